Background: an optimization exercise with open tools, aiming at small area, a short achievable clock period and few clock cycles. Do not read the settings as production practice.
RTL that was checked went through simulation tests only; none was proved equivalent to the original.
The runs stand in the order in which they began. Some may have run side by side, so a run need not build on the results above it, and the first need not be the original design.
Some runs may be left out. An edit can pass the tests and still lose a function that they never use.
No functional check of the RTL was part of runs 19 to 21, 23 to 27, 29, 34, 40, 42 and 43.
The clock input has no modelled driver; a real chip could not lean on it and would need a root buffer or a full tree.
Power is estimated from default activity; no workload was simulated.

==> design/flow/design.v <==
module lcd_ctrl(clk, reset, datain, cmd, cmd_valid, dataout, output_valid, busy);
input           clk;
input           reset;
input   [7:0]   datain;
input   [2:0]   cmd;
input           cmd_valid;
output  reg     [7:0]dataout;
output  reg     output_valid;
output  reg     busy;
reg   [7:0]buffer[35:0];   
reg   [5:0]count;
reg   [3:0]out_count;
reg   [5:0]origin;
reg   valid;
parameter reflash = 3'd0,
          load = 3'd1,
          right = 3'd2,
          left = 3'd3,
          up = 3'd4,
          down = 3'd5;  
integer i;
always@(posedge clk)
  begin
    if(reset)
      begin
        origin <= 6'd0;
        valid <= 1'b0;
        output_valid <= 1'b0;  
        out_count <= 4'd0; 
        busy <= 1'b0;      
        count <= 6'd0;  
        for(i = 0; i < 36; i = i + 1)
          begin
            buffer[i] <= 0;
        end 
    end
    else
      begin
        if(cmd_valid)
          begin
            if(!busy)
              begin
                busy <= 1'b1;
                case(cmd)
                  reflash:begin
                    origin <= origin;
                    output_valid <= 1'b1;
                  end
                  load:begin          
                    origin <= 6'd14;
                    valid <= 1'b1;  
                    output_valid <= 1'b0; 
                  end
                  right:begin
                    if(origin == 6'd3 || origin == 6'd9 || origin == 6'd15 || origin == 6'd21)
                      origin <= origin;
                    else
                      origin <= origin + 1;
                    output_valid <= 1'b1;
                  end
                  left:begin
                    if(origin == 6'd0 || origin == 6'd6 || origin == 6'd12 || origin == 6'd18)
                      origin <= origin;
                    else
                      origin <= origin - 1;
                    output_valid <= 1'b1;
                  end
                  up:begin
                    if(origin == 6'd0 || origin == 6'd1 || origin == 6'd2 || origin == 6'd3)
                      origin <= origin;
                    else
                      origin <= origin - 6;
                    output_valid <= 1'b1;
                  end
                  down:begin
                    if(origin == 6'd18 || origin == 6'd19 || origin == 6'd20 || origin == 6'd21)
                      origin <= origin;
                    else
                      origin <= origin + 6;
                    output_valid <= 1'b1;
                  end
                  default:begin
                    origin <= origin;
                    output_valid <= 1'b0;
                  end
                endcase
            end
            else
              begin
                origin <= origin;
                valid <= valid;
                output_valid <= output_valid;
            end
        end 
        else
          begin
            output_valid <= output_valid;
            origin <= origin;
            valid <= valid;
            if(valid)
              begin
                busy <= 1'b1;
                if(count == 6'd36)
                  begin
                    count <= count;
                    output_valid <= 1'b1;
                    valid <= 1'b0;
                end
       	        else
                  begin         
                    buffer[count] <= datain;
                    count <= count + 1;
                    output_valid <= 1'b0;
                end
            end
            else
              begin
                if(output_valid)
                  begin  
                    if(out_count == 4'd8)
                      begin                     
                        busy <= 1'b0;
                        output_valid <= 1'b0;
                        out_count <= 4'd0;
                        count <= 6'd0;
                        origin <= origin - 14;
                    end
                    else 
                      begin                       
              	         busy <= 1'b1;
              	         out_count <= out_count + 1'b1;
                        if(out_count == 4'd2 || out_count == 4'd5)
              	           begin
                            origin <= origin + 4;
                        end               	 	 	
                        else
                          begin             
                            origin <= origin + 1; 
                    	   end
                    end
                end
                else
                  begin
                    origin <= origin;
                    valid <= valid;
                   	output_valid <= output_valid;
                end
          	 end
        end
    end
end  
always@(negedge clk)
begin
  if(reset)
      dataout <= 8'd0;     
  else
    begin
    if(valid)
        dataout <= 8'd0;
    else
        dataout <= buffer[origin];
  end 
end                                                                             
endmodule
==> design/flow/run.sh <==
#!/bin/bash
# synth_recipe.tcl (not shown) runs the flow's synth.tcl, then flattens the netlist and writes it again
# the make line also repeats each setting of config.mk as NAME=value (left out here)
make -C /OpenROAD-flow-scripts/flow DESIGN_CONFIG=/design/flow/config.mk WORK_HOME=/design/flow/orfs CLKGATE_MAP_FILE= SYNTH_SCRIPT=/design/flow/synth_recipe.tcl finish
==> design/flow/config.mk <==
export PLATFORM = sky130hd
export DESIGN_NAME = lcd_ctrl
export DESIGN_NICKNAME = lcd_ctrl
export VERILOG_FILES = /design/flow/design.v
export SDC_FILE = /design/flow/constraint.sdc
export NUM_CORES = 4
export LEC_CHECK = 0
export CAP_MARGIN = 20
export CORE_MARGIN = 2
export CORE_UTILIZATION = 40
export SETUP_SLACK_MARGIN = 0.2
export SLEW_MARGIN = 20
==> design/flow/constraint.sdc <==
create_clock -name core_clock -period 5.5 [get_ports {clk}]
set_input_delay 1.1000 -clock core_clock [delete_from_list [all_inputs] [get_ports {clk}]]
set_output_delay 1.1000 -clock core_clock [all_outputs]
set_load 0.01 [all_outputs]
==> run_results.csv, run 1 <==
group,metric,value,unit
finish,nNetsFinal,1644,
critical_path,crit_arrival,4.10,ns
finish,final_layout_size_suffix_gt1_frac,0.179,
placed_design,placed_cells,2318,
floorplan,io_pins,24,
critical_path,reg2reg_to,"dataout[2]$_SDFF_NP0_",
power,power.density,343,nW/um2
routing,postRouteAntennaNets,0,
synth,syn_area,24100,um2
grt,grt_pass1_wl,90800,um
cts,holdBufCountCts,0,
cts,numClockSinks,539,
timing,grt_setup_unrepaired,"false",
cts,htreeDepth,2,
timing,setup_viol,0,
floorplan,die_x,249,um
critical_path,r2r_setup_slack,0.32,ns
min_path,hold_path.startpoint,"out_count[1]$_SDFFE_PP0P_",
placed_design,numPortBuffers,23,
critical_path,cp_cell_sequence,"dlygate4sd2_1",
synth,ys_ff_latch,539,
floorplan,start_util,0.407,
timing,fin_ws,0.299,ns
grt,grt_max_degree,65,
placed_design,dp_hpwl,38400,um
timing,hold_violations,0,
cts,clock-root-buffer,"clkbuf_16",
synth,synth_edf_count,512,
critical_path,cp_top_family,"flip-flops",
critical_path,worstSetupPathType,"register to primary output",
min_path,min_path_type,"register to register",
grt,antenna_found_initial,3,
routing,vias,13637,
placed_design,gp_congestion,0.871,
synth,async_flop_share,0,
cts,clk_latency,0.66,ns
finish,final_util,0.456,
critical_path,reg2reg_from,"origin[1]$_SDFFE_PP0P_",
synth,yosys_most_used_dff,"edfxtp_1",
floorplan,die_h,249,um
routing,drcViolationCount,0,
outcome,status,"finished clean",
critical_path,end_kind,"primary output",
cts,clock_path_buffers,3,
routing,routed_wl,60800,um
floorplan,die_area,62200,um2
critical_path,cp-start-kind,"register",
finish,area_growth,12.2,%
floorplan,fp.coreArea,59200,um2
cts,cts_tree,"yes",
critical_path,path_max_fanout,1,
finish,instances_no_fill,2431,
timing,skew,0.0563,ns
critical_path,cp_slowest_cell,"dfxtp_1",
cts,cts_buffers,56,
flow_run,maxCapViolCount,0,
critical_path,crit_required,4.40,ns
power,ir_worst_vdd,0.282,mV
placed_design,pre_cts_slack,0.245,ns
cts,path_clk_slew,0.06,ns
power,p_leak,9.18,nW
placed_design,dpl-instance-area,25200,um2
finish,design_area,27000,um2
grt,grt_usage,0.196,
routing,wl_per_cell,25.0,um
critical_path,startpoint,"dataout[6]$_SDFF_NP0_",
critical_path,critPathMaxStageDelay,0.40,ns
finish,num_antenna_cells,0,
synth,synth_warnings,1,
min_path,hold_end,"out_count[3]$_SDFFE_PP0P_",
critical_path,ff2ff_path_depth,8,
synth,ys_types,64,
floorplan,row_count,89,
timing,worst_pin_slew,0.911,ns
routing,dr.pass1.iters,5,
routing,drt_iter0_markers,1284,
synth,avgSynthCellArea,15.4,um2
timing,holdWs,0.606,ns
min_path,holdPathStages,3,
synth,synth_cells,1566,
synth,seq_area_frac_synth,0.661,
power,total_power,9.26,mW
grt,grt_pass1_vias,13701,
routing,vias_per_cell,5.61,
synth,syn_nets,1599,
finish,fillers,5165,
grt,globalRouteOverflowTotal,0,
timing,slew_headroom,0.390,
critical_path,path_buf_inv,1,
timing,setup_tns,0,ns
timing,drv_slew,0,
## worst register-to-register path, stage by stage, from the launching register on
cell and delay [ns]:
dfxtp_4 0.48, buf_12 0.31, buf_6 0.30, mux2i_1 0.14, a221oi_1 0.28, o21ai_0 0.22, nand2_1 0.19, a21oi_1 0.09
nor4_1 0.34
## routing by layer
layer | up-vias | wire (um) | GRT usage
met4 | 0 | 1190 | 0.0537
li1 | 6036 | - | -
met3 | 71 | 3960 | 0.0288
met1 | 7005 | 26900 | 0.283
met5 | - | 0 | 0
met2 | 525 | 28800 | 0.311
## cell type report
type,instances,area (um2),share of cell area
repair buffers,75,664,0.0246
clock inverters,43,327,0.0121
clock buffers,70,1490,0.0553
well taps,773,967,0.0358
multi-input cells,918,7600,0.281
flip-flops and latches,539,15900,0.589
inverters,13,48.8,0.00181
## what timing repair did
action	CTS	global route
setup buffers	0	1
pin swaps	0	0
resized for setup	8	1
endpoints found under the setup margin	8	7
cloned	0	0
## synthesized netlist by cell type (5+ instances only)
cell type | number | area share
edfxtp_1 | 512 | 0.64
and2_1 | 289 | 0.075
mux4_2 | 101 | 0.094
nor2_1 | 90 | 0.014
nand2_1 | 58 | 0.0090
mux2i_1 | 52 | 0.022
clkbuf_1 | 49 | 0.0076
a21oi_1 | 43 | 0.0089
or2_2 | 37 | 0.0096
o21ai_0 | 32 | 0.0066
nand3_1 | 30 | 0.0062
dfxtp_1 | 27 | 0.022
a221oi_1 | 21 | 0.0076
ha_1 | 19 | 0.0099
buf_2 | 18 | 0.0037
nor2b_1 | 15 | 0.0039
buf_4 | 14 | 0.0044
inv_1 | 12 | 0.0019
buf_6 | 9 | 0.0042
nand2b_1 | 9 | 0.0023
a221o_1 | 8 | 0.0033
a22oi_1 | 7 | 0.0022
mux4_1 | 7 | 0.0076
nor4_1 | 7 | 0.0018
xnor2_1 | 7 | 0.0025
xor2_1 | 7 | 0.0025
nor3_1 | 6 | 0.0012
o31ai_1 | 6 | 0.0019
a31oi_1 | 5 | 0.0013
or3_1 | 5 | 0.0013
## worst max-delay path by stage
| stage | to | slack (ns) | cells past startpoint |
|---|---|---|---|
| after floorplan | dataout[0]$_SDFF_NP0_ | 0.72 | 4 |
| after global placement | dataout[1]$_SDFF_NP0_ | 0.19 | 7 |
| after detailed placement | dataout[0]$_SDFF_NP0_ | 0.24 | 7 |
| after CTS | dataout[0]$_SDFF_NP0_ | 0.22 | 7 |
| after global routing | dataout[2]$_SDFF_NP0_ | 0.23 | 8 |
| final | dataout[6] | 0.30 | 1 |
## sequential cells by signal, summed over array words and instances, names as in the netlist
name	flops
dataout	8
output_valid	1
valid	1
busy	1
origin	6
count	6
buffer	512
out_count	4
## kinds of logic after synthesis
kind of cell             count (synthesis)  share of synthesized area
AND/OR/NAND/NOR                        567                      0.132
flip-flops                             539                      0.661
multiplexers                           160                      0.124
AO/OA/AOI/OAI                          158                     0.0451
buffers and inverters                  109                     0.0238
adder cells (fa/ha/maj)                 19                    0.00987
XOR/XNOR                                14                    0.00509
## power by group
| group | internal, mW | switching [mW] | total [mW] |
|---|---|---|---|
| Sequential | 4.57 | 0.0551 | 4.63 |
| Clock | 2.12 | 1.62 | 3.74 |
| Combinational | 0.349 | 0.536 | 0.885 |
| Total | 7.04 | 2.22 | 9.26 |
## cells in the final DEF (no fill, tap or decap), types with 9 or more instances in the layout
master,instances
o21ai_0,32
buf_4,43
mux2i_1,52
nand2_1,58
buf_2,9
clkinv_2,12
nor2b_1,15
nand3_1,30
mux4_2,101
nand2b_1,9
clkbuf_1,10
edfxtp_1,512
and2_1,289
clkinv_1,11
or2_2,37
ha_1,19
a221oi_1,21
inv_1,19
a21oi_1,43
nor2_1,90
dfxtp_1,24
clkbuf_16,56
Testbench counts, summed over its fixed seeds: cycles 14,476.
==> inputs of run 2 (changes only) <==
==> design/flow/design.v (replaced) <==
module lcd_ctrl(clk, reset, datain, cmd, cmd_valid, dataout, output_valid, busy);
input           clk;
input           reset;
input   [7:0]   datain;
input   [2:0]   cmd;
input           cmd_valid;
output  reg [7:0] dataout;
output  reg     output_valid;
output  reg     busy;
reg  [7:0] p [0:35];     
reg        loading;      
reg  [5:0] lcnt;         
reg  [1:0] wr, wc;       
reg  [3:0] pq;           
reg  [1:0] pm;
reg        qv;           
reg        rd;           
reg  [3:0] rcnt;         
reg  [3:0] rq;           
reg  [2:0] uc;           
integer i;
wire acc   = cmd_valid & ~busy;
wire c_ld  = (cmd == 3'd1);
wire c_rt  = (cmd == 3'd2) & (wc != 2'd3);
wire c_lf  = (cmd == 3'd3) & (wc != 2'd0);
wire c_up  = cmd[2] & ~cmd[0] & (wr != 2'd0);
wire c_dn  = cmd[2] &  cmd[0] & (wr != 2'd3);
wire       m0 = (pm == 2'd0);
reg  [1:0] npm;
reg  [3:0] dq;           
always @* begin
  npm = m0 ? 2'd2 : pm - 2'd1;
  dq  = m0 ? 4'd11 : 4'd0;
  if (acc) begin
    if (c_rt) begin
      npm = pm; dq = 4'd0;
    end else if (c_lf) begin
      npm = (pm == 2'd2) ? 2'd0 : pm + 2'd1;
      dq  = (pm == 2'd2) ? 4'd0 : 4'd11;
    end else if (c_up) begin
      dq  = m0 ? 4'd9 : 4'd10;
    end else if (c_dn) begin
      dq  = m0 ? 4'd1 : 4'd2;
    end
  end
end
wire [4:0] qs  = pq + dq;
wire [3:0] npq = (qs >= 5'd12) ? qs[3:0] - 4'd12 : qs[3:0];
wire last   = (rcnt == 4'd8);
wire free   = ~rd | last;
wire start  = qv & free & (pm == 2'd1);
wire ldpulse = loading & ((lcnt == 6'd16) | (lcnt == 6'd17) | (lcnt == 6'd18) |
                          (lcnt == 6'd22) | (lcnt == 6'd23) | (lcnt == 6'd24) |
                          (lcnt == 6'd28) | (lcnt == 6'd29) | (lcnt == 6'd30));
wire       nload = reset ? 1'b0 : (acc & c_ld) ? 1'b1 : (loading & (lcnt == 6'd35)) ? 1'b0 : loading;
wire       nqv   = reset ? 1'b0 : (acc & ~c_ld) ? 1'b1 : start ? 1'b0 : qv;
wire [2:0] nuc   = reset ? 3'd0 :
                   start ? ((pq == 4'd9) ? 3'd5 : (pq == 4'd8 || pq == 4'd10) ? 3'd2 : 3'd0) :
                   (uc != 3'd0) ? uc - 3'd1 : 3'd0;
always @(posedge clk) begin
  for (i = 0; i < 35; i = i + 1)
    p[i] <= p[i+1];
  p[35] <= loading ? datain : p[0];
  dataout <= p[3*rq];
  loading <= nload;
  lcnt    <= (acc & c_ld) ? 6'd0 : lcnt + 6'd1;
  qv      <= nqv;
  uc      <= nuc;
  busy    <= nload | nqv | (nuc != 3'd0);
  output_valid <= ~reset & rd;
  if (acc & c_ld) begin
    wr <= 2'd2; wc <= 2'd2;
    pq <= 4'd4; pm <= 2'd2;
  end else begin
    if (acc & c_rt) wc <= wc + 2'd1;
    if (acc & c_lf) wc <= wc - 2'd1;
    if (acc & c_up) wr <= wr - 2'd1;
    if (acc & c_dn) wr <= wr + 2'd1;
    pq <= npq; pm <= npm;
  end
  if (reset) begin
    rd <= 1'b0;
    rcnt <= 4'd8;
  end else if (start) begin
    rd <= 1'b1;
    rcnt <= 4'd0;
    rq <= pq;
  end else if (rd & ~last) begin
    rcnt <= rcnt + 4'd1;
    if (rcnt == 4'd2 || rcnt == 4'd5)
      rq <= (rq == 4'd11) ? 4'd0 : rq + 4'd1;
  end else begin
    rd <= ldpulse;
    if (ldpulse) rq <= 4'd11;
  end
end
endmodule
==> run 2 against run 1 <==
  * Critical path depth is 9 higher
  * Clock power is about 40% lower
  * Sequential power is 42% lower
  * Count of clock-buffer cells in the layout is 25 lower
  * Synthesized cell count is 41% lower
  * Register-to-register slack better by 1.0 ns
  * Still clean on timing, DRC and antenna
  * Combinational power is 25% lower
  * Total power is 40% lower
==> run_results.csv, run 2 <==
group,metric,value,unit
outcome,status,"finished clean",
grt,globalRouteOverflowTotal,0,
finish,reg_top3,"p x288, dataout x8, lcnt x6",
timing,setup_viol,0,
critical_path,end_kind,"register",
power,switching_share,0.251,
critical_path,path_buf_inv,1,
routing,postRouteAntennaNets,0,
routing,drcViolationCount,0,
cts,cts_buffers,34,
finish,nNetsFinal,1008,
finish,num_antenna_cells,0,
power,power.density,450,nW/um2
routing,vias_per_cell,5.63,
timing,fmax,241,MHz
placed_design,dp_hpwl,18000,um
finish,final_cell_mix,"324 x dfxtp_1, 61 x nand2_1, 44 x a22oi_1",
floorplan,row_count,59,
grt,grt_pass1_vias,7402,
placed_design,numPortBuffers,23,
synth,synth_edf_count,4,
power,p_int,4.19,mW
floorplan,die_h,167,um
routing,wl_per_cell,21.3,um
synth,synth_warnings,2,
min_path,min_path_type,"register to register",
finish,area_growth,16.8,%
power,seq_power_share,0.479,
cts,postCtsSetupRepairBufs,0,
synth,synth_common_cells,"324 x dfxtp_1, 61 x nand2_1, 44 x a22oi_1",
floorplan,die_area,27900,um2
critical_path,cp_top_family,"compound AO/OA/AOI/OAI gates",
timing,grt_setup_unrepaired,"false",
finish,fillers,2338,
timing,fin_crit_sh,0.756,
placed_design,gp_congestion,0.862,
critical_path,critPathMaxStageDelay,0.56,ns
placed_design,placed_cells,1261,
power,p_comb_frac,0.118,
critical_path,cp_slowest_cell,"fa_1",
critical_path,crit_required,5.89,ns
routing,routed_wl,28100,um
cts,cts_resized,0,
power,p_leak,4.81,nW
grt,grt_max_degree,42,
synth,yosys_most_used_dff,"dfxtp_1",
timing,setup_tns,0,ns
synth,synthTopCellsByArea,"dfxtp_1 61%, ha_1 3.5%, a22oi_1 3.1%",
timing,hold_violations,0,
power,switchingPower,1.40,mW
synth,yosys.area.top_type,"dfxtp_1",
cts,clock-root-buffer,"clkbuf_16",
synth,async_flop_share,0,
cts,numClockSinks,328,
routing,dr.pass1.iters,5,
synth,synth_top_area_share,0.610,
cts,clock_path_buffers,3,
timing,worst_pin_slew,1.25,ns
floorplan,fp.coreArea,26100,um2
critical_path,cp-start-kind,"register",
critical_path,crit_arrival,4.55,ns
synth,ys_ff_latch,328,
grt,antenna_found_initial,0,
finish,final_util,0.477,
synth,syn_nets,968,
routing,vias,7421,
finish,largest_reg_flops,288,
synth,avgSynthCellArea,11.5,um2
cts,holdBufCountCts,0,
cts,htreeDepth,2,
power,ir_worst_vdd,0.311,mV
floorplan,die_x,167,um
floorplan,io_pins,24,
critical_path,path_max_fanout,12,
power,pwr-share-clk,0.403,
finish,final_layout_size_suffix_gt1_frac,0.111,
critical_path,worstSetupPathType,"register to register",
grt,grt_usage,0.200,
timing,slew_headroom,0.158,
timing,drv_slew,0,
cts,path_clk_slew,0.06,ns
synth,syn_area,10600,um2
cts,clk_latency,0.51,ns
grt,grt_pass1_wl,43400,um
synth,synth_cells,922,
timing,skew,0.0153,ns
finish,final_common_cell,"dfxtp_1",
synth,ys_types,81,
cts,cts_tree,"yes",
floorplan,start_util,0.408,
timing,min_period,4.16,ns
critical_path,cp_cell_sequence,"ha_1, fa_1, or3b_1, a211oi_2, buf_4, a2111oi_0, nand2_1, a2111oi_4, nand3_4, mux2_4",
finish,top_register,"p",
flow_run,maxCapViolCount,0,
finish,instances_no_fill,1319,
routing,drt_iter0_markers,681,
synth,seq_area_frac_synth,0.621,
synth,synth.most_common_cell,"dfxtp_1",
## run 2: path summary, 6_finish.rpt
kind	slack, ns	endpoint	startpoint	cells past startpoint
setup / recovery	1.34	dataout[6]$_DFF_P_	rq[1]$_DFFE_PP_	10
hold reg to reg	0.34	p[21][3]$_DFF_P_	p[22][3]$_DFF_P_	0
setup reg to reg	1.34	dataout[6]$_DFF_P_	rq[1]$_DFFE_PP_	10
hold / removal	0.34	p[21][3]$_DFF_P_	p[22][3]$_DFF_P_	0
## run 2: through the flow
| step | worst slack, ns | instance area, um2 | total power, mW | hold WS, ns |
|---|---|---|---|---|
| floorplan | 1.45 | 10600 | 3.17 | 0.322 |
| global placement | 1.20 | 11300 | 3.37 | 0.331 |
| detailed placement | 1.13 | 11300 | 3.37 | 0.335 |
| CTS | 1.38 | 12400 | 5.62 | 0.341 |
| global route | 1.07 | 12400 | 5.83 | 0.348 |
| finish | 1.34 | 12400 | 5.59 | 0.335 |
## run 2: area by class of cell
cell class	instances	area (um2)	share of cell area
timing repair buffer	52	448	0.0361
clock buffer	45	932	0.0750
multi-input combinational	524	3770	0.304
tap	335	419	0.0337
inverter	22	82.6	0.00665
clock inverter	13	161	0.0130
sequential	328	6610	0.532
## run 2: per-layer routing
metal / share of wire / global-route usage / wire [um] / vias up
met3: 0.069 / 0.0349 / 1930 / 60
met1: 0.45 / 0.275 / 12700 / 3595
met5: 0 / 0 / 0 / -
met4: 0.028 / 0.0678 / 795 / 0
met2: 0.45 / 0.320 / 12700 / 285
li1: - / - / - / 3481
## run 2: cells by family (layout without fill, tap and decap cells)
| family | Yosys count | count (layout) | share of synthesized area |
|---|---|---|---|
| flip-flops | 328 | 328 | 0.621 |
| AO/OA/AOI/OAI | 247 | 247 | 0.177 |
| AND/OR/NAND/NOR | 210 | 210 | 0.102 |
| buffers and inverters | 70 | 132 | 0.0262 |
| adder cells (fa/ha/maj) | 32 | 32 | 0.0390 |
| multiplexers | 23 | 23 | 0.0245 |
| XOR/XNOR | 12 | 12 | 0.00988 |
## run 2: power by group through the flow
| stage | clock network (mW) | registers, mW | logic [mW] |
|---|---|---|---|
| floorplan | 0 | 2.69 | 0.482 |
| CTS | 2.29 | 2.68 | 0.655 |
| detailed placement | 0 | 2.72 | 0.648 |
| finish | 2.25 | 2.68 | 0.660 |
| global route | 2.39 | 2.70 | 0.736 |
| global placement | 0 | 2.73 | 0.643 |
Testbench counts for the RTL of run 2, summed over its fixed seeds: cycles 12,106.
==> inputs of run 3 (changes only) <==
--- a/design/flow/design.v
+++ b/design/flow/design.v
@@ -20,4 +20,14 @@
 reg  [2:0] uc;           
 integer i;
+reg [7:0] g0, g1, g2, tap;
+always @* begin
+  case (rq[1:0])
+    2'd0: begin g0 = p[0];  g1 = p[12]; g2 = p[24]; end
+    2'd1: begin g0 = p[3];  g1 = p[15]; g2 = p[27]; end
+    2'd2: begin g0 = p[6];  g1 = p[18]; g2 = p[30]; end
+    default: begin g0 = p[9]; g1 = p[21]; g2 = p[33]; end
+  endcase
+  tap = rq[3] ? g2 : rq[2] ? g1 : g0;
+end
 wire acc   = cmd_valid & ~busy;
 wire c_ld  = (cmd == 3'd1);
@@ -62,5 +72,5 @@
     p[i] <= p[i+1];
   p[35] <= loading ? datain : p[0];
-  dataout <= p[3*rq];
+  dataout <= tap;
   loading <= nload;
   lcnt    <= (acc & c_ld) ? 6'd0 : lcnt + 6'd1;
==> run 3 against run 2 <==
  * Worst hold slack worse by 0.014 ns
  * Die area down 18%
  * Synthesized cell count down 32%
  * Non-clock buffer count down 25
  * Combinational power down 19%
  * Clock power down 8%
  * Total power down 6.2%
  * Via count down 39%
  * Count of clock-buffer cells in the layout down 3
  * Critical path depth up 4
  * Sequential cell count unchanged
  * Critical path type is now input pin to register
  * Critical endpoint is now pq[2]$_SDFF_PP1_
  * Highest routed layer unchanged
==> run_results.csv, run 3 <==
group,metric,value,unit
outcome,status,"finished clean",
grt,grtUsageMet1,0.176,
finish,reg_top3,"p x288, dataout x8, lcnt x6",
critical_path,worstSetupPathType,"input pin to register",
min_path,holdPathStages,0,
min_path,hold_end,"p[0][2]$_DFF_P_",
critical_path,reg2reg_from,"pm[0]$_SDFFE_PP0N_",
placed_design,placed_cells,917,
grt,grt-busiest-layer,"met2",
synth,synth_warnings,2,
grt,grt_usage,0.130,
synth,avgSynthCellArea,13.9,um2
finish,final_layout_size_suffix_gt1_frac,0.107,
cts,clock-root-buffer,"clkbuf_16",
routing,drt_iter0_markers,369,
placed_design,numPortBuffers,23,
routing,vias,4534,
grt,globalRouteOverflowTotal,0,
timing,fin_crit_sh,0.805,
synth,synth_common_cells,"324 x dfxtp_1, 30 x nor2_1, 25 x mux2i_1",
grt,grt_pass1_vias,4704,
finish,top_register,"p",
synth,syn_nets,668,
critical_path,path_max_fanout,15,
floorplan,row_count,54,
cts,cts_buffers,31,
synth,synth_cells,629,
finish,largest_reg_flops,288,
finish,num_antenna_cells,0,
timing,grt_setup_unrepaired,"false",
synth,syn_area,8720,um2
grt,grt_pass1_wl,23900,um
finish,instances_no_fill,972,
cts,cts_resized,0,
timing,setup_viol,0,
placed_design,dp_hpwl,8660,um
critical_path,ff2ff_path_depth,14,
power,power.density,511,nW/um2
critical_path,critPathMaxStageDelay,0.76,ns
timing,worst_pin_slew,0.929,ns
cts,clk_latency,0.54,ns
cts,numClockSinks,328,
grt,grt_max_degree,37,
critical_path,path_common_cell,"ha_1",
critical_path,cp-start-kind,"input pin",
power,ir_worst_vdd,0.270,mV
critical_path,reg2reg_to,"pq[2]$_SDFF_PP1_",
grt,met2_usage,0.208,
grt,antenna_found_initial,0,
finish,area_growth,17.6,%
floorplan,die_x,152,um
synth,synth.most_common_cell,"dfxtp_1",
routing,routed_wl,14600,um
cts,path_clk_slew,0.06,ns
floorplan,fp.coreArea,21600,um2
routing,wl_per_cell,15.0,um
floorplan,die_h,152,um
timing,drv_slew,0,
grt,grt_use_met3,0.0272,
timing,min_period,4.43,ns
timing,slew_headroom,0.380,
critical_path,crit_arrival,4.83,ns
placed_design,dpl-instance-area,9250,um2
routing,drcViolationCount,0,
timing,skew,0.0163,ns
synth,yosys_most_used_dff,"dfxtp_1",
cts,cts_tree,"yes",
routing,vias_per_cell,4.66,
synth,synth_top_area_share,0.744,
synth,ys_types,57,
min_path,hold_path.startpoint,"p[1][2]$_DFF_P_",
routing,dr.pass1.iters,5,
routing,postRouteAntennaNets,0,
cts,htreeDepth,1,
synth,ys_ff_latch,328,
cts,clock_path_buffers,3,
floorplan,die_area,23000,um2
timing,fmax,226,MHz
finish,final_cell_mix,"324 x dfxtp_1, 32 x clkbuf_16, 30 x nor2_1",
synth,synth_edf_count,4,
synth,synthTopCellsByArea,"dfxtp_1 74%, ha_1 3.4%, mux2i_1 2.9%",
finish,final_common_cell,"dfxtp_1",
synth,async_flop_share,0,
critical_path,end_kind,"register",
critical_path,cp_cell_sequence,"clkdlybuf4s50_1, nand3_1, ha_1, o21ba_2, o32a_1, o22a_1, fa_1, xnor2_1, inv_1, ha_1, nor3b_1, a311oi_1, and2_1, o21ai_0",
timing,setup_tns,0,ns
power,p_leak,4.11,nW
critical_path,r2r_setup_slack,1.80,ns
floorplan,start_util,0.403,
finish,design_area,10300,um2
timing,holdWs,0.321,ns
cts,holdBufCountCts,0,
critical_path,cp_slowest_cell,"clkdlybuf4s50_1",
synth,seq_area_frac_synth,0.757,
cts,postCtsSetupRepairBufs,0,
synth,yosys.area.top_type,"dfxtp_1",
placed_design,gp_congestion,0.826,
floorplan,io_pins,24,
critical_path,crit_required,5.91,ns
finish,nNetsFinal,709,
timing,hold_violations,0,
flow_run,maxCapViolCount,0,
min_path,min_path_type,"register to register",
==> run 3: through the flow <==
stage | power (mW) | setup slack [ns] | util
after floorplan | 3.07 | 1.58 | -
after CTS | 5.30 | 1.16 | 0.474
after detailed placement | 3.23 | 0.573 | 0.428
final | 5.25 | 1.07 | 0.474
after global placement | 3.19 | 0.850 | 0.428
after global routing | 5.49 | 0.917 | 0.474
==> run 3: cells by family (layout without fill, tap and decap cells) <==
group / Yosys count / after routing / share of synthesized area
xor+xnor: 8 / 8 / 0.00803
compound gates: 95 / 95 / 0.0782
simple gates: 101 / 101 / 0.0597
mux: 36 / 36 / 0.0433
flops: 328 / 328 / 0.757
fa+ha+maj: 25 / 25 / 0.0367
buf+inv: 36 / 99 / 0.0166
==> run 3: worst max path at each step <==
stage,from,endpoint
floorplan,cmd[0],pq[2]$_SDFF_PP1_
global placement,cmd[0],pq[2]$_SDFF_PP1_
detailed placement,cmd[0],pq[2]$_SDFF_PP1_
CTS,cmd[0],pq[2]$_SDFF_PP1_
global route,cmd[0],pq[2]$_SDFF_PP1_
finish,cmd[0],pq[2]$_SDFF_PP1_
==> run 3: area by class of cell <==
cell class                 count  area (um2)
clock buffer                  42         878
timing repair buffer          27         260
multi-input combinational    265        1970
tap                          280         350
inverter                      17        63.8
clock inverter                13         126
fill                        1900       11400
sequential                   328        6610
==> run 3: worst max-delay path: cells and delay by family <==
family	cells	cell delay [ns]
AOI/OAI and AO/OA	5	1.11
xor gates and xnor gates	1	0.28
and+or+nand+nor	3	0.48
adders and majority gates	3	0.99
buffers and inverters	2	0.84
==> run 3: routing by layer <==
| layer | vias to the layer above | part of all wire |
|---|---|---|
| met5 | - | 0 |
| met4 | 0 | 0.025 |
| met2 | 83 | 0.46 |
| met1 | 2155 | 0.48 |
| met3 | 31 | 0.041 |
| li1 | 2265 | - |
==> run 3: power by group <==
group	internal, mW	switching [mW]	leakage (nW)
registers	2.54	0.117	2.67
clock network	1.21	0.846	0.503
logic	0.255	0.277	0.937
total	4.01	1.24	4.11
Testbench counts for the RTL of run 3, summed over its fixed seeds: cycles 12,106.
==> inputs of run 4 (changes only) <==
--- a/design/flow/config.mk
+++ b/design/flow/config.mk
@@ -9,4 +9,6 @@
 export CORE_MARGIN = 2
 export CORE_UTILIZATION = 40
+export CTS_BUF_LIST = sky130_fd_sc_hd__clkbuf_8
+export CTS_CLUSTER_SIZE = 30
 export SETUP_SLACK_MARGIN = 0.2
 export SLEW_MARGIN = 20
==> run 4 against run 3 <==
  * Clock skew up 0.0028 ns
  * Sequential cell count unchanged
  * Synthesized cell count unchanged
  * Count of clock-buffer cells in the layout up 18
  * Critical path type unchanged
  * Largest cell class unchanged
==> run_results.csv, run 4 <==
group,metric,value,unit
outcome,status,"finished clean",
floorplan,die_h,152,um
grt,grt_pass1_vias,4862,
grt,grt_usage,0.134,
placed_design,gp_congestion,0.826,
grt,grt_max_degree,37,
synth,syn_nets,668,
synth,synth_warnings,2,
cts,clk_latency,0.55,ns
power,ir_worst_vdd,0.190,mV
cts,htreeDepth,2,
finish,largest_reg_flops,288,
synth,async_flop_share,0,
timing,fin_crit_sh,0.804,
critical_path,path_max_fanout,15,
synth,synth_edf_count,4,
cts,cts_tree,"yes",
cts,path_clk_slew,0.06,ns
power,power.density,498,nW/um2
timing,skew,0.0191,ns
synth,seq_area_frac_synth,0.757,
timing,hold_violations,0,
timing,min_period,4.42,ns
finish,final_cell_mix,"324 x dfxtp_1, 60 x clkbuf_8, 30 x inv_1, 30 x nor2_1, 25 x mux2i_1",
routing,vias,4662,
synth,synth_cells,629,
synth,synthTopCellsByArea,"dfxtp_1 74%, ha_1 3.4%, mux2i_1 2.9%",
timing,fin_ws,1.08,ns
critical_path,crit_arrival,4.82,ns
floorplan,start_util,0.403,
finish,top_register,"p",
synth,syn_area,8720,um2
grt,globalRouteOverflowTotal,0,
synth,yosys.area.top_type,"dfxtp_1",
finish,area_growth,17.3,%
floorplan,io_pins,24,
synth,avgSynthCellArea,13.9,um2
flow_run,maxCapViolCount,0,
timing,slew_headroom,0.394,
finish,final_common_cell,"dfxtp_1",
floorplan,fp.coreArea,21600,um2
routing,drcViolationCount,0,
critical_path,crit_required,5.90,ns
timing,drv_slew,0,
finish,final_layout_size_suffix_gt1_frac,0.133,
cts,cts_resized,0,
placed_design,numPortBuffers,23,
grt,antenna_found_initial,0,
cts,clock_path_buffers,3,
finish,reg_top3,"p x288, dataout x8, lcnt x6",
timing,fmax,226,MHz
power,total_power,5.09,mW
finish,num_antenna_cells,0,
cts,holdBufCountCts,0,
routing,dr.pass1.iters,5,
routing,wl_per_cell,14.8,um
critical_path,end_kind,"register",
power,p_leak,4.17,nW
floorplan,die_area,23000,um2
timing,setup_viol,0,
placed_design,pre_cts_slack,0.573,ns
timing,worst_pin_slew,0.909,ns
synth,synth_top_area_share,0.744,
synth,synth_common_cells,"324 x dfxtp_1, 30 x nor2_1, 25 x mux2i_1",
floorplan,die_x,152,um
min_path,min_path_type,"register to register",
routing,vias_per_cell,4.65,
finish,nNetsFinal,727,
routing,routed_wl,14900,um
timing,setup_tns,0,ns
cts,postCtsSetupRepairBufs,0,
cts,numClockSinks,328,
routing,postRouteAntennaNets,0,
routing,drt_iter0_markers,306,
synth,synth.most_common_cell,"dfxtp_1",
floorplan,row_count,54,
critical_path,cp-start-kind,"input pin",
grt,grt_pass1_wl,24300,um
timing,grt_setup_unrepaired,"false",
synth,ys_types,57,
cts,clock-root-buffer,"clkbuf_8",
synth,ys_ff_latch,328,
placed_design,dp_hpwl,8660,um
critical_path,worstSetupPathType,"input pin to register",
synth,yosys_most_used_dff,"dfxtp_1",
cts,cts_buffers,49,
==> run 4: cell count changes in the layout (fill, tap and decap cells not counted), moves of 6 or more <==
cell,previous run,this run
clkbuf_16,32,0
clkbuf_8,4,60
inv_1,16,30
clkbuf_1,6,0
==> run 4: per-layer routing <==
metal / part of all wire / vias up / GRT usage
met5: 0 / - / 0
met4: 0.024 / 0 / 0.0519
met3: 0.049 / 35 / 0.0392
met2: 0.45 / 96 / 0.208
met1: 0.48 / 2219 / 0.178
li1: - / 2312 / -
==> run 4: logic make-up after synthesis <==
| group | after synthesis | share of synthesized area |
|---|---|---|
| xor gates and xnor gates | 8 | 0.00803 |
| adders and majority gates | 25 | 0.0367 |
| buffers and inverters | 36 | 0.0166 |
| and+or+nand+nor | 101 | 0.0597 |
| DFF | 328 | 0.757 |
| muxes | 36 | 0.0433 |
| AOI/OAI and AO/OA | 95 | 0.0782 |
==> run 4: cell type report <==
cell class	count	area [um2]
clock inverters	25	151
inverters	17	63.8
well taps	280	350
clock buffers	60	826
flip-flops and latches	328	6610
repair buffers	27	260
fillers	1903	11400
multi-input cells	265	1970
==> run 4: through the flow <==
stage	area (um2)	std cells	hold slack (ns)	util
after floorplan	8720	629	0.310	-
after global placement	9250	917	0.311	0.428
after detailed placement	9250	917	0.312	0.428
after CTS	10200	1002	0.310	0.473
after global routing	10200	1002	0.323	0.473
final	10200	1002	0.312	0.473
==> run 4: path summary, 6_finish.rpt <==
check,startpoint,endpoint,slack (ns),depth (start not counted)
setup / recovery,cmd[0],pq[2]$_SDFF_PP1_,1.08,14
hold / removal,p[16][4]$_DFF_P_,p[15][4]$_DFF_P_,0.31,0
setup reg to reg,pm[0]$_SDFFE_PP0N_,pq[2]$_SDFF_PP1_,1.81,14
hold reg to reg,p[16][4]$_DFF_P_,p[15][4]$_DFF_P_,0.31,0
==> run 4: critical path, stage by stage <==
cell	delay, ns
clkdlybuf4s50_1	0.76
nand3_1	0.14
ha_1	0.34
o21ba_2	0.16
o32a_1	0.28
o22a_1	0.23
fa_1	0.45
xnor2_1	0.28
inv_1	0.08
ha_1	0.20
nor3b_1	0.13
a311oi_1	0.35
and2_1	0.21
o21ai_0	0.10
==> run 4: where the power goes <==
part           switching, mW  internal, mW  total, mW
Combinational          0.279         0.255      0.534
Sequential             0.117          2.54       2.66
Clock                  0.860          1.04       1.90
==> inputs of run 5 (changes only) <==
==> design/flow/design.v (replaced) <==
module lcd_ctrl(clk, reset, datain, cmd, cmd_valid, dataout, output_valid, busy);
input           clk;
input           reset;
input   [7:0]   datain;
input   [2:0]   cmd;
input           cmd_valid;
output  reg [7:0] dataout;
output  reg     output_valid;
output  reg     busy;
reg  [7:0] p [0:35];     
reg        loading;      
reg  [1:0] wr, wc;       
reg  [3:0] pq;           
reg  [1:0] pm;
reg        qv;           
reg        rd;           
reg  [3:0] rcnt;         
reg  [3:0] rq;           
reg  [2:0] uc;           
integer i;
reg [7:0] g0, g1, g2, tap;
always @* begin
  case (rq[1:0])
    2'd0: begin g0 = p[0];  g1 = p[12]; g2 = p[24]; end
    2'd1: begin g0 = p[3];  g1 = p[15]; g2 = p[27]; end
    2'd2: begin g0 = p[6];  g1 = p[18]; g2 = p[30]; end
    default: begin g0 = p[9]; g1 = p[21]; g2 = p[33]; end
  endcase
  tap = rq[3] ? g2 : rq[2] ? g1 : g0;
end
wire       m0  = (pm == 2'd0);
wire       m2  = (pm == 2'd2);
wire [3:0] qm1 = (pq == 4'd0) ? 4'd11 : pq - 4'd1;
wire [3:0] qm2 = (pq <  4'd2) ? pq + 4'd10 : pq - 4'd2;
wire [3:0] qm3 = (pq <  4'd3) ? pq + 4'd9  : pq - 4'd3;
wire [3:0] qp1 = (pq == 4'd11) ? 4'd0 : pq + 4'd1;
wire [3:0] qp2 = (pq >= 4'd10) ? pq - 4'd10 : pq + 4'd2;
wire [1:0] pm_dec = m0 ? 2'd2 : pm - 2'd1;
wire [3:0] pq_dec = m0 ? qm1 : pq;
wire [1:0] pm_lf  = m2 ? 2'd0 : pm + 2'd1;
wire [3:0] pq_lf  = m2 ? pq : qm1;
wire [3:0] pq_up  = m0 ? qm3 : qm2;
wire [3:0] pq_dn  = m0 ? qp1 : qp2;
wire acc   = cmd_valid & ~busy;
wire s_ld  = acc & (cmd == 3'd1);
wire s_rt  = acc & (cmd == 3'd2) & (wc != 2'd3);
wire s_lf  = acc & (cmd == 3'd3) & (wc != 2'd0);
wire s_up  = acc & cmd[2] & ~cmd[0] & (wr != 2'd0);
wire s_dn  = acc & cmd[2] &  cmd[0] & (wr != 2'd3);
wire s_st  = ~(s_ld | s_rt | s_lf | s_up | s_dn);
wire [3:0] npq = ({4{s_ld}} & 4'd4) | ({4{s_rt}} & pq) | ({4{s_lf}} & pq_lf) |
                 ({4{s_up}} & pq_up) | ({4{s_dn}} & pq_dn) | ({4{s_st}} & pq_dec);
wire [1:0] npm = ({2{s_ld}} & 2'd2) | ({2{s_rt}} & pm) | ({2{s_lf}} & pm_lf) |
                 ({2{s_up | s_dn | s_st}} & pm_dec);
wire last    = (rcnt == 4'd8);
wire free    = ~rd | last;
wire start   = qv & free & (pm == 2'd1);
wire ldpulse = loading & (((pq == 4'd11) & ~m2) | ((pq == 4'd10) & m2) |
                          ((pq == 4'd9)  & ~m2) | ((pq == 4'd8)  & m2) |
                          ((pq == 4'd7)  & ~m2) | ((pq == 4'd6)  & m2));
wire ldend   = (pq == 4'd5) & m0;
wire       nload = ~reset & (s_ld | (loading & ~ldend));
wire       nqv   = ~reset & ((acc & ~(cmd == 3'd1)) | (qv & ~start));
wire [2:0] nuc   = reset ? 3'd0 :
                   start ? ((pq == 4'd9) ? 3'd5 : (pq == 4'd8 || pq == 4'd10) ? 3'd2 : 3'd0) :
                   (uc != 3'd0) ? uc - 3'd1 : 3'd0;
always @(posedge clk) begin
  for (i = 0; i < 35; i = i + 1)
    p[i] <= p[i+1];
  p[35] <= loading ? datain : p[0];
  dataout <= tap;
  loading <= nload;
  qv      <= nqv;
  uc      <= nuc;
  busy    <= nload | nqv | (nuc != 3'd0);
  output_valid <= ~reset & rd;
  pq <= npq;
  pm <= npm;
  if (s_ld) begin
    wr <= 2'd2; wc <= 2'd2;
  end else begin
    if (s_rt) wc <= wc + 2'd1;
    if (s_lf) wc <= wc - 2'd1;
    if (s_up) wr <= wr - 2'd1;
    if (s_dn) wr <= wr + 2'd1;
  end
  if (reset) begin
    rd <= 1'b0;
    rcnt <= 4'd8;
  end else if (start) begin
    rd <= 1'b1;
    rcnt <= 4'd0;
    rq <= pq;
  end else if (rd & ~last) begin
    rcnt <= rcnt + 4'd1;
    if (rcnt == 4'd2 || rcnt == 4'd5)
      rq <= (rq == 4'd11) ? 4'd0 : rq + 4'd1;
  end else begin
    rd <= ldpulse;
    if (ldpulse) rq <= 4'd11;
  end
end
endmodule
--- a/design/flow/config.mk
+++ b/design/flow/config.mk
@@ -9,6 +9,4 @@
 export CORE_MARGIN = 2
 export CORE_UTILIZATION = 40
-export CTS_BUF_LIST = sky130_fd_sc_hd__clkbuf_8
-export CTS_CLUSTER_SIZE = 30
 export SETUP_SLACK_MARGIN = 0.2
 export SLEW_MARGIN = 20
==> run 5 against run 4 <==
  * Sequential power fell by 3%
  * Critical endpoint is now pq[3]$_DFF_P_
  * Count of clock-buffer cells in the layout fell by 18
  * Clock skew fell by 0.0063 ns
  * Largest cell class unchanged
  * Die area rose by 1.4%
  * Via count rose by 5.0%
  * Core utilization rose by 0.98 points
  * Non-clock buffer count rose by 1
  * Fmax rose by 58%
  * Highest routed layer unchanged
  * Area after synthesis rose by 1.4%
==> run_results.csv, run 5 <==
group,metric,value,unit
outcome,status,"finished clean",
synth,synthTopCellsByArea,"dfxtp_1 72%, ha_1 3.4%, mux2i_1 3.1%",
routing,drcViolationCount,0,
critical_path,r2r_setup_slack,2.71,ns
power,power.density,522,nW/um2
cts,path_clk_slew,0.07,ns
timing,fmax,359,MHz
finish,nNetsFinal,745,
synth,synth_edf_count,4,
critical_path,endpoint,"pq[3]$_DFF_P_",
finish,final_common_cell,"dfxtp_1",
timing,setup_tns,0,ns
synth,synth_top_area_share,0.720,
floorplan,die_h,153,um
finish,fillers,1894,
synth,avgSynthCellArea,13.1,um2
critical_path,ff2ff_path_depth,6,
synth,synth_warnings,2,
critical_path,end_kind,"register",
synth,synth_cells,673,
synth,ys_types,55,
finish,area_growth,18.8,%
synth,seq_area_frac_synth,0.733,
grt,grt_pass1_vias,5100,
floorplan,start_util,0.407,
synth,yosys.area.top_type,"dfxtp_1",
power,ir_worst_vdd,0.281,mV
critical_path,crit_arrival,3.21,ns
routing,drt_iter0_markers,384,
floorplan,die_x,153,um
placed_design,gp_congestion,0.861,
synth,yosys_most_used_dff,"dfxtp_1",
grt,antenna_found_initial,0,
synth,syn_nets,711,
timing,slew_headroom,0.432,
floorplan,fp.coreArea,21800,um2
finish,top_register,"p",
critical_path,reg2reg_from,"pq[2]$_DFF_P_",
finish,num_antenna_cells,0,
cts,postCtsSetupRepairBufs,0,
floorplan,row_count,54,
timing,min_period,2.79,ns
placed_design,numPortBuffers,23,
grt,grt_pass1_wl,26000,um
placed_design,dp_hpwl,9370,um
cts,htreeDepth,1,
timing,worst_pin_slew,0.851,ns
cts,holdBufCountCts,0,
timing,drv_slew,0,
critical_path,worstSetupPathType,"register to register",
finish,reg_top3,"p x288, dataout x8",
critical_path,startpoint,"pq[2]$_DFF_P_",
timing,grt_setup_unrepaired,"false",
placed_design,placed_cells,954,
timing,fin_crit_sh,0.507,
finish,largest_reg_flops,288,
floorplan,die_area,23300,um2
grt,globalRouteOverflowTotal,0,
floorplan,io_pins,24,
routing,wl_per_cell,15.8,um
critical_path,cp-start-kind,"register",
cts,numClockSinks,322,
routing,postRouteAntennaNets,0,
grt,grt_usage,0.136,
synth,synth.most_common_cell,"dfxtp_1",
routing,routed_wl,15900,um
cts,clk_latency,0.55,ns
timing,hold_violations,0,
synth,syn_area,8850,um2
timing,setup_viol,0,
cts,cts_tree,"yes",
cts,cts_buffers,31,
timing,holdWs,0.321,ns
routing,vias_per_cell,4.84,
synth,async_flop_share,0,
finish,final_cell_mix,"318 x dfxtp_1, 33 x nand2_1, 31 x clkbuf_16",
power,p_leak,4.18,nW
critical_path,crit_required,5.92,ns
critical_path,path_max_fanout,20,
critical_path,reg2reg_to,"pq[3]$_DFF_P_",
flow_run,maxCapViolCount,0,
cts,clock_path_buffers,3,
min_path,min_path_type,"register to register",
finish,final_layout_size_suffix_gt1_frac,0.113,
finish,instances_no_fill,1012,
timing,skew,0.0127,ns
routing,dr.pass1.iters,5,
cts,cts_resized,0,
synth,ys_ff_latch,322,
cts,clock-root-buffer,"clkbuf_16",
grt,grt_max_degree,37,
routing,vias,4897,
synth,synth_common_cells,"318 x dfxtp_1, 33 x nand2_1, 30 x a21oi_1",
[run 5: metrics by stage]
step	power, mW	instance area (um2)	setup slack, ns	utilization
after floorplan	3.07	8850	3.37	-
after global placement	3.22	9350	2.29	0.430
after detailed placement	3.23	9350	2.25	0.430
after CTS	5.52	10500	2.81	0.483
after global routing	5.73	10500	2.51	0.483
final	5.49	10500	2.71	0.483
[run 5: logic make-up after synthesis]
| kind of cell | Yosys count | share of synthesized area |
|---|---|---|
| AOI/OAI and AO/OA | 130 | 0.103 |
| DFF | 322 | 0.733 |
| xor gates and xnor gates | 4 | 0.00396 |
| muxes | 37 | 0.0433 |
| buffers and inverters | 48 | 0.0215 |
| and+or+nand+nor | 108 | 0.0608 |
| adders and majority gates | 24 | 0.0339 |
[run 5: how the worst min path moves through the flow]
stage,startpoint,to,depth (start not counted)
after global routing,p[31][7]$_DFF_P_,p[30][7]$_DFF_P_,0
after CTS,p[2][0]$_DFF_P_,p[1][0]$_DFF_P_,0
after detailed placement,p[20][5]$_DFF_P_,p[19][5]$_DFF_P_,0
final,p[28][2]$_DFF_P_,p[27][2]$_DFF_P_,0
after floorplan,p[1][0]$_DFF_P_,p[0][0]$_DFF_P_,0
after global placement,p[26][0]$_DFF_P_,p[25][0]$_DFF_P_,0
[run 5: layout make-up]
| cell class | count | area [um2] | area share |
|---|---|---|---|
| multi-input combinational | 303 | 2170 | 0.207 |
| clock buffer | 42 | 917 | 0.0873 |
| timing repair buffer | 28 | 268 | 0.0255 |
| clock inverter | 16 | 236 | 0.0225 |
| tap | 280 | 350 | 0.0333 |
| sequential | 322 | 6490 | 0.617 |
| inverter | 21 | 78.8 | 0.00750 |
[run 5: report_power, final]
group	switching [mW]	internal, mW	total (mW)
sequential	0.126	2.46	2.58
combinational	0.364	0.254	0.618
clock	0.878	1.41	2.29
total	1.37	4.12	5.49
[run 5: critical path, stage by stage, from the launching register on]
cell and delay (ns):
dfxtp_1 0.77, clkinv_1 0.52, ha_1 0.33, a21boi_0 0.50, o21ai_0 0.19, a32oi_1 0.24, nand4_1 0.10
[run 5: metal layers]
layer,vias up,wire [um],GRT usage
met4,0,303,0.0463
met1,2342,7490,0.181
met3,23,797,0.0290
met2,108,7350,0.220
li1,2424,-,-
met5,-,0,0
Testbench counts for the RTL of run 5, summed over its fixed seeds: cycles 12,106.
==> inputs of run 6 (changes only) <==
--- a/design/flow/config.mk
+++ b/design/flow/config.mk
@@ -6,7 +6,8 @@
 export NUM_CORES = 4
 export LEC_CHECK = 0
+export ABC_CLOCK_PERIOD_IN_PS = 2500
 export CAP_MARGIN = 20
 export CORE_MARGIN = 2
 export CORE_UTILIZATION = 40
-export SETUP_SLACK_MARGIN = 0.2
+export SETUP_SLACK_MARGIN = 2.5
 export SLEW_MARGIN = 20
==> run 6 against run 5 <==
  * Still clean
  * Synthesized cell count stayed put
  * Core utilization unchanged
  * Area after synthesis unchanged
  * Critical endpoint unchanged
==> run_results.csv, run 6 <==
group,metric,value,unit
routing,dr.pass1.iters,5,
outcome,status,"finished clean",
min_path,hold_path.startpoint,"p[28][2]$_DFF_P_",
power,total_power,5.49,mW
timing,min_period,2.79,ns
cts,clk_latency,0.55,ns
synth,yosys.area.top_type,"dfxtp_1",
placed_design,numPortBuffers,23,
floorplan,die_h,153,um
grt,grt_usage,0.136,
cts,clock-root-buffer,"clkbuf_16",
finish,num_antenna_cells,0,
critical_path,critPathMaxStageDelay,0.77,ns
finish,largest_reg_flops,288,
timing,hold_violations,0,
cts,cts_tree,"yes",
finish,area_growth,18.8,%
critical_path,path_max_fanout,20,
routing,dr_wl_met3,797,um
timing,setup_tns,0,ns
cts,htreeDepth,1,
power,power.density,522,nW/um2
timing,slew_headroom,0.432,
synth,synth_top_area_share,0.720,
synth,seq_area_frac_synth,0.733,
finish,final_common_cell,"dfxtp_1",
critical_path,r2r_setup_slack,2.71,ns
timing,fmax,359,MHz
synth,async_flop_share,0,
synth,synth_edf_count,4,
cts,holdBufCountCts,0,
routing,wl_per_cell,15.8,um
critical_path,cp-start-kind,"register",
critical_path,cp_top_family,"compound AO/OA/AOI/OAI gates",
floorplan,start_util,0.407,
timing,setup_viol,0,
critical_path,worstSetupPathType,"register to register",
synth,syn_area,8850,um2
finish,top_register,"p",
routing,drcViolationCount,0,
routing,vias,4897,
critical_path,crit_arrival,3.21,ns
routing,top_layer,"met4",
critical_path,reg2reg_from,"pq[2]$_DFF_P_",
cts,cts_buffers,31,
timing,worst_pin_slew,0.851,ns
cts,clock_path_buffers,3,
synth,synth_cells,673,
placed_design,gp_congestion,0.861,
timing,drv_slew,0,
grt,globalRouteOverflowTotal,0,
synth,synth_common_cells,"318 x dfxtp_1, 33 x nand2_1, 30 x a21oi_1",
min_path,hold_end,"p[27][2]$_DFF_P_",
routing,postRouteAntennaNets,0,
synth,ys_ff_latch,322,
floorplan,die_area,23300,um2
synth,ys_types,55,
critical_path,end_kind,"register",
finish,nNetsFinal,745,
synth,syn_nets,711,
critical_path,ff2ff_path_depth,6,
floorplan,fp.coreArea,21800,um2
timing,grt_setup_unrepaired,"false",
power,ir_worst_vdd,0.281,mV
placed_design,dp_hpwl,9370,um
routing,drt_iter0_markers,384,
cts,numClockSinks,322,
routing,drt-met1-wl,7490,um
synth,synth.most_common_cell,"dfxtp_1",
min_path,holdPathStages,0,
floorplan,die_x,153,um
routing,routed_wl,15900,um
synth,avgSynthCellArea,13.1,um2
floorplan,row_count,54,
timing,skew,0.0127,ns
finish,final_layout_size_suffix_gt1_frac,0.113,
finish,fillers,1894,
critical_path,crit_required,5.92,ns
min_path,min_path_type,"register to register",
synth,synthTopCellsByArea,"dfxtp_1 72%, ha_1 3.4%, mux2i_1 3.1%",
critical_path,path_buf_inv,1,
synth,yosys_most_used_dff,"dfxtp_1",
flow_run,maxCapViolCount,0,
routing,wl_met2,7350,um
finish,reg_top3,"p x288, dataout x8",
synth,synth_warnings,2,
finish,final_cell_mix,"318 x dfxtp_1, 33 x nand2_1, 31 x clkbuf_16",
critical_path,reg2reg_to,"pq[3]$_DFF_P_",
cts,cts_resized,0,
cts,path_clk_slew,0.07,ns
routing,vias_per_cell,4.84,
floorplan,io_pins,24,
grt,grt_max_degree,37,
grt,grt_pass1_wl,26000,um
grt,grt_pass1_vias,5100,
critical_path,cp_cell_sequence,"clkinv_1, ha_1, a21boi_0, o21ai_0, a32oi_1, nand4_1",
power,p_leak,4.18,nW
cts,postCtsSetupRepairBufs,0,
grt,antenna_found_initial,0,
critical_path,cp_slowest_cell,"dfxtp_1",
timing,fin_crit_sh,0.507,
==> run 6: cell counts after synthesis <==
No cell type changed its count.
==> run 6: per-layer routing <==
| metal | vias up | global-route usage |
|---|---|---|
| met3 | 23 | 0.0290 |
| met5 | - | 0 |
| li1 | 2424 | - |
| met2 | 108 | 0.220 |
| met4 | 0 | 0.0463 |
| met1 | 2342 | 0.181 |
==> run 6: logic make-up after synthesis <==
family / after synthesis / share of synthesized area
adders and majority gates: 24 / 0.0339
buffers and inverters: 48 / 0.0215
AOI/OAI and AO/OA: 130 / 0.103
and+or+nand+nor: 108 / 0.0608
xor gates and xnor gates: 4 / 0.00396
muxes: 37 / 0.0433
DFF: 322 / 0.733
==> run 6: layout make-up <==
type	instances	area, um2	area share
clock inverters	16	236	0.0225
inverters	21	78.8	0.00750
well taps	280	350	0.0333
repair buffers	28	268	0.0255
clock buffers	42	917	0.0873
multi-input cells	303	2170	0.207
flip-flops and latches	322	6490	0.617
==> run 6: worst register-to-register path, cell delays in order, from the launching register on <==
cell	delay, ns
dfxtp_1	0.77
clkinv_1	0.52
ha_1	0.33
a21boi_0	0.50
o21ai_0	0.19
a32oi_1	0.24
nand4_1	0.10
==> run 6: where the power goes <==
| group | total [mW] | switching, mW | internal (mW) |
|---|---|---|---|
| registers | 2.58 | 0.126 | 2.46 |
| logic | 0.618 | 0.364 | 0.254 |
| clock network | 2.29 | 0.878 | 1.41 |
| total | 5.49 | 1.37 | 4.12 |
==> run 6: per-stage QoR <==
step	hold slack [ns]	worst slack, ns	area, um2	util	cells
2_1_floorplan	0.310	3.37	8850	-	673
3_3_place_gp	0.311	2.29	9350	0.430	954
3_5_place_dp	0.312	2.25	9350	0.430	954
4_1_cts	0.326	2.81	10500	0.483	1012
5_1_grt	0.328	2.51	10500	0.483	1012
6_report	0.321	2.71	10500	0.483	1012
==> run 6: worst max path at each step <==
| stage | start | endpoint | slack (ns) | cells past startpoint |
|---|---|---|---|---|
| floorplan | cmd[0] | pq[0]$_DFF_P_ | 3.37 | 5 |
| global placement | cmd[0] | pq[0]$_DFF_P_ | 2.29 | 6 |
| detailed placement | cmd[0] | pq[0]$_DFF_P_ | 2.25 | 6 |
| CTS | pq[2]$_DFF_P_ | pq[2]$_DFF_P_ | 2.81 | 7 |
| global route | pq[2]$_DFF_P_ | pq[2]$_DFF_P_ | 2.51 | 7 |
| finish | pq[2]$_DFF_P_ | pq[3]$_DFF_P_ | 2.71 | 6 |
==> inputs of run 7 (changes only) <==
--- a/design/flow/config.mk
+++ b/design/flow/config.mk
@@ -6,8 +6,8 @@
 export NUM_CORES = 4
 export LEC_CHECK = 0
-export ABC_CLOCK_PERIOD_IN_PS = 2500
+export ABC_CLOCK_PERIOD_IN_PS = 2000
 export CAP_MARGIN = 20
 export CORE_MARGIN = 2
 export CORE_UTILIZATION = 40
-export SETUP_SLACK_MARGIN = 2.5
+export SETUP_SLACK_MARGIN = 3.3
 export SLEW_MARGIN = 20
==> run 7 against run 6 <==
  * Core utilization grew 0.10 points
  * Total power rose by 0.31%
  * Worst setup slack improved by 0.65 ns
  * Sequential share of layout area about the same
  * Still clean
  * Worst hold slack worse by 0.00074 ns
==> run_results.csv, run 7 <==
group,metric,value,unit
power,total_power,5.50,mW
synth,synth_cells,673,
critical_path,r2r_setup_slack,3.44,ns
cts,path_clk_slew,0.07,ns
cts,cts_buffers,31,
timing,setup_tns,0,ns
finish,multi_input_area,2190,um2
critical_path,worstSetupPathType,"input pin to register",
min_path,hold_end,"p[27][2]$_DFF_P_",
timing,grt_setup_unrepaired,"true",
timing,slew_headroom,0.434,
min_path,min_path_type,"register to register",
finish,area_growth,19.0,%
floorplan,row_count,54,
grt,grt_pass1_vias,5135,
floorplan,die_area,23300,um2
cts,htreeDepth,1,
timing,setup_viol,0,
synth,async_flop_share,0,
finish,num_antenna_cells,0,
grt,grt_usage,0.136,
finish,largest_reg_flops,288,
cts,holdBufCountCts,0,
critical_path,crit_required,5.93,ns
cts,clock-root-buffer,"clkbuf_16",
synth,ys_types,55,
floorplan,io_pins,24,
critical_path,ff2ff_path_depth,7,
floorplan,fp.coreArea,21800,um2
grt,grt_max_degree,37,
finish,final_layout_size_suffix_gt1_frac,0.154,
synth,synth_edf_count,4,
synth,syn_area,8850,um2
critical_path,cp-start-kind,"input pin",
routing,dr.pass1.iters,6,
timing,worst_pin_slew,0.848,ns
flow_run,maxCapViolCount,0,
routing,vias,4924,
min_path,holdPathStages,0,
timing,drv_slew,0,
routing,wl_per_cell,15.7,um
routing,drcViolationCount,0,
critical_path,reg2reg_from,"pq[0]$_DFF_P_",
synth,synth_top_area_share,0.720,
floorplan,die_x,153,um
critical_path,reg2reg_to,"pq[2]$_DFF_P_",
timing,skew,0.0135,ns
cts,clk_latency,0.56,ns
timing,hold_violations,0,
power,ir_worst_vdd,0.281,mV
finish,final_cell_mix,"311 x dfxtp_1, 32 x nand2_1, 31 x clkbuf_16",
cts,numClockSinks,322,
routing,routed_wl,16000,um
critical_path,path_max_fanout,6,
placed_design,numPortBuffers,23,
placed_design,dpl-instance-area,9350,um2
synth,synthTopCellsByArea,"dfxtp_1 72%, ha_1 3.4%, mux2i_1 3.1%",
timing,fin_crit_sh,0.388,
synth,syn_nets,711,
synth,yosys_most_used_dff,"dfxtp_1",
finish,top_register,"p",
routing,postRouteAntennaNets,0,
placed_design,dp_hpwl,9370,um
floorplan,start_util,0.407,
min_path,hold_path.startpoint,"p[28][2]$_DFF_P_",
synth,seq_area_frac_synth,0.733,
timing,holdWs,0.320,ns
timing,min_period,2.14,ns
grt,globalRouteOverflowTotal,0,
synth,avgSynthCellArea,13.1,um2
power,p_leak,4.23,nW
finish,reg_top3,"p x288, dataout x8",
routing,vias_per_cell,4.85,
cts,cts_tree,"yes",
finish,fillers,1895,
placed_design,placed_cells,954,
timing,fmax,468,MHz
routing,drt_iter0_markers,380,
finish,final_common_cell,"dfxtp_1",
placed_design,gp_congestion,0.861,
floorplan,die_h,153,um
synth,yosys.area.top_type,"dfxtp_1",
finish,regArea,6500,um2
finish,design_area,10500,um2
finish,instances_no_fill,1016,
cts,clock_path_buffers,3,
outcome,status,"finished clean",
grt,grt_pass1_wl,26100,um
synth,synth_common_cells,"318 x dfxtp_1, 33 x nand2_1, 30 x a21oi_1",
synth,synth.most_common_cell,"dfxtp_1",
synth,synth_warnings,2,
critical_path,end_kind,"register",
critical_path,crit_arrival,2.57,ns
finish,nNetsFinal,749,
power,power.density,523,nW/um2
synth,ys_ff_latch,322,
grt,antenna_found_initial,0,
[run 7: cell counts after synthesis]
No cell type changed its count.
[run 7: worst max-delay path, cell delays in order]
cell and delay [ns]:
clkdlybuf4s50_1 0.52, nor3b_4 0.26, nand2_2 0.11, o32a_1 0.28
a21bo_2 0.23, nand3_1 0.07
[run 7: kinds of logic after synthesis]
kind of cell,Yosys count,synth area share
xor gates and xnor gates,4,0.00396
AOI/OAI and AO/OA,130,0.103
buffers and inverters,48,0.0215
and+or+nand+nor,108,0.0608
DFF,322,0.733
adders and majority gates,24,0.0339
muxes,37,0.0433
[run 7: layer usage]
metal | vias up | share of wire | GRT usage
met5 | - | 0 | 0
met4 | 0 | 0.018 | 0.0463
met3 | 23 | 0.050 | 0.0290
met2 | 116 | 0.46 | 0.221
met1 | 2354 | 0.47 | 0.181
li1 | 2431 | - | -
[run 7: report_power, final]
group	internal, mW	switching, mW	leakage [nW]	total, mW
combinational	0.257	0.367	1.05	0.624
clock	1.41	0.880	0.565	2.29
sequential	2.46	0.129	2.62	2.59
total	4.13	1.38	4.23	5.50
[run 7: final cells by class]
| type | count | share of cell area |
|---|---|---|
| Clock buffer | 42 | 0.0871 |
| Clock inverter | 16 | 0.0225 |
| Inverter | 21 | 0.00784 |
| Multi-Input combinational cell | 303 | 0.208 |
| Sequential cell | 322 | 0.617 |
| Tap cell | 280 | 0.0333 |
| Timing Repair Buffer | 32 | 0.0238 |
[run 7: worst max-delay path by stage]
stage,endpoint,from,slack (ns),depth (start not counted)
after global routing,pq[2]$_DFF_P_,pq[2]$_DFF_P_,3.30,7
final,pq[0]$_DFF_P_,cmd_valid,3.36,6
after CTS,dataout[5],dataout[5]$_DFF_P_,3.30,1
after global placement,pq[0]$_DFF_P_,cmd[0],2.29,6
after detailed placement,pq[0]$_DFF_P_,cmd[0],2.25,6
after floorplan,pq[0]$_DFF_P_,cmd[0],3.37,5
[run 7: through the flow]
stage,util,setup WS (ns)
3_5_place_dp,0.430,2.25
2_1_floorplan,-,3.37
5_1_grt,0.484,3.30
4_1_cts,0.484,3.30
3_3_place_gp,0.430,2.29
6_report,0.484,3.36
[run 7: what timing repair did]
item                       in CTS  in global routing
resized for setup              48                 18
buffers inserted                2                  2
pin swaps                       2                  2
setup endpoints to repair      23                 20
==> inputs of run 8 (changes only) <==
--- a/design/flow/config.mk
+++ b/design/flow/config.mk
@@ -10,4 +10,4 @@
 export CORE_MARGIN = 2
 export CORE_UTILIZATION = 40
-export SETUP_SLACK_MARGIN = 3.3
+export SETUP_SLACK_MARGIN = 3.7
 export SLEW_MARGIN = 20
==> run 8 against run 7 <==
  * Sequential cell count stayed put
  * Total power is 2.7% higher
  * Register-to-register slack better by 0.28 ns
  * Clock power is 3% lower
  * Critical path depth is 5 lower
  * Cell area is 6.3% higher
  * Final cell count is 3.0% higher
  * Largest power group unchanged
  * Synthesized cell count stayed put
  * Sequential share of layout area is 3.5 points lower
==> run_results.csv, run 8 <==
group,metric,value,unit
outcome,status,"finished clean",
grt,antenna_found_initial,0,
timing,fin_ws,3.41,ns
synth,synth_top_area_share,0.720,
critical_path,cp.depth,1,
synth,async_flop_share,0,
synth,synth_edf_count,4,
synth,synth_top_family_by_area,"compound AO/OA/AOI/OAI gates",
routing,drcViolationCount,0,
synth,synth_warnings,2,
synth,ys_types,55,
power,power.density,505,nW/um2
timing,skew,0.0311,ns
synth,synth-simple-area-share,0.0608,
routing,wl_per_cell,16.6,um
placed_design,pre_cts_slack,2.25,ns
timing,min_period,2.09,ns
finish,nNetsFinal,781,
min_path,min_path_type,"register to register",
cts,cts_buffers,30,
finish,final_cell_mix,"304 x dfxtp_1, 33 x clkbuf_16, 30 x nand2_1",
critical_path,end_kind,"primary output",
finish,fillers,1836,
critical_path,critPathMaxStageDelay,0.34,ns
floorplan,die_area,23300,um2
synth,syn_nets,711,
grt,globalRouteOverflowTotal,0,
power,p_leak,4.47,nW
synth,ys_ff_latch,322,
cts,holdBufCountCts,0,
timing,hold_violations,0,
finish,instances_no_fill,1046,
floorplan,die_x,153,um
routing,top_layer,"met4",
floorplan,fp.coreArea,21800,um2
grt,grt_max_degree,37,
placed_design,dp_hpwl,9080,um
grt,grt_usage,0.143,
synth,synth.most_common_cell,"dfxtp_1",
synth,synth_xor_area_frac,0.00396,
floorplan,start_util,0.407,
critical_path,cp_top_family,"flip-flops",
cts,clock-root-buffer,"clkbuf_16",
finish,reg_top3,"p x288, dataout x8",
routing,drt_iter0_markers,322,
cts,clock_path_buffers,3,
critical_path,worstSetupPathType,"register to primary output",
placed_design,numPortBuffers,23,
critical_path,reg2reg_from,"rq[1]$_DFFE_PP_",
synth,muxShareOfSynthArea,0.0433,
power,total_power,5.65,mW
synth,synth_common_cells,"318 x dfxtp_1, 33 x nand2_1, 30 x a21oi_1",
critical_path,crit_arrival,0.99,ns
critical_path,cp_slowest_cell,"dfxtp_4",
timing,fmax,478,MHz
synth,avgSynthCellArea,13.1,um2
synth,syn_area,8850,um2
routing,vias,5153,
timing,setup_tns,0,ns
synth,synth_cells,673,
routing,vias_per_cell,4.93,
routing,dr_wl_met3,795,um
finish,top_register,"p",
placed_design,placed_cells,954,
cts,htreeDepth,1,
critical_path,crit_required,4.40,ns
routing,wl_met2,8190,um
critical_path,cp-start-kind,"register",
critical_path,ff2ff_path_depth,8,
finish,num_antenna_cells,0,
routing,postRouteAntennaNets,0,
grt,grt_pass1_wl,27000,um
synth,synth_compound_area_frac,0.103,
placed_design,gp_congestion,0.781,
power,ir_worst_vdd,0.219,mV
timing,drv_slew,0,
floorplan,io_pins,24,
floorplan,row_count,54,
flow_run,maxCapViolCount,0,
synth,synthTopCellsByArea,"dfxtp_1 72%, ha_1 3.4%, mux2i_1 3.1%",
finish,final_layout_size_suffix_gt1_frac,0.234,
synth,yosys.area_share.adder,0.0339,
finish,area_growth,26.5,%
critical_path,endpoint,"busy",
routing,dr.pass1.iters,5,
critical_path,r2r_setup_slack,3.72,ns
finish,final_common_cell,"dfxtp_1",
critical_path,path_max_fanout,2,
critical_path,path_buf_inv,1,
routing,routed_wl,17400,um
critical_path,startpoint,"busy$_DFF_P_",
critical_path,cp_cell_sequence,"buf_6",
cts,clk_latency,0.56,ns
synth,seq_area_frac_synth,0.733,
cts,numClockSinks,322,
timing,grt_setup_unrepaired,"true",
cts,cts_tree,"yes",
synth,yosys_most_used_dff,"dfxtp_1",
finish,largest_reg_flops,288,
routing,drt-met1-wl,8090,um
critical_path,reg2reg_to,"dataout[7]$_DFF_P_",
timing,worst_pin_slew,0.789,ns
timing,setup_viol,0,
floorplan,die_h,153,um
cts,path_clk_slew,0.06,ns
timing,fin_crit_sh,0.381,
synth,yosys.area.top_type,"dfxtp_1",
grt,grt_pass1_vias,5111,
timing,slew_headroom,0.473,
-- run 8: stage by stage --
| step | hold WS [ns] | instance area, um2 | util |
|---|---|---|---|
| 2_1_floorplan | 0.310 | 8900 | - |
| 3_3_place_gp | 0.311 | 9390 | 0.432 |
| 6_report | 0.307 | 11200 | 0.514 |
| 3_5_place_dp | 0.312 | 9390 | 0.432 |
| 5_1_grt | 0.310 | 11200 | 0.514 |
| 4_1_cts | 0.309 | 10900 | 0.500 |
-- run 8: kinds of logic (layout without fill, tap and decap cells) --
logic type | after synthesis | count (layout)
AOI/OAI and AO/OA | 130 | 130
xor gates and xnor gates | 4 | 4
adders and majority gates | 24 | 24
buffers and inverters | 48 | 141
DFF | 322 | 322
muxes | 37 | 37
and+or+nand+nor | 108 | 108
-- run 8: per-layer routing --
| metal | vias up | track usage |
|---|---|---|
| met4 | 0 | 0.0445 |
| met1 | 2521 | 0.194 |
| met5 | - | 0 |
| met3 | 20 | 0.0245 |
| li1 | 2502 | - |
| met2 | 110 | 0.235 |
-- run 8: final cells by class --
class / instances / area, um2 / share of cell area
multi-input combinational: 303 / 2410 / 0.216
tap: 280 / 350 / 0.0313
clock buffer: 42 / 887 / 0.0793
timing repair buffer: 65 / 696 / 0.0622
clock inverter: 13 / 228 / 0.0203
inverter: 21 / 101 / 0.00906
sequential: 322 / 6520 / 0.582
-- run 8: where the power goes --
part | switching (mW) | total [mW] | leakage [nW] | internal, mW
registers | 0.125 | 2.59 | 2.62 | 2.47
clock network | 0.860 | 2.23 | 0.539 | 1.37
logic | 0.442 | 0.831 | 1.31 | 0.389
-- run 8: what timing repair did --
action,CTS,global route
gates resized for setup,120,49
gates cloned,4,2
setup endpoints to repair,36,35
pin swaps,18,16
buffers inserted,16,15
-- run 8: worst min path at each step --
stage                     startpoint               end  slack [ns]  cells past startpoint
detailed placement  p[16][0]$_DFF_P_  p[15][0]$_DFF_P_        0.31                      0
global placement    p[20][0]$_DFF_P_  p[19][0]$_DFF_P_        0.31                      0
CTS                 p[16][2]$_DFF_P_  p[15][2]$_DFF_P_        0.31                      0
global route        p[16][2]$_DFF_P_  p[15][2]$_DFF_P_        0.31                      0
finish              p[16][2]$_DFF_P_  p[15][2]$_DFF_P_        0.31                      0
floorplan            p[1][0]$_DFF_P_   p[0][0]$_DFF_P_        0.31                      0
==> inputs of run 9 (changes only) <==
--- a/design/flow/design.v
+++ b/design/flow/design.v
@@ -31,12 +31,17 @@
 wire       m0  = (pm == 2'd0);
 wire       m2  = (pm == 2'd2);
-wire [3:0] qm1 = (pq == 4'd0) ? 4'd11 : pq - 4'd1;
-wire [3:0] qm2 = (pq <  4'd2) ? pq + 4'd10 : pq - 4'd2;
-wire [3:0] qm3 = (pq <  4'd3) ? pq + 4'd9  : pq - 4'd3;
-wire [3:0] qp1 = (pq == 4'd11) ? 4'd0 : pq + 4'd1;
-wire [3:0] qp2 = (pq >= 4'd10) ? pq - 4'd10 : pq + 4'd2;
-wire [1:0] pm_dec = m0 ? 2'd2 : pm - 2'd1;
+reg [3:0] qm1, qm2, qm3, qp1, qp2;
+integer k;
+always @* begin
+  qm1 = 4'd0; qm2 = 4'd0; qm3 = 4'd0; qp1 = 4'd0; qp2 = 4'd0;
+  for (k = 0; k < 12; k = k + 1)
+    if (pq == k) begin
+      qm1 = (k + 11) % 12; qm2 = (k + 10) % 12; qm3 = (k + 9) % 12;
+      qp1 = (k + 1) % 12;  qp2 = (k + 2) % 12;
+    end
+end
+wire [1:0] pm_dec = m0 ? 2'd2 : {1'b0, pm[1]};           
 wire [3:0] pq_dec = m0 ? qm1 : pq;
-wire [1:0] pm_lf  = m2 ? 2'd0 : pm + 2'd1;
+wire [1:0] pm_lf  = {pm[0], ~pm[1] & ~pm[0]};          
 wire [3:0] pq_lf  = m2 ? pq : qm1;
 wire [3:0] pq_up  = m0 ? qm3 : qm2;
@@ -53,4 +58,13 @@
 wire [1:0] npm = ({2{s_ld}} & 2'd2) | ({2{s_rt}} & pm) | ({2{s_lf}} & pm_lf) |
                  ({2{s_up | s_dn | s_st}} & pm_dec);
+reg [3:0] rq_inc, rcnt_inc;
+always @* begin
+  rq_inc = 4'd0; rcnt_inc = 4'd0;
+  for (k = 0; k < 12; k = k + 1)
+    if (rq == k) rq_inc = (k + 1) % 12;
+  for (k = 0; k < 8; k = k + 1)
+    if (rcnt == k) rcnt_inc = k + 1;
+end
+wire [2:0] uc_dec = {uc[2] & (uc[1] | uc[0]), (uc[1] & uc[0]) | (uc[2] & ~uc[1] & ~uc[0]), uc[1] & ~uc[0] | uc[2] & ~uc[0]};
 wire last    = (rcnt == 4'd8);
 wire free    = ~rd | last;
@@ -64,5 +78,5 @@
 wire [2:0] nuc   = reset ? 3'd0 :
                    start ? ((pq == 4'd9) ? 3'd5 : (pq == 4'd8 || pq == 4'd10) ? 3'd2 : 3'd0) :
-                   (uc != 3'd0) ? uc - 3'd1 : 3'd0;
+                   uc_dec;
 always @(posedge clk) begin
   for (i = 0; i < 35; i = i + 1)
@@ -80,8 +94,8 @@
     wr <= 2'd2; wc <= 2'd2;
   end else begin
-    if (s_rt) wc <= wc + 2'd1;
-    if (s_lf) wc <= wc - 2'd1;
-    if (s_up) wr <= wr - 2'd1;
-    if (s_dn) wr <= wr + 2'd1;
+    if (s_rt) wc <= {wc[1] ^ wc[0], ~wc[0]};
+    if (s_lf) wc <= {wc[1] ^ ~wc[0], ~wc[0]};
+    if (s_up) wr <= {wr[1] ^ ~wr[0], ~wr[0]};
+    if (s_dn) wr <= {wr[1] ^ wr[0], ~wr[0]};
   end
   if (reset) begin
@@ -93,7 +107,7 @@
     rq <= pq;
   end else if (rd & ~last) begin
-    rcnt <= rcnt + 4'd1;
+    rcnt <= rcnt_inc;
     if (rcnt == 4'd2 || rcnt == 4'd5)
-      rq <= (rq == 4'd11) ? 4'd0 : rq + 4'd1;
+      rq <= rq_inc;
   end else begin
     rd <= ldpulse;
--- a/design/flow/config.mk
+++ b/design/flow/config.mk
@@ -10,4 +10,4 @@
 export CORE_MARGIN = 2
 export CORE_UTILIZATION = 40
-export SETUP_SLACK_MARGIN = 3.7
+export SETUP_SLACK_MARGIN = 3.3
 export SLEW_MARGIN = 20
==> run 9 against run 8 <==
  * Still clean
  * Wire length down 23%
  * Die area decreased by 3.8%
  * Synthesized cell count decreased by 14%
  * First-iteration DRC count down 22%
  * Sequential share of layout area up 7.1 points
  * Combinational power shrank about 60%
  * Clock power fell by 12%
  * Worst setup slack worse by 0.069 ns
  * Global-route usage fell by 2.1 points
  * Fmax shrank 3.2%
  * Critical path type unchanged
  * Largest cell class unchanged
  * Highest routed layer unchanged
==> run_results.csv, run 9 <==
group,metric,value,unit
grt,met2_usage,0.195,
routing,routed_wl,13300,um
grt,grt-busiest-layer,"met2",
floorplan,row_count,53,
finish,area_growth,16.9,%
floorplan,die_area,22400,um2
timing,setup_viol,0,
synth,synth_common_cells,"318 x dfxtp_1, 24 x mux4_2, 21 x a21oi_1",
critical_path,cp-start-kind,"register",
finish,fillers,1844,
critical_path,end_kind,"primary output",
power,p_leak,3.80,nW
finish,reg_top3,"p x288, dataout x8",
floorplan,die_h,150,um
critical_path,cp_slowest_cell,"dfxtp_1",
synth,synth.most_common_cell,"dfxtp_1",
power,pwr-share-clk,0.402,
critical_path,critPathMaxStageDelay,0.31,ns
cts,cts_tree,"yes",
critical_path,crit_arrival,1.06,ns
grt,grtUsageMet1,0.164,
grt,grt_pass1_wl,22100,um
power,p_int,3.74,mW
routing,postRouteAntennaNets,0,
floorplan,start_util,0.406,
synth,ys_types,59,
placed_design,gp_congestion,0.822,
timing,slew_headroom,0.446,
timing,skew,0.0137,ns
power,switching_share,0.236,
finish,num_antenna_cells,0,
critical_path,cp_cell_sequence,"clkdlybuf4s15_2",
power,ir_worst_vdd,0.231,mV
synth,yosys.area_share.adder,0,
timing,grt_setup_unrepaired,"false",
timing,drv_slew,0,
cts,holdBufCountCts,0,
outcome,status,"finished clean",
finish,nNetsFinal,623,
synth,synth_top_area_share,0.749,
grt,grt_max_degree,27,
synth,seq_area_frac_synth,0.763,
cts,postCtsSetupRepairBufs,0,
power,total_power,4.89,mW
cts,htreeDepth,1,
power,switchingPower,1.16,mW
synth,muxShareOfSynthArea,0.0872,
placed_design,dp_hpwl,7890,um
finish,final_cell_mix,"317 x dfxtp_1, 30 x clkbuf_16, 24 x mux4_2",
cts,clock-root-buffer,"clkbuf_16",
grt,grt_use_met3,0.0235,
flow_run,maxCapViolCount,0,
finish,final_layout_size_suffix_gt1_frac,0.181,
synth,ys_ff_latch,322,
synth,synthTopCellsByArea,"dfxtp_1 75%, mux4_2 6.4%, edfxtp_1 1.4%",
placed_design,numPortBuffers,23,
synth,async_flop_share,0,
cts,cts_resized,33,
synth,synth_cells,579,
timing,fin_crit_sh,0.393,
routing,wl_per_cell,14.7,um
timing,setup_tns,0,ns
cts,cts_buffers,29,
critical_path,path_max_fanout,1,
grt,antenna_found_initial,0,
timing,hold_violations,0,
critical_path,path_buf_inv,1,
synth,synth_edf_count,4,
cts,clk_latency,0.54,ns
cts,path_clk_slew,0.06,ns
finish,final_common_cell,"dfxtp_1",
synth,synth_xor_area_frac,0.00618,
synth,syn_area,8500,um2
synth,synth_warnings,2,
critical_path,r2r_setup_slack,3.46,ns
finish,top_register,"p",
routing,drt_iter0_markers,251,
floorplan,fp.coreArea,21000,um2
synth,yosys.area.top_type,"dfxtp_1",
synth,synth_top_family_by_area,"multiplexers",
cts,clock_path_buffers,3,
routing,dr.pass1.iters,4,
finish,largest_reg_flops,288,
power,seq_power_share,0.531,
grt,grt_usage,0.122,
routing,drcViolationCount,0,
routing,vias,4235,
power,power.density,492,nW/um2
timing,worst_pin_slew,0.831,ns
critical_path,crit_required,4.40,ns
grt,globalRouteOverflowTotal,0,
routing,vias_per_cell,4.67,
floorplan,io_pins,24,
cts,numClockSinks,322,
synth,synth_compound_area_frac,0.0655,
timing,min_period,2.16,ns
synth,avgSynthCellArea,14.7,um2
grt,grt_pass1_vias,4409,
synth,synth-simple-area-share,0.0606,
floorplan,die_x,150,um
synth,syn_nets,593,
min_path,min_path_type,"register to register",
timing,fmax,462,MHz
critical_path,cp_top_family,"flip-flops",
power,p_comb_frac,0.067,
critical_path,worstSetupPathType,"register to primary output",
synth,yosys_most_used_dff,"dfxtp_1",
## run 9: cell types whose count changed after synthesis, moves of 4 or more
cell,change
inv_1,-9
buf_4,+5
buf_2,-4
mux4_2,+24
a222oi_1,-22
nand2_1,-16
a31oi_1,-5
o21ai_0,-11
ha_1,-24
nor2b_1,-5
nor2_1,-12
mux2i_1,-17
a21oi_1,-9
## run 9: routing by layer
layer | vias up | share of wire
met5 | - | 0
li1 | 2091 | -
met3 | 36 | 0.044
met4 | 0 | 0.027
met2 | 90 | 0.45
met1 | 2018 | 0.48
## run 9: kinds of logic (layout without fill, tap and decap cells)
logic type	count (synthesis)	count (layout)
flops	322	322
simple gates	92	92
compound gates	82	82
mux	43	43
buf+inv	34	86
xor+xnor	6	6
## run 9: path summary, 6_finish.rpt
path	to	from	cells after the start
setup / recovery	dataout[5]	dataout[5]$_DFF_P_	1
hold / removal	p[27][2]$_DFF_P_	p[28][2]$_DFF_P_	0
setup reg to reg	rq[1]$_DFFE_PP_	rcnt[0]$_SDFFE_PP0P_	4
hold reg to reg	p[27][2]$_DFF_P_	p[28][2]$_DFF_P_	0
## run 9: power by group through the flow
stage / Clock (mW) / Combinational (mW) / Sequential [mW]
finish: 1.97 / 0.329 / 2.60
global route: 2.11 / 0.363 / 2.61
CTS: 2.02 / 0.329 / 2.59
detailed placement: 0 / 0.328 / 2.64
global placement: 0 / 0.321 / 2.64
floorplan: 0 / 0.329 / 2.54
## run 9: area by class of cell
type	instances	area, um2	area share
Sequential cell	322	6490	0.653
Clock buffer	41	832	0.0837
Timing Repair Buffer	25	201	0.0203
Clock inverter	12	126	0.0127
Tap cell	275	344	0.0346
Inverter	8	30.0	0.00302
Multi-Input combinational cell	223	1920	0.193
## run 9: metrics by stage
stage / util / instances / cell area [um2] / setup WS [ns] / hold slack, ns
5_1_grt: 0.474 / 906 / 9940 / 3.30 / 0.319
3_5_place_dp: 0.429 / 853 / 8990 / 2.45 / 0.312
3_3_place_gp: 0.429 / 853 / 8990 / 2.57 / 0.311
6_report: 0.474 / 906 / 9940 / 3.34 / 0.315
4_1_cts: 0.476 / 906 / 9980 / 3.22 / 0.317
2_1_floorplan: - / 579 / 8540 / 3.26 / 0.310
Testbench counts for the RTL of run 9, summed over its fixed seeds: cycles 12,106.
==> inputs of run 10 (changes only) <==
--- a/design/flow/config.mk
+++ b/design/flow/config.mk
@@ -6,4 +6,5 @@
 export NUM_CORES = 4
 export LEC_CHECK = 0
+export ABC_AREA = 1
 export ABC_CLOCK_PERIOD_IN_PS = 2000
 export CAP_MARGIN = 20
==> run 10 against run 9 <==
  * Still clean
  * Critical path type unchanged
  * Worst setup slack better by 0.048 ns
  * First-iteration DRC count is 24% higher
  * Sequential share of layout area decreased by 0.24 points
  * Global-route usage is 1.1 points higher
  * Core utilization up 0.32 points
  * Final cell count rose by 20%
==> run_results.csv, run 10 <==
group,metric,value,unit
outcome,status,"finished clean",
power,ir_worst_vdd,0.208,mV
cts,cts_buffers,30,
grt,grt_pass1_wl,23600,um
floorplan,row_count,53,
placed_design,numPortBuffers,23,
routing,vias_per_cell,4.42,
placed_design,pre_cts_slack,2.86,ns
critical_path,end_kind,"primary output",
critical_path,cp_cell_sequence,"buf_2",
critical_path,crit_required,4.40,ns
power,p_leak,4.25,nW
timing,fmax,473,MHz
finish,area_growth,18.2,%
finish,largest_reg_flops,288,
cts,numClockSinks,322,
synth,ys_types,35,
finish,fillers,1899,
placed_design,gp_congestion,0.857,
routing,postRouteAntennaNets,0,
finish,design_area,9970,um2
floorplan,io_pins,24,
timing,grt_setup_unrepaired,"false",
critical_path,worstSetupPathType,"register to primary output",
timing,slew_headroom,0.436,
synth,async_flop_share,0,
min_path,min_path_type,"register to register",
timing,skew,0.0177,ns
synth,yosys_most_used_dff,"dfxtp_1",
timing,fin_ws,3.39,ns
timing,setup_viol,0,
grt,grt_pass1_vias,4598,
critical_path,path_buf_inv,1,
synth,ys_ff_latch,322,
synth,syn_nets,761,
finish,final_layout_size_suffix_gt1_frac,0.124,
cts,htreeDepth,1,
finish,final_util,0.478,
cts,postCtsSetupRepairBufs,0,
power,total_power,5.19,mW
finish,final_common_cell,"dfxtp_1",
routing,dr.pass1.iters,4,
timing,worst_pin_slew,0.842,ns
floorplan,fp.coreArea,20900,um2
timing,setup_tns,0,ns
finish,reg_top3,"p x288, dataout x8",
timing,fin_crit_sh,0.384,
finish,num_antenna_cells,0,
routing,routed_wl,14500,um
synth,synth.most_common_cell,"dfxtp_1",
synth,synth_cells,747,
finish,nNetsFinal,807,
grt,antenna_found_initial,0,
critical_path,path_max_fanout,3,
timing,min_period,2.11,ns
floorplan,die_h,149,um
critical_path,cp_top_family,"flip-flops",
synth,syn_area,8440,um2
critical_path,cp_slowest_cell,"dfxtp_2",
routing,wl_per_cell,13.3,um
placed_design,dp_hpwl,8890,um
floorplan,die_x,149,um
grt,grt_usage,0.133,
cts,path_clk_slew,0.06,ns
finish,final_cell_mix,"317 x dfxtp_1, 185 x nand2_1, 43 x nand3_1",
power,power.density,520,nW/um2
routing,vias,4825,
cts,clk_latency,0.55,ns
synth,synth_edf_count,4,
critical_path,critPathMaxStageDelay,0.35,ns
routing,drcViolationCount,0,
synth,seq_area_frac_synth,0.769,
synth,synthTopCellsByArea,"dfxtp_1 75%, nand2_1 8.3%, nand3_1 2.6%",
flow_run,maxCapViolCount,0,
grt,globalRouteOverflowTotal,0,
cts,clock-root-buffer,"clkbuf_16",
floorplan,die_area,22300,um2
finish,top_register,"p",
critical_path,cp-start-kind,"register",
synth,avgSynthCellArea,11.3,um2
synth,synth_common_cells,"318 x dfxtp_1, 187 x nand2_1, 43 x nand3_1",
synth,yosys.area.top_type,"dfxtp_1",
cts,cts_tree,"yes",
routing,drt_iter0_markers,311,
timing,hold_violations,0,
synth,synth_top_area_share,0.755,
critical_path,crit_arrival,1.01,ns
placed_design,dpl-instance-area,8960,um2
floorplan,start_util,0.404,
cts,clock_path_buffers,3,
grt,grt_max_degree,25,
timing,drv_slew,0,
synth,synth_warnings,2,
==> run 10: cell types whose count changed after synthesis, moves of 8 or more <==
cell	change
clkbuf_1	-13
inv_1	+27
inv_2	+11
mux2i_1	-10
mux4_2	-24
nand2_1	+170
nand2b_1	-8
nand3_1	+37
nand4_1	+13
nor2_1	+13
==> run 10: worst paths after layout <==
check / slack (ns) / cells past startpoint / to / start
max: 3.39 / 1 / busy / busy$_DFF_P_
max reg2reg: 3.54 / 7 / dataout[7]$_DFF_P_ / rq[0]$_DFFE_PP_
min: 0.31 / 0 / p[0][4]$_DFF_P_ / p[1][4]$_DFF_P_
min reg2reg: 0.31 / 0 / p[0][4]$_DFF_P_ / p[1][4]$_DFF_P_
==> run 10: metrics by stage <==
| stage | instances | hold slack (ns) |
|---|---|---|
| 2_1_floorplan | 747 | 0.310 |
| 3_3_place_gp | 1036 | 0.310 |
| 3_5_place_dp | 1036 | 0.312 |
| 4_1_cts | 1091 | 0.318 |
| 5_1_grt | 1091 | 0.327 |
| 6_report | 1091 | 0.314 |
==> run 10: cell families (layout without fill, tap and decap cells) <==
kind of cell,after synthesis,after routing,share of synthesized area
compound gates,58,58,0.0380
xor+xnor,1,1,0.00104
mux,6,6,0.00801
buf+inv,60,129,0.0306
simple gates,300,300,0.154
flops,322,322,0.769
==> run 10: timing repair <==
action,in CTS,in global routing
hold buffers,0,0
gates cloned,0,0
resized for setup,28,11
endpoints found under the setup margin,10,13
==> run 10: layout make-up <==
cell class | instances | area, um2 | area share
well taps | 275 | 344 | 0.0345
multi-input cells | 365 | 1700 | 0.170
clock inverters | 18 | 220 | 0.0221
clock buffers | 37 | 837 | 0.0839
flip-flops and latches | 322 | 6490 | 0.650
inverters | 48 | 183 | 0.0183
repair buffers | 26 | 203 | 0.0203
==> run 10: per-layer routing <==
metal	vias up	global-route usage	part of all wire
li1	2498	-	-
met1	2219	0.188	0.50
met2	87	0.210	0.44
met3	21	0.0223	0.038
met4	0	0.0424	0.019
met5	-	0	0
==> run 10: power by group <==
part           internal (mW)  leakage [nW]  switching (mW)  total, mW
clock network           1.27         0.525           0.849       2.12
registers               2.50          2.62           0.102       2.60
logic                  0.161          1.11           0.307      0.468
==> inputs of run 11 (changes only) <==
==> design/flow/flow/run.sh (new file) <==
#!/bin/bash
set -euo pipefail
export CTS_ARGS="-sink_clustering_enable -repair_clock_nets -dont_use_dummy_load"
bash standard.sh > standard.log 2>&1
==> design/flow/standard.sh (new file) <==
#!/bin/bash
# synth_recipe.tcl (not shown) runs the flow's synth.tcl, then flattens the netlist and writes it again
# the make line also repeats each setting of config.mk as NAME=value (left out here)
make -C /OpenROAD-flow-scripts/flow DESIGN_CONFIG=/design/flow/config.mk WORK_HOME=/design/flow/orfs CLKGATE_MAP_FILE= SYNTH_SCRIPT=/design/flow/synth_recipe.tcl "${@:-finish}"
--- a/design/flow/config.mk
+++ b/design/flow/config.mk
@@ -6,5 +6,4 @@
 export NUM_CORES = 4
 export LEC_CHECK = 0
-export ABC_AREA = 1
 export ABC_CLOCK_PERIOD_IN_PS = 2000
 export CAP_MARGIN = 20
removed: design/flow/run.sh
==> run 11 against run 10 <==
  * Still clean
  * Sequential cell count unchanged
  * Sequential share of layout area up 1.3 points
  * Non-clock buffer count unchanged
  * Core utilization fell by 1.1 points
  * Count of clock-buffer cells in the layout is 8 lower
  * Cell area shrank 2.0%
  * Critical path depth unchanged
  * Register-to-register slack got worse by 0.06 ns
  * Area after synthesis grew 0.80%
  * Highest routed layer unchanged
==> run_results.csv, run 11 <==
group,metric,value,unit
synth,synth_edf_count,4,
synth,seq_area_frac_synth,0.763,
finish,reg_top3,"p x288, dataout x8",
synth,synthTopCellsByArea,"dfxtp_1 75%, mux4_2 6.4%, edfxtp_1 1.4%",
placed_design,gp_congestion,0.822,
floorplan,fp.coreArea,21000,um2
critical_path,crit_arrival,1.06,ns
routing,dr.pass1.iters,4,
grt,grt_max_degree,27,
synth,ys_types,59,
timing,min_period,2.16,ns
synth,synth_warnings,2,
floorplan,row_count,53,
cts,cts_tree,"yes",
timing,hold_violations,0,
timing,slew_headroom,0.446,
finish,final_layout_size_suffix_gt1_frac,0.158,
placed_design,placed_cells,853,
critical_path,reg2reg_to,"rq[2]$_DFFE_PP_",
synth,syn_area,8500,um2
finish,final_common_cell,"dfxtp_1",
critical_path,r2r_setup_slack,3.48,ns
critical_path,critPathMaxStageDelay,0.31,ns
floorplan,die_x,150,um
routing,drcViolationCount,0,
timing,setup_tns,0,ns
synth,yosys.area.top_type,"dfxtp_1",
synth,synth.most_common_cell,"dfxtp_1",
timing,fin_crit_sh,0.392,
routing,wl_per_cell,15.1,um
grt,antenna_found_initial,0,
min_path,min_path_type,"register to register",
routing,vias,4249,
cts,numClockSinks,322,
finish,area_growth,15.0,%
cts,holdBufCountCts,0,
floorplan,start_util,0.406,
critical_path,cp_top_family,"flip-flops",
grt,globalRouteOverflowTotal,0,
synth,synth_top_area_share,0.749,
floorplan,die_area,22400,um2
min_path,hold_end,"p[33][1]$_DFF_P_",
finish,nNetsFinal,624,
cts,path_clk_slew,0.06,ns
power,ir_worst_vdd,0.229,mV
timing,skew,0.0551,ns
routing,postRouteAntennaNets,0,
critical_path,crit_required,4.40,ns
critical_path,cp-start-kind,"register",
synth,yosys_most_used_dff,"dfxtp_1",
timing,fmax,464,MHz
min_path,holdPathStages,0,
floorplan,die_h,150,um
timing,grt_setup_unrepaired,"true",
timing,holdWs,0.269,ns
min_path,hold_path.startpoint,"p[34][1]$_DFF_P_",
timing,setup_viol,0,
synth,syn_nets,593,
critical_path,reg2reg_from,"pm[0]$_DFF_P_",
placed_design,numPortBuffers,23,
cts,cts_buffers,29,
timing,drv_slew,0,
power,p_leak,3.71,nW
critical_path,end_kind,"primary output",
timing,worst_pin_slew,0.831,ns
synth,async_flop_share,0,
critical_path,worstSetupPathType,"register to primary output",
outcome,status,"finished clean",
cts,clock_path_buffers,3,
flow_run,maxCapViolCount,0,
finish,instances_no_fill,883,
finish,num_antenna_cells,0,
synth,synth_cells,579,
routing,drt_iter0_markers,246,
grt,grt_usage,0.123,
finish,top_register,"p",
critical_path,cp_cell_sequence,"clkdlybuf4s15_2",
floorplan,io_pins,24,
critical_path,ff2ff_path_depth,4,
critical_path,cp_slowest_cell,"dfxtp_1",
grt,grt_pass1_vias,4377,
power,total_power,4.58,mW
finish,largest_reg_flops,288,
synth,synth_common_cells,"318 x dfxtp_1, 24 x mux4_2, 21 x a21oi_1",
cts,clock-root-buffer,"clkbuf_16",
critical_path,path_max_fanout,1,
synth,avgSynthCellArea,14.7,um2
cts,htreeDepth,1,
power,power.density,469,nW/um2
finish,final_cell_mix,"317 x dfxtp_1, 29 x clkbuf_16, 24 x mux4_2",
placed_design,dp_hpwl,7890,um
routing,vias_per_cell,4.81,
cts,clk_latency,0.53,ns
critical_path,path_buf_inv,1,
synth,ys_ff_latch,322,
routing,routed_wl,13300,um
grt,grt_pass1_wl,22100,um
-- run 11: cell types whose count changed in the layout (fill, tap and decap cells not counted), moves of 6 or more --
cell,before,now
nand2_1,185,16
inv_1,35,8
mux2i_1,0,10
clkbuf_8,6,0
mux4_2,0,24
o21ai_1,6,0
nor2_1,29,17
nor2_2,7,0
nand2b_1,0,8
nand3_1,43,6
nand4_1,20,7
inv_2,11,0
clkinv_2,11,0
-- run 11: where the power goes --
group / total, mW / internal [mW] / switching, mW
sequential: 2.60 / 2.45 / 0.148
combinational: 0.337 / 0.167 / 0.170
clock: 1.64 / 0.920 / 0.725
-- run 11: cell families after synthesis --
group / synth area share
xor gates and xnor gates: 0.00618
AOI/OAI and AO/OA: 0.0655
DFF: 0.763
buffers and inverters: 0.0178
muxes: 0.0872
and+or+nand+nor: 0.0606
-- run 11: final cells by class --
class	count	area (um2)
Clock buffer	29	726
Fill cell	1845	11200
Inverter	8	30.0
Multi-Input combinational cell	223	1950
Sequential cell	322	6490
Tap cell	275	344
Timing Repair Buffer	26	240
-- run 11: how the worst max path moves through the flow --
| stage | cells after the start | endpoint | slack, ns | start |
|---|---|---|---|---|
| after global placement | 5 | pq[3]$_DFF_P_ | 2.57 | cmd[0] |
| after detailed placement | 5 | pq[2]$_DFF_P_ | 2.45 | cmd[0] |
| after CTS | 1 | busy | 3.21 | busy$_DFF_P_ |
| final | 1 | dataout[7] | 3.34 | dataout[7]$_DFF_P_ |
| after floorplan | 5 | busy$_DFF_P_ | 3.26 | cmd[2] |
| after global routing | 2 | rq[2]$_DFFE_PP_ | 3.30 | reset |
-- run 11: per-stage QoR --
stage          setup WS, ns  cell area [um2]  utilization
6_report               3.34             9780        0.467
3_5_place_dp           2.45             8990        0.429
3_3_place_gp           2.57             8990        0.429
2_1_floorplan          3.26             8540            -
4_1_cts                3.21             9760        0.466
5_1_grt                3.30             9780        0.467
-- run 11: timing repair --
item	4_1_cts	5_1_grt
gates resized for setup	32	14
setup endpoints to repair	24	15
buffers inserted	1	0
pin swaps	1	2
-- run 11: per-layer routing --
metal  global-route usage  vias to the layer above  part of all wire  wire (um)
li1                     -                     2063                 -          -
met1                0.161                     2036              0.47       6230
met2                0.197                      111              0.46       6100
met3               0.0250                       39             0.045        592
met4               0.0509                        0             0.028        367
met5                    0                        -                 0          0
==> inputs of run 12 (changes only) <==
==> design/flow/flow/run.sh (replaced) <==
#!/bin/bash
set -euo pipefail
export CTS_ARGS="-sink_clustering_enable -repair_clock_nets -dont_use_dummy_load -buf_list sky130_fd_sc_hd__clkbuf_8 -sink_clustering_size 25"
bash standard.sh > standard.log 2>&1
==> run 12 against run 11 <==
  * Still clean
  * Sequential power hardly changed
  * Core utilization is 0.64 points lower
  * Synthesized cell count stayed put
  * Combinational power is 2% lower
  * Global-route usage is 0.30 points higher
  * Clock power is 9% lower
  * Critical path type unchanged
  * Largest cell class unchanged
==> run_results.csv, run 12 <==
group,metric,value,unit
floorplan,fp.coreArea,21000,um2
cts,clock-root-buffer,"clkbuf_8",
critical_path,path_buf_inv,1,
grt,antenna_found_initial,0,
power,switchingPower,1.04,mW
floorplan,die_x,150,um
cts,clk_latency,0.54,ns
finish,num_antenna_cells,0,
critical_path,end_kind,"primary output",
synth,synth_cells,579,
routing,dr.pass1.iters,4,
cts,path_clk_slew,0.05,ns
critical_path,critPathMaxStageDelay,0.36,ns
synth,synth.most_common_cell,"dfxtp_1",
power,p_int,3.39,mW
power,power.density,459,nW/um2
finish,area_growth,13.4,%
finish,final_common_cell,"dfxtp_1",
synth,ys_ff_latch,322,
flow_run,maxCapViolCount,0,
power,pwr-share-clk,0.338,
timing,min_period,2.19,ns
routing,wl_per_cell,14.9,um
floorplan,die_h,150,um
timing,hold_violations,0,
synth,syn_area,8500,um2
timing,grt_setup_unrepaired,"true",
timing,holdWs,0.278,ns
synth,synth_edf_count,4,
timing,skew,0.0541,ns
floorplan,die_area,22400,um2
synth,avgSynthCellArea,14.7,um2
cts,holdBufCountCts,0,
timing,setup_viol,0,
routing,vias_per_cell,4.77,
critical_path,cp-start-kind,"register",
power,switching_share,0.235,
floorplan,io_pins,24,
synth,synth_top_area_share,0.749,
synth,seq_area_frac_synth,0.763,
critical_path,path_max_fanout,6,
timing,drv_slew,0,
power,p_leak,3.68,nW
placed_design,gp_congestion,0.822,
critical_path,cp_cell_sequence,"clkdlybuf4s15_1",
critical_path,cp_slowest_cell,"dfxtp_2",
min_path,min_path_type,"register to register",
grt,grt_usage,0.126,
timing,slew_headroom,0.432,
finish,nNetsFinal,642,
routing,postRouteAntennaNets,0,
floorplan,start_util,0.406,
critical_path,cp_top_family,"flip-flops",
grt,globalRouteOverflowTotal,0,
grt,grt_max_degree,27,
critical_path,worstSetupPathType,"register to primary output",
synth,ys_types,59,
power,seq_power_share,0.587,
finish,top_register,"p",
finish,fillers,1850,
finish,final_cell_mix,"317 x dfxtp_1, 48 x clkbuf_8, 24 x mux4_2",
synth,yosys.area.top_type,"dfxtp_1",
placed_design,numPortBuffers,23,
critical_path,crit_arrival,1.09,ns
finish,final_layout_size_suffix_gt1_frac,0.182,
placed_design,dp_hpwl,7890,um
grt,grt_pass1_wl,22400,um
synth,syn_nets,593,
critical_path,ff2ff_path_depth,4,
timing,fin_ws,3.31,ns
power,ir_worst_vdd,0.189,mV
synth,yosys_most_used_dff,"dfxtp_1",
critical_path,crit_required,4.40,ns
placed_design,pre_cts_slack,2.45,ns
synth,synth_warnings,2,
synth,synth_common_cells,"318 x dfxtp_1, 24 x mux4_2, 21 x a21oi_1",
min_path,holdPathStages,0,
routing,routed_wl,13400,um
synth,synthTopCellsByArea,"dfxtp_1 75%, mux4_2 6.4%, edfxtp_1 1.4%",
timing,fin_crit_sh,0.398,
finish,largest_reg_flops,288,
power,p_comb_frac,0.075,
cts,htreeDepth,2,
finish,final_util,0.460,
routing,vias,4300,
routing,drcViolationCount,0,
timing,setup_tns,0,ns
synth,async_flop_share,0,
grt,grt_pass1_vias,4529,
cts,clock_path_buffers,3,
timing,worst_pin_slew,0.852,ns
cts,cts_tree,"yes",
timing,fmax,456,MHz
routing,drt_iter0_markers,253,
finish,reg_top3,"p x288, dataout x8",
cts,numClockSinks,322,
outcome,status,"finished clean",
critical_path,cp.depth,1,
cts,cts_buffers,48,
floorplan,row_count,53,
==> run 12: cell counts after synthesis <==
Identical to the previous run, type by type.
==> run 12: path summary, 6_finish.rpt <==
check	slack, ns	end	start
worst max register to register	3.42	rq[2]$_DFFE_PP_	pm[0]$_DFF_P_
worst min-delay path	0.28	p[30][0]$_DFF_P_	p[31][0]$_DFF_P_
worst min register to register	0.28	p[30][0]$_DFF_P_	p[31][0]$_DFF_P_
worst max-delay path	3.31	busy	busy$_DFF_P_
==> run 12: power by group through the flow <==
stage / clock network [mW] / registers (mW) / logic (mW)
5_1_grt: 1.65 / 2.62 / 0.365
3_5_place_dp: 0 / 2.64 / 0.328
4_1_cts: 1.56 / 2.59 / 0.329
6_report: 1.50 / 2.60 / 0.331
2_1_floorplan: 0 / 2.54 / 0.329
3_3_place_gp: 0 / 2.64 / 0.321
==> run 12: logic make-up after synthesis <==
logic type,count (synthesis),synth area share
flip-flops,322,0.763
AND/OR/NAND/NOR,92,0.0606
AO/OA/AOI/OAI,82,0.0655
multiplexers,43,0.0872
buffers and inverters,34,0.0178
XOR/XNOR,6,0.00618
==> run 12: what timing repair did <==
item,CTS,global route
buffers inserted,0,0
endpoints found under the setup margin,23,18
resized for setup,34,10
==> run 12: through the flow <==
stage / std cells / area, um2 / total power [mW]
after global placement: 853 / 8990 / 2.96
after floorplan: 579 / 8540 / 2.87
after global routing: 901 / 9640 / 4.63
after detailed placement: 853 / 8990 / 2.97
final: 901 / 9640 / 4.43
after CTS: 901 / 9670 / 4.48
==> run 12: per-layer routing <==
layer	track usage	wire, um	part of all wire
met4	0.0608	337	0.025
met5	0	0	0
met1	0.160	6160	0.46
met2	0.196	6210	0.46
met3	0.0366	732	0.054
==> run 12: final cells by class <==
| cell class | instances | area, um2 | area share |
|---|---|---|---|
| flip-flops and latches | 322 | 6490 | 0.673 |
| multi-input cells | 223 | 1920 | 0.199 |
| clock buffers | 48 | 661 | 0.0685 |
| well taps | 275 | 344 | 0.0357 |
| repair buffers | 25 | 205 | 0.0213 |
| inverters | 8 | 30.0 | 0.00311 |
==> inputs of run 13 (changes only) <==
--- a/design/flow/design.v
+++ b/design/flow/design.v
@@ -17,5 +17,4 @@
 reg  [3:0] rcnt;         
 reg  [3:0] rq;           
-reg  [2:0] uc;           
 integer i;
 reg [7:0] g0, g1, g2, tap;
@@ -66,5 +65,4 @@
     if (rcnt == k) rcnt_inc = k + 1;
 end
-wire [2:0] uc_dec = {uc[2] & (uc[1] | uc[0]), (uc[1] & uc[0]) | (uc[2] & ~uc[1] & ~uc[0]), uc[1] & ~uc[0] | uc[2] & ~uc[0]};
 wire last    = (rcnt == 4'd8);
 wire free    = ~rd | last;
@@ -74,9 +72,29 @@
                           ((pq == 4'd7)  & ~m2) | ((pq == 4'd6)  & m2));
 wire ldend   = (pq == 4'd5) & m0;
+reg        nrd;
+reg  [3:0] nrcnt, nrq;
+always @* begin
+  nrd = rd; nrcnt = rcnt; nrq = rq;
+  if (reset) begin
+    nrd = 1'b0;
+    nrcnt = 4'd8;
+  end else if (start) begin
+    nrd = 1'b1;
+    nrcnt = 4'd0;
+    nrq = pq;
+  end else if (rd & ~last) begin
+    nrcnt = rcnt_inc;
+    if (rcnt == 4'd2 || rcnt == 4'd5)
+      nrq = rq_inc;
+  end else begin
+    nrd = ldpulse;
+    if (ldpulse) nrq = 4'd11;
+  end
+end
+wire unsafe = nrd & (((nrq == 4'd8)  & (nrcnt < 4'd2)) |
+                     ((nrq == 4'd9)  & (nrcnt < 4'd3)) |
+                     ((nrq == 4'd10) & ((nrcnt < 4'd2) | (nrcnt == 4'd3) | (nrcnt == 4'd4))));
 wire       nload = ~reset & (s_ld | (loading & ~ldend));
 wire       nqv   = ~reset & ((acc & ~(cmd == 3'd1)) | (qv & ~start));
-wire [2:0] nuc   = reset ? 3'd0 :
-                   start ? ((pq == 4'd9) ? 3'd5 : (pq == 4'd8 || pq == 4'd10) ? 3'd2 : 3'd0) :
-                   uc_dec;
 always @(posedge clk) begin
   for (i = 0; i < 35; i = i + 1)
@@ -86,6 +104,5 @@
   loading <= nload;
   qv      <= nqv;
-  uc      <= nuc;
-  busy    <= nload | nqv | (nuc != 3'd0);
+  busy    <= nload | nqv | unsafe;
   output_valid <= ~reset & rd;
   pq <= npq;
@@ -99,19 +116,7 @@
     if (s_dn) wr <= {wr[1] ^ wr[0], ~wr[0]};
   end
-  if (reset) begin
-    rd <= 1'b0;
-    rcnt <= 4'd8;
-  end else if (start) begin
-    rd <= 1'b1;
-    rcnt <= 4'd0;
-    rq <= pq;
-  end else if (rd & ~last) begin
-    rcnt <= rcnt_inc;
-    if (rcnt == 4'd2 || rcnt == 4'd5)
-      rq <= rq_inc;
-  end else begin
-    rd <= ldpulse;
-    if (ldpulse) rq <= 4'd11;
-  end
+  rd   <= nrd;
+  rcnt <= nrcnt;
+  rq   <= nrq;
 end
 endmodule
==> design/flow/flow/run.sh (replaced) <==
#!/bin/bash
set -euo pipefail
export CTS_ARGS="-sink_clustering_enable -repair_clock_nets -dont_use_dummy_load -buf_list sky130_fd_sc_hd__clkbuf_16 -sink_clustering_size 30 -sink_clustering_max_diameter 200 -sink_buffer_max_cap_derate 0.12"
bash standard.sh > standard.log 2>&1
==> run 13 against run 12 <==
  * Cell area is 3.2% lower
  * Sequential cell count is 3 lower
  * Largest power group unchanged
  * Highest routed layer unchanged
  * Count of clock-buffer cells in the layout shrank 34
  * Synthesized cell count increased by 0.52%
  * Non-clock buffer count rose by 10
  * Final cell count fell by 2.3%
  * Core utilization fell by 0.20 points
  * Wire length shrank 1.5%
  * Critical path depth increased by 6
  * Register-to-register slack is essentially flat
  * Fmax is 0.83% higher
==> run_results.csv, run 13 <==
group,metric,value,unit
synth,synth_common_cells,"319 x dfxtp_1, 30 x o21ai_0, 25 x nor2_1",
floorplan,die_area,22100,um2
synth,yosys_most_used_dff,"dfxtp_1",
synth,synth.most_common_cell,"dfxtp_1",
min_path,min_path_type,"register to register",
timing,setup_tns,0,ns
synth,syn_nets,596,
critical_path,cp-start-kind,"input pin",
timing,setup_viol,0,
finish,multi_input_area,1900,um2
placed_design,gp_congestion,0.776,
finish,reg_top3,"p x288, dataout x8",
finish,final_layout_size_suffix_gt1_frac,0.139,
synth,synth_cells,582,
timing,worst_pin_slew,0.879,ns
floorplan,io_pins,24,
synth,async_flop_share,0,
synth,seq_area_frac_synth,0.763,
timing,hold_violations,0,
cts,cts_tree,"yes",
synth,ys_ff_latch,319,
critical_path,crit_arrival,2.59,ns
power,power.density,451,nW/um2
cts,path_clk_slew,0.11,ns
finish,regArea,6390,um2
finish,num_antenna_cells,0,
placed_design,dp_hpwl,8040,um
cts,clock_path_buffers,3,
critical_path,worstSetupPathType,"input pin to register",
timing,fmax,460,MHz
routing,dr.pass1.iters,4,
grt,grt_pass1_vias,4240,
finish,fillers,1801,
critical_path,end_kind,"register",
flow_run,maxCapViolCount,0,
synth,synth_edf_count,0,
routing,vias,4224,
critical_path,path_max_fanout,6,
routing,drcViolationCount,0,
cts,htreeDepth,1,
grt,grt_pass1_wl,21900,um
cts,numClockSinks,319,
finish,final_common_cell,"dfxtp_1",
routing,routed_wl,13200,um
grt,antenna_found_initial,0,
cts,cts_buffers,14,
power,ir_worst_vdd,0.261,mV
synth,synthTopCellsByArea,"dfxtp_1 76%, mux4_2 5.9%, o21ai_0 1.8%",
synth,synth_top_area_share,0.763,
timing,drv_slew,0,
floorplan,die_h,149,um
grt,grt_max_degree,34,
cts,clock-root-buffer,"clkbuf_16",
routing,drt_iter0_markers,196,
routing,wl_per_cell,15.0,um
timing,holdWs,0.299,ns
routing,vias_per_cell,4.80,
floorplan,row_count,52,
routing,postRouteAntennaNets,0,
timing,slew_headroom,0.413,
grt,grt_usage,0.121,
finish,largest_reg_flops,288,
placed_design,numPortBuffers,23,
floorplan,start_util,0.411,
timing,min_period,2.17,ns
finish,nNetsFinal,626,
timing,grt_setup_unrepaired,"true",
critical_path,crit_required,5.92,ns
finish,final_cell_mix,"314 x dfxtp_1, 27 x o21ai_0, 25 x nor2_1",
synth,synth_warnings,2,
timing,fin_crit_sh,0.395,
floorplan,die_x,149,um
power,p_leak,3.58,nW
cts,clk_latency,0.47,ns
timing,skew,0.0303,ns
synth,yosys.area.top_type,"dfxtp_1",
grt,globalRouteOverflowTotal,0,
synth,avgSynthCellArea,14.4,um2
floorplan,fp.coreArea,20400,um2
synth,ys_types,56,
outcome,status,"finished clean",
synth,syn_area,8370,um2
finish,area_growth,11.5,%
finish,top_register,"p",
cts,holdBufCountCts,0,
-- run 13: changes by cell type after synthesis, sizes merged, moves of 4 or more --
cell,before,now
a21oi,22,17
a22oi,2,8
clkbuf,15,10
edfxtp,4,0
inv,8,12
nand2,17,24
nand2b,8,4
nand3b,6,2
nand4,7,2
nor2,17,25
nor3,8,12
o211ai,7,0
o21ai,18,31
-- run 13: final timing paths --
path                                 startpoint         endpoint  slack (ns)  cells after the start
worst max-delay path                  cmd_valid    pq[0]$_DFF_P_        3.33                      7
worst min-delay path            p[2][0]$_DFF_P_  p[1][0]$_DFF_P_        0.30                      0
worst max register to register    rq[3]$_DFF_P_     busy$_DFF_P_        3.43                      6
worst min register to register  p[2][0]$_DFF_P_  p[1][0]$_DFF_P_        0.30                      0
-- run 13: final cells by class --
type | count | share of cell area
tap | 270 | 0.0362
multi-input combinational | 230 | 0.204
clock buffer | 14 | 0.0375
inverter | 12 | 0.00523
sequential | 319 | 0.685
timing repair buffer | 35 | 0.0322
-- run 13: cells by family (layout without fill, tap and decap cells) --
kind of cell,after synthesis,in the layout,share of synthesized area
xor+xnor,4,4,0.00419
buf+inv,33,61,0.0200
flops,319,319,0.763
simple gates,94,94,0.0575
mux,43,43,0.0856
compound gates,89,89,0.0698
-- run 13: per-layer routing --
metal | vias to the layer above | wire length [um] | track usage
met3 | 26 | 507 | 0.0233
met4 | 0 | 220 | 0.0300
li1 | 2058 | - | -
met5 | - | 0 | 0
met1 | 2071 | 6380 | 0.170
met2 | 69 | 6130 | 0.196
-- run 13: what timing repair did --
item | in CTS | in global routing
endpoints found under the setup margin | 21 | 18
setup buffers | 7 | 4
gates resized for setup | 28 | 24
pin swaps | 3 | 2
-- run 13: critical path: stages --
cell	delay, ns
dlygate4sd2_1	0.27
nand3b_1	0.24
nor3_4	0.09
or4_4	0.55
a22oi_2	0.14
nor2_1	0.06
a21oi_1	0.14
-- run 13: metrics by stage --
step	util	power [mW]	area [um2]	worst slack [ns]	cells
after floorplan	-	2.98	8430	3.01	582
after global placement	0.435	3.14	8860	2.39	855
after detailed placement	0.435	3.15	8860	2.36	855
after CTS	0.456	4.23	9290	3.30	876
after global routing	0.458	4.41	9330	3.29	880
final	0.458	4.21	9330	3.33	880
-- run 13: power by group --
part	leakage, nW	switching, mW	internal [mW]	total, mW
Clock	0.173	0.625	0.461	1.09
Sequential	2.59	0.205	2.43	2.64
Combinational	0.818	0.245	0.240	0.485
Testbench counts for the RTL of run 13, summed over its fixed seeds: cycles 12,106.
==> inputs of run 14 (changes only) <==
==> design/flow/flow/run.sh (replaced) <==
#!/bin/bash
set -euo pipefail
export CTS_ARGS="-sink_clustering_enable -repair_clock_nets -dont_use_dummy_load -buf_list sky130_fd_sc_hd__clkbuf_16 -sink_clustering_size 24 -sink_clustering_max_diameter 200 -sink_buffer_max_cap_derate 0.12"
bash standard.sh > standard.log 2>&1
==> run 14 against run 13 <==
  * Die area is the same
  * Largest power group unchanged
  * Area after synthesis is the same
  * Total power grew 2.7%
  * Worst setup slack gained 0.020 ns
  * Clock power grew about 10%
  * Sequential power is essentially flat
  * Critical endpoint is now busy$_DFF_P_
  * Core utilization grew 0.38 points
  * Via count shrank 0.38%
  * Worst hold slack lost 0.021 ns
  * Final cell count grew 0.23%
  * Combinational power is essentially flat
  * Clock skew grew 0.0083 ns
==> run_results.csv, run 14 <==
group,metric,value,unit
grt,grt_max_degree,34,
power,switching_share,0.254,
floorplan,fp.coreArea,20400,um2
timing,fin_ws,3.35,ns
min_path,hold_path.startpoint,"p[2][0]$_DFF_P_",
timing,fin_crit_sh,0.392,
grt,globalRouteOverflowTotal,0,
critical_path,cp-start-kind,"input pin",
grt,antenna_found_initial,0,
synth,synth_warnings,2,
floorplan,die_h,149,um
min_path,holdPathStages,0,
cts,clk_latency,0.48,ns
cts,clock_path_buffers,3,
timing,worst_pin_slew,0.865,ns
critical_path,crit_required,5.88,ns
timing,setup_viol,0,
floorplan,start_util,0.411,
timing,setup_tns,0,ns
synth,seq_area_frac_synth,0.763,
min_path,hold_end,"p[1][0]$_DFF_P_",
critical_path,cp_slowest_cell,"dlygate4sd2_1",
floorplan,io_pins,24,
synth,syn_nets,596,
timing,skew,0.0386,ns
grt,grt_pass1_vias,4296,
critical_path,critPathMaxStageDelay,0.50,ns
routing,drcViolationCount,0,
synth,synth_cells,582,
grt,grt_pass1_wl,22200,um
floorplan,die_x,149,um
finish,top_register,"p",
placed_design,dp_hpwl,8040,um
timing,min_period,2.15,ns
timing,fmax,464,MHz
critical_path,reg2reg_from,"rq[3]$_DFF_P_",
critical_path,end_kind,"register",
power,pwr-share-clk,0.278,
synth,yosys.area.top_type,"dfxtp_1",
timing,hold_violations,0,
routing,vias,4208,
synth,synth_common_cells,"319 x dfxtp_1, 30 x o21ai_0, 25 x nor2_1",
placed_design,pre_cts_slack,2.36,ns
critical_path,path_buf_inv,2,
synth,ys_types,56,
critical_path,ff2ff_path_depth,6,
routing,dr.pass1.iters,4,
floorplan,row_count,52,
finish,largest_reg_flops,288,
finish,regArea,6390,um2
power,seq_power_share,0.610,
routing,drt_iter0_markers,197,
synth,synthTopCellsByArea,"dfxtp_1 76%, mux4_2 5.9%, o21ai_0 1.8%",
power,p_comb_frac,0.112,
finish,num_antenna_cells,0,
cts,holdBufCountCts,0,
cts,path_clk_slew,0.10,ns
outcome,status,"finished clean",
routing,wl_per_cell,15.3,um
placed_design,gp_congestion,0.776,
critical_path,reg2reg_to,"busy$_DFF_P_",
synth,avgSynthCellArea,14.4,um2
power,p_leak,3.61,nW
min_path,min_path_type,"register to register",
power,power.density,459,nW/um2
finish,area_growth,12.4,%
timing,drv_slew,0,
synth,syn_area,8370,um2
routing,postRouteAntennaNets,0,
timing,grt_setup_unrepaired,"true",
finish,design_area,9410,um2
synth,async_flop_share,0,
flow_run,maxCapViolCount,0,
critical_path,cp_cell_sequence,"dlygate4sd2_1, inv_2, a32oi_1, o31a_1, mux2i_1, o21ai_1",
cts,clock-root-buffer,"clkbuf_16",
power,switchingPower,1.10,mW
grt,grt_usage,0.124,
cts,cts_buffers,17,
timing,slew_headroom,0.423,
critical_path,cp_top_family,"buffers and inverters",
routing,vias_per_cell,4.77,
floorplan,die_area,22100,um2
critical_path,r2r_setup_slack,3.43,ns
critical_path,worstSetupPathType,"input pin to register",
finish,nNetsFinal,628,
critical_path,path_max_fanout,12,
finish,final_layout_size_suffix_gt1_frac,0.139,
finish,reg_top3,"p x288, dataout x8",
finish,final_common_cell,"dfxtp_1",
finish,fillers,1791,
critical_path,crit_arrival,2.54,ns
cts,cts_tree,"yes",
placed_design,numPortBuffers,23,
synth,synth.most_common_cell,"dfxtp_1",
cts,numClockSinks,319,
finish,multi_input_area,1890,um2
synth,synth_top_area_share,0.763,
power,p_int,3.23,mW
finish,final_cell_mix,"314 x dfxtp_1, 26 x o21ai_0, 25 x nor2_1",
power,ir_worst_vdd,0.241,mV
synth,yosys_most_used_dff,"dfxtp_1",
synth,ys_ff_latch,319,
cts,htreeDepth,1,
routing,routed_wl,13500,um
synth,synth_edf_count,0,
placed_design,dpl-instance-area,8860,um2
run 14: cell counts after synthesis:
No cell type changed its count.
run 14: metal layers:
metal  track usage  routed length [um]  up-vias
li1              -                   -     2059
met1         0.172                6470     2046
met2         0.200                6250       79
met3        0.0212                 488       24
met4        0.0371                 261        0
met5             0                   0        -
run 14: timing repair:
| item | CTS | global route |
|---|---|---|
| resized for setup | 28 | 23 |
| pin swaps | 4 | 2 |
| hold endpoints to repair | 0 | 0 |
| endpoints found under the setup margin | 21 | 13 |
| buffers inserted | 7 | 3 |
run 14: kinds of logic (layout without fill, tap and decap cells):
kind of cell	count (synthesis)	count (layout)	share of synthesized area
flip-flops	319	319	0.763
multiplexers	43	43	0.0856
AO/OA/AOI/OAI	89	89	0.0698
AND/OR/NAND/NOR	94	94	0.0575
XOR/XNOR	4	4	0.00419
buffers and inverters	33	63	0.0200
run 14: area by class of cell:
class | instances | share of cell area
Sequential cell | 319 | 0.680
Multi-Input combinational cell | 230 | 0.201
Clock buffer | 17 | 0.0452
Tap cell | 270 | 0.0359
Timing Repair Buffer | 34 | 0.0327
Inverter | 12 | 0.00519
run 14: worst max-delay path by stage:
stage                start             to  slack (ns)  cells past startpoint
CTS                 cmd[2]  pq[0]$_DFF_P_        3.28                      7
global placement    cmd[2]  pq[3]$_DFF_P_        2.39                      7
finish               reset   busy$_DFF_P_        3.35                      6
detailed placement  cmd[0]  pq[3]$_DFF_P_        2.36                      7
global route         reset   busy$_DFF_P_        3.28                      6
floorplan           cmd[2]  pq[3]$_DFF_P_        3.01                      7
run 14: stage by stage:
stage / util / total power, mW / std cells / hold WS (ns)
floorplan: - / 2.98 / 582 / 0.310
global placement: 0.435 / 3.14 / 855 / 0.310
detailed placement: 0.435 / 3.15 / 855 / 0.312
CTS: 0.460 / 4.34 / 879 / 0.280
global route: 0.462 / 4.53 / 882 / 0.280
finish: 0.462 / 4.32 / 882 / 0.279
run 14: power groups by stage:
stage	Sequential, mW	Clock [mW]	Combinational, mW
after floorplan	2.54	0	0.442
after global placement	2.68	0	0.459
after detailed placement	2.69	0	0.457
after CTS	2.64	1.24	0.460
after global routing	2.67	1.33	0.530
final	2.64	1.20	0.484
==> inputs of run 15 (changes only) <==
==> design/flow/flow/run.sh (replaced) <==
#!/bin/bash
set -euo pipefail
export CTS_ARGS="-sink_clustering_enable -repair_clock_nets -dont_use_dummy_load -buf_list sky130_fd_sc_hd__clkbuf_16 -sink_clustering_size 30 -sink_clustering_max_diameter 200 -sink_buffer_max_cap_derate 0.12"
export BUFFER_PORTS_ARGS="-buffer_cell sky130_fd_sc_hd__buf_2"
bash standard.sh > standard.log 2>&1
==> run 15 against run 14 <==
  * Still clean
  * Register-to-register slack lost 0.02 ns
  * Sequential share of layout area up 1.7 points
  * Final cell count shrank 0.68%
  * Via count down 1.3%
  * Global-route usage fell by 0.40 points
  * Critical path type unchanged
  * Critical endpoint is now pq[0]$_DFF_P_
==> run_results.csv, run 15 <==
group,metric,value,unit
outcome,status,"finished clean",
routing,dr.pass1.iters,4,
synth,synth_cells,582,
timing,fin_crit_sh,0.386,
timing,drv_slew,0,
routing,vias_per_cell,4.74,
min_path,hold_end,"p[27][0]$_DFF_P_",
floorplan,row_count,52,
placed_design,dp_hpwl,8040,um
finish,reg_top3,"p x288, dataout x8",
finish,top_register,"p",
critical_path,crit_required,5.89,ns
floorplan,die_area,22100,um2
critical_path,r2r_setup_slack,3.41,ns
power,power.density,453,nW/um2
placed_design,numPortBuffers,23,
critical_path,path_max_fanout,9,
critical_path,end_kind,"register",
timing,fin_ws,3.38,ns
timing,grt_setup_unrepaired,"true",
routing,drcViolationCount,0,
synth,avgSynthCellArea,14.4,um2
routing,routed_wl,13000,um
cts,holdBufCountCts,0,
timing,hold_violations,0,
placed_design,placed_cells,855,
critical_path,ff2ff_path_depth,7,
timing,setup_viol,0,
placed_design,gp_congestion,0.824,
cts,clk_latency,0.49,ns
synth,synth_common_cells,"319 x dfxtp_1, 30 x o21ai_0, 25 x nor2_1",
finish,area_growth,9.82,%
cts,clock_path_buffers,3,
timing,setup_tns,0,ns
cts,clock-root-buffer,"clkbuf_16",
placed_design,dpl-instance-area,8750,um2
cts,cts_tree,"yes",
finish,design_area,9190,um2
critical_path,crit_arrival,2.51,ns
cts,path_clk_slew,0.12,ns
critical_path,worstSetupPathType,"input pin to register",
finish,final_cell_mix,"311 x dfxtp_1, 28 x o21ai_0, 25 x nor2_1",
finish,final_common_cell,"dfxtp_1",
timing,fmax,471,MHz
floorplan,die_x,149,um
finish,final_layout_size_suffix_gt1_frac,0.167,
cts,cts_buffers,14,
min_path,min_path_type,"register to register",
power,p_leak,3.56,nW
floorplan,fp.coreArea,20400,um2
timing,holdWs,0.313,ns
synth,yosys_most_used_dff,"dfxtp_1",
timing,min_period,2.12,ns
synth,syn_nets,596,
finish,largest_reg_flops,288,
finish,instances_no_fill,876,
timing,worst_pin_slew,0.670,ns
grt,antenna_found_initial,0,
cts,numClockSinks,319,
routing,postRouteAntennaNets,0,
cts,htreeDepth,1,
floorplan,io_pins,24,
synth,async_flop_share,0,
grt,grt_pass1_wl,21500,um
finish,num_antenna_cells,0,
timing,slew_headroom,0.553,
synth,seq_area_frac_synth,0.763,
min_path,hold_path.startpoint,"p[28][0]$_DFF_P_",
synth,synth.most_common_cell,"dfxtp_1",
grt,globalRouteOverflowTotal,0,
power,ir_worst_vdd,0.260,mV
synth,syn_area,8370,um2
flow_run,maxCapViolCount,0,
synth,synth_warnings,2,
floorplan,start_util,0.411,
synth,synth_edf_count,0,
routing,wl_per_cell,14.8,um
finish,fillers,1769,
grt,grt_pass1_vias,4179,
finish,final_util,0.451,
synth,ys_ff_latch,319,
floorplan,die_h,149,um
synth,synthTopCellsByArea,"dfxtp_1 76%, mux4_2 5.9%, o21ai_0 1.8%",
synth,ys_types,56,
grt,grt_max_degree,34,
timing,skew,0.0485,ns
finish,nNetsFinal,622,
power,total_power,4.16,mW
placed_design,pre_cts_slack,2.79,ns
routing,drt_iter0_markers,178,
synth,yosys.area.top_type,"dfxtp_1",
critical_path,reg2reg_to,"busy$_DFF_P_",
critical_path,cp-start-kind,"input pin",
synth,synth_top_area_share,0.763,
routing,vias,4154,
min_path,holdPathStages,0,
grt,grt_usage,0.120,
critical_path,reg2reg_from,"rcnt[0]$_DFF_P_",
-- run 15: area by class of cell --
class	count	area (um2)	area share
inverter	12	45.0	0.00490
sequential	319	6400	0.696
clock buffer	14	350	0.0381
timing repair buffer	31	175	0.0191
multi-input combinational	230	1880	0.205
tap	270	338	0.0367
-- run 15: worst max path at each step --
stage | from | end | slack [ns] | cells past startpoint
CTS | pq[2]$_DFF_P_ | busy$_DFF_P_ | 3.32 | 7
floorplan | cmd[2] | pq[3]$_DFF_P_ | 3.01 | 7
detailed placement | cmd_valid | pq[3]$_DFF_P_ | 2.79 | 7
finish | cmd[0] | pq[0]$_DFF_P_ | 3.38 | 8
global placement | cmd[2] | pq[3]$_DFF_P_ | 2.85 | 7
global route | cmd[2] | pq[3]$_DFF_P_ | 3.26 | 7
-- run 15: what timing repair did --
| item | in CTS | in global routing |
|---|---|---|
| buffers inserted | 0 | 7 |
| setup endpoints to repair | 7 | 5 |
| pin swaps | 1 | 3 |
| resized for setup | 4 | 11 |
-- run 15: power by group --
part           switching (mW)  leakage, nW  internal, mW
combinational           0.227        0.803         0.218
sequential              0.202         2.59          2.44
clock                   0.620        0.173         0.461
-- run 15: cell families (layout without fill, tap and decap cells) --
family / count (synthesis) / count (layout) / share of synthesized area
flops: 319 / 319 / 0.763
simple gates: 94 / 94 / 0.0575
compound gates: 89 / 89 / 0.0698
mux: 43 / 43 / 0.0856
buf+inv: 33 / 57 / 0.0200
xor+xnor: 4 / 4 / 0.00419
-- run 15: layer usage --
layer	GRT usage	up-vias	wire, um	part of all wire
met5	0	-	0	0
met1	0.175	2005	6350	0.49
met2	0.189	79	5910	0.46
met4	0.0319	0	310	0.024
met3	0.0169	20	391	0.030
li1	-	2050	-	-
-- run 15: critical path, cell delays in order --
cell      delay (ns)
buf_2           0.19
nand3b_1        0.18
nor3_4          0.35
buf_4           0.18
nand3_1         0.08
o21ai_0         0.12
o21ai_0         0.12
a21oi_1         0.18
==> inputs of run 16 (changes only) <==
--- a/design/flow/config.mk
+++ b/design/flow/config.mk
@@ -10,4 +10,4 @@
 export CORE_MARGIN = 2
 export CORE_UTILIZATION = 40
-export SETUP_SLACK_MARGIN = 3.3
+export SETUP_SLACK_MARGIN = 3.7
 export SLEW_MARGIN = 20
==> run 16 against run 15 <==
  * Still clean on timing, DRC and antenna
  * Non-clock buffer count rose by 18
  * Sequential share of layout area shrank 3.0 points
  * Final cell count up 2.1%
  * Sequential power about the same
  * Clock skew decreased by 0.016 ns
  * Critical path depth decreased by 7
  * Worst setup slack improved by 0.058 ns
  * Wire length increased by 9.4%
  * Sequential cell count did not move
  * Worst hold slack got worse by 0.013 ns
  * Critical path type is now register to primary output
  * Critical endpoint is now busy
==> run_results.csv, run 16 <==
group,metric,value,unit
outcome,status,"finished clean",
min_path,hold_path.startpoint,"p[1][0]$_DFF_P_",
finish,final_layout_size_suffix_gt1_frac,0.240,
critical_path,cp_top_family,"flip-flops",
critical_path,crit_arrival,0.96,ns
critical_path,cp-start-kind,"register",
timing,drv_slew,0,
power,p_leak,3.73,nW
synth,synthTopCellsByArea,"dfxtp_1 76%, mux4_2 5.9%, o21ai_0 1.8%",
power,total_power,4.33,mW
floorplan,start_util,0.411,
routing,wl_per_cell,15.9,um
critical_path,crit_required,4.40,ns
routing,vias_per_cell,4.79,
critical_path,cp_cell_sequence,"buf_6",
cts,cts_buffers,14,
synth,synth.most_common_cell,"dfxtp_1",
critical_path,cp_slowest_cell,"dfxtp_2",
timing,setup_tns,0,ns
grt,globalRouteOverflowTotal,0,
floorplan,die_x,149,um
critical_path,startpoint,"busy$_DFF_P_",
routing,dr.pass1.iters,4,
grt,grt_pass1_vias,4394,
cts,clock_path_buffers,3,
timing,worst_pin_slew,0.493,ns
synth,synth_top_area_share,0.763,
synth,yosys.area.top_type,"dfxtp_1",
critical_path,reg2reg_from,"rcnt[0]$_DFF_P_",
routing,postRouteAntennaNets,0,
critical_path,reg2reg_to,"busy$_DFF_P_",
finish,num_antenna_cells,0,
synth,synth_edf_count,0,
grt,antenna_found_initial,0,
routing,routed_wl,14200,um
flow_run,maxCapViolCount,0,
grt,grt_max_degree,31,
critical_path,ff2ff_path_depth,7,
timing,skew,0.0320,ns
finish,final_common_cell,"dfxtp_1",
critical_path,end_kind,"primary output",
critical_path,endpoint,"busy",
grt,grt_pass1_wl,22400,um
placed_design,dp_hpwl,8110,um
timing,setup_viol,0,
critical_path,critPathMaxStageDelay,0.38,ns
synth,avgSynthCellArea,14.4,um2
synth,ys_types,56,
floorplan,die_area,22100,um2
floorplan,fp.coreArea,20400,um2
floorplan,io_pins,24,
grt,grt_usage,0.125,
synth,syn_nets,596,
finish,top_register,"p",
synth,synth_cells,582,
critical_path,r2r_setup_slack,3.47,ns
floorplan,row_count,52,
synth,syn_area,8370,um2
power,power.density,449,nW/um2
cts,numClockSinks,319,
critical_path,path_buf_inv,1,
placed_design,gp_congestion,0.805,
synth,synth_common_cells,"319 x dfxtp_1, 30 x o21ai_0, 25 x nor2_1",
power,ir_worst_vdd,0.302,mV
finish,largest_reg_flops,288,
timing,slew_headroom,0.671,
cts,cts_tree,"yes",
timing,fmax,485,MHz
cts,path_clk_slew,0.12,ns
critical_path,path_max_fanout,2,
routing,drt_iter0_markers,291,
min_path,min_path_type,"register to register",
synth,async_flop_share,0,
synth,ys_ff_latch,319,
placed_design,numPortBuffers,23,
timing,hold_violations,0,
critical_path,cp.depth,1,
routing,vias,4285,
synth,seq_area_frac_synth,0.763,
routing,drcViolationCount,0,
timing,fin_crit_sh,0.375,
timing,min_period,2.06,ns
synth,synth_warnings,2,
timing,holdWs,0.301,ns
critical_path,worstSetupPathType,"register to primary output",
finish,fillers,1729,
finish,final_cell_mix,"304 x dfxtp_1, 24 x nand2_1, 23 x o21ai_0",
finish,area_growth,15.1,%
floorplan,die_h,149,um
cts,clock-root-buffer,"clkbuf_16",
synth,yosys_most_used_dff,"dfxtp_1",
finish,reg_top3,"p x288, dataout x8",
timing,grt_setup_unrepaired,"true",
finish,nNetsFinal,640,
cts,clk_latency,0.47,ns
cts,htreeDepth,1,
==> run 16: layout make-up <==
type,count,area [um2],share of cell area
multi-input combinational,230,2020,0.210
clock buffer,14,350,0.0364
tap,270,338,0.0351
inverter,12,48.8,0.00507
timing repair buffer,49,464,0.0482
sequential,319,6410,0.666
==> run 16: kinds of logic (layout without fill, tap and decap cells) <==
kind of cell	count (synthesis)	count (layout)	share of synthesized area
AOI/OAI and AO/OA	89	89	0.0698
xor gates and xnor gates	4	4	0.00419
buffers and inverters	33	75	0.0200
DFF	319	319	0.763
muxes	43	43	0.0856
and+or+nand+nor	94	94	0.0575
==> run 16: where the power goes <==
| part | total [mW] | switching, mW | internal [mW] |
|---|---|---|---|
| registers | 2.64 | 0.200 | 2.44 |
| clock network | 1.09 | 0.631 | 0.461 |
| logic | 0.601 | 0.307 | 0.295 |
==> run 16: metrics by stage <==
step | cells | utilization | area, um2 | worst slack (ns)
4_1_cts | 884 | 0.460 | 9380 | 3.43
3_5_place_dp | 855 | 0.430 | 8750 | 2.83
3_3_place_gp | 855 | 0.430 | 8750 | 2.82
6_report | 894 | 0.473 | 9630 | 3.44
2_1_floorplan | 582 | - | 8440 | 3.01
5_1_grt | 894 | 0.473 | 9630 | 3.39
==> run 16: how the worst min path moves through the flow <==
| stage | to | slack, ns | cells past startpoint |
|---|---|---|---|
| floorplan | p[0][0]$_DFF_P_ | 0.31 | 0 |
| global placement | p[22][2]$_DFF_P_ | 0.31 | 0 |
| detailed placement | p[16][1]$_DFF_P_ | 0.31 | 0 |
| CTS | p[0][0]$_DFF_P_ | 0.30 | 0 |
| global route | p[0][0]$_DFF_P_ | 0.31 | 0 |
| finish | p[0][0]$_DFF_P_ | 0.30 | 0 |
==> run 16: what timing repair did <==
item / 4_1_cts / 5_1_grt
gates cloned: 0 / 1
pin swaps: 8 / 17
buffers inserted: 15 / 9
hold buffers: 0 / 0
endpoints found under the setup margin: 30 / 22
resized for setup: 35 / 43
==> run 16: metal layers <==
metal,part of all wire,GRT usage
met5,0,0
met4,0.021,0.0329
met3,0.039,0.0187
met2,0.47,0.204
met1,0.47,0.176
==> inputs of run 17 (changes only) <==
--- a/design/flow/config.mk
+++ b/design/flow/config.mk
@@ -9,5 +9,5 @@
 export CAP_MARGIN = 20
 export CORE_MARGIN = 2
-export CORE_UTILIZATION = 40
-export SETUP_SLACK_MARGIN = 3.7
+export CORE_UTILIZATION = 60
+export SETUP_SLACK_MARGIN = 3.5
 export SLEW_MARGIN = 20
==> run 17 against run 16 <==
  * First-iteration DRC count increased by 18%
  * Sequential cell count unchanged
  * Area after synthesis unchanged
  * Total power decreased by 2.9%
  * Fmax shrank 0.39%
  * Wire length fell by 11%
  * Largest cell class unchanged
==> run_results.csv, run 17 <==
group,metric,value,unit
timing,drv_slew,0,
timing,holdWs,0.309,ns
power,ir_worst_vdd,0.312,mV
critical_path,cp-start-kind,"register",
critical_path,reg2reg_to,"busy$_DFF_P_",
grt,globalRouteOverflowTotal,0,
cts,clock_path_buffers,3,
routing,drcViolationCount,0,
flow_run,maxCapViolCount,0,
timing,setup_viol,0,
synth,ys_types,56,
floorplan,row_count,43,
routing,postRouteAntennaNets,0,
power,switchingPower,1.06,mW
timing,grt_setup_unrepaired,"true",
cts,path_clk_slew,0.11,ns
routing,routed_wl,12600,um
critical_path,worstSetupPathType,"register to register",
routing,vias,4175,
power,p_int,3.14,mW
critical_path,ff2ff_path_depth,7,
synth,yosys_most_used_dff,"dfxtp_1",
critical_path,critPathMaxStageDelay,0.60,ns
grt,antenna_found_initial,0,
cts,clk_latency,0.47,ns
min_path,min_path_type,"register to register",
cts,numClockSinks,319,
timing,fin_crit_sh,0.377,
synth,syn_area,8370,um2
grt,grt_pass1_vias,4081,
finish,largest_reg_flops,288,
synth,synth_common_cells,"319 x dfxtp_1, 30 x o21ai_0, 25 x nor2_1",
grt,grt_usage,0.173,
power,power.density,453,nW/um2
synth,async_flop_share,0,
timing,worst_pin_slew,0.562,ns
timing,min_period,2.07,ns
power,p_leak,3.64,nW
cts,cts_tree,"yes",
power,total_power,4.21,mW
synth,ys_ff_latch,319,
placed_design,numPortBuffers,23,
finish,reg_top3,"p x288, dataout x8",
critical_path,reg2reg_from,"rcnt[0]$_DFF_P_",
routing,dr_wl_met3,487,um
power,switching_share,0.252,
synth,synthTopCellsByArea,"dfxtp_1 76%, mux4_2 5.9%, o21ai_0 1.8%",
routing,vias_per_cell,5.24,
synth,syn_nets,596,
cts,clock-root-buffer,"clkbuf_16",
cts,holdBufCountCts,0,
synth,synth_top_area_share,0.763,
routing,drt-met1-wl,6330,um
placed_design,gp_congestion,0.849,
critical_path,path_max_fanout,9,
timing,slew_headroom,0.626,
placed_design,dp_hpwl,7520,um
routing,wl_per_cell,15.8,um
finish,design_area,9280,um2
finish,final_cell_mix,"308 x dfxtp_1, 27 x o21ai_0, 24 x nand2_1, 24 x nor2_1, 22 x mux4_2",
synth,synth.most_common_cell,"dfxtp_1",
floorplan,io_pins,24,
power,p_comb_frac,0.119,
cts,cts_buffers,14,
floorplan,die_h,122,um
power,seq_power_share,0.626,
timing,skew,0.0262,ns
floorplan,die_x,122,um
critical_path,endpoint,"busy$_DFF_P_",
critical_path,cp_slowest_cell,"or4b_4",
finish,num_antenna_cells,0,
finish,nNetsFinal,632,
synth,yosys.area.top_type,"dfxtp_1",
critical_path,cp_cell_sequence,"or4b_4, a21oi_4, nor3_2, o211a_1, a311oi_2, mux2i_1, o21ai_1",
routing,top_layer,"met4",
critical_path,end_kind,"register",
finish,final_layout_size_suffix_gt1_frac,0.201,
routing,drt_iter0_markers,344,
grt,grt_max_degree,34,
synth,synth_edf_count,0,
critical_path,startpoint,"rcnt[0]$_DFF_P_",
cts,htreeDepth,1,
routing,wl_met2,5570,um
synth,seq_area_frac_synth,0.763,
routing,dr.pass1.iters,5,
synth,synth_cells,582,
grt,grt_pass1_wl,20400,um
finish,final_util,0.674,
timing,fmax,483,MHz
synth,synth_warnings,2,
finish,final_common_cell,"dfxtp_1",
finish,top_register,"p",
synth,avgSynthCellArea,14.4,um2
critical_path,r2r_setup_slack,3.43,ns
power,pwr-share-clk,0.255,
timing,hold_violations,0,
placed_design,dpl-instance-area,8650,um2
floorplan,start_util,0.608,
floorplan,fp.coreArea,13800,um2
outcome,status,"finished clean",
timing,setup_tns,0,ns
critical_path,crit_required,5.91,ns
finish,area_growth,10.8,%
critical_path,crit_arrival,2.48,ns
floorplan,die_area,14900,um2
==> run 17: power groups by stage <==
stage               Combinational, mW  Sequential (mW)  Clock [mW]
floorplan                       0.444             2.54           0
global placement                0.438             2.68           0
detailed placement              0.440             2.68           0
CTS                             0.462             2.63        1.11
global route                    0.548             2.66        1.19
finish                          0.499             2.63        1.07
==> run 17: worst min-delay path by stage <==
| stage | slack [ns] | cells after the start | end | start |
|---|---|---|---|---|
| after floorplan | 0.31 | 0 | p[0][0]$_DFF_P_ | p[1][0]$_DFF_P_ |
| after global placement | 0.31 | 0 | p[3][0]$_DFF_P_ | p[4][0]$_DFF_P_ |
| after detailed placement | 0.31 | 0 | p[13][6]$_DFF_P_ | p[14][6]$_DFF_P_ |
| after CTS | 0.31 | 0 | p[3][0]$_DFF_P_ | p[4][0]$_DFF_P_ |
| after global routing | 0.31 | 0 | p[7][0]$_DFF_P_ | p[8][0]$_DFF_P_ |
| final | 0.31 | 0 | p[7][0]$_DFF_P_ | p[8][0]$_DFF_P_ |
==> run 17: area by class of cell <==
| cell class | count | area (um2) |
|---|---|---|
| Clock buffer | 14 | 350 |
| Inverter | 12 | 48.8 |
| Multi-Input combinational cell | 230 | 1940 |
| Timing Repair Buffer | 41 | 314 |
| Sequential cell | 319 | 6400 |
| Tap cell | 180 | 225 |
| Fill cell | 1027 | 4490 |
==> run 17: cell families (layout without fill, tap and decap cells) <==
group / Yosys count / in the layout / share of synthesized area
flops: 319 / 319 / 0.763
simple gates: 94 / 94 / 0.0575
compound gates: 89 / 89 / 0.0698
mux: 43 / 43 / 0.0856
buf+inv: 33 / 67 / 0.0200
xor+xnor: 4 / 4 / 0.00419
==> run 17: stage by stage <==
stage	cells	setup slack (ns)
after global routing	796	3.31
final	796	3.43
after floorplan	582	3.01
after CTS	788	3.43
after global placement	766	2.85
after detailed placement	766	2.82
==> run 17: repair_timing <==
item                                    CTS  global route
gates cloned                              0             0
endpoints found under the setup margin   21            16
gates resized for setup                  19            24
pin swaps                                 5             7
setup buffers                             8             8
==> run 17: layer usage <==
metal	GRT usage	up-vias
li1	-	2067
met1	0.259	2003
met2	0.263	83
met3	0.0304	22
met4	0.0431	0
met5	0	-
==> run 17: worst max-delay path, delay by kind of cell, from the launching register on <==
kind | cells | cell delay [ns]
mux | 1 | 0.11
flops | 1 | 0.42
compound gates | 4 | 0.80
simple gates | 2 | 0.69
==> inputs of run 18 (changes only) <==
==> design/flow/flow/run.sh (replaced) <==
#!/bin/bash
set -euo pipefail
export CTS_ARGS="-sink_clustering_enable -repair_clock_nets -dont_use_dummy_load -buf_list sky130_fd_sc_hd__clkbuf_16 -sink_clustering_size 30 -sink_clustering_max_diameter 200 -sink_buffer_max_cap_derate 0.12"
export BUFFER_PORTS_ARGS="-buffer_cell sky130_fd_sc_hd__buf_2"
export POST_CTS_TCL="$(pwd)/flow/post_cts.tcl"
bash standard.sh > standard.log 2>&1
==> design/flow/flow/post_cts.tcl (new file) <==
set block [ord::get_db_block]
set clknet [[$block findBTerm clk] getNet]
set roots {}
foreach it [$clknet getITerms] { lappend roots [$it getInst] }
if {[llength $roots] == 1} {
  set root [lindex $roots 0]
  set onet [[$root findITerm X] getNet]
  set loads {}
  foreach it [$onet getITerms] {
    if {[$it getInst] != $root} { lappend loads $it }
  }
  if {[llength $loads] <= 4} {
    puts "post_cts: removing clock root buffer [$root getName], [llength $loads] loads move to the clock port"
    foreach it $loads { $it disconnect; $it connect $clknet }
    odb::dbInst_destroy $root
    odb::dbNet_destroy $onet
    estimate_parasitics -placement
    repair_timing_helper
    detailed_placement
    check_placement -verbose
  }
}
--- a/design/flow/config.mk
+++ b/design/flow/config.mk
@@ -9,5 +9,5 @@
 export CAP_MARGIN = 20
 export CORE_MARGIN = 2
-export CORE_UTILIZATION = 60
+export CORE_UTILIZATION = 40
 export SETUP_SLACK_MARGIN = 3.5
 export SLEW_MARGIN = 20
==> run 18 against run 17 <==
  * Still clean
  * Cell area up 0.90%
  * Area after synthesis unchanged
  * Critical path depth unchanged
  * Largest cell class unchanged
==> run_results.csv, run 18 <==
group,metric,value,unit
critical_path,cp_cell_sequence,"buf_12, nand3b_1, nor3_4, or4_4, o21ai_2, a221oi_2, o21ai_1",
critical_path,worstSetupPathType,"input pin to register",
floorplan,io_pins,24,
routing,vias,4245,
critical_path,path_max_fanout,4,
power,power.density,447,nW/um2
placed_design,placed_cells,855,
finish,final_util,0.460,
routing,wl_per_cell,15.3,um
critical_path,startpoint,"cmd[0]",
timing,setup_tns,0,ns
critical_path,reg2reg_to,"busy$_DFF_P_",
timing,setup_viol,0,
cts,numClockSinks,319,
timing,slew_headroom,0.610,
min_path,hold_path.startpoint,"p[16][0]$_DFF_P_",
floorplan,start_util,0.411,
timing,fin_ws,3.37,ns
finish,reg_top3,"p x288, dataout x8",
critical_path,r2r_setup_slack,3.49,ns
placed_design,numPortBuffers,23,
critical_path,cp-start-kind,"input pin",
timing,worst_pin_slew,0.585,ns
critical_path,end_kind,"register",
power,p_comb_frac,0.119,
finish,final_common_cell,"dfxtp_1",
synth,synth_warnings,2,
outcome,status,"finished clean",
power,ir_worst_vdd,0.286,mV
critical_path,crit_required,5.78,ns
synth,avgSynthCellArea,14.4,um2
routing,vias_per_cell,4.80,
cts,path_clk_slew,0.11,ns
timing,fmax,471,MHz
finish,top_register,"p",
floorplan,die_area,22100,um2
grt,grt_pass1_wl,22400,um
synth,async_flop_share,0,
timing,grt_setup_unrepaired,"true",
floorplan,fp.coreArea,20400,um2
routing,postRouteAntennaNets,0,
critical_path,ff2ff_path_depth,7,
power,switchingPower,1.08,mW
finish,largest_reg_flops,288,
timing,drv_slew,0,
placed_design,dp_hpwl,8090,um
synth,synth_xor_area_frac,0.00418,
synth,synth_common_cells,"319 x dfxtp_1, 30 x o21ai_0, 25 x nor2_1",
finish,final_cell_mix,"306 x dfxtp_1, 26 x o21ai_0, 24 x nand2_1, 24 x nor2_1, 22 x mux4_2",
finish,num_antenna_cells,0,
synth,ys_ff_latch,319,
floorplan,die_x,149,um
synth,ys_types,56,
power,pwr-share-clk,0.249,
routing,dr.pass1.iters,5,
power,p_int,3.11,mW
synth,synth_cells,582,
synth,synth_edf_count,0,
cts,clk_latency,0.36,ns
min_path,hold_end,"p[15][0]$_DFF_P_",
synth,yosys_most_used_dff,"dfxtp_1",
critical_path,crit_arrival,2.40,ns
placed_design,pre_cts_slack,2.77,ns
timing,fin_crit_sh,0.386,
grt,grt_max_degree,34,
finish,instances_no_fill,884,
routing,drt_iter0_markers,161,
min_path,holdPathStages,0,
synth,seq_area_frac_synth,0.763,
synth,synth.most_common_cell,"dfxtp_1",
critical_path,critPathMaxStageDelay,0.56,ns
synth,synth_compound_area_frac,0.0698,
synth,synth_top_area_share,0.763,
grt,grt_pass1_vias,4492,
critical_path,cp_slowest_cell,"or4_4",
power,p_leak,3.62,nW
synth,yosys.area.top_type,"dfxtp_1",
synth,syn_area,8370,um2
grt,globalRouteOverflowTotal,0,
grt,grt_usage,0.124,
finish,nNetsFinal,630,
finish,fillers,1764,
floorplan,row_count,52,
critical_path,reg2reg_from,"rcnt[0]$_DFF_P_",
synth,syn_nets,596,
synth,synthTopCellsByArea,"dfxtp_1 76%, mux4_2 5.9%, o21ai_0 1.8%",
synth,yosys.area_share.adder,0,
synth,synth_top_family_by_area,"multiplexers",
synth,muxShareOfSynthArea,0.0856,
timing,holdWs,0.301,ns
power,seq_power_share,0.632,
min_path,min_path_type,"register to register",
synth,synth-simple-area-share,0.0575,
grt,antenna_found_initial,0,
power,switching_share,0.258,
routing,routed_wl,13500,um
flow_run,maxCapViolCount,0,
floorplan,die_h,149,um
placed_design,gp_congestion,0.821,
timing,min_period,2.13,ns
finish,area_growth,11.8,%
timing,hold_violations,0,
timing,skew,0.0275,ns
routing,drcViolationCount,0,
finish,final_layout_size_suffix_gt1_frac,0.204,
run 18: through the flow:
stage	instance area [um2]	total power [mW]
6_report	9360	4.19
3_5_place_dp	8750	3.13
5_1_grt	9360	4.39
3_3_place_gp	8750	3.11
2_1_floorplan	8440	2.99
run 18: worst max-delay path, delay by kind of cell:
kind,cells,cell delay (ns)
buffers and inverters,1,0.11
and+or+nand+nor,3,0.85
AOI/OAI and AO/OA,3,0.35
run 18: per-layer routing:
metal	vias up	share of wire	GRT usage	wire length, um
met1	2023	0.47	0.169	6410
met2	112	0.45	0.202	6110
met5	-	0	0	0
li1	2073	-	-	-
met4	0	0.028	0.0410	375
met3	37	0.045	0.0218	602
run 18: worst max-delay path by stage:
stage,depth (start not counted),to
final,7,pq[3]$_DFF_P_
after floorplan,7,pq[3]$_DFF_P_
after detailed placement,7,pq[3]$_DFF_P_
after global placement,7,pq[3]$_DFF_P_
after global routing,7,pq[0]$_DFF_P_
run 18: logic make-up (layout without fill, tap and decap cells):
group	after synthesis	count (layout)
mux	43	43
buf+inv	33	65
flops	319	319
simple gates	94	94
xor+xnor	4	4
compound gates	89	89
run 18: cell type report:
| class | count | area [um2] | share of cell area |
|---|---|---|---|
| inverters | 12 | 48.8 | 0.00521 |
| well taps | 270 | 338 | 0.0361 |
| multi-input cells | 230 | 1930 | 0.206 |
| flip-flops and latches | 319 | 6410 | 0.685 |
| clock buffers | 13 | 325 | 0.0347 |
| repair buffers | 40 | 308 | 0.0329 |
run 18: power by group through the flow:
stage	Combinational (mW)	Clock, mW	Sequential [mW]
after floorplan	0.444	0	2.54
after global placement	0.430	0	2.68
after detailed placement	0.444	0	2.69
after global routing	0.540	1.17	2.68
final	0.498	1.04	2.65
==> inputs of run 19 (changes only) <==
--- a/design/flow/design.v
+++ b/design/flow/design.v
@@ -46,15 +46,27 @@
 wire [3:0] pq_up  = m0 ? qm3 : qm2;
 wire [3:0] pq_dn  = m0 ? qp1 : qp2;
+wire rt_ok = (wc != 2'd3);
+wire lf_ok = (wc != 2'd0);
+wire up_ok = (wr != 2'd0);
+wire dn_ok = (wr != 2'd3);
+wire [1:0] wc_inc = {wc[1] ^ wc[0], ~wc[0]};
+wire [1:0] wc_dec = {wc[1] ^ ~wc[0], ~wc[0]};
+wire [1:0] wr_inc = {wr[1] ^ wr[0], ~wr[0]};
+wire [1:0] wr_dec = {wr[1] ^ ~wr[0], ~wr[0]};
+reg  [5:0] cand_p;       
+reg  [3:0] cand_w;       
+always @* begin
+  case (cmd)
+    3'd1:    begin cand_p = {4'd4, 2'd2}; cand_w = {2'd2, 2'd2}; end
+    3'd2:    begin cand_p = rt_ok ? {pq, pm} : {pq_dec, pm_dec};       cand_w = {wr, rt_ok ? wc_inc : wc}; end
+    3'd3:    begin cand_p = lf_ok ? {pq_lf, pm_lf} : {pq_dec, pm_dec}; cand_w = {wr, lf_ok ? wc_dec : wc}; end
+    3'd4, 3'd6: begin cand_p = {up_ok ? pq_up : pq_dec, pm_dec};       cand_w = {up_ok ? wr_dec : wr, wc}; end
+    3'd5, 3'd7: begin cand_p = {dn_ok ? pq_dn : pq_dec, pm_dec};       cand_w = {dn_ok ? wr_inc : wr, wc}; end
+    default: begin cand_p = {pq_dec, pm_dec}; cand_w = {wr, wc}; end
+  endcase
+end
 wire acc   = cmd_valid & ~busy;
-wire s_ld  = acc & (cmd == 3'd1);
-wire s_rt  = acc & (cmd == 3'd2) & (wc != 2'd3);
-wire s_lf  = acc & (cmd == 3'd3) & (wc != 2'd0);
-wire s_up  = acc & cmd[2] & ~cmd[0] & (wr != 2'd0);
-wire s_dn  = acc & cmd[2] &  cmd[0] & (wr != 2'd3);
-wire s_st  = ~(s_ld | s_rt | s_lf | s_up | s_dn);
-wire [3:0] npq = ({4{s_ld}} & 4'd4) | ({4{s_rt}} & pq) | ({4{s_lf}} & pq_lf) |
-                 ({4{s_up}} & pq_up) | ({4{s_dn}} & pq_dn) | ({4{s_st}} & pq_dec);
-wire [1:0] npm = ({2{s_ld}} & 2'd2) | ({2{s_rt}} & pm) | ({2{s_lf}} & pm_lf) |
-                 ({2{s_up | s_dn | s_st}} & pm_dec);
+wire [3:0] npq = acc ? cand_p[5:2] : pq_dec;
+wire [1:0] npm = acc ? cand_p[1:0] : pm_dec;
 reg [3:0] rq_inc, rcnt_inc;
 always @* begin
@@ -95,5 +107,6 @@
                      ((nrq == 4'd9)  & (nrcnt < 4'd3)) |
                      ((nrq == 4'd10) & ((nrcnt < 4'd2) | (nrcnt == 4'd3) | (nrcnt == 4'd4))));
-wire       nload = ~reset & (s_ld | (loading & ~ldend));
+wire       ld_in = acc & (cmd == 3'd1);
+wire       nload = ~reset & (ld_in | (loading & ~ldend));
 wire       nqv   = ~reset & ((acc & ~(cmd == 3'd1)) | (qv & ~start));
 always @(posedge clk) begin
@@ -104,16 +117,9 @@
   loading <= nload;
   qv      <= nqv;
-  busy    <= nload | nqv | unsafe;
+  busy    <= ~reset & (acc | (loading & ~ldend) | (qv & ~start) | unsafe);
   output_valid <= ~reset & rd;
   pq <= npq;
   pm <= npm;
-  if (s_ld) begin
-    wr <= 2'd2; wc <= 2'd2;
-  end else begin
-    if (s_rt) wc <= {wc[1] ^ wc[0], ~wc[0]};
-    if (s_lf) wc <= {wc[1] ^ ~wc[0], ~wc[0]};
-    if (s_up) wr <= {wr[1] ^ ~wr[0], ~wr[0]};
-    if (s_dn) wr <= {wr[1] ^ wr[0], ~wr[0]};
-  end
+  if (acc) {wr, wc} <= cand_w;
   rd   <= nrd;
   rcnt <= nrcnt;
==> run 19 against run 18 <==
  * Clock skew down 0.00081 ns
  * Core utilization about the same
  * Critical path depth down 1
  * Critical path type is now register to register
  * Highest routed layer unchanged
  * Sequential power down 2%
  * First-iteration DRC count up 35%
  * Wire length up 2.2%
  * Area after synthesis up 1.8%
  * Worst setup slack better by 0.065 ns
  * Sequential cell count unchanged
==> run_results.csv, run 19 <==
group,metric,value,unit
placed_design,gp_congestion,0.822,
critical_path,worstSetupPathType,"register to register",
floorplan,start_util,0.407,
finish,largest_reg_flops,288,
synth,synth_compound_area_frac,0.0741,
floorplan,die_h,150,um
synth,muxShareOfSynthArea,0.0845,
floorplan,fp.coreArea,21000,um2
grt,grt_max_degree,32,
synth,avgSynthCellArea,14.6,um2
finish,design_area,9620,um2
timing,skew,0.0266,ns
min_path,hold_path.startpoint,"p[8][0]$_DFF_P_",
critical_path,reg2reg_from,"pq[0]$_DFFE_PP_",
finish,final_common_cell,"dfxtp_1",
grt,grt_pass1_vias,4287,
critical_path,startpoint,"pq[0]$_DFFE_PP_",
synth,seq_area_frac_synth,0.761,
timing,hold_violations,0,
timing,setup_tns,0,ns
routing,wl_per_cell,15.4,um
critical_path,end_kind,"register",
finish,top_register,"p",
routing,postRouteAntennaNets,0,
synth,ys_types,58,
min_path,hold_end,"p[7][0]$_DFF_P_",
finish,num_antenna_cells,0,
timing,drv_slew,0,
grt,antenna_found_initial,0,
timing,worst_pin_slew,0.589,ns
synth,syn_area,8520,um2
power,p_leak,3.66,nW
cts,path_clk_slew,0.11,ns
critical_path,r2r_setup_slack,3.44,ns
synth,synth_top_family_by_area,"multiplexers",
cts,numClockSinks,319,
outcome,status,"finished clean",
critical_path,ff2ff_path_depth,6,
grt,grt_pass1_wl,22600,um
floorplan,row_count,53,
min_path,min_path_type,"register to register",
synth,synthTopCellsByArea,"dfxtp_1 73%, mux4_2 6.3%, edfxtp_1 3.5%",
grt,grt_usage,0.125,
routing,vias_per_cell,4.78,
routing,drt_iter0_markers,217,
synth,synth_xor_area_frac,0.00411,
power,power.density,444,nW/um2
critical_path,crit_arrival,2.31,ns
synth,synth-simple-area-share,0.0596,
synth,synth.most_common_cell,"dfxtp_1",
synth,synth_top_area_share,0.726,
timing,fin_crit_sh,0.375,
floorplan,io_pins,24,
timing,grt_setup_unrepaired,"true",
synth,synth_edf_count,10,
grt,globalRouteOverflowTotal,0,
critical_path,reg2reg_to,"busy$_DFF_P_",
floorplan,die_x,150,um
timing,setup_viol,0,
synth,synth_warnings,2,
synth,async_flop_share,0,
critical_path,cp-start-kind,"register",
routing,dr.pass1.iters,4,
finish,area_growth,12.9,%
synth,ys_ff_latch,319,
finish,nNetsFinal,639,
floorplan,die_area,22500,um2
finish,final_cell_mix,"298 x dfxtp_1, 31 x nand2_1, 24 x mux4_2",
critical_path,crit_required,5.75,ns
power,ir_worst_vdd,0.199,mV
routing,drcViolationCount,0,
synth,yosys.area_share.adder,0,
routing,routed_wl,13800,um
cts,clk_latency,0.34,ns
synth,synth_common_cells,"309 x dfxtp_1, 33 x nand2_1, 26 x o21ai_0",
placed_design,dpl-instance-area,8910,um2
routing,vias,4294,
finish,final_layout_size_suffix_gt1_frac,0.225,
critical_path,path_max_fanout,5,
synth,syn_nets,599,
finish,reg_top3,"p x288, dataout x8",
timing,min_period,2.06,ns
min_path,holdPathStages,0,
timing,slew_headroom,0.608,
synth,yosys_most_used_dff,"dfxtp_1",
flow_run,maxCapViolCount,0,
finish,final_util,0.459,
timing,fmax,485,MHz
placed_design,numPortBuffers,23,
synth,synth_cells,585,
placed_design,dp_hpwl,8330,um
synth,yosys.area.top_type,"dfxtp_1",
[run 19: cell types whose count changed after synthesis, moves of 7 or more]
cell and delta:
nor2_1 -7, nand2_1 +9, clkbuf_1 +8, edfxtp_1 +10, dfxtp_1 -10
[run 19: power breakdown]
group,internal [mW],switching [mW]
Clock,0.429,0.603
Sequential,2.45,0.163
Combinational,0.309,0.319
Total,3.19,1.08
[run 19: how the worst max path moves through the flow]
stage,endpoint,slack (ns)
detailed placement,pq[1]$_DFFE_PP_,2.90
finish,busy$_DFF_P_,3.44
global placement,pq[1]$_DFFE_PP_,2.93
floorplan,pq[0]$_DFFE_PP_,3.29
global route,pq[3]$_DFFE_PP_,3.31
[run 19: through the flow]
stage          hold WS, ns  power (mW)  cells  setup slack (ns)
2_1_floorplan        0.310        3.02    585              3.29
5_1_grt              0.308        4.48    898              3.31
3_5_place_dp         0.312        3.17    861              2.90
6_report             0.299        4.27    898              3.44
3_3_place_gp         0.310        3.17    861              2.93
[run 19: logic make-up (layout without fill, tap and decap cells)]
logic type                after synthesis  in the layout
AOI/OAI and AO/OA                      91             92
xor gates and xnor gates                4              4
buffers and inverters                  31             68
DFF                                   319            319
muxes                                  41             41
and+or+nand+nor                        99             99
[run 19: worst max-delay path, stage by stage, from the launching register on]
cell and delay [ns]:
edfxtp_1 0.42, buf_4 0.16, or4bb_4 0.52, o21ai_4 0.11
nand3_2 0.10, a211o_1 0.34, o41ai_2 0.33
[run 19: final cells by class]
type | count | area, um2
inverters | 8 | 30.0
multi-input cells | 236 | 2070
clock buffers | 13 | 325
flip-flops and latches | 319 | 6520
well taps | 275 | 344
repair buffers | 47 | 344
fillers | 1886 | 11300
[run 19: layer usage]
metal / wire length (um) / global-route usage
met5: 0 / 0
met4: 319 / 0.0358
met3: 505 / 0.0174
met2: 6410 / 0.199
met1: 6550 / 0.179
==> inputs of run 20 (changes only) <==
==> design/flow/flow/run.sh (replaced) <==
#!/bin/bash
set -euo pipefail
export CTS_ARGS="-sink_clustering_enable -repair_clock_nets -dont_use_dummy_load -buf_list sky130_fd_sc_hd__clkbuf_16 -sink_clustering_size 30 -sink_clustering_max_diameter 200 -sink_buffer_max_cap_derate 0.12"
export BUFFER_PORTS_ARGS="-buffer_cell sky130_fd_sc_hd__buf_2"
bash standard.sh > standard.log 2>&1
removed: design/flow/flow/post_cts.tcl
==> run 20 against run 19 <==
  * Non-clock buffer count is 4 higher
  * Fmax shrank 0.24%
  * First-iteration DRC count up 39%
  * Sequential cell count unchanged
  * Area after synthesis did not move
  * Via count up 1.3%
  * Global-route usage shrank 0.098 points
  * Final cell count increased by 0.56%
  * Sequential share of layout area fell by 0.31 points
  * Count of clock-buffer cells in the layout grew 1
  * Critical path type is now register to primary output
  * Critical endpoint is now busy
==> run_results.csv, run 20 <==
group,metric,value,unit
synth,yosys_most_used_dff,"dfxtp_1",
critical_path,worstSetupPathType,"register to primary output",
timing,drv_slew,0,
synth,seq_area_frac_synth,0.761,
timing,setup_tns,0,ns
critical_path,end_kind,"primary output",
power,p_leak,3.70,nW
synth,synth_warnings,2,
timing,worst_pin_slew,0.586,ns
finish,multi_input_area,2040,um2
finish,largest_reg_flops,288,
synth,async_flop_share,0,
synth,synth_edf_count,10,
placed_design,placed_cells,861,
floorplan,die_area,22500,um2
finish,final_layout_size_suffix_gt1_frac,0.231,
finish,instances_no_fill,903,
synth,ys_types,58,
finish,fillers,1877,
finish,regArea,6520,um2
critical_path,crit_required,4.40,ns
synth,synth.most_common_cell,"dfxtp_1",
critical_path,cp_slowest_cell,"dfxtp_4",
floorplan,die_x,150,um
cts,path_clk_slew,0.11,ns
finish,num_antenna_cells,0,
synth,synthTopCellsByArea,"dfxtp_1 73%, mux4_2 6.3%, edfxtp_1 3.5%",
cts,numClockSinks,319,
synth,syn_nets,599,
finish,area_growth,13.5,%
routing,vias_per_cell,4.82,
placed_design,gp_congestion,0.822,
finish,reg_top3,"p x288, dataout x8",
critical_path,crit_arrival,0.97,ns
timing,fin_crit_sh,0.375,
cts,clk_latency,0.47,ns
grt,grt_pass1_vias,4258,
finish,design_area,9680,um2
floorplan,fp.coreArea,21000,um2
power,ir_worst_vdd,0.198,mV
routing,wl_per_cell,15.3,um
floorplan,io_pins,24,
timing,min_period,2.07,ns
timing,fin_ws,3.43,ns
timing,setup_viol,0,
critical_path,path_buf_inv,1,
cts,cts_tree,"yes",
flow_run,maxCapViolCount,0,
routing,postRouteAntennaNets,0,
placed_design,pre_cts_slack,2.90,ns
grt,globalRouteOverflowTotal,0,
synth,syn_area,8520,um2
cts,htreeDepth,1,
routing,drcViolationCount,0,
outcome,status,"finished clean",
routing,dr.pass1.iters,4,
timing,fmax,484,MHz
synth,ys_ff_latch,319,
placed_design,dp_hpwl,8330,um
synth,synth_cells,585,
cts,clock_path_buffers,3,
grt,grt_max_degree,32,
routing,vias,4350,
critical_path,cp_top_family,"flip-flops",
placed_design,dpl-instance-area,8910,um2
finish,top_register,"p",
routing,routed_wl,13800,um
placed_design,numPortBuffers,23,
timing,hold_violations,0,
cts,holdBufCountCts,0,
grt,grt_usage,0.124,
synth,synth_top_area_share,0.726,
critical_path,critPathMaxStageDelay,0.38,ns
floorplan,die_h,150,um
finish,final_common_cell,"dfxtp_1",
grt,antenna_found_initial,0,
finish,final_cell_mix,"295 x dfxtp_1, 33 x nand2_1, 24 x mux4_2",
synth,yosys.area.top_type,"dfxtp_1",
critical_path,cp_cell_sequence,"buf_6",
cts,cts_buffers,14,
routing,drt_iter0_markers,302,
finish,nNetsFinal,644,
timing,grt_setup_unrepaired,"true",
cts,clock-root-buffer,"clkbuf_16",
grt,grt_pass1_wl,22300,um
timing,skew,0.0267,ns
power,power.density,451,nW/um2
timing,slew_headroom,0.609,
floorplan,row_count,53,
synth,avgSynthCellArea,14.6,um2
critical_path,cp-start-kind,"register",
min_path,min_path_type,"register to register",
floorplan,start_util,0.407,
critical_path,path_max_fanout,2,
synth,synth_common_cells,"309 x dfxtp_1, 33 x nand2_1, 26 x o21ai_0",
[run 20: area by class of cell]
class / instances / area share
well taps: 275 / 0.0356
repair buffers: 51 / 0.0405
flip-flops and latches: 319 / 0.674
multi-input cells: 236 / 0.211
clock buffers: 14 / 0.0362
inverters: 8 / 0.00310
[run 20: kinds of logic after synthesis]
family                 after synthesis  synth area share
XOR/XNOR                             4           0.00411
multiplexers                        41            0.0845
buffers and inverters               31            0.0167
flip-flops                         319             0.761
AND/OR/NAND/NOR                     99            0.0596
AO/OA/AOI/OAI                       91            0.0741
[run 20: power breakdown]
part	leakage [nW]	internal [mW]	switching, mW	total [mW]
Sequential	2.62	2.45	0.165	2.61
Combinational	0.905	0.344	0.329	0.673
Clock	0.173	0.461	0.614	1.08
Total	3.70	3.25	1.11	4.36
[run 20: through the flow]
stage	power, mW	util	hold WS [ns]
global route	4.57	0.462	0.308
detailed placement	3.17	0.425	0.312
finish	4.36	0.462	0.299
CTS	4.29	0.449	0.304
global placement	3.17	0.425	0.310
floorplan	3.02	-	0.310
[run 20: what timing repair did]
action	4_1_cts	5_1_grt
gates resized for setup	24	41
setup endpoints to repair	25	16
buffers inserted	9	18
cloned	1	0
pin swaps	2	17
[run 20: worst register-to-register path: stages (launching register included)]
cell and delay (ns):
edfxtp_1 0.40, buf_4 0.15, or4bb_1 0.52, o21ai_4 0.12, nand3_2 0.11, a211o_1 0.33, o41ai_2 0.30
[run 20: final timing paths]
path	from	to	slack [ns]	cells after the start
max	busy$_DFF_P_	busy	3.43	1
min	p[8][0]$_DFF_P_	p[7][0]$_DFF_P_	0.30	0
max reg2reg	pm[0]$_DFFE_PP_	busy$_DFF_P_	3.46	6
min reg2reg	p[8][0]$_DFF_P_	p[7][0]$_DFF_P_	0.30	0
[run 20: routing by layer]
layer / global-route usage / up-vias / share of wire
li1: - / 2115 / -
met1: 0.177 / 2125 / 0.48
met2: 0.195 / 85 / 0.46
met3: 0.0220 / 25 / 0.036
met4: 0.0363 / 0 / 0.025
met5: 0 / - / 0
==> inputs of run 21 (changes only) <==
--- a/design/flow/design.v
+++ b/design/flow/design.v
@@ -104,7 +104,9 @@
   end
 end
-wire unsafe = nrd & (((nrq == 4'd8)  & (nrcnt < 4'd2)) |
-                     ((nrq == 4'd9)  & (nrcnt < 4'd3)) |
-                     ((nrq == 4'd10) & ((nrcnt < 4'd2) | (nrcnt == 4'd3) | (nrcnt == 4'd4))));
+wire unsafe_st = (pq == 4'd8) | (pq == 4'd9) | (pq == 4'd10);
+wire unsafe_rd = rd & (((rq == 4'd8) & (rcnt == 4'd0)) |
+                       ((rq == 4'd9) & (rcnt <= 4'd2)) |
+                       ((rq == 4'd10) & ((rcnt == 4'd0) | (rcnt == 4'd3))));
+wire unsafe = ~reset & (start ? unsafe_st : unsafe_rd);
 wire       ld_in = acc & (cmd == 3'd1);
 wire       nload = ~reset & (ld_in | (loading & ~ldend));
==> design/flow/flow/run.sh (replaced) <==
#!/bin/bash
set -euo pipefail
export CTS_ARGS="-sink_clustering_enable -repair_clock_nets -dont_use_dummy_load -buf_list sky130_fd_sc_hd__clkbuf_16 -sink_clustering_size 30 -sink_clustering_max_diameter 200 -sink_buffer_max_cap_derate 0.12"
export BUFFER_PORTS_ARGS="-buffer_cell sky130_fd_sc_hd__buf_2"
export POST_CTS_TCL="$(pwd)/flow/post_cts.tcl"
bash standard.sh > standard.log 2>&1
==> design/flow/flow/post_cts.tcl (new file) <==
set block [ord::get_db_block]
set clknet [[$block findBTerm clk] getNet]
set roots {}
foreach it [$clknet getITerms] { lappend roots [$it getInst] }
if {[llength $roots] == 1} {
  set root [lindex $roots 0]
  set onet [[$root findITerm X] getNet]
  set loads {}
  foreach it [$onet getITerms] {
    if {[$it getInst] != $root} { lappend loads $it }
  }
  if {[llength $loads] <= 4} {
    puts "post_cts: removing clock root buffer [$root getName], [llength $loads] loads move to the clock port"
    foreach it $loads { $it disconnect; $it connect $clknet }
    odb::dbInst_destroy $root
    odb::dbNet_destroy $onet
    estimate_parasitics -placement
    repair_timing_helper
    detailed_placement
    check_placement -verbose
  }
}
==> run 21 against run 20 <==
  * Combinational power down 32%
  * First-iteration DRC count down 27%
  * Clock skew up 0.00053 ns
  * Worst hold slack about the same
  * Still clean on timing, DRC and antenna
  * Sequential power down 4%
  * Fmax down 1.4%
  * Register-to-register slack better by 0.08 ns
  * Non-clock buffer count down 7
  * Via count down 5.0%
  * Die area down 0.71%
  * Sequential cell count unchanged
==> run_results.csv, run 21 <==
group,metric,value,unit
floorplan,die_h,149,um
critical_path,crit_required,5.70,ns
floorplan,io_pins,24,
flow_run,maxCapViolCount,0,
synth,yosys.area.top_type,"dfxtp_1",
routing,vias,4131,
critical_path,cp_cell_sequence,"buf_8, nand3b_4, or3_4, a311oi_2, nor3_2, o22ai_1",
synth,synth.most_common_cell,"dfxtp_1",
finish,final_common_cell,"dfxtp_1",
timing,drv_slew,0,
synth,synth-simple-area-share,0.0543,
grt,grt_pass1_vias,4264,
grt,grt_usage,0.123,
synth,synth_common_cells,"305 x dfxtp_1, 26 x nand2_1, 24 x mux4_2",
synth,async_flop_share,0,
floorplan,row_count,53,
synth,syn_area,8460,um2
timing,grt_setup_unrepaired,"true",
cts,clk_latency,0.35,ns
synth,synth_edf_count,14,
routing,vias_per_cell,4.74,
power,p_leak,3.61,nW
routing,routed_wl,13500,um
grt,grt_max_degree,31,
finish,largest_reg_flops,288,
timing,worst_pin_slew,0.949,ns
finish,nNetsFinal,613,
synth,yosys.area_share.adder,0,
routing,drt_iter0_markers,219,
placed_design,dp_hpwl,7870,um
synth,ys_types,52,
min_path,min_path_type,"register to register",
critical_path,cp-start-kind,"input pin",
synth,synth_top_area_share,0.721,
routing,dr.pass1.iters,5,
finish,top_register,"p",
power,total_power,4.02,mW
floorplan,die_area,22300,um2
synth,yosys_most_used_dff,"dfxtp_1",
synth,muxShareOfSynthArea,0.0875,
critical_path,end_kind,"register",
power,ir_worst_vdd,0.255,mV
grt,antenna_found_initial,0,
routing,drcViolationCount,0,
outcome,status,"finished clean",
critical_path,path_max_fanout,15,
finish,final_layout_size_suffix_gt1_frac,0.186,
timing,fin_crit_sh,0.381,
placed_design,gp_congestion,0.845,
grt,grt_pass1_wl,22300,um
finish,num_antenna_cells,0,
synth,ys_ff_latch,319,
synth,synthTopCellsByArea,"dfxtp_1 72%, mux4_2 6.4%, edfxtp_1 5.0%",
timing,fmax,477,MHz
finish,multi_input_area,1860,um2
synth,synth_cells,563,
critical_path,critPathMaxStageDelay,0.33,ns
grt,globalRouteOverflowTotal,0,
synth,synth_top_family_by_area,"multiplexers",
critical_path,cp_slowest_cell,"or3_4",
timing,setup_viol,0,
synth,avgSynthCellArea,15.0,um2
synth,seq_area_frac_synth,0.771,
cts,path_clk_slew,0.12,ns
timing,holdWs,0.299,ns
finish,final_cell_mix,"301 x dfxtp_1, 26 x nand2_1, 24 x mux4_2",
finish,area_growth,11.0,%
timing,slew_headroom,0.367,
timing,setup_tns,0,ns
synth,syn_nets,577,
routing,postRouteAntennaNets,0,
finish,regArea,6530,um2
finish,fillers,1845,
synth,synth_warnings,2,
timing,min_period,2.10,ns
floorplan,start_util,0.405,
finish,reg_top3,"p x288, dataout x8",
floorplan,fp.coreArea,20900,um2
floorplan,die_x,149,um
timing,hold_violations,0,
synth,synth_xor_area_frac,0.0103,
power,power.density,428,nW/um2
critical_path,worstSetupPathType,"input pin to register",
placed_design,numPortBuffers,23,
critical_path,crit_arrival,2.29,ns
timing,skew,0.0272,ns
routing,wl_per_cell,15.5,um
cts,numClockSinks,319,
synth,synth_compound_area_frac,0.0584,
run 21: path summary, 6_finish.rpt:
| kind | depth (start not counted) | start | end | slack, ns |
|---|---|---|---|---|
| min | 0 | p[29][3]$_DFF_P_ | p[28][3]$_DFF_P_ | 0.30 |
| min reg2reg | 0 | p[29][3]$_DFF_P_ | p[28][3]$_DFF_P_ | 0.30 |
| max reg2reg | 5 | pm[1]$_DFFE_PP_ | pq[2]$_DFFE_PP_ | 3.54 |
| max | 6 | cmd[2] | pq[3]$_DFFE_PP_ | 3.40 |
run 21: routing by layer:
layer / GRT usage / vias up / wire length [um]
met3: 0.0177 / 38 / 451
met1: 0.178 / 2012 / 6620
met2: 0.196 / 84 / 5950
met5: 0 / - / 0
li1: - / 1997 / -
met4: 0.0338 / 0 / 452
run 21: cells by family after synthesis:
logic type / after synthesis
AO/OA/AOI/OAI: 73
XOR/XNOR: 10
buffers and inverters: 30
flip-flops: 319
multiplexers: 43
AND/OR/NAND/NOR: 88
run 21: layout make-up:
| cell class | instances | area share |
|---|---|---|
| flip-flops and latches | 319 | 0.695 |
| multi-input cells | 215 | 0.198 |
| well taps | 275 | 0.0366 |
| clock buffers | 13 | 0.0346 |
| repair buffers | 44 | 0.0334 |
| inverters | 6 | 0.00240 |
run 21: worst max-delay path, delay by kind of cell:
family / cells / cell delay [ns]
compound gates: 2 / 0.50
simple gates: 3 / 0.57
buf+inv: 1 / 0.12
run 21: where the power goes:
| group | total (mW) | leakage (nW) | switching (mW) | internal, mW |
|---|---|---|---|---|
| logic | 0.456 | 0.837 | 0.250 | 0.206 |
| clock network | 1.05 | 0.160 | 0.619 | 0.430 |
| registers | 2.51 | 2.61 | 0.0826 | 2.43 |
run 21: stage by stage:
step	instances	utilization	instance area [um2]	setup slack (ns)
after global routing	872	0.450	9390	3.35
final	872	0.450	9390	3.40
after global placement	839	0.423	8840	2.77
after detailed placement	839	0.423	8840	2.71
after floorplan	563	-	8520	3.31
==> inputs of run 22 (changes only) <==
==> design/flow/design.v: back to that of run 13 <==
==> design/flow/flow/run.sh (replaced) <==
#!/bin/bash
set -euo pipefail
export CTS_ARGS="-sink_clustering_enable -repair_clock_nets -dont_use_dummy_load -buf_list sky130_fd_sc_hd__clkbuf_16 -sink_clustering_size 30 -sink_clustering_max_diameter 200 -sink_buffer_max_cap_derate 0.12"
export BUFFER_PORTS_ARGS="-buffer_cell sky130_fd_sc_hd__buf_2"
bash standard.sh > standard.log 2>&1
removed: design/flow/flow/post_cts.tcl
==> run 22 against run 21 <==
  * Still clean
  * Fmax rose by 2.4%
  * Via count rose by 3.9%
  * Sequential power rose by 6%
  * Sequential cell count did not move
  * Combinational power rose by 12%
  * Wire length rose by 1.7%
  * Area after synthesis fell by 1.1%
  * Die area fell by 1.0%
==> run_results.csv, run 22 <==
group,metric,value,unit
cts,clock-root-buffer,"clkbuf_16",
placed_design,pre_cts_slack,2.77,ns
synth,syn_area,8370,um2
routing,vias_per_cell,4.81,
critical_path,cp_slowest_cell,"dfxtp_2",
cts,clk_latency,0.49,ns
synth,syn_nets,596,
cts,cts_buffers,14,
routing,drt_iter0_markers,179,
placed_design,dp_hpwl,8090,um
routing,postRouteAntennaNets,0,
synth,yosys_most_used_dff,"dfxtp_1",
power,switching_share,0.259,
power,p_int,3.15,mW
timing,fmax,489,MHz
finish,largest_reg_flops,288,
floorplan,start_util,0.411,
critical_path,r2r_setup_slack,3.49,ns
grt,grt_pass1_vias,4395,
cts,holdBufCountCts,0,
routing,dr.pass1.iters,4,
critical_path,worstSetupPathType,"register to primary output",
timing,setup_tns,0,ns
timing,worst_pin_slew,0.589,ns
synth,synth_warnings,2,
power,pwr-share-clk,0.256,
critical_path,crit_arrival,0.95,ns
critical_path,cp_cell_sequence,"buf_6",
finish,top_register,"p",
timing,hold_violations,0,
synth,synthTopCellsByArea,"dfxtp_1 76%, mux4_2 5.9%, o21ai_0 1.8%",
routing,routed_wl,13700,um
finish,num_antenna_cells,0,
finish,final_layout_size_suffix_gt1_frac,0.218,
floorplan,die_h,149,um
power,p_leak,3.68,nW
cts,htreeDepth,1,
synth,synth_edf_count,0,
critical_path,path_buf_inv,1,
synth,ys_ff_latch,319,
critical_path,crit_required,4.40,ns
min_path,min_path_type,"register to register",
routing,vias,4291,
timing,fin_crit_sh,0.372,
power,switchingPower,1.10,mW
critical_path,path_max_fanout,3,
finish,fillers,1749,
grt,globalRouteOverflowTotal,0,
finish,area_growth,13.2,%
floorplan,row_count,52,
cts,cts_tree,"yes",
timing,slew_headroom,0.607,
grt,grt_pass1_wl,22200,um
flow_run,maxCapViolCount,0,
floorplan,die_x,149,um
timing,min_period,2.05,ns
critical_path,end_kind,"primary output",
power,p_comb_frac,0.121,
synth,async_flop_share,0,
power,ir_worst_vdd,0.286,mV
floorplan,fp.coreArea,20400,um2
timing,drv_slew,0,
placed_design,numPortBuffers,23,
synth,ys_types,56,
synth,synth_common_cells,"319 x dfxtp_1, 30 x o21ai_0, 25 x nor2_1",
floorplan,io_pins,24,
outcome,status,"finished clean",
synth,seq_area_frac_synth,0.763,
synth,yosys.area.top_type,"dfxtp_1",
timing,setup_viol,0,
placed_design,gp_congestion,0.821,
timing,skew,0.0287,ns
routing,wl_per_cell,15.3,um
finish,final_cell_mix,"306 x dfxtp_1, 27 x o21ai_0, 24 x nand2_1, 24 x nor2_1",
routing,drcViolationCount,0,
synth,synth_top_area_share,0.763,
grt,grt_max_degree,34,
synth,avgSynthCellArea,14.4,um2
cts,numClockSinks,319,
finish,reg_top3,"p x288, dataout x8",
cts,clock_path_buffers,3,
power,seq_power_share,0.623,
finish,final_common_cell,"dfxtp_1",
grt,antenna_found_initial,0,
critical_path,critPathMaxStageDelay,0.37,ns
floorplan,die_area,22100,um2
critical_path,cp_top_family,"flip-flops",
synth,synth_cells,582,
synth,synth.most_common_cell,"dfxtp_1",
grt,grt_usage,0.124,
cts,path_clk_slew,0.11,ns
finish,nNetsFinal,639,
power,power.density,448,nW/um2
finish,final_util,0.465,
timing,grt_setup_unrepaired,"true",
critical_path,cp-start-kind,"register",
timing,fin_ws,3.45,ns
-- run 22: changes by cell type after synthesis, sizes merged, moves of 6 or more --
cell and change:
nor2 +7, dfxtp +14, edfxtp -14, nor3 +7, nor2b -6, inv +6, o21ai +12, a22oi +7
-- run 22: layout make-up --
class,count,area (um2),area share
flip-flops and latches,319,6410,0.677
multi-input cells,230,1950,0.206
repair buffers,48,374,0.0395
clock buffers,14,350,0.0370
well taps,270,338,0.0357
inverters,12,48.8,0.00515
-- run 22: per-stage QoR --
step,hold WS [ns],cells,total power [mW],cell area (um2)
after floorplan,0.310,582,2.99,8440
after global placement,0.311,855,3.11,8750
after detailed placement,0.312,855,3.13,8750
after CTS,0.301,878,4.23,9220
after global routing,0.298,893,4.45,9470
final,0.301,893,4.25,9470
-- run 22: power by group through the flow --
| stage | logic [mW] | registers [mW] | clock network (mW) |
|---|---|---|---|
| after global placement | 0.430 | 2.68 | 0 |
| after floorplan | 0.444 | 2.54 | 0 |
| after global routing | 0.556 | 2.68 | 1.21 |
| final | 0.512 | 2.65 | 1.09 |
| after CTS | 0.460 | 2.64 | 1.13 |
| after detailed placement | 0.444 | 2.69 | 0 |
-- run 22: kinds of logic after synthesis --
family / synth area share
simple gates: 0.0575
buf+inv: 0.0200
xor+xnor: 0.00419
compound gates: 0.0698
flops: 0.763
mux: 0.0856
-- run 22: path summary, 6_finish.rpt --
kind                    startpoint               end  cells past startpoint
setup / recovery      busy$_DFF_P_              busy                      1
hold / removal    p[16][0]$_DFF_P_  p[15][0]$_DFF_P_                      0
setup reg to reg   rcnt[2]$_DFF_P_      busy$_DFF_P_                      7
hold reg to reg   p[16][0]$_DFF_P_  p[15][0]$_DFF_P_                      0
-- run 22: what timing repair did --
| action | in CTS | in global routing |
|---|---|---|
| pin swaps | 6 | 15 |
| setup endpoints to repair | 23 | 16 |
| setup buffers | 9 | 15 |
| gates resized for setup | 16 | 40 |
-- run 22: per-layer routing --
layer | GRT usage | up-vias | wire, um
li1 | - | 2089 | -
met1 | 0.170 | 2056 | 6490
met2 | 0.200 | 112 | 6290
met3 | 0.0209 | 34 | 593
met4 | 0.0400 | 0 | 333
met5 | 0 | - | 0
Testbench counts for the RTL of run 22, summed over its fixed seeds: cycles 12,106.
==> inputs of run 23 (changes only) <==
==> design/flow/design.v: back to that of run 21 <==
==> design/flow/flow/run.sh (replaced) <==
#!/bin/bash
set -euo pipefail
export CTS_ARGS="-sink_clustering_enable -repair_clock_nets -dont_use_dummy_load -buf_list sky130_fd_sc_hd__clkbuf_16 -sink_clustering_size 30 -sink_clustering_max_diameter 200 -sink_buffer_max_cap_derate 0.12"
export BUFFER_PORTS_ARGS="-buffer_cell sky130_fd_sc_hd__buf_2"
export POST_CTS_TCL="$(pwd)/flow/post_cts.tcl"
bash standard.sh > standard.log 2>&1
==> design/flow/flow/post_cts.tcl (new file) <==
set block [ord::get_db_block]
set clknet [[$block findBTerm clk] getNet]
set roots {}
foreach it [$clknet getITerms] { lappend roots [$it getInst] }
if {[llength $roots] == 1} {
  set root [lindex $roots 0]
  set onet [[$root findITerm X] getNet]
  set loads {}
  foreach it [$onet getITerms] {
    if {[$it getInst] != $root} { lappend loads $it }
  }
  if {[llength $loads] <= 4} {
    puts "post_cts: removing clock root buffer [$root getName], [llength $loads] loads move to the clock port"
    foreach it $loads { $it disconnect; $it connect $clknet }
    odb::dbInst_destroy $root
    odb::dbNet_destroy $onet
    estimate_parasitics -placement
    repair_timing_helper
    detailed_placement
    check_placement -verbose
  }
}
--- a/design/flow/config.mk
+++ b/design/flow/config.mk
@@ -6,5 +6,5 @@
 export NUM_CORES = 4
 export LEC_CHECK = 0
-export ABC_CLOCK_PERIOD_IN_PS = 2000
+export ABC_CLOCK_PERIOD_IN_PS = 1000
 export CAP_MARGIN = 20
 export CORE_MARGIN = 2
==> run 23 against run 22 <==
  * Sequential share of layout area up 1.8 points
  * Core utilization shrank 1.6 points
  * Total power down 5.4%
  * Critical path depth up 5
  * Count of clock-buffer cells in the layout fell by 1
  * Sequential power is 5% lower
  * Area after synthesis rose by 1.1%
  * Via count is 3.7% lower
  * Wire length shrank 1.7%
  * Worst setup slack got worse by 0.049 ns
  * Combinational power shrank 11%
  * Clock skew shrank 0.0015 ns
  * Critical path type is now input pin to register
  * Largest cell class unchanged
  * Largest power group unchanged
==> run_results.csv, run 23 <==
group,metric,value,unit
synth,synthTopCellsByArea,"dfxtp_1 72%, mux4_2 6.4%, edfxtp_1 5.0%",
grt,globalRouteOverflowTotal,0,
timing,drv_slew,0,
timing,slew_headroom,0.367,
critical_path,critPathMaxStageDelay,0.33,ns
critical_path,crit_arrival,2.29,ns
cts,path_clk_slew,0.12,ns
timing,worst_pin_slew,0.949,ns
synth,synth_xor_area_frac,0.0103,
synth,ys_types,52,
routing,drt_iter0_markers,219,
finish,num_antenna_cells,0,
timing,hold_violations,0,
synth,synth_cells,563,
synth,synth_compound_area_frac,0.0584,
floorplan,die_x,149,um
critical_path,worstSetupPathType,"input pin to register",
power,ir_worst_vdd,0.255,mV
critical_path,cp_cell_sequence,"buf_8, nand3b_4, or3_4, a311oi_2, nor3_2, o22ai_1",
grt,grt_usage,0.123,
grt,antenna_found_initial,0,
power,p_leak,3.61,nW
routing,vias_per_cell,4.74,
synth,yosys_most_used_dff,"dfxtp_1",
synth,synth_edf_count,14,
finish,design_area,9390,um2
routing,dr.pass1.iters,5,
placed_design,gp_congestion,0.845,
finish,reg_top3,"p x288, dataout x8",
synth,avgSynthCellArea,15.0,um2
floorplan,die_area,22300,um2
flow_run,maxCapViolCount,0,
synth,yosys.area_share.adder,0,
finish,final_cell_mix,"301 x dfxtp_1, 26 x nand2_1, 24 x mux4_2",
routing,postRouteAntennaNets,0,
timing,fin_crit_sh,0.381,
outcome,status,"finished clean",
floorplan,die_h,149,um
critical_path,end_kind,"register",
floorplan,row_count,53,
placed_design,dp_hpwl,7870,um
finish,top_register,"p",
routing,vias,4131,
finish,nNetsFinal,613,
finish,final_layout_size_suffix_gt1_frac,0.186,
routing,drcViolationCount,0,
timing,setup_tns,0,ns
synth,synth-simple-area-share,0.0543,
floorplan,start_util,0.405,
critical_path,path_max_fanout,15,
synth,syn_area,8460,um2
synth,syn_nets,577,
synth,synth_warnings,2,
synth,synth.most_common_cell,"dfxtp_1",
synth,synth_common_cells,"305 x dfxtp_1, 26 x nand2_1, 24 x mux4_2",
routing,wl_per_cell,15.5,um
cts,numClockSinks,319,
timing,skew,0.0272,ns
timing,fin_ws,3.40,ns
cts,clk_latency,0.35,ns
synth,ys_ff_latch,319,
synth,seq_area_frac_synth,0.771,
timing,setup_viol,0,
finish,area_growth,11.0,%
grt,grt_max_degree,31,
power,power.density,428,nW/um2
finish,fillers,1845,
critical_path,cp_slowest_cell,"or3_4",
timing,min_period,2.10,ns
grt,grt_pass1_vias,4264,
synth,synth_top_area_share,0.721,
placed_design,numPortBuffers,23,
grt,grt_pass1_wl,22300,um
floorplan,fp.coreArea,20900,um2
placed_design,pre_cts_slack,2.71,ns
timing,fmax,477,MHz
finish,final_common_cell,"dfxtp_1",
timing,grt_setup_unrepaired,"true",
floorplan,io_pins,24,
synth,muxShareOfSynthArea,0.0875,
critical_path,cp-start-kind,"input pin",
routing,routed_wl,13500,um
finish,largest_reg_flops,288,
critical_path,crit_required,5.70,ns
placed_design,dpl-instance-area,8840,um2
synth,async_flop_share,0,
synth,synth_top_family_by_area,"multiplexers",
min_path,min_path_type,"register to register",
synth,yosys.area.top_type,"dfxtp_1",
run 23: cell types whose count changed in the layout (fill, tap and decap cells not counted), moves of 5 or more:
cell and change:
edfxtp_1 +14, o21ai_1 +9, nor2b_1 +9, dfxtp_1 -5, inv_1 -5, nor2_1 -7
o21ai_0 -20, dfxtp_2 -5, a22oi_1 -6
run 23: layout make-up:
type,instances,area (um2),area share
Timing Repair Buffer,44,314,0.0334
Tap cell,275,344,0.0366
Multi-Input combinational cell,215,1860,0.198
Inverter,6,22.5,0.00240
Clock buffer,13,325,0.0346
Sequential cell,319,6530,0.695
run 23: stage by stage:
| stage | util | power, mW | cells | hold WS, ns |
|---|---|---|---|---|
| detailed placement | 0.423 | 2.92 | 839 | 0.312 |
| finish | 0.450 | 4.02 | 872 | 0.299 |
| global placement | 0.423 | 2.91 | 839 | 0.311 |
| global route | 0.450 | 4.19 | 872 | 0.314 |
| floorplan | - | 2.84 | 563 | 0.310 |
run 23: cells by family (layout without fill, tap and decap cells):
logic type | after synthesis | after routing
DFF | 319 | 319
and+or+nand+nor | 88 | 89
AOI/OAI and AO/OA | 73 | 73
muxes | 43 | 43
buffers and inverters | 30 | 63
xor gates and xnor gates | 10 | 10
run 23: power breakdown:
part | switching, mW | internal [mW]
sequential | 0.0826 | 2.43
clock | 0.619 | 0.430
combinational | 0.250 | 0.206
run 23: path summary, 6_finish.rpt:
kind	to	start	cells past startpoint	slack [ns]
max	pq[3]$_DFFE_PP_	cmd[2]	6	3.40
min	p[28][3]$_DFF_P_	p[29][3]$_DFF_P_	0	0.30
max reg2reg	pq[2]$_DFFE_PP_	pm[1]$_DFFE_PP_	5	3.54
min reg2reg	p[28][3]$_DFF_P_	p[29][3]$_DFF_P_	0	0.30
run 23: worst max-delay path: cells and delay by family:
| kind | cells | cell delay [ns] |
|---|---|---|
| buf+inv | 1 | 0.12 |
| simple gates | 3 | 0.57 |
| compound gates | 2 | 0.50 |
run 23: routing by layer:
layer | GRT usage | wire length (um) | vias to the layer above
met5 | 0 | 0 | -
met1 | 0.178 | 6620 | 2012
met4 | 0.0338 | 452 | 0
met3 | 0.0177 | 451 | 38
met2 | 0.196 | 5950 | 84
li1 | - | - | 1997
==> inputs of run 24 (changes only) <==
==> design/flow/design.v (replaced) <==
module lcd_ctrl(clk, reset, datain, cmd, cmd_valid, dataout, output_valid, busy);
input           clk;
input           reset;
input   [7:0]   datain;
input   [2:0]   cmd;
input           cmd_valid;
output  reg [7:0] dataout;
output  reg     output_valid;
output  reg     busy;
reg  [7:0] p [0:35];     
reg        loading;      
reg  [1:0] wr, wc;       
reg  [3:0] pq;           
reg  [1:0] pm;
reg        cv_r;         
reg  [2:0] cmd_r;        
reg        qv;           
reg        rd;           
reg  [3:0] rcnt;         
reg  [3:0] rq;           
integer i, k;
reg [7:0] g0, g1, g2, tap;
always @* begin
  case (rq[1:0])
    2'd0: begin g0 = p[0];  g1 = p[12]; g2 = p[24]; end
    2'd1: begin g0 = p[3];  g1 = p[15]; g2 = p[27]; end
    2'd2: begin g0 = p[6];  g1 = p[18]; g2 = p[30]; end
    default: begin g0 = p[9]; g1 = p[21]; g2 = p[33]; end
  endcase
  tap = rq[3] ? g2 : rq[2] ? g1 : g0;
end
reg [3:0] qm1, qm2, qm3, qp1, qp2;
always @* begin
  qm1 = 4'd0; qm2 = 4'd0; qm3 = 4'd0; qp1 = 4'd0; qp2 = 4'd0;
  for (k = 0; k < 12; k = k + 1)
    if (pq == k) begin
      qm1 = (k + 11) % 12; qm2 = (k + 10) % 12; qm3 = (k + 9) % 12;
      qp1 = (k + 1) % 12;  qp2 = (k + 2) % 12;
    end
end
wire       m0 = (pm == 2'd0);
wire       m1 = (pm == 2'd1);
wire [1:0] pm_dec = m0 ? 2'd2 : {1'b0, pm[1]};           
wire [1:0] pm_inc = {pm[0], ~pm[1] & ~pm[0]};            
wire rt_ok = (wc != 2'd3);
wire lf_ok = (wc != 2'd0);
wire up_ok = (wr != 2'd0);
wire dn_ok = (wr != 2'd3);
wire acc = cmd_valid & ~busy;
reg  [1:0] npm;
always @* begin
  npm = pm_dec;
  if (acc)
    case (cmd)
      3'd1: npm = 2'd2;
      3'd2: if (rt_ok) npm = pm;
      3'd3: if (lf_ok) npm = pm_inc;
      default: ;
    endcase
end
wire r_ld = cv_r & (cmd_r == 3'd1);
wire r_rt = cv_r & (cmd_r == 3'd2) & rt_ok;
wire r_lf = cv_r & (cmd_r == 3'd3) & lf_ok;
wire r_up = cv_r & cmd_r[2] & ~cmd_r[0] & up_ok;
wire r_dn = cv_r & cmd_r[2] &  cmd_r[0] & dn_ok;
wire r_st = ~(r_ld | r_rt | r_lf | r_up | r_dn);      
wire [3:0] npq = acc  ? pq :
                 ({4{r_ld}} & 4'd4) |
                 ({4{r_st & cv_r}} & (m1 ? pq : qm1)) |
                 ({4{~cv_r | r_rt}} & (m0 ? qm1 : pq)) |
                 ({4{r_lf}} & qm1) |
                 ({4{r_up}} & (m1 ? qm2 : qm3)) |
                 ({4{r_dn}} & (m1 ? qp2 : qp1));
wire [3:0] pq_s = ({4{r_st | r_rt}} & pq) | ({4{r_lf}} & qm1) |
                  ({4{r_up}} & qm2) | ({4{r_dn}} & qp2);
reg [3:0] rq_inc, rcnt_inc;
always @* begin
  rq_inc = 4'd0; rcnt_inc = 4'd0;
  for (k = 0; k < 12; k = k + 1)
    if (rq == k) rq_inc = (k + 1) % 12;
  for (k = 0; k < 8; k = k + 1)
    if (rcnt == k) rcnt_inc = k + 1;
end
wire last    = (rcnt == 4'd8);
wire free    = ~rd | last;
wire start   = qv & free & m1;
wire m2      = (pm == 2'd2);
wire ldpulse = loading & ~cv_r & (((pq == 4'd11) & ~m2) | ((pq == 4'd10) & m2) |
                                  ((pq == 4'd9)  & ~m2) | ((pq == 4'd8)  & m2) |
                                  ((pq == 4'd7)  & ~m2) | ((pq == 4'd6)  & m2));
wire ldend   = (pq == 4'd5) & m0 & ~cv_r;
reg        nrd;
reg  [3:0] nrcnt, nrq;
always @* begin
  nrd = rd; nrcnt = rcnt; nrq = rq;
  if (reset) begin
    nrd = 1'b0;
    nrcnt = 4'd8;
  end else if (start) begin
    nrd = 1'b1;
    nrcnt = 4'd0;
    nrq = pq_s;
  end else if (rd & ~last) begin
    nrcnt = rcnt_inc;
    if (rcnt == 4'd2 || rcnt == 4'd5)
      nrq = rq_inc;
  end else begin
    nrd = ldpulse;
    if (ldpulse) nrq = 4'd11;
  end
end
wire unsafe_st = (pq_s == 4'd8) | (pq_s == 4'd9) | (pq_s == 4'd10);
wire unsafe_rd = rd & (((rq == 4'd8) & (rcnt == 4'd0)) |
                       ((rq == 4'd9) & (rcnt <= 4'd2)) |
                       ((rq == 4'd10) & ((rcnt == 4'd0) | (rcnt == 4'd3))));
wire unsafe = ~reset & (start ? unsafe_st : unsafe_rd);
wire       nload = ~reset & ((acc & (cmd == 3'd1)) | (loading & ~ldend));
wire       nqv   = ~reset & ((acc & ~(cmd == 3'd1)) | (qv & ~start));
always @(posedge clk) begin
  for (i = 0; i < 35; i = i + 1)
    p[i] <= p[i+1];
  p[35] <= loading ? datain : p[0];
  dataout <= tap;
  loading <= nload;
  qv      <= nqv;
  busy    <= ~reset & (acc | (loading & ~ldend) | (qv & ~start) | unsafe);
  output_valid <= ~reset & rd;
  cv_r  <= ~reset & acc;
  cmd_r <= cmd;
  pq    <= npq;
  pm    <= npm;
  if (r_ld) begin
    wr <= 2'd2; wc <= 2'd2;
  end else begin
    if (r_rt) wc <= {wc[1] ^ wc[0], ~wc[0]};
    if (r_lf) wc <= {wc[1] ^ ~wc[0], ~wc[0]};
    if (r_up) wr <= {wr[1] ^ ~wr[0], ~wr[0]};
    if (r_dn) wr <= {wr[1] ^ wr[0], ~wr[0]};
  end
  rd   <= nrd;
  rcnt <= nrcnt;
  rq   <= nrq;
end
endmodule
--- a/design/flow/config.mk
+++ b/design/flow/config.mk
@@ -6,5 +6,5 @@
 export NUM_CORES = 4
 export LEC_CHECK = 0
-export ABC_CLOCK_PERIOD_IN_PS = 1000
+export ABC_CLOCK_PERIOD_IN_PS = 2000
 export CAP_MARGIN = 20
 export CORE_MARGIN = 2
==> run 24 against run 23 <==
  * Still clean on timing, DRC and antenna
  * Die area up 4.0%
  * Worst hold slack better by 0.013 ns
  * Synthesized cell count up 11%
  * Count of clock-buffer cells in the layout unchanged
  * Global-route usage up 0.32 points
  * Sequential share of layout area down 2.9 points
  * Final cell count up 8.0%
  * First-iteration DRC count down 9.6%
  * Via count up 12%
  * Wire length up 11%
  * Largest power group unchanged
  * Highest routed layer unchanged
==> run_results.csv, run 24 <==
group,metric,value,unit
critical_path,cp-start-kind,"register",
routing,wl_per_cell,15.9,um
timing,worst_pin_slew,0.877,ns
power,seq_power_share,0.610,
grt,grt_usage,0.127,
placed_design,pre_cts_slack,2.87,ns
synth,muxShareOfSynthArea,0.0841,
critical_path,end_kind,"register",
synth,synth_edf_count,10,
critical_path,crit_arrival,2.20,ns
routing,dr.pass1.iters,4,
synth,synth_top_family_by_area,"multiplexers",
synth,seq_area_frac_synth,0.746,
synth,yosys.area.top_type,"dfxtp_1",
timing,slew_headroom,0.415,
synth,synthTopCellsByArea,"dfxtp_1 71%, mux4_2 6.1%, edfxtp_1 3.4%",
floorplan,start_util,0.406,
timing,setup_viol,0,
finish,final_cell_mix,"300 x dfxtp_1, 31 x buf_4, 25 x nand2_1",
synth,yosys_most_used_dff,"dfxtp_1",
power,pwr-share-clk,0.250,
synth,async_flop_share,0,
synth,ys_types,66,
floorplan,io_pins,24,
finish,reg_top3,"p x288, dataout x8",
synth,synth_top_area_share,0.711,
critical_path,path_max_fanout,7,
timing,skew,0.0219,ns
finish,largest_reg_flops,288,
finish,top_register,"p",
grt,grt_pass1_wl,24400,um
routing,vias,4608,
grt,grt_max_degree,31,
outcome,status,"finished clean",
placed_design,numPortBuffers,23,
synth,yosys.area_share.adder,0,
power,switchingPower,1.05,mW
synth,synth_warnings,2,
critical_path,crit_required,5.74,ns
cts,numClockSinks,323,
critical_path,r2r_setup_slack,3.54,ns
placed_design,dp_hpwl,9200,um
finish,final_layout_size_suffix_gt1_frac,0.228,
routing,routed_wl,15000,um
timing,hold_violations,0,
finish,final_common_cell,"dfxtp_1",
synth,synth_xor_area_frac,0.00398,
synth,syn_nets,638,
routing,drt_iter0_markers,198,
power,p_leak,3.80,nW
timing,grt_setup_unrepaired,"true",
min_path,min_path_type,"register to register",
finish,nNetsFinal,678,
finish,num_antenna_cells,0,
floorplan,row_count,54,
synth,syn_area,8810,um2
power,p_int,3.16,mW
synth,synth_cells,624,
power,power.density,426,nW/um2
cts,path_clk_slew,0.12,ns
timing,fin_ws,3.54,ns
synth,ys_ff_latch,323,
floorplan,die_x,152,um
timing,setup_tns,0,ns
synth,synth.most_common_cell,"dfxtp_1",
routing,postRouteAntennaNets,0,
floorplan,die_h,152,um
synth,synth_common_cells,"313 x dfxtp_1, 26 x a21oi_1, 26 x nand2_1",
timing,fmax,511,MHz
floorplan,die_area,23200,um2
power,switching_share,0.249,
routing,drcViolationCount,0,
grt,grt_pass1_vias,4687,
placed_design,gp_congestion,0.766,
synth,synth_compound_area_frac,0.0794,
power,ir_worst_vdd,0.245,mV
grt,antenna_found_initial,0,
timing,drv_slew,0,
flow_run,maxCapViolCount,0,
routing,vias_per_cell,4.89,
synth,synth-simple-area-share,0.0656,
power,p_comb_frac,0.140,
timing,fin_crit_sh,0.356,
floorplan,fp.coreArea,21700,um2
timing,min_period,1.96,ns
synth,avgSynthCellArea,14.1,um2
cts,clk_latency,0.35,ns
finish,area_growth,12.4,%
grt,globalRouteOverflowTotal,0,
critical_path,worstSetupPathType,"register to register",
run 24: changes by cell type in the layout (fill, tap and decap cells not counted), moves of 5 or more:
cell and change:
a21oi_1 +5, nor2_1 +6, nor3_1 +7, nor2b_1 -7
o211ai_1 +5, dfxtp_2 +5, buf_4 +11, o21ai_0 +14
o21ai_1 -8
run 24: kinds of logic (layout without fill, tap and decap cells):
family	count (synthesis)	after routing
simple gates	112	112
flops	323	323
buf+inv	40	78
xor+xnor	4	4
compound gates	102	102
mux	43	43
run 24: through the flow:
step	hold slack [ns]	util	cell area, um2	power [mW]	std cells
after global placement	0.310	0.422	9140	3.04	898
after floorplan	0.310	-	8820	2.93	624
final	0.313	0.456	9900	4.21	942
after global routing	0.328	0.456	9900	4.40	942
after detailed placement	0.312	0.422	9140	3.05	898
run 24: final timing paths:
| kind | from | end | depth (start not counted) |
|---|---|---|---|
| max | pq[2]$_DFFE_PN_ | busy$_DFF_P_ | 6 |
| min | p[19][5]$_DFF_P_ | p[18][5]$_DFF_P_ | 0 |
| max reg2reg | pq[2]$_DFFE_PN_ | busy$_DFF_P_ | 6 |
| min reg2reg | p[19][5]$_DFF_P_ | p[18][5]$_DFF_P_ | 0 |
run 24: metal layers:
metal / share of wire / GRT usage
met1: 0.48 / 0.177
met4: 0.019 / 0.0347
met2: 0.47 / 0.208
met5: 0 / 0
met3: 0.038 / 0.0173
run 24: cell type report:
cell class / count / area [um2]
fillers: 1920 / 11800
flip-flops and latches: 323 / 6590
multi-input cells: 261 / 2200
repair buffers: 56 / 395
well taps: 280 / 350
clock buffers: 13 / 325
inverters: 9 / 37.5
run 24: worst max-delay path: stages, from the launching register on:
cell and delay (ns):
edfxtp_1 0.53, and2_2 0.29, or4_1 0.49, o21ai_0 0.09
o22ai_1 0.15, o21ai_1 0.20, o41ai_2 0.10
run 24: power by group through the flow:
stage               sequential, mW  clock (mW)  combinational [mW]
floorplan                     2.56           0               0.371
global placement              2.66           0               0.380
detailed placement            2.66           0               0.383
global route                  2.59        1.17               0.643
finish                        2.57        1.05               0.591
==> inputs of run 25 (changes only) <==
--- a/design/flow/config.mk
+++ b/design/flow/config.mk
@@ -10,4 +10,4 @@
 export CORE_MARGIN = 2
 export CORE_UTILIZATION = 40
-export SETUP_SLACK_MARGIN = 3.5
+export SETUP_SLACK_MARGIN = 3.3
 export SLEW_MARGIN = 20
==> run 25 against run 24 <==
  * Die area stayed put
  * Clock power hardly changed
  * Fmax is 7.5% lower
  * Largest cell class unchanged
==> run_results.csv, run 25 <==
group,metric,value,unit
power,total_power,4.17,mW
routing,postRouteAntennaNets,0,
synth,seq_area_frac_synth,0.746,
timing,fin_ws,3.38,ns
power,seq_power_share,0.616,
synth,avgSynthCellArea,14.1,um2
power,switchingPower,1.03,mW
critical_path,path_buf_inv,1,
finish,reg_top3,"p x288, dataout x8",
routing,routed_wl,14600,um
synth,async_flop_share,0,
timing,drv_slew,0,
synth,yosys_most_used_dff,"dfxtp_1",
cts,clk_latency,0.34,ns
timing,skew,0.0194,ns
synth,synth.most_common_cell,"dfxtp_1",
timing,setup_viol,0,
critical_path,cp_slowest_cell,"edfxtp_1",
cts,numClockSinks,323,
finish,top_register,"p",
finish,nNetsFinal,664,
routing,wl_per_cell,15.7,um
power,p_comb_frac,0.131,
critical_path,cp_cell_sequence,"buf_4, and2_1, or4_1, o21ai_0, o22ai_1, o21ai_1, o41ai_2",
critical_path,path_max_fanout,7,
timing,fmax,472,MHz
grt,antenna_found_initial,1,
timing,slew_headroom,0.395,
timing,worst_pin_slew,0.908,ns
flow_run,maxCapViolCount,0,
timing,hold_violations,0,
placed_design,numPortBuffers,23,
power,p_int,3.14,mW
grt,grt-busiest-layer,"met2",
synth,ys_types,66,
placed_design,dp_hpwl,8860,um
grt,grt_pass1_wl,23600,um
synth,synthTopCellsByArea,"dfxtp_1 71%, mux4_2 6.1%, edfxtp_1 3.4%",
routing,dr.pass1.iters,4,
critical_path,crit_required,5.73,ns
synth,synth_top_area_share,0.711,
floorplan,fp.coreArea,21700,um2
critical_path,crit_arrival,2.34,ns
synth,synth_common_cells,"313 x dfxtp_1, 26 x a21oi_1, 26 x nand2_1",
grt,grt_pass1_vias,4537,
synth,yosys.area.top_type,"dfxtp_1",
routing,drcViolationCount,0,
timing,fin_crit_sh,0.385,
synth,synth_cells,624,
synth,ys_ff_latch,323,
timing,min_period,2.12,ns
synth,synth_warnings,2,
critical_path,cp-start-kind,"register",
routing,drt_iter0_markers,211,
floorplan,die_x,152,um
timing,grt_setup_unrepaired,"false",
finish,largest_reg_flops,288,
critical_path,critPathMaxStageDelay,0.52,ns
placed_design,pre_cts_slack,2.92,ns
power,pwr-share-clk,0.253,
finish,final_cell_mix,"308 x dfxtp_1, 26 x nand2_1, 25 x nor2_1, 25 x a21oi_1, 24 x mux4_2",
finish,final_common_cell,"dfxtp_1",
outcome,status,"finished clean",
critical_path,end_kind,"register",
grt,grt_max_degree,31,
min_path,min_path_type,"register to register",
finish,area_growth,9.56,%
routing,vias,4574,
grt,grt_use_met3,0.0216,
power,power.density,433,nW/um2
critical_path,cp_top_family,"simple AND/OR/NAND/NOR gates",
grt,grtUsageMet1,0.168,
power,switching_share,0.248,
synth,syn_area,8810,um2
floorplan,io_pins,24,
floorplan,start_util,0.406,
floorplan,die_h,152,um
grt,met2_usage,0.203,
grt,grt_usage,0.123,
synth,synth_edf_count,10,
floorplan,row_count,54,
synth,syn_nets,638,
routing,vias_per_cell,4.93,
power,p_leak,3.70,nW
placed_design,gp_congestion,0.801,
grt,globalRouteOverflowTotal,0,
finish,num_antenna_cells,0,
cts,path_clk_slew,0.12,ns
power,ir_worst_vdd,0.245,mV
finish,final_layout_size_suffix_gt1_frac,0.174,
timing,setup_tns,0,ns
critical_path,worstSetupPathType,"register to register",
floorplan,die_area,23200,um2
==> run 25: routing by layer <==
layer  vias to the layer above  wire [um]
met4                         2        264
met1                      2256       6960
met5                         -         11
met3                        22        566
met2                        83       6780
li1                       2211          -
==> run 25: worst register-to-register path, stage by stage, from the launching register on <==
cell      delay (ns)
edfxtp_1        0.52
buf_4           0.21
and2_1          0.23
or4_1           0.51
o21ai_0         0.10
o22ai_1         0.14
o21ai_1         0.20
o41ai_2         0.09
==> run 25: final cells by class <==
type                    count  area (um2)
flip-flops and latches    323        6580
repair buffers             42         258
well taps                 280         350
multi-input cells         261        2110
fillers                  1910       12000
clock buffers              13         325
inverters                   9        33.8
==> run 25: kinds of logic after synthesis <==
logic type,count (synthesis),share of synthesized area
buf+inv,40,0.0213
xor+xnor,4,0.00398
flops,323,0.746
mux,43,0.0841
simple gates,112,0.0656
compound gates,102,0.0794
==> run 25: power groups by stage <==
stage / registers, mW / clock network [mW] / logic, mW
6_report: 2.57 / 1.06 / 0.549
5_1_grt: 2.59 / 1.18 / 0.602
3_5_place_dp: 2.66 / 0 / 0.389
3_3_place_gp: 2.65 / 0 / 0.388
2_1_floorplan: 2.56 / 0 / 0.369
==> run 25: path summary, 6_finish.rpt <==
path                                        from          endpoint  slack (ns)  cells after the start
worst min-delay path            p[17][5]$_DFF_P_  p[16][5]$_DFF_P_        0.32                      0
worst max-delay path             pq[3]$_DFFE_PN_      busy$_DFF_P_        3.38                      7
worst min register to register  p[17][5]$_DFF_P_  p[16][5]$_DFF_P_        0.32                      0
worst max register to register   pq[3]$_DFFE_PN_      busy$_DFF_P_        3.38                      7
==> run 25: per-stage QoR <==
| step | instances | hold slack (ns) | cell area, um2 | util |
|---|---|---|---|---|
| after detailed placement | 898 | 0.312 | 9140 | 0.421 |
| final | 928 | 0.316 | 9650 | 0.445 |
| after global routing | 928 | 0.328 | 9650 | 0.445 |
| after floorplan | 624 | 0.310 | 8810 | - |
| after global placement | 898 | 0.311 | 9140 | 0.421 |
==> inputs of run 26 (changes only) <==
==> design/flow/design.v (replaced) <==
module lcd_ctrl(clk, reset, datain, cmd, cmd_valid, dataout, output_valid, busy);
input           clk;
input           reset;
input   [7:0]   datain;
input   [2:0]   cmd;
input           cmd_valid;
output  reg [7:0] dataout;
output  reg     output_valid;
output  reg     busy;
reg  [7:0] p [0:35];     
reg        loading;      
reg  [1:0] wr, wc;       
reg  [3:0] pq;           
reg  [1:0] pm;
reg        qv;           
reg        rd;           
reg  [3:0] rcnt;         
reg  [3:0] rq;           
integer i;
reg [7:0] g0, g1, g2, tap;
always @* begin
  case (rq[1:0])
    2'd0: begin g0 = p[0];  g1 = p[12]; g2 = p[24]; end
    2'd1: begin g0 = p[3];  g1 = p[15]; g2 = p[27]; end
    2'd2: begin g0 = p[6];  g1 = p[18]; g2 = p[30]; end
    default: begin g0 = p[9]; g1 = p[21]; g2 = p[33]; end
  endcase
  tap = rq[3] ? g2 : rq[2] ? g1 : g0;
end
wire       m0  = (pm == 2'd0);
wire       m2  = (pm == 2'd2);
reg [3:0] qm1, qm2, qm3, qp1, qp2;
integer k;
always @* begin
  qm1 = 4'd0; qm2 = 4'd0; qm3 = 4'd0; qp1 = 4'd0; qp2 = 4'd0;
  for (k = 0; k < 12; k = k + 1)
    if (pq == k) begin
      qm1 = (k + 11) % 12; qm2 = (k + 10) % 12; qm3 = (k + 9) % 12;
      qp1 = (k + 1) % 12;  qp2 = (k + 2) % 12;
    end
end
wire [1:0] pm_dec = m0 ? 2'd2 : {1'b0, pm[1]};           
wire [3:0] pq_dec = m0 ? qm1 : pq;
wire [1:0] pm_lf  = {pm[0], ~pm[1] & ~pm[0]};          
wire [3:0] pq_lf  = m2 ? pq : qm1;
wire [3:0] pq_up  = m0 ? qm3 : qm2;
wire [3:0] pq_dn  = m0 ? qp1 : qp2;
wire acc   = cmd_valid & ~busy;
wire s_ld  = acc & (cmd == 3'd1);
wire s_rt  = acc & (cmd == 3'd2) & (wc != 2'd3);
wire s_lf  = acc & (cmd == 3'd3) & (wc != 2'd0);
wire s_up  = acc & cmd[2] & ~cmd[0] & (wr != 2'd0);
wire s_dn  = acc & cmd[2] &  cmd[0] & (wr != 2'd3);
wire s_st  = ~(s_ld | s_rt | s_lf | s_up | s_dn);
wire [3:0] npq = ({4{s_ld}} & 4'd4) | ({4{s_rt}} & pq) | ({4{s_lf}} & pq_lf) |
                 ({4{s_up}} & pq_up) | ({4{s_dn}} & pq_dn) | ({4{s_st}} & pq_dec);
wire [1:0] npm = ({2{s_ld}} & 2'd2) | ({2{s_rt}} & pm) | ({2{s_lf}} & pm_lf) |
                 ({2{s_up | s_dn | s_st}} & pm_dec);
reg [3:0] rq_inc, rcnt_inc;
always @* begin
  rq_inc = 4'd0; rcnt_inc = 4'd0;
  for (k = 0; k < 12; k = k + 1)
    if (rq == k) rq_inc = (k + 1) % 12;
  for (k = 0; k < 8; k = k + 1)
    if (rcnt == k) rcnt_inc = k + 1;
end
wire last    = (rcnt == 4'd8);
wire free    = ~rd | last;
wire start   = qv & free & (pm == 2'd1) & (~loading | (pq == 4'd9));
wire ldend   = (pq == 4'd5) & m0;
reg        nrd;
reg  [3:0] nrcnt, nrq;
always @* begin
  nrd = rd; nrcnt = rcnt; nrq = rq;
  if (reset) begin
    nrd = 1'b0;
    nrcnt = 4'd8;
  end else if (start) begin
    nrd = 1'b1;
    nrcnt = 4'd0;
    nrq = pq;
  end else if (rd & ~last) begin
    nrcnt = rcnt_inc;
    if (rcnt == 4'd2 || rcnt == 4'd5)
      nrq = rq_inc;
  end else begin
    nrd = 1'b0;
  end
end
wire unsafe = nrd & (((nrq == 4'd8)  & (nrcnt < 4'd2)) |
                     ((nrq == 4'd9)  & (nrcnt < 4'd3)) |
                     ((nrq == 4'd10) & ((nrcnt < 4'd2) | (nrcnt == 4'd3) | (nrcnt == 4'd4))));
wire early = qv & ~start & (pm == 2'd2) & (~rd | last | (rcnt == 4'd7)) &
             ~loading & ~((pq == 4'd8) | (pq == 4'd9) | (pq == 4'd10));
wire       nload = ~reset & (s_ld | (loading & ~ldend));
wire       nqv   = ~reset & (acc | (qv & ~start));
always @(posedge clk) begin
  for (i = 0; i < 35; i = i + 1)
    p[i] <= p[i+1];
  p[35] <= loading ? datain : p[0];
  dataout <= tap;
  loading <= nload;
  qv      <= nqv;
  busy    <= nload | (nqv & ~(~acc & early)) | unsafe;
  output_valid <= ~reset & rd;
  pq <= npq;
  pm <= npm;
  if (s_ld) begin
    wr <= 2'd2; wc <= 2'd2;
  end else begin
    if (s_rt) wc <= {wc[1] ^ wc[0], ~wc[0]};
    if (s_lf) wc <= {wc[1] ^ ~wc[0], ~wc[0]};
    if (s_up) wr <= {wr[1] ^ ~wr[0], ~wr[0]};
    if (s_dn) wr <= {wr[1] ^ wr[0], ~wr[0]};
  end
  rd   <= nrd;
  rcnt <= nrcnt;
  rq   <= nrq;
end
endmodule
==> design/flow/flow/run.sh (replaced) <==
#!/bin/bash
set -euo pipefail
export CTS_ARGS="-sink_clustering_enable -repair_clock_nets -dont_use_dummy_load -buf_list sky130_fd_sc_hd__clkbuf_16 -sink_clustering_size 30 -sink_clustering_max_diameter 200 -sink_buffer_max_cap_derate 0.12"
export BUFFER_PORTS_ARGS="-buffer_cell sky130_fd_sc_hd__buf_2"
bash standard.sh > standard.log 2>&1
--- a/design/flow/config.mk
+++ b/design/flow/config.mk
@@ -10,4 +10,4 @@
 export CORE_MARGIN = 2
 export CORE_UTILIZATION = 40
-export SETUP_SLACK_MARGIN = 3.3
+export SETUP_SLACK_MARGIN = 3.5
 export SLEW_MARGIN = 20
removed: design/flow/flow/post_cts.tcl
==> run 26 against run 25 <==
  * Still clean
  * Global-route usage hardly changed
  * Fmax is 2.7% lower
  * Clock skew is 0.044 ns higher
  * Critical path depth stayed put
  * Area after synthesis is 4.5% lower
  * Total power is 6.2% higher
  * Die area is 4.4% lower
  * Synthesized cell count is 7.5% lower
  * Register-to-register slack worse by 0.06 ns
  * Via count is 8.8% lower
  * Sequential power is 6% higher
  * Critical path type unchanged
==> run_results.csv, run 26 <==
group,metric,value,unit
outcome,status,"finished clean",
routing,wl_per_cell,15.4,um
cts,clk_latency,0.50,ns
routing,postRouteAntennaNets,0,
timing,min_period,2.18,ns
timing,fmax,460,MHz
power,ir_worst_vdd,0.299,mV
finish,nNetsFinal,621,
critical_path,worstSetupPathType,"register to register",
timing,worst_pin_slew,0.602,ns
min_path,min_path_type,"register to register",
floorplan,io_pins,24,
finish,area_growth,12.4,%
power,power.density,469,nW/um2
critical_path,path_max_fanout,8,
finish,top_register,"p",
power,switchingPower,1.16,mW
placed_design,gp_congestion,0.786,
critical_path,crit_required,5.93,ns
synth,yosys_most_used_dff,"dfxtp_1",
synth,synth_common_cells,"319 x dfxtp_1, 26 x nand2_1, 24 x mux4_2",
routing,drt_iter0_markers,214,
placed_design,dpl-instance-area,8810,um2
cts,cts_buffers,14,
timing,slew_headroom,0.599,
synth,seq_area_frac_synth,0.759,
routing,routed_wl,13500,um
floorplan,die_h,149,um
synth,syn_nets,591,
flow_run,maxCapViolCount,0,
synth,syn_area,8410,um2
finish,design_area,9460,um2
power,switching_share,0.262,
finish,final_layout_size_suffix_gt1_frac,0.217,
synth,ys_types,62,
timing,drv_slew,0,
synth,synth.most_common_cell,"dfxtp_1",
grt,grt_pass1_wl,21900,um
synth,yosys.area.top_type,"dfxtp_1",
timing,hold_violations,0,
timing,setup_tns,0,ns
cts,htreeDepth,1,
cts,numClockSinks,319,
grt,grt_usage,0.123,
finish,num_antenna_cells,0,
finish,final_util,0.454,
floorplan,die_x,149,um
finish,largest_reg_flops,288,
synth,async_flop_share,0,
synth,synth_warnings,2,
power,p_leak,3.63,nW
critical_path,r2r_setup_slack,3.32,ns
floorplan,row_count,53,
routing,vias_per_cell,4.74,
cts,holdBufCountCts,0,
synth,ys_ff_latch,319,
placed_design,dp_hpwl,7780,um
cts,cts_tree,"yes",
critical_path,end_kind,"register",
critical_path,crit_arrival,2.60,ns
routing,dr.pass1.iters,4,
power,seq_power_share,0.614,
routing,vias,4173,
floorplan,start_util,0.404,
synth,synth_top_area_share,0.759,
power,p_comb_frac,0.139,
cts,clock-root-buffer,"clkbuf_16",
synth,synth_cells,577,
grt,antenna_found_initial,0,
timing,grt_setup_unrepaired,"true",
cts,clock_path_buffers,3,
timing,skew,0.0635,ns
finish,final_cell_mix,"302 x dfxtp_1, 25 x nand2_1, 24 x mux4_2",
routing,drcViolationCount,0,
synth,synth_edf_count,0,
grt,grt_pass1_vias,4200,
timing,holdWs,0.297,ns
timing,fin_crit_sh,0.396,
floorplan,die_area,22200,um2
grt,globalRouteOverflowTotal,0,
critical_path,cp-start-kind,"register",
synth,avgSynthCellArea,14.6,um2
finish,final_common_cell,"dfxtp_1",
grt,grt_max_degree,31,
finish,reg_top3,"p x288, dataout x8",
power,pwr-share-clk,0.247,
timing,setup_viol,0,
synth,synthTopCellsByArea,"dfxtp_1 76%, mux4_2 6.4%, mux2i_1 1.7%",
placed_design,numPortBuffers,23,
power,p_int,3.27,mW
floorplan,fp.coreArea,20800,um2
cts,path_clk_slew,0.12,ns
-- run 26: changes by cell type in the layout (fill, tap and decap cells not counted), moves of 4 or more --
cell,before,now
a21oi_1,25,14
dfxtp_2,4,14
edfxtp_1,10,0
nor2_1,25,15
buf_6,0,9
buf_2,23,15
o21ai_0,23,15
buf_4,19,12
nor3_1,10,3
dfxtp_1,308,302
a22o_1,4,0
-- run 26: final timing paths --
kind,from,to,cells after the start
setup / recovery,rcnt[1]$_DFF_P_,busy$_DFF_P_,7
hold / removal,p[28][7]$_DFF_P_,p[27][7]$_DFF_P_,0
setup reg to reg,rcnt[1]$_DFF_P_,busy$_DFF_P_,7
hold reg to reg,p[28][7]$_DFF_P_,p[27][7]$_DFF_P_,0
-- run 26: per-layer routing --
| layer | part of all wire | global-route usage | vias to the layer above |
|---|---|---|---|
| met5 | 0 | 0 | - |
| met4 | 0.015 | 0.0348 | 0 |
| met3 | 0.032 | 0.0211 | 18 |
| met2 | 0.46 | 0.192 | 59 |
| met1 | 0.49 | 0.176 | 2054 |
| li1 | - | - | 2042 |
-- run 26: what timing repair did --
action	in CTS	in global routing
resized for setup	31	19
buffers inserted	9	4
gates cloned	0	1
pin swaps	9	9
endpoints found under the setup margin	27	23
-- run 26: kinds of logic after synthesis --
group,after synthesis,synth area share
flops,319,0.759
simple gates,91,0.0588
compound gates,84,0.0701
mux,46,0.0916
buf+inv,34,0.0173
xor+xnor,3,0.00312
-- run 26: layout make-up --
class | count | area, um2
timing repair buffer | 38 | 312
clock buffer | 14 | 350
tap | 275 | 344
inverter | 10 | 37.5
multi-input combinational | 224 | 2000
fill | 1868 | 11400
sequential | 319 | 6410
-- run 26: power groups by stage --
stage               Sequential, mW  Combinational [mW]  Clock, mW
global route                  2.76               0.678       1.22
floorplan                     2.59               0.549          0
finish                        2.72               0.615       1.10
global placement              2.76               0.551          0
detailed placement            2.77               0.549          0
CTS                           2.72               0.588       1.14
-- run 26: worst max-delay path, cell delays in order (launching register included) --
cell and delay, ns:
dfxtp_4 0.36, or4b_4 0.56, a221oi_4 0.30, buf_6 0.18
and3_4 0.23, a211oi_2 0.05, o31a_1 0.27, a22oi_2 0.15
-- run 26: through the flow --
stage	setup slack, ns	total power, mW	instances
finish	3.32	4.43	880
global route	3.25	4.65	880
CTS	3.38	4.45	875
detailed placement	2.84	3.31	852
global placement	2.86	3.31	852
floorplan	3.16	3.14	577
==> inputs of run 27 (changes only) <==
==> design/flow/flow/run.sh (replaced) <==
#!/bin/bash
set -euo pipefail
export CTS_ARGS="-sink_clustering_enable -repair_clock_nets -dont_use_dummy_load -buf_list sky130_fd_sc_hd__clkbuf_16 -sink_clustering_size 30 -sink_clustering_max_diameter 200 -sink_buffer_max_cap_derate 0.12"
export BUFFER_PORTS_ARGS="-buffer_cell sky130_fd_sc_hd__buf_2"
export POST_CTS_TCL="$(pwd)/flow/post_cts.tcl"
bash standard.sh > standard.log 2>&1
==> design/flow/flow/post_cts.tcl (new file) <==
set block [ord::get_db_block]
set clknet [[$block findBTerm clk] getNet]
set roots {}
foreach it [$clknet getITerms] { lappend roots [$it getInst] }
if {[llength $roots] == 1} {
  set root [lindex $roots 0]
  set onet [[$root findITerm X] getNet]
  set loads {}
  foreach it [$onet getITerms] {
    if {[$it getInst] != $root} { lappend loads $it }
  }
  if {[llength $loads] <= 4} {
    puts "post_cts: removing clock root buffer [$root getName], [llength $loads] loads move to the clock port"
    foreach it $loads { $it disconnect; $it connect $clknet }
    odb::dbInst_destroy $root
    odb::dbNet_destroy $onet
    estimate_parasitics -placement
    repair_timing_helper
    detailed_placement
    check_placement -verbose
  }
}
==> run 27 against run 26 <==
  * Worst setup slack worse by 0.0053 ns
  * Area after synthesis unchanged
  * First-iteration DRC count down 1.4%
  * Global-route usage about the same
  * Clock skew down 0.0014 ns
  * Non-clock buffer count up 6
  * Sequential cell count unchanged
  * Combinational power up 2%
  * Worst hold slack about the same
  * Register-to-register slack about the same
  * Critical path type unchanged
  * Critical endpoint unchanged
  * Largest power group unchanged
==> run_results.csv, run 27 <==
group,metric,value,unit
finish,reg_top3,"p x288, dataout x8",
placed_design,numPortBuffers,23,
synth,ys_ff_latch,319,
finish,fillers,1865,
timing,grt_setup_unrepaired,"true",
outcome,status,"finished clean",
cts,clk_latency,0.37,ns
finish,nNetsFinal,626,
routing,vias,4190,
critical_path,cp-start-kind,"register",
floorplan,die_area,22200,um2
synth,synth_warnings,2,
finish,final_util,0.456,
grt,grt_usage,0.123,
placed_design,pre_cts_slack,2.84,ns
floorplan,fp.coreArea,20800,um2
synth,seq_area_frac_synth,0.759,
synth,async_flop_share,0,
synth,synth_edf_count,0,
synth,syn_area,8410,um2
finish,design_area,9500,um2
timing,fin_ws,3.32,ns
timing,setup_viol,0,
power,power.density,463,nW/um2
floorplan,io_pins,24,
synth,synth.most_common_cell,"dfxtp_1",
timing,fin_crit_sh,0.397,
power,total_power,4.40,mW
timing,fmax,458,MHz
routing,postRouteAntennaNets,0,
placed_design,dpl-instance-area,8810,um2
finish,largest_reg_flops,288,
power,p_leak,3.66,nW
placed_design,placed_cells,852,
finish,num_antenna_cells,0,
critical_path,crit_arrival,2.48,ns
timing,min_period,2.18,ns
timing,setup_tns,0,ns
synth,synthTopCellsByArea,"dfxtp_1 76%, mux4_2 6.4%, mux2i_1 1.7%",
routing,routed_wl,13500,um
grt,grt_max_degree,31,
floorplan,die_x,149,um
placed_design,dp_hpwl,7780,um
synth,synth_top_area_share,0.759,
cts,path_clk_slew,0.13,ns
finish,final_common_cell,"dfxtp_1",
routing,wl_per_cell,15.3,um
grt,grt_pass1_wl,22100,um
critical_path,path_max_fanout,8,
timing,drv_slew,0,
finish,final_cell_mix,"303 x dfxtp_1, 25 x nand2_1, 24 x mux4_2",
finish,area_growth,13.0,%
synth,ys_types,62,
finish,top_register,"p",
floorplan,start_util,0.404,
timing,holdWs,0.298,ns
routing,dr.pass1.iters,4,
critical_path,end_kind,"register",
critical_path,worstSetupPathType,"register to register",
synth,yosys_most_used_dff,"dfxtp_1",
finish,final_layout_size_suffix_gt1_frac,0.225,
synth,yosys.area.top_type,"dfxtp_1",
floorplan,die_h,149,um
critical_path,crit_required,5.79,ns
synth,synth_cells,577,
timing,worst_pin_slew,0.583,ns
grt,globalRouteOverflowTotal,0,
floorplan,row_count,53,
synth,avgSynthCellArea,14.6,um2
synth,synth_common_cells,"319 x dfxtp_1, 26 x nand2_1, 24 x mux4_2",
flow_run,maxCapViolCount,0,
timing,slew_headroom,0.612,
routing,drt_iter0_markers,211,
timing,hold_violations,0,
power,ir_worst_vdd,0.299,mV
routing,drcViolationCount,0,
timing,skew,0.0620,ns
synth,syn_nets,591,
grt,antenna_found_initial,0,
cts,numClockSinks,319,
routing,vias_per_cell,4.73,
grt,grt_pass1_vias,4249,
min_path,min_path_type,"register to register",
placed_design,gp_congestion,0.786,
finish,instances_no_fill,885,
run 27: cell types whose count changed in the layout (fill, tap and decap cells not counted), sizes merged:
cell    previous run  this run
buf               37        43
clkbuf            15        14
run 27: layer usage:
metal  global-route usage  part of all wire  vias to the layer above
li1                     -                 -                     2049
met1                0.177              0.49                     2062
met2                0.195              0.46                       63
met3               0.0199             0.034                       16
met4               0.0295             0.013                        0
met5                    0                 0                        -
run 27: final cells by class:
class                           count  area (um2)  area share
Tap cell                          275         344      0.0362
Inverter                           10        37.5     0.00395
Sequential cell                   319        6410       0.675
Multi-Input combinational cell    224        2010       0.212
Timing Repair Buffer               44         370      0.0390
Clock buffer                       13         325      0.0342
run 27: worst max-delay path: stages (launching register included):
cell and delay (ns):
dfxtp_4 0.36, or4b_4 0.56, a221oi_4 0.33, buf_6 0.18
o21ai_2 0.10, a2111oi_4 0.31, o21ai_1 0.13, a22oi_2 0.14
run 27: path summary, 6_finish.rpt:
kind	startpoint	to	slack, ns	depth (start not counted)
min	p[28][7]$_DFF_P_	p[27][7]$_DFF_P_	0.30	0
max	rcnt[1]$_DFF_P_	busy$_DFF_P_	3.32	7
min reg2reg	p[28][7]$_DFF_P_	p[27][7]$_DFF_P_	0.30	0
max reg2reg	rcnt[1]$_DFF_P_	busy$_DFF_P_	3.32	7
run 27: cells by family after synthesis:
logic type	after synthesis	share of synthesized area
XOR/XNOR	3	0.00312
flip-flops	319	0.759
buffers and inverters	34	0.0173
AND/OR/NAND/NOR	91	0.0588
multiplexers	46	0.0916
AO/OA/AOI/OAI	84	0.0701
run 27: where the power goes:
group	internal (mW)	switching (mW)
combinational	0.348	0.282
clock	0.430	0.618
sequential	2.47	0.246
==> inputs of run 28 (changes only) <==
--- a/design/flow/design.v
+++ b/design/flow/design.v
@@ -65,6 +65,6 @@
     if (rcnt == k) rcnt_inc = k + 1;
 end
-wire last    = (rcnt == 4'd8);
-wire free    = ~rd | last;
+wire last    = rcnt[3];
+wire free    = last;
 wire start   = qv & free & (pm == 2'd1) & (~loading | (pq == 4'd9));
 wire ldend   = (pq == 4'd5) & m0;
@@ -88,9 +88,11 @@
   end
 end
-wire unsafe = nrd & (((nrq == 4'd8)  & (nrcnt < 4'd2)) |
-                     ((nrq == 4'd9)  & (nrcnt < 4'd3)) |
-                     ((nrq == 4'd10) & ((nrcnt < 4'd2) | (nrcnt == 4'd3) | (nrcnt == 4'd4))));
-wire early = qv & ~start & (pm == 2'd2) & (~rd | last | (rcnt == 4'd7)) &
-             ~loading & ~((pq == 4'd8) | (pq == 4'd9) | (pq == 4'd10));
+wire unsafe_st = (pq == 4'd8) | (pq == 4'd9) | (pq == 4'd10);
+wire unsafe_rd = rd & (((rq == 4'd8) & (rcnt == 4'd0)) |
+                       ((rq == 4'd9) & (rcnt <= 4'd2)) |
+                       ((rq == 4'd10) & ((rcnt == 4'd0) | (rcnt == 4'd3))));
+wire unsafe = start ? unsafe_st : unsafe_rd;
+wire early = qv & (pm == 2'd2) & (last | (rcnt[2] & rcnt[1] & rcnt[0])) &
+             ~loading & ~unsafe_st;
 wire       nload = ~reset & (s_ld | (loading & ~ldend));
 wire       nqv   = ~reset & (acc | (qv & ~start));
@@ -102,5 +104,5 @@
   loading <= nload;
   qv      <= nqv;
-  busy    <= nload | (nqv & ~(~acc & early)) | unsafe;
+  busy    <= ~reset & (acc | (loading & ~ldend) | (qv & ~start & ~early) | unsafe);
   output_valid <= ~reset & rd;
   pq <= npq;
==> design/flow/flow/run.sh (replaced) <==
#!/bin/bash
set -euo pipefail
export CTS_ARGS="-sink_clustering_enable -repair_clock_nets -dont_use_dummy_load -buf_list sky130_fd_sc_hd__clkbuf_16 -sink_clustering_size 30 -sink_clustering_max_diameter 200 -sink_buffer_max_cap_derate 0.12"
export BUFFER_PORTS_ARGS="-buffer_cell sky130_fd_sc_hd__buf_2"
bash standard.sh > standard.log 2>&1
removed: design/flow/flow/post_cts.tcl
==> run 28 against run 27 <==
  * Combinational power fell by 43%
  * Wire length fell by 5.3%
  * Sequential cell count did not move
  * First-iteration DRC count rose by 2.4%
  * Core utilization fell by 0.58 points
  * Clock power rose by 4%
  * Global-route usage fell by 0.52 points
  * Fmax rose by 6.8%
  * Sequential power fell by 6%
  * Sequential share of layout area rose by 2.7 points
  * Clock skew fell by 0.037 ns
==> run_results.csv, run 28 <==
group,metric,value,unit
grt,globalRouteOverflowTotal,0,
floorplan,start_util,0.411,
synth,synth_warnings,2,
finish,largest_reg_flops,288,
synth,synth_common_cells,"315 x dfxtp_1, 24 x mux4_2, 24 x nand2_1",
finish,nNetsFinal,593,
power,total_power,4.01,mW
synth,synth_cells,559,
finish,final_cell_mix,"303 x dfxtp_1, 24 x nand2_1, 24 x mux4_2",
finish,top_register,"p",
power,ir_worst_vdd,0.238,mV
timing,setup_viol,0,
timing,fin_ws,3.46,ns
timing,setup_tns,0,ns
cts,clock_path_buffers,3,
routing,vias,3947,
synth,yosys.area_share.adder,0,
synth,ys_types,63,
power,p_leak,3.52,nW
routing,drt-met1-wl,6570,um
synth,yosys.area.top_type,"dfxtp_1",
cts,clock-root-buffer,"clkbuf_16",
finish,area_growth,9.51,%
synth,synthTopCellsByArea,"dfxtp_1 75%, mux4_2 6.5%, edfxtp_1 1.4%",
timing,worst_pin_slew,0.833,ns
grt,grt_pass1_wl,20700,um
timing,hold_violations,0,
timing,min_period,2.04,ns
synth,syn_area,8380,um2
routing,routed_wl,12800,um
grt,grt_pass1_vias,3893,
timing,grt_setup_unrepaired,"true",
critical_path,crit_required,4.40,ns
synth,syn_nets,573,
synth,avgSynthCellArea,15.0,um2
routing,top_layer,"met4",
synth,synth_xor_area_frac,0.00627,
cts,clk_latency,0.48,ns
floorplan,die_area,22100,um2
cts,path_clk_slew,0.11,ns
cts,cts_buffers,14,
timing,slew_headroom,0.445,
finish,final_layout_size_suffix_gt1_frac,0.179,
synth,async_flop_share,0,
timing,drv_slew,0,
critical_path,path_max_fanout,2,
routing,vias_per_cell,4.66,
timing,fmax,489,MHz
synth,synth_edf_count,4,
placed_design,dp_hpwl,7530,um
synth,yosys_most_used_dff,"dfxtp_1",
synth,synth_top_area_share,0.753,
routing,wl_met2,5630,um
floorplan,fp.coreArea,20400,um2
synth,synth-simple-area-share,0.0645,
routing,dr.pass1.iters,4,
grt,grt_usage,0.118,
floorplan,io_pins,24,
floorplan,die_h,149,um
synth,muxShareOfSynthArea,0.0860,
critical_path,end_kind,"primary output",
placed_design,gp_congestion,0.793,
routing,wl_per_cell,15.1,um
finish,final_common_cell,"dfxtp_1",
flow_run,maxCapViolCount,0,
finish,num_antenna_cells,0,
min_path,min_path_type,"register to register",
synth,ys_ff_latch,319,
routing,drt_iter0_markers,216,
grt,antenna_found_initial,0,
critical_path,cp_cell_sequence,"buf_6",
routing,drcViolationCount,0,
placed_design,numPortBuffers,23,
cts,htreeDepth,1,
power,power.density,437,nW/um2
critical_path,cp_slowest_cell,"dfxtp_2",
placed_design,pre_cts_slack,3.00,ns
outcome,status,"finished clean",
synth,synth_top_family_by_area,"multiplexers",
routing,dr_wl_met3,378,um
cts,numClockSinks,319,
routing,postRouteAntennaNets,0,
synth,synth_compound_area_frac,0.0562,
critical_path,worstSetupPathType,"register to primary output",
critical_path,cp_top_family,"flip-flops",
critical_path,path_buf_inv,1,
floorplan,row_count,52,
cts,cts_tree,"yes",
synth,seq_area_frac_synth,0.767,
timing,skew,0.0249,ns
floorplan,die_x,149,um
finish,reg_top3,"p x288, dataout x8",
critical_path,crit_arrival,0.94,ns
critical_path,critPathMaxStageDelay,0.37,ns
timing,holdWs,0.303,ns
synth,synth.most_common_cell,"dfxtp_1",
timing,fin_crit_sh,0.371,
critical_path,cp-start-kind,"register",
cts,holdBufCountCts,0,
grt,grt_max_degree,31,
==> run 28: cell count changes in the layout (fill, tap and decap cells not counted), sizes merged, moves of 4 or more <==
cell	change
buf	-13
inv	-7
o21ai	-7
mux2i	-5
dfxtp	-4
edfxtp	+4
==> run 28: metrics by stage <==
step           utilization  instances  area [um2]
2_1_floorplan            -        559        8390
3_3_place_gp         0.427        827        8690
3_5_place_dp         0.427        827        8690
4_1_cts              0.448        846        9130
5_1_grt              0.451        847        9180
6_report             0.451        847        9180
==> run 28: final timing paths <==
check              startpoint          endpoint  slack, ns  cells after the start
max              busy$_DFF_P_              busy       3.46                      1
min          p[31][3]$_DFF_P_  p[30][3]$_DFF_P_       0.30                      0
max reg2reg     pq[0]$_DFF_P_     pq[3]$_DFF_P_       3.64                      5
min reg2reg  p[31][3]$_DFF_P_  p[30][3]$_DFF_P_       0.30                      0
==> run 28: final cells by class <==
| class | count | area, um2 |
|---|---|---|
| Multi-Input combinational cell | 210 | 1790 |
| Tap cell | 270 | 338 |
| Clock buffer | 14 | 350 |
| Sequential cell | 319 | 6440 |
| Inverter | 3 | 11.3 |
| Fill cell | 1792 | 11200 |
| Timing Repair Buffer | 31 | 244 |
==> run 28: logic make-up after synthesis <==
family                    count (synthesis)
and+or+nand+nor                          96
DFF                                     319
AOI/OAI and AO/OA                        67
muxes                                    41
xor gates and xnor gates                  6
buffers and inverters                    30
==> run 28: layer usage <==
layer,track usage,vias to the layer above
met5,0,-
li1,-,1952
met4,0.0329,0
met3,0.0209,17
met2,0.173,42
met1,0.178,1936
==> run 28: worst register-to-register path: stages (launching register included) <==
cell,delay (ns)
dfxtp_2,0.52
or2_0,0.38
nor4_1,0.10
a221oi_1,0.32
o22ai_1,0.14
a211o_1,0.30
==> run 28: power by group <==
| part | internal (mW) | switching (mW) | leakage, nW |
|---|---|---|---|
| logic | 0.176 | 0.185 | 0.748 |
| clock network | 0.462 | 0.633 | 0.173 |
| registers | 2.43 | 0.127 | 2.60 |
| total | 3.07 | 0.945 | 3.52 |
==> run 28: what timing repair did <==
item,CTS,global route
pin swaps,0,0
setup buffers,5,1
endpoints found under the setup margin,25,19
gates resized for setup,12,11
gates cloned,0,0
hold endpoints to repair,0,0
Testbench counts for the RTL of run 28, summed over its fixed seeds: cycles 12,034.
==> inputs of run 29 (changes only) <==
--- a/design/flow/design.v
+++ b/design/flow/design.v
@@ -53,8 +53,21 @@
 wire s_dn  = acc & cmd[2] &  cmd[0] & (wr != 2'd3);
 wire s_st  = ~(s_ld | s_rt | s_lf | s_up | s_dn);
-wire [3:0] npq = ({4{s_ld}} & 4'd4) | ({4{s_rt}} & pq) | ({4{s_lf}} & pq_lf) |
-                 ({4{s_up}} & pq_up) | ({4{s_dn}} & pq_dn) | ({4{s_st}} & pq_dec);
-wire [1:0] npm = ({2{s_ld}} & 2'd2) | ({2{s_rt}} & pm) | ({2{s_lf}} & pm_lf) |
-                 ({2{s_up | s_dn | s_st}} & pm_dec);
+wire rt_ok = (wc != 2'd3);
+wire lf_ok = (wc != 2'd0);
+wire up_ok = (wr != 2'd0);
+wire dn_ok = (wr != 2'd3);
+reg  [5:0] cand;         
+always @* begin
+  case (cmd)
+    3'd1:       cand = {4'd4, 2'd2};
+    3'd2:       cand = rt_ok ? {pq, pm}       : {pq_dec, pm_dec};
+    3'd3:       cand = lf_ok ? {pq_lf, pm_lf} : {pq_dec, pm_dec};
+    3'd4, 3'd6: cand = {up_ok ? pq_up : pq_dec, pm_dec};
+    3'd5, 3'd7: cand = {dn_ok ? pq_dn : pq_dec, pm_dec};
+    default:    cand = {pq_dec, pm_dec};
+  endcase
+end
+wire [3:0] npq = acc ? cand[5:2] : pq_dec;
+wire [1:0] npm = acc ? cand[1:0] : pm_dec;
 reg [3:0] rq_inc, rcnt_inc;
 always @* begin
==> design/flow/flow/run.sh (replaced) <==
#!/bin/bash
set -euo pipefail
export CTS_ARGS="-sink_clustering_enable -repair_clock_nets -dont_use_dummy_load -buf_list sky130_fd_sc_hd__clkbuf_16 -sink_clustering_size 30 -sink_clustering_max_diameter 200 -sink_buffer_max_cap_derate 0.12"
export BUFFER_PORTS_ARGS="-buffer_cell sky130_fd_sc_hd__buf_2"
export POST_CTS_TCL="$(pwd)/flow/post_cts.tcl"
bash standard.sh > standard.log 2>&1
==> design/flow/flow/post_cts.tcl (new file) <==
set block [ord::get_db_block]
set clknet [[$block findBTerm clk] getNet]
set roots {}
foreach it [$clknet getITerms] { lappend roots [$it getInst] }
if {[llength $roots] == 1} {
  set root [lindex $roots 0]
  set onet [[$root findITerm X] getNet]
  set loads {}
  foreach it [$onet getITerms] {
    if {[$it getInst] != $root} { lappend loads $it }
  }
  if {[llength $loads] <= 4} {
    puts "post_cts: removing clock root buffer [$root getName], [llength $loads] loads move to the clock port"
    foreach it $loads { $it disconnect; $it connect $clknet }
    odb::dbInst_destroy $root
    odb::dbNet_destroy $onet
    estimate_parasitics -placement
    repair_timing_helper
    detailed_placement
    check_placement -verbose
  }
}
==> run 29 against run 28 <==
  * Fmax up 2.9%
  * Sequential share of layout area down 0.094 points
  * First-iteration DRC count rose by 19%
  * Count of clock-buffer cells in the layout fell by 1
  * Sequential power barely moved
  * Clock power decreased by 5%
  * Clock skew rose by 0.0012 ns
  * Largest cell class unchanged
  * Critical path depth grew 5
  * Die area fell by 1.0%
  * Still clean on timing, DRC and antenna
==> run_results.csv, run 29 <==
group,metric,value,unit
outcome,status,"finished clean",
synth,syn_nets,565,
placed_design,gp_congestion,0.858,
critical_path,critPathMaxStageDelay,0.29,ns
grt,grt_max_degree,31,
synth,yosys.area.top_type,"dfxtp_1",
placed_design,numPortBuffers,23,
finish,num_antenna_cells,0,
critical_path,crit_required,5.61,ns
critical_path,cp-start-kind,"input pin",
floorplan,die_h,148,um
routing,routed_wl,12300,um
timing,grt_setup_unrepaired,"true",
routing,vias,3915,
synth,async_flop_share,0,
min_path,min_path_type,"register to register",
finish,final_common_cell,"dfxtp_1",
synth,ys_types,45,
floorplan,io_pins,24,
synth,synth_edf_count,10,
floorplan,die_x,148,um
timing,min_period,1.98,ns
grt,globalRouteOverflowTotal,0,
timing,setup_tns,0,ns
cts,numClockSinks,319,
finish,instances_no_fill,855,
finish,nNetsFinal,601,
timing,drv_slew,0,
critical_path,cp_cell_sequence,"clkbuf_4, nand3b_1, nor3_2, a211oi_2, a21oi_1, a211o_1",
finish,reg_top3,"p x288, dataout x8",
timing,fmax,504,MHz
critical_path,path_buf_inv,1,
critical_path,cp_slowest_cell,"a211oi_2",
grt,grt_usage,0.114,
grt,grt_pass1_wl,20400,um
finish,final_util,0.456,
synth,synth_common_cells,"309 x dfxtp_1, 23 x nand2_1, 22 x mux4_2",
critical_path,r2r_setup_slack,3.62,ns
floorplan,fp.coreArea,20300,um2
synth,synth_cells,551,
floorplan,die_area,21900,um2
routing,postRouteAntennaNets,0,
cts,clk_latency,0.35,ns
grt,grt_pass1_vias,3910,
floorplan,start_util,0.408,
critical_path,crit_arrival,2.09,ns
flow_run,maxCapViolCount,0,
synth,yosys_most_used_dff,"dfxtp_1",
timing,skew,0.0261,ns
routing,drt_iter0_markers,257,
synth,syn_area,8290,um2
power,power.density,432,nW/um2
grt,antenna_found_initial,0,
synth,synth_warnings,2,
routing,wl_per_cell,14.4,um
finish,final_cell_mix,"307 x dfxtp_1, 22 x mux4_2, 21 x nand2_1, 21 x buf_4, 20 x a21oi_1",
timing,hold_violations,0,
floorplan,row_count,52,
synth,synthTopCellsByArea,"dfxtp_1 75%, mux4_2 6.0%, edfxtp_1 3.6%",
synth,avgSynthCellArea,15.0,um2
timing,setup_viol,0,
routing,dr.pass1.iters,5,
critical_path,path_max_fanout,7,
critical_path,cp_top_family,"compound AO/OA/AOI/OAI gates",
power,ir_worst_vdd,0.260,mV
critical_path,end_kind,"register",
routing,drcViolationCount,0,
synth,synth_top_area_share,0.746,
finish,top_register,"p",
finish,final_layout_size_suffix_gt1_frac,0.188,
timing,fin_crit_sh,0.361,
synth,ys_ff_latch,319,
finish,largest_reg_flops,288,
synth,seq_area_frac_synth,0.782,
synth,synth.most_common_cell,"dfxtp_1",
placed_design,placed_cells,823,
timing,slew_headroom,0.439,
critical_path,worstSetupPathType,"input pin to register",
placed_design,dp_hpwl,7330,um
finish,area_growth,11.6,%
power,p_leak,3.58,nW
timing,holdWs,0.303,ns
routing,vias_per_cell,4.58,
timing,worst_pin_slew,0.840,ns
cts,path_clk_slew,0.11,ns
==> run 29: cell count changes in the layout (fill, tap and decap cells not counted), moves of 5 or more <==
| cell | change |
|---|---|
| mux2i_1 | +5 |
| buf_6 | -7 |
| edfxtp_1 | +6 |
| a21oi_1 | +6 |
| dfxtp_2 | -10 |
| buf_4 | +15 |
==> run 29: metrics by stage <==
stage                     worst slack [ns]  instance area [um2]  total power, mW
after floorplan                       3.28                 8380             2.85
after global placement                3.02                 8710             2.93
after detailed placement              2.99                 8710             2.93
after global routing                  3.48                 9260             4.18
final                                 3.52                 9260             4.00
==> run 29: final cells by class <==
cell class / instances / area (um2)
Timing Repair Buffer: 44 / 318
Multi-Input combinational cell: 207 / 1780
Clock buffer: 13 / 325
Fill cell: 1776 / 11000
Tap cell: 270 / 338
Inverter: 2 / 7.51
Sequential cell: 319 / 6490
==> run 29: routing by layer <==
layer | global-route usage | vias up | share of wire
li1 | - | 1947 | -
met1 | 0.168 | 1874 | 0.50
met2 | 0.178 | 71 | 0.45
met3 | 0.0167 | 23 | 0.030
met4 | 0.0310 | 0 | 0.023
met5 | 0 | - | 0
==> run 29: cell families after synthesis <==
kind of cell,Yosys count,synth area share
AND/OR/NAND/NOR,81,0.0494
flip-flops,319,0.782
buffers and inverters,25,0.0139
AO/OA/AOI/OAI,72,0.0554
multiplexers,47,0.0916
XOR/XNOR,7,0.00740
==> run 29: worst paths after layout <==
| path | startpoint | endpoint | depth (start not counted) |
|---|---|---|---|
| max | cmd[1] | pq[3]$_DFFE_PP_ | 6 |
| min | p[5][1]$_DFF_P_ | p[4][1]$_DFF_P_ | 0 |
| max reg2reg | pm[1]$_DFFE_PP_ | pq[2]$_DFFE_PP_ | 5 |
| min reg2reg | p[5][1]$_DFF_P_ | p[4][1]$_DFF_P_ | 0 |
==> run 29: power breakdown <==
group / switching, mW / leakage [nW] / internal [mW]
Clock: 0.609 / 0.160 / 0.430
Sequential: 0.107 / 2.61 / 2.44
Combinational: 0.198 / 0.811 / 0.209
==> inputs of run 30 (changes only) <==
--- a/design/flow/design.v
+++ b/design/flow/design.v
@@ -53,21 +53,8 @@
 wire s_dn  = acc & cmd[2] &  cmd[0] & (wr != 2'd3);
 wire s_st  = ~(s_ld | s_rt | s_lf | s_up | s_dn);
-wire rt_ok = (wc != 2'd3);
-wire lf_ok = (wc != 2'd0);
-wire up_ok = (wr != 2'd0);
-wire dn_ok = (wr != 2'd3);
-reg  [5:0] cand;         
-always @* begin
-  case (cmd)
-    3'd1:       cand = {4'd4, 2'd2};
-    3'd2:       cand = rt_ok ? {pq, pm}       : {pq_dec, pm_dec};
-    3'd3:       cand = lf_ok ? {pq_lf, pm_lf} : {pq_dec, pm_dec};
-    3'd4, 3'd6: cand = {up_ok ? pq_up : pq_dec, pm_dec};
-    3'd5, 3'd7: cand = {dn_ok ? pq_dn : pq_dec, pm_dec};
-    default:    cand = {pq_dec, pm_dec};
-  endcase
-end
-wire [3:0] npq = acc ? cand[5:2] : pq_dec;
-wire [1:0] npm = acc ? cand[1:0] : pm_dec;
+wire [3:0] npq = ({4{s_ld}} & 4'd4) | ({4{s_rt}} & pq) | ({4{s_lf}} & pq_lf) |
+                 ({4{s_up}} & pq_up) | ({4{s_dn}} & pq_dn) | ({4{s_st}} & pq_dec);
+wire [1:0] npm = ({2{s_ld}} & 2'd2) | ({2{s_rt}} & pm) | ({2{s_lf}} & pm_lf) |
+                 ({2{s_up | s_dn | s_st}} & pm_dec);
 reg [3:0] rq_inc, rcnt_inc;
 always @* begin
--- a/design/flow/config.mk
+++ b/design/flow/config.mk
@@ -10,4 +10,4 @@
 export CORE_MARGIN = 2
 export CORE_UTILIZATION = 40
-export SETUP_SLACK_MARGIN = 3.5
+export SETUP_SLACK_MARGIN = 3.65
 export SLEW_MARGIN = 20
==> run 30 against run 29 <==
  * Final cell count up 0.23%
  * Still clean on timing, DRC and antenna
  * Critical path type unchanged
  * Sequential cell count is the same
  * Largest cell class unchanged
  * Combinational power is 1% lower
  * Critical path depth increased by 1
  * Wire length up 4.3%
  * Sequential share of layout area down 1.1 points
  * Register-to-register slack barely moved
  * Die area up 1.0%
  * Clock skew up 0.0058 ns
==> run_results.csv, run 30 <==
group,metric,value,unit
outcome,status,"finished clean",
power,power.density,429,nW/um2
floorplan,row_count,52,
critical_path,end_kind,"register",
power,p_int,3.05,mW
grt,grt_max_degree,31,
placed_design,numPortBuffers,23,
finish,final_common_cell,"dfxtp_1",
floorplan,start_util,0.411,
cts,path_clk_slew,0.12,ns
finish,top_register,"p",
synth,synth_top_area_share,0.753,
synth,synth.most_common_cell,"dfxtp_1",
flow_run,maxCapViolCount,0,
routing,vias,4014,
critical_path,cp_slowest_cell,"nor4b_2",
critical_path,cp_cell_sequence,"buf_12, buf_6, nand3b_1, nor4b_2, nor2_1, a211oi_1, a211o_1",
routing,wl_met2,5660,um
timing,slew_headroom,0.636,
cts,numClockSinks,319,
critical_path,crit_required,5.80,ns
floorplan,io_pins,24,
power,ir_worst_vdd,0.212,mV
synth,ys_types,63,
synth,syn_area,8380,um2
critical_path,cp-start-kind,"input pin",
placed_design,gp_congestion,0.844,
placed_design,dp_hpwl,7490,um
finish,instances_no_fill,857,
cts,clk_latency,0.36,ns
grt,globalRouteOverflowTotal,0,
routing,dr.pass1.iters,4,
synth,avgSynthCellArea,15.0,um2
routing,drt-met1-wl,6530,um
synth,synthTopCellsByArea,"dfxtp_1 75%, mux4_2 6.5%, edfxtp_1 1.4%",
timing,setup_tns,0,ns
routing,postRouteAntennaNets,0,
finish,area_growth,11.4,%
routing,vias_per_cell,4.68,
finish,nNetsFinal,603,
finish,design_area,9330,um2
finish,num_antenna_cells,0,
timing,fmax,509,MHz
grt,grt_pass1_vias,4100,
critical_path,path_buf_inv,2,
timing,setup_viol,0,
timing,hold_violations,0,
routing,wl_per_cell,15.0,um
routing,drt_iter0_markers,211,
synth,synth_warnings,2,
synth,yosys.area.top_type,"dfxtp_1",
power,seq_power_share,0.637,
critical_path,crit_arrival,2.26,ns
routing,top_layer,"met4",
finish,largest_reg_flops,288,
synth,ys_ff_latch,319,
timing,min_period,1.96,ns
routing,dr_wl_met3,373,um
timing,fin_crit_sh,0.357,
power,switchingPower,0.947,mW
min_path,min_path_type,"register to register",
placed_design,placed_cells,827,
critical_path,critPathMaxStageDelay,0.34,ns
timing,grt_setup_unrepaired,"true",
power,p_leak,3.59,nW
synth,async_flop_share,0,
finish,final_cell_mix,"306 x dfxtp_1, 24 x nand2_1, 24 x mux4_2",
finish,reg_top3,"p x288, dataout x8",
synth,syn_nets,573,
routing,routed_wl,12900,um
grt,grt_usage,0.120,
critical_path,worstSetupPathType,"input pin to register",
synth,synth_edf_count,4,
floorplan,die_area,22100,um2
timing,skew,0.0319,ns
routing,drcViolationCount,0,
power,switching_share,0.237,
critical_path,cp_top_family,"simple AND/OR/NAND/NOR gates",
finish,final_layout_size_suffix_gt1_frac,0.210,
grt,antenna_found_initial,0,
synth,yosys_most_used_dff,"dfxtp_1",
synth,synth_cells,559,
floorplan,die_x,149,um
floorplan,fp.coreArea,20400,um2
floorplan,die_h,149,um
critical_path,path_max_fanout,8,
power,p_comb_frac,0.100,
timing,drv_slew,0,
timing,holdWs,0.304,ns
grt,grt_pass1_wl,21300,um
power,pwr-share-clk,0.263,
synth,synth_common_cells,"315 x dfxtp_1, 24 x mux4_2, 24 x nand2_1",
synth,seq_area_frac_synth,0.767,
placed_design,dpl-instance-area,8690,um2
timing,worst_pin_slew,0.547,ns
==> run 30: power by group through the flow <==
stage                     registers (mW)  clock network [mW]  logic (mW)
after floorplan                     2.53                   0       0.351
after global placement              2.60                   0       0.341
after detailed placement            2.60                   0       0.344
after global routing                2.57                1.16       0.442
final                               2.55                1.05       0.400
==> run 30: worst reg2reg max path, stage by stage (launching register included) <==
cell and delay [ns]:
dfxtp_1 0.59, or2_0 0.38, nor4_1 0.08, a221oi_1 0.31
o32ai_2 0.14, a211o_1 0.28
==> run 30: layout make-up <==
cell class / instances / area (um2)
inverters: 3 / 13.8
flip-flops and latches: 319 / 6440
fillers: 1762 / 11000
clock buffers: 13 / 325
well taps: 270 / 338
repair buffers: 42 / 345
multi-input cells: 210 / 1870
==> run 30: cell families after synthesis <==
family	after synthesis	synth area share
simple gates	96	0.0645
buf+inv	30	0.0200
compound gates	67	0.0562
flops	319	0.767
xor+xnor	6	0.00627
mux	41	0.0860
==> run 30: layer usage <==
layer,GRT usage,vias to the layer above
li1,-,1971
met1,0.178,1959
met2,0.186,63
met3,0.0156,21
met4,0.0357,0
met5,0,-
==> run 30: metrics by stage <==
| step | total power [mW] | util | setup slack [ns] |
|---|---|---|---|
| 3_5_place_dp | 2.94 | 0.427 | 2.97 |
| 5_1_grt | 4.17 | 0.458 | 3.50 |
| 2_1_floorplan | 2.88 | - | 3.20 |
| 6_report | 4.00 | 0.458 | 3.54 |
| 3_3_place_gp | 2.94 | 0.427 | 3.00 |
==> run 30: final timing paths <==
| check | start | end | slack (ns) | cells after the start |
|---|---|---|---|---|
| min reg2reg | p[19][3]$_DFF_P_ | p[18][3]$_DFF_P_ | 0.30 | 0 |
| min | p[19][3]$_DFF_P_ | p[18][3]$_DFF_P_ | 0.30 | 0 |
| max | cmd[2] | pq[3]$_DFF_P_ | 3.54 | 7 |
| max reg2reg | pq[1]$_DFF_P_ | pq[3]$_DFF_P_ | 3.63 | 5 |
Testbench counts for the RTL of run 30, summed over its fixed seeds: cycles 12,034.
==> inputs of run 31 (changes only) <==
--- a/design/flow/config.mk
+++ b/design/flow/config.mk
@@ -10,4 +10,4 @@
 export CORE_MARGIN = 2
 export CORE_UTILIZATION = 40
-export SETUP_SLACK_MARGIN = 3.65
+export SETUP_SLACK_MARGIN = 3.5
 export SLEW_MARGIN = 20
==> run 31 against run 30 <==
  * Clock power about the same
  * Fmax down 2.4%
  * Clock skew down 0.0070 ns
  * Non-clock buffer count down 10
  * Total power down 0.67%
  * Final cell count down 1.2%
  * Via count down 1.2%
  * Critical path depth down 1
  * Wire length down 0.23%
  * Sequential cell count unchanged
  * Combinational power down 8.3%
  * Largest power group unchanged
==> run_results.csv, run 31 <==
group,metric,value,unit
routing,routed_wl,12800,um
floorplan,die_h,149,um
routing,postRouteAntennaNets,0,
finish,area_growth,9.27,%
synth,synth_edf_count,4,
routing,dr.pass1.iters,4,
placed_design,dpl-instance-area,8690,um2
synth,synth_common_cells,"315 x dfxtp_1, 24 x mux4_2, 24 x nand2_1",
timing,drv_slew,0,
critical_path,startpoint,"cmd[2]",
synth,async_flop_share,0,
critical_path,crit_required,5.74,ns
min_path,hold_path.startpoint,"p[31][3]$_DFF_P_",
synth,synth_xor_area_frac,0.00627,
timing,slew_headroom,0.450,
synth,avgSynthCellArea,15.0,um2
timing,setup_viol,0,
synth,muxShareOfSynthArea,0.0860,
finish,final_util,0.450,
critical_path,worstSetupPathType,"input pin to register",
routing,drcViolationCount,0,
finish,nNetsFinal,593,
finish,final_layout_size_suffix_gt1_frac,0.177,
critical_path,path_max_fanout,11,
critical_path,endpoint,"pq[1]$_DFF_P_",
power,ir_worst_vdd,0.238,mV
critical_path,ff2ff_path_depth,5,
grt,antenna_found_initial,0,
synth,yosys.area_share.adder,0,
cts,numClockSinks,319,
finish,final_common_cell,"dfxtp_1",
synth,synth_cells,559,
finish,instances_no_fill,847,
power,power.density,434,nW/um2
timing,worst_pin_slew,0.825,ns
timing,fin_crit_sh,0.366,
placed_design,numPortBuffers,23,
timing,setup_tns,0,ns
flow_run,maxCapViolCount,0,
grt,globalRouteOverflowTotal,0,
critical_path,r2r_setup_slack,3.65,ns
synth,synth_compound_area_frac,0.0562,
critical_path,crit_arrival,2.25,ns
synth,syn_nets,573,
grt,grt_pass1_vias,3881,
timing,hold_violations,0,
grt,grt_pass1_wl,20700,um
placed_design,dp_hpwl,7530,um
placed_design,gp_congestion,0.793,
synth,synth_warnings,2,
routing,drt_iter0_markers,222,
grt,grt-busiest-layer,"met1",
timing,fmax,497,MHz
floorplan,die_area,22100,um2
synth,ys_types,63,
grt,met2_usage,0.173,
finish,num_antenna_cells,0,
grt,grtUsageMet1,0.178,
critical_path,cp-start-kind,"input pin",
routing,vias_per_cell,4.68,
grt,grt_use_met3,0.0199,
synth,seq_area_frac_synth,0.767,
synth,syn_area,8380,um2
timing,skew,0.0249,ns
synth,synth_top_family_by_area,"multiplexers",
critical_path,critPathMaxStageDelay,0.34,ns
critical_path,reg2reg_to,"rq[1]$_DFFE_PP_",
critical_path,end_kind,"register",
outcome,status,"finished clean",
timing,grt_setup_unrepaired,"true",
critical_path,reg2reg_from,"pq[2]$_DFF_P_",
min_path,min_path_type,"register to register",
cts,path_clk_slew,0.12,ns
synth,synthTopCellsByArea,"dfxtp_1 75%, mux4_2 6.5%, edfxtp_1 1.4%",
floorplan,io_pins,24,
routing,wl_per_cell,15.2,um
synth,synth-simple-area-share,0.0645,
finish,largest_reg_flops,288,
grt,grt_max_degree,31,
critical_path,path_buf_inv,1,
critical_path,cp_cell_sequence,"buf_6, nand4bb_4, a211o_4, nand2_4, o211ai_2, or3_1",
floorplan,die_x,149,um
synth,yosys.area.top_type,"dfxtp_1",
critical_path,cp.depth,6,
placed_design,placed_cells,827,
floorplan,row_count,52,
finish,final_cell_mix,"307 x dfxtp_1, 24 x nand2_1, 24 x mux4_2",
synth,synth_top_area_share,0.753,
finish,reg_top3,"p x288, dataout x8",
synth,yosys_most_used_dff,"dfxtp_1",
synth,synth.most_common_cell,"dfxtp_1",
critical_path,cp_top_family,"simple AND/OR/NAND/NOR gates",
timing,min_period,2.01,ns
finish,fillers,1792,
critical_path,cp_slowest_cell,"a211o_4",
synth,ys_ff_latch,319,
floorplan,start_util,0.411,
cts,clk_latency,0.35,ns
finish,design_area,9160,um2
routing,vias,3966,
finish,top_register,"p",
power,p_leak,3.51,nW
floorplan,fp.coreArea,20400,um2
grt,grt_usage,0.117,
## run 31: area by class of cell
cell class	count	area (um2)	share of cell area
multi-input combinational	210	1800	0.197
inverter	3	11.3	0.00123
clock buffer	13	325	0.0355
sequential	319	6440	0.703
tap	270	338	0.0369
timing repair buffer	32	240	0.0262
## run 31: power breakdown
part	internal, mW	switching [mW]	leakage, nW
clock	0.430	0.623	0.160
sequential	2.43	0.127	2.60
combinational	0.178	0.189	0.758
total	3.04	0.938	3.51
## run 31: kinds of logic (layout without fill, tap and decap cells)
kind of cell | count (synthesis) | in the layout
and+or+nand+nor | 96 | 96
AOI/OAI and AO/OA | 67 | 67
xor gates and xnor gates | 6 | 6
DFF | 319 | 319
muxes | 41 | 41
buffers and inverters | 30 | 48
## run 31: through the flow
step	worst slack [ns]	power, mW	hold WS (ns)
detailed placement	3.00	2.95	0.312
global route	3.48	4.15	0.317
floorplan	3.20	2.88	0.310
finish	3.49	3.97	0.303
global placement	3.02	2.94	0.311
## run 31: worst min-delay path by stage
| stage | end | cells after the start |
|---|---|---|
| detailed placement | p[33][7]$_DFF_P_ | 0 |
| finish | p[30][3]$_DFF_P_ | 0 |
| global route | p[25][0]$_DFF_P_ | 0 |
| global placement | p[21][1]$_DFF_P_ | 0 |
| floorplan | p[0][0]$_DFF_P_ | 0 |
## run 31: worst reg2reg max path, stage by stage (launching register included)
cell,delay (ns)
dfxtp_1,0.44
nand2b_1,0.24
o21ai_0,0.19
and4bb_4,0.38
a21oi_1,0.08
nor2_2,0.23
## run 31: metal layers
layer | wire (um) | share of wire
met2 | 5610 | 0.44
met3 | 412 | 0.032
met1 | 6610 | 0.51
met5 | 0 | 0
met4 | 201 | 0.016
==> inputs of run 32 (changes only) <==
--- a/design/flow/config.mk
+++ b/design/flow/config.mk
@@ -9,5 +9,5 @@
 export CAP_MARGIN = 20
 export CORE_MARGIN = 2
-export CORE_UTILIZATION = 40
+export CORE_UTILIZATION = 55
 export SETUP_SLACK_MARGIN = 3.5
 export SLEW_MARGIN = 20
==> run 32 against run 31 <==
  * Sequential cell count did not move
  * Clock skew rose by 0.0016 ns
  * Still clean on timing, DRC and antenna
  * Combinational power fell by 1%
==> run_results.csv, run 32 <==
group,metric,value,unit
power,pwr-share-clk,0.263,
power,p_comb_frac,0.092,
synth,yosys_most_used_dff,"dfxtp_1",
timing,fin_ws,3.49,ns
timing,skew,0.0265,ns
synth,synth_warnings,2,
grt,grt_pass1_vias,3872,
routing,vias_per_cell,5.15,
timing,slew_headroom,0.437,
min_path,holdPathStages,0,
grt,antenna_found_initial,0,
routing,drcViolationCount,0,
grt,globalRouteOverflowTotal,0,
cts,numClockSinks,319,
finish,area_growth,8.12,%
synth,seq_area_frac_synth,0.767,
power,switching_share,0.233,
placed_design,dpl-instance-area,8590,um2
finish,top_register,"p",
placed_design,dp_hpwl,7300,um
synth,ys_types,63,
timing,holdWs,0.304,ns
critical_path,cp-start-kind,"input pin",
timing,fmax,498,MHz
finish,fillers,1169,
critical_path,cp_cell_sequence,"buf_12, nand4bb_4, a211o_4, nand2_4, o211ai_2, or3_1",
finish,design_area,9060,um2
finish,reg_top3,"p x288, dataout x8",
synth,syn_area,8380,um2
synth,ys_ff_latch,319,
placed_design,gp_congestion,0.892,
critical_path,cp_slowest_cell,"a211o_4",
synth,synth_common_cells,"315 x dfxtp_1, 24 x mux4_2, 24 x nand2_1",
floorplan,row_count,45,
timing,grt_setup_unrepaired,"true",
power,power.density,437,nW/um2
finish,final_common_cell,"dfxtp_1",
timing,min_period,2.01,ns
timing,hold_violations,0,
critical_path,crit_required,5.74,ns
critical_path,critPathMaxStageDelay,0.34,ns
critical_path,path_max_fanout,8,
floorplan,die_x,127,um
grt,grt_usage,0.153,
placed_design,pre_cts_slack,2.99,ns
routing,routed_wl,12100,um
power,p_leak,3.51,nW
routing,drt_iter0_markers,218,
timing,setup_viol,0,
timing,fin_crit_sh,0.365,
finish,final_layout_size_suffix_gt1_frac,0.179,
floorplan,start_util,0.557,
floorplan,io_pins,24,
finish,multi_input_area,1810,um2
critical_path,ff2ff_path_depth,5,
critical_path,worstSetupPathType,"input pin to register",
power,seq_power_share,0.645,
grt,grt_max_degree,31,
synth,syn_nets,573,
cts,clk_latency,0.35,ns
finish,regArea,6440,um2
synth,synth_top_area_share,0.753,
synth,synth_cells,559,
grt,grt_pass1_wl,20000,um
synth,yosys.area.top_type,"dfxtp_1",
routing,wl_per_cell,15.8,um
floorplan,die_area,16200,um2
timing,worst_pin_slew,0.845,ns
placed_design,numPortBuffers,23,
synth,synthTopCellsByArea,"dfxtp_1 75%, mux4_2 6.5%, edfxtp_1 1.4%",
outcome,status,"finished clean",
power,ir_worst_vdd,0.235,mV
cts,path_clk_slew,0.11,ns
power,p_int,3.04,mW
routing,vias,3933,
timing,setup_tns,0,ns
floorplan,fp.coreArea,15000,um2
timing,drv_slew,0,
synth,async_flop_share,0,
floorplan,die_h,127,um
power,total_power,3.96,mW
finish,num_antenna_cells,0,
routing,postRouteAntennaNets,0,
finish,final_cell_mix,"306 x dfxtp_1, 24 x nand2_1, 24 x mux4_2",
min_path,min_path_type,"register to register",
power,switchingPower,0.923,mW
synth,synth_edf_count,4,
synth,synth.most_common_cell,"dfxtp_1",
critical_path,crit_arrival,2.25,ns
finish,nNetsFinal,592,
flow_run,maxCapViolCount,0,
synth,avgSynthCellArea,15.0,um2
finish,largest_reg_flops,288,
critical_path,end_kind,"register",
routing,dr.pass1.iters,4,
## run 32: final cells by class
type | instances | share of cell area
Timing Repair Buffer | 31 | 0.0262
Inverter | 3 | 0.00124
Multi-Input combinational cell | 210 | 0.200
Tap cell | 188 | 0.0260
Sequential cell | 319 | 0.711
Clock buffer | 13 | 0.0359
## run 32: metrics by stage
step	cells	util
global route	764	0.603
detailed placement	745	0.571
finish	764	0.603
global placement	745	0.571
floorplan	559	-
## run 32: final timing paths
path	startpoint	endpoint	slack (ns)
setup / recovery	cmd[2]	pq[1]$_DFF_P_	3.49
hold / removal	p[26][1]$_DFF_P_	p[25][1]$_DFF_P_	0.30
setup reg to reg	pq[2]$_DFF_P_	rq[3]$_DFFE_PP_	3.64
hold reg to reg	p[26][1]$_DFF_P_	p[25][1]$_DFF_P_	0.30
## run 32: metal layers
layer / up-vias / track usage / part of all wire
li1: 1946 / - / -
met1: 1907 / 0.228 / 0.51
met2: 58 / 0.236 / 0.44
met3: 22 / 0.0251 / 0.031
met4: 0 / 0.0381 / 0.019
met5: - / 0 / 0
## run 32: critical path: cells and delay by family
family          cells  cell delay (ns)
compound gates      2             0.41
buf+inv             1             0.11
simple gates        3             0.62
## run 32: power by group through the flow
stage	Combinational, mW	Sequential, mW	Clock, mW
global route	0.406	2.57	1.16
finish	0.363	2.55	1.04
floorplan	0.351	2.53	0
global placement	0.335	2.60	0
detailed placement	0.341	2.60	0
## run 32: logic make-up after synthesis
| family | after synthesis | share of synthesized area |
|---|---|---|
| flops | 319 | 0.767 |
| simple gates | 96 | 0.0645 |
| compound gates | 67 | 0.0562 |
| mux | 41 | 0.0860 |
| buf+inv | 30 | 0.0200 |
| xor+xnor | 6 | 0.00627 |
==> inputs of run 33 (changes only) <==
==> design/flow/flow/run.sh (replaced) <==
#!/bin/bash
set -euo pipefail
export CTS_ARGS="-sink_clustering_enable -repair_clock_nets -dont_use_dummy_load -buf_list sky130_fd_sc_hd__clkbuf_16 -sink_clustering_size 26 -sink_clustering_max_diameter 200 -sink_buffer_max_cap_derate 0.12"
export BUFFER_PORTS_ARGS="-buffer_cell sky130_fd_sc_hd__buf_2"
export POST_CTS_TCL="$(pwd)/flow/post_cts.tcl"
bash standard.sh > standard.log 2>&1
--- a/design/flow/config.mk
+++ b/design/flow/config.mk
@@ -9,5 +9,5 @@
 export CAP_MARGIN = 20
 export CORE_MARGIN = 2
-export CORE_UTILIZATION = 55
+export CORE_UTILIZATION = 40
 export SETUP_SLACK_MARGIN = 3.5
 export SLEW_MARGIN = 20
==> run 33 against run 32 <==
  * Worst hold slack lost 0.013 ns
  * Sequential share of layout area shrank 1.1 points
  * Largest power group unchanged
  * Worst setup slack gained 0.010 ns
  * Combinational power is essentially flat
  * Via count grew 1.1%
  * Global-route usage shrank 3.7 points
  * Cell area grew 1.5%
  * Fmax grew 0.51%
==> run_results.csv, run 33 <==
group,metric,value,unit
timing,fin_ws,3.50,ns
critical_path,r2r_setup_slack,3.66,ns
placed_design,dp_hpwl,7530,um
synth,yosys.area.top_type,"dfxtp_1",
min_path,min_path_type,"register to register",
grt,grt_pass1_vias,3897,
routing,wl_per_cell,15.1,um
timing,fmax,500,MHz
routing,drt_iter0_markers,171,
critical_path,critPathMaxStageDelay,0.34,ns
timing,skew,0.0438,ns
outcome,status,"finished clean",
finish,instances_no_fill,848,
floorplan,die_x,149,um
placed_design,pre_cts_slack,3.00,ns
critical_path,cp_top_family,"simple AND/OR/NAND/NOR gates",
synth,synth_cells,559,
critical_path,cp_cell_sequence,"buf_6, nand4bb_4, a211o_4, nand2_4, o211ai_2, or3_1",
synth,synth_warnings,2,
synth,ys_types,63,
routing,dr.pass1.iters,4,
synth,avgSynthCellArea,15.0,um2
synth,yosys_most_used_dff,"dfxtp_1",
critical_path,worstSetupPathType,"input pin to register",
synth,syn_area,8380,um2
min_path,hold_path.startpoint,"p[32][3]$_DFF_P_",
floorplan,row_count,52,
routing,vias,3977,
synth,async_flop_share,0,
floorplan,fp.coreArea,20400,um2
synth,synth_top_area_share,0.753,
timing,slew_headroom,0.441,
synth,ys_ff_latch,319,
synth,synth.most_common_cell,"dfxtp_1",
finish,final_common_cell,"dfxtp_1",
cts,clk_latency,0.35,ns
finish,top_register,"p",
grt,grt_pass1_wl,20600,um
power,ir_worst_vdd,0.208,mV
power,p_leak,3.53,nW
floorplan,die_h,149,um
placed_design,gp_congestion,0.793,
routing,postRouteAntennaNets,0,
finish,fillers,1794,
critical_path,cp_slowest_cell,"a211o_4",
power,total_power,4.04,mW
finish,area_growth,9.78,%
finish,nNetsFinal,594,
synth,synth_common_cells,"315 x dfxtp_1, 24 x mux4_2, 24 x nand2_1",
placed_design,placed_cells,827,
critical_path,crit_required,5.75,ns
timing,setup_viol,0,
timing,drv_slew,0,
critical_path,end_kind,"register",
grt,grt_max_degree,28,
critical_path,reg2reg_to,"pq[3]$_DFF_P_",
synth,seq_area_frac_synth,0.767,
critical_path,path_max_fanout,11,
critical_path,cp-start-kind,"input pin",
finish,largest_reg_flops,288,
finish,final_cell_mix,"307 x dfxtp_1, 24 x nand2_1, 24 x mux4_2",
critical_path,reg2reg_from,"pq[0]$_DFF_P_",
routing,vias_per_cell,4.69,
cts,numClockSinks,319,
cts,path_clk_slew,0.11,ns
grt,globalRouteOverflowTotal,0,
floorplan,start_util,0.411,
min_path,hold_end,"p[31][3]$_DFF_P_",
synth,syn_nets,573,
critical_path,ff2ff_path_depth,5,
synth,synthTopCellsByArea,"dfxtp_1 75%, mux4_2 6.5%, edfxtp_1 1.4%",
power,power.density,439,nW/um2
timing,setup_tns,0,ns
critical_path,path_buf_inv,1,
grt,grt_usage,0.116,
finish,final_layout_size_suffix_gt1_frac,0.178,
synth,synth_edf_count,4,
floorplan,io_pins,24,
finish,reg_top3,"p x288, dataout x8",
min_path,holdPathStages,0,
timing,grt_setup_unrepaired,"true",
finish,num_antenna_cells,0,
floorplan,die_area,22100,um2
placed_design,numPortBuffers,23,
timing,min_period,2.00,ns
flow_run,maxCapViolCount,0,
routing,routed_wl,12800,um
timing,worst_pin_slew,0.839,ns
timing,hold_violations,0,
timing,fin_crit_sh,0.363,
critical_path,crit_arrival,2.25,ns
routing,drcViolationCount,0,
grt,antenna_found_initial,0,
run 33: cell counts after synthesis:
No cell type changed its count.
run 33: cell type report:
| cell class | count | area, um2 | area share |
|---|---|---|---|
| Timing Repair Buffer | 31 | 233 | 0.0253 |
| Sequential cell | 319 | 6440 | 0.700 |
| Multi-Input combinational cell | 210 | 1800 | 0.196 |
| Tap cell | 270 | 338 | 0.0367 |
| Clock buffer | 15 | 375 | 0.0408 |
| Inverter | 3 | 11.3 | 0.00122 |
run 33: layer usage:
metal / track usage / vias to the layer above / wire [um]
met5: 0 / - / 0
met4: 0.0338 / 0 / 293
met3: 0.0166 / 23 / 359
met2: 0.172 / 44 / 5600
met1: 0.177 / 1958 / 6550
li1: - / 1952 / -
run 33: worst max path at each step:
| stage | from | end | slack (ns) | cells after the start |
|---|---|---|---|---|
| after floorplan | cmd[2] | pq[1]$_DFF_P_ | 3.20 | 6 |
| after global placement | cmd[0] | pq[1]$_DFF_P_ | 3.02 | 6 |
| after detailed placement | cmd[0] | pq[0]$_DFF_P_ | 3.00 | 6 |
| after global routing | cmd[2] | pq[1]$_DFF_P_ | 3.49 | 6 |
| final | cmd[2] | pq[1]$_DFF_P_ | 3.50 | 6 |
run 33: through the flow:
stage / util / cell area (um2) / hold slack [ns]
floorplan: - / 8390 / 0.310
global placement: 0.427 / 8690 / 0.311
detailed placement: 0.427 / 8690 / 0.312
global route: 0.452 / 9200 / 0.283
finish: 0.452 / 9200 / 0.291
run 33: logic make-up after synthesis:
| family | Yosys count | share of synthesized area |
|---|---|---|
| AOI/OAI and AO/OA | 67 | 0.0562 |
| muxes | 41 | 0.0860 |
| and+or+nand+nor | 96 | 0.0645 |
| xor gates and xnor gates | 6 | 0.00627 |
| buffers and inverters | 30 | 0.0200 |
| DFF | 319 | 0.767 |
run 33: power by group:
group          total [mW]  leakage [nW]  switching [mW]  internal (mW)
clock network        1.12         0.185           0.625          0.491
logic               0.366         0.753           0.188          0.178
registers            2.55          2.60           0.126           2.43
total                4.04          3.53           0.940           3.10
==> inputs of run 34 (changes only) <==
--- a/design/flow/design.v
+++ b/design/flow/design.v
@@ -13,4 +13,5 @@
 reg  [3:0] pq;           
 reg  [1:0] pm;
+reg  [2:0] corr;         
 reg        qv;           
 reg        rd;           
@@ -53,6 +54,19 @@
 wire s_dn  = acc & cmd[2] &  cmd[0] & (wr != 2'd3);
 wire s_st  = ~(s_ld | s_rt | s_lf | s_up | s_dn);
-wire [3:0] npq = ({4{s_ld}} & 4'd4) | ({4{s_rt}} & pq) | ({4{s_lf}} & pq_lf) |
-                 ({4{s_up}} & pq_up) | ({4{s_dn}} & pq_dn) | ({4{s_st}} & pq_dec);
+wire m1 = (pm == 2'd1);
+wire [2:0] ncorr = ~acc ? 3'd0 : s_ld ? 3'd5 : s_rt ? 3'd0 : s_lf ? 3'd2 :
+                   s_up ? 3'd3 : s_dn ? 3'd4 : 3'd1;
+reg  [3:0] npq, pq_s;
+always @* begin
+  case (corr)
+    3'd1:    begin npq = m1 ? pq  : qm1; pq_s = pq;  end    
+    3'd2:    begin npq = qm1;            pq_s = qm1; end    
+    3'd3:    begin npq = m1 ? qm2 : qm3; pq_s = qm2; end    
+    3'd4:    begin npq = m1 ? qp2 : qp1; pq_s = qp2; end    
+    3'd5:    begin npq = 4'd4;           pq_s = pq;  end    
+    default: begin npq = m0 ? qm1 : pq;  pq_s = pq;  end    
+  endcase
+  if (acc) npq = pq;
+end
 wire [1:0] npm = ({2{s_ld}} & 2'd2) | ({2{s_rt}} & pm) | ({2{s_lf}} & pm_lf) |
                  ({2{s_up | s_dn | s_st}} & pm_dec);
@@ -79,5 +93,5 @@
     nrd = 1'b1;
     nrcnt = 4'd0;
-    nrq = pq;
+    nrq = pq_s;
   end else if (rd & ~last) begin
     nrcnt = rcnt_inc;
@@ -88,5 +102,6 @@
   end
 end
-wire unsafe_st = (pq == 4'd8) | (pq == 4'd9) | (pq == 4'd10);
+wire unsafe_st = (pq_s == 4'd8) | (pq_s == 4'd9) | (pq_s == 4'd10);
+wire unsafe_nx = (npq == 4'd8) | (npq == 4'd9) | (npq == 4'd10);
 wire unsafe_rd = rd & (((rq == 4'd8) & (rcnt == 4'd0)) |
                        ((rq == 4'd9) & (rcnt <= 4'd2)) |
@@ -94,5 +109,5 @@
 wire unsafe = start ? unsafe_st : unsafe_rd;
 wire early = qv & (pm == 2'd2) & (last | (rcnt[2] & rcnt[1] & rcnt[0])) &
-             ~loading & ~unsafe_st;
+             ~loading & ~unsafe_nx;
 wire       nload = ~reset & (s_ld | (loading & ~ldend));
 wire       nqv   = ~reset & (acc | (qv & ~start));
@@ -108,4 +123,5 @@
   pq <= npq;
   pm <= npm;
+  corr <= ncorr;
   if (s_ld) begin
     wr <= 2'd2; wc <= 2'd2;
==> run 34 against run 33 <==
  * Still clean on timing, DRC and antenna
  * Core utilization is essentially flat
  * Sequential share of layout area shrank 3.7 points
  * Total power grew 7.2%
  * Sequential cell count grew 3
  * Critical path type unchanged
  * Highest routed layer unchanged
==> run_results.csv, run 34 <==
group,metric,value,unit
grt,grt_pass1_wl,23400,um
timing,drv_slew,0,
synth,synthTopCellsByArea,"dfxtp_1 72%, mux4_2 6.1%, edfxtp_1 1.4%",
finish,final_cell_mix,"304 x dfxtp_1, 28 x nand2_1, 24 x mux4_2",
synth,synth_common_cells,"318 x dfxtp_1, 28 x nand2_1, 24 x mux4_2",
synth,synth_warnings,2,
synth,synth_edf_count,4,
flow_run,maxCapViolCount,0,
timing,fmax,501,MHz
routing,postRouteAntennaNets,0,
critical_path,crit_arrival,2.22,ns
floorplan,row_count,54,
min_path,min_path_type,"register to register",
routing,vias_per_cell,4.95,
timing,grt_setup_unrepaired,"true",
finish,largest_reg_flops,288,
synth,syn_nets,649,
floorplan,die_x,153,um
timing,hold_violations,0,
routing,wl_per_cell,15.5,um
finish,nNetsFinal,677,
cts,numClockSinks,322,
critical_path,critPathMaxStageDelay,0.30,ns
timing,holdWs,0.287,ns
finish,reg_top3,"p x288, dataout x8",
synth,synth_xor_area_frac,0.00794,
cts,clk_latency,0.36,ns
floorplan,fp.coreArea,21800,um2
routing,vias,4659,
power,ir_worst_vdd,0.244,mV
finish,final_layout_size_suffix_gt1_frac,0.194,
synth,synth_top_family_by_area,"multiplexers",
finish,area_growth,11.4,%
grt,grt_max_degree,27,
timing,worst_pin_slew,0.852,ns
power,p_leak,3.76,nW
synth,synth_compound_area_frac,0.0837,
critical_path,cp_slowest_cell,"nor3_4",
floorplan,die_h,153,um
floorplan,start_util,0.406,
critical_path,cp_cell_sequence,"buf_2, nor2b_4, nor3_4, buf_4, a31o_1, o211a_1, o32ai_2",
timing,fin_crit_sh,0.363,
floorplan,die_area,23300,um2
routing,drcViolationCount,0,
placed_design,gp_congestion,0.846,
grt,antenna_found_initial,0,
synth,synth.most_common_cell,"dfxtp_1",
routing,routed_wl,14600,um
grt,globalRouteOverflowTotal,0,
placed_design,dp_hpwl,8920,um
synth,async_flop_share,0,
synth,muxShareOfSynthArea,0.0841,
synth,synth_cells,635,
outcome,status,"finished clean",
timing,setup_viol,0,
timing,slew_headroom,0.432,
routing,drt_iter0_markers,353,
finish,top_register,"p",
finish,num_antenna_cells,0,
synth,avgSynthCellArea,13.9,um2
floorplan,io_pins,24,
cts,path_clk_slew,0.10,ns
critical_path,cp-start-kind,"input pin",
synth,ys_types,64,
synth,yosys.area_share.adder,0,
finish,fillers,1934,
grt,grt_pass1_vias,4487,
timing,skew,0.0433,ns
critical_path,end_kind,"register",
synth,yosys.area.top_type,"dfxtp_1",
critical_path,worstSetupPathType,"input pin to register",
routing,dr.pass1.iters,5,
synth,synth-simple-area-share,0.0676,
finish,final_util,0.452,
critical_path,r2r_setup_slack,3.57,ns
critical_path,path_max_fanout,5,
synth,seq_area_frac_synth,0.735,
synth,synth_top_area_share,0.721,
grt,grt_usage,0.121,
finish,final_common_cell,"dfxtp_1",
placed_design,numPortBuffers,23,
timing,min_period,2.00,ns
synth,yosys_most_used_dff,"dfxtp_1",
timing,setup_tns,0,ns
power,total_power,4.33,mW
critical_path,crit_required,5.72,ns
power,power.density,440,nW/um2
synth,syn_area,8820,um2
synth,ys_ff_latch,322,
-- run 34: cell count changes after synthesis, sizes merged, moves of 5 or more --
cell    change
a21oi       +6
a311oi      +5
and2        +5
inv         +5
nand2b      +6
nor2        +6
o21ai      +13
-- run 34: cell type report --
class                           instances  area, um2  share of cell area
Sequential cell                       322       6520               0.663
Multi-Input combinational cell        272       2250               0.229
Clock buffer                           15        375              0.0382
Tap cell                              280        350              0.0356
Timing Repair Buffer                   43        304              0.0309
Inverter                                9       33.8             0.00344
-- run 34: final timing paths --
kind,startpoint,end,depth (start not counted)
setup / recovery,cmd_valid,busy$_DFF_P_,7
hold / removal,p[4][2]$_DFF_P_,p[3][2]$_DFF_P_,0
setup reg to reg,rq[2]$_DFFE_PP_,busy$_DFF_P_,4
hold reg to reg,p[4][2]$_DFF_P_,p[3][2]$_DFF_P_,0
-- run 34: cells by family (layout without fill, tap and decap cells) --
logic type,count (synthesis),after routing
flops,322,322
simple gates,114,115
compound gates,106,106
mux,43,43
buf+inv,42,67
xor+xnor,8,8
-- run 34: power by group --
group	leakage (nW)	switching, mW	total, mW	internal (mW)
logic	0.955	0.326	0.591	0.264
registers	2.62	0.156	2.62	2.46
clock network	0.185	0.625	1.12	0.491
total	3.76	1.11	4.33	3.22
-- run 34: per-layer routing --
metal  GRT usage  up-vias  share of wire
met5           0        -              0
met4      0.0340        0          0.021
met3      0.0205       24          0.042
met2       0.191      108           0.45
met1       0.174     2273           0.48
li1            -     2254              -
-- run 34: critical path, delay by kind of cell --
family | cells | cell delay (ns)
AND/OR/NAND/NOR | 2 | 0.44
AO/OA/AOI/OAI | 3 | 0.39
buffers and inverters | 2 | 0.29
-- run 34: through the flow --
stage,area (um2),setup slack [ns],std cells
2_1_floorplan,8860,3.28,635
6_report,9830,3.50,941
3_5_place_dp,9170,2.82,907
3_3_place_gp,9170,2.93,907
5_1_grt,9830,3.44,941
==> inputs of run 35 (changes only) <==
--- a/design/flow/design.v
+++ b/design/flow/design.v
@@ -13,5 +13,4 @@
 reg  [3:0] pq;           
 reg  [1:0] pm;
-reg  [2:0] corr;         
 reg        qv;           
 reg        rd;           
@@ -54,19 +53,6 @@
 wire s_dn  = acc & cmd[2] &  cmd[0] & (wr != 2'd3);
 wire s_st  = ~(s_ld | s_rt | s_lf | s_up | s_dn);
-wire m1 = (pm == 2'd1);
-wire [2:0] ncorr = ~acc ? 3'd0 : s_ld ? 3'd5 : s_rt ? 3'd0 : s_lf ? 3'd2 :
-                   s_up ? 3'd3 : s_dn ? 3'd4 : 3'd1;
-reg  [3:0] npq, pq_s;
-always @* begin
-  case (corr)
-    3'd1:    begin npq = m1 ? pq  : qm1; pq_s = pq;  end    
-    3'd2:    begin npq = qm1;            pq_s = qm1; end    
-    3'd3:    begin npq = m1 ? qm2 : qm3; pq_s = qm2; end    
-    3'd4:    begin npq = m1 ? qp2 : qp1; pq_s = qp2; end    
-    3'd5:    begin npq = 4'd4;           pq_s = pq;  end    
-    default: begin npq = m0 ? qm1 : pq;  pq_s = pq;  end    
-  endcase
-  if (acc) npq = pq;
-end
+wire [3:0] npq = ({4{s_ld}} & 4'd4) | ({4{s_rt}} & pq) | ({4{s_lf}} & pq_lf) |
+                 ({4{s_up}} & pq_up) | ({4{s_dn}} & pq_dn) | ({4{s_st}} & pq_dec);
 wire [1:0] npm = ({2{s_ld}} & 2'd2) | ({2{s_rt}} & pm) | ({2{s_lf}} & pm_lf) |
                  ({2{s_up | s_dn | s_st}} & pm_dec);
@@ -93,5 +79,5 @@
     nrd = 1'b1;
     nrcnt = 4'd0;
-    nrq = pq_s;
+    nrq = pq;
   end else if (rd & ~last) begin
     nrcnt = rcnt_inc;
@@ -102,6 +88,5 @@
   end
 end
-wire unsafe_st = (pq_s == 4'd8) | (pq_s == 4'd9) | (pq_s == 4'd10);
-wire unsafe_nx = (npq == 4'd8) | (npq == 4'd9) | (npq == 4'd10);
+wire unsafe_st = (pq == 4'd8) | (pq == 4'd9) | (pq == 4'd10);
 wire unsafe_rd = rd & (((rq == 4'd8) & (rcnt == 4'd0)) |
                        ((rq == 4'd9) & (rcnt <= 4'd2)) |
@@ -109,5 +94,5 @@
 wire unsafe = start ? unsafe_st : unsafe_rd;
 wire early = qv & (pm == 2'd2) & (last | (rcnt[2] & rcnt[1] & rcnt[0])) &
-             ~loading & ~unsafe_nx;
+             ~loading & ~unsafe_st;
 wire       nload = ~reset & (s_ld | (loading & ~ldend));
 wire       nqv   = ~reset & (acc | (qv & ~start));
@@ -123,5 +108,4 @@
   pq <= npq;
   pm <= npm;
-  corr <= ncorr;
   if (s_ld) begin
     wr <= 2'd2; wc <= 2'd2;
--- a/design/flow/config.mk
+++ b/design/flow/config.mk
@@ -10,4 +10,6 @@
 export CORE_MARGIN = 2
 export CORE_UTILIZATION = 40
+export GPL_ROUTABILITY_DRIVEN = 0
+export GPL_TIMING_DRIVEN = 0
 export SETUP_SLACK_MARGIN = 3.5
 export SLEW_MARGIN = 20
==> run 35 against run 34 <==
  * Still clean on timing, DRC and antenna
  * Die area is 4.9% lower
  * Via count is 12% lower
  * Area after synthesis is 5.0% lower
  * First-iteration DRC count is 34% lower
  * Sequential cell count is 3 lower
  * Global-route usage is 0.48 points higher
  * Clock skew hardly changed
  * Non-clock buffer count is 11 higher
  * Sequential share of layout area is 2.6 points higher
==> run_results.csv, run 35 <==
group,metric,value,unit
floorplan,die_area,22100,um2
placed_design,dpl-instance-area,8830,um2
finish,num_antenna_cells,0,
finish,reg_top3,"p x288, dataout x8",
power,p_leak,3.61,nW
critical_path,ff2ff_path_depth,6,
synth,async_flop_share,0,
routing,postRouteAntennaNets,0,
routing,vias,4081,
critical_path,crit_arrival,2.32,ns
floorplan,io_pins,24,
power,power.density,439,nW/um2
finish,largest_reg_flops,288,
synth,synthTopCellsByArea,"dfxtp_1 75%, mux4_2 6.5%, edfxtp_1 1.4%",
power,seq_power_share,0.609,
critical_path,cp.depth,7,
timing,hold_violations,0,
critical_path,path_buf_inv,3,
critical_path,path_max_fanout,6,
placed_design,dp_hpwl,8400,um
critical_path,worstSetupPathType,"input pin to register",
timing,worst_pin_slew,0.993,ns
outcome,status,"finished clean",
synth,ys_ff_latch,319,
routing,vias_per_cell,4.69,
synth,synth_warnings,2,
min_path,min_path_type,"register to register",
floorplan,row_count,52,
grt,grt_pass1_vias,4136,
cts,numClockSinks,319,
critical_path,end_kind,"register",
power,total_power,4.10,mW
routing,drt_iter0_markers,233,
synth,synth_cells,559,
critical_path,cp_top_family,"simple AND/OR/NAND/NOR gates",
cts,path_clk_slew,0.09,ns
routing,wl_per_cell,15.5,um
synth,seq_area_frac_synth,0.767,
synth,syn_nets,573,
grt,grt_usage,0.126,
timing,grt_setup_unrepaired,"true",
synth,avgSynthCellArea,15.0,um2
synth,syn_area,8380,um2
floorplan,fp.coreArea,20400,um2
flow_run,maxCapViolCount,0,
synth,ys_types,63,
synth,synth_common_cells,"315 x dfxtp_1, 24 x mux4_2, 24 x nand2_1",
grt,grt_max_degree,27,
finish,final_common_cell,"dfxtp_1",
timing,slew_headroom,0.338,
power,ir_worst_vdd,0.279,mV
timing,drv_slew,0,
placed_design,numPortBuffers,21,
routing,dr.pass1.iters,6,
finish,top_register,"p",
power,p_comb_frac,0.117,
critical_path,critPathMaxStageDelay,0.37,ns
power,switching_share,0.235,
power,pwr-share-clk,0.274,
floorplan,start_util,0.411,
power,switchingPower,0.964,mW
timing,fin_crit_sh,0.384,
timing,holdWs,0.279,ns
finish,design_area,9330,um2
timing,skew,0.0434,ns
grt,antenna_found_initial,0,
critical_path,cp_slowest_cell,"or3_1",
critical_path,cp-start-kind,"input pin",
min_path,holdPathStages,0,
synth,yosys.area.top_type,"dfxtp_1",
grt,grt_pass1_wl,21900,um
floorplan,die_h,149,um
cts,clk_latency,0.36,ns
critical_path,crit_required,5.71,ns
grt,globalRouteOverflowTotal,0,
finish,area_growth,11.4,%
timing,setup_viol,0,
floorplan,die_x,149,um
synth,synth_top_area_share,0.753,
routing,drcViolationCount,0,
timing,min_period,2.11,ns
synth,yosys_most_used_dff,"dfxtp_1",
critical_path,cp_cell_sequence,"buf_6, buf_8, and3b_2, nand4_1, buf_4, a21oi_2, or3_1",
finish,final_layout_size_suffix_gt1_frac,0.203,
power,p_int,3.13,mW
timing,setup_tns,0,ns
timing,fmax,474,MHz
finish,final_cell_mix,"311 x dfxtp_1, 25 x buf_2, 24 x nand2_1, 24 x mux4_2",
synth,synth.most_common_cell,"dfxtp_1",
finish,nNetsFinal,617,
synth,synth_edf_count,4,
routing,routed_wl,13500,um
-- run 35: cell types whose count changed in the layout (fill, tap and decap cells not counted), moves of 5 or more --
cell      change
a21oi_1       -8
buf_2         +7
buf_4         -6
clkbuf_1      +7
dfxtp_1       +7
dfxtp_2       -6
inv_1         -5
nor2_1        -7
o211ai_1      -5
o21ai_0       -6
o21ai_1       -5
-- run 35: routing by layer --
layer  global-route usage  part of all wire  up-vias
met5                    0                 0        -
met4               0.0343             0.021        0
met3               0.0172             0.034       23
met2                0.202              0.45       73
met1                0.181              0.49     1984
li1                     -                 -     2001
-- run 35: through the flow --
step | util | setup WS (ns) | instances
global route | 0.458 | 3.39 | 871
finish | 0.458 | 3.39 | 871
global placement | 0.434 | 2.99 | 850
floorplan | - | 3.20 | 559
detailed placement | 0.434 | 2.98 | 850
-- run 35: layout make-up --
cell class                      instances  area [um2]
Fill cell                            1789       11000
Sequential cell                       319        6430
Multi-Input combinational cell        210        1830
Clock buffer                           15         375
Tap cell                              270         338
Buffer                                 27         174
Timing Repair Buffer                   27         169
Inverter                                3        11.3
-- run 35: worst paths after layout --
check	from	to	slack, ns
worst max-delay path	cmd[2]	pq[1]$_DFF_P_	3.39
worst min-delay path	p[32][3]$_DFF_P_	p[31][3]$_DFF_P_	0.28
worst max register to register	rq[1]$_DFFE_PP_	dataout[2]$_DFF_P_	3.63
worst min register to register	p[32][3]$_DFF_P_	p[31][3]$_DFF_P_	0.28
-- run 35: kinds of logic (layout without fill, tap and decap cells) --
kind of cell / count (synthesis) / in the layout / share of synthesized area
xor+xnor: 6 / 6 / 0.00627
buf+inv: 30 / 72 / 0.0200
mux: 41 / 41 / 0.0860
compound gates: 67 / 67 / 0.0562
flops: 319 / 319 / 0.767
simple gates: 96 / 96 / 0.0645
-- run 35: power groups by stage --
stage,clock (mW),sequential [mW],combinational [mW]
global route,1.24,2.51,0.522
finish,1.12,2.50,0.480
floorplan,0,2.53,0.351
detailed placement,0,2.55,0.447
global placement,0,2.54,0.433
-- run 35: worst register-to-register path, stage by stage, from the launching register on --
cell and delay (ns):
edfxtp_1 0.34, buf_4 0.26, buf_4 0.28, buf_4 0.28, mux4_2 0.33, nand2_1 0.08, o21ai_0 0.13
Testbench counts for the RTL of run 35, summed over its fixed seeds: cycles 12,034.
==> inputs of run 36 (changes only) <==
--- a/design/flow/config.mk
+++ b/design/flow/config.mk
@@ -10,6 +10,5 @@
 export CORE_MARGIN = 2
 export CORE_UTILIZATION = 40
-export GPL_ROUTABILITY_DRIVEN = 0
-export GPL_TIMING_DRIVEN = 0
+export PLACE_DENSITY = 0.75
 export SETUP_SLACK_MARGIN = 3.5
 export SLEW_MARGIN = 20
==> run 36 against run 35 <==
  * Clock skew fell by 0.0015 ns
  * Total power fell by 1.3%
  * Sequential power rose by 2%
  * Clock power barely moved
  * Still clean
  * Combinational power fell by 22%
  * Worst setup slack improved by 0.077 ns
  * Fmax rose by 3.8%
  * Non-clock buffer count fell by 21
  * Worst hold slack got worse by 0.0059 ns
==> run_results.csv, run 36 <==
group,metric,value,unit
routing,vias_per_cell,4.64,
synth,ys_ff_latch,319,
timing,skew,0.0419,ns
synth,syn_nets,573,
floorplan,start_util,0.411,
power,ir_worst_vdd,0.177,mV
routing,drt_iter0_markers,211,
synth,synth_cells,559,
min_path,min_path_type,"register to register",
finish,area_growth,9.92,%
finish,regArea,6430,um2
finish,final_common_cell,"dfxtp_1",
synth,syn_area,8380,um2
finish,top_register,"p",
placed_design,dp_hpwl,7650,um
synth,ys_types,63,
routing,drcViolationCount,0,
finish,instances_no_fill,850,
finish,largest_reg_flops,288,
placed_design,placed_cells,827,
synth,synth.most_common_cell,"dfxtp_1",
timing,slew_headroom,0.454,
critical_path,startpoint,"cmd[0]",
finish,fillers,1737,
timing,grt_setup_unrepaired,"true",
floorplan,io_pins,24,
routing,routed_wl,12600,um
timing,drv_slew,0,
placed_design,gp_congestion,0.793,
grt,grt_pass1_wl,20800,um
floorplan,die_x,149,um
cts,clk_latency,0.36,ns
synth,async_flop_share,0,
floorplan,fp.coreArea,20400,um2
routing,vias,3941,
grt,grt_usage,0.116,
timing,setup_viol,0,
grt,antenna_found_initial,0,
timing,hold_violations,0,
critical_path,crit_required,5.73,ns
routing,postRouteAntennaNets,0,
finish,design_area,9210,um2
power,p_leak,3.54,nW
placed_design,dpl-instance-area,8690,um2
timing,worst_pin_slew,0.819,ns
synth,synth_top_area_share,0.753,
grt,grt_pass1_vias,3935,
synth,synth_warnings,2,
critical_path,endpoint,"pq[1]$_DFF_P_",
critical_path,path_max_fanout,18,
critical_path,r2r_setup_slack,3.62,ns
synth,avgSynthCellArea,15.0,um2
finish,final_layout_size_suffix_gt1_frac,0.178,
placed_design,numPortBuffers,23,
synth,synth_edf_count,4,
floorplan,die_h,149,um
synth,seq_area_frac_synth,0.767,
power,power.density,439,nW/um2
grt,grt_max_degree,28,
flow_run,maxCapViolCount,0,
power,total_power,4.04,mW
synth,yosys_most_used_dff,"dfxtp_1",
outcome,status,"finished clean",
finish,final_cell_mix,"308 x dfxtp_1, 24 x nand2_1, 24 x mux4_2",
critical_path,cp-start-kind,"input pin",
critical_path,end_kind,"register",
timing,holdWs,0.273,ns
cts,numClockSinks,319,
routing,wl_per_cell,14.9,um
critical_path,worstSetupPathType,"input pin to register",
critical_path,crit_arrival,2.26,ns
timing,fmax,492,MHz
grt,globalRouteOverflowTotal,0,
finish,reg_top3,"p x288, dataout x8",
timing,fin_crit_sh,0.370,
synth,yosys.area.top_type,"dfxtp_1",
critical_path,ff2ff_path_depth,5,
synth,synth_common_cells,"315 x dfxtp_1, 24 x mux4_2, 24 x nand2_1",
synth,synthTopCellsByArea,"dfxtp_1 75%, mux4_2 6.5%, edfxtp_1 1.4%",
critical_path,reg2reg_from,"pq[1]$_DFF_P_",
finish,num_antenna_cells,0,
floorplan,row_count,52,
timing,setup_tns,0,ns
critical_path,reg2reg_to,"pq[3]$_DFF_P_",
cts,path_clk_slew,0.10,ns
finish,multi_input_area,1800,um2
routing,dr.pass1.iters,5,
timing,min_period,2.03,ns
floorplan,die_area,22100,um2
finish,nNetsFinal,596,
run 36: cell types whose count changed in the layout (fill, tap and decap cells not counted), sizes merged:
cell	delta
buf	-11
clkbuf	-10
run 36: report_power, final:
group | internal (mW) | switching, mW
logic | 0.183 | 0.194
registers | 2.43 | 0.121
clock network | 0.491 | 0.628
total | 3.10 | 0.943
run 36: worst min path at each step:
stage / from / endpoint / slack [ns] / cells after the start
2_1_floorplan: p[1][0]$_DFF_P_ / p[0][0]$_DFF_P_ / 0.31 / 0
3_3_place_gp: p[23][6]$_DFF_P_ / p[22][6]$_DFF_P_ / 0.31 / 0
3_5_place_dp: p[14][4]$_DFF_P_ / p[13][4]$_DFF_P_ / 0.31 / 0
5_1_grt: p[22][0]$_DFF_P_ / p[21][0]$_DFF_P_ / 0.28 / 0
6_report: p[34][6]$_DFF_P_ / p[33][6]$_DFF_P_ / 0.27 / 0
run 36: kinds of logic after synthesis:
| family | count (synthesis) | synth area share |
|---|---|---|
| flip-flops | 319 | 0.767 |
| AND/OR/NAND/NOR | 96 | 0.0645 |
| AO/OA/AOI/OAI | 67 | 0.0562 |
| multiplexers | 41 | 0.0860 |
| buffers and inverters | 30 | 0.0200 |
| XOR/XNOR | 6 | 0.00627 |
run 36: worst max-delay path: stages:
cell and delay [ns]:
buf_12 0.12, and3b_1 0.21, a211o_4 0.33, nand2_4 0.09, o211ai_2 0.09, or3_1 0.32
run 36: stage by stage:
step,worst slack (ns),utilization
5_1_grt,3.45,0.452
3_5_place_dp,2.96,0.427
3_3_place_gp,3.02,0.427
2_1_floorplan,3.20,-
6_report,3.47,0.452
run 36: final cells by class:
| cell class | count | share of cell area |
|---|---|---|
| Clock buffer | 15 | 0.0408 |
| Multi-Input combinational cell | 210 | 0.196 |
| Tap cell | 270 | 0.0367 |
| Sequential cell | 319 | 0.699 |
| Timing Repair Buffer | 33 | 0.0270 |
| Inverter | 3 | 0.00122 |
run 36: per-layer routing:
layer | up-vias | share of wire | track usage
li1 | 1954 | - | -
met1 | 1900 | 0.49 | 0.165
met2 | 69 | 0.45 | 0.186
met3 | 18 | 0.043 | 0.0202
met4 | 0 | 0.019 | 0.0319
met5 | - | 0 | 0
==> inputs of run 37 (changes only) <==
--- a/design/flow/config.mk
+++ b/design/flow/config.mk
@@ -6,9 +6,9 @@
 export NUM_CORES = 4
 export LEC_CHECK = 0
+export ABC_AREA = 1
 export ABC_CLOCK_PERIOD_IN_PS = 2000
 export CAP_MARGIN = 20
 export CORE_MARGIN = 2
 export CORE_UTILIZATION = 40
-export PLACE_DENSITY = 0.75
 export SETUP_SLACK_MARGIN = 3.5
 export SLEW_MARGIN = 20
==> run 37 against run 36 <==
  * Synthesized cell count is 36% higher
  * Final cell count is 26% higher
  * Combinational power is 14% higher
  * Worst hold slack better by 0.0021 ns
  * First-iteration DRC count is 1.4% higher
==> run_results.csv, run 37 <==
group,metric,value,unit
synth,synth_warnings,2,
finish,final_layout_size_suffix_gt1_frac,0.0992,
floorplan,die_x,149,um
finish,fillers,1959,
timing,worst_pin_slew,0.807,ns
finish,reg_top3,"p x288, dataout x8",
critical_path,end_kind,"primary output",
power,ir_worst_vdd,0.210,mV
power,p_leak,3.91,nW
critical_path,critPathMaxStageDelay,0.33,ns
placed_design,dp_hpwl,9140,um
finish,largest_reg_flops,288,
min_path,holdPathStages,0,
synth,yosys.area.top_type,"dfxtp_1",
critical_path,path_buf_inv,1,
timing,skew,0.0456,ns
timing,grt_setup_unrepaired,"false",
power,power.density,440,nW/um2
finish,instances_no_fill,1071,
finish,final_cell_mix,"308 x dfxtp_1, 208 x nand2_1, 42 x nand3_1",
grt,grt_pass1_vias,4545,
critical_path,ff2ff_path_depth,8,
placed_design,gp_congestion,0.850,
routing,dr.pass1.iters,4,
placed_design,placed_cells,1044,
critical_path,cp_top_family,"flip-flops",
routing,routed_wl,14700,um
synth,ys_ff_latch,319,
routing,wl_per_cell,13.7,um
critical_path,cp_slowest_cell,"dfxtp_2",
grt,antenna_found_initial,0,
timing,fin_crit_sh,0.348,
synth,synth.most_common_cell,"dfxtp_1",
timing,setup_viol,0,
critical_path,cp-start-kind,"register",
critical_path,reg2reg_from,"pq[3]$_DFF_P_",
flow_run,maxCapViolCount,0,
synth,synth_edf_count,4,
synth,synth_common_cells,"315 x dfxtp_1, 209 x nand2_1, 44 x nand3_1",
routing,vias_per_cell,4.46,
timing,min_period,1.91,ns
synth,async_flop_share,0,
timing,fmax,523,MHz
finish,nNetsFinal,812,
critical_path,crit_arrival,0.81,ns
critical_path,r2r_setup_slack,3.66,ns
floorplan,row_count,53,
synth,syn_nets,776,
synth,synthTopCellsByArea,"dfxtp_1 75%, nand2_1 9.3%, nand3_1 2.6%",
timing,drv_slew,0,
synth,seq_area_frac_synth,0.765,
finish,final_common_cell,"dfxtp_1",
synth,synth_cells,762,
routing,drt_iter0_markers,214,
routing,vias,4774,
grt,grt_usage,0.133,
timing,setup_tns,0,ns
synth,avgSynthCellArea,11.0,um2
floorplan,fp.coreArea,20800,um2
critical_path,cp_cell_sequence,"buf_2",
critical_path,worstSetupPathType,"register to primary output",
finish,num_antenna_cells,0,
finish,top_register,"p",
cts,path_clk_slew,0.09,ns
min_path,hold_path.startpoint,"p[35][0]$_DFF_P_",
outcome,status,"finished clean",
cts,clk_latency,0.36,ns
synth,ys_types,29,
min_path,min_path_type,"register to register",
finish,area_growth,10.6,%
floorplan,die_h,149,um
grt,grt_max_degree,27,
floorplan,io_pins,24,
synth,synth_top_area_share,0.751,
grt,globalRouteOverflowTotal,0,
critical_path,path_max_fanout,1,
grt,grt_pass1_wl,23600,um
routing,drcViolationCount,0,
timing,hold_violations,0,
min_path,hold_end,"p[34][0]$_DFF_P_",
critical_path,reg2reg_to,"rq[3]$_DFFE_PP_",
floorplan,die_area,22200,um2
cts,numClockSinks,319,
synth,yosys_most_used_dff,"dfxtp_1",
floorplan,start_util,0.403,
synth,syn_area,8400,um2
routing,postRouteAntennaNets,0,
placed_design,numPortBuffers,23,
timing,slew_headroom,0.461,
critical_path,crit_required,4.40,ns
-- run 37: cell count changes after synthesis, moves of 16 or more --
cell / delta
nand2_1: +185
nor2_1: +25
nand4_1: +16
mux4_2: -24
nand3_1: +36
inv_1: +33
-- run 37: cell type report --
class	count	area (um2)	area share
flip-flops and latches	319	6430	0.693
multi-input cells	384	1720	0.185
clock buffers	15	375	0.0404
well taps	275	344	0.0371
repair buffers	35	236	0.0255
inverters	43	174	0.0187
-- run 37: metal layers --
| layer | GRT usage | up-vias | part of all wire |
|---|---|---|---|
| li1 | - | 2479 | - |
| met1 | 0.196 | 2206 | 0.51 |
| met2 | 0.206 | 76 | 0.43 |
| met3 | 0.0214 | 13 | 0.043 |
| met4 | 0.0329 | 0 | 0.013 |
| met5 | 0 | - | 0 |
-- run 37: worst max path at each step --
| stage | startpoint | to | cells after the start |
|---|---|---|---|
| floorplan | cmd_valid | pq[3]$_DFF_P_ | 7 |
| global placement | cmd_valid | pm[1]$_DFF_P_ | 6 |
| detailed placement | cmd_valid | pm[0]$_DFF_P_ | 6 |
| global route | pq[3]$_DFF_P_ | rq[3]$_DFFE_PP_ | 8 |
| finish | dataout[0]$_DFF_P_ | dataout[0] | 1 |
-- run 37: stage by stage --
step | instance area, um2 | hold slack (ns) | setup slack, ns | utilization | power [mW]
5_1_grt | 9290 | 0.271 | 3.50 | 0.446 | 4.29
3_5_place_dp | 8750 | 0.312 | 3.21 | 0.420 | 2.99
6_report | 9290 | 0.275 | 3.59 | 0.446 | 4.08
2_1_floorplan | 8400 | 0.310 | 3.55 | - | 2.87
3_3_place_gp | 8750 | 0.310 | 3.24 | 0.420 | 2.99
-- run 37: cell families after synthesis --
family,share of synthesized area
buf+inv,0.0325
compound gates,0.0381
simple gates,0.164
flops,0.765
-- run 37: power by group --
group	leakage [nW]	total, mW	switching (mW)	internal, mW
combinational	1.12	0.430	0.280	0.150
sequential	2.60	2.52	0.0860	2.43
clock	0.185	1.13	0.640	0.492
==> inputs of run 38 (changes only) <==
--- a/design/flow/config.mk
+++ b/design/flow/config.mk
@@ -11,4 +11,4 @@
 export CORE_MARGIN = 2
 export CORE_UTILIZATION = 40
-export SETUP_SLACK_MARGIN = 3.5
+export SETUP_SLACK_MARGIN = 3.3
 export SLEW_MARGIN = 20
==> run 38 against run 37 <==
  * Register-to-register slack worse by 0.17 ns
  * Fmax down 5.0%
  * Cell area down 1.7%
  * First-iteration DRC count up 13%
  * Area after synthesis unchanged
==> run_results.csv, run 38 <==
group,metric,value,unit
outcome,status,"finished clean",
grt,grt_usage,0.133,
grt,grt_max_degree,27,
power,seq_power_share,0.618,
synth,ys_types,29,
finish,top_register,"p",
synth,synth_common_cells,"315 x dfxtp_1, 209 x nand2_1, 44 x nand3_1",
power,switchingPower,1.01,mW
power,power.density,446,nW/um2
synth,seq_area_frac_synth,0.765,
power,pwr-share-clk,0.278,
routing,postRouteAntennaNets,0,
flow_run,maxCapViolCount,0,
floorplan,die_h,149,um
timing,slew_headroom,0.517,
routing,vias,4694,
routing,vias_per_cell,4.43,
routing,drt_iter0_markers,241,
power,p_int,3.07,mW
power,p_leak,3.86,nW
synth,syn_nets,776,
routing,dr.pass1.iters,4,
synth,synth_cells,762,
floorplan,die_area,22200,um2
placed_design,gp_congestion,0.850,
finish,reg_top3,"p x288, dataout x8",
finish,instances_no_fill,1059,
critical_path,path_max_fanout,11,
finish,final_common_cell,"dfxtp_1",
grt,grt_pass1_vias,4545,
cts,numClockSinks,319,
timing,setup_viol,0,
placed_design,dp_hpwl,9140,um
grt,antenna_found_initial,0,
grt,globalRouteOverflowTotal,0,
synth,synth.most_common_cell,"dfxtp_1",
timing,fmax,496,MHz
power,switching_share,0.247,
finish,final_cell_mix,"315 x dfxtp_1, 209 x nand2_1, 44 x nand3_1",
timing,drv_slew,0,
timing,worst_pin_slew,0.723,ns
synth,synth_warnings,2,
synth,ys_ff_latch,319,
synth,yosys.area.top_type,"dfxtp_1",
cts,path_clk_slew,0.11,ns
placed_design,numPortBuffers,23,
power,ir_worst_vdd,0.211,mV
critical_path,end_kind,"register",
synth,async_flop_share,0,
timing,grt_setup_unrepaired,"false",
floorplan,die_x,149,um
finish,largest_reg_flops,288,
cts,clk_latency,0.36,ns
critical_path,crit_required,5.76,ns
min_path,min_path_type,"register to register",
power,p_comb_frac,0.103,
finish,nNetsFinal,800,
critical_path,worstSetupPathType,"register to register",
finish,final_layout_size_suffix_gt1_frac,0.0663,
synth,avgSynthCellArea,11.0,um2
synth,synthTopCellsByArea,"dfxtp_1 75%, nand2_1 9.3%, nand3_1 2.6%",
synth,syn_area,8400,um2
floorplan,start_util,0.403,
finish,area_growth,8.73,%
synth,yosys_most_used_dff,"dfxtp_1",
floorplan,row_count,53,
floorplan,fp.coreArea,20800,um2
grt,grt_pass1_wl,23600,um
critical_path,crit_arrival,2.27,ns
placed_design,placed_cells,1044,
routing,routed_wl,14400,um
timing,setup_tns,0,ns
routing,drcViolationCount,0,
synth,synth_edf_count,4,
timing,hold_violations,0,
timing,skew,0.0480,ns
floorplan,io_pins,24,
timing,fin_crit_sh,0.366,
timing,min_period,2.01,ns
critical_path,cp-start-kind,"register",
synth,synth_top_area_share,0.751,
routing,wl_per_cell,13.6,um
finish,num_antenna_cells,0,
[run 38: changes by cell type in the layout (fill, tap and decap cells not counted), moves of 2 or more]
cell,previous run,this run
clkinvlp_4,3,0
nand3_2,2,0
dfxtp_1,308,315
buf_2,18,23
dfxtp_2,7,0
buf_4,12,1
clkinv_1,0,2
nand3_1,42,44
nor2_2,4,2
inv_1,34,36
buf_6,5,0
[run 38: final timing paths]
check / startpoint / endpoint / slack [ns] / cells past startpoint
worst min-delay path: p[35][0]$_DFF_P_ / p[34][0]$_DFF_P_ / 0.27 / 0
worst min register to register: p[35][0]$_DFF_P_ / p[34][0]$_DFF_P_ / 0.27 / 0
worst max-delay path: loading$_DFF_P_ / busy$_DFF_P_ / 3.49 / 6
worst max register to register: loading$_DFF_P_ / busy$_DFF_P_ / 3.49 / 6
[run 38: cell families after synthesis]
logic type,synth area share
AO/OA/AOI/OAI,0.0381
AND/OR/NAND/NOR,0.164
flip-flops,0.765
buffers and inverters,0.0325
[run 38: cell type report]
| type | count | area, um2 |
|---|---|---|
| tap | 275 | 344 |
| multi-input combinational | 383 | 1700 |
| clock buffer | 15 | 375 |
| fill | 1970 | 11700 |
| timing repair buffer | 24 | 123 |
| sequential | 319 | 6430 |
| inverter | 43 | 161 |
[run 38: per-stage QoR]
step | setup slack [ns] | hold WS, ns | power, mW | utilization | instance area, um2
detailed placement | 3.21 | 0.312 | 2.99 | 0.420 | 8750
global placement | 3.24 | 0.310 | 2.99 | 0.420 | 8750
finish | 3.49 | 0.274 | 4.08 | 0.438 | 9130
floorplan | 3.55 | 0.310 | 2.87 | - | 8400
global route | 3.31 | 0.271 | 4.28 | 0.438 | 9130
[run 38: power by group through the flow]
stage | clock (mW) | combinational (mW) | sequential [mW]
final | 1.14 | 0.422 | 2.52
after global routing | 1.25 | 0.492 | 2.53
after global placement | 0 | 0.416 | 2.57
after floorplan | 0 | 0.344 | 2.53
after detailed placement | 0 | 0.420 | 2.57
[run 38: worst max-delay path, cell delays in order, from the launching register on]
cell and delay (ns):
dfxtp_1 0.77, clkinv_1 0.61, nand4_1 0.26, nand2_1 0.07, nand2_1 0.06, nand2_1 0.05, nand2_1 0.08
[run 38: per-layer routing]
layer,wire (um),vias up,GRT usage
met5,0,-,0
met4,197,0,0.0329
met3,526,13,0.0214
met2,6160,66,0.206
met1,7470,2161,0.196
li1,-,2454,-
==> inputs of run 39 (changes only) <==
--- a/design/flow/config.mk
+++ b/design/flow/config.mk
@@ -11,4 +11,4 @@
 export CORE_MARGIN = 2
 export CORE_UTILIZATION = 40
-export SETUP_SLACK_MARGIN = 3.3
+export SETUP_SLACK_MARGIN = 3.65
 export SLEW_MARGIN = 20
==> run 39 against run 38 <==
  * Still clean on timing, DRC and antenna
  * Area after synthesis unchanged
  * First-iteration DRC count fell by 0.83%
  * Sequential cell count unchanged
  * Worst hold slack improved by 0.0065 ns
  * Clock power about the same
  * Sequential power about the same
==> run_results.csv, run 39 <==
group,metric,value,unit
finish,multi_input_area,1740,um2
synth,yosys.area.top_type,"dfxtp_1",
finish,regArea,6440,um2
finish,top_register,"p",
power,p_leak,3.94,nW
finish,fillers,2003,
synth,syn_area,8400,um2
cts,path_clk_slew,0.09,ns
routing,dr.pass1.iters,4,
synth,async_flop_share,0,
floorplan,io_pins,24,
routing,vias,4780,
floorplan,row_count,53,
flow_run,maxCapViolCount,0,
synth,synth_warnings,2,
power,ir_worst_vdd,0.232,mV
timing,hold_violations,0,
critical_path,crit_required,4.40,ns
critical_path,path_max_fanout,1,
synth,synth_edf_count,4,
timing,grt_setup_unrepaired,"true",
timing,setup_tns,0,ns
cts,numClockSinks,319,
critical_path,cp_cell_sequence,"buf_6",
grt,antenna_found_initial,0,
synth,synth_cells,762,
grt,globalRouteOverflowTotal,0,
grt,grtUsageMet1,0.201,
grt,grt_use_met3,0.0217,
timing,fmax,525,MHz
synth,yosys_most_used_dff,"dfxtp_1",
timing,drv_slew,0,
critical_path,path_buf_inv,1,
floorplan,start_util,0.403,
grt,grt_pass1_wl,23800,um
finish,final_layout_size_suffix_gt1_frac,0.120,
grt,grt_max_degree,27,
power,switchingPower,1.00,mW
synth,ys_types,29,
cts,clk_latency,0.35,ns
synth,synth.most_common_cell,"dfxtp_1",
routing,routed_wl,14700,um
power,p_comb_frac,0.105,
finish,area_growth,11.8,%
critical_path,critPathMaxStageDelay,0.34,ns
min_path,min_path_type,"register to register",
critical_path,worstSetupPathType,"register to primary output",
timing,slew_headroom,0.628,
power,pwr-share-clk,0.277,
grt,grt-busiest-layer,"met2",
timing,worst_pin_slew,0.557,ns
power,seq_power_share,0.618,
placed_design,pre_cts_slack,3.17,ns
floorplan,die_area,22200,um2
synth,seq_area_frac_synth,0.765,
routing,drt_iter0_markers,239,
routing,postRouteAntennaNets,0,
critical_path,r2r_setup_slack,3.82,ns
placed_design,numPortBuffers,23,
synth,synthTopCellsByArea,"dfxtp_1 75%, nand2_1 9.3%, nand3_1 2.6%",
placed_design,gp_congestion,0.846,
finish,num_antenna_cells,0,
floorplan,fp.coreArea,20800,um2
timing,setup_viol,0,
power,switching_share,0.246,
finish,final_common_cell,"dfxtp_1",
timing,skew,0.0425,ns
timing,min_period,1.91,ns
timing,fin_ws,3.59,ns
finish,nNetsFinal,818,
critical_path,end_kind,"primary output",
finish,largest_reg_flops,288,
synth,synth_top_area_share,0.751,
floorplan,die_x,149,um
critical_path,crit_arrival,0.81,ns
finish,reg_top3,"p x288, dataout x8",
placed_design,dp_hpwl,8930,um
synth,syn_nets,776,
power,p_int,3.08,mW
grt,grt_pass1_vias,4538,
finish,final_cell_mix,"304 x dfxtp_1, 205 x nand2_1, 42 x nand3_1",
synth,avgSynthCellArea,11.0,um2
grt,met2_usage,0.207,
routing,vias_per_cell,4.44,
critical_path,cp_slowest_cell,"dfxtp_2",
timing,fin_crit_sh,0.346,
outcome,status,"finished clean",
routing,wl_per_cell,13.7,um
critical_path,cp_top_family,"flip-flops",
grt,grt_usage,0.135,
floorplan,die_h,149,um
synth,synth_common_cells,"315 x dfxtp_1, 209 x nand2_1, 44 x nand3_1",
synth,ys_ff_latch,319,
power,power.density,435,nW/um2
critical_path,cp-start-kind,"register",
routing,drcViolationCount,0,
[run 39: changes by cell type in the layout (fill, tap and decap cells not counted), moves of 8 or more]
cell     before  now
buf_4         1   17
buf_2        23   15
buf_6         0    8
dfxtp_2       0   11
dfxtp_1     315  304
[run 39: power by group through the flow]
stage / Sequential [mW] / Clock [mW] / Combinational [mW]
finish: 2.52 / 1.13 / 0.428
global route: 2.54 / 1.24 / 0.493
detailed placement: 2.57 / 0 / 0.410
global placement: 2.57 / 0 / 0.410
floorplan: 2.53 / 0 / 0.347
[run 39: routing by layer]
metal | up-vias | routed length (um) | share of wire
met1 | 2195 | 7550 | 0.51
li1 | 2490 | - | -
met3 | 21 | 651 | 0.044
met5 | - | 0 | 0
met4 | 0 | 250 | 0.017
met2 | 74 | 6260 | 0.43
[run 39: kinds of logic (layout without fill, tap and decap cells)]
group           count (synthesis)  after routing  synth area share
flops                         319            319             0.765
buf+inv                        60             99            0.0325
simple gates                  326            327             0.164
compound gates                 57             57            0.0381
[run 39: path summary, 6_finish.rpt]
path,from,end,depth (start not counted)
worst max-delay path,dataout[2]$_DFF_P_,dataout[2],1
worst max register to register,pq[2]$_DFF_P_,rq[3]$_DFFE_PP_,7
worst min register to register,p[14][0]$_DFF_P_,p[13][0]$_DFF_P_,0
worst min-delay path,p[14][0]$_DFF_P_,p[13][0]$_DFF_P_,0
[run 39: metrics by stage]
stage	util	cell area [um2]	total power [mW]	hold WS, ns	instances
2_1_floorplan	-	8420	2.88	0.310	762
3_3_place_gp	0.421	8760	2.98	0.310	1043
3_5_place_dp	0.421	8760	2.98	0.312	1043
5_1_grt	0.451	9390	4.27	0.282	1077
6_report	0.451	9390	4.08	0.281	1077
[run 39: area by class of cell]
class,instances,area share
Timing Repair Buffer,41,0.0333
Tap cell,275,0.0367
Inverter,43,0.0183
Sequential cell,319,0.686
Clock buffer,15,0.0400
Multi-Input combinational cell,384,0.186
==> inputs of run 40 (changes only) <==
--- a/design/flow/design.v
+++ b/design/flow/design.v
@@ -14,5 +14,4 @@
 reg  [1:0] pm;
 reg        qv;           
-reg        rd;           
 reg  [3:0] rcnt;         
 reg  [3:0] rq;           
@@ -65,33 +64,31 @@
     if (rcnt == k) rcnt_inc = k + 1;
 end
-wire last    = rcnt[3];
-wire free    = last;
+wire rd      = ~(rcnt[3] & rcnt[0]);
+wire last    = rcnt[3] & ~rcnt[0];
+wire free    = rcnt[3];
 wire start   = qv & free & (pm == 2'd1) & (~loading | (pq == 4'd9));
 wire ldend   = (pq == 4'd5) & m0;
-reg        nrd;
 reg  [3:0] nrcnt, nrq;
 always @* begin
-  nrd = rd; nrcnt = rcnt; nrq = rq;
+  nrcnt = rcnt; nrq = rq;
   if (reset) begin
-    nrd = 1'b0;
-    nrcnt = 4'd8;
+    nrcnt = 4'd9;
   end else if (start) begin
-    nrd = 1'b1;
     nrcnt = 4'd0;
     nrq = pq;
-  end else if (rd & ~last) begin
+  end else if (free) begin
+    nrcnt = 4'd9;
+  end else begin
     nrcnt = rcnt_inc;
     if (rcnt == 4'd2 || rcnt == 4'd5)
       nrq = rq_inc;
-  end else begin
-    nrd = 1'b0;
   end
 end
 wire unsafe_st = (pq == 4'd8) | (pq == 4'd9) | (pq == 4'd10);
-wire unsafe_rd = rd & (((rq == 4'd8) & (rcnt == 4'd0)) |
+wire unsafe_rd = (((rq == 4'd8) & (rcnt == 4'd0)) |
                        ((rq == 4'd9) & (rcnt <= 4'd2)) |
                        ((rq == 4'd10) & ((rcnt == 4'd0) | (rcnt == 4'd3))));
 wire unsafe = start ? unsafe_st : unsafe_rd;
-wire early = qv & (pm == 2'd2) & (last | (rcnt[2] & rcnt[1] & rcnt[0])) &
+wire early = qv & (pm == 2'd2) & (free | (~rcnt[3] & rcnt[2] & rcnt[1] & rcnt[0])) &
              ~loading & ~unsafe_st;
 wire       nload = ~reset & (s_ld | (loading & ~ldend));
@@ -116,5 +113,4 @@
     if (s_dn) wr <= {wr[1] ^ wr[0], ~wr[0]};
   end
-  rd   <= nrd;
   rcnt <= nrcnt;
   rq   <= nrq;
--- a/design/flow/config.mk
+++ b/design/flow/config.mk
@@ -11,4 +11,4 @@
 export CORE_MARGIN = 2
 export CORE_UTILIZATION = 40
-export SETUP_SLACK_MARGIN = 3.65
+export SETUP_SLACK_MARGIN = 3.5
 export SLEW_MARGIN = 20
==> run 40 against run 39 <==
  * First-iteration DRC count down 7.1%
  * Total power rose by 0.88%
  * Area after synthesis is 1.4% lower
  * Synthesized cell count fell by 2.1%
  * Largest power group unchanged
  * Highest routed layer unchanged
==> run_results.csv, run 40 <==
group,metric,value,unit
outcome,status,"finished clean",
finish,reg_top3,"p x288, dataout x8",
grt,grt_usage,0.136,
finish,final_cell_mix,"306 x dfxtp_1, 212 x nand2_1, 42 x nand3_1",
routing,drt_iter0_markers,222,
placed_design,numPortBuffers,23,
flow_run,maxCapViolCount,0,
finish,multi_input_area,1640,um2
finish,largest_reg_flops,288,
placed_design,pre_cts_slack,3.12,ns
floorplan,die_area,21900,um2
routing,dr.pass1.iters,6,
power,pwr-share-clk,0.276,
power,switchingPower,1.04,mW
min_path,hold_path.startpoint,"p[15][7]$_DFF_P_",
synth,synth_common_cells,"314 x dfxtp_1, 212 x nand2_1, 42 x nand3_1",
min_path,hold_end,"p[14][7]$_DFF_P_",
routing,postRouteAntennaNets,0,
synth,ys_ff_latch,318,
synth,yosys_most_used_dff,"dfxtp_1",
timing,setup_viol,0,
critical_path,cp-start-kind,"register",
cts,numClockSinks,318,
synth,seq_area_frac_synth,0.774,
critical_path,reg2reg_to,"rq[3]$_DFFE_PP_",
timing,slew_headroom,0.449,
critical_path,end_kind,"primary output",
timing,min_period,1.92,ns
synth,syn_nets,760,
min_path,holdPathStages,0,
power,ir_worst_vdd,0.222,mV
synth,synth_edf_count,4,
grt,grt_max_degree,27,
placed_design,gp_congestion,0.858,
synth,synth.most_common_cell,"dfxtp_1",
synth,synth_cells,746,
routing,vias_per_cell,4.48,
floorplan,die_h,148,um
finish,num_antenna_cells,0,
synth,synthTopCellsByArea,"dfxtp_1 76%, nand2_1 9.6%, nand3_1 2.5%",
critical_path,ff2ff_path_depth,5,
critical_path,cp_slowest_cell,"dfxtp_2",
timing,grt_setup_unrepaired,"true",
min_path,min_path_type,"register to register",
synth,avgSynthCellArea,11.1,um2
synth,yosys.area.top_type,"dfxtp_1",
timing,setup_tns,0,ns
cts,path_clk_slew,0.11,ns
power,seq_power_share,0.613,
floorplan,fp.coreArea,20300,um2
timing,fin_crit_sh,0.349,
timing,fmax,521,MHz
grt,antenna_found_initial,0,
finish,design_area,9120,um2
grt,globalRouteOverflowTotal,0,
power,p_int,3.08,mW
grt,grt_pass1_wl,23900,um
synth,async_flop_share,0,
floorplan,row_count,52,
finish,nNetsFinal,789,
placed_design,dp_hpwl,9100,um
timing,fin_ws,3.58,ns
finish,fillers,1951,
routing,drcViolationCount,0,
critical_path,crit_arrival,0.82,ns
finish,area_growth,10.1,%
critical_path,cp.depth,1,
critical_path,worstSetupPathType,"register to primary output",
critical_path,r2r_setup_slack,3.66,ns
critical_path,cp_cell_sequence,"buf_6",
critical_path,path_max_fanout,1,
finish,final_util,0.449,
critical_path,crit_required,4.40,ns
synth,ys_types,26,
finish,top_register,"p",
synth,synth_warnings,2,
critical_path,cp_top_family,"flip-flops",
power,p_leak,3.82,nW
power,p_comb_frac,0.111,
grt,grt_pass1_vias,4652,
synth,synth_top_area_share,0.759,
timing,worst_pin_slew,0.826,ns
timing,drv_slew,0,
floorplan,io_pins,24,
timing,hold_violations,0,
finish,final_layout_size_suffix_gt1_frac,0.0880,
timing,holdWs,0.277,ns
placed_design,dpl-instance-area,8650,um2
routing,vias,4677,
power,power.density,452,nW/um2
finish,regArea,6420,um2
routing,wl_per_cell,14.3,um
critical_path,reg2reg_from,"rq[2]$_DFFE_PP_",
power,switching_share,0.252,
floorplan,start_util,0.408,
cts,clk_latency,0.36,ns
critical_path,path_buf_inv,1,
finish,final_common_cell,"dfxtp_1",
synth,syn_area,8280,um2
floorplan,die_x,148,um
critical_path,critPathMaxStageDelay,0.34,ns
routing,routed_wl,14900,um
timing,skew,0.0584,ns
run 40: cell count changes in the layout (fill, tap and decap cells not counted), sizes merged, moves of 4 or more:
| cell | before | now |
|---|---|---|
| buf | 41 | 26 |
| nor2 | 47 | 36 |
| nand4 | 18 | 25 |
| o21ai | 26 | 21 |
| or2 | 5 | 1 |
run 40: area by class of cell:
type	instances	share of cell area
multi-input combinational	370	0.179
clock buffer	15	0.0412
inverter	44	0.0187
sequential	318	0.704
timing repair buffer	26	0.0199
tap	270	0.0371
run 40: metal layers:
metal	up-vias	share of wire	track usage
met3	23	0.034	0.0198
met4	0	0.022	0.0305
met2	72	0.45	0.226
met5	-	0	0
li1	2412	-	-
met1	2170	0.50	0.190
run 40: kinds of logic (layout without fill, tap and decap cells):
group / Yosys count / in the layout / synth area share
compound gates: 51 / 51 / 0.0338
buf+inv: 59 / 85 / 0.0308
simple gates: 318 / 319 / 0.162
flops: 318 / 318 / 0.774
run 40: worst reg2reg max path, delay by kind of cell, from the launching register on:
kind | cells | cell delay [ns]
AO/OA/AOI/OAI | 2 | 0.27
AND/OR/NAND/NOR | 1 | 0.19
flip-flops | 1 | 0.66
buffers and inverters | 2 | 0.47
run 40: worst max path at each step:
stage                            to  slack (ns)                from
floorplan             pm[0]$_DFF_P_        3.59           cmd_valid
global placement      pq[2]$_DFF_P_        3.16           cmd_valid
detailed placement    pm[0]$_DFF_P_        3.12           cmd_valid
global route        rq[1]$_DFFE_PP_        3.48       pq[0]$_DFF_P_
finish                   dataout[3]        3.58  dataout[3]$_DFF_P_
run 40: power by group through the flow:
stage / Sequential, mW / Clock [mW] / Combinational (mW)
floorplan: 2.53 / 0 / 0.361
global placement: 2.57 / 0 / 0.436
detailed placement: 2.57 / 0 / 0.440
global route: 2.54 / 1.25 / 0.526
finish: 2.52 / 1.14 / 0.458
run 40: through the flow:
stage	cells	total power, mW
after global placement	1025	3.01
after floorplan	746	2.90
after detailed placement	1025	3.01
after global routing	1043	4.32
final	1043	4.12
==> inputs of run 41 (changes only) <==
--- a/design/flow/design.v
+++ b/design/flow/design.v
@@ -14,4 +14,5 @@
 reg  [1:0] pm;
 reg        qv;           
+reg        rd;           
 reg  [3:0] rcnt;         
 reg  [3:0] rq;           
@@ -64,31 +65,33 @@
     if (rcnt == k) rcnt_inc = k + 1;
 end
-wire rd      = ~(rcnt[3] & rcnt[0]);
-wire last    = rcnt[3] & ~rcnt[0];
-wire free    = rcnt[3];
+wire last    = rcnt[3];
+wire free    = last;
 wire start   = qv & free & (pm == 2'd1) & (~loading | (pq == 4'd9));
 wire ldend   = (pq == 4'd5) & m0;
+reg        nrd;
 reg  [3:0] nrcnt, nrq;
 always @* begin
-  nrcnt = rcnt; nrq = rq;
+  nrd = rd; nrcnt = rcnt; nrq = rq;
   if (reset) begin
-    nrcnt = 4'd9;
+    nrd = 1'b0;
+    nrcnt = 4'd8;
   end else if (start) begin
+    nrd = 1'b1;
     nrcnt = 4'd0;
     nrq = pq;
-  end else if (free) begin
-    nrcnt = 4'd9;
-  end else begin
+  end else if (rd & ~last) begin
     nrcnt = rcnt_inc;
     if (rcnt == 4'd2 || rcnt == 4'd5)
       nrq = rq_inc;
+  end else begin
+    nrd = 1'b0;
   end
 end
 wire unsafe_st = (pq == 4'd8) | (pq == 4'd9) | (pq == 4'd10);
-wire unsafe_rd = (((rq == 4'd8) & (rcnt == 4'd0)) |
+wire unsafe_rd = rd & (((rq == 4'd8) & (rcnt == 4'd0)) |
                        ((rq == 4'd9) & (rcnt <= 4'd2)) |
                        ((rq == 4'd10) & ((rcnt == 4'd0) | (rcnt == 4'd3))));
 wire unsafe = start ? unsafe_st : unsafe_rd;
-wire early = qv & (pm == 2'd2) & (free | (~rcnt[3] & rcnt[2] & rcnt[1] & rcnt[0])) &
+wire early = qv & (pm == 2'd2) & (last | (rcnt[2] & rcnt[1] & rcnt[0])) &
              ~loading & ~unsafe_st;
 wire       nload = ~reset & (s_ld | (loading & ~ldend));
@@ -113,4 +116,5 @@
     if (s_dn) wr <= {wr[1] ^ wr[0], ~wr[0]};
   end
+  rd   <= nrd;
   rcnt <= nrcnt;
   rq   <= nrq;
--- a/design/flow/flow/post_cts.tcl
+++ b/design/flow/flow/post_cts.tcl
@@ -15,4 +15,43 @@
     odb::dbInst_destroy $root
     odb::dbNet_destroy $onet
+    set mids {}
+    foreach it [$clknet getITerms] { lappend mids [$it getInst] }
+    set n [llength $mids]
+    foreach mid $mids {
+      if {$n >= 4} break
+      set mnet [[$mid findITerm X] getNet]
+      set sinks {}
+      foreach it [$mnet getITerms] {
+        if {[$it getInst] != $mid} {
+          set bb [[$it getInst] getBBox]
+          lappend sinks [list [expr {[$bb xMin] + [$bb yMin] * 0}] $it]
+        }
+      }
+      if {[llength $sinks] < 4} continue
+      # order the loads by x, and give the half farther from the buffer to a copy
+      set sinks [lsort -integer -index 0 $sinks]
+      set half [expr {[llength $sinks] / 2}]
+      set lo [lrange $sinks 0 [expr {$half - 1}]]
+      set hi [lrange $sinks $half end]
+      set name "[$mid getName]_b"
+      set new [odb::dbInst_create $block [$mid getMaster] $name]
+      set nnet [odb::dbNet_create $block "${name}_net"]
+      $nnet setSigType CLOCK
+      # place the copy at the centre of its loads
+      set sx 0; set sy 0
+      foreach s $hi { set bb [[[lindex $s 1] getInst] getBBox]; incr sx [$bb xMin]; incr sy [$bb yMin] }
+      $new setLocation [expr {$sx / [llength $hi]}] [expr {$sy / [llength $hi]}]
+      $new setPlacementStatus PLACED
+      [$new findITerm A] connect $clknet
+      [$new findITerm X] connect $nnet
+      foreach s $hi { set it [lindex $s 1]; $it disconnect; $it connect $nnet }
+      # move the original to the centre of the loads it keeps
+      set sx 0; set sy 0
+      foreach s $lo { set bb [[[lindex $s 1] getInst] getBBox]; incr sx [$bb xMin]; incr sy [$bb yMin] }
+      $mid setLocation [expr {$sx / [llength $lo]}] [expr {$sy / [llength $lo]}]
+      incr n
+      puts "post_cts: split [$mid getName]: [llength $lo] + [llength $hi] loads"
+    }
+    detailed_placement
     estimate_parasitics -placement
     repair_timing_helper
==> run 41 against run 40 <==
  * Still clean
  * Combinational power is 5.7% lower
  * Die area up 1.3%
  * First-iteration DRC count grew 1.8%
  * Synthesized cell count grew 2.1%
  * Sequential power is essentially flat
  * Sequential share of layout area is 1.5 points lower
  * Core utilization about the same
  * Sequential cell count is 1 higher
  * Clock power is 4% higher
  * Wire length shrank 0.89%
  * Critical path depth unchanged
  * Via count grew 2.6%
==> run_results.csv, run 41 <==
group,metric,value,unit
floorplan,fp.coreArea,20800,um2
synth,synth.most_common_cell,"dfxtp_1",
placed_design,numPortBuffers,23,
critical_path,end_kind,"primary output",
finish,final_layout_size_suffix_gt1_frac,0.107,
routing,vias,4798,
min_path,hold_path.startpoint,"p[35][0]$_DFF_P_",
routing,wl_met2,6420,um
floorplan,die_area,22200,um2
finish,final_cell_mix,"307 x dfxtp_1, 207 x nand2_1, 42 x nand3_1",
synth,synth_edf_count,4,
critical_path,cp_slowest_cell,"dfxtp_2",
floorplan,io_pins,24,
timing,hold_violations,0,
floorplan,row_count,53,
critical_path,critPathMaxStageDelay,0.33,ns
placed_design,placed_cells,1044,
synth,syn_area,8400,um2
routing,postRouteAntennaNets,0,
cts,path_clk_slew,0.10,ns
routing,drt-met1-wl,7540,um
critical_path,cp_cell_sequence,"buf_2",
flow_run,maxCapViolCount,0,
critical_path,cp-start-kind,"register",
grt,grt_pass1_wl,23600,um
placed_design,pre_cts_slack,3.21,ns
critical_path,crit_required,4.40,ns
critical_path,cp.depth,1,
grt,antenna_found_initial,0,
routing,drt_iter0_markers,226,
floorplan,die_x,149,um
grt,globalRouteOverflowTotal,0,
synth,async_flop_share,0,
power,total_power,4.14,mW
min_path,holdPathStages,0,
critical_path,crit_arrival,0.76,ns
timing,drv_slew,0,
routing,top_layer,"met4",
outcome,status,"finished clean",
cts,clk_latency,0.31,ns
floorplan,start_util,0.403,
routing,dr_wl_met3,517,um
finish,instances_no_fill,1073,
placed_design,gp_congestion,0.850,
grt,grt_max_degree,27,
synth,synth_top_area_share,0.751,
critical_path,worstSetupPathType,"register to primary output",
routing,wl_per_cell,13.7,um
critical_path,cp_top_family,"flip-flops",
timing,min_period,1.86,ns
timing,slew_headroom,0.457,
timing,worst_pin_slew,0.813,ns
floorplan,die_h,149,um
synth,ys_types,29,
routing,drcViolationCount,0,
timing,fin_ws,3.64,ns
timing,grt_setup_unrepaired,"false",
grt,grt_usage,0.136,
placed_design,dp_hpwl,9140,um
synth,synth_cells,762,
critical_path,path_max_fanout,1,
synth,seq_area_frac_synth,0.765,
critical_path,r2r_setup_slack,3.67,ns
finish,largest_reg_flops,288,
grt,grt_pass1_vias,4554,
synth,yosys.area.top_type,"dfxtp_1",
finish,nNetsFinal,814,
synth,avgSynthCellArea,11.0,um2
timing,fin_crit_sh,0.338,
finish,area_growth,11.3,%
finish,num_antenna_cells,0,
routing,routed_wl,14700,um
finish,final_common_cell,"dfxtp_1",
timing,skew,0.0570,ns
critical_path,path_buf_inv,1,
finish,reg_top3,"p x288, dataout x8",
synth,synth_common_cells,"315 x dfxtp_1, 209 x nand2_1, 44 x nand3_1",
timing,fmax,538,MHz
timing,setup_viol,0,
synth,synth_warnings,2,
timing,setup_tns,0,ns
min_path,hold_end,"p[34][0]$_DFF_P_",
critical_path,reg2reg_from,"pq[3]$_DFF_P_",
synth,ys_ff_latch,319,
synth,syn_nets,776,
synth,synthTopCellsByArea,"dfxtp_1 75%, nand2_1 9.3%, nand3_1 2.6%",
critical_path,ff2ff_path_depth,8,
routing,vias_per_cell,4.47,
critical_path,reg2reg_to,"rq[3]$_DFFE_PP_",
cts,numClockSinks,319,
power,p_leak,3.93,nW
power,ir_worst_vdd,0.206,mV
routing,dr.pass1.iters,4,
power,power.density,443,nW/um2
timing,holdWs,0.276,ns
finish,fillers,1956,
finish,top_register,"p",
min_path,min_path_type,"register to register",
synth,yosys_most_used_dff,"dfxtp_1",
-- run 41: changes by cell type in the layout (fill, tap and decap cells not counted), moves of 3 or more --
cell | before | now
buf_4 | 3 | 12
nand2_1 | 212 | 207
nand4_1 | 25 | 18
nor2_1 | 29 | 38
o21ai_0 | 9 | 20
o21ai_1 | 12 | 6
or2_0 | 0 | 3
-- run 41: cell families after synthesis --
group,count (synthesis),share of synthesized area
and+or+nand+nor,326,0.164
buffers and inverters,60,0.0325
AOI/OAI and AO/OA,57,0.0381
DFF,319,0.765
-- run 41: through the flow --
| stage | utilization | area (um2) |
|---|---|---|
| after floorplan | - | 8400 |
| after global placement | 0.420 | 8750 |
| after detailed placement | 0.420 | 8750 |
| after global routing | 0.449 | 9350 |
| final | 0.449 | 9350 |
-- run 41: worst max path at each step --
stage	startpoint	endpoint	slack, ns
2_1_floorplan	cmd_valid	pq[3]$_DFF_P_	3.55
3_3_place_gp	cmd_valid	pm[1]$_DFF_P_	3.24
3_5_place_dp	cmd_valid	pm[0]$_DFF_P_	3.21
5_1_grt	pq[3]$_DFF_P_	rq[3]$_DFFE_PP_	3.52
6_report	dataout[0]$_DFF_P_	dataout[0]	3.64
-- run 41: cell type report, clock buffers not listed --
type                            count  area [um2]  area share
Sequential cell                   319        6440       0.689
Buffer                              2        50.0     0.00536
Tap cell                          275         344      0.0368
Inverter                           43         174      0.0186
Timing Repair Buffer               35         236      0.0253
Multi-Input combinational cell    384        1730       0.185
-- run 41: routing by layer --
layer,up-vias,GRT usage
met5,-,0
met4,0,0.0386
met2,61,0.206
met1,2230,0.196
li1,2488,-
met3,19,0.0297
-- run 41: report_power, final --
part           switching, mW  internal, mW  leakage (nW)
Combinational          0.281         0.151          1.12
Sequential            0.0859          2.43          2.61
Clock                  0.633         0.557         0.209
Total                   1.00          3.14          3.93
Testbench counts for the RTL of run 41, summed over its fixed seeds: cycles 12,034.
==> inputs of run 42 (changes only) <==
--- a/design/flow/design.v
+++ b/design/flow/design.v
@@ -14,5 +14,4 @@
 reg  [1:0] pm;
 reg        qv;           
-reg        rd;           
 reg  [3:0] rcnt;         
 reg  [3:0] rq;           
@@ -65,33 +64,31 @@
     if (rcnt == k) rcnt_inc = k + 1;
 end
-wire last    = rcnt[3];
-wire free    = last;
+wire rd      = ~(rcnt[3] & rcnt[0]);
+wire last    = rcnt[3] & ~rcnt[0];
+wire free    = rcnt[3];
 wire start   = qv & free & (pm == 2'd1) & (~loading | (pq == 4'd9));
 wire ldend   = (pq == 4'd5) & m0;
-reg        nrd;
 reg  [3:0] nrcnt, nrq;
 always @* begin
-  nrd = rd; nrcnt = rcnt; nrq = rq;
+  nrcnt = rcnt; nrq = rq;
   if (reset) begin
-    nrd = 1'b0;
-    nrcnt = 4'd8;
+    nrcnt = 4'd9;
   end else if (start) begin
-    nrd = 1'b1;
     nrcnt = 4'd0;
     nrq = pq;
-  end else if (rd & ~last) begin
+  end else if (free) begin
+    nrcnt = 4'd9;
+  end else begin
     nrcnt = rcnt_inc;
     if (rcnt == 4'd2 || rcnt == 4'd5)
       nrq = rq_inc;
-  end else begin
-    nrd = 1'b0;
   end
 end
 wire unsafe_st = (pq == 4'd8) | (pq == 4'd9) | (pq == 4'd10);
-wire unsafe_rd = rd & (((rq == 4'd8) & (rcnt == 4'd0)) |
+wire unsafe_rd = (((rq == 4'd8) & (rcnt == 4'd0)) |
                        ((rq == 4'd9) & (rcnt <= 4'd2)) |
                        ((rq == 4'd10) & ((rcnt == 4'd0) | (rcnt == 4'd3))));
 wire unsafe = start ? unsafe_st : unsafe_rd;
-wire early = qv & (pm == 2'd2) & (last | (rcnt[2] & rcnt[1] & rcnt[0])) &
+wire early = qv & (pm == 2'd2) & (free | (~rcnt[3] & rcnt[2] & rcnt[1] & rcnt[0])) &
              ~loading & ~unsafe_st;
 wire       nload = ~reset & (s_ld | (loading & ~ldend));
@@ -116,5 +113,4 @@
     if (s_dn) wr <= {wr[1] ^ wr[0], ~wr[0]};
   end
-  rd   <= nrd;
   rcnt <= nrcnt;
   rq   <= nrq;
==> run 42 against run 41 <==
  * Clock power about the same
  * Sequential share of layout area grew 1.1 points
  * Highest routed layer unchanged
  * Die area is 1.3% lower
  * Global-route usage up 0.16 points
==> run_results.csv, run 42 <==
group,metric,value,unit
synth,yosys_most_used_dff,"dfxtp_1",
synth,synth_warnings,2,
critical_path,reg2reg_to,"rq[3]$_DFFE_PP_",
critical_path,startpoint,"cmd_valid",
grt,grt_usage,0.137,
timing,drv_slew,0,
timing,fin_ws,3.62,ns
timing,min_period,1.88,ns
flow_run,maxCapViolCount,0,
floorplan,die_x,148,um
synth,synth.most_common_cell,"dfxtp_1",
floorplan,row_count,52,
placed_design,pre_cts_slack,3.12,ns
floorplan,start_util,0.408,
power,p_leak,3.84,nW
finish,largest_reg_flops,288,
routing,routed_wl,15000,um
min_path,hold_path.startpoint,"p[15][7]$_DFF_P_",
grt,grt_pass1_vias,4685,
critical_path,cp_slowest_cell,"nor2_1",
finish,fillers,1943,
power,pwr-share-clk,0.286,
finish,area_growth,10.8,%
timing,grt_setup_unrepaired,"true",
synth,async_flop_share,0,
routing,dr.pass1.iters,4,
synth,synth_cells,746,
power,power.density,456,nW/um2
critical_path,cp-start-kind,"input pin",
finish,design_area,9170,um2
critical_path,path_common_cell,"nand2_1",
routing,drcViolationCount,0,
floorplan,fp.coreArea,20300,um2
power,p_int,3.14,mW
critical_path,cp_top_family,"simple AND/OR/NAND/NOR gates",
critical_path,crit_required,5.76,ns
grt,antenna_found_initial,0,
floorplan,io_pins,24,
synth,seq_area_frac_synth,0.774,
min_path,min_path_type,"register to register",
finish,final_cell_mix,"306 x dfxtp_1, 212 x nand2_1, 41 x nand3_1",
routing,drt_iter0_markers,197,
synth,yosys.area.top_type,"dfxtp_1",
finish,reg_top3,"p x288, dataout x8",
placed_design,gp_congestion,0.858,
synth,synth_edf_count,4,
timing,hold_violations,0,
finish,final_common_cell,"dfxtp_1",
synth,synth_common_cells,"314 x dfxtp_1, 212 x nand2_1, 42 x nand3_1",
grt,globalRouteOverflowTotal,0,
grt,grt_pass1_wl,24000,um
critical_path,end_kind,"register",
power,switchingPower,1.04,mW
critical_path,r2r_setup_slack,3.64,ns
timing,setup_tns,0,ns
power,switching_share,0.249,
critical_path,ff2ff_path_depth,5,
critical_path,worstSetupPathType,"input pin to register",
cts,clk_latency,0.31,ns
finish,instances_no_fill,1045,
timing,fin_crit_sh,0.341,
synth,avgSynthCellArea,11.1,um2
routing,vias_per_cell,4.50,
outcome,status,"finished clean",
critical_path,endpoint,"pq[0]$_DFF_P_",
routing,vias,4703,
finish,final_util,0.452,
synth,synth_top_area_share,0.759,
floorplan,die_area,21900,um2
timing,skew,0.0551,ns
critical_path,cp.depth,9,
timing,slew_headroom,0.396,
timing,setup_viol,0,
cts,path_clk_slew,0.10,ns
timing,worst_pin_slew,0.905,ns
timing,fmax,533,MHz
critical_path,cp_cell_sequence,"buf_2, inv_1, nor2_2, nand2_1, nor2_1, o211ai_1, nand2_1, nor2_1, nand2_1",
finish,nNetsFinal,791,
critical_path,path_max_fanout,6,
synth,syn_area,8280,um2
synth,ys_types,26,
power,p_comb_frac,0.110,
power,seq_power_share,0.604,
critical_path,path_buf_inv,2,
critical_path,critPathMaxStageDelay,0.28,ns
placed_design,dpl-instance-area,8650,um2
cts,numClockSinks,318,
placed_design,placed_cells,1025,
finish,final_layout_size_suffix_gt1_frac,0.0929,
finish,top_register,"p",
grt,grt_max_degree,27,
synth,ys_ff_latch,318,
critical_path,crit_arrival,2.14,ns
floorplan,die_h,148,um
finish,regArea,6420,um2
synth,synthTopCellsByArea,"dfxtp_1 76%, nand2_1 9.6%, nand3_1 2.5%",
placed_design,numPortBuffers,23,
synth,syn_nets,760,
finish,multi_input_area,1640,um2
finish,num_antenna_cells,0,
critical_path,reg2reg_from,"rq[2]$_DFFE_PP_",
routing,postRouteAntennaNets,0,
power,ir_worst_vdd,0.182,mV
placed_design,dp_hpwl,9100,um
routing,wl_per_cell,14.3,um
-- run 42: cell count changes after synthesis, moves of 3 or more --
cell / delta
nor2_1: -12
o21ai_0: -11
nand4_1: +7
o21ai_1: +6
nand2_1: +3
or2_0: -3
-- run 42: worst min path at each step --
stage / end / slack, ns / cells after the start
2_1_floorplan: p[0][0]$_DFF_P_ / 0.31 / 0
3_3_place_gp: p[1][2]$_DFF_P_ / 0.31 / 0
3_5_place_dp: p[12][5]$_DFF_P_ / 0.31 / 0
5_1_grt: p[14][7]$_DFF_P_ / 0.27 / 0
6_report: p[14][7]$_DFF_P_ / 0.28 / 0
-- run 42: power by group through the flow --
stage / clock (mW) / sequential (mW) / combinational [mW]
detailed placement: 0 / 2.57 / 0.440
finish: 1.20 / 2.53 / 0.461
global placement: 0 / 2.57 / 0.436
floorplan: 0 / 2.53 / 0.361
global route: 1.32 / 2.54 / 0.528
-- run 42: per-layer routing --
metal  part of all wire  wire [um]  up-vias  track usage
met5                  0          0        -            0
li1                   -          -     2420            -
met1               0.50       7520     2202        0.190
met4              0.030        446        0       0.0410
met2               0.45       6670       53        0.226
met3              0.022        332       28       0.0185
-- run 42: final cells by class, clock buffers not listed --
type	count	share of cell area
timing repair buffer	26	0.0198
inverter	44	0.0185
sequential	318	0.699
multi-input combinational	370	0.179
tap	270	0.0368
buffer	2	0.00546
-- run 42: cell families (layout without fill, tap and decap cells) --
group / after synthesis / after routing / synth area share
compound gates: 51 / 51 / 0.0338
buf+inv: 59 / 87 / 0.0308
flops: 318 / 318 / 0.774
simple gates: 318 / 319 / 0.162
-- run 42: metrics by stage --
stage	total power, mW	hold slack, ns
global route	4.39	0.273
detailed placement	3.01	0.312
global placement	3.01	0.309
finish	4.19	0.281
floorplan	2.90	0.310
==> inputs of run 43 (changes only) <==
--- a/design/flow/config.mk
+++ b/design/flow/config.mk
@@ -11,4 +11,4 @@
 export CORE_MARGIN = 2
 export CORE_UTILIZATION = 40
-export SETUP_SLACK_MARGIN = 3.5
+export SETUP_SLACK_MARGIN = 3.6
 export SLEW_MARGIN = 20
==> run 43 against run 42 <==
  * Sequential power hardly changed
  * Core utilization is 0.20 points higher
  * Global-route usage is 0.22 points lower
  * Worst hold slack better by 0.038 ns
  * Critical path type is now register to primary output
  * Largest power group unchanged
  * Highest routed layer unchanged
==> run_results.csv, run 43 <==
group,metric,value,unit
cts,clk_latency,0.32,ns
timing,fin_crit_sh,0.344,
synth,synth-simple-area-share,0.162,
synth,syn_area,8280,um2
finish,area_growth,11.3,%
finish,multi_input_area,1660,um2
finish,final_common_cell,"dfxtp_1",
cts,numClockSinks,318,
grt,grt_max_degree,27,
synth,syn_nets,760,
routing,dr.pass1.iters,4,
critical_path,cp_cell_sequence,"buf_6",
power,ir_worst_vdd,0.219,mV
finish,nNetsFinal,796,
flow_run,maxCapViolCount,0,
critical_path,cp_slowest_cell,"dfxtp_4",
timing,fmax,528,MHz
synth,synth_top_family_by_area,"simple AND/OR/NAND/NOR gates",
routing,drt_iter0_markers,221,
floorplan,row_count,52,
routing,drcViolationCount,0,
routing,vias,4719,
critical_path,crit_arrival,0.79,ns
timing,worst_pin_slew,0.871,ns
placed_design,gp_congestion,0.869,
outcome,status,"finished clean",
finish,instances_no_fill,1050,
critical_path,cp-start-kind,"register",
synth,synth.most_common_cell,"dfxtp_1",
synth,synthTopCellsByArea,"dfxtp_1 76%, nand2_1 9.6%, nand3_1 2.5%",
finish,reg_top3,"p x288, dataout x8",
critical_path,worstSetupPathType,"register to primary output",
synth,yosys_most_used_dff,"dfxtp_1",
timing,setup_viol,0,
finish,num_antenna_cells,0,
critical_path,path_max_fanout,2,
finish,final_layout_size_suffix_gt1_frac,0.0962,
cts,path_clk_slew,0.09,ns
critical_path,end_kind,"primary output",
synth,synth_top_area_share,0.759,
finish,final_cell_mix,"310 x dfxtp_1, 211 x nand2_1, 41 x nand3_1",
placed_design,dp_hpwl,9170,um
grt,grt_usage,0.135,
finish,top_register,"p",
timing,fin_ws,3.61,ns
timing,hold_violations,0,
routing,postRouteAntennaNets,0,
synth,synth_compound_area_frac,0.0338,
critical_path,r2r_setup_slack,3.72,ns
synth,muxShareOfSynthArea,0,
routing,wl_per_cell,14.0,um
floorplan,die_h,148,um
finish,largest_reg_flops,288,
placed_design,placed_cells,1025,
critical_path,crit_required,4.40,ns
critical_path,critPathMaxStageDelay,0.37,ns
floorplan,die_x,148,um
timing,min_period,1.89,ns
synth,seq_area_frac_synth,0.774,
min_path,min_path_type,"register to register",
synth,synth_edf_count,4,
floorplan,io_pins,24,
timing,setup_tns,0,ns
power,power.density,453,nW/um2
synth,synth_common_cells,"314 x dfxtp_1, 212 x nand2_1, 42 x nand3_1",
synth,synth_cells,746,
timing,drv_slew,0,
synth,synth_warnings,2,
grt,globalRouteOverflowTotal,0,
timing,grt_setup_unrepaired,"true",
timing,slew_headroom,0.419,
synth,avgSynthCellArea,11.1,um2
grt,antenna_found_initial,0,
synth,ys_ff_latch,318,
floorplan,die_area,21900,um2
finish,regArea,6410,um2
grt,grt_pass1_vias,4643,
routing,vias_per_cell,4.49,
placed_design,pre_cts_slack,3.20,ns
synth,ys_types,26,
synth,yosys.area.top_type,"dfxtp_1",
power,p_leak,3.86,nW
critical_path,cp_top_family,"flip-flops",
floorplan,start_util,0.408,
placed_design,numPortBuffers,23,
synth,synth_xor_area_frac,0,
timing,holdWs,0.318,ns
synth,yosys.area_share.adder,0,
floorplan,fp.coreArea,20300,um2
finish,fillers,1913,
synth,async_flop_share,0,
timing,skew,0.0598,ns
grt,grt_pass1_wl,23500,um
routing,routed_wl,14700,um
critical_path,path_buf_inv,1,
-- run 43: final cells by class, clock buffers not listed --
| cell class | count | area share |
|---|---|---|
| timing repair buffer | 31 | 0.0217 |
| multi-input combinational | 370 | 0.180 |
| sequential | 318 | 0.696 |
| buffer | 2 | 0.00543 |
| inverter | 44 | 0.0190 |
| tap | 270 | 0.0367 |
-- run 43: power by group --
group,switching (mW),total [mW],internal (mW),leakage [nW]
registers,0.0923,2.52,2.43,2.60
logic,0.305,0.460,0.156,1.06
clock network,0.633,1.19,0.557,0.209
total,1.03,4.17,3.14,3.86
-- run 43: logic make-up after synthesis --
kind of cell,count (synthesis)
simple gates,318
compound gates,51
buf+inv,59
flops,318
-- run 43: stage by stage --
stage	util	area [um2]	total power, mW
after detailed placement	0.426	8660	3.01
after global routing	0.454	9210	4.38
after floorplan	-	8290	2.90
after global placement	0.426	8660	3.01
final	0.454	9210	4.17
-- run 43: path summary, 6_finish.rpt --
kind	from	endpoint	cells past startpoint
worst max-delay path	busy$_DFF_P_	busy	1
worst min-delay path	p[26][2]$_DFF_P_	p[25][2]$_DFF_P_	0
worst min register to register	p[26][2]$_DFF_P_	p[25][2]$_DFF_P_	0
worst max register to register	rq[0]$_DFFE_PP_	dataout[4]$_DFF_P_	5
-- run 43: routing by layer --
metal  part of all wire  vias to the layer above  track usage
li1                   -                     2429            -
met1               0.51                     2192        0.187
met2               0.43                       71        0.217
met3              0.029                       27       0.0225
met4              0.030                        0       0.0462
met5                  0                        -            0
==> inputs of run 44 (changes only) <==
--- a/design/flow/design.v
+++ b/design/flow/design.v
@@ -45,5 +45,5 @@
 wire [3:0] pq_up  = m0 ? qm3 : qm2;
 wire [3:0] pq_dn  = m0 ? qp1 : qp2;
-wire acc   = cmd_valid & ~busy;
+wire acc   = cmd_valid;      
 wire s_ld  = acc & (cmd == 3'd1);
 wire s_rt  = acc & (cmd == 3'd2) & (wc != 2'd3);
==> run 44 against run 43 <==
  * Still clean
  * Combinational power down 4%
  * Sequential power about the same
  * Worst setup slack better by 0.037 ns
  * Largest power group unchanged
==> run_results.csv, run 44 <==
group,metric,value,unit
outcome,status,"finished clean",
synth,synth_warnings,2,
grt,globalRouteOverflowTotal,0,
critical_path,path_max_fanout,1,
finish,final_common_cell,"dfxtp_1",
cts,numClockSinks,318,
critical_path,crit_arrival,0.76,ns
synth,ys_ff_latch,318,
placed_design,dp_hpwl,8470,um
timing,drv_slew,0,
floorplan,die_x,147,um
routing,vias,4548,
grt,grt_max_degree,27,
routing,drcViolationCount,0,
critical_path,cp_slowest_cell,"dfxtp_2",
min_path,hold_path.startpoint,"p[20][7]$_DFF_P_",
grt,grt_pass1_vias,4323,
placed_design,gp_congestion,0.849,
power,total_power,4.12,mW
finish,nNetsFinal,773,
cts,path_clk_slew,0.09,ns
finish,final_layout_size_suffix_gt1_frac,0.111,
synth,yosys_most_used_dff,"dfxtp_1",
synth,synth_edf_count,4,
critical_path,cp.depth,1,
timing,worst_pin_slew,0.704,ns
synth,yosys.area.top_type,"dfxtp_1",
grt,antenna_found_initial,0,
grt,grt_pass1_wl,22600,um
synth,async_flop_share,0,
floorplan,fp.coreArea,20200,um2
placed_design,numPortBuffers,23,
finish,area_growth,12.1,%
min_path,hold_end,"p[19][7]$_DFF_P_",
routing,postRouteAntennaNets,0,
power,p_leak,3.89,nW
synth,synth.most_common_cell,"dfxtp_1",
critical_path,critPathMaxStageDelay,0.34,ns
finish,largest_reg_flops,288,
timing,fin_crit_sh,0.337,
critical_path,reg2reg_to,"rq[3]$_DFFE_PP_",
routing,dr.pass1.iters,5,
routing,drt_iter0_markers,239,
floorplan,io_pins,24,
finish,final_cell_mix,"312 x dfxtp_1, 179 x nand2_1, 43 x nand3_1",
power,power.density,449,nW/um2
grt,grt_usage,0.131,
finish,num_antenna_cells,0,
synth,synthTopCellsByArea,"dfxtp_1 77%, nand2_1 8.4%, nand3_1 2.9%",
routing,vias_per_cell,4.43,
critical_path,end_kind,"primary output",
critical_path,r2r_setup_slack,3.72,ns
placed_design,placed_cells,1003,
synth,synth_common_cells,"314 x dfxtp_1, 183 x nand2_1, 47 x nand3_1",
routing,routed_wl,14100,um
synth,syn_area,8190,um2
timing,slew_headroom,0.530,
timing,setup_tns,0,ns
timing,skew,0.0488,ns
critical_path,cp_top_family,"flip-flops",
finish,final_util,0.455,
flow_run,maxCapViolCount,0,
synth,ys_types,29,
synth,seq_area_frac_synth,0.782,
floorplan,row_count,52,
routing,wl_per_cell,13.7,um
finish,reg_top3,"p x288, dataout x8",
power,ir_worst_vdd,0.183,mV
floorplan,die_h,147,um
finish,top_register,"p",
timing,min_period,1.86,ns
synth,synth_top_area_share,0.767,
timing,setup_viol,0,
min_path,holdPathStages,0,
critical_path,crit_required,4.40,ns
synth,avgSynthCellArea,11.4,um2
synth,syn_nets,734,
floorplan,die_area,21600,um2
critical_path,worstSetupPathType,"register to primary output",
critical_path,path_buf_inv,1,
floorplan,start_util,0.406,
critical_path,ff2ff_path_depth,4,
timing,grt_setup_unrepaired,"false",
critical_path,cp-start-kind,"register",
critical_path,reg2reg_from,"rq[3]$_DFFE_PP_",
critical_path,cp_cell_sequence,"buf_6",
synth,synth_cells,720,
cts,clk_latency,0.30,ns
min_path,min_path_type,"register to register",
timing,hold_violations,0,
finish,instances_no_fill,1027,
timing,fmax,539,MHz
## run 44: changes by cell type after synthesis, sizes merged, moves of 4 or more
| cell | previous run | this run |
|---|---|---|
| nand4 | 25 | 9 |
| a21oi | 20 | 30 |
| nor2 | 35 | 31 |
| nand3 | 42 | 47 |
| o21ai | 21 | 26 |
| nand2 | 214 | 185 |
## run 44: final cells by class, clock buffers not listed
type                    count  area, um2
fillers                  1889      11000
flip-flops and latches    318       6410
multi-input cells         349       1650
well taps                 270        338
repair buffers             31        194
inverters                  42        166
plain buffers               2       50.0
## run 44: worst max path at each step
stage                       startpoint             to
floorplan                       cmd[0]  pm[0]$_DFF_P_
global placement                cmd[0]  pm[0]$_DFF_P_
detailed placement              cmd[0]  pm[0]$_DFF_P_
global route                 cmd_valid  pm[0]$_DFF_P_
finish              dataout[7]$_DFF_P_     dataout[7]
## run 44: through the flow
step	hold WS, ns	worst slack (ns)	instance area (um2)
global route	0.274	3.55	9180
detailed placement	0.312	3.28	8590
floorplan	0.310	3.60	8200
finish	0.273	3.64	9180
global placement	0.310	3.34	8590
## run 44: where the power goes
part | total, mW | switching [mW] | internal, mW
clock network | 1.18 | 0.627 | 0.557
logic | 0.443 | 0.302 | 0.141
registers | 2.50 | 0.0718 | 2.43
## run 44: cell families (layout without fill, tap and decap cells)
logic type | Yosys count | in the layout | synth area share
AO/OA/AOI/OAI | 69 | 69 | 0.0460
flip-flops | 318 | 318 | 0.782
buffers and inverters | 54 | 90 | 0.0289
AND/OR/NAND/NOR | 279 | 280 | 0.143
## run 44: per-layer routing
layer / routed length, um / track usage
met1: 7120 / 0.187
met2: 6150 / 0.205
met3: 463 / 0.0211
met4: 364 / 0.0413
met5: 0 / 0
Testbench counts for the RTL of run 44, summed over its fixed seeds: cycles 12,034.
==> inputs of run 45 (changes only) <==
==> design/flow/flow/run.sh (replaced) <==
#!/bin/bash
set -euo pipefail
export CTS_ARGS="-sink_clustering_enable -repair_clock_nets -dont_use_dummy_load -buf_list sky130_fd_sc_hd__clkbuf_8 -sink_clustering_size 16 -sink_clustering_max_diameter 200 -sink_buffer_max_cap_derate 0.12"
export BUFFER_PORTS_ARGS="-buffer_cell sky130_fd_sc_hd__buf_2"
export POST_CTS_TCL="$(pwd)/flow/post_cts.tcl"
bash standard.sh > standard.log 2>&1
==> run 45 against run 44 <==
  * Still clean
  * Sequential power is essentially flat
  * Fmax decreased by 1.1%
  * Clock skew is 0.034 ns lower
  * Total power shrank 3.9%
  * Synthesized cell count unchanged
  * Sequential cell count did not move
  * First-iteration DRC count down 7.5%
  * Largest power group unchanged
==> run_results.csv, run 45 <==
group,metric,value,unit
outcome,status,"finished clean",
grt,grt_pass1_vias,4420,
critical_path,cp_slowest_cell,"dfxtp_2",
timing,fin_ws,3.62,ns
critical_path,crit_required,4.40,ns
power,power.density,438,nW/um2
critical_path,cp_top_family,"flip-flops",
grt,globalRouteOverflowTotal,0,
finish,final_layout_size_suffix_gt1_frac,0.113,
finish,top_register,"p",
power,p_comb_frac,0.111,
timing,worst_pin_slew,0.681,ns
floorplan,start_util,0.406,
power,seq_power_share,0.630,
routing,drt_iter0_markers,221,
critical_path,end_kind,"primary output",
finish,area_growth,10.5,%
critical_path,reg2reg_to,"rq[3]$_DFFE_PP_",
synth,synthTopCellsByArea,"dfxtp_1 77%, nand2_1 8.4%, nand3_1 2.9%",
finish,nNetsFinal,779,
synth,yosys_most_used_dff,"dfxtp_1",
critical_path,reg2reg_from,"rq[3]$_DFFE_PP_",
finish,final_common_cell,"dfxtp_1",
critical_path,startpoint,"dataout[7]$_DFF_P_",
synth,async_flop_share,0,
min_path,min_path_type,"register to register",
placed_design,placed_cells,1003,
power,switching_share,0.252,
timing,fmax,533,MHz
synth,syn_area,8190,um2
finish,reg_top3,"p x288, dataout x8",
critical_path,path_max_fanout,1,
synth,synth.most_common_cell,"dfxtp_1",
grt,antenna_found_initial,0,
placed_design,numPortBuffers,23,
routing,postRouteAntennaNets,0,
synth,yosys.area.top_type,"dfxtp_1",
finish,instances_no_fill,1033,
timing,grt_setup_unrepaired,"true",
synth,synth_common_cells,"314 x dfxtp_1, 183 x nand2_1, 47 x nand3_1",
routing,wl_per_cell,13.8,um
routing,drcViolationCount,0,
synth,synth_edf_count,4,
power,switchingPower,0.999,mW
finish,final_cell_mix,"312 x dfxtp_1, 181 x nand2_1, 43 x nand3_1",
placed_design,pre_cts_slack,3.28,ns
floorplan,io_pins,24,
critical_path,r2r_setup_slack,3.75,ns
routing,vias,4609,
synth,synth_cells,720,
timing,hold_violations,0,
critical_path,ff2ff_path_depth,4,
grt,grt_usage,0.135,
power,p_int,2.96,mW
timing,setup_viol,0,
timing,setup_tns,0,ns
placed_design,gp_congestion,0.849,
cts,path_clk_slew,0.10,ns
critical_path,endpoint,"dataout[7]",
synth,seq_area_frac_synth,0.782,
finish,largest_reg_flops,288,
routing,dr.pass1.iters,5,
critical_path,worstSetupPathType,"register to primary output",
power,ir_worst_vdd,0.139,mV
power,p_leak,3.85,nW
synth,synth_top_area_share,0.767,
timing,fin_crit_sh,0.341,
floorplan,die_x,147,um
synth,syn_nets,734,
synth,ys_types,29,
floorplan,die_h,147,um
floorplan,fp.coreArea,20200,um2
critical_path,cp-start-kind,"register",
critical_path,cp_cell_sequence,"buf_6",
critical_path,cp.depth,1,
synth,ys_ff_latch,318,
critical_path,critPathMaxStageDelay,0.34,ns
routing,vias_per_cell,4.46,
critical_path,path_buf_inv,1,
critical_path,crit_arrival,0.78,ns
finish,num_antenna_cells,0,
floorplan,die_area,21600,um2
synth,synth_warnings,2,
grt,grt_pass1_wl,22900,um
grt,grt_max_degree,25,
timing,min_period,1.88,ns
routing,routed_wl,14300,um
timing,skew,0.0147,ns
placed_design,dp_hpwl,8470,um
flow_run,maxCapViolCount,0,
cts,numClockSinks,318,
cts,clk_latency,0.33,ns
floorplan,row_count,52,
timing,slew_headroom,0.546,
timing,drv_slew,0,
power,pwr-share-clk,0.259,
finish,fillers,1923,
synth,avgSynthCellArea,11.4,um2
-- run 45: final cells by class, clock buffers not listed --
cell class / count / area [um2] / area share
flip-flops and latches: 318 / 6410 / 0.708
multi-input cells: 349 / 1620 / 0.179
well taps: 270 / 338 / 0.0373
repair buffers: 30 / 186 / 0.0206
inverters: 42 / 166 / 0.0184
plain buffers: 2 / 27.5 / 0.00304
-- run 45: per-stage QoR --
| stage | utilization | hold slack (ns) | area (um2) | power (mW) |
|---|---|---|---|---|
| after floorplan | - | 0.310 | 8200 | 2.84 |
| after global placement | 0.426 | 0.310 | 8590 | 2.96 |
| after detailed placement | 0.426 | 0.312 | 8590 | 2.96 |
| after global routing | 0.449 | 0.332 | 9050 | 4.16 |
| final | 0.449 | 0.328 | 9050 | 3.96 |
-- run 45: how the worst min path moves through the flow --
stage	from	endpoint	slack [ns]	cells past startpoint
3_3_place_gp	p[31][3]$_DFF_P_	p[30][3]$_DFF_P_	0.31	0
3_5_place_dp	p[13][0]$_DFF_P_	p[12][0]$_DFF_P_	0.31	0
2_1_floorplan	p[1][0]$_DFF_P_	p[0][0]$_DFF_P_	0.31	0
6_report	p[19][6]$_DFF_P_	p[18][6]$_DFF_P_	0.33	0
5_1_grt	p[17][4]$_DFF_P_	p[16][4]$_DFF_P_	0.33	0
-- run 45: kinds of logic (layout without fill, tap and decap cells) --
kind of cell	count (synthesis)	count (layout)	synth area share
AOI/OAI and AO/OA	69	69	0.0460
buffers and inverters	54	96	0.0289
DFF	318	318	0.782
and+or+nand+nor	279	280	0.143
-- run 45: power groups by stage --
stage               logic, mW  clock network (mW)  registers (mW)
detailed placement      0.413                   0            2.55
global route            0.502                1.14            2.51
floorplan               0.312                   0            2.53
finish                  0.441                1.03            2.50
global placement        0.415                   0            2.55
-- run 45: routing by layer --
layer	track usage	part of all wire	up-vias
li1	-	-	2367
met1	0.185	0.49	2112
met2	0.210	0.44	101
met3	0.0348	0.051	29
met4	0.0418	0.021	0
met5	0	0	-
==> inputs of run 46 (changes only) <==
==> design/flow/flow/run.sh (replaced) <==
#!/bin/bash
set -euo pipefail
export CTS_ARGS="-sink_clustering_enable -repair_clock_nets -dont_use_dummy_load -buf_list sky130_fd_sc_hd__clkbuf_8 -sink_clustering_size 13 -sink_clustering_max_diameter 200 -sink_buffer_max_cap_derate 0.12"
export BUFFER_PORTS_ARGS="-buffer_cell sky130_fd_sc_hd__buf_2"
export POST_CTS_TCL="$(pwd)/flow/post_cts.tcl"
bash standard.sh > standard.log 2>&1
==> run 46 against run 45 <==
  * Clock power is 9% higher
  * Largest power group unchanged
  * Sequential share of layout area fell by 0.59 points
  * First-iteration DRC count is 5.9% higher
  * Largest cell class unchanged
==> run_results.csv, run 46 <==
group,metric,value,unit
min_path,min_path_type,"register to register",
finish,reg_top3,"p x288, dataout x8",
outcome,status,"finished clean",
grt,grt_pass1_wl,23000,um
synth,muxShareOfSynthArea,0,
synth,synthTopCellsByArea,"dfxtp_1 77%, nand2_1 8.4%, nand3_1 2.9%",
timing,fin_ws,3.63,ns
synth,ys_types,29,
grt,globalRouteOverflowTotal,0,
critical_path,critPathMaxStageDelay,0.33,ns
critical_path,crit_required,4.40,ns
synth,syn_area,8190,um2
finish,fillers,1910,
grt,grt_usage,0.135,
finish,area_growth,11.4,%
routing,dr.pass1.iters,7,
critical_path,r2r_setup_slack,3.75,ns
timing,slew_headroom,0.544,
critical_path,path_max_fanout,1,
floorplan,row_count,52,
critical_path,crit_arrival,0.77,ns
timing,grt_setup_unrepaired,"true",
critical_path,reg2reg_from,"rq[3]$_DFFE_PP_",
power,p_int,3.04,mW
finish,nNetsFinal,785,
routing,drcViolationCount,0,
synth,yosys.area_share.adder,0,
finish,final_common_cell,"dfxtp_1",
synth,synth_top_area_share,0.767,
synth,synth_common_cells,"314 x dfxtp_1, 183 x nand2_1, 47 x nand3_1",
synth,synth-simple-area-share,0.143,
cts,path_clk_slew,0.08,ns
floorplan,die_h,147,um
cts,clk_latency,0.34,ns
power,p_leak,3.88,nW
synth,ys_ff_latch,318,
grt,antenna_found_initial,0,
synth,synth_cells,720,
routing,routed_wl,14200,um
critical_path,path_buf_inv,1,
power,pwr-share-clk,0.277,
synth,synth_top_family_by_area,"simple AND/OR/NAND/NOR gates",
timing,min_period,1.87,ns
critical_path,ff2ff_path_depth,4,
synth,yosys_most_used_dff,"dfxtp_1",
floorplan,fp.coreArea,20200,um2
finish,largest_reg_flops,288,
routing,drt_iter0_markers,234,
flow_run,maxCapViolCount,0,
finish,final_layout_size_suffix_gt1_frac,0.124,
min_path,hold_end,"p[6][4]$_DFF_P_",
power,ir_worst_vdd,0.156,mV
routing,vias_per_cell,4.45,
finish,top_register,"p",
routing,vias,4628,
timing,fin_crit_sh,0.340,
synth,synth.most_common_cell,"dfxtp_1",
critical_path,end_kind,"primary output",
timing,setup_tns,0,ns
critical_path,cp_slowest_cell,"dfxtp_2",
placed_design,numPortBuffers,23,
timing,drv_slew,0,
timing,setup_viol,0,
floorplan,io_pins,24,
power,switching_share,0.250,
floorplan,die_area,21600,um2
critical_path,worstSetupPathType,"register to primary output",
synth,yosys.area.top_type,"dfxtp_1",
synth,synth_xor_area_frac,0,
synth,synth_edf_count,4,
min_path,hold_path.startpoint,"p[7][4]$_DFF_P_",
synth,synth_warnings,2,
critical_path,reg2reg_to,"rq[3]$_DFFE_PP_",
critical_path,cp_top_family,"flip-flops",
placed_design,gp_congestion,0.849,
finish,num_antenna_cells,0,
grt,grt_max_degree,25,
timing,hold_violations,0,
timing,fmax,535,MHz
routing,postRouteAntennaNets,0,
floorplan,die_x,147,um
finish,multi_input_area,1620,um2
cts,numClockSinks,318,
placed_design,dp_hpwl,8470,um
power,seq_power_share,0.616,
power,power.density,444,nW/um2
critical_path,cp-start-kind,"register",
finish,final_cell_mix,"312 x dfxtp_1, 179 x nand2_1, 43 x nand3_1",
finish,regArea,6410,um2
synth,syn_nets,734,
min_path,holdPathStages,0,
synth,synth_compound_area_frac,0.0460,
routing,wl_per_cell,13.7,um
power,switchingPower,1.01,mW
critical_path,cp_cell_sequence,"buf_6",
synth,seq_area_frac_synth,0.782,
synth,avgSynthCellArea,11.4,um2
timing,worst_pin_slew,0.684,ns
floorplan,start_util,0.406,
placed_design,pre_cts_slack,3.28,ns
synth,async_flop_share,0,
timing,skew,0.0319,ns
grt,grt_pass1_vias,4453,
power,p_comb_frac,0.107,
==> run 46: metal layers <==
layer  track usage  wire length [um]  up-vias
met5             0                 0        -
met4        0.0452               298        0
met3        0.0342               631       28
met2         0.211              6310       86
met1         0.183              7000     2133
li1              -                 -     2381
==> run 46: cell families (layout without fill, tap and decap cells) <==
family          count (synthesis)  after routing
compound gates                 69             69
buf+inv                        54            102
flops                         318            318
simple gates                  279            280
==> run 46: worst max path at each step <==
stage                          to  cells past startpoint          startpoint  slack [ns]
detailed placement  pm[0]$_DFF_P_                      8              cmd[0]        3.28
floorplan           pm[0]$_DFF_P_                      7              cmd[0]        3.60
global placement    pm[0]$_DFF_P_                      8              cmd[0]        3.34
global route        pm[0]$_DFF_P_                      8           cmd_valid        3.55
finish                 dataout[7]                      1  dataout[7]$_DFF_P_        3.63
==> run 46: power by group through the flow <==
| stage | clock network, mW | logic, mW | registers (mW) |
|---|---|---|---|
| 2_1_floorplan | 0 | 0.312 | 2.53 |
| 3_3_place_gp | 0 | 0.415 | 2.55 |
| 3_5_place_dp | 0 | 0.413 | 2.55 |
| 5_1_grt | 1.24 | 0.498 | 2.51 |
| 6_report | 1.12 | 0.434 | 2.50 |
==> run 46: per-stage QoR <==
step / util / power [mW] / instance area [um2] / cells / hold WS [ns]
global placement: 0.426 / 2.96 / 8590 / 1003 / 0.310
detailed placement: 0.426 / 2.96 / 8590 / 1003 / 0.312
global route: 0.453 / 4.25 / 9130 / 1039 / 0.327
finish: 0.453 / 4.05 / 9130 / 1039 / 0.318
floorplan: - / 2.84 / 8200 / 720 / 0.310
==> run 46: area by class of cell, clock buffers not listed <==
type	instances	area share
Buffer	2	0.00302
Inverter	42	0.0182
Multi-Input combinational cell	349	0.178
Sequential cell	318	0.702
Tap cell	270	0.0370
Timing Repair Buffer	31	0.0212
==> inputs of run 47 (changes only) <==
==> design/flow/flow/run.sh (replaced) <==
#!/bin/bash
set -euo pipefail
export CTS_ARGS="-sink_clustering_enable -repair_clock_nets -dont_use_dummy_load -buf_list sky130_fd_sc_hd__clkbuf_8 -sink_clustering_size 16 -sink_clustering_max_diameter 200 -sink_buffer_max_cap_derate 0.12"
export BUFFER_PORTS_ARGS="-buffer_cell sky130_fd_sc_hd__buf_2"
export POST_CTS_TCL="$(pwd)/flow/post_cts.tcl"
bash standard.sh > standard.log 2>&1
--- a/design/flow/config.mk
+++ b/design/flow/config.mk
@@ -10,5 +10,5 @@
 export CAP_MARGIN = 20
 export CORE_MARGIN = 2
-export CORE_UTILIZATION = 40
+export CORE_UTILIZATION = 50
 export SETUP_SLACK_MARGIN = 3.6
 export SLEW_MARGIN = 20
==> run 47 against run 46 <==
  * Still clean on timing, DRC and antenna
  * Clock power fell by 8%
  * Clock skew fell by 0.0025 ns
  * Cell area fell by 1.8%
  * Wire length rose by 2.6%
  * Total power fell by 2.2%
  * Core utilization rose by 11 points
  * Worst hold slack got worse by 0.013 ns
  * Critical path depth did not move
==> run_results.csv, run 47 <==
group,metric,value,unit
cts,path_clk_slew,0.10,ns
floorplan,die_h,132,um
critical_path,path_buf_inv,1,
timing,worst_pin_slew,0.681,ns
critical_path,r2r_setup_slack,3.68,ns
grt,globalRouteOverflowTotal,0,
synth,syn_area,8190,um2
floorplan,start_util,0.514,
finish,largest_reg_flops,288,
routing,postRouteAntennaNets,0,
grt,grt_max_degree,24,
finish,reg_top3,"p x288, dataout x8",
routing,wl_per_cell,15.0,um
routing,routed_wl,14600,um
synth,synth_edf_count,4,
outcome,status,"finished clean",
synth,synth_warnings,2,
grt,antenna_found_initial,0,
finish,design_area,8960,um2
synth,async_flop_share,0,
cts,clk_latency,0.33,ns
critical_path,cp_slowest_cell,"dfxtp_1",
timing,drv_slew,0,
synth,yosys.area.top_type,"dfxtp_1",
placed_design,dpl-instance-area,8520,um2
finish,final_layout_size_suffix_gt1_frac,0.117,
synth,synth_common_cells,"314 x dfxtp_1, 183 x nand2_1, 47 x nand3_1",
timing,hold_violations,0,
finish,final_common_cell,"dfxtp_1",
grt,grt_pass1_vias,4773,
critical_path,worstSetupPathType,"register to primary output",
finish,area_growth,9.42,%
floorplan,die_x,132,um
routing,drt_iter0_markers,274,
critical_path,end_kind,"primary output",
cts,numClockSinks,318,
grt,grt_usage,0.173,
floorplan,row_count,46,
critical_path,critPathMaxStageDelay,0.32,ns
timing,setup_tns,0,ns
routing,vias,4635,
finish,nNetsFinal,776,
timing,fmax,533,MHz
finish,top_register,"p",
synth,synth_top_area_share,0.767,
synth,ys_ff_latch,318,
power,p_leak,3.83,nW
placed_design,numPortBuffers,23,
critical_path,crit_arrival,0.78,ns
placed_design,gp_congestion,0.869,
power,ir_worst_vdd,0.201,mV
synth,synth_cells,720,
timing,setup_viol,0,
flow_run,maxCapViolCount,0,
critical_path,cp_cell_sequence,"buf_2",
floorplan,fp.coreArea,15900,um2
critical_path,reg2reg_from,"pq[2]$_DFF_P_",
timing,skew,0.0294,ns
critical_path,cp_top_family,"flip-flops",
synth,avgSynthCellArea,11.4,um2
routing,dr.pass1.iters,4,
synth,ys_types,29,
synth,yosys_most_used_dff,"dfxtp_1",
synth,synth.most_common_cell,"dfxtp_1",
timing,slew_headroom,0.545,
synth,syn_nets,734,
synth,seq_area_frac_synth,0.782,
min_path,hold_path.startpoint,"p[22][7]$_DFF_P_",
routing,drcViolationCount,0,
finish,num_antenna_cells,0,
synth,synthTopCellsByArea,"dfxtp_1 77%, nand2_1 8.4%, nand3_1 2.9%",
timing,min_period,1.88,ns
critical_path,crit_required,4.40,ns
min_path,min_path_type,"register to register",
critical_path,path_max_fanout,1,
floorplan,die_area,17400,um2
power,power.density,442,nW/um2
critical_path,startpoint,"dataout[2]$_DFF_P_",
placed_design,dp_hpwl,8730,um
routing,vias_per_cell,4.75,
floorplan,io_pins,24,
timing,grt_setup_unrepaired,"true",
grt,grt_pass1_wl,24300,um
timing,fin_crit_sh,0.341,
critical_path,cp-start-kind,"register",
finish,final_cell_mix,"311 x dfxtp_1, 179 x nand2_1, 43 x nand3_1",
## run 47: cell counts after synthesis
Identical to the previous run, type by type.
## run 47: logic make-up after synthesis
kind of cell	Yosys count	share of synthesized area
compound gates	69	0.0460
simple gates	279	0.143
flops	318	0.782
buf+inv	54	0.0289
## run 47: worst paths after layout
kind | cells after the start | end
hold reg to reg | 0 | p[21][7]$_DFF_P_
setup / recovery | 1 | dataout[2]
hold / removal | 0 | p[21][7]$_DFF_P_
setup reg to reg | 5 | rq[0]$_DFFE_PP_
## run 47: routing by layer
layer / vias up / global-route usage / part of all wire
li1: 2366 / - / -
met1: 2150 / 0.233 / 0.49
met2: 78 / 0.283 / 0.45
met3: 41 / 0.0281 / 0.029
met4: 0 / 0.0652 / 0.033
met5: - / 0 / 0
## run 47: area by class of cell, clock buffers not listed
class,instances,area [um2]
inverter,42,165
multi-input combinational,349,1630
timing repair buffer,27,164
fill,1398,6980
sequential,318,6410
buffer,2,27.5
tap,216,270
## run 47: metrics by stage
stage | power [mW] | setup slack (ns) | instances | util | hold slack (ns)
finish | 3.96 | 3.62 | 976 | 0.562 | 0.305
detailed placement | 2.97 | 3.28 | 948 | 0.534 | 0.312
global route | 4.17 | 3.55 | 976 | 0.562 | 0.321
global placement | 2.96 | 3.35 | 948 | 0.534 | 0.310
floorplan | 2.84 | 3.60 | 720 | - | 0.310
## run 47: power breakdown
group	leakage, nW	switching [mW]	internal (mW)	total [mW]
clock network	0.173	0.630	0.396	1.03
logic	1.06	0.295	0.136	0.432
registers	2.60	0.0771	2.43	2.50
==> inputs of run 48 (changes only) <==
--- a/design/flow/config.mk
+++ b/design/flow/config.mk
@@ -6,9 +6,8 @@
 export NUM_CORES = 4
 export LEC_CHECK = 0
-export ABC_AREA = 1
 export ABC_CLOCK_PERIOD_IN_PS = 2000
 export CAP_MARGIN = 20
 export CORE_MARGIN = 2
-export CORE_UTILIZATION = 50
+export CORE_UTILIZATION = 40
 export SETUP_SLACK_MARGIN = 3.6
 export SLEW_MARGIN = 20
==> run 48 against run 47 <==
  * Largest power group unchanged
  * Fmax decreased by 3.1%
  * Global-route usage decreased by 5.8 points
  * First-iteration DRC count decreased by 41%
==> run_results.csv, run 48 <==
group,metric,value,unit
timing,grt_setup_unrepaired,"true",
routing,wl_per_cell,14.5,um
routing,dr_wl_met3,521,um
placed_design,numPortBuffers,23,
power,power.density,428,nW/um2
outcome,status,"finished clean",
timing,fmax,516,MHz
finish,nNetsFinal,588,
placed_design,dpl-instance-area,8550,um2
critical_path,ff2ff_path_depth,4,
floorplan,fp.coreArea,20200,um2
finish,num_antenna_cells,0,
timing,setup_tns,0,ns
grt,grt_usage,0.116,
timing,worst_pin_slew,0.914,ns
timing,min_period,1.94,ns
routing,wl_met2,5330,um
critical_path,startpoint,"cmd[1]",
critical_path,cp_top_family,"compound AO/OA/AOI/OAI gates",
critical_path,path_max_fanout,6,
routing,vias,3781,
timing,drv_slew,0,
synth,synth.most_common_cell,"dfxtp_1",
timing,hold_violations,0,
finish,design_area,9110,um2
synth,yosys.area.top_type,"dfxtp_1",
floorplan,die_x,147,um
floorplan,die_area,21600,um2
routing,top_layer,"met4",
grt,grt_max_degree,22,
placed_design,gp_congestion,0.773,
synth,syn_area,8180,um2
synth,seq_area_frac_synth,0.784,
power,p_leak,3.52,nW
finish,area_growth,11.5,%
cts,numClockSinks,318,
synth,ys_ff_latch,318,
critical_path,r2r_setup_slack,3.76,ns
floorplan,io_pins,24,
finish,largest_reg_flops,288,
routing,drcViolationCount,0,
routing,dr.pass1.iters,4,
critical_path,reg2reg_to,"rq[1]$_DFFE_PP_",
synth,synthTopCellsByArea,"dfxtp_1 77%, mux4_2 6.6%, edfxtp_1 1.5%",
critical_path,crit_required,5.79,ns
critical_path,cp-start-kind,"input pin",
finish,final_cell_mix,"305 x dfxtp_1, 25 x clkbuf_8, 24 x nand2_1, 24 x mux4_2, 16 x o21ai_0",
critical_path,reg2reg_from,"loading$_DFF_P_",
synth,ys_types,56,
routing,postRouteAntennaNets,0,
synth,yosys_most_used_dff,"dfxtp_1",
cts,clk_latency,0.33,ns
placed_design,dp_hpwl,7190,um
timing,skew,0.0333,ns
synth,syn_nets,548,
routing,drt_iter0_markers,161,
timing,fin_crit_sh,0.352,
synth,synth_warnings,2,
finish,top_register,"p",
routing,routed_wl,12200,um
critical_path,end_kind,"register",
power,ir_worst_vdd,0.182,mV
critical_path,crit_arrival,2.23,ns
finish,multi_input_area,1730,um2
critical_path,worstSetupPathType,"input pin to register",
routing,vias_per_cell,4.49,
floorplan,die_h,147,um
synth,avgSynthCellArea,15.3,um2
finish,regArea,6420,um2
timing,slew_headroom,0.390,
routing,drt-met1-wl,6040,um
finish,final_layout_size_suffix_gt1_frac,0.212,
floorplan,row_count,52,
synth,synth_cells,534,
grt,antenna_found_initial,0,
min_path,min_path_type,"register to register",
critical_path,endpoint,"pq[1]$_DFF_P_",
synth,async_flop_share,0,
synth,synth_edf_count,4,
critical_path,cp_slowest_cell,"o221a_4",
critical_path,path_buf_inv,1,
flow_run,maxCapViolCount,0,
grt,globalRouteOverflowTotal,0,
synth,synth_top_area_share,0.769,
timing,setup_viol,0,
grt,grt_pass1_vias,3870,
floorplan,start_util,0.405,
critical_path,critPathMaxStageDelay,0.29,ns
finish,final_common_cell,"dfxtp_1",
finish,reg_top3,"p x288, dataout x8",
finish,fillers,1800,
critical_path,cp.depth,6,
cts,path_clk_slew,0.11,ns
critical_path,cp_cell_sequence,"clkbuf_4, a21boi_2, o221a_4, nor3_2, o21ai_0, nand4_1",
synth,synth_common_cells,"314 x dfxtp_1, 24 x mux4_2, 24 x nand2_1",
grt,grt_pass1_wl,20000,um
-- run 48: cell count changes after synthesis, moves of 11 or more --
cell	delta
nand3_1	-43
o21ai_1	-17
a21oi_1	-20
mux4_2	+24
inv_2	-11
nor2_1	-15
nand2_1	-159
inv_1	-26
-- run 48: worst min-delay path by stage --
| stage | start | end | slack, ns | depth (start not counted) |
|---|---|---|---|---|
| finish | p[19][1]$_DFF_P_ | p[18][1]$_DFF_P_ | 0.31 | 0 |
| global route | p[8][0]$_DFF_P_ | p[7][0]$_DFF_P_ | 0.32 | 0 |
| floorplan | p[1][0]$_DFF_P_ | p[0][0]$_DFF_P_ | 0.31 | 0 |
| global placement | p[5][5]$_DFF_P_ | p[4][5]$_DFF_P_ | 0.31 | 0 |
| detailed placement | p[35][4]$_DFF_P_ | p[34][4]$_DFF_P_ | 0.31 | 0 |
-- run 48: stage by stage --
stage               instances  power [mW]  setup slack [ns]   util  hold slack, ns
floorplan                 534        2.81              3.28      -           0.310
global placement          807        2.88              3.08  0.424           0.311
detailed placement        807        2.89              3.02  0.424           0.312
global route              842        4.09              3.51  0.452           0.318
finish                    842        3.90              3.56  0.452           0.313
-- run 48: area by class of cell, clock buffers not listed --
class,instances,area share
timing repair buffer,36,0.0312
sequential,318,0.704
tap,270,0.0371
multi-input combinational,191,0.190
inverter,3,0.00124
buffer,2,0.00302
-- run 48: cells by family after synthesis --
| logic type | Yosys count | synth area share |
|---|---|---|
| muxes | 42 | 0.0895 |
| buffers and inverters | 25 | 0.0135 |
| xor gates and xnor gates | 7 | 0.00750 |
| and+or+nand+nor | 86 | 0.0579 |
| AOI/OAI and AO/OA | 56 | 0.0481 |
| DFF | 318 | 0.784 |
-- run 48: layer usage --
layer	vias to the layer above	track usage
li1	1894	-
met3	26	0.0301
met2	64	0.174
met5	-	0
met1	1797	0.164
met4	0	0.0375
-- run 48: power breakdown --
group          internal, mW  switching, mW  total [mW]
combinational         0.166          0.154       0.319
clock                 0.396          0.618        1.01
sequential             2.43          0.139        2.57
-- run 48: worst reg2reg max path, delay by kind of cell, from the launching register on --
| kind | cells | cell delay, ns |
|---|---|---|
| flops | 1 | 0.93 |
| compound gates | 3 | 0.48 |
| buf+inv | 1 | 0.20 |
==> inputs of run 49 (changes only) <==
--- a/design/flow/config.mk
+++ b/design/flow/config.mk
@@ -6,8 +6,9 @@
 export NUM_CORES = 4
 export LEC_CHECK = 0
+export ABC_AREA = 1
 export ABC_CLOCK_PERIOD_IN_PS = 2000
 export CAP_MARGIN = 20
 export CORE_MARGIN = 2
-export CORE_UTILIZATION = 40
-export SETUP_SLACK_MARGIN = 3.6
+export CORE_UTILIZATION = 50
+export SETUP_SLACK_MARGIN = 3.55
 export SLEW_MARGIN = 20
==> run 49 against run 48 <==
  * Worst hold slack worse by 0.0012 ns
  * Final cell count is 16% higher
  * Sequential cell count stayed put
  * Total power is 1.5% higher
  * Combinational power is 37% higher
  * Area after synthesis is 0.21% higher
  * Clock power hardly changed
  * Critical path type is now register to primary output
  * Highest routed layer unchanged
==> run_results.csv, run 49 <==
group,metric,value,unit
routing,dr_wl_met3,428,um
grt,globalRouteOverflowTotal,0,
routing,routed_wl,14700,um
power,ir_worst_vdd,0.232,mV
critical_path,path_max_fanout,1,
timing,setup_viol,0,
synth,muxShareOfSynthArea,0,
floorplan,row_count,46,
routing,wl_per_cell,15.0,um
synth,synth_top_family_by_area,"simple AND/OR/NAND/NOR gates",
finish,top_register,"p",
critical_path,end_kind,"primary output",
timing,skew,0.0244,ns
finish,final_layout_size_suffix_gt1_frac,0.107,
critical_path,cp-start-kind,"register",
timing,fin_crit_sh,0.347,
synth,syn_nets,734,
grt,antenna_found_initial,0,
placed_design,pre_cts_slack,3.25,ns
min_path,min_path_type,"register to register",
placed_design,placed_cells,948,
grt,grt_pass1_wl,24500,um
finish,final_common_cell,"dfxtp_1",
synth,synth-simple-area-share,0.143,
timing,fmax,524,MHz
synth,synth_common_cells,"314 x dfxtp_1, 183 x nand2_1, 47 x nand3_1",
synth,synthTopCellsByArea,"dfxtp_1 77%, nand2_1 8.4%, nand3_1 2.9%",
floorplan,die_h,132,um
finish,final_util,0.562,
timing,grt_setup_unrepaired,"true",
critical_path,cp_top_family,"flip-flops",
routing,drt-met1-wl,7190,um
synth,avgSynthCellArea,11.4,um2
power,power.density,442,nW/um2
synth,syn_area,8190,um2
floorplan,die_x,132,um
finish,nNetsFinal,779,
grt,grt_usage,0.177,
critical_path,worstSetupPathType,"register to primary output",
synth,synth_compound_area_frac,0.0460,
synth,yosys_most_used_dff,"dfxtp_1",
timing,drv_slew,0,
synth,seq_area_frac_synth,0.782,
critical_path,crit_arrival,0.81,ns
timing,worst_pin_slew,0.613,ns
floorplan,die_area,17400,um2
finish,area_growth,9.29,%
synth,ys_types,29,
finish,final_cell_mix,"313 x dfxtp_1, 181 x nand2_1, 45 x nand3_1",
routing,wl_met2,6820,um
routing,drcViolationCount,0,
synth,synth_edf_count,4,
finish,num_antenna_cells,0,
cts,path_clk_slew,0.09,ns
finish,reg_top3,"p x288, dataout x8",
cts,clk_latency,0.33,ns
routing,vias_per_cell,4.78,
timing,setup_tns,0,ns
synth,synth_cells,720,
floorplan,fp.coreArea,15900,um2
synth,yosys.area_share.adder,0,
routing,vias,4683,
placed_design,numPortBuffers,23,
floorplan,io_pins,24,
placed_design,gp_congestion,0.820,
placed_design,dp_hpwl,9110,um
outcome,status,"finished clean",
routing,top_layer,"met4",
synth,synth_xor_area_frac,0,
finish,instances_no_fill,979,
grt,grt_max_degree,24,
power,total_power,3.96,mW
timing,hold_violations,0,
synth,synth_warnings,2,
grt,grt_pass1_vias,4817,
flow_run,maxCapViolCount,0,
synth,synth_top_area_share,0.767,
synth,yosys.area.top_type,"dfxtp_1",
critical_path,critPathMaxStageDelay,0.37,ns
routing,postRouteAntennaNets,0,
critical_path,path_buf_inv,1,
timing,min_period,1.91,ns
routing,dr.pass1.iters,4,
timing,fin_ws,3.59,ns
cts,numClockSinks,318,
floorplan,start_util,0.514,
critical_path,crit_required,4.40,ns
critical_path,cp_slowest_cell,"dfxtp_2",
finish,largest_reg_flops,288,
synth,synth.most_common_cell,"dfxtp_1",
synth,ys_ff_latch,318,
critical_path,cp_cell_sequence,"buf_6",
timing,slew_headroom,0.591,
routing,drt_iter0_markers,209,
power,p_leak,3.84,nW
synth,async_flop_share,0,
run 49: cell types whose count changed in the layout (fill, tap and decap cells not counted), sizes merged, moves of 19 or more:
cell   previous run  this run
mux4             24         0
nand2            24       185
nor2             13        32
a21oi            10        30
inv               3        40
nand3             4        47
run 49: kinds of logic after synthesis:
group                  Yosys count
AO/OA/AOI/OAI                   69
flip-flops                     318
buffers and inverters           54
AND/OR/NAND/NOR                279
run 49: worst paths after layout:
check / start / end / slack (ns) / cells after the start
max reg2reg: pq[2]$_DFF_P_ / rq[1]$_DFFE_PP_ / 3.74 / 5
max: dataout[7]$_DFF_P_ / dataout[7] / 3.59 / 1
min: p[4][7]$_DFF_P_ / p[3][7]$_DFF_P_ / 0.31 / 0
min reg2reg: p[4][7]$_DFF_P_ / p[3][7]$_DFF_P_ / 0.31 / 0
run 49: power breakdown:
group          internal [mW]  switching [mW]  total (mW)
Combinational          0.135           0.300       0.436
Clock                  0.397           0.627        1.02
Sequential              2.42          0.0755        2.50
Total                   2.96            1.00        3.96
run 49: final cells by class, clock buffers not listed:
class,instances,area (um2)
Fill cell,1370,6990
Sequential cell,318,6410
Multi-Input combinational cell,349,1600
Tap cell,216,270
Timing Repair Buffer,30,174
Inverter,42,170
Buffer,2,27.5
run 49: routing by layer:
layer,global-route usage,vias up
li1,-,2368
met4,0.0531,0
met3,0.0411,32
met2,0.287,63
met1,0.238,2220
met5,0,-
run 49: stage by stage:
step                      hold slack [ns]  instance area [um2]
final                               0.312                 8950
after global routing                0.326                 8950
after detailed placement            0.312                 8510
after global placement              0.310                 8510
after floorplan                     0.310                 8190
==> inputs of run 50 (changes only) <==
--- a/design/flow/config.mk
+++ b/design/flow/config.mk
@@ -11,4 +11,4 @@
 export CORE_MARGIN = 2
 export CORE_UTILIZATION = 50
-export SETUP_SLACK_MARGIN = 3.55
+export SETUP_SLACK_MARGIN = 3.7
 export SLEW_MARGIN = 20
==> run 50 against run 49 <==
  * Still clean
  * Final cell count rose by 0.41%
  * Critical path depth did not move
  * Worst setup slack improved by 0.026 ns
  * Fmax rose by 1.4%
  * Global-route usage fell by 0.53 points
  * Clock skew fell by 0.0030 ns
  * Wire length fell by 0.88%
  * Critical path type unchanged
  * Critical endpoint unchanged
  * Largest power group unchanged
  * Highest routed layer unchanged
==> run_results.csv, run 50 <==
group,metric,value,unit
grt,grt_use_met3,0.0358,
critical_path,r2r_setup_slack,3.80,ns
synth,avgSynthCellArea,11.4,um2
timing,fin_ws,3.62,ns
critical_path,cp_cell_sequence,"buf_6",
timing,grt_setup_unrepaired,"true",
synth,seq_area_frac_synth,0.782,
grt,antenna_found_initial,0,
synth,syn_area,8190,um2
timing,worst_pin_slew,0.503,ns
synth,synth_cells,720,
critical_path,critPathMaxStageDelay,0.34,ns
placed_design,pre_cts_slack,3.21,ns
timing,drv_slew,0,
finish,final_util,0.573,
cts,numClockSinks,318,
synth,synthTopCellsByArea,"dfxtp_1 77%, nand2_1 8.4%, nand3_1 2.9%",
critical_path,cp_slowest_cell,"dfxtp_2",
synth,ys_ff_latch,318,
routing,drcViolationCount,0,
finish,final_layout_size_suffix_gt1_frac,0.133,
critical_path,crit_required,4.40,ns
critical_path,cp-start-kind,"register",
routing,dr.pass1.iters,4,
finish,reg_top3,"p x288, dataout x8",
outcome,status,"finished clean",
synth,yosys.area.top_type,"dfxtp_1",
floorplan,die_x,132,um
finish,area_growth,11.6,%
placed_design,dp_hpwl,8620,um
routing,drt_iter0_markers,212,
cts,path_clk_slew,0.10,ns
synth,synth_edf_count,4,
critical_path,end_kind,"primary output",
synth,syn_nets,734,
grt,grt_max_degree,24,
critical_path,path_buf_inv,1,
floorplan,die_area,17400,um2
timing,min_period,1.88,ns
grt,grt_usage,0.172,
placed_design,gp_congestion,0.788,
critical_path,cp_top_family,"flip-flops",
timing,skew,0.0214,ns
synth,synth_top_area_share,0.767,
grt,globalRouteOverflowTotal,0,
power,ir_worst_vdd,0.205,mV
finish,nNetsFinal,783,
critical_path,path_max_fanout,1,
floorplan,start_util,0.514,
routing,vias_per_cell,4.75,
grt,grtUsageMet1,0.234,
timing,setup_tns,0,ns
synth,synth_common_cells,"314 x dfxtp_1, 183 x nand2_1, 47 x nand3_1",
timing,holdWs,0.315,ns
timing,hold_violations,0,
floorplan,io_pins,24,
power,p_leak,3.89,nW
finish,num_antenna_cells,0,
finish,top_register,"p",
synth,synth.most_common_cell,"dfxtp_1",
finish,largest_reg_flops,288,
grt,met2_usage,0.278,
synth,ys_types,29,
timing,fin_crit_sh,0.342,
placed_design,numPortBuffers,23,
routing,routed_wl,14600,um
timing,setup_viol,0,
finish,instances_no_fill,983,
critical_path,worstSetupPathType,"register to primary output",
placed_design,placed_cells,948,
floorplan,die_h,132,um
timing,fmax,532,MHz
critical_path,crit_arrival,0.78,ns
synth,synth_warnings,2,
cts,clk_latency,0.33,ns
grt,grt_pass1_wl,24000,um
floorplan,row_count,46,
min_path,min_path_type,"register to register",
routing,vias,4674,
synth,yosys_most_used_dff,"dfxtp_1",
finish,final_cell_mix,"309 x dfxtp_1, 178 x nand2_1, 43 x nand3_1",
synth,async_flop_share,0,
floorplan,fp.coreArea,15900,um2
grt,grt-busiest-layer,"met2",
grt,grt_pass1_vias,4654,
flow_run,maxCapViolCount,0,
routing,wl_per_cell,14.9,um
finish,final_common_cell,"dfxtp_1",
timing,slew_headroom,0.664,
power,power.density,434,nW/um2
routing,postRouteAntennaNets,0,
## run 50: power by group
group          switching [mW]  internal [mW]
sequential             0.0735           2.43
combinational           0.303          0.145
clock                   0.623          0.396
## run 50: path summary, 6_finish.rpt
kind	cells after the start	startpoint	to
worst max-delay path	1	dataout[7]$_DFF_P_	dataout[7]
worst min-delay path	0	p[5][4]$_DFF_P_	p[4][4]$_DFF_P_
worst max register to register	6	rq[3]$_DFFE_PP_	busy$_DFF_P_
worst min register to register	0	p[5][4]$_DFF_P_	p[4][4]$_DFF_P_
## run 50: cell type report, clock buffers not listed
class | instances | area [um2]
plain buffers | 2 | 27.5
fillers | 1353 | 6800
inverters | 42 | 198
flip-flops and latches | 318 | 6410
well taps | 216 | 270
multi-input cells | 349 | 1680
repair buffers | 34 | 256
## run 50: cell families (layout without fill, tap and decap cells)
family / after synthesis / count (layout) / synth area share
buf+inv: 54 / 100 / 0.0289
compound gates: 69 / 69 / 0.0460
simple gates: 279 / 280 / 0.143
flops: 318 / 318 / 0.782
## run 50: per-stage QoR
| step | power, mW | instance area [um2] |
|---|---|---|
| global placement | 2.97 | 8590 |
| detailed placement | 2.97 | 8590 |
| global route | 4.16 | 9140 |
| floorplan | 2.85 | 8270 |
| finish | 3.97 | 9140 |
## run 50: per-layer routing
layer | vias to the layer above | routed length, um
li1 | 2373 | -
met1 | 2210 | 7100
met2 | 65 | 6730
met3 | 26 | 503
met4 | 0 | 272
met5 | - | 0
==> inputs of run 51 (changes only) <==
--- a/design/flow/flow/post_cts.tcl
+++ b/design/flow/flow/post_cts.tcl
@@ -53,4 +53,10 @@
       puts "post_cts: split [$mid getName]: [llength $lo] + [llength $hi] loads"
     }
+    # the port's loads: strong clock buffers
+    set big [[ord::get_db] findMaster sky130_fd_sc_hd__clkbuf_16]
+    foreach it [$clknet getITerms] {
+      set inst [$it getInst]
+      if {[[$inst getMaster] getName] != "sky130_fd_sc_hd__clkbuf_16"} { $inst swapMaster $big }
+    }
     detailed_placement
     estimate_parasitics -placement
--- a/design/flow/config.mk
+++ b/design/flow/config.mk
@@ -11,4 +11,4 @@
 export CORE_MARGIN = 2
 export CORE_UTILIZATION = 50
-export SETUP_SLACK_MARGIN = 3.7
+export SETUP_SLACK_MARGIN = 3.6
 export SLEW_MARGIN = 20
==> run 51 against run 50 <==
  * Via count fell by 0.66%
  * Worst hold slack lost 0.0071 ns
  * Critical endpoint unchanged
  * Clock power increased by 8%
  * Largest cell class unchanged
  * Sequential power is essentially flat
  * Die area unchanged
  * Still clean
  * Sequential share of layout area rose by 0.98 points
  * Synthesized cell count did not move
==> run_results.csv, run 51 <==
group,metric,value,unit
flow_run,maxCapViolCount,0,
routing,drcViolationCount,0,
finish,final_common_cell,"dfxtp_1",
critical_path,crit_arrival,0.76,ns
critical_path,ff2ff_path_depth,5,
floorplan,die_x,132,um
synth,synth_top_area_share,0.767,
grt,globalRouteOverflowTotal,0,
synth,synthTopCellsByArea,"dfxtp_1 77%, nand2_1 8.4%, nand3_1 2.9%",
min_path,holdPathStages,0,
timing,grt_setup_unrepaired,"true",
synth,synth_warnings,2,
timing,fin_crit_sh,0.339,
finish,largest_reg_flops,288,
synth,synth_cells,720,
power,ir_worst_vdd,0.201,mV
synth,yosys_most_used_dff,"dfxtp_1",
power,power.density,447,nW/um2
grt,grt_usage,0.173,
floorplan,io_pins,24,
finish,num_antenna_cells,0,
critical_path,cp-start-kind,"register",
routing,wl_per_cell,14.9,um
routing,drt_iter0_markers,288,
critical_path,reg2reg_to,"rq[0]$_DFFE_PP_",
synth,ys_ff_latch,318,
finish,instances_no_fill,976,
placed_design,placed_cells,948,
grt,grt_pass1_wl,24300,um
synth,seq_area_frac_synth,0.782,
grt,antenna_found_initial,0,
grt,grt-busiest-layer,"met2",
synth,synth.most_common_cell,"dfxtp_1",
placed_design,pre_cts_slack,3.28,ns
critical_path,cp_cell_sequence,"buf_2",
critical_path,worstSetupPathType,"register to primary output",
placed_design,dpl-instance-area,8520,um2
min_path,hold_end,"p[21][7]$_DFF_P_",
min_path,hold_path.startpoint,"p[22][7]$_DFF_P_",
power,p_leak,3.85,nW
cts,path_clk_slew,0.10,ns
finish,design_area,9010,um2
critical_path,r2r_setup_slack,3.69,ns
timing,min_period,1.86,ns
finish,final_cell_mix,"311 x dfxtp_1, 180 x nand2_1, 43 x nand3_1",
grt,grtUsageMet1,0.235,
timing,skew,0.0257,ns
synth,avgSynthCellArea,11.4,um2
synth,yosys.area.top_type,"dfxtp_1",
critical_path,crit_required,4.40,ns
finish,final_util,0.565,
finish,fillers,1388,
min_path,min_path_type,"register to register",
timing,fmax,537,MHz
grt,grt_pass1_vias,4767,
finish,reg_top3,"p x288, dataout x8",
synth,ys_types,29,
synth,syn_nets,734,
routing,routed_wl,14600,um
finish,final_layout_size_suffix_gt1_frac,0.117,
timing,setup_viol,0,
routing,postRouteAntennaNets,0,
finish,nNetsFinal,776,
synth,synth_edf_count,4,
timing,slew_headroom,0.549,
cts,numClockSinks,318,
floorplan,start_util,0.514,
synth,syn_area,8190,um2
placed_design,gp_congestion,0.869,
critical_path,cp_slowest_cell,"dfxtp_2",
critical_path,critPathMaxStageDelay,0.33,ns
finish,area_growth,10.0,%
placed_design,dp_hpwl,8730,um
critical_path,cp_top_family,"flip-flops",
routing,vias_per_cell,4.76,
grt,grt_max_degree,24,
cts,clk_latency,0.31,ns
critical_path,reg2reg_from,"pq[2]$_DFF_P_",
critical_path,path_buf_inv,1,
synth,synth_common_cells,"314 x dfxtp_1, 183 x nand2_1, 47 x nand3_1",
routing,vias,4643,
outcome,status,"finished clean",
floorplan,fp.coreArea,15900,um2
timing,drv_slew,0,
placed_design,numPortBuffers,23,
timing,setup_tns,0,ns
timing,fin_ws,3.64,ns
floorplan,die_h,132,um
routing,dr.pass1.iters,4,
critical_path,path_max_fanout,1,
grt,met2_usage,0.283,
synth,async_flop_share,0,
grt,grt_use_met3,0.0261,
timing,worst_pin_slew,0.675,ns
finish,top_register,"p",
critical_path,end_kind,"primary output",
floorplan,die_area,17400,um2
floorplan,row_count,46,
timing,hold_violations,0,
-- run 51: worst max-delay path by stage --
stage / from / end / slack, ns / cells after the start
6_report: dataout[7]$_DFF_P_ / dataout[7] / 3.64 / 1
5_1_grt: pq[2]$_DFF_P_ / rq[0]$_DFFE_PP_ / 3.55 / 5
2_1_floorplan: cmd[0] / pm[0]$_DFF_P_ / 3.60 / 7
3_3_place_gp: cmd[0] / pm[0]$_DFF_P_ / 3.35 / 8
3_5_place_dp: cmd[0] / pm[0]$_DFF_P_ / 3.28 / 8
-- run 51: cell families (layout without fill, tap and decap cells) --
| group | count (synthesis) | count (layout) | share of synthesized area |
|---|---|---|---|
| compound gates | 69 | 69 | 0.0460 |
| buf+inv | 54 | 93 | 0.0289 |
| flops | 318 | 318 | 0.782 |
| simple gates | 279 | 280 | 0.143 |
-- run 51: stage by stage --
step | total power, mW | hold slack, ns
floorplan | 2.84 | 0.310
global placement | 2.96 | 0.310
detailed placement | 2.97 | 0.312
global route | 4.24 | 0.327
finish | 4.03 | 0.308
-- run 51: power breakdown --
| part | switching, mW | total [mW] | internal (mW) | leakage (nW) |
|---|---|---|---|---|
| Clock | 0.635 | 1.10 | 0.461 | 0.193 |
| Sequential | 0.0784 | 2.50 | 2.43 | 2.60 |
| Combinational | 0.296 | 0.432 | 0.135 | 1.06 |
-- run 51: layer usage --
layer,share of wire,wire (um)
met5,0,0
met4,0.034,491
met3,0.027,399
met2,0.45,6600
met1,0.49,7090
-- run 51: cell type report, clock buffers not listed --
| cell class | count | area (um2) | area share |
|---|---|---|---|
| Tap cell | 216 | 270 | 0.0300 |
| Inverter | 42 | 168 | 0.0186 |
| Sequential cell | 318 | 6410 | 0.711 |
| Timing Repair Buffer | 27 | 158 | 0.0175 |
| Buffer | 2 | 50.0 | 0.00555 |
| Multi-Input combinational cell | 349 | 1630 | 0.181 |

[static timing again, ports no longer ideal]
The results above use ideal ports. As a check the final layouts listed here were re-extracted and re-timed, cells and wires unchanged.
Step 1 (the two cells are an assumption about what drives the block):
set clk [get_ports {clk}]
set_driving_cell -lib_cell sky130_fd_sc_hd__clkbuf_16 $clk
set_driving_cell -lib_cell sky130_fd_sc_hd__buf_2 [delete_from_list [all_inputs] $clk]
Step 2 adds t to the input delays and takes it off the output delays; t is the mean of the earliest and latest rising clock arrival at the registers after step 1. Input paths then give back, and output paths get back, about the clock's delay inside the block.
Slacks: ideal ports / drivers / drivers and shift; pairs: ideal ports / drivers.
run | t (ns) | setup WS [ns] | worst hold slack (ns)
run 2 | 0.550 | 1.343 / 1.343 / 1.079 | 0.335 / 0.335 / 0.335
run 3 | 0.579 | 1.074 / 1.093 / 0.514 | 0.321 / 0.321 / 0.321
run 4 | 0.580 | 1.081 / 1.096 / 0.516 | 0.312 / 0.312 / 0.312
run 5 | 0.595 | 2.711 / 2.711 / 2.230 | 0.321 / 0.321 / 0.321
run 6 | 0.595 | 2.711 / 2.711 / 2.230 | 0.321 / 0.321 / 0.321
run 7 | 0.595 | 3.364 / 3.338 / 2.785 | 0.320 / 0.320 / 0.320
run 8 | 0.598 | 3.407 / 3.357 / 3.061 | 0.307 / 0.307 / 0.307
run 9 | 0.577 | 3.338 / 3.294 / 2.805 | 0.315 / 0.315 / 0.315
run 10 | 0.585 | 3.386 / 3.340 / 2.869 | 0.314 / 0.314 / 0.314
run 11 | 0.551 | 3.344 / 3.301 / 2.844 | 0.269 / 0.269 / 0.269
run 12 | 0.548 | 3.308 / 3.270 / 2.790 | 0.278 / 0.278 / 0.278
run 13 | 0.502 | 3.326 / 3.328 / 2.846 | 0.299 / 0.299 / 0.299
run 14 | 0.500 | 3.346 / 3.309 / 2.857 | 0.279 / 0.279 / 0.279
run 15 | 0.502 | 3.379 / 3.378 / 2.877 | 0.313 / 0.313 / 0.313
run 16 | 0.497 | 3.437 / 3.398 / 3.026 | 0.301 / 0.301 / 0.301
run 17 | 0.496 | 3.429 / 3.411 / 2.996 | 0.309 / 0.309 / 0.309
run 18 | 0.394 | 3.375 / 3.378 / 2.984 | 0.301 / 0.301 / 0.301
run 19 | 0.390 | 3.440 / 3.440 / 3.113 | 0.299 / 0.299 / 0.299
run 20 | 0.505 | 3.435 / 3.392 / 3.112 | 0.299 / 0.299 / 0.299
run 21 | 0.392 | 3.405 / 3.412 / 3.020 | 0.299 / 0.299 / 0.299
run 22 | 0.512 | 3.454 / 3.415 / 2.965 | 0.301 / 0.301 / 0.301
run 23 | 0.392 | 3.405 / 3.412 / 3.020 | 0.299 / 0.299 / 0.299
run 24 | 0.395 | 3.542 / 3.532 / 3.243 | 0.313 / 0.313 / 0.313
run 25 | 0.396 | 3.383 / 3.383 / 3.097 | 0.316 / 0.316 / 0.316
run 26 | 0.510 | 3.324 / 3.324 / 2.867 | 0.297 / 0.297 / 0.297
run 27 | 0.392 | 3.319 / 3.319 / 2.931 | 0.298 / 0.298 / 0.298
run 28 | 0.509 | 3.457 / 3.415 / 3.066 | 0.303 / 0.303 / 0.303
run 29 | 0.389 | 3.515 / 3.497 / 3.108 | 0.303 / 0.303 / 0.303
run 30 | 0.395 | 3.537 / 3.509 / 3.130 | 0.304 / 0.304 / 0.304
run 31 | 0.394 | 3.488 / 3.514 / 3.120 | 0.303 / 0.303 / 0.303
run 32 | 0.388 | 3.491 / 3.496 / 3.108 | 0.304 / 0.304 / 0.304
run 33 | 0.385 | 3.501 / 3.524 / 3.139 | 0.291 / 0.291 / 0.291
run 34 | 0.395 | 3.503 / 3.497 / 3.142 | 0.287 / 0.287 / 0.287
run 35 | 0.399 | 3.391 / 3.414 / 3.014 | 0.279 / 0.279 / 0.279
run 36 | 0.400 | 3.468 / 3.463 / 3.063 | 0.273 / 0.273 / 0.273
run 37 | 0.395 | 3.588 / 3.530 / 3.322 | 0.275 / 0.275 / 0.275
run 38 | 0.396 | 3.486 / 3.486 / 3.230 | 0.274 / 0.274 / 0.274
run 39 | 0.389 | 3.595 / 3.538 / 3.391 | 0.281 / 0.281 / 0.281
run 40 | 0.390 | 3.581 / 3.523 / 3.279 | 0.277 / 0.277 / 0.277
run 41 | 0.378 | 3.641 / 3.547 / 3.386 | 0.276 / 0.276 / 0.276
run 42 | 0.366 | 3.622 / 3.543 / 3.313 | 0.281 / 0.281 / 0.281
run 43 | 0.366 | 3.607 / 3.532 / 3.360 | 0.318 / 0.318 / 0.318
run 44 | 0.363 | 3.644 / 3.567 / 3.344 | 0.273 / 0.273 / 0.273
run 45 | 0.397 | 3.624 / 3.551 / 3.313 | 0.328 / 0.328 / 0.328
run 46 | 0.395 | 3.630 / 3.555 / 3.317 | 0.318 / 0.318 / 0.318
run 47 | 0.385 | 3.623 / 3.558 / 3.296 | 0.305 / 0.305 / 0.305
run 48 | 0.386 | 3.562 / 3.532 / 3.197 | 0.313 / 0.313 / 0.313
run 49 | 0.390 | 3.593 / 3.520 / 3.304 | 0.312 / 0.312 / 0.312
run 50 | 0.393 | 3.619 / 3.546 / 3.347 | 0.315 / 0.315 / 0.315
run 51 | 0.384 | 3.637 / 3.553 / 3.326 | 0.308 / 0.308 / 0.308
After both steps setup and hold are still met in every run listed. For run 7, which loses most, drivers alone change the setup slack by -0.026 ns; drivers and shift together by -0.579 ns.
